This design comes from an exercise in tuning for small area, a short achievable clock period and few clock cycles per item on the open sky130 flow, not from production work. At most, simulation tests tie the RTL to the original design; equivalence was not proved. Runs are listed by start time; runs that overlapped did not see each other's results, and the first one shown may already differ from the original design. The series may have gaps, and a smaller design here may also do less where the tests do not look. Function not checked in runs 2 to 7, 9, 11, 13 to 15, 17, 19, 21, 23, 25, 27, 29 to 31, 49 to 52, 65, 66 and 70 to 78: the RTL went through the layout flow alone. Power is estimated from default activity; no workload was simulated.

[flow/config.mk]
export PLATFORM = sky130hd
export DESIGN_NAME = huffmandecode
export DESIGN_NICKNAME = huffmandecode
export VERILOG_FILES = /design/flow/design.v
export SDC_FILE = /design/flow/constraint.sdc
export NUM_CORES = 8
export LEC_CHECK = 0
export CAP_MARGIN = 20
export CORE_MARGIN = 2
export CORE_UTILIZATION = 40
export SLEW_MARGIN = 20
[flow/constraint.sdc]
create_clock -name core_clock -period 11.0 [get_ports {clk}]
set_input_delay 2.2000 -clock core_clock [delete_from_list [all_inputs] [get_ports {clk}]]
set_output_delay 2.2000 -clock core_clock [all_outputs]
set_load 0.01 [all_outputs]
[flow/design.v]
`timescale 1ns / 1ps
module huffmandecode(
clk,
huffrst,
code,
hufftable,
symaddr,
symdata,
huffdata,
hufflength,
hufffinish
    );
input clk,huffrst;
input[15:0] code;
input[8*16-1:0] hufftable;
output reg[7:0] symaddr;    
input[7:0] symdata;         
output reg[7:0] huffdata;
output reg[7:0] hufflength;
output reg hufffinish;
reg[23:0] ub;
reg[7:0] n;
reg[15:0] comp;
reg[7:0] sc;
reg[7:0] index;
reg[7:0] count;
reg[7:0] dummy;
reg found;
reg rd;
always@(posedge clk or negedge huffrst)begin
    if(~huffrst)begin
		hufffinish<=0;
		 ub <= 0;   
		 n <=0;;  
		 comp<=0;
		 sc<=0;
		 index<=0;
		 dummy<=0;
		 huffdata<=0;
		 hufflength<=0;
		 symaddr<=0;
		 found<=0;
		 rd<=0;
    end
    else begin
    if(hufffinish ==0) begin
	if(found) begin   
		if(rd) begin
			huffdata<=symdata;   
			hufffinish<=1;
		end
		rd<=1;
	end
	else if(n < 16) begin   
		 comp = (code >> (15-n)); 
	     dummy = (hufftable >> (8*n)) & 'hff;
		 ub = (ub<<1) + dummy;  
		 count =(hufftable >> (8*n)) & 'hff;
		sc = sc + count;   
		if(comp < ub) begin  
		    index = sc-(ub-comp);   
			hufflength =n+1;   
			symaddr <= index;   
			found <= 1;
		end
		n = n + 1;  
	end	
	else begin 
	    hufflength <=0;
		hufffinish<=1;
		huffdata<='hff;
	end
	end
    end
end
endmodule
[flow/run.sh]
#!/bin/bash
# synth_recipe.tcl (not shown) runs the flow's synth.tcl, then flattens the netlist and writes it again
# the make line also repeats each setting of config.mk as NAME=value (left out here)
make -C /OpenROAD-flow-scripts/flow DESIGN_CONFIG=/design/flow/config.mk WORK_HOME=/design/flow/orfs CLKGATE_MAP_FILE= SYNTH_SCRIPT=/design/flow/synth_recipe.tcl finish
==> impl_results.md, run 1 <==
- Outcome: no timing/DRC/antenna violations
- # nets final: 989
- Starting density of the core: 40.7%
- CP endpoint kind: flip-flop
- First-pass GRT wire length: 30.0 mm
- Detailed Route Iter0 Violations: 235
- Non-Filler Instances: 982
- Initial antenna violation count: 1
- GPL Wtd Cong: 0.892
- Fin. max-slew vios: 0
- Pleak: 0.00347 µW
- Share of cells above drive strength 1: 10.5%
- Top FF cell, synth: dfrtp_1
- DR pass1 iterations: 5
- Register area share after synthesis: 26.9%
- Class of the worst hold path: reg2reg
- Required time worst endpoint: 11.21 ns
- Clock Skew: 0.00524 ns
- Worst-path clk slew: 0.05 ns
- Synth Register Bits: 66
- Post-CTS Hold Buffers: 0
- Num rows: 45
- Final setup fails: 0
- Drt drc: 0
- YS warnings: 1
- Largest net degree at the start of global routing: 67
- Max-Cap Viols: 0
- Total power: 745 µW
- Layout area overhead: 36.8%
- Final Hold Fails: 0
- CTS Buf Count: 9
- Post-detail-place hpwl: 15.5 mm
- Critical Path, Cell by Cell: clkdlybuf4s50_1 > mux4_2 > mux4_2 > and2_1 > ha_1 > and4_1 > a21oi_1 > o21ai_0 > a21oi_1 > nand2_1 > nand2_1 > xor2_1 > ha_1 > nand4_1 > nor4_1 > o21ai_0 > a41oi_1 > o21ai_0 > a221oi_2 > nand4_2 > o21ai_4 > mux2_1
- Critical Path Max Stage Delay: 0.50 ns
- Mapped Cells: 628
- Pwr per Cell Area: 88.7 nW/µm²
- Vias per cell: 5.62
- Antenna viol nets, final: 0
- Crit-path most repeated cell: o21ai_0
- Root buffer cell: clkbuf_16
- Number of setup buffers added after CTS: 0
- Mapped cell area: 6140 µm²
- Fmax: 125 MHz
- Final Cycle Share: 72.9%
- Clk buf depth: 2
- Die ar.: 16400 µm²
- Setup CP Type: in2reg
- Crit Path Max Fanout: 15
- CP top delay family: compound AO/OA/AOI/OAI gates
- IO Count: 179
- Die Wd: 128 µm
- Final Util: 55.7%
- Placed cell count: 966
- RSZ-0062 raised after global routing: false
- H-tree depth: 3
- Crit path buffers/inverters: 1
- Startpoint Class: input port
- Crit path DAT: 8.23 ns
- Avg WL per Cell: 19.4 µm
- Cts repair resizes: 0
- Worst-Margin Slew: 0.943 ns
- Worst-Skew Late Latency: 0.33 ns
- Die height: 128 µm
- Relative slew slack: 36.8%
- TritonCTS clock tree: built
- Count of different cell masters after synthesis: 65
- Total routed wirelength: 19.0 mm
- IO Port Bufs: 178
- Synth Area per Inst: 9.78 µm²
- Tot GR Track Use: 23.7%
- Number of synthesized flops with an enable pin: 0
- Peak VDD IR: 0.0000834 V
- Final setup TNS: 0 ns
- Global route total overflow: 0
- Total number of vias: 5521
- Tmin final: 8.02 ns
- Vias in the first global route: 5770
- Asr flop ratio synth: 100%
- Clk sink count: 66
- CP max-delay cell: mux4_2
- Core ar.: 15100 µm²
cell usage in the layout (no fill, tap or decap), types with 28 or more instances in the layout:
master	instances
a21oi_1	28
xnor2_1	35
nand2_1	73
mux4_2	37
nor2_1	31
dfrtp_1	64
clkdlybuf4s50_1	177
ha_1	38
mux2i_1	35
inv_1	33
o21ai_0	37
sequential cells by signal (all words and copies together) (netlist names):
name	cells
ub	23
huffdata	8
hufflength	8
n	8
sc	8
symaddr	8
found	1
hufffinish	1
rd	1
Yosys cell counts, types with 11 or more instances:
library cell  count  area share (%)
o21ai_0          37             3.0
nor2_1           31             1.9
o22a_1           11             1.6
mux4_2           37              14
nand3_1          16             1.3
xnor2_1          35             5.0
dfrtp_1          66              27
clkbuf_1         17             1.0
inv_1            33             2.0
a21oi_1          28             2.3
ha_1             38             7.7
nand2_1          73             4.5
xor2_1           15             2.1
mux2i_1          35             5.7
power breakdown:
group	leakage [µW]	switching [µW]	internal, µW
Clock	0.000162	103	216
Combinational	0.00258	76.8	105
Sequential	0.000728	0.761	244
Total	0.00347	180	565
cell type report:
class | count | area (µm²)
fill | 1338 | 6690
multi-input combinational | 495 | 4230
timing repair buffer | 184 | 1820
sequential | 66 | 1660
clock buffer | 13 | 270
tap | 188 | 235
inverter | 33 | 124
clock inverter | 2 | 60.1
antenna | 1 | 2.50
stage by stage:
| step | cell area [µm²] | worst slack, ns | hold slack (ns) |
|---|---|---|---|
| after floorplan | 6140 | 3.96 | 0.449 |
| after global placement | 8060 | 2.94 | 0.398 |
| after detailed placement | 8060 | 2.77 | 0.408 |
| after CTS | 8390 | 3.00 | 0.434 |
| after global routing | 8400 | 2.47 | 0.458 |
| final | 8400 | 2.98 | 0.449 |
logic make-up (layout without fill, tap and decap cells):
group / after synthesis / in the layout / share of synthesized area (%)
simple gates: 177 / 177 / 13.7
compound gates: 135 / 135 / 15.4
mux: 86 / 86 / 21.9
buf+inv: 67 / 232 / 4.52
flops: 66 / 66 / 26.9
xor+xnor: 50 / 50 / 7.13
fa+ha+maj: 47 / 47 / 10.5
other cells: 0 / 1 / 0
worst register-to-register path: stages, from the launching register on:
cell and delay [ns]:
dfrtp_4 0.52, buf_4 0.74, mux4_2 0.70, mux4_2 0.49
and2_1 0.21, ha_1 0.35, and4_1 0.24, a21oi_1 0.14
o21ai_0 0.10, a21oi_1 0.46, nand2_1 0.31, nand2_1 0.15
xor2_1 0.09, ha_1 0.34, nand4_1 0.15, nor4_1 0.34
o21ai_0 0.15, a41oi_1 0.21, o21ai_0 0.12, a221oi_2 0.24
nand4_2 0.23, o21ai_4 0.43, mux2_1 0.38
layer usage:
| metal | track usage (%) | part of all wire, % | vias up |
|---|---|---|---|
| met5 | 0 | 0 | - |
| met4 | 7.30 | 1.7 | 0 |
| met3 | 5.22 | 6.7 | 26 |
| met2 | 41.7 | 50 | 216 |
| met1 | 29.0 | 42 | 2647 |
| li1 | - | - | 2632 |
path summary, 6_finish.rpt:
check	startpoint	endpoint	slack, ns	cells after the start
max	hufftable[103]	symaddr[0]	2.98	22
min	n[7]	n[7]	0.45	0
max reg2reg	n[0]	symaddr[0]	3.80	22
min reg2reg	n[7]	n[7]	0.45	0
max in group asynchronous	huffrst	n[0]	8.31	2
min in group asynchronous	huffrst	huffdata[7]	2.07	2
Testbench counts, summed over its fixed seeds: cycles 14,533, items 2,048.
==> run 2, diff against run 1 <==
==> flow/design.v (replaced) <==
`timescale 1ns / 1ps
module huffmandecode(
clk,
huffrst,
code,
hufftable,
symaddr,
symdata,
huffdata,
hufflength,
hufffinish
    );
input clk,huffrst;
input[15:0] code;
input[8*16-1:0] hufftable;
output reg[7:0] symaddr;    
input[7:0] symdata;         
output reg[7:0] huffdata;
output [7:0] hufflength;
output reg hufffinish;
reg [7:0] ca;       
reg [7:0] cb;       
reg [2:0] w;        
reg [8:0] g;        
reg [7:0] sc;       
reg [4:0] n;        
reg       sp1, sp2;  
assign hufflength = {3'b000, n};
wire [9:0] x     = {g, w[2]};                     
wire       hit   = (g[8:7] == 2'b00) && ({g[6:0], w[2]} < cb);
wire [9:0] gn    = x - {2'b00, cb};
wire       dead  = g[8] | gn[8];
wire [7:0] anext = sc - cb - {cb[6:0], 1'b0} - ca + {g[4:0], w};
wire       busy  = ~hufffinish & ~sp1 & ~sp2;
reg [7:0] fetch_c;
always @* begin
    case (n)
        5'd1:  fetch_c = hufftable[8*2 +: 8];
        5'd2:  fetch_c = hufftable[8*3 +: 8];
        5'd3:  fetch_c = hufftable[8*4 +: 8];
        5'd4:  fetch_c = hufftable[8*5 +: 8];
        5'd5:  fetch_c = hufftable[8*6 +: 8];
        5'd6:  fetch_c = hufftable[8*7 +: 8];
        5'd7:  fetch_c = hufftable[8*8 +: 8];
        5'd8:  fetch_c = hufftable[8*9 +: 8];
        5'd9:  fetch_c = hufftable[8*10 +: 8];
        5'd10: fetch_c = hufftable[8*11 +: 8];
        5'd11: fetch_c = hufftable[8*12 +: 8];
        5'd12: fetch_c = hufftable[8*13 +: 8];
        5'd13: fetch_c = hufftable[8*14 +: 8];
        5'd14: fetch_c = hufftable[8*15 +: 8];
        default: fetch_c = 8'hxx;
    endcase
end
reg fetch_b;
always @* begin
    case (n)
        5'd1:  fetch_b = code[12];
        5'd2:  fetch_b = code[11];
        5'd3:  fetch_b = code[10];
        5'd4:  fetch_b = code[9];
        5'd5:  fetch_b = code[8];
        5'd6:  fetch_b = code[7];
        5'd7:  fetch_b = code[6];
        5'd8:  fetch_b = code[5];
        5'd9:  fetch_b = code[4];
        5'd10: fetch_b = code[3];
        5'd11: fetch_b = code[2];
        5'd12: fetch_b = code[1];
        5'd13: fetch_b = code[0];
        default: fetch_b = 1'bx;
    endcase
end
always @(posedge clk) begin
    if (~huffrst) begin
        symaddr <= {6'd0, code[15:14]} - hufftable[7:0];    
        cb <= hufftable[7:0];
        ca <= hufftable[15:8];
        w  <= code[15:13];
    end else if (busy) begin
        symaddr <= (n == 5'd1 && hit) ? {7'd0, w[2]} : anext;
        cb <= ca;
        ca <= fetch_c;
        w  <= {w[1:0], fetch_b};
    end
    if (huffrst && busy && n != 5'd1 && hit)
        huffdata <= symdata;
    else if (huffrst && sp2)
        huffdata <= symdata;
    else if (huffrst && busy && (dead || n == 5'd16))
        huffdata <= 8'hff;
end
always @(posedge clk or negedge huffrst) begin
    if (~huffrst) begin
        hufffinish <= 1'b0;
        g   <= 9'd0;
        sc  <= 8'd0;
        n   <= 5'd1;
        sp1 <= 1'b0;
        sp2 <= 1'b0;
    end else begin
        sp2 <= sp1;
        sp1 <= 1'b0;
        if (sp2)
            hufffinish <= 1'b1;
        if (busy) begin
            if (hit) begin
                if (n == 5'd1) sp1 <= 1'b1;
                else hufffinish <= 1'b1;
            end else if (dead || n == 5'd16) begin
                hufffinish <= 1'b1;
                n <= 5'd0;
            end else begin
                n  <= n + 5'd1;
                g  <= gn[8:0];
                sc <= sc + cb;
            end
        end
    end
end
endmodule
==> impl_results.md, run 2 <==
- Combinational Power Share: 35.9% (was 24.4%)
- Synth Register Bits: 60 (was 66)
- Detailed Route Iter0 Violations: 268 (was 235)
- Root buffer cell: clkbuf_16 (unchanged)
- Initial antenna violation count: 1 (unchanged)
- Required time worst endpoint: 11.03 ns (was 11.21 ns)
- Seq area share: 23.1% (was 19.7%)
- Clock network fraction of total power: 30.3% (was 42.7%)
- Tot GR Track Use: 25.1% (was 23.7%)
- Total power: 803 µW (was 745 µW)
- Starting density of the core: 40.7% (about the same)
- Crit path buffers/inverters: 2 (was 1)
- Tmin final: 4.14 ns (was 8.02 ns)
- Area of the multi-input gates: 3090 µm² (was 4230 µm²)
- Final Hold Fails: 0 (unchanged)
- Post-detail-place hpwl: 13.8 mm (was 15.5 mm)
- Critical path depth: 8 (was 22)
- Die height: 117 µm (was 128 µm)
- CP top delay family: adder cells (was compound AO/OA/AOI/OAI gates)
- DR pass1 iterations: 4 (was 5)
- YS warnings: 1 (unchanged)
- Core ar.: 12600 µm² (was 15100 µm²)
- Psw: 238 µW (was 180 µW)
- Total number of vias: 4699 (was 5521)
- Outcome: no timing/DRC/antenna violations (unchanged)
- DP Area: 6990 µm² (was 8060 µm²)
- P_clk: 244 µW (was 319 µW)
- Mapped Cells: 554 (was 628)
- Final Util: 57.7% (was 55.7%)
- Asr flop ratio synth: 41.7% (was 100%)
- Number of synthesized flops with an enable pin: 35 (was 0)
- Number of setup buffers added after CTS: 0 (unchanged)
- Total routed wirelength: 16.8 mm (was 19.0 mm)
- Relative slew slack: 34.3% (was 36.8%)
- Power Sequential: 271 µW (was 245 µW)
- # nets final: 927 (was 989)
- Top FF cell, synth: edfxtp_1 (was dfrtp_1)
- Global route total overflow: 0 (unchanged)
- Drt drc: 0 (unchanged)
- Top-count cell post-synth: inv_1 (was nand2_1)
- Share of cells above drive strength 1: 6.34% (was 10.5%)
- Fin. max-slew vios: 0 (unchanged)
- P_comb: 288 µW (was 182 µW)
- Register area share after synthesis: 32.8% (was 26.9%)
- H-tree depth: 3 (unchanged)
- IO Port Bufs: 175 (was 178)
- Worst-case reg-to-reg path depth: 13 (was 22)
- Fmax: 242 MHz (was 125 MHz)
- Layout area overhead: 41.8% (was 36.8%)
[run 2: cell count changes after synthesis, moves of 19 or more]
cell / change
nand2_1: -22
dfrtp_1: -42
xnor2_1: -19
inv_1: +31
mux2i_1: -20
edfxtp_1: +35
mux4_2: -36
[run 2: kinds of logic after synthesis]
family                   after synthesis  synth area share, %
AO/OA/AOI/OAI                        123                 16.3
XOR/XNOR                              30                 5.14
adder cells (fa/ha/maj)               52                 15.8
buffers and inverters                 88                 6.92
flip-flops                            60                 32.8
multiplexers                          30                 6.46
other                                  1               0.0733
AND/OR/NAND/NOR                      170                 16.5
[run 2: metal layers]
layer | vias up | global-route usage (%) | part of all wire, %
li1 | 2307 | - | -
met1 | 2206 | 26.9 | 38
met2 | 159 | 48.3 | 53
met3 | 27 | 5.46 | 6.0
met4 | 0 | 8.94 | 2.6
met5 | - | 0 | 0
==> run 3, diff against run 2 <==
==> flow/design.v (replaced) <==
`timescale 1ns / 1ps
module huffmandecode(
clk,
huffrst,
code,
hufftable,
symaddr,
symdata,
huffdata,
hufflength,
hufffinish
    );
input clk,huffrst;
input[15:0] code;
input[8*16-1:0] hufftable;
output reg[7:0] symaddr;    
input[7:0] symdata;         
output reg[7:0] huffdata;
output [7:0] hufflength;
output reg hufffinish;
reg [7:0] ca;        
reg [7:0] cb;        
reg [2:0] w;         
reg [7:0] s;         
reg [7:0] g;         
reg [4:0] n;         
reg       first;     
reg       sp1, sp2;  
reg [4:0] hl;        
assign hufflength = {3'b000, hl};
wire [9:0] gn   = {1'b0, g, w[2]} - {2'b00, cb};    
wire       hit  = gn[9];                            
wire       dead = ~gn[9] & gn[8];                   
wire       busy = ~sp1 & ~sp2;
wire       nf   = busy & ~hit & (dead | n[4]);      
wire       done = busy & hit & ~first;              
reg [7:0] fetch_c;
always @* begin
    case (n[3:0])
        4'd1:  fetch_c = hufftable[8*2 +: 8];
        4'd2:  fetch_c = hufftable[8*3 +: 8];
        4'd3:  fetch_c = hufftable[8*4 +: 8];
        4'd4:  fetch_c = hufftable[8*5 +: 8];
        4'd5:  fetch_c = hufftable[8*6 +: 8];
        4'd6:  fetch_c = hufftable[8*7 +: 8];
        4'd7:  fetch_c = hufftable[8*8 +: 8];
        4'd8:  fetch_c = hufftable[8*9 +: 8];
        4'd9:  fetch_c = hufftable[8*10 +: 8];
        4'd10: fetch_c = hufftable[8*11 +: 8];
        4'd11: fetch_c = hufftable[8*12 +: 8];
        4'd12: fetch_c = hufftable[8*13 +: 8];
        4'd13: fetch_c = hufftable[8*14 +: 8];
        4'd14: fetch_c = hufftable[8*15 +: 8];
        default: fetch_c = 8'hxx;
    endcase
end
reg fetch_b;
always @* begin
    case (n[3:0])
        4'd1:  fetch_b = code[12];
        4'd2:  fetch_b = code[11];
        4'd3:  fetch_b = code[10];
        4'd4:  fetch_b = code[9];
        4'd5:  fetch_b = code[8];
        4'd6:  fetch_b = code[7];
        4'd7:  fetch_b = code[6];
        4'd8:  fetch_b = code[5];
        4'd9:  fetch_b = code[4];
        4'd10: fetch_b = code[3];
        4'd11: fetch_b = code[2];
        4'd12: fetch_b = code[1];
        4'd13: fetch_b = code[0];
        default: fetch_b = 1'bx;
    endcase
end
always @(posedge clk) begin
    if (~huffrst) begin
        symaddr <= {6'd0, hufftable[0] ? {code[14], ~code[14]} : code[15:14]};
        s  <= hufftable[0] ? 8'hfd : 8'h00;
        cb <= hufftable[7:0];
        ca <= hufftable[15:8];
        w  <= code[15:13];
    end else begin
        symaddr <= first & hit ? {7'd0, w[2]} : s - ca + {g[4:0], w};
        s  <= s + {cb[5:0], 2'b00} - ca - {ca[6:0], 1'b0};
        cb <= ca;
        ca <= fetch_c;
        w  <= {w[1:0], fetch_b};
    end
    if (~hufffinish) begin
        huffdata <= symdata | {8{nf}};
        hl <= sp2 ? 5'd1 : nf ? 5'd0 : n;
    end
end
always @(posedge clk or negedge huffrst) begin
    if (~huffrst) begin
        hufffinish <= 1'b0;
        g     <= 8'd0;
        n     <= 5'd1;
        first <= 1'b1;
        sp1   <= 1'b0;
        sp2   <= 1'b0;
    end else begin
        first <= 1'b0;
        sp1   <= first & hit;
        sp2   <= sp1;
        if (done | nf | sp2)
            hufffinish <= 1'b1;
        g <= gn[7:0];
        n <= n + 5'd1;
    end
end
endmodule
==> impl_results.md, run 3 <==
- Critical path launch point: hufffinish (was code[14])
- CP endpoint kind: output port (was flip-flop)
- Hold Crit Start: sp1 (was g[8])
- Avg WL per Cell: 16.6 µm (was 18.7 µm)
- Layout filler cell count: 1018 (was 1147)
- Outcome: no timing/DRC/antenna violations (unchanged)
- Largest net degree at the start of global routing: 61 (was 74)
- RSZ-0062 raised after global routing: false (unchanged)
- Total number of vias: 4070 (was 4699)
- TritonCTS clock tree: built (unchanged)
- Total power: 1250 µW (was 803 µW)
- Worst-Margin Slew: 0.983 ns (was 0.979 ns)
- Synth top area share: 15.3% (was 20.6%)
- Synth top cells by count: 53 x inv_1, 35 x dfxtp_1, 31 x nand2_1 (was 64 x inv_1, 51 x nand2_1, 37 x nor2_1)
- YS warnings: 1 (unchanged)
- DP Area: 6370 µm² (was 6990 µm²)
- Initial antenna violation count: 0 (was 1)
- Post-synthesis mux area share: 6.21% (was 6.46%)
- Dpl ws: 7.31 ns (was 6.53 ns)
- Hold path cells: 0 (unchanged)
- Synth Area in Simple Gates: 12.6% (was 16.5%)
- H-tree depth: 3 (unchanged)
- DR pass1 iterations: 4 (unchanged)
- Startpoint Class: flip-flop (was input port)
- Post-CTS Hold Buffers: 0 (unchanged)
- Most common cell after layout, fill and taps aside: clkdlybuf4s50_1 (unchanged)
- Detailed Route Iter0 Violations: 201 (was 268)
- Required time worst endpoint: 8.80 ns (was 11.03 ns)
- Finished Cell Area: 6660 µm² (was 7250 µm²)
- Clk sink count: 65 (was 60)
- Tot GR Track Use: 22.0% (was 25.1%)
- Final setup TNS: 0 ns (unchanged)
- WHS Endpoint: sp2 (was g[8])
- Antenna viol nets, final: 0 (unchanged)
-- run 3: cell types whose count changed in the layout (fill, tap and decap cells not counted), sizes merged, moves of 7 or more --
cell | previous run | this run
nand2 | 51 | 31
xor2 | 14 | 5
dfrtp | 24 | 15
nor2 | 37 | 23
o21ai | 35 | 22
a222oi | 3 | 11
nor3 | 17 | 3
dfxtp | 0 | 35
a21oi | 15 | 25
mux2i | 15 | 7
or2 | 8 | 1
edfxtp | 35 | 13
inv | 64 | 54
-- run 3: cell type report --
cell class | instances | area [µm²] | area share, %
well taps | 143 | 179 | 2.69
clock buffers | 10 | 250 | 3.76
flip-flops and latches | 65 | 1520 | 22.8
repair buffers | 179 | 1780 | 26.7
multi-input cells | 333 | 2690 | 40.5
clock inverters | 6 | 40.0 | 0.601
inverters | 53 | 199 | 2.99
-- run 3: power breakdown --
group          switching, µW  internal [µW]  leakage, µW  total, µW
clock network            108            166     0.000145        274
logic                    329            322      0.00199        652
registers               23.7            300     0.000611        324
==> run 4, diff against run 3 <==
--- a/flow/config.mk
+++ b/flow/config.mk
@@ -7,2 +7,3 @@
 export LEC_CHECK = 0
+export ABC_AREA = 1
 export CAP_MARGIN = 20
==> impl_results.md, run 4 <==
- Outcome: no timing/DRC/antenna violations (unchanged)
- Crit Path Max Fanout: 38 (was 3)
- Area of the multi-input gates: 2700 µm² (was 2690 µm²)
- Total power: 1220 µW (was 1250 µW)
- Count of different cell masters after synthesis: 35 (was 58)
- Cts repair resizes: 0 (unchanged)
- Final Cycle Share: 35.8% (was 31.6%)
- CP top delay family: buffers and inverters (unchanged)
- Fin. max-slew vios: 0 (unchanged)
- Num rows: 39 (unchanged)
- Starting density of the core: 40.9% (was 40.6%)
- Critical path depth: 5 (was 1)
- Total routed wirelength: 14.8 mm (was 13.1 mm)
- Critical Path End: s[5] (was hufffinish)
- Multi-input gate share of total cell area: 39.8% (was 40.5%)
- Critical Path Max Stage Delay: 0.52 ns (was 0.57 ns)
- Number of setup buffers added after CTS: 0 (unchanged)
- Met1 usage: 27.8% (was 25.2%)
- Class of the worst hold path: reg2reg (unchanged)
- Tot GR Track Use: 24.2% (was 22.0%)
- Reg2Reg Setup Slack: 8.13 ns (was 8.05 ns)
- Reg power frac: 26.2% (was 25.9%)
- Layout area overhead: 45.4% (was 45.6%)
- Clk sink count: 65 (unchanged)
- Relative slew slack: 41.6% (was 34.5%)
- Synth Register Bits: 65 (unchanged)
- Most common cell after layout, fill and taps aside: nand2_1 (was clkdlybuf4s50_1)
- CTS Buf Count: 9 (unchanged)
- Detailed Route Iter0 Violations: 225 (was 201)
- Synth Area per Inst: 7.15 µm² (was 9.63 µm²)
- YS warnings: 1 (unchanged)
- Psw: 482 µW (was 461 µW)
- Max-Cap Viols: 0 (unchanged)
- Largest net degree at the start of global routing: 39 (was 61)
==> run 4: changes by cell type after synthesis, sizes merged, moves of 11 or more <==
| cell | delta |
|---|---|
| nand2 | +222 |
| inv | +48 |
| nor2 | +40 |
| nand4 | +20 |
| nand3 | +14 |
| mux2 | -13 |
| nand2b | -13 |
| a21oi | -12 |
| a222oi | -11 |
| o21ai | -11 |
==> run 4: kinds of logic (layout without fill, tap and decap cells) <==
logic type	after synthesis	in the layout
buf+inv	113	293
fa+ha+maj	46	46
flops	65	65
other cells	1	4
simple gates	373	373
xor+xnor	18	18
compound gates	37	37
==> run 4: worst min-delay path by stage <==
stage	from	to	slack [ns]	cells past startpoint
2_1_floorplan	sp1	sp2	0.35	0
3_3_place_gp	sp1	sp2	0.36	0
3_5_place_dp	sp1	sp2	0.36	0
4_1_cts	sp1	sp2	0.38	0
5_1_grt	sp1	sp2	0.38	0
6_report	sp1	sp2	0.37	0
==> run 4: layer usage <==
layer	vias up	wire (µm)
met5	-	0
met4	0	346
met3	25	1150
met2	153	7360
met1	2143	5960
li1	2370	-
==> run 5, diff against run 4 <==
==> flow/design.v (replaced) <==
`timescale 1ns / 1ps
module huffmandecode(
clk,
huffrst,
code,
hufftable,
symaddr,
symdata,
huffdata,
hufflength,
hufffinish
    );
input clk,huffrst;
input[15:0] code;
input[8*16-1:0] hufftable;
output reg[7:0] symaddr;    
input[7:0] symdata;         
output reg[7:0] huffdata;
output [7:0] hufflength;
output reg hufffinish;
reg [7:0] g;         
reg [7:0] sc;        
reg [7:0] ca;        
reg [1:0] w;         
reg [3:0] n;         
reg       h;         
reg       one;       
reg [4:0] hl;        
assign hufflength = {3'b000, hl};
wire [7:0] c1   = hufftable[7:0];
wire       b1   = code[15];
wire       hit1 = (c1[7:1] != 7'd0) | (c1[0] & ~b1);
wire [9:0] gn   = {1'b0, g, w[1]} - {2'b00, ca};    
wire       hit  = gn[9];                            
wire       dead = ~gn[9] & gn[8];                   
wire       nf   = ~one & ~h & ~hit & (dead | n == 4'd14);   
wire [3:0] n1   = n + 4'd1;
reg [7:0] fetch_c;   
always @* begin
    case (n)
        4'd0:  fetch_c = hufftable[8*2 +: 8];
        4'd1:  fetch_c = hufftable[8*3 +: 8];
        4'd2:  fetch_c = hufftable[8*4 +: 8];
        4'd3:  fetch_c = hufftable[8*5 +: 8];
        4'd4:  fetch_c = hufftable[8*6 +: 8];
        4'd5:  fetch_c = hufftable[8*7 +: 8];
        4'd6:  fetch_c = hufftable[8*8 +: 8];
        4'd7:  fetch_c = hufftable[8*9 +: 8];
        4'd8:  fetch_c = hufftable[8*10 +: 8];
        4'd9:  fetch_c = hufftable[8*11 +: 8];
        4'd10: fetch_c = hufftable[8*12 +: 8];
        4'd11: fetch_c = hufftable[8*13 +: 8];
        4'd12: fetch_c = hufftable[8*14 +: 8];
        4'd13: fetch_c = hufftable[8*15 +: 8];
        default: fetch_c = 8'hxx;
    endcase
end
reg fetch_b;         
always @* begin
    case (n)
        4'd0:  fetch_b = code[12];
        4'd1:  fetch_b = code[11];
        4'd2:  fetch_b = code[10];
        4'd3:  fetch_b = code[9];
        4'd4:  fetch_b = code[8];
        4'd5:  fetch_b = code[7];
        4'd6:  fetch_b = code[6];
        4'd7:  fetch_b = code[5];
        4'd8:  fetch_b = code[4];
        4'd9:  fetch_b = code[3];
        4'd10: fetch_b = code[2];
        4'd11: fetch_b = code[1];
        4'd12: fetch_b = code[0];
        default: fetch_b = 1'bx;
    endcase
end
always @(posedge clk) begin
    one <= hit1;
    if (~huffrst) begin
        g  <= {7'd0, b1 & ~c1[0]};
        sc <= {7'd0, c1[0]};
        symaddr <= hit1 ? {7'd0, b1} : {6'd0, c1[0] ? {code[14], ~code[14]} : code[15:14]};
        ca <= hufftable[15:8];
        w  <= code[14:13];
    end else begin
        g  <= gn[7:0];
        sc <= sc + ca;
        symaddr <= sc - ca + {g[5:0], w};
        ca <= fetch_c;
        w  <= {w[0], fetch_b};
    end
    if (~hufffinish & (h | nf)) begin
        huffdata <= h ? symdata : 8'hff;
        hl <= ~h ? 5'd0 : one ? 5'd1 : {1'b0, n} + 5'd1;
    end
end
always @(posedge clk or negedge huffrst) begin
    if (~huffrst) begin
        hufffinish <= 1'b0;
        h <= 1'b0;
        n <= 4'd0;
    end else begin
        if (h | nf)
            hufffinish <= 1'b1;
        h <= one | hit;
        n <= n1;
    end
end
endmodule
--- a/flow/config.mk
+++ b/flow/config.mk
@@ -7,3 +7,2 @@
 export LEC_CHECK = 0
-export ABC_AREA = 1
 export CAP_MARGIN = 20
==> impl_results.md, run 5 <==
- Outcome: no timing/DRC/antenna violations (unchanged)
- Worst-Margin Slew: 0.968 ns (was 0.874 ns)
- Hold slack: 0.541 ns (was 0.373 ns)
- Non-Filler Instances: 766 (was 979)
- H-tree depth: 2 (was 3)
- Adder-cell share of the synthesized area: 13.1% (was 15.5%)
- Mapped cell area: 4060 µm² (was 4670 µm²)
- YS warnings: 1 (unchanged)
- Hold Crit Start: w[0] (was sp1)
- Post-synthesis mux area share: 5.55% (was 0%)
- Synth top cells by count: 49 x inv_1, 37 x nand2_1, 35 x dfxtp_1 (was 249 x nand2_1, 97 x inv_1, 50 x nor2_1)
- Met1 usage: 25.6% (was 27.8%)
- Die ar.: 11000 µm² (was 12600 µm²)
- Core ar.: 9820 µm² (was 11400 µm²)
- Starting density of the core: 41.4% (was 40.9%)
- Crit path DAT: 4.02 ns (was 4.11 ns)
- Top-count cell post-synth: inv_1 (was nand2_1)
- # nets final: 821 (was 1031)
- Fmax: 259 MHz (was 254 MHz)
- Critical Path Max Stage Delay: 0.68 ns (was 0.52 ns)
- Synth Area in Simple Gates: 17.1% (was 33.8%)
- Num rows: 36 (was 39)
- Final Cycle Share: 35.0% (was 35.8%)
- Global routing usage on met3: 4.99% (was 7.56%)
- Final Hold Fails: 0 (unchanged)
- Pwr per Cell Area: 119 nW/µm² (was 180 nW/µm²)
- CTS Buf Count: 5 (was 9)
- Total routed wirelength: 12.6 mm (was 14.8 mm)
- Post-synthesis xor/xnor area fraction: 1.73% (was 3.38%)
- Cts repair resizes: 0 (unchanged)
- Busiest grt layer: met2 (unchanged)
- Post-detail-place hpwl: 10.1 mm (was 12.5 mm)
- Startpoint Class: input port (unchanged)
- Avg WL per Cell: 16.5 µm (was 15.1 µm)
## run 5: cell count changes in the layout (fill, tap and decap cells not counted), moves of 11 or more
| cell | previous run | this run |
|---|---|---|
| nor3_1 | 0 | 12 |
| nor2_1 | 50 | 28 |
| nor2_2 | 12 | 0 |
| a21oi_1 | 13 | 24 |
| inv_1 | 97 | 49 |
| o21ai_0 | 10 | 22 |
| nand3_1 | 32 | 10 |
| nand4_1 | 20 | 1 |
| nand2b_1 | 0 | 13 |
| fa_1 | 20 | 9 |
| nor2b_1 | 0 | 12 |
| nand2_1 | 249 | 37 |
## run 5: cell type report
class                           instances  area (µm²)
Fill cell                             953        3860
Multi-Input combinational cell        338        2480
Timing Repair Buffer                  181        1800
Sequential cell                        54        1240
Inverter                               50         188
Tap cell                              133         166
Clock buffer                            6        72.6
Clock inverter                          2        8.76
Antenna cell                            2        5.00
## run 5: metrics by stage
stage	area, µm²	total power (µW)	util [%]
2_1_floorplan	4070	478	-
3_3_place_gp	5880	598	59.8
3_5_place_dp	5880	609	59.8
4_1_cts	5960	717	60.7
5_1_grt	5960	767	60.7
6_report	5960	710	60.7
==> run 6, diff against run 5 <==
==> flow/flow/run.sh (new file) <==
#!/bin/bash
# Standard layout, with plain buffers on the ports and repair_timing aiming
# below the clock period (setup margin).
set -euo pipefail
export BUFFER_PORTS_ARGS="-buffer_cell sky130_fd_sc_hd__buf_1"
export SETUP_SLACK_MARGIN=0
bash standard.sh > standard.log 2>&1
==> flow/standard.sh (new file) <==
#!/bin/bash
# synth_recipe.tcl (not shown) runs the flow's synth.tcl, then flattens the netlist and writes it again
# the make line also repeats each setting of config.mk as NAME=value (left out here)
make -C /OpenROAD-flow-scripts/flow DESIGN_CONFIG=/design/flow/config.mk WORK_HOME=/design/flow/orfs CLKGATE_MAP_FILE= SYNTH_SCRIPT=/design/flow/synth_recipe.tcl "${@:-finish}"
removed: flow/run.sh
==> impl_results.md, run 6 <==
- Final worst setup slack: 7.21 ns (was 7.15 ns)
- Crit Path Max Fanout: 38 (unchanged)
- Register area share after synthesis: 30.6% (unchanged)
- IO Port Bufs: 175 (unchanged)
- Multi-input gate share of total cell area: 50.9% (was 41.7%)
- Die Wd: 105 µm (unchanged)
- Pwr per Cell Area: 140 nW/µm² (was 119 nW/µm²)
- Vias per cell: 5.26 (was 5.29)
- Reg power frac: 36.6% (was 35.5%)
- Final-layout clock buffer total: 6 (unchanged)
- Mapped Cells: 468 (unchanged)
- Starting density of the core: 41.4% (unchanged)
- Synth Register Bits: 54 (unchanged)
- Tmin final: 3.79 ns (was 3.85 ns)
- Outcome: no timing/DRC/antenna violations (unchanged)
- Final setup fails: 0 (unchanged)
- Seq_cells: 54 (unchanged)
- Power Sequential: 251 µW (was 252 µW)
- Avg WL per Cell: 15.7 µm (was 16.5 µm)
- Synth Area per Inst: 8.68 µm² (unchanged)
- Top-count cell post-synth: inv_1 (unchanged)
- Biggest Area Class: multi-input gates (unchanged)
- Int Pwr: 431 µW (was 464 µW)
- P_clk: 133 µW (was 107 µW)
- Crit-path most repeated cell: or3_1
- Most common cell after layout, fill and taps aside: buf_1 (was clkdlybuf4s50_1)
- CP top delay family: buffers and inverters (was compound AO/OA/AOI/OAI gates)
- Multi-In Gates: 338 (unchanged)
- Switching portion of total power: 37.1% (was 34.7%)
- Seq. cell area: 1240 µm² (unchanged)
- Clk buf depth: 2 (unchanged)
- Mapped cell area: 4060 µm² (unchanged)
- Final setup TNS: 0 ns (unchanged)
- Finished Cell Area: 4880 µm² (was 5960 µm²)
==> run 6: cell counts after synthesis <==
Identical to the previous run, type by type.
==> run 6: routing by layer <==
layer / part of all wire, % / global-route usage (%) / vias to the layer above
met2: 51 / 37.8 / 122
met1: 42 / 25.6 / 1858
met5: 0 / 0 / -
li1: - / - / 2021
met4: 1.9 / 6.95 / 0
met3: 4.5 / 2.12 / 13
==> run 6: kinds of logic after synthesis <==
family,Yosys count,synth area share [%]
other,1,0.0923
XOR/XNOR,8,1.73
AO/OA/AOI/OAI,134,23.3
adder cells (fa/ha/maj),37,13.1
buffers and inverters,78,8.60
multiplexers,19,5.55
AND/OR/NAND/NOR,137,17.1
flip-flops,54,30.6
==> run 6: worst max path at each step <==
| stage | startpoint | to | cells past startpoint |
|---|---|---|---|
| 2_1_floorplan | hufftable[3] | symaddr[0] | 5 |
| 3_3_place_gp | huffrst | sc[6] | 5 |
| 3_5_place_dp | huffrst | sc[6] | 5 |
| 4_1_cts | huffrst | sc[6] | 5 |
| 5_1_grt | huffrst | sc[6] | 5 |
| 6_report | huffrst | sc[6] | 5 |
==> run 7, diff against run 6 <==
--- a/flow/flow/run.sh
+++ b/flow/flow/run.sh
@@ -5,3 +5,3 @@
 export BUFFER_PORTS_ARGS="-buffer_cell sky130_fd_sc_hd__buf_1"
-export SETUP_SLACK_MARGIN=0
+export SETUP_SLACK_MARGIN=8
 bash standard.sh > standard.log 2>&1
==> impl_results.md, run 7 <==
- Top FF cell, synth: dfxtp_1 (unchanged)
- Die height: 105 µm (unchanged)
- Final setup fails: 0 (unchanged)
- H-tree depth: 2 (unchanged)
- Pwr per Cell Area: 139 nW/µm² (was 140 nW/µm²)
- RSZ-0062 raised after global routing: true (was false)
- Switching portion of total power: 36.3% (was 37.1%)
- Tot GR Track Use: 21.8% (was 20.8%)
- Fmax: 317 MHz (was 264 MHz)
- Layout filler cell count: 1002 (was 1041)
- CP endpoint kind: flip-flop (unchanged)
- Clk buf depth: 2 (unchanged)
- Share of cells above drive strength 1: 9.49% (was 4.77%)
- Synth area leader: dfxtp_1 (unchanged)
- Placed cell count: 755 (was 754)
- Non-Filler Instances: 765 (was 763)
- Total number of vias: 4128 (was 4014)
- CTS Buf Count: 5 (unchanged)
- Reg power frac: 36.1% (was 36.6%)
- Required time worst endpoint: 11.19 ns (was 11.25 ns)
- Number of setup buffers added after CTS: 1 (was 0)
- Adder-cell share of the synthesized area: 13.1% (unchanged)
- Crit path buffers/inverters: 1 (was 2)
- Startpoint Class: input port (unchanged)
- CP top delay family: compound AO/OA/AOI/OAI gates (was buffers and inverters)
- Outcome: no timing/DRC/antenna violations (unchanged)
- Root buffer cell: clkbuf_8 (unchanged)
- Relative slew slack: 39.8% (was 30.0%)
- DR pass1 iterations: 6 (was 5)
- Clock Skew: 0.00556 ns (was 0.00827 ns)
- Diodes inserted: 0 (was 1)
- Clk sink count: 54 (unchanged)
- Crit path DAT: 3.34 ns (was 4.04 ns)
- Vias per cell: 5.40 (was 5.26)
## run 7: cell count changes in the layout (fill, tap and decap cells not counted), sizes merged
cell	before	now
clkbuf	7	25
bufinv	0	1
diode	1	0
inv	52	51
buf	178	163
## run 7: path summary, 6_finish.rpt
check / slack [ns] / from / depth (start not counted) / to
max: 7.85 / hufftable[64] / 6 / ca[0]
min: 0.53 / w[0] / 1 / w[1]
max reg2reg: 8.38 / ca[2] / 7 / huffdata[0]
min reg2reg: 0.53 / w[0] / 1 / w[1]
max in group asynchronous: 9.09 / huffrst / 1 / n[1]
min in group asynchronous: 1.74 / huffrst / 1 / hufffinish
## run 7: cell type report
class                      instances  area (µm²)  share of cell area (%)
multi-input combinational        338        2560                    50.9
sequential                        54        1240                    24.7
timing repair buffer             182         761                    15.1
inverter                          50         190                    3.78
tap                              133         166                    3.31
clock buffer                       6        72.6                    1.44
clock inverter                     2        36.3                   0.722
## run 7: metal layers
layer  track usage, %  vias to the layer above  routed length [µm]
met4             7.24                        0                 190
met2             40.9                      142                6460
met1             25.7                     1951                5000
met3             2.25                       13                 584
met5                0                        -                   0
li1                 -                     2022                   -
==> run 8, diff against run 7 <==
--- a/flow/design.v
+++ b/flow/design.v
@@ -37,22 +37,5 @@
 wire [3:0] n1   = n + 4'd1;
-reg [7:0] fetch_c;   
-always @* begin
-    case (n)
-        4'd0:  fetch_c = hufftable[8*2 +: 8];
-        4'd1:  fetch_c = hufftable[8*3 +: 8];
-        4'd2:  fetch_c = hufftable[8*4 +: 8];
-        4'd3:  fetch_c = hufftable[8*5 +: 8];
-        4'd4:  fetch_c = hufftable[8*6 +: 8];
-        4'd5:  fetch_c = hufftable[8*7 +: 8];
-        4'd6:  fetch_c = hufftable[8*8 +: 8];
-        4'd7:  fetch_c = hufftable[8*9 +: 8];
-        4'd8:  fetch_c = hufftable[8*10 +: 8];
-        4'd9:  fetch_c = hufftable[8*11 +: 8];
-        4'd10: fetch_c = hufftable[8*12 +: 8];
-        4'd11: fetch_c = hufftable[8*13 +: 8];
-        4'd12: fetch_c = hufftable[8*14 +: 8];
-        4'd13: fetch_c = hufftable[8*15 +: 8];
-        default: fetch_c = 8'hxx;
-    endcase
-end
+wire [7:0] scn  = sc + ca;                          
+wire [127:0] tbl2 = {16'd0, hufftable[127:16]};
+wire [7:0] fetch_c = tbl2[8*n +: 8];    
 reg fetch_b;         
@@ -86,4 +69,4 @@
         g  <= gn[7:0];
-        sc <= sc + ca;
-        symaddr <= sc - ca + {g[5:0], w};
+        sc <= scn;
+        symaddr <= scn + {gn[6:0], w[0]};
         ca <= fetch_c;
==> impl_results.md, run 8 <==
- CP max-delay cell: or4_4 (was a311oi_2)
- Synth top area share: 18.3% (was 17.3%)
- Largest net degree at the start of global routing: 41 (unchanged)
- Outcome: no timing/DRC/antenna violations (unchanged)
- Critical path launch point: hufftable[3] (was hufftable[64])
- Starting density of the core: 41.4% (about the same)
- Hold slack: 0.465 ns (was 0.532 ns)
- Critical Path Max Stage Delay: 0.54 ns (was 0.35 ns)
- YS warnings: 1 (unchanged)
- # nets final: 735 (was 822)
- Peak VDD IR: 0.0000816 V (was 0.0000767 V)
- Critical path depth: 6 (unchanged)
- TritonCTS clock tree: built (unchanged)
- Avg WL per Cell: 14.8 µm (was 16.0 µm)
- Clock Skew: 0.00614 ns (was 0.00556 ns)
- Required time worst endpoint: 11.21 ns (was 11.19 ns)
- Combinational Power Share: 52.5% (was 44.4%)
- CP top delay family: simple AND/OR/NAND/NOR gates (was compound AO/OA/AOI/OAI gates)
- H-tree depth: 2 (unchanged)
- Startpoint Class: input port (unchanged)
- Class of the worst hold path: reg2reg (unchanged)
- Final Hold Fails: 0 (unchanged)
- Worst-path clk slew: 0.10 ns (about the same)
- Top FF cell, synth: dfxtp_1 (unchanged)
- Cts repair resizes: 20 (was 15)
- Number of synthesized flops with an enable pin: 13 (unchanged)
- Finished Cell Area: 4830 µm² (was 5030 µm²)
- Mapped cell area: 3820 µm² (was 4060 µm²)
- Total power: 821 µW (was 697 µW)
- Final worst setup slack: 7.87 ns (was 7.85 ns)
- Die ar.: 10400 µm² (was 11000 µm²)
- Clk sink count: 54 (unchanged)
- First-pass GRT wire length: 16.5 mm (was 19.5 mm)
- Placed cell count: 669 (was 755)
[run 8: cell types whose count changed in the layout (fill, tap and decap cells not counted), moves of 7 or more]
cell / delta
nor2_1: +7
a222oi_1: -7
nand2_1: -18
o21ai_0: -11
and2_1: +8
nor2b_1: -10
inv_1: -29
mux4_2: +22
a22oi_1: -12
a31oi_1: -9
[run 8: per-layer routing]
layer	share of wire, %	global-route usage, %	up-vias
li1	-	-	1738
met1	41	24.5	1584
met2	52	36.9	137
met3	5.9	3.17	12
met4	1.6	6.86	0
met5	0	0	-
[run 8: area by class of cell]
type / count / area (µm²) / share of cell area, %
well taps: 129 / 161 / 3.34
flip-flops and latches: 54 / 1240 / 25.8
repair buffers: 183 / 764 / 15.8
clock inverters: 3 / 47.5 / 0.983
inverters: 22 / 86.3 / 1.79
clock buffers: 5 / 68.8 / 1.42
multi-input cells: 286 / 2460 / 50.9
[run 8: cell families after synthesis]
group	after synthesis	synth area share (%)
mux	37	17.9
xor+xnor	18	4.52
compound gates	84	14.4
simple gates	115	15.0
other cells	1	0.0981
fa+ha+maj	29	10.1
flops	54	32.5
buf+inv	44	5.60
Testbench counts for the RTL of run 8, summed over its fixed seeds: cycles 10,437, items 2,048.
==> run 9, diff against run 8 <==
==> flow/design.v (replaced) <==
`timescale 1ns / 1ps
module huffmandecode(
clk,
huffrst,
code,
hufftable,
symaddr,
symdata,
huffdata,
hufflength,
hufffinish
    );
input clk,huffrst;
input[15:0] code;
input[8*16-1:0] hufftable;
output reg[7:0] symaddr;    
input[7:0] symdata;         
output reg[7:0] huffdata;
output [7:0] hufflength;
output reg hufffinish;
reg [7:0] g;         
reg [7:0] sc;        
reg [7:0] ca;        
reg [1:0] w;         
reg [3:0] n;         
reg       h;         
reg       one;       
reg       short;     
reg [4:0] hl;        
assign hufflength = {3'b000, hl};
wire [7:0] c1   = hufftable[7:0];
wire [7:0] c2   = hufftable[15:8];
wire       b1   = code[15];
wire       b2   = code[14];
wire       b3   = code[13];
wire       hit1 = (c1[7:1] != 7'd0) | (c1[0] & ~b1);
wire       g1   = b1 & ~c1[0];                            
wire       hit2 = (c2[7:2] != 6'd0) | (c2[1:0] > {g1, b2});
wire [1:0] g2   = {g1, b2} - c2[1:0];                     
wire [2:0] sc2  = {2'b00, c1[0]} + {1'b0, c2[1:0]};       
wire [3:0] a1   = {3'd0, b1};
wire [3:0] a2   = {3'd0, c1[0]} + {2'd0, g1, b2};
wire [3:0] a3   = {1'b0, sc2} + {1'b0, g2, b3};
wire [3:0] a0   = hit1 ? a1 : hit2 ? a2 : a3;
wire [9:0] gn   = {1'b0, g, w[1]} - {2'b00, ca};    
wire       hit  = gn[9];                            
wire       dead = ~gn[9] & gn[8];                   
wire       nf   = ~short & ~h & ~hit & (dead | n == 4'd13);   
wire [7:0] scn  = sc + ca;                          
wire [127:0] tbl3 = {24'd0, hufftable[127:24]};
wire [7:0] fetch_c = tbl3[8*n +: 8];                
wire [15:0] code4 = {code[11:0], 4'd0};
wire       fetch_b = code4[15 - n];                 
always @(posedge clk) begin
    one   <= hit1;
    short <= hit1 | hit2;
    if (~huffrst) begin
        g  <= {6'd0, g2};
        sc <= {5'd0, sc2};
        symaddr <= {4'd0, a0};
        ca <= hufftable[23:16];
        w  <= code[13:12];
    end else begin
        g  <= gn[7:0];
        sc <= scn;
        symaddr <= scn + {gn[6:0], w[0]};
        ca <= fetch_c;
        w  <= {w[0], fetch_b};
    end
    if (~hufffinish & (h | nf)) begin
        huffdata <= h ? symdata : 8'hff;
        hl <= ~h ? 5'd0 : one ? 5'd1 : short ? 5'd2 : {1'b0, n} + 5'd2;
    end
end
always @(posedge clk or negedge huffrst) begin
    if (~huffrst) begin
        hufffinish <= 1'b0;
        h <= 1'b0;
        n <= 4'd0;
    end else begin
        if (h | nf)
            hufffinish <= 1'b1;
        h <= short | hit;
        n <= n + 4'd1;
    end
end
endmodule
==> impl_results.md, run 9 <==
- Tmin final: 3.50 ns (was 3.13 ns)
- YS warnings: 1 (unchanged)
- DP Area: 4790 µm² (was 4550 µm²)
- Synth top area share: 18.3% (about the same)
- Drt drc: 0 (unchanged)
- Tap cells: 133 (was 129)
- Final-layout clock buffer total: 5 (unchanged)
- Met2 wire length: 5.77 mm (was 5.25 mm)
- WHS Endpoint: w[1] (was n[0])
- Avg WL per Cell: 15.7 µm (was 14.8 µm)
- Crit Path Max Fanout: 2 (was 3)
- IO Count: 179 (unchanged)
- Core ar.: 9680 µm² (was 9240 µm²)
- Total routed wirelength: 10.9 mm (was 10.1 mm)
- # nets final: 751 (was 735)
- Vias in the first global route: 3567 (was 3580)
- Seq area share: 24.2% (was 25.8%)
- Worst-path clk slew: 0.10 ns (about the same)
- R2r endpoint: symaddr[7] (unchanged)
- Main combinational cell family by area after synthesis: multiplexers (unchanged)
- Final clock-cell share: 1.81% (was 2.41%)
- Final worst setup slack: 7.50 ns (was 7.87 ns)
- Crit path buffers/inverters: 3 (was 1)
- Antenna viol nets, final: 0 (unchanged)
- Synth area leader: dfxtp_1 (unchanged)
- Post-synthesis mux area share: 19.1% (was 17.9%)
- Area share of buffers outside the clock network: 16.6% (was 15.8%)
- Mapped Cells: 379 (was 382)
- Outcome: no timing/DRC/antenna violations (unchanged)
- Setup CP Type: in2reg (unchanged)
- Worst-Skew Late Latency: 0.31 ns (about the same)
- Met1 usage: 24.0% (was 24.5%)
- Total number of vias: 3593 (was 3471)
- Synth top area cells: dfxtp_1 18%, mux4_2 15%, ha_1 10% (was dfxtp_1 18%, mux4_2 12%, edfxtp_1 10%)
==> run 9: worst max-delay path by stage <==
stage	start	endpoint	slack, ns	depth (start not counted)
after floorplan	code[14]	symaddr[3]	7.35	8
after global placement	code[14]	symaddr[3]	6.95	9
after detailed placement	code[14]	symaddr[3]	6.89	9
after CTS	code[14]	symaddr[3]	7.49	9
after global routing	code[14]	symaddr[2]	7.40	10
final	code[14]	symaddr[2]	7.50	10
==> run 9: kinds of logic (layout without fill, tap and decap cells) <==
family                   after synthesis  after routing
AND/OR/NAND/NOR                      102            102
flip-flops                            55             55
other                                  1              3
AO/OA/AOI/OAI                         79             79
multiplexers                          41             41
XOR/XNOR                              16             16
adder cells (fa/ha/maj)               38             38
buffers and inverters                 47            226
==> run 9: power groups by stage <==
| stage | Clock (µW) | Combinational (µW) | Sequential (µW) |
|---|---|---|---|
| 2_1_floorplan | 0 | 321 | 263 |
| 3_3_place_gp | 0 | 410 | 260 |
| 3_5_place_dp | 0 | 420 | 260 |
| 4_1_cts | 123 | 443 | 257 |
| 5_1_grt | 134 | 535 | 263 |
| 6_report | 121 | 478 | 259 |
==> run 10, diff against run 9 <==
==> flow/design.v (replaced) <==
`timescale 1ns / 1ps
module huffmandecode(
clk,
huffrst,
code,
hufftable,
symaddr,
symdata,
huffdata,
hufflength,
hufffinish
    );
input clk,huffrst;
input[15:0] code;
input[8*16-1:0] hufftable;
output reg[7:0] symaddr;    
input[7:0] symdata;         
output reg[7:0] huffdata;
output [7:0] hufflength;
output reg hufffinish;
reg [7:0] g;         
reg [7:0] sc;        
reg [7:0] ca;        
reg [1:0] w;         
reg [3:0] n;         
reg       h;         
reg       one;       
reg [4:0] hl;        
assign hufflength = {3'b000, hl};
wire [7:0] c1   = hufftable[7:0];
wire       b1   = code[15];
wire       hit1 = (c1[7:1] != 7'd0) | (c1[0] & ~b1);
wire [9:0] gn   = {1'b0, g, w[1]} - {2'b00, ca};    
wire       hit  = gn[9];                            
wire       dead = ~gn[9] & gn[8];                   
wire       nf   = ~one & ~h & ~hit & (dead | n == 4'd14);   
wire [3:0] n1   = n + 4'd1;
wire [7:0] scn  = sc + ca;                          
wire [127:0] tbl2 = {16'd0, hufftable[127:16]};
wire [7:0] fetch_c = tbl2[8*n +: 8];    
reg fetch_b;         
always @* begin
    case (n)
        4'd0:  fetch_b = code[12];
        4'd1:  fetch_b = code[11];
        4'd2:  fetch_b = code[10];
        4'd3:  fetch_b = code[9];
        4'd4:  fetch_b = code[8];
        4'd5:  fetch_b = code[7];
        4'd6:  fetch_b = code[6];
        4'd7:  fetch_b = code[5];
        4'd8:  fetch_b = code[4];
        4'd9:  fetch_b = code[3];
        4'd10: fetch_b = code[2];
        4'd11: fetch_b = code[1];
        4'd12: fetch_b = code[0];
        default: fetch_b = 1'bx;
    endcase
end
always @(posedge clk) begin
    one <= hit1;
    if (~huffrst) begin
        g  <= {7'd0, b1 & ~c1[0]};
        sc <= {7'd0, c1[0]};
        symaddr <= hit1 ? {7'd0, b1} : {6'd0, c1[0] ? {code[14], ~code[14]} : code[15:14]};
        ca <= hufftable[15:8];
        w  <= code[14:13];
    end else begin
        g  <= gn[7:0];
        sc <= scn;
        symaddr <= scn + {gn[6:0], w[0]};
        ca <= fetch_c;
        w  <= {w[0], fetch_b};
    end
    if (~hufffinish & (h | nf)) begin
        huffdata <= h ? symdata : 8'hff;
        hl <= ~h ? 5'd0 : one ? 5'd1 : {1'b0, n} + 5'd1;
    end
end
always @(posedge clk or negedge huffrst) begin
    if (~huffrst) begin
        hufffinish <= 1'b0;
        h <= 1'b0;
        n <= 4'd0;
    end else begin
        if (h | nf)
            hufffinish <= 1'b1;
        h <= one | hit;
        n <= n1;
    end
end
endmodule
==> flow/flow/run.sh (replaced) <==
#!/bin/bash
# Standard layout, with plain buffers on the ports, repair_timing aiming
# below the clock period (setup margin), and no full/half adder cells.
set -euo pipefail
export BUFFER_PORTS_ARGS="-buffer_cell sky130_fd_sc_hd__buf_1"
export SETUP_SLACK_MARGIN=8
export DONT_USE_CELLS="sky130_fd_sc_hd__fa_1 sky130_fd_sc_hd__fa_2 sky130_fd_sc_hd__fa_4 sky130_fd_sc_hd__ha_1 sky130_fd_sc_hd__ha_2 sky130_fd_sc_hd__ha_4 sky130_fd_sc_hd__fah_1 sky130_fd_sc_hd__fahcin_1 sky130_fd_sc_hd__fahcon_1"
bash standard.sh > standard.log 2>&1
==> impl_results.md, run 10 <==
- Clock Skew: 0.00614 ns (was 0.00789 ns)
- P_clk: 138 µW (was 121 µW)
- Clk buf depth: 2 (unchanged)
- Crit path buffers/inverters: 1 (was 3)
- Core ar.: 9240 µm² (was 9680 µm²)
- Starting density of the core: 41.4% (was 40.7%)
- Finished Cell Area: 4830 µm² (was 5270 µm²)
- Crit path DAT: 3.34 ns (was 3.73 ns)
- Synth area leader: dfxtp_1 (unchanged)
- # nets final: 735 (was 751)
- Num rows: 35 (was 36)
- Vias in the first global route: 3580 (was 3567)
- Asr flop ratio synth: 11.1% (was 10.9%)
- Critical path launch point: hufftable[3] (was code[14])
- Met2 wire length: 5.25 mm (was 5.77 mm)
- Synth Register Bits: 54 (was 55)
- Initial antenna violation count: 0 (unchanged)
- Combinational Power Share: 52.5% (was 55.7%)
- Outcome: no timing/DRC/antenna violations (unchanged)
- Worst-path clk slew: 0.10 ns (about the same)
- Startpoint Class: input port (unchanged)
- H-tree depth: 2 (unchanged)
- Pleak: 0.00197 µW (was 0.00212 µW)
- Post-detail-place hpwl: 8.44 mm (was 8.73 mm)
- Dpl ws: 7.17 ns (was 6.89 ns)
- Fin. max-slew vios: 0 (unchanged)
- Share of cells above drive strength 1: 18.1% (was 23.6%)
- Final worst setup slack: 7.87 ns (was 7.50 ns)
- CP top delay family: simple AND/OR/NAND/NOR gates (was adder cells)
- Vias per cell: 5.09 (was 5.18)
- Root buffer cell: clkbuf_8 (unchanged)
- Tot GR Track Use: 20.4% (was 20.3%)
- Adder-cell share of the synthesized area: 10.1% (was 13.0%)
- Antenna viol nets, final: 0 (unchanged)
==> run 10: cell types whose count changed after synthesis, moves of 6 or more <==
cell	before	now
a221oi_1	10	0
a311oi_1	1	8
ha_1	33	26
inv_1	28	21
mux4_2	27	21
nand2_1	7	25
nor2_1	42	35
o21ai_0	6	16
==> run 10: cell type report <==
| class | count | area (µm²) |
|---|---|---|
| Fill cell | 883 | 4410 |
| Clock inverter | 3 | 47.5 |
| Clock buffer | 5 | 68.8 |
| Timing Repair Buffer | 183 | 764 |
| Inverter | 22 | 86.3 |
| Sequential cell | 54 | 1240 |
| Tap cell | 129 | 161 |
| Multi-Input combinational cell | 286 | 2460 |
==> run 10: per-stage QoR <==
stage | std cells | total power [µW]
CTS | 680 | 809
global route | 682 | 891
global placement | 669 | 658
floorplan | 384 | 572
finish | 682 | 821
detailed placement | 669 | 664
==> run 10: logic make-up after synthesis <==
logic type | Yosys count
AOI/OAI and AO/OA | 84
other | 1
xor gates and xnor gates | 18
buffers and inverters | 44
DFF | 54
muxes | 37
and+or+nand+nor | 115
adders and majority gates | 29
Testbench counts for the RTL of run 10, summed over its fixed seeds: cycles 10,437, items 2,048.
==> run 11, diff against run 10 <==
==> flow/design.v: back to that of run 9 <==
==> impl_results.md, run 11 <==
- Num rows: 36 (was 35)
- Mapped cell area: 3940 µm² (was 3820 µm²)
- Largest net degree at the start of global routing: 46 (was 41)
- Number of setup buffers added after CTS: 5 (was 3)
- Area of the multi-input gates: 2730 µm² (was 2460 µm²)
- Diodes inserted: 0 (unchanged)
- Pleak: 0.00212 µW (was 0.00197 µW)
- CP endpoint kind: flip-flop (unchanged)
- Root buffer cell: clkbuf_8 (unchanged)
- Top FF cell, synth: dfxtp_1 (unchanged)
- Non-Clock Buffer Count: 189 (was 183)
- Top-count cell post-synth: nor2_1
- Starting density of the core: 40.7% (was 41.4%)
- Met2 global-route usage: 37.2% (was 36.9%)
- CTS Buf Count: 5 (unchanged)
- Complex-gate fraction of the synthesized area: 14.3% (was 14.4%)
- Total routed wirelength: 10.9 mm (was 10.1 mm)
- First-pass GRT wire length: 16.7 mm (was 16.5 mm)
- Area share of buffers outside the clock network: 16.6% (was 15.8%)
- Clk sink count: 55 (was 54)
- GPL Wtd Cong: 0.794 (was 0.857)
- Worst-Margin Slew: 0.977 ns (was 0.976 ns)
- Register area share after synthesis: 32.0% (was 32.5%)
- Required time worst endpoint: 11.23 ns (was 11.21 ns)
- Final Cycle Share: 31.8% (was 28.5%)
- Tmin final: 3.50 ns (was 3.13 ns)
- Synth Area in Simple Gates: 13.1% (was 15.0%)
- DR pass1 iterations: 4 (unchanged)
- Critical Path Max Stage Delay: 0.56 ns (was 0.54 ns)
- Fmax: 286 MHz (was 319 MHz)
- Outcome: no timing/DRC/antenna violations (unchanged)
- Dpl ws: 6.89 ns (was 7.17 ns)
- Final-layout clock buffer total: 5 (unchanged)
- Hold path cells: 1 (unchanged)
[run 11: cell count changes in the layout (fill, tap and decap cells not counted), sizes merged, moves of 4 or more]
| cell | delta |
|---|---|
| nand2 | -18 |
| buf | +11 |
| o21ai | -11 |
| a221oi | +10 |
| inv | +9 |
| a311oi | -7 |
| ha | +7 |
| nor2 | +7 |
| clkbuf | -5 |
| xnor2 | -4 |
[run 11: power breakdown]
part | leakage [µW] | switching (µW) | internal (µW)
Clock | 0.0000491 | 73.4 | 47.1
Combinational | 0.00158 | 237 | 241
Sequential | 0.000491 | 15.6 | 244
[run 11: worst max-delay path by stage]
stage | slack [ns] | cells past startpoint | end | from
5_1_grt | 7.40 | 10 | symaddr[2] | code[14]
3_5_place_dp | 6.89 | 9 | symaddr[3] | code[14]
4_1_cts | 7.49 | 9 | symaddr[3] | code[14]
2_1_floorplan | 7.35 | 8 | symaddr[3] | code[14]
3_3_place_gp | 6.95 | 9 | symaddr[3] | code[14]
6_report | 7.50 | 10 | symaddr[2] | code[14]
==> run 12, diff against run 11 <==
==> flow/design.v (replaced) <==
`timescale 1ns / 1ps
module huffmandecode(
clk,
huffrst,
code,
hufftable,
symaddr,
symdata,
huffdata,
hufflength,
hufffinish
    );
input clk,huffrst;
input[15:0] code;
input[8*16-1:0] hufftable;
output reg[7:0] symaddr;    
input[7:0] symdata;         
output reg[7:0] huffdata;
output [7:0] hufflength;
output reg hufffinish;
reg [7:0] g;         
reg [7:0] sc;        
reg [7:0] ca;        
reg [1:0] w;         
reg [3:0] n;         
reg       h;         
reg       one;       
reg [4:0] hl;        
assign hufflength = {3'b000, hl};
wire [7:0] c1   = hufftable[7:0];
wire       b1   = code[15];
wire       hit1 = (c1[7:1] != 7'd0) | (c1[0] & ~b1);
wire [9:0] gn   = {1'b0, g, w[1]} - {2'b00, ca};    
wire       hit  = gn[9];                            
wire       dead = ~gn[9] & gn[8];                   
wire       nf   = ~one & ~h & ~hit & (dead | n == 4'd14);   
wire [3:0] n1   = n + 4'd1;
wire [7:0] scn  = sc + ca;                          
wire [127:0] tbl2 = {16'd0, hufftable[127:16]};
wire [7:0] fetch_c = tbl2[8*n +: 8];    
reg fetch_b;         
always @* begin
    case (n)
        4'd0:  fetch_b = code[12];
        4'd1:  fetch_b = code[11];
        4'd2:  fetch_b = code[10];
        4'd3:  fetch_b = code[9];
        4'd4:  fetch_b = code[8];
        4'd5:  fetch_b = code[7];
        4'd6:  fetch_b = code[6];
        4'd7:  fetch_b = code[5];
        4'd8:  fetch_b = code[4];
        4'd9:  fetch_b = code[3];
        4'd10: fetch_b = code[2];
        4'd11: fetch_b = code[1];
        4'd12: fetch_b = code[0];
        default: fetch_b = 1'bx;
    endcase
end
always @(posedge clk) begin
    one <= hit1;
    if (~huffrst) begin
        g  <= {7'd0, b1 & ~c1[0]};
        sc <= {7'd0, c1[0]};
        symaddr <= hit1 ? {7'd0, b1} : {6'd0, c1[0] ? {code[14], ~code[14]} : code[15:14]};
        ca <= hufftable[15:8];
        w  <= code[14:13];
    end else begin
        g  <= gn[7:0];
        sc <= scn;
        symaddr <= scn + {gn[6:0], w[0]};
        ca <= fetch_c;
        w  <= {w[0], fetch_b};
    end
    if (~hufffinish & (h | nf)) begin
        huffdata <= h ? symdata : 8'hff;
        hl <= ~h ? 5'd0 : one ? 5'd1 : {1'b0, n} + 5'd1;
    end
end
always @(posedge clk or negedge huffrst) begin
    if (~huffrst) begin
        hufffinish <= 1'b0;
        h <= 1'b0;
        n <= 4'd0;
    end else begin
        if (h | nf)
            hufffinish <= 1'b1;
        h <= one | hit;
        n <= n1;
    end
end
endmodule
==> flow/flow/run.sh (replaced) <==
#!/bin/bash
# Standard layout, with plain buffers on the ports, repair_timing aiming
# below the clock period (setup margin), and no full/half adder cells.
set -euo pipefail
export BUFFER_PORTS_ARGS="-buffer_cell sky130_fd_sc_hd__buf_1"
export SETUP_SLACK_MARGIN=8
DU="sky130_fd_sc_hd__probe_p_8 sky130_fd_sc_hd__probec_p_8 sky130_fd_sc_hd__lpflow_bleeder_1 sky130_fd_sc_hd__lpflow_clkbufkapwr_1 sky130_fd_sc_hd__lpflow_clkbufkapwr_16 sky130_fd_sc_hd__lpflow_clkbufkapwr_2 sky130_fd_sc_hd__lpflow_clkbufkapwr_4 sky130_fd_sc_hd__lpflow_clkbufkapwr_8 sky130_fd_sc_hd__lpflow_clkinvkapwr_1 sky130_fd_sc_hd__lpflow_clkinvkapwr_16 sky130_fd_sc_hd__lpflow_clkinvkapwr_2 sky130_fd_sc_hd__lpflow_clkinvkapwr_4 sky130_fd_sc_hd__lpflow_clkinvkapwr_8 sky130_fd_sc_hd__lpflow_decapkapwr_12 sky130_fd_sc_hd__lpflow_decapkapwr_3 sky130_fd_sc_hd__lpflow_decapkapwr_4 sky130_fd_sc_hd__lpflow_decapkapwr_6 sky130_fd_sc_hd__lpflow_decapkapwr_8 sky130_fd_sc_hd__lpflow_inputiso0n_1 sky130_fd_sc_hd__lpflow_inputiso0p_1 sky130_fd_sc_hd__lpflow_inputiso1n_1 sky130_fd_sc_hd__lpflow_inputiso1p_1 sky130_fd_sc_hd__lpflow_inputisolatch_1 sky130_fd_sc_hd__lpflow_isobufsrc_1 sky130_fd_sc_hd__lpflow_isobufsrc_16 sky130_fd_sc_hd__lpflow_isobufsrc_2 sky130_fd_sc_hd__lpflow_isobufsrc_4 sky130_fd_sc_hd__lpflow_isobufsrc_8 sky130_fd_sc_hd__lpflow_isobufsrckapwr_16 sky130_fd_sc_hd__lpflow_lsbuf_lh_hl_isowell_tap_1 sky130_fd_sc_hd__lpflow_lsbuf_lh_hl_isowell_tap_2 sky130_fd_sc_hd__lpflow_lsbuf_lh_hl_isowell_tap_4 sky130_fd_sc_hd__lpflow_lsbuf_lh_isowell_4 sky130_fd_sc_hd__lpflow_lsbuf_lh_isowell_tap_1 sky130_fd_sc_hd__lpflow_lsbuf_lh_isowell_tap_2 sky130_fd_sc_hd__lpflow_lsbuf_lh_isowell_tap_4 sky130_fd_sc_hd__fill_1 sky130_fd_sc_hd__fill_2 sky130_fd_sc_hd__fill_4 sky130_fd_sc_hd__fill_8  sky130_fd_sc_hd__fa_1 sky130_fd_sc_hd__fa_2 sky130_fd_sc_hd__fa_4 sky130_fd_sc_hd__ha_1 sky130_fd_sc_hd__ha_2 sky130_fd_sc_hd__ha_4 sky130_fd_sc_hd__fah_1 sky130_fd_sc_hd__fahcin_1 sky130_fd_sc_hd__fahcon_1"
bash standard.sh "DONT_USE_CELLS=$DU" finish > standard.log 2>&1
==> impl_results.md, run 12 <==
- Outcome: no timing/DRC/antenna violations (unchanged)
- Synth area leader: dfxtp_1 (unchanged)
- Placed cell count: 652 (was 673)
- # nets final: 712 (was 751)
- Clk sink count: 54 (was 55)
- IO Count: 179 (unchanged)
- Relative slew slack: 51.7% (was 34.7%)
- Clk buf depth: 2 (unchanged)
- Max-Cap Viols: 0 (unchanged)
- Final Hold Fails: 0 (unchanged)
- Complex-gate fraction of the synthesized area: 11.8% (was 14.3%)
- Crit path buffers/inverters: 1 (was 3)
- Multi-input gate share of total cell area: 50.2% (was 51.9%)
- Psw: 238 µW (was 326 µW)
- Tap cells: 111 (was 133)
- Hold Crit Start: g[7] (was w[0])
- Tmin final: 3.24 ns (was 3.50 ns)
- Main combinational cell family by area after synthesis: multiplexers (unchanged)
- Post-synthesis mux area share: 21.5% (was 19.1%)
- Asr flop ratio synth: 11.1% (was 10.9%)
- Synth top area cells: dfxtp_1 19%, mux4_2 15%, edfxtp_1 11% (was dfxtp_1 18%, mux4_2 15%, ha_1 10%)
- Multi-In Gates: 297 (was 279)
- CP top delay family: simple AND/OR/NAND/NOR gates (was adder cells)
- Seq. cell area: 1240 µm² (was 1270 µm²)
- Post-synthesis xor/xnor area fraction: 9.44% (was 3.56%)
- Final-layout clock buffer total: 6 (was 5)
- Worst-Skew Late Latency: 0.32 ns (was 0.31 ns)
- Final worst setup slack: 7.76 ns (was 7.50 ns)
- Hold path cells: 1 (unchanged)
- Clock network fraction of total power: 19.0% (was 14.1%)
- Peak VDD IR: 0.0000679 V (was 0.0000863 V)
- Synth top cells by count: 56 x nor2_1, 35 x dfxtp_1, 27 x xnor2_1 (was 42 x nor2_1, 36 x dfxtp_1, 33 x ha_1)
- Pwr per Cell Area: 142 nW/µm² (was 163 nW/µm²)
- Finished Cell Area: 4780 µm² (was 5270 µm²)
## run 12: changes by cell type in the layout (fill, tap and decap cells not counted), sizes merged, moves of 8 or more
cell / before / now
clkbuf: 17 / 25
buf: 177 / 169
inv: 31 / 11
mux2i: 11 / 20
xnor2: 8 / 27
ha: 33 / 0
nor2: 42 / 56
nor2b: 5 / 13
nand2: 7 / 22
## run 12: worst reg2reg max path, cell delays in order, from the launching register on
cell,delay [ns]
dfxtp_1,0.53
nor2b_4,0.08
maj3_2,0.35
o221a_4,0.29
o31ai_1,0.29
a32o_1,0.25
and2_1,0.16
a221oi_1,0.12
nor2_4,0.34
## run 12: per-layer routing
layer	track usage [%]	up-vias	share of wire, %
met2	38.7	125	53
met1	24.5	1661	39
met3	4.11	16	5.6
met5	0	-	0
met4	6.53	0	2.3
li1	-	1729	-
## run 12: timing repair
| action | 4_1_cts | 5_1_grt |
|---|---|---|
| endpoints found under the hold margin | 0 | 0 |
| gates resized for setup | 11 | 39 |
| buffers inserted | 8 | 1 |
| cloned | 0 | 1 |
| setup endpoints to repair | 45 | 53 |
| pin swaps | 3 | 4 |
Testbench counts for the RTL of run 12, summed over its fixed seeds: cycles 10,437, items 2,048.
==> run 13, diff against run 12 <==
==> flow/design.v: back to that of run 9 <==
==> impl_results.md, run 13 <==
- Required time worst endpoint: 11.22 ns (about the same)
- Total routed wirelength: 10.3 mm (was 10.7 mm)
- Post-CTS Hold Buffers: 0 (unchanged)
- Synth top area share: 18.4% (was 18.9%)
- First-pass GRT wire length: 16.7 mm (was 16.5 mm)
- Seq area share: 25.2% (was 26.0%)
- Outcome: no timing/DRC/antenna violations (unchanged)
- Top power group: combinational cells (unchanged)
- YS warnings: 1 (unchanged)
- WL met1: 4.29 mm (was 4.22 mm)
- Global routing usage on met3: 4.68% (was 4.11%)
- IO Port Bufs: 175 (unchanged)
- Final Cycle Share: 31.5% (was 29.4%)
- Clk buf depth: 2 (unchanged)
- Class of the worst hold path: reg2reg (unchanged)
- Diodes inserted: 0 (unchanged)
- Pleak: 0.00184 µW (was 0.00179 µW)
- CTS Buf Count: 5 (unchanged)
- Mapped Cells: 401 (was 387)
- Switching portion of total power: 34.3% (was 35.1%)
- P_clk: 138 µW (was 129 µW)
- Non-Clock Buffer Count: 189 (was 188)
- Die height: 103 µm (was 100 µm)
- Asr flop ratio synth: 10.9% (was 11.1%)
- Vias in the first global route: 3527 (was 3492)
- Max-Cap Viols: 0 (unchanged)
- Pwr per Cell Area: 148 nW/µm² (was 142 nW/µm²)
- Power Sequential: 274 µW (was 260 µW)
- Busiest grt layer: met2 (unchanged)
- Drt drc: 0 (unchanged)
- Area of the multi-input gates: 2550 µm² (was 2400 µm²)
- Synth top cells by count: 40 x nor2_1, 36 x dfxtp_1, 36 x xnor2_1 (was 56 x nor2_1, 35 x dfxtp_1, 27 x xnor2_1)
- Detailed Route Iter0 Violations: 71 (was 174)
- Hold Crit Start: g[7] (unchanged)
-- run 13: logic make-up (layout without fill, tap and decap cells) --
kind of cell | Yosys count | count (layout) | synth area share [%]
adders and majority gates | 6 | 6 | 1.66
xor gates and xnor gates | 51 | 51 | 12.0
and+or+nand+nor | 127 | 127 | 17.1
buffers and inverters | 46 | 212 | 4.99
DFF | 55 | 55 | 32.3
other | 1 | 3 | 0.0959
muxes | 41 | 41 | 18.5
AOI/OAI and AO/OA | 74 | 74 | 13.4
-- run 13: path summary, 6_finish.rpt --
check,endpoint,cells after the start
hold / removal,h,1
min in group asynchronous,hufffinish,1
setup / recovery,symaddr[1],9
hold reg to reg,h,1
max in group asynchronous,n[0],1
setup reg to reg,huffdata[7],9
-- run 13: worst max-delay path, cell delays in order --
cell,delay [ns]
buf_8,0.08
nand2b_4,0.12
inv_2,0.04
maj3_2,0.32
nor4_4,0.25
buf_4,0.18
mux2i_1,0.20
o21ai_1,0.08
o41ai_1,0.21
-- run 13: repair_timing --
action	in CTS	in global routing
pin swaps	7	11
endpoints found under the setup margin	44	48
setup buffers	5	7
gates resized for setup	21	48
==> run 14, diff against run 13 <==
--- a/flow/design.v
+++ b/flow/design.v
@@ -28,2 +28,3 @@
 reg       short;     
+reg       fix;       
 reg [4:0] hl;        
@@ -40,6 +41,8 @@
 wire [2:0] sc2  = {2'b00, c1[0]} + {1'b0, c2[1:0]};       
-wire [3:0] a1   = {3'd0, b1};
-wire [3:0] a2   = {3'd0, c1[0]} + {2'd0, g1, b2};
-wire [3:0] a3   = {1'b0, sc2} + {1'b0, g2, b3};
-wire [3:0] a0   = hit1 ? a1 : hit2 ? a2 : a3;
+wire       big  = (c1[7:1] != 7'd0) | (c2[7:2] != 6'd0);
+wire       hs1  = c1[0] & ~b1;                            
+wire       hs2  = c2[1:0] > {g1, b2};                     
+wire [1:0] a2   = c1[0] ? {b2, ~b2} : {b1, b2};           
+wire [3:0] a3   = {1'b0, sc2} + {1'b0, g2, b3};           
+wire [3:0] a0   = hs1 ? {3'd0, b1} : hs2 ? {2'd0, a2} : a3;
 wire [9:0] gn   = {1'b0, g, w[1]} - {2'b00, ca};    
@@ -56,2 +59,3 @@
     short <= hit1 | hit2;
+    fix   <= big;
     if (~huffrst) begin
@@ -65,3 +69,3 @@
         sc <= scn;
-        symaddr <= scn + {gn[6:0], w[0]};
+        symaddr <= fix & (n == 4'd0) ? {6'd0, one ? {1'b0, b1} : a2} : scn + {gn[6:0], w[0]};
         ca <= fetch_c;
@@ -82,3 +86,3 @@
             hufffinish <= 1'b1;
-        h <= short | hit;
+        h <= short ? ~fix | (n == 4'd1) : hit;
         n <= n + 4'd1;
==> flow/flow/run.sh (replaced) <==
#!/bin/bash
# Standard layout, with plain buffers on the ports and repair_timing aiming
# below the clock period (setup margin).
set -euo pipefail
export BUFFER_PORTS_ARGS="-buffer_cell sky130_fd_sc_hd__buf_1"
export SETUP_SLACK_MARGIN=8
bash standard.sh > standard.log 2>&1
==> impl_results.md, run 14 <==
- Synth top cells by count: 38 x nor2_1, 37 x dfxtp_1, 32 x ha_1 (was 40 x nor2_1, 36 x dfxtp_1, 36 x xnor2_1)
- Crit Path Max Fanout: 2 (was 6)
- Starting density of the core: 40.6% (about the same)
- Count of different cell masters after synthesis: 65 (was 61)
- Total routed wirelength: 11.3 mm (was 10.3 mm)
- Die ar.: 11100 µm² (was 10600 µm²)
- Tmin final: 3.29 ns (was 3.47 ns)
- Crit path buffers/inverters: 3 (unchanged)
- Worst-path clk slew: 0.10 ns (was 0.11 ns)
- Total number of vias: 3685 (was 3510)
- Cts repair resizes: 33 (was 21)
- Share of cells above drive strength 1: 22.8% (was 20.6%)
- Placed cell count: 689 (was 681)
- First-pass GRT wire length: 18.2 mm (was 16.7 mm)
- CP top delay family: adder cells (was simple AND/OR/NAND/NOR gates)
- Post-synthesis mux area share: 18.3% (was 18.5%)
- Top-count cell post-synth: nor2_1 (unchanged)
- Num rows: 37 (was 36)
- Drt drc: 0 (unchanged)
- Synth top area share: 18.0% (was 18.4%)
- DR pass1 iterations: 5 (was 4)
- Post-synthesis xor/xnor area fraction: 4.22% (was 12.0%)
- Post-detail-place hpwl: 9.23 mm (was 8.17 mm)
- Met2 global-route usage: 36.8% (was 34.9%)
- Outcome: no timing/DRC/antenna violations (unchanged)
- Number of synthesized flops with an enable pin: 13 (unchanged)
- Non-Filler Instances: 703 (was 702)
- Complex-gate fraction of the synthesized area: 16.4% (was 13.4%)
- Avg WL per Cell: 16.1 µm (was 14.6 µm)
- Met2 wire length: 5.81 mm (was 5.08 mm)
- GPL Wtd Cong: 0.874 (was 0.938)
- Fmax: 304 MHz (was 288 MHz)
- Detailed Route Iter0 Violations: 125 (was 71)
- Final Util: 52.8% (was 52.2%)
run 14: area by class of cell:
type | count | area [µm²]
clock inverters | 3 | 46.3
clock buffers | 5 | 68.8
well taps | 136 | 170
multi-input cells | 295 | 2870
inverters | 26 | 110
fillers | 944 | 4790
repair buffers | 182 | 801
flip-flops and latches | 56 | 1290
run 14: final timing paths:
check | slack [ns] | cells past startpoint | to | start
min in group asynchronous | 1.78 | 1 | n[3] | huffrst
setup / recovery | 7.71 | 8 | symaddr[3] | code[14]
setup reg to reg | 8.17 | 12 | symaddr[7] | ca[0]
hold / removal | 0.51 | 1 | w[1] | w[0]
max in group asynchronous | 8.97 | 1 | n[0] | huffrst
hold reg to reg | 0.51 | 1 | w[1] | w[0]
run 14: power breakdown:
part | internal, µW | switching (µW)
combinational | 239 | 275
sequential | 237 | 11.8
clock | 68.9 | 69.9
total | 545 | 357
run 14: per-stage QoR:
step                      cell area [µm²]  hold slack [ns]
after floorplan                      4220            0.463
after global placement               4950            0.492
after detailed placement             4950            0.498
after CTS                            5220            0.518
after global routing                 5350            0.538
final                                5350            0.511
==> run 15, diff against run 14 <==
--- a/flow/design.v
+++ b/flow/design.v
@@ -35,3 +35,2 @@
 wire       b2   = code[14];
-wire       b3   = code[13];
 wire       hit1 = (c1[7:1] != 7'd0) | (c1[0] & ~b1);
@@ -39,10 +38,33 @@
 wire       hit2 = (c2[7:2] != 6'd0) | (c2[1:0] > {g1, b2});
-wire [1:0] g2   = {g1, b2} - c2[1:0];                     
-wire [2:0] sc2  = {2'b00, c1[0]} + {1'b0, c2[1:0]};       
 wire       big  = (c1[7:1] != 7'd0) | (c2[7:2] != 6'd0);
-wire       hs1  = c1[0] & ~b1;                            
-wire       hs2  = c2[1:0] > {g1, b2};                     
 wire [1:0] a2   = c1[0] ? {b2, ~b2} : {b1, b2};           
-wire [3:0] a3   = {1'b0, sc2} + {1'b0, g2, b3};           
-wire [3:0] a0   = hs1 ? {3'd0, b1} : hs2 ? {2'd0, a2} : a3;
+function [8:0] first_entry(input [5:0] x);
+    reg [2:0] c, b, g, s, a;
+    reg       h1, h2;
+    begin
+        c = {1'b0, x[4:3]};           
+        b = x[2:0];                   
+        h1 = x[5] & ~b[2];            
+        g = {2'b00, b[2] & ~x[5]};    
+        g = {g[1:0], b[1]};           
+        h2 = c > g;
+        g = g - c;                    
+        s = {2'b00, x[5]} + c;        
+        a = s + {g[1:0], b[0]};       
+        if (h1)      first_entry = {3'd0, b[2], 5'd0};
+        else if (h2) first_entry = {2'd0, x[5] ? {b[1], ~b[1]} : b[2:1], 5'd0};
+        else         first_entry = {1'b0, a, g[1:0], s};
+    end
+endfunction
+function [64*9-1:0] first_table(input dummy);
+    integer i;
+    begin
+        for (i = 0; i < 64; i = i + 1) first_table[9*i +: 9] = first_entry(i[5:0]);
+    end
+endfunction
+localparam [64*9-1:0] FIRST = first_table(1'b0);
+wire [8:0] first = FIRST[9*{c1[0], c2[1:0], code[15:13]} +: 9];
+wire [3:0] a0   = first[8:5];
+wire [1:0] g2   = first[4:3];
+wire [2:0] sc2  = first[2:0];
 wire [9:0] gn   = {1'b0, g, w[1]} - {2'b00, ca};    
==> impl_results.md, run 15 <==
- Outcome: no timing/DRC/antenna violations (unchanged)
- Register area share after synthesis: 30.7% (was 31.1%)
- Top FF cell, synth: dfxtp_1 (unchanged)
- Hold Crit Start: w[0] (unchanged)
- Worst reg2reg startpoint: ca[0] (unchanged)
- CP endpoint kind: flip-flop (unchanged)
- Reg power frac: 29.6% (was 27.6%)
- Synth area leader: dfxtp_1 (unchanged)
- TritonCTS clock tree: built (unchanged)
- Num rows: 37 (unchanged)
- P_clk: 129 µW (was 139 µW)
- Required time worst endpoint: 11.22 ns (was 11.20 ns)
- Tap cells: 136 (unchanged)
- Final Hold Fails: 0 (unchanged)
- Power Sequential: 248 µW (was 249 µW)
- Most common cell after layout, fill and taps aside: buf_1 (unchanged)
- Worst-Margin Slew: 1.01 ns (was 0.990 ns)
- Largest net degree at the start of global routing: 34 (was 43)
- Clk buf depth: 2 (unchanged)
- Non-Clock Buffer Count: 187 (was 182)
- Pleak: 0.00216 µW (was 0.00206 µW)
- Seq_cells: 56 (unchanged)
- YS warnings: 1 (unchanged)
- Worst-path clk slew: 0.12 ns (was 0.10 ns)
- Synth top area share: 17.8% (was 18.0%)
- Post-CTS Hold Buffers: 0 (unchanged)
- Asr flop ratio synth: 10.7% (unchanged)
- Vias in the first global route: 4022 (was 3919)
- First-pass GRT wire length: 19.2 mm (was 18.2 mm)
- Count of different cell masters after synthesis: 59 (was 65)
- Busiest grt layer: met2 (unchanged)
- Tot GR Track Use: 21.3% (was 20.4%)
- CP max-delay cell: or4_4 (was fa_2)
- Diodes inserted: 0 (unchanged)
## run 15: cell families (layout without fill, tap and decap cells)
group | Yosys count | after routing | synth area share (%)
compound gates | 112 | 112 | 18.8
xor+xnor | 19 | 19 | 4.17
fa+ha+maj | 34 | 34 | 10.7
buf+inv | 53 | 225 | 5.16
flops | 56 | 56 | 30.7
mux | 38 | 38 | 17.3
other cells | 1 | 3 | 0.0899
simple gates | 112 | 112 | 13.1
## run 15: metrics by stage
stage | cells | setup slack, ns | total power [µW] | util [%] | area (µm²)
after floorplan | 427 | 7.65 | 579 | - | 4320
after global placement | 717 | 7.16 | 664 | 49.0 | 5010
after detailed placement | 717 | 7.13 | 669 | 49.0 | 5010
after CTS | 731 | 7.84 | 811 | 52.1 | 5340
after global routing | 735 | 7.78 | 904 | 53.8 | 5510
final | 735 | 7.82 | 838 | 53.8 | 5510
## run 15: layer usage
layer  wire, µm  vias up
met5          0        -
met3        725       11
met4        180        0
met2       6550      141
met1       4980     1928
li1           -     1932
==> run 16, diff against run 15 <==
==> flow/design.v (replaced) <==
`timescale 1ns / 1ps
module huffmandecode(
clk,
huffrst,
code,
hufftable,
symaddr,
symdata,
huffdata,
hufflength,
hufffinish
    );
input clk,huffrst;
input[15:0] code;
input[8*16-1:0] hufftable;
output reg[7:0] symaddr;    
input[7:0] symdata;         
output reg[7:0] huffdata;
output [7:0] hufflength;
output reg hufffinish;
reg [7:0] g;         
reg [7:0] sc;        
reg [7:0] ca;        
reg [1:0] w;         
reg [3:0] n;         
reg       h;         
reg       one;       
reg [4:0] hl;        
assign hufflength = {3'b000, hl};
wire [7:0] c1   = hufftable[7:0];
wire       b1   = code[15];
wire       hit1 = (c1[7:1] != 7'd0) | (c1[0] & ~b1);
wire [9:0] gn   = {1'b0, g, w[1]} - {2'b00, ca};    
wire       hit  = gn[9];                            
wire       dead = ~gn[9] & gn[8];                   
wire       nf   = ~one & ~h & ~hit & (dead | n == 4'd14);   
wire [3:0] n1   = n + 4'd1;
wire [7:0] scn  = sc + ca;                          
wire [127:0] tbl2 = {16'd0, hufftable[127:16]};
wire [7:0] fetch_c = tbl2[8*n +: 8];    
reg fetch_b;         
always @* begin
    case (n)
        4'd0:  fetch_b = code[12];
        4'd1:  fetch_b = code[11];
        4'd2:  fetch_b = code[10];
        4'd3:  fetch_b = code[9];
        4'd4:  fetch_b = code[8];
        4'd5:  fetch_b = code[7];
        4'd6:  fetch_b = code[6];
        4'd7:  fetch_b = code[5];
        4'd8:  fetch_b = code[4];
        4'd9:  fetch_b = code[3];
        4'd10: fetch_b = code[2];
        4'd11: fetch_b = code[1];
        4'd12: fetch_b = code[0];
        default: fetch_b = 1'bx;
    endcase
end
always @(posedge clk) begin
    one <= hit1;
    if (~huffrst) begin
        g  <= {7'd0, b1 & ~c1[0]};
        sc <= {7'd0, c1[0]};
        symaddr <= hit1 ? {7'd0, b1} : {6'd0, c1[0] ? {code[14], ~code[14]} : code[15:14]};
        ca <= hufftable[15:8];
        w  <= code[14:13];
    end else begin
        g  <= gn[7:0];
        sc <= scn;
        symaddr <= scn + {gn[6:0], w[0]};
        ca <= fetch_c;
        w  <= {w[0], fetch_b};
    end
    if (~hufffinish & (h | nf)) begin
        huffdata <= h ? symdata : 8'hff;
        hl <= ~h ? 5'd0 : one ? 5'd1 : {1'b0, n} + 5'd1;
    end
end
always @(posedge clk or negedge huffrst) begin
    if (~huffrst) begin
        hufffinish <= 1'b0;
        h <= 1'b0;
        n <= 4'd0;
    end else begin
        if (h | nf)
            hufffinish <= 1'b1;
        h <= one | hit;
        n <= n1;
    end
end
endmodule
--- a/flow/flow/run.sh
+++ b/flow/flow/run.sh
@@ -5,3 +5,3 @@
 export BUFFER_PORTS_ARGS="-buffer_cell sky130_fd_sc_hd__buf_1"
-export SETUP_SLACK_MARGIN=8
+export SETUP_SLACK_MARGIN=6.5
 bash standard.sh > standard.log 2>&1
==> impl_results.md, run 16 <==
- Register area share after synthesis: 32.5% (was 30.7%)
- Synth top cells by count: 35 x dfxtp_1, 35 x nor2_1, 27 x a21oi_1 (was 40 x nor2_1, 37 x dfxtp_1, 32 x a21oi_1)
- YS warnings: 1 (unchanged)
- Vias in the first global route: 3543 (was 4022)
- Met2 wire length: 5.18 mm (was 6.55 mm)
- Mapped cell area: 3820 µm² (was 4170 µm²)
- Number of setup buffers added after CTS: 0 (was 5)
- Dpl ws: 7.18 ns (was 7.13 ns)
- Total number of vias: 3489 (was 4012)
- Crit Path Max Fanout: 40 (was 2)
- Synth top area share: 18.3% (was 17.8%)
- Biggest Area Class: multi-input gates (unchanged)
- Outcome: no timing/DRC/antenna violations (unchanged)
- Final setup fails: 0 (unchanged)
- Final clock-cell share: 1.92% (was 1.86%)
- Final worst setup slack: 7.50 ns (was 7.82 ns)
- Busiest grt layer: met2 (unchanged)
- Final Cycle Share: 31.8% (was 28.9%)
- DR pass1 iterations: 4 (was 5)
- Non-Clock Buffer Count: 177 (was 187)
- Share of cells above drive strength 1: 8.23% (was 21.4%)
- Non-clk invs: 22 (was 30)
- Tot GR Track Use: 20.1% (was 21.3%)
- Worst-Skew Late Latency: 0.31 ns (was 0.32 ns)
- Area of the multi-input gates: 2380 µm² (was 2890 µm²)
- Combinational Power Share: 53.0% (was 54.9%)
- Drt drc: 0 (unchanged)
- Synth area leader: dfxtp_1 (unchanged)
- Top power group: combinational cells (unchanged)
- Synth Area per Inst: 10.0 µm² (was 9.81 µm²)
- Class of the worst hold path: reg2reg (unchanged)
- Seq area share: 26.9% (was 23.4%)
- Post-CTS Hold Buffers: 0 (unchanged)
- Root buffer cell: clkbuf_8 (unchanged)
[run 16: path summary, 6_finish.rpt]
| path | depth (start not counted) | to | slack (ns) | startpoint |
|---|---|---|---|---|
| setup / recovery | 6 | symaddr[7] | 7.50 | huffrst |
| hold / removal | 1 | n[0] | 0.47 | n[0] |
| setup reg to reg | 14 | symaddr[7] | 7.78 | ca[1] |
| hold reg to reg | 1 | n[0] | 0.47 | n[0] |
| max in group asynchronous | 2 | n[0] | 8.77 | huffrst |
| min in group asynchronous | 2 | n[2] | 1.92 | huffrst |
[run 16: kinds of logic (layout without fill, tap and decap cells)]
family | count (synthesis) | in the layout | share of synthesized area (%)
xor gates and xnor gates | 18 | 18 | 4.52
DFF | 54 | 54 | 32.5
AOI/OAI and AO/OA | 84 | 84 | 14.4
muxes | 37 | 37 | 17.9
adders and majority gates | 29 | 29 | 10.1
buffers and inverters | 44 | 207 | 5.60
other | 1 | 3 | 0.0981
and+or+nand+nor | 115 | 115 | 15.0
Testbench counts for the RTL of run 16, summed over its fixed seeds: cycles 10,437, items 2,048.
==> run 17, diff against run 16 <==
==> flow/design.v: back to that of run 15 <==
==> impl_results.md, run 17 <==
- Critical path depth: 8 (was 6)
- Final setup TNS: 0 ns (unchanged)
- Global route total overflow: 0 (unchanged)
- Seq. cell area: 1280 µm² (was 1240 µm²)
- P_clk: 121 µW (was 110 µW)
- Int Pwr: 476 µW (was 474 µW)
- Required time worst endpoint: 11.25 ns (about the same)
- Most common cell after layout, fill and taps aside: buf_1 (unchanged)
- Class of the worst hold path: reg2reg (unchanged)
- Diodes inserted: 0 (unchanged)
- Synth top cells by count: 40 x nor2_1, 37 x dfxtp_1, 32 x a21oi_1 (was 35 x dfxtp_1, 35 x nor2_1, 27 x a21oi_1)
- Met2 wire length: 5.84 mm (was 5.18 mm)
- Busiest grt layer: met2 (unchanged)
- Num rows: 37 (was 35)
- H-tree depth: 2 (unchanged)
- Final Hold Fails: 0 (unchanged)
- Non-Filler Instances: 725 (was 676)
- Top FF cell, synth: dfxtp_1 (unchanged)
- Mapped Cells: 425 (was 382)
- Clock Skew: 0.0119 ns (was 0.00843 ns)
- WL met1: 4.88 mm (was 4.02 mm)
- GPL Wtd Cong: 0.807 (was 0.914)
- DP Area: 4920 µm² (was 4540 µm²)
- First-pass GRT wire length: 18.5 mm (was 16.3 mm)
- Synth Area per Inst: 9.81 µm² (was 10.0 µm²)
- Layout filler cell count: 1004 (was 922)
- Root buffer cell: clkbuf_8 (unchanged)
- Uppermost layer routed: met4 (unchanged)
- Die ar.: 11300 µm² (was 10400 µm²)
- Number of synthesized flops with an enable pin: 13 (unchanged)
- Outcome: no timing/DRC/antenna violations (unchanged)
- Final Cycle Share: 33.6% (was 31.8%)
- CP endpoint kind: flip-flop (unchanged)
- Final Util: 49.1% (was 50.1%)
==> run 17: changes by cell type after synthesis, sizes merged, moves of 5 or more <==
cell | before | now
a221oi | 0 | 9
inv | 22 | 29
nand2 | 25 | 16
nor2 | 35 | 40
a21oi | 27 | 32
a311oi | 8 | 1
o2111a | 0 | 5
ha | 26 | 31
nand3 | 6 | 11
==> run 17: cells by family after synthesis <==
| group | count (synthesis) | share of synthesized area, % |
|---|---|---|
| multiplexers | 38 | 17.3 |
| adder cells (fa/ha/maj) | 34 | 10.7 |
| AND/OR/NAND/NOR | 112 | 13.1 |
| buffers and inverters | 53 | 5.16 |
| XOR/XNOR | 19 | 4.17 |
| other | 1 | 0.0899 |
| AO/OA/AOI/OAI | 112 | 18.8 |
| flip-flops | 56 | 30.7 |
==> run 17: area by class of cell <==
cell class / instances / area share (%)
multi-input cells: 318 / 53.5
flip-flops and latches: 56 / 25.6
well taps: 136 / 3.39
repair buffers: 177 / 13.4
inverters: 30 / 2.24
clock buffers: 5 / 1.37
clock inverters: 3 / 0.524
==> run 18, diff against run 17 <==
==> flow/design.v (replaced) <==
`timescale 1ns / 1ps
module huffmandecode(
clk,
huffrst,
code,
hufftable,
symaddr,
symdata,
huffdata,
hufflength,
hufffinish
    );
input clk,huffrst;
input[15:0] code;
input[8*16-1:0] hufftable;
output reg[7:0] symaddr;    
input[7:0] symdata;         
output reg[7:0] huffdata;
output [7:0] hufflength;
output reg hufffinish;
reg [7:0] g;         
reg [7:0] sc;        
reg [7:0] ca;        
reg [1:0] w;         
reg [3:0] n;         
reg       h;         
reg       one;       
reg [4:0] hl;        
assign hufflength = {3'b000, hl};
wire [7:0] c1   = hufftable[7:0];
wire       b1   = code[15];
wire       hit1 = (c1[7:1] != 7'd0) | (c1[0] & ~b1);
wire [9:0] gn   = {1'b0, g, w[1]} - {2'b00, ca};    
wire       hit  = gn[9];                            
wire       dead = ~gn[9] & gn[8];                   
wire       nf   = ~one & ~h & ~hit & (dead | n == 4'd14);   
wire [3:0] n1   = n + 4'd1;
wire [7:0] scn  = sc + ca;                          
wire [127:0] tbl2 = {16'd0, hufftable[127:16]};
wire [7:0] fetch_c = tbl2[8*n +: 8];    
reg fetch_b;         
always @* begin
    case (n)
        4'd0:  fetch_b = code[12];
        4'd1:  fetch_b = code[11];
        4'd2:  fetch_b = code[10];
        4'd3:  fetch_b = code[9];
        4'd4:  fetch_b = code[8];
        4'd5:  fetch_b = code[7];
        4'd6:  fetch_b = code[6];
        4'd7:  fetch_b = code[5];
        4'd8:  fetch_b = code[4];
        4'd9:  fetch_b = code[3];
        4'd10: fetch_b = code[2];
        4'd11: fetch_b = code[1];
        4'd12: fetch_b = code[0];
        default: fetch_b = 1'bx;
    endcase
end
always @(posedge clk) begin
    one <= hit1;
    if (~huffrst) begin
        g  <= {7'd0, b1 & ~c1[0]};
        sc <= {7'd0, c1[0]};
        symaddr <= hit1 ? {7'd0, b1} : {6'd0, c1[0] ? {code[14], ~code[14]} : code[15:14]};
        ca <= hufftable[15:8];
        w  <= code[14:13];
    end else begin
        g  <= gn[7:0];
        sc <= scn;
        symaddr <= scn + {gn[6:0], w[0]};
        ca <= fetch_c;
        w  <= {w[0], fetch_b};
    end
    if (~hufffinish & (h | nf)) begin
        huffdata <= h ? symdata : 8'hff;
        hl <= ~h ? 5'd0 : one ? 5'd1 : {1'b0, n} + 5'd1;
    end
end
always @(posedge clk or negedge huffrst) begin
    if (~huffrst) begin
        hufffinish <= 1'b0;
        h <= 1'b0;
        n <= 4'd0;
    end else begin
        if (h | nf)
            hufffinish <= 1'b1;
        h <= one | hit;
        n <= n1;
    end
end
endmodule
--- a/flow/flow/run.sh
+++ b/flow/flow/run.sh
@@ -5,3 +5,3 @@
 export BUFFER_PORTS_ARGS="-buffer_cell sky130_fd_sc_hd__buf_1"
-export SETUP_SLACK_MARGIN=6.5
+export SETUP_SLACK_MARGIN=7.5
 bash standard.sh > standard.log 2>&1
==> impl_results.md, run 18 <==
- Vias in the first global route: 3543 (was 3920)
- Global route total overflow: 0 (unchanged)
- Psw: 297 µW (was 307 µW)
- Complex-gate fraction of the synthesized area: 14.4% (was 18.8%)
- Total routed wirelength: 10.0 mm (was 11.5 mm)
- Synth top area share: 18.3% (was 17.8%)
- Fin. max-slew vios: 0 (unchanged)
- Outcome: no timing/DRC/antenna violations (unchanged)
- Max-Cap Viols: 0 (unchanged)
- Crit path DAT: 3.58 ns (was 3.95 ns)
- IO Count: 179 (unchanged)
- Met2 global-route usage: 37.1% (about the same)
- Seq area share: 26.7% (was 25.6%)
- Register area share after synthesis: 32.5% (was 30.7%)
- Largest net degree at the start of global routing: 41 (was 43)
- Uppermost layer routed: met4 (unchanged)
- Reg2Reg Setup Slack: 7.86 ns (was 7.74 ns)
- Final Util: 50.5% (was 49.1%)
- Number of synthesized flops with an enable pin: 13 (unchanged)
- Root buffer cell: clkbuf_8 (unchanged)
- Critical path depth: 6 (was 8)
- Detailed Route Iter0 Violations: 215 (was 145)
- Num rows: 35 (was 37)
- Met1 usage: 23.8% (was 25.2%)
- Post-CTS Hold Buffers: 0 (unchanged)
- Die Wd: 102 µm (was 106 µm)
- Final setup TNS: 0 ns (unchanged)
- Die ar.: 10400 µm² (was 11300 µm²)
- Worst-path clk slew: 0.09 ns (was 0.11 ns)
- TritonCTS clock tree: built (unchanged)
- Die height: 102 µm (was 106 µm)
- Antenna viol nets, final: 0 (unchanged)
- Worst-case reg-to-reg path depth: 13 (was 14)
- Clock network fraction of total power: 14.3% (was 15.5%)
[run 18: cell types whose count changed in the layout (fill, tap and decap cells not counted), moves of 7 or more]
cell | before | now
inv_1 | 29 | 20
a221oi_1 | 9 | 0
a311oi_1 | 1 | 8
nand2_1 | 16 | 25
[run 18: timing repair]
action,CTS,global route
setup endpoints to repair,0,2
resized for setup,0,4
buffers inserted,0,3
[run 18: how the worst max path moves through the flow]
stage,start,endpoint
2_1_floorplan,hufftable[3],symaddr[0]
3_5_place_dp,huffrst,symaddr[7]
5_1_grt,ca[0],symaddr[7]
6_report,huffrst,symaddr[7]
3_3_place_gp,huffrst,symaddr[7]
4_1_cts,huffrst,symaddr[7]
[run 18: metrics by stage]
step,total power (µW),area [µm²],hold WS (ns)
global route,848,4660,0.490
detailed placement,664,4540,0.459
global placement,656,4540,0.445
finish,772,4660,0.468
CTS,779,4630,0.473
floorplan,572,3830,0.460
[run 18: power groups by stage]
stage	combinational, µW	clock [µW]	sequential, µW
after global placement	399	0	256
after floorplan	313	0	259
after global routing	471	122	255
after detailed placement	407	0	257
after CTS	411	117	252
final	410	110	251
Testbench counts for the RTL of run 18, summed over its fixed seeds: cycles 10,437, items 2,048.
==> run 19, diff against run 18 <==
==> flow/design.v: back to that of run 15 <==
==> impl_results.md, run 19 <==
- Outcome: no timing/DRC/antenna violations (unchanged)
- Total power: 779 µW (was 772 µW)
- Class of the worst hold path: reg2reg (unchanged)
- RSZ-0062 raised after global routing: true (was false)
- Biggest Area Class: multi-input gates (unchanged)
- Crit path DAT: 3.66 ns (was 3.58 ns)
- Combinational Power Share: 53.0% (was 53.1%)
- Dpl ws: 6.98 ns (was 7.18 ns)
- Vias per cell: 5.35 (was 5.15)
- Relative slew slack: 32.6% (was 37.5%)
- Worst reg2reg startpoint: ca[1] (was sc[0])
- Clock Skew: 0.0102 ns (was 0.00747 ns)
- Fin. max-slew vios: 0 (unchanged)
- Post-detail-place hpwl: 9.42 mm (was 8.28 mm)
- Setup CP Type: in2reg (unchanged)
- R2r endpoint: symaddr[7] (unchanged)
- Final Cycle Share: 31.1% (was 30.2%)
- Worst-Skew Late Latency: 0.31 ns (about the same)
- DR pass1 iterations: 4 (unchanged)
- DP Area: 4920 µm² (was 4540 µm²)
- Synth Register Bits: 56 (was 54)
- CTS Buf Count: 5 (unchanged)
- Crit path buffers/inverters: 2 (was 3)
- WHS Endpoint: w[1] (was n[0])
- Critical Path Max Stage Delay: 0.43 ns (was 0.39 ns)
- CP endpoint kind: flip-flop (unchanged)
- Reg2Reg Setup Slack: 7.88 ns (was 7.86 ns)
- H-tree depth: 2 (unchanged)
- # nets final: 776 (was 732)
- Top power group: combinational cells (unchanged)
- Commonest cells after routing, fill and taps aside: 171 x buf_1, 40 x nor2_1, 37 x dfxtp_1 (was 175 x buf_1, 35 x nor2_1, 35 x dfxtp_1)
- Met1 usage: 26.3% (was 23.8%)
- P_comb: 412 µW (was 410 µW)
- Initial antenna violation count: 0 (unchanged)
## run 19: cell count changes after synthesis, moves of 4 or more
cell / change
a311oi_1: -7
a221oi_1: +9
o32ai_1: +4
o2111a_1: +5
nand2_1: -9
ha_1: +5
o21ai_0: +5
nand3_1: +6
a21oi_1: +5
mux4_2: +6
nor2_1: +5
inv_1: +8
## run 19: kinds of logic (layout without fill, tap and decap cells)
group	Yosys count	count (layout)	synth area share, %
AOI/OAI and AO/OA	112	112	18.8
and+or+nand+nor	112	112	13.1
DFF	56	56	30.7
buffers and inverters	53	215	5.16
muxes	38	38	17.3
adders and majority gates	34	34	10.7
xor gates and xnor gates	19	19	4.17
other	1	4	0.0899
## run 19: worst max path at each step
stage	cells after the start	startpoint	end
4_1_cts	9	code[13]	symaddr[0]
3_5_place_dp	8	code[14]	symaddr[1]
2_1_floorplan	8	code[14]	symaddr[1]
3_3_place_gp	8	code[14]	symaddr[1]
6_report	8	code[14]	symaddr[1]
5_1_grt	8	code[14]	symaddr[1]
==> run 20, diff against run 19 <==
==> flow/design.v (replaced) <==
`timescale 1ns / 1ps
module huffmandecode(
clk,
huffrst,
code,
hufftable,
symaddr,
symdata,
huffdata,
hufflength,
hufffinish
    );
input clk,huffrst;
input[15:0] code;
input[8*16-1:0] hufftable;
output reg[7:0] symaddr;    
input[7:0] symdata;         
output reg[7:0] huffdata;
output [7:0] hufflength;
output reg hufffinish;
reg [7:0] g;         
reg [7:0] sc;        
reg [7:0] ca;        
reg [1:0] w;         
reg [3:0] n;         
reg       h;         
reg       one;       
reg [4:0] hl;        
assign hufflength = {3'b000, hl};
wire [7:0] c1   = hufftable[7:0];
wire       b1   = code[15];
wire       hit1 = (c1[7:1] != 7'd0) | (c1[0] & ~b1);
wire [9:0] gn   = {1'b0, g, w[1]} - {2'b00, ca};    
wire       hit  = gn[9];                            
wire       dead = ~gn[9] & gn[8];                   
wire       nf   = ~one & ~h & ~hit & (dead | n == 4'd14);   
wire [3:0] n1   = n + 4'd1;
wire [7:0] scn  = sc + ca;                          
wire [127:0] tbl2 = {16'd0, hufftable[127:16]};
wire [7:0] fetch_c = tbl2[8*n +: 8];    
reg fetch_b;         
always @* begin
    case (n)
        4'd0:  fetch_b = code[12];
        4'd1:  fetch_b = code[11];
        4'd2:  fetch_b = code[10];
        4'd3:  fetch_b = code[9];
        4'd4:  fetch_b = code[8];
        4'd5:  fetch_b = code[7];
        4'd6:  fetch_b = code[6];
        4'd7:  fetch_b = code[5];
        4'd8:  fetch_b = code[4];
        4'd9:  fetch_b = code[3];
        4'd10: fetch_b = code[2];
        4'd11: fetch_b = code[1];
        4'd12: fetch_b = code[0];
        default: fetch_b = 1'bx;
    endcase
end
always @(posedge clk) begin
    one <= hit1;
    if (~huffrst) begin
        g  <= {7'd0, b1 & ~c1[0]};
        sc <= {7'd0, c1[0]};
        symaddr <= hit1 ? {7'd0, b1} : {6'd0, c1[0] ? {code[14], ~code[14]} : code[15:14]};
        ca <= hufftable[15:8];
        w  <= code[14:13];
    end else begin
        g  <= gn[7:0];
        sc <= scn;
        symaddr <= scn + {gn[6:0], w[0]};
        ca <= fetch_c;
        w  <= {w[0], fetch_b};
    end
    if (~hufffinish & (h | nf)) begin
        huffdata <= h ? symdata : 8'hff;
        hl <= ~h ? 5'd0 : one ? 5'd1 : {1'b0, n} + 5'd1;
    end
end
always @(posedge clk or negedge huffrst) begin
    if (~huffrst) begin
        hufffinish <= 1'b0;
        h <= 1'b0;
        n <= 4'd0;
    end else begin
        if (h | nf)
            hufffinish <= 1'b1;
        h <= one | hit;
        n <= n1;
    end
end
endmodule
--- a/flow/flow/run.sh
+++ b/flow/flow/run.sh
@@ -5,3 +5,3 @@
 export BUFFER_PORTS_ARGS="-buffer_cell sky130_fd_sc_hd__buf_1"
-export SETUP_SLACK_MARGIN=7.5
+export SETUP_SLACK_MARGIN=8.3
 bash standard.sh > standard.log 2>&1
==> impl_results.md, run 20 <==
- Reg2Reg Setup Slack: 8.03 ns (was 7.88 ns)
- DR pass1 iterations: 4 (unchanged)
- Final-layout clock buffer total: 6 (was 5)
- Area of the multi-input gates: 2490 µm² (was 2690 µm²)
- Register area share after synthesis: 32.5% (was 30.7%)
- Die height: 102 µm (was 106 µm)
- Share of cells above drive strength 1: 17.5% (was 9.00%)
- Pleak: 0.00200 µW (was 0.00193 µW)
- Initial antenna violation count: 0 (unchanged)
- Combinational Power Share: 56.0% (was 53.0%)
- Commonest cells after routing, fill and taps aside: 156 x buf_1, 34 x nor2_1, 33 x dfxtp_1 (was 171 x buf_1, 40 x nor2_1, 37 x dfxtp_1)
- Synth top cells by count: 35 x dfxtp_1, 35 x nor2_1, 27 x a21oi_1 (was 40 x nor2_1, 37 x dfxtp_1, 32 x a21oi_1)
- Final setup fails: 0 (unchanged)
- Root buffer cell: clkbuf_8 (unchanged)
- Met2 wire length: 5.43 mm (was 5.82 mm)
- GPL Wtd Cong: 0.855 (was 0.816)
- Placed cell count: 669 (was 717)
- YS warnings: 1 (unchanged)
- Largest net degree at the start of global routing: 28 (was 43)
- Outcome: no timing/DRC/antenna violations (unchanged)
- Tmin final: 3.14 ns (was 3.42 ns)
- Worst-path clk slew: 0.10 ns (about the same)
- Biggest Area Class: multi-input gates (unchanged)
- Worst-Skew Late Latency: 0.30 ns (was 0.31 ns)
- Final worst setup slack: 7.86 ns (was 7.58 ns)
- Global routing usage on met3: 4.00% (was 3.31%)
- Clock Skew: 0.00941 ns (was 0.0102 ns)
- Critical Path, Cell by Cell: buf_1 > mux4_2 > mux2i_2 > nor2_1 > a311oi_1 > a21oi_1 (was buf_2 > inv_1 > ha_1 > nor2_1 > a21oi_1 > a2111oi_0 > a211oi_1 > a21oi_1)
- Busiest grt layer: met2 (unchanged)
- Tap cells: 129 (was 136)
- Synth area leader: dfxtp_1 (unchanged)
- CP max-delay cell: mux4_2 (was a2111oi_0)
- Top FF cell, synth: dfxtp_1 (unchanged)
- Mapped cell area: 3820 µm² (was 4170 µm²)
==> run 20: changes by cell type in the layout (fill, tap and decap cells not counted), moves of 5 or more <==
cell	before	now
a311oi_1	0	6
nand2_1	16	21
buf_1	171	156
nor2_1	40	34
inv_1	29	20
o21ai_1	0	6
a221oi_1	9	0
o21ai_0	21	10
nand3_1	11	5
clkbuf_2	3	9
o2111a_1	5	0
buf_2	1	6
ha_1	31	26
a21oi_1	32	23
==> run 20: what timing repair did <==
item,in CTS,in global routing
setup endpoints to repair,59,51
pin swaps,8,10
buffers inserted,4,1
gates cloned,2,0
gates resized for setup,24,33
==> run 20: path summary, 6_finish.rpt <==
path,startpoint,endpoint,cells past startpoint
worst max-delay path,hufftable[87],ca[7],6
worst min-delay path,hufffinish,hufffinish,1
worst max register to register,ca[0],symaddr[7],13
worst min register to register,hufffinish,hufffinish,1
max in group asynchronous,huffrst,n[0],2
min in group asynchronous,huffrst,n[2],2
Testbench counts for the RTL of run 20, summed over its fixed seeds: cycles 10,437, items 2,048.
==> run 21, diff against run 20 <==
==> flow/design.v: back to that of run 15 <==
==> impl_results.md, run 21 <==
- Outcome: no timing/DRC/antenna violations (unchanged)
- Crit Path Max Fanout: 2 (was 1)
- Number of synthesized flops with an enable pin: 13 (unchanged)
- Crit path DAT: 3.39 ns (was 3.34 ns)
- IO Count: 179 (unchanged)
- Pleak: 0.00231 µW (was 0.00200 µW)
- Worst-path clk slew: 0.10 ns (about the same)
- Hold slack: 0.536 ns (was 0.598 ns)
- Root buffer cell: clkbuf_8 (unchanged)
- Startpoint Class: input port (unchanged)
- Top-count cell post-synth: nor2_1
- CTS Buf Count: 5 (unchanged)
- Clk buf depth: 2 (unchanged)
- Final setup fails: 0 (unchanged)
- # nets final: 806 (was 737)
- Vias in the first global route: 4253 (was 3567)
- Register area share after synthesis: 30.7% (was 32.5%)
- Avg WL per Cell: 16.5 µm (was 15.4 µm)
- Placed cell count: 717 (was 669)
- DP Area: 5090 µm² (was 4560 µm²)
- Top FF cell, synth: dfxtp_1 (unchanged)
- Synth top area cells: dfxtp_1 18%, mux4_2 15%, edfxtp_1 9.4% (was dfxtp_1 18%, mux4_2 12%, edfxtp_1 10%)
- H-tree depth: 2 (unchanged)
- Commonest cells after routing, fill and taps aside: 148 x buf_1, 37 x nor2_1, 32 x dfxtp_1 (was 156 x buf_1, 34 x nor2_1, 33 x dfxtp_1)
- Total number of vias: 4087 (was 3502)
- Initial antenna violation count: 0 (unchanged)
- Met2 wire length: 6.37 mm (was 5.43 mm)
- Diodes inserted: 0 (unchanged)
- Post-synthesis mux area share: 17.3% (was 17.9%)
- IO Port Bufs: 175 (unchanged)
- WL met1: 4.94 mm (was 4.24 mm)
- Synth Register Bits: 56 (was 54)
- Largest net degree at the start of global routing: 34 (was 28)
- Total routed wirelength: 12.5 mm (was 10.5 mm)
run 21: power by group:
group          leakage [µW]  internal, µW  switching (µW)
clock             0.0000422          45.0            67.7
combinational       0.00177           255             268
sequential         0.000499           236            12.5
run 21: worst max-delay path, cell delays in order:
cell	delay [ns]
buf_1	0.08
or4_4	0.54
nor4_4	0.18
nand3_2	0.12
a211o_1	0.27
run 21: layout make-up:
class / count / area share, %
well taps: 136 / 2.89
inverters: 30 / 2.74
repair buffers: 207 / 18.9
clock inverters: 1 / 0.0850
multi-input cells: 318 / 52.2
clock buffers: 7 / 1.30
flip-flops and latches: 56 / 21.9
run 21: worst paths after layout:
kind | from | end | cells past startpoint
max | hufftable[3] | short | 5
min | w[0] | w[1] | 2
max reg2reg | ca[0] | symaddr[7] | 12
min reg2reg | w[0] | w[1] | 2
max in group asynchronous | huffrst | n[0] | 3
min in group asynchronous | huffrst | h | 3
run 21: repair_timing:
action                     in CTS  in global routing
hold endpoints to repair        0                  0
hold buffers                    0                  0
cloned                          2                  0
setup endpoints to repair      60                 56
resized for setup              69                 49
pin swaps                      20                 24
setup buffers                  20                  8
==> run 22, diff against run 21 <==
==> flow/design.v (replaced) <==
`timescale 1ns / 1ps
module huffmandecode(
clk,
huffrst,
code,
hufftable,
symaddr,
symdata,
huffdata,
hufflength,
hufffinish
    );
input clk,huffrst;
input[15:0] code;
input[8*16-1:0] hufftable;
output reg[7:0] symaddr;    
input[7:0] symdata;         
output reg[7:0] huffdata;
output [7:0] hufflength;
output reg hufffinish;
reg [7:0] g;         
reg [7:0] sc;        
reg [7:0] ca;        
reg [1:0] w;         
reg [3:0] n;         
reg       h;         
reg       one;       
reg [4:0] hl;        
assign hufflength = {3'b000, hl};
wire [7:0] c1   = hufftable[7:0];
wire       b1   = code[15];
wire       hit1 = (c1[7:1] != 7'd0) | (c1[0] & ~b1);
wire [9:0] gn   = {1'b0, g, w[1]} - {2'b00, ca};    
wire       hit  = gn[9];                            
wire       dead = ~gn[9] & gn[8];                   
wire       nf   = ~one & ~h & ~hit & (dead | n == 4'd14);   
wire [3:0] n1   = n + 4'd1;
wire [7:0] scn  = sc + ca;                          
wire [127:0] tbl2 = {16'd0, hufftable[127:16]};
wire [7:0] fetch_c = tbl2[8*n +: 8];    
reg fetch_b;         
always @* begin
    case (n)
        4'd0:  fetch_b = code[12];
        4'd1:  fetch_b = code[11];
        4'd2:  fetch_b = code[10];
        4'd3:  fetch_b = code[9];
        4'd4:  fetch_b = code[8];
        4'd5:  fetch_b = code[7];
        4'd6:  fetch_b = code[6];
        4'd7:  fetch_b = code[5];
        4'd8:  fetch_b = code[4];
        4'd9:  fetch_b = code[3];
        4'd10: fetch_b = code[2];
        4'd11: fetch_b = code[1];
        4'd12: fetch_b = code[0];
        default: fetch_b = 1'bx;
    endcase
end
always @(posedge clk) begin
    one <= hit1;
    if (~huffrst) begin
        g  <= {7'd0, b1 & ~c1[0]};
        sc <= {7'd0, c1[0]};
        symaddr <= hit1 ? {7'd0, b1} : {6'd0, c1[0] ? {code[14], ~code[14]} : code[15:14]};
        ca <= hufftable[15:8];
        w  <= code[14:13];
    end else begin
        g  <= gn[7:0];
        sc <= scn;
        symaddr <= scn + {gn[6:0], w[0]};
        ca <= fetch_c;
        w  <= {w[0], fetch_b};
    end
    if (~hufffinish & (h | nf)) begin
        huffdata <= h ? symdata : 8'hff;
        hl <= ~h ? 5'd0 : one ? 5'd1 : {1'b0, n} + 5'd1;
    end
end
always @(posedge clk or negedge huffrst) begin
    if (~huffrst) begin
        hufffinish <= 1'b0;
        h <= 1'b0;
        n <= 4'd0;
    end else begin
        if (h | nf)
            hufffinish <= 1'b1;
        h <= one | hit;
        n <= n1;
    end
end
endmodule
--- a/flow/flow/run.sh
+++ b/flow/flow/run.sh
@@ -5,3 +5,3 @@
 export BUFFER_PORTS_ARGS="-buffer_cell sky130_fd_sc_hd__buf_1"
-export SETUP_SLACK_MARGIN=8.3
+export SETUP_SLACK_MARGIN=7.8
 bash standard.sh > standard.log 2>&1
--- a/flow/config.mk
+++ b/flow/config.mk
@@ -11 +11,2 @@
 export SLEW_MARGIN = 20
+export TNS_END_PERCENT = 5
==> impl_results.md, run 22 <==
- Detailed Route Iter0 Violations: 126 (was 152)
- Hold path cells: 1 (was 2)
- Synth top area share: 18.3% (was 17.8%)
- Starting density of the core: 41.4% (was 40.8%)
- Synth Area per Inst: 10.0 µm² (was 9.81 µm²)
- Total routed wirelength: 9.98 mm (was 12.5 mm)
- Diodes inserted: 0 (unchanged)
- Final Cycle Share: 28.8% (about the same)
- Top FF cell, synth: dfxtp_1 (unchanged)
- Final setup TNS: 0 ns (unchanged)
- Global routing usage on met3: 3.04% (was 4.11%)
- Die ar.: 10400 µm² (was 11300 µm²)
- Top power group: combinational cells (unchanged)
- Clk buf depth: 2 (unchanged)
- # nets final: 732 (was 806)
- Mapped Cells: 382 (was 425)
- Drt drc: 0 (unchanged)
- Vias per cell: 5.13 (was 5.41)
- Crit-path most repeated cell: a21oi_1
- DR pass1 iterations: 4 (unchanged)
- Required time worst endpoint: 11.20 ns (was 11.22 ns)
- Tot GR Track Use: 19.8% (was 22.2%)
- Tmin final: 3.17 ns (about the same)
- Hold Crit Start: n[0] (was w[0])
- Mapped cell area: 3820 µm² (was 4170 µm²)
- Max-Cap Viols: 0 (unchanged)
- Setup CP Type: in2reg (unchanged)
- Count of different cell masters after synthesis: 60 (was 59)
- Outcome: no timing/DRC/antenna violations (unchanged)
- WL met1: 3.99 mm (was 4.94 mm)
- Post-CTS Hold Buffers: 0 (unchanged)
- WHS Endpoint: n[0] (was w[1])
- Fmax: 315 MHz (was 316 MHz)
- H-tree depth: 2 (unchanged)
run 22: metrics by stage:
step | area [µm²] | hold slack, ns
after floorplan | 3840 | 0.460
after global placement | 4550 | 0.448
after detailed placement | 4550 | 0.457
after CTS | 4680 | 0.472
after global routing | 4720 | 0.490
final | 4720 | 0.466
run 22: cell families after synthesis:
| kind of cell | Yosys count | share of synthesized area (%) |
|---|---|---|
| buffers and inverters | 44 | 5.60 |
| other | 1 | 0.0981 |
| AND/OR/NAND/NOR | 115 | 15.0 |
| flip-flops | 54 | 32.5 |
| AO/OA/AOI/OAI | 84 | 14.4 |
| multiplexers | 37 | 17.9 |
| XOR/XNOR | 18 | 4.52 |
| adder cells (fa/ha/maj) | 29 | 10.1 |
run 22: area by class of cell:
cell class,instances,area (µm²),area share (%)
Tap cell,129,161,3.42
Inverter,22,86.3,1.83
Timing Repair Buffer,180,702,14.9
Sequential cell,54,1240,26.3
Multi-Input combinational cell,286,2410,51.1
Clock buffer,5,68.8,1.46
Clock inverter,3,48.8,1.03
Testbench counts for the RTL of run 22, summed over its fixed seeds: cycles 10,437, items 2,048.
==> run 23, diff against run 22 <==
==> flow/design.v: back to that of run 15 <==
==> impl_results.md, run 23 <==
- Clk buf depth: 2 (unchanged)
- Critical Path End: short (was ca[3])
- Die Wd: 106 µm (was 102 µm)
- Critical path depth: 5 (was 6)
- Outcome: no timing/DRC/antenna violations (unchanged)
- Critical Path Max Stage Delay: 0.54 ns (was 0.49 ns)
- Global routing usage on met3: 3.31% (was 3.04%)
- Register area share after synthesis: 30.7% (was 32.5%)
- Root buffer cell: clkbuf_8 (unchanged)
- Final setup fails: 0 (unchanged)
- Worst-path clk slew: 0.10 ns (about the same)
- Synth Area per Inst: 9.81 µm² (was 10.0 µm²)
- Crit path buffers/inverters: 1 (unchanged)
- Worst-case reg-to-reg path depth: 13 (unchanged)
- Tmin final: 3.22 ns (was 3.17 ns)
- Total number of vias: 3930 (was 3485)
- H-tree depth: 2 (unchanged)
- Asr flop ratio synth: 10.7% (was 11.1%)
- Top FF cell, synth: dfxtp_1 (unchanged)
- Final Cycle Share: 29.2% (was 28.8%)
- IO Port Bufs: 175 (unchanged)
- Area share of buffers outside the clock network: 13.6% (was 14.9%)
- R2r endpoint: symaddr[7] (unchanged)
- Busiest grt layer: met2 (unchanged)
- Core ar.: 10200 µm² (was 9240 µm²)
- Reg power frac: 30.2% (was 31.0%)
- Mapped Cells: 425 (was 382)
- TritonCTS clock tree: built (unchanged)
- Multi-input gate share of total cell area: 53.6% (was 51.1%)
- Vias in the first global route: 3975 (was 3564)
- Peak VDD IR: 0.0000914 V (was 0.0000858 V)
- Area of the multi-input gates: 2780 µm² (was 2410 µm²)
- Worst reg2reg startpoint: ca[0] (unchanged)
- Total power: 822 µW (was 814 µW)
-- run 23: logic make-up (layout without fill, tap and decap cells) --
logic type                 after synthesis  in the layout  synth area share [%]
AOI/OAI and AO/OA                      112            112                  18.8
and+or+nand+nor                        112            112                  13.1
DFF                                     56             56                  30.7
buffers and inverters                   53            217                  5.16
muxes                                   38             38                  17.3
adders and majority gates               34             34                  10.7
xor gates and xnor gates                19             19                  4.17
other                                    1              3                0.0899
-- run 23: timing repair --
action / 4_1_cts / 5_1_grt
endpoints found under the setup margin: 8 / 23
pin swaps: 2 / 8
hold buffers: 0 / 0
setup buffers: 1 / 1
gates resized for setup: 10 / 22
-- run 23: worst min-delay path by stage --
stage | cells after the start | startpoint | end
after global routing | 2 | w[0] | w[1]
after global placement | 2 | hufffinish | hufffinish
after floorplan | 2 | w[0] | w[1]
final | 2 | w[0] | w[1]
after CTS | 2 | w[0] | w[1]
after detailed placement | 2 | hufffinish | hufffinish
-- run 23: metrics by stage --
step                std cells  hold slack, ns
global route              727           0.573
finish                    727           0.521
detailed placement        717           0.512
floorplan                 427           0.435
global placement          717           0.506
CTS                       726           0.527
==> run 24, diff against run 23 <==
==> flow/design.v (replaced) <==
`timescale 1ns / 1ps
module huffmandecode(
clk,
huffrst,
code,
hufftable,
symaddr,
symdata,
huffdata,
hufflength,
hufffinish
    );
input clk,huffrst;
input[15:0] code;
input[8*16-1:0] hufftable;
output reg[7:0] symaddr;    
input[7:0] symdata;         
output reg[7:0] huffdata;
output [7:0] hufflength;
output reg hufffinish;
reg [7:0] g;         
reg [7:0] sc;        
reg [7:0] ca;        
reg [1:0] w;         
reg [3:0] n;         
reg       h;         
reg       one;       
reg [4:0] hl;        
assign hufflength = {3'b000, hl};
wire [7:0] c1   = hufftable[7:0];
wire       b1   = code[15];
wire       hit1 = (c1[7:1] != 7'd0) | (c1[0] & ~b1);
wire [9:0] gn   = {1'b0, g, w[1]} - {2'b00, ca};    
wire       hit  = gn[9];                            
wire       dead = ~gn[9] & gn[8];                   
wire       nf   = ~one & ~h & ~hit & (dead | n == 4'd14);   
wire [3:0] n1   = n + 4'd1;
wire [7:0] scn  = sc + ca;                          
wire [127:0] tbl2 = {16'd0, hufftable[127:16]};
wire [7:0] fetch_c = tbl2[8*n +: 8];    
reg fetch_b;         
always @* begin
    case (n)
        4'd0:  fetch_b = code[12];
        4'd1:  fetch_b = code[11];
        4'd2:  fetch_b = code[10];
        4'd3:  fetch_b = code[9];
        4'd4:  fetch_b = code[8];
        4'd5:  fetch_b = code[7];
        4'd6:  fetch_b = code[6];
        4'd7:  fetch_b = code[5];
        4'd8:  fetch_b = code[4];
        4'd9:  fetch_b = code[3];
        4'd10: fetch_b = code[2];
        4'd11: fetch_b = code[1];
        4'd12: fetch_b = code[0];
        default: fetch_b = 1'bx;
    endcase
end
always @(posedge clk) begin
    one <= hit1;
    if (~huffrst) begin
        g  <= {7'd0, b1 & ~c1[0]};
        sc <= {7'd0, c1[0]};
        symaddr <= hit1 ? {7'd0, b1} : {6'd0, c1[0] ? {code[14], ~code[14]} : code[15:14]};
        ca <= hufftable[15:8];
        w  <= code[14:13];
    end else begin
        g  <= gn[7:0];
        sc <= scn;
        symaddr <= scn + {gn[6:0], w[0]};
        ca <= fetch_c;
        w  <= {w[0], fetch_b};
    end
    if (~hufffinish & (h | nf)) begin
        huffdata <= h ? symdata : 8'hff;
        hl <= ~h ? 5'd0 : one ? 5'd1 : {1'b0, n} + 5'd1;
    end
end
always @(posedge clk or negedge huffrst) begin
    if (~huffrst) begin
        hufffinish <= 1'b0;
        h <= 1'b0;
        n <= 4'd0;
    end else begin
        if (h | nf)
            hufffinish <= 1'b1;
        h <= one | hit;
        n <= n1;
    end
end
endmodule
--- a/flow/config.mk
+++ b/flow/config.mk
@@ -11,2 +11,2 @@
 export SLEW_MARGIN = 20
-export TNS_END_PERCENT = 5
+export TNS_END_PERCENT = 20
==> impl_results.md, run 24 <==
- Final worst setup slack: 7.79 ns (was 7.78 ns)
- Drt drc: 0 (unchanged)
- Met3 wire length: 552 µm (was 607 µm)
- Synth Register Bits: 54 (was 56)
- Diodes inserted: 0 (unchanged)
- Placed cell count: 669 (was 717)
- Count of different cell masters after synthesis: 60 (was 59)
- Startpoint Class: input port (unchanged)
- DP Area: 4550 µm² (was 4950 µm²)
- Outcome: no timing/DRC/antenna violations (unchanged)
- Starting density of the core: 41.4% (was 40.8%)
- Synth top area cells: dfxtp_1 18%, mux4_2 12%, edfxtp_1 10% (was dfxtp_1 18%, mux4_2 15%, edfxtp_1 9.4%)
- Crit Path Max Fanout: 1 (was 2)
- Final Hold Fails: 0 (unchanged)
- Worst-Skew Late Latency: 0.31 ns (was 0.32 ns)
- Crit-path most repeated cell: a21oi_1
- Die height: 102 µm (was 106 µm)
- CP max-delay cell: mux4_1 (was or4_4)
- Final Cycle Share: 29.2% (about the same)
- Mapped cell area: 3820 µm² (was 4170 µm²)
- Busiest grt layer: met2 (unchanged)
- Global routing usage on met3: 3.11% (was 3.31%)
- Fmax: 312 MHz (was 311 MHz)
- IO Count: 179 (unchanged)
- Adder-cell share of the synthesized area: 10.1% (was 10.7%)
- Synth Area in Simple Gates: 15.0% (was 13.1%)
- Main combinational cell family by area after synthesis: multiplexers (was compound AO/OA/AOI/OAI gates)
- CP endpoint kind: flip-flop (unchanged)
- Root buffer cell: clkbuf_8 (unchanged)
- Register area share after synthesis: 32.5% (was 30.7%)
- YS warnings: 1 (unchanged)
- Met2 wire length: 5.08 mm (was 6.22 mm)
- First-pass GRT wire length: 16.2 mm (was 18.7 mm)
- GPL Wtd Cong: 0.891 (was 0.803)
-- run 24: report_power, final --
group	internal (µW)	switching, µW	total [µW]
Clock	69.4	69.1	139
Sequential	239	12.8	252
Combinational	208	228	435
Total	516	309	826
-- run 24: final timing paths --
| path | to | depth (start not counted) | slack, ns | startpoint |
|---|---|---|---|---|
| setup / recovery | ca[3] | 6 | 7.79 | hufftable[27] |
| hold / removal | n[0] | 1 | 0.47 | n[0] |
| setup reg to reg | symaddr[7] | 13 | 7.99 | ca[0] |
| hold reg to reg | n[0] | 1 | 0.47 | n[0] |
| max in group asynchronous | n[0] | 2 | 8.86 | huffrst |
| min in group asynchronous | n[2] | 2 | 1.89 | huffrst |
-- run 24: layout make-up --
| type | count | area (µm²) |
|---|---|---|
| clock buffers | 5 | 68.8 |
| flip-flops and latches | 54 | 1240 |
| well taps | 129 | 161 |
| clock inverters | 3 | 48.8 |
| multi-input cells | 286 | 2420 |
| repair buffers | 181 | 706 |
| fillers | 883 | 4500 |
| inverters | 22 | 86.3 |
Testbench counts for the RTL of run 24, summed over its fixed seeds: cycles 10,437, items 2,048.
==> run 25, diff against run 24 <==
==> flow/design.v: back to that of run 15 <==
==> impl_results.md, run 25 <==
- YS warnings: 1 (unchanged)
- Synth top area cells: dfxtp_1 18%, mux4_2 15%, edfxtp_1 9.4% (was dfxtp_1 18%, mux4_2 12%, edfxtp_1 10%)
- Core ar.: 10200 µm² (was 9240 µm²)
- Critical Path Max Stage Delay: 0.52 ns (was 0.49 ns)
- DP Area: 4950 µm² (was 4550 µm²)
- CP endpoint kind: flip-flop (unchanged)
- Relative slew slack: 31.1% (was 42.9%)
- Switching portion of total power: 38.4% (was 37.5%)
- Post-detail-place hpwl: 9.66 mm (was 8.34 mm)
- Finished Cell Area: 5220 µm² (was 4740 µm²)
- Critical Path, Cell by Cell: buf_1 > or4_4 > nor4_2 > nand3_1 > a211o_1 (was buf_1 > mux4_1 > nand2_1 > a21oi_1 > a311oi_1 > a21oi_1)
- Class of the worst hold path: reg2reg (unchanged)
- Total number of vias: 3946 (was 3492)
- Total power: 820 µW (was 826 µW)
- Clock Skew: 0.00712 ns (was 0.00997 ns)
- Synth Register Bits: 56 (was 54)
- Reg2Reg Setup Slack: 7.92 ns (was 7.99 ns)
- Pleak: 0.00198 µW (was 0.00188 µW)
- Pwr per Cell Area: 157 nW/µm² (was 174 nW/µm²)
- Global route total overflow: 0 (unchanged)
- Worst reg2reg startpoint: w[1] (was ca[0])
- Top power group: combinational cells (unchanged)
- Outcome: no timing/DRC/antenna violations (unchanged)
- Final Util: 51.0% (was 51.3%)
- Setup CP Type: in2reg (unchanged)
- Reg power frac: 30.3% (was 30.5%)
- P_comb: 429 µW (was 435 µW)
- Clock network fraction of total power: 17.4% (was 16.8%)
- Count of different cell masters after synthesis: 59 (was 60)
- Final Hold Fails: 0 (unchanged)
- Busiest grt layer: met2 (unchanged)
- Avg WL per Cell: 16.5 µm (was 14.8 µm)
- Worst-case reg-to-reg path depth: 9 (was 13)
- Worst-Margin Slew: 1.03 ns (was 0.856 ns)
[run 25: cells by family after synthesis]
group | synth area share, %
AOI/OAI and AO/OA | 18.8
xor gates and xnor gates | 4.17
adders and majority gates | 10.7
buffers and inverters | 5.16
DFF | 30.7
muxes | 17.3
other | 0.0899
and+or+nand+nor | 13.1
[run 25: critical path: cells and delay by family]
kind,cells,cell delay (ns)
AND/OR/NAND/NOR,3,0.86
buffers and inverters,1,0.07
AO/OA/AOI/OAI,1,0.29
[run 25: area by class of cell]
cell class	instances	share of cell area (%)
Antenna cell	3	0.144
Clock buffer	5	1.32
Clock inverter	3	0.911
Multi-Input combinational cell	318	53.2
Tap cell	136	3.26
Timing Repair Buffer	181	14.1
Sequential cell	56	24.6
Inverter	30	2.44
[run 25: repair_timing]
| item | CTS | global route |
|---|---|---|
| buffers inserted | 0 | 4 |
| pin swaps | 1 | 7 |
| endpoints found under the setup margin | 9 | 24 |
| hold buffers | 0 | 0 |
| gates resized for setup | 5 | 39 |
==> run 26, diff against run 25 <==
==> flow/design.v (replaced) <==
`timescale 1ns / 1ps
module huffmandecode(
clk,
huffrst,
code,
hufftable,
symaddr,
symdata,
huffdata,
hufflength,
hufffinish
    );
input clk,huffrst;
input[15:0] code;
input[8*16-1:0] hufftable;
output reg[7:0] symaddr;    
input[7:0] symdata;         
output reg[7:0] huffdata;
output [7:0] hufflength;
output reg hufffinish;
reg [7:0] g;         
reg [7:0] sc;        
reg [7:0] ca;        
reg [1:0] w;         
reg [3:0] n;         
reg       h;         
reg       one;       
reg [4:0] hl;        
assign hufflength = {3'b000, hl};
wire [7:0] c1   = hufftable[7:0];
wire       b1   = code[15];
wire       hit1 = (c1[7:1] != 7'd0) | (c1[0] & ~b1);
wire [9:0] gn   = {1'b0, g, w[1]} - {2'b00, ca};    
wire       hit  = gn[9];                            
wire       dead = ~gn[9] & gn[8];                   
wire       nf   = ~one & ~h & ~hit & (dead | n == 4'd14);   
wire [3:0] n1   = n + 4'd1;
wire [7:0] scn  = sc + ca;                          
wire [127:0] tbl2 = {16'd0, hufftable[127:16]};
wire [7:0] fetch_c = tbl2[8*n +: 8];    
reg fetch_b;         
always @* begin
    case (n)
        4'd0:  fetch_b = code[12];
        4'd1:  fetch_b = code[11];
        4'd2:  fetch_b = code[10];
        4'd3:  fetch_b = code[9];
        4'd4:  fetch_b = code[8];
        4'd5:  fetch_b = code[7];
        4'd6:  fetch_b = code[6];
        4'd7:  fetch_b = code[5];
        4'd8:  fetch_b = code[4];
        4'd9:  fetch_b = code[3];
        4'd10: fetch_b = code[2];
        4'd11: fetch_b = code[1];
        4'd12: fetch_b = code[0];
        default: fetch_b = 1'bx;
    endcase
end
always @(posedge clk) begin
    one <= hit1;
    if (~huffrst) begin
        g  <= {7'd0, b1 & ~c1[0]};
        sc <= {7'd0, c1[0]};
        symaddr <= hit1 ? {7'd0, b1} : {6'd0, c1[0] ? {code[14], ~code[14]} : code[15:14]};
        ca <= hufftable[15:8];
        w  <= code[14:13];
    end else begin
        g  <= gn[7:0];
        sc <= scn;
        symaddr <= scn + {gn[6:0], w[0]};
        ca <= fetch_c;
        w  <= {w[0], fetch_b};
    end
    if (~hufffinish & (h | nf)) begin
        huffdata <= h ? symdata : 8'hff;
        hl <= ~h ? 5'd0 : one ? 5'd1 : {1'b0, n} + 5'd1;
    end
end
always @(posedge clk or negedge huffrst) begin
    if (~huffrst) begin
        hufffinish <= 1'b0;
        h <= 1'b0;
        n <= 4'd0;
    end else begin
        if (h | nf)
            hufffinish <= 1'b1;
        h <= one | hit;
        n <= n1;
    end
end
endmodule
--- a/flow/flow/run.sh
+++ b/flow/flow/run.sh
@@ -5,3 +5,3 @@
 export BUFFER_PORTS_ARGS="-buffer_cell sky130_fd_sc_hd__buf_1"
-export SETUP_SLACK_MARGIN=7.8
+export SETUP_SLACK_MARGIN=8.0
 bash standard.sh > standard.log 2>&1
--- a/flow/config.mk
+++ b/flow/config.mk
@@ -11,2 +11,2 @@
 export SLEW_MARGIN = 20
-export TNS_END_PERCENT = 20
+export TNS_END_PERCENT = 5
==> impl_results.md, run 26 <==
- Int Pwr: 509 µW (was 505 µW)
- Clk sink count: 54 (was 56)
- Worst reg2reg startpoint: ca[0] (was w[1])
- Synth top area cells: dfxtp_1 18%, mux4_2 12%, edfxtp_1 10% (was dfxtp_1 18%, mux4_2 15%, edfxtp_1 9.4%)
- Share of cells above drive strength 1: 9.82% (was 13.2%)
- Clock Skew: 0.00953 ns (was 0.00712 ns)
- IO Port Bufs: 175 (unchanged)
- Final Util: 51.2% (was 51.0%)
- Avg WL per Cell: 14.7 µm (was 16.5 µm)
- Fmax: 316 MHz (was 312 MHz)
- Diodes inserted: 0 (was 3)
- WL met1: 3.98 mm (was 5.05 mm)
- Asr flop ratio synth: 11.1% (was 10.7%)
- Seq. cell area: 1240 µm² (was 1280 µm²)
- # nets final: 732 (was 780)
- Worst-case reg-to-reg path depth: 13 (was 9)
- Outcome: no timing/DRC/antenna violations (unchanged)
- Layout area overhead: 23.9% (was 25.2%)
- Critical Path, Cell by Cell: buf_1 > or4_1 > nor4_4 > o21ai_1 > a21oi_1 > o21ai_0 (was buf_1 > or4_4 > nor4_2 > nand3_1 > a211o_1)
- Register area share after synthesis: 32.5% (was 30.7%)
- Met3 wire length: 568 µm (was 526 µm)
- Worst-Skew Late Latency: 0.31 ns (was 0.32 ns)
- YS warnings: 1 (unchanged)
- RSZ-0062 raised after global routing: true (unchanged)
- Drt drc: 0 (unchanged)
- Finished Cell Area: 4730 µm² (was 5220 µm²)
- Clk buf depth: 2 (unchanged)
- Starting density of the core: 41.4% (was 40.8%)
- Met1 usage: 21.9% (was 25.7%)
- Critical path launch point: hufftable[3] (unchanged)
- Power Sequential: 252 µW (was 248 µW)
- Top power group: combinational cells (unchanged)
- Post-CTS Hold Buffers: 0 (unchanged)
- Setup CP Type: in2reg (unchanged)
run 26: cells by family after synthesis:
group / Yosys count / synth area share, %
and+or+nand+nor: 115 / 15.0
AOI/OAI and AO/OA: 84 / 14.4
DFF: 54 / 32.5
buffers and inverters: 44 / 5.60
muxes: 37 / 17.9
adders and majority gates: 29 / 10.1
xor gates and xnor gates: 18 / 4.52
other: 1 / 0.0981
run 26: final cells by class:
class / instances / share of cell area (%)
Inverter: 22 / 1.82
Multi-Input combinational cell: 286 / 51.1
Timing Repair Buffer: 180 / 14.9
Clock buffer: 5 / 1.45
Tap cell: 129 / 3.41
Clock inverter: 3 / 1.03
Sequential cell: 54 / 26.2
run 26: stage by stage:
stage	cells	setup WS [ns]	total power [µW]
final	679	7.83	816
after global routing	679	7.78	889
after CTS	678	7.83	805
after detailed placement	669	7.17	663
after global placement	669	7.27	657
after floorplan	384	7.66	572
run 26: timing repair:
item / in CTS / in global routing
buffers inserted: 1 / 1
endpoints found under the hold margin: 0 / 0
gates resized for setup: 6 / 7
cloned: 0 / 0
pin swaps: 1 / 2
setup endpoints to repair: 45 / 48
Testbench counts for the RTL of run 26, summed over its fixed seeds: cycles 10,437, items 2,048.
==> run 27, diff against run 26 <==
==> flow/design.v: back to that of run 15 <==
==> impl_results.md, run 27 <==
- Number of setup buffers added after CTS: 5 (was 1)
- Clk buf depth: 2 (unchanged)
- Die height: 106 µm (was 102 µm)
- Drt drc: 0 (unchanged)
- Die Wd: 106 µm (was 102 µm)
- Placed cell count: 717 (was 669)
- P_comb: 430 µW (was 427 µW)
- Uppermost layer routed: met4 (unchanged)
- Final Hold Fails: 0 (unchanged)
- Most common cell after layout, fill and taps aside: buf_1 (unchanged)
- Peak VDD IR: 0.0000912 V (was 0.0000858 V)
- Complex-gate fraction of the synthesized area: 18.8% (was 14.4%)
- CTS Buf Count: 5 (unchanged)
- H-tree depth: 2 (unchanged)
- CP endpoint kind: flip-flop (unchanged)
- Diodes inserted: 0 (unchanged)
- Psw: 318 µW (was 308 µW)
- Worst-Skew Late Latency: 0.32 ns (was 0.31 ns)
- TritonCTS clock tree: built (unchanged)
- Met3 wire length: 615 µm (was 568 µm)
- Outcome: no timing/DRC/antenna violations (unchanged)
- Combinational Power Share: 52.2% (was 52.4%)
- Worst-path clk slew: 0.10 ns (about the same)
- Critical Path, Cell by Cell: buf_1 > or4_4 > nor4_4 > nand3_2 > a211o_1 (was buf_1 > or4_1 > nor4_4 > o21ai_1 > a21oi_1 > o21ai_0)
- IO Port Bufs: 175 (unchanged)
- Hold path cells: 2 (was 1)
- Relative slew slack: 34.4% (was 39.8%)
- Avg WL per Cell: 16.2 µm (was 14.7 µm)
- Core ar.: 10200 µm² (was 9240 µm²)
- Critical Path Max Stage Delay: 0.54 ns (was 0.56 ns)
- Class of the worst hold path: reg2reg (unchanged)
- Total number of vias: 3922 (was 3456)
- Pleak: 0.00200 µW (was 0.00188 µW)
- GPL Wtd Cong: 0.803 (was 0.890)
run 27: changes by cell type in the layout (fill, tap and decap cells not counted), sizes merged, moves of 5 or more:
cell    before  now
nand3        6   11
nor2        35   40
ha          26   31
o2111a       0    5
inv         22   30
a221oi       0    9
a21oi       27   32
nand2       25   16
a311oi       8    1
run 27: final cells by class:
cell class	count	area [µm²]
fill	994	4990
multi-input combinational	318	2770
sequential	56	1280
timing repair buffer	183	758
tap	136	170
inverter	30	134
clock buffer	5	68.8
clock inverter	3	50.0
run 27: stage by stage:
step | cell area [µm²] | utilization [%] | power (µW) | worst slack [ns]
after floorplan | 4210 | - | 575 | 7.63
after global placement | 4950 | 48.4 | 661 | 7.17
after detailed placement | 4950 | 48.4 | 670 | 7.10
after CTS | 5180 | 50.7 | 824 | 7.77
after global routing | 5240 | 51.2 | 887 | 7.66
final | 5240 | 51.2 | 824 | 7.78
run 27: worst min-delay path, delay by kind of cell, from the launching register on:
kind / cells / cell delay [ns]
simple gates: 1 / 0.07
flops: 1 / 0.35
compound gates: 1 / 0.07
==> run 28, diff against run 27 <==
==> flow/design.v (replaced) <==
`timescale 1ns / 1ps
module huffmandecode(
clk,
huffrst,
code,
hufftable,
symaddr,
symdata,
huffdata,
hufflength,
hufffinish
    );
input clk,huffrst;
input[15:0] code;
input[8*16-1:0] hufftable;
output reg[7:0] symaddr;    
input[7:0] symdata;         
output reg[7:0] huffdata;
output [7:0] hufflength;
output reg hufffinish;
reg [7:0] g;         
reg [7:0] sc;        
reg [7:0] ca;        
reg [1:0] w;         
reg [3:0] n;         
reg       h;         
reg       one;       
reg [4:0] hl;        
assign hufflength = {3'b000, hl};
wire [7:0] c1   = hufftable[7:0];
wire       b1   = code[15];
wire       hit1 = (c1[7:1] != 7'd0) | (c1[0] & ~b1);
wire [9:0] gn   = {1'b0, g, w[1]} - {2'b00, ca};    
wire       hit  = gn[9];                            
wire       dead = ~gn[9] & gn[8];                   
wire       nf   = ~one & ~h & ~hit & (dead | n == 4'd14);   
wire [3:0] n1   = n + 4'd1;
wire [7:0] scn  = sc + ca;                          
wire [127:0] tbl2 = {16'd0, hufftable[127:16]};
wire [7:0] fetch_c = tbl2[8*n +: 8];    
reg fetch_b;         
always @* begin
    case (n)
        4'd0:  fetch_b = code[12];
        4'd1:  fetch_b = code[11];
        4'd2:  fetch_b = code[10];
        4'd3:  fetch_b = code[9];
        4'd4:  fetch_b = code[8];
        4'd5:  fetch_b = code[7];
        4'd6:  fetch_b = code[6];
        4'd7:  fetch_b = code[5];
        4'd8:  fetch_b = code[4];
        4'd9:  fetch_b = code[3];
        4'd10: fetch_b = code[2];
        4'd11: fetch_b = code[1];
        4'd12: fetch_b = code[0];
        default: fetch_b = 1'bx;
    endcase
end
always @(posedge clk) begin
    one <= hit1;
    if (~huffrst) begin
        g  <= {7'd0, b1 & ~c1[0]};
        sc <= {7'd0, c1[0]};
        symaddr <= hit1 ? {7'd0, b1} : {6'd0, c1[0] ? {code[14], ~code[14]} : code[15:14]};
        ca <= hufftable[15:8];
        w  <= code[14:13];
    end else begin
        g  <= gn[7:0];
        sc <= scn;
        symaddr <= scn + {gn[6:0], w[0]};
        ca <= fetch_c;
        w  <= {w[0], fetch_b};
    end
    if (~hufffinish & (h | nf)) begin
        huffdata <= h ? symdata : 8'hff;
        hl <= ~h ? 5'd0 : one ? 5'd1 : {1'b0, n} + 5'd1;
    end
end
always @(posedge clk or negedge huffrst) begin
    if (~huffrst) begin
        hufffinish <= 1'b0;
        h <= 1'b0;
        n <= 4'd0;
    end else begin
        if (h | nf)
            hufffinish <= 1'b1;
        h <= one | hit;
        n <= n1;
    end
end
endmodule
--- a/flow/config.mk
+++ b/flow/config.mk
@@ -11,2 +11,2 @@
 export SLEW_MARGIN = 20
-export TNS_END_PERCENT = 5
+export TNS_END_PERCENT = 20
==> impl_results.md, run 28 <==
- Pwr per Cell Area: 169 nW/µm² (was 157 nW/µm²)
- Final Util: 51.8% (was 51.2%)
- Clock Skew: 0.00925 ns (was 0.0109 ns)
- Crit path DAT: 3.35 ns (was 3.43 ns)
- Global route total overflow: 0 (unchanged)
- Peak VDD IR: 0.0000789 V (was 0.0000912 V)
- Outcome: no timing/DRC/antenna violations (unchanged)
- Tot GR Track Use: 20.7% (was 20.9%)
- Dpl ws: 7.16 ns (was 7.10 ns)
- Commonest cells after routing, fill and taps aside: 174 x buf_1, 35 x dfxtp_1, 34 x nor2_1 (was 169 x buf_1, 38 x nor2_1, 36 x dfxtp_1)
- Register area share after synthesis: 32.5% (was 30.7%)
- First-pass GRT wire length: 16.7 mm (was 18.9 mm)
- Tmin final: 3.15 ns (was 3.22 ns)
- Synth Register Bits: 54 (was 56)
- Clk buf depth: 2 (unchanged)
- TritonCTS clock tree: built (unchanged)
- Complex-gate fraction of the synthesized area: 14.4% (was 18.8%)
- Seq_cells: 54 (was 56)
- Reg2Reg Setup Slack: 7.99 ns (was 7.96 ns)
- Final setup TNS: 0 ns (unchanged)
- Mapped cell area: 3820 µm² (was 4170 µm²)
- WL met1: 3.98 mm (was 4.88 mm)
- Worst-Skew Late Latency: 0.31 ns (was 0.32 ns)
- Class of the worst hold path: reg2reg (unchanged)
- Final Hold Fails: 0 (unchanged)
- Hold Crit Start: w[0] (unchanged)
- Worst-path clk slew: 0.10 ns (about the same)
- Met1 usage: 23.2% (was 25.7%)
- Detailed Route Iter0 Violations: 100 (was 109)
- Crit Path Max Fanout: 3 (was 2)
- Main combinational cell family by area after synthesis: multiplexers (was compound AO/OA/AOI/OAI gates)
- Seq area share: 26.0% (was 24.5%)
- Top FF cell, synth: dfxtp_1 (unchanged)
- Multi-input gate share of total cell area: 51.6% (was 52.9%)
## run 28: kinds of logic (layout without fill, tap and decap cells)
family | Yosys count | after routing
flip-flops | 54 | 54
buffers and inverters | 44 | 211
other | 1 | 3
XOR/XNOR | 18 | 18
adder cells (fa/ha/maj) | 29 | 29
AO/OA/AOI/OAI | 84 | 84
multiplexers | 37 | 37
AND/OR/NAND/NOR | 115 | 115
## run 28: final timing paths
check                              to  cells after the start
setup / recovery           symaddr[0]                      6
min in group asynchronous        n[2]                      2
max in group asynchronous        n[0]                      2
setup reg to reg           symaddr[7]                     13
hold reg to reg                  w[1]                      1
hold / removal                   w[1]                      1
## run 28: power by group
group	internal (µW)	switching, µW
sequential	239	12.5
clock	45.0	66.8
combinational	205	239
total	489	318
## run 28: what timing repair did
action | CTS | global route
hold endpoints to repair | 0 | 0
endpoints found under the setup margin | 45 | 48
gates resized for setup | 23 | 7
pin swaps | 15 | 3
setup buffers | 3 | 2
## run 28: critical path, delay by kind of cell
kind	cells	cell delay, ns
AND/OR/NAND/NOR	2	0.71
buffers and inverters	1	0.07
AO/OA/AOI/OAI	3	0.37
Testbench counts for the RTL of run 28, summed over its fixed seeds: cycles 10,437, items 2,048.
==> run 29, diff against run 28 <==
==> flow/design.v: back to that of run 15 <==
==> impl_results.md, run 29 <==
- Final setup fails: 0 (unchanged)
- Pleak: 0.00202 µW (was 0.00188 µW)
- Pwr per Cell Area: 152 nW/µm² (was 169 nW/µm²)
- Clock Skew: 0.0178 ns (was 0.00925 ns)
- Non-clk invs: 30 (was 22)
- Worst-path clk slew: 0.12 ns (was 0.10 ns)
- Class of the worst hold path: reg2reg (unchanged)
- Synth Area in Simple Gates: 13.1% (was 15.0%)
- Count of different cell masters after synthesis: 59 (was 60)
- Commonest cells after routing, fill and taps aside: 167 x buf_1, 38 x nor2_1, 36 x dfxtp_1 (was 174 x buf_1, 35 x dfxtp_1, 34 x nor2_1)
- Seq. cell area: 1280 µm² (was 1250 µm²)
- Seq_cells: 56 (was 54)
- Dpl ws: 6.93 ns (was 7.16 ns)
- Synth top cells by count: 40 x nor2_1, 37 x dfxtp_1, 32 x a21oi_1 (was 35 x dfxtp_1, 35 x nor2_1, 27 x a21oi_1)
- Mapped Cells: 425 (was 382)
- Final clock-cell share: 1.72% (was 1.86%)
- Max-Cap Viols: 0 (unchanged)
- DR pass1 iterations: 4 (unchanged)
- Die height: 106 µm (was 102 µm)
- IO Count: 179 (unchanged)
- Layout filler cell count: 989 (was 898)
- Area of the multi-input gates: 2810 µm² (was 2470 µm²)
- Met1 usage: 26.5% (was 23.2%)
- Post-detail-place hpwl: 9.57 mm (was 8.39 mm)
- WHS Endpoint: w[1] (unchanged)
- H-tree depth: 2 (unchanged)
- Die Wd: 106 µm (was 102 µm)
- Psw: 322 µW (was 318 µW)
- GPL Wtd Cong: 0.837 (was 0.916)
- Cts repair resizes: 33 (was 23)
- Mapped cell area: 4170 µm² (was 3820 µm²)
- Outcome: no timing/DRC/antenna violations (unchanged)
- P_comb: 438 µW (was 444 µW)
- Clk sink count: 56 (was 54)
## run 29: changes by cell type after synthesis, sizes merged, moves of 4 or more
cell,change
o21ai,+4
a311oi,-7
a221oi,+9
a2111oi,+4
o2111a,+5
inv,+7
nand3,+5
a21oi,+5
nand2,-9
ha,+5
o32ai,+4
nor2,+5
## run 29: tightest hold or removal path: stages (launching register included)
cell	delay (ns)
dfxtp_1	0.35
nand2_1	0.06
o21ai_0	0.07
## run 29: stage by stage
| step | hold slack (ns) | total power (µW) | util, % | instance area (µm²) | cells |
|---|---|---|---|---|---|
| 4_1_cts | 0.513 | 800 | 51.1 | 5230 | 729 |
| 5_1_grt | 0.560 | 870 | 51.8 | 5300 | 732 |
| 3_3_place_gp | 0.510 | 665 | 48.8 | 4990 | 716 |
| 2_1_floorplan | 0.435 | 577 | - | 4280 | 427 |
| 3_5_place_dp | 0.508 | 672 | 48.8 | 4990 | 716 |
| 6_report | 0.520 | 805 | 51.8 | 5300 | 732 |
==> run 30, diff against run 29 <==
--- a/flow/design.v
+++ b/flow/design.v
@@ -28,3 +28,2 @@
 reg       short;     
-reg       fix;       
 reg [4:0] hl;        
@@ -38,5 +37,3 @@
 wire       hit2 = (c2[7:2] != 6'd0) | (c2[1:0] > {g1, b2});
-wire       big  = (c1[7:1] != 7'd0) | (c2[7:2] != 6'd0);
-wire [1:0] a2   = c1[0] ? {b2, ~b2} : {b1, b2};           
-function [8:0] first_entry(input [5:0] x);
+function [8:0] first_entry(input [7:0] x);
     reg [2:0] c, b, g, s, a;
@@ -46,6 +43,6 @@
         b = x[2:0];                   
-        h1 = x[5] & ~b[2];            
+        h1 = x[7] | (x[5] & ~b[2]);   
         g = {2'b00, b[2] & ~x[5]};    
         g = {g[1:0], b[1]};           
-        h2 = c > g;
+        h2 = x[6] | (c > g);
         g = g - c;                    
@@ -58,10 +55,10 @@
 endfunction
-function [64*9-1:0] first_table(input dummy);
+function [256*9-1:0] first_table(input dummy);
     integer i;
     begin
-        for (i = 0; i < 64; i = i + 1) first_table[9*i +: 9] = first_entry(i[5:0]);
+        for (i = 0; i < 256; i = i + 1) first_table[9*i +: 9] = first_entry(i[7:0]);
     end
 endfunction
-localparam [64*9-1:0] FIRST = first_table(1'b0);
-wire [8:0] first = FIRST[9*{c1[0], c2[1:0], code[15:13]} +: 9];
+localparam [256*9-1:0] FIRST = first_table(1'b0);
+wire [8:0] first = FIRST[9*{c1[7:1] != 7'd0, c2[7:2] != 6'd0, c1[0], c2[1:0], code[15:13]} +: 9];
 wire [3:0] a0   = first[8:5];
@@ -81,3 +78,2 @@
     short <= hit1 | hit2;
-    fix   <= big;
     if (~huffrst) begin
@@ -91,3 +87,3 @@
         sc <= scn;
-        symaddr <= fix & (n == 4'd0) ? {6'd0, one ? {1'b0, b1} : a2} : scn + {gn[6:0], w[0]};
+        symaddr <= scn + {gn[6:0], w[0]};
         ca <= fetch_c;
@@ -108,3 +104,3 @@
             hufffinish <= 1'b1;
-        h <= short ? ~fix | (n == 4'd1) : hit;
+        h <= short | hit;
         n <= n + 4'd1;
--- a/flow/flow/run.sh
+++ b/flow/flow/run.sh
@@ -5,3 +5,3 @@
 export BUFFER_PORTS_ARGS="-buffer_cell sky130_fd_sc_hd__buf_1"
-export SETUP_SLACK_MARGIN=8.0
+export SETUP_SLACK_MARGIN=7.8
 bash standard.sh > standard.log 2>&1
--- a/flow/config.mk
+++ b/flow/config.mk
@@ -11,2 +11,2 @@
 export SLEW_MARGIN = 20
-export TNS_END_PERCENT = 20
+export TNS_END_PERCENT = 5
==> impl_results.md, run 30 <==
- Outcome: no timing/DRC/antenna violations (unchanged)
- Crit path DAT: 3.60 ns (was 3.38 ns)
- Max-Cap Viols: 0 (unchanged)
- Fmax: 293 MHz (was 316 MHz)
- Synth top area share: 17.7% (was 17.8%)
- Diodes inserted: 0 (unchanged)
- Final worst setup slack: 7.59 ns (was 7.83 ns)
- Pwr per Cell Area: 151 nW/µm² (was 152 nW/µm²)
- R2r endpoint: symaddr[7] (unchanged)
- Placed cell count: 699 (was 716)
- Synth top area cells: dfxtp_1 18%, mux4_2 15%, edfxtp_1 9.6% (was dfxtp_1 18%, mux4_2 15%, edfxtp_1 9.4%)
- Met3 wire length: 647 µm (was 688 µm)
- Synth top cells by count: 42 x nor2_1, 36 x dfxtp_1, 31 x ha_1 (was 40 x nor2_1, 37 x dfxtp_1, 32 x a21oi_1)
- Top FF cell, synth: dfxtp_1 (unchanged)
- Final setup TNS: 0 ns (unchanged)
- Worst-path clk slew: 0.10 ns (was 0.12 ns)
- Antenna viol nets, final: 0 (unchanged)
- Post-detail-place hpwl: 8.81 mm (was 9.57 mm)
- Required time worst endpoint: 11.20 ns (was 11.21 ns)
- Layout filler cell count: 991 (was 989)
- Most common cell after layout, fill and taps aside: buf_1 (unchanged)
- Met2 global-route usage: 32.6% (was 37.0%)
- Vias in the first global route: 3690 (was 3917)
- Finished Cell Area: 5100 µm² (was 5300 µm²)
- Starting density of the core: 41.5% (was 40.8%)
- Synth Area in Simple Gates: 13.8% (was 13.1%)
- Vias per cell: 5.25 (was 5.39)
- Count of different cell masters after synthesis: 59 (unchanged)
- Startpoint Class: input port (unchanged)
- Critical Path, Cell by Cell: buf_12 > inv_8 > ha_4 > a21oi_2 > mux4_2 > mux2_4 > a22oi_2 > o31ai_1 (was buf_6 > mux4_2 > mux2i_1 > nor2_1 > a221oi_2 > a21oi_1)
- CP endpoint kind: flip-flop (unchanged)
- Dpl ws: 6.65 ns (was 6.93 ns)
- TritonCTS clock tree: built (unchanged)
- Synth Area per Inst: 9.92 µm² (was 9.81 µm²)
run 30: cell types whose count changed in the layout (fill, tap and decap cells not counted), sizes merged, moves of 3 or more:
cell and delta:
a2111oi -4, nor3 +5, a21oi -5, o21ai -6, o2111a -4, o21a +3, nand3 -8, a31oi +4
run 30: cell type report:
type / count / share of cell area [%]
clock buffer: 5 / 1.35
clock inverter: 3 / 0.515
inverter: 30 / 2.58
multi-input combinational: 304 / 52.1
sequential: 55 / 24.8
tap: 133 / 3.26
timing repair buffer: 185 / 15.4
run 30: where the power goes:
group / internal, µW / switching [µW] / leakage, µW
Sequential: 241 / 11.6 / 0.000478
Combinational: 186 / 215 / 0.00140
Clock: 47.0 / 72.1 / 0.0000491
Total: 474 / 298 / 0.00192
run 30: worst max-delay path: cells and delay by family:
kind / cells / cell delay, ns
AO/OA/AOI/OAI: 3 / 0.28
buffers and inverters: 2 / 0.14
multiplexers: 2 / 0.73
adder cells (fa/ha/maj): 1 / 0.25
==> run 31, diff against run 30 <==
--- a/flow/flow/run.sh
+++ b/flow/flow/run.sh
@@ -5,3 +5,3 @@
 export BUFFER_PORTS_ARGS="-buffer_cell sky130_fd_sc_hd__buf_1"
-export SETUP_SLACK_MARGIN=7.8
+export SETUP_SLACK_MARGIN=8.0
 bash standard.sh > standard.log 2>&1
==> impl_results.md, run 31 <==
- Startpoint Class: input port (unchanged)
- Hold path cells: 2 (unchanged)
- Root buffer cell: clkbuf_8 (unchanged)
- Synth Register Bits: 55 (unchanged)
- Post-synthesis xor/xnor area fraction: 4.27% (unchanged)
- Die Wd: 105 µm (unchanged)
- Final worst setup slack: 7.59 ns (about the same)
- Outcome: no timing/DRC/antenna violations (unchanged)
- Critical Path End: symaddr[1] (unchanged)
- Post-detail-place hpwl: 8.81 mm (unchanged)
- Complex-gate fraction of the synthesized area: 15.9% (unchanged)
- P_clk: 119 µW (about the same)
- Worst reg2reg startpoint: ca[0] (unchanged)
- Area of the multi-input gates: 2660 µm² (about the same)
- Pleak: 0.00193 µW (was 0.00192 µW)
- Relative slew slack: 36.6% (about the same)
- Count of different cell masters after synthesis: 59 (unchanged)
- YS warnings: 1 (unchanged)
- Top FF cell, synth: dfxtp_1 (unchanged)
- Fmax: 294 MHz (was 293 MHz)
- Tot GR Track Use: 19.8% (unchanged)
- Final setup fails: 0 (unchanged)
- Clk buf depth: 2 (unchanged)
- DP Area: 4850 µm² (unchanged)
- Vias per cell: 5.23 (was 5.25)
- Synth area leader: dfxtp_1 (unchanged)
- Top power group: combinational cells (unchanged)
- Hold slack: 0.525 ns (was 0.524 ns)
- Synth top area share: 17.7% (unchanged)
- Seq. cell area: 1260 µm² (unchanged)
- # nets final: 771 (was 769)
- R2r endpoint: symaddr[7] (unchanged)
- Antenna viol nets, final: 0 (unchanged)
- TritonCTS clock tree: built (unchanged)
==> run 31: repair_timing <==
action	CTS	global route
setup buffers	8	2
gates resized for setup	23	4
pin swaps	4	8
endpoints found under the setup margin	37	48
==> run 31: kinds of logic (layout without fill, tap and decap cells) <==
| kind of cell | Yosys count | count (layout) |
|---|---|---|
| other cells | 1 | 3 |
| simple gates | 112 | 112 |
| flops | 55 | 55 |
| buf+inv | 54 | 225 |
| compound gates | 96 | 96 |
| fa+ha+maj | 34 | 34 |
| xor+xnor | 19 | 19 |
| mux | 40 | 40 |
==> run 31: layout make-up <==
| class | instances | share of cell area (%) |
|---|---|---|
| Clock buffer | 5 | 1.34 |
| Clock inverter | 3 | 0.513 |
| Tap cell | 133 | 3.25 |
| Timing Repair Buffer | 187 | 15.6 |
| Inverter | 30 | 2.57 |
| Multi-Input combinational cell | 304 | 52.0 |
| Sequential cell | 55 | 24.7 |
==> run 31: critical path, cell delays in order <==
cell and delay (ns):
buf_12 0.10, inv_8 0.03, ha_4 0.26, a21oi_2 0.04
mux4_2 0.45, mux2_4 0.28, a22oi_2 0.15, o31ai_1 0.09
==> run 32, diff against run 31 <==
--- a/flow/design.v
+++ b/flow/design.v
@@ -21,3 +21,2 @@
 reg [7:0] g;         
-reg [7:0] sc;        
 reg [7:0] ca;        
@@ -28,2 +27,3 @@
 reg       short;     
+reg       fix;       
 reg [4:0] hl;        
@@ -37,3 +37,5 @@
 wire       hit2 = (c2[7:2] != 6'd0) | (c2[1:0] > {g1, b2});
-function [8:0] first_entry(input [7:0] x);
+wire       big  = (c1[7:1] != 7'd0) | (c2[7:2] != 6'd0);
+wire [1:0] a2   = c1[0] ? {b2, ~b2} : {b1, b2};           
+function [5:0] first_entry(input [5:0] x);
     reg [2:0] c, b, g, s, a;
@@ -43,6 +45,6 @@
         b = x[2:0];                   
-        h1 = x[7] | (x[5] & ~b[2]);   
+        h1 = x[5] & ~b[2];            
         g = {2'b00, b[2] & ~x[5]};    
         g = {g[1:0], b[1]};           
-        h2 = x[6] | (c > g);
+        h2 = c > g;
         g = g - c;                    
@@ -50,18 +52,17 @@
         a = s + {g[1:0], b[0]};       
-        if (h1)      first_entry = {3'd0, b[2], 5'd0};
-        else if (h2) first_entry = {2'd0, x[5] ? {b[1], ~b[1]} : b[2:1], 5'd0};
-        else         first_entry = {1'b0, a, g[1:0], s};
+        if (h1)      first_entry = {3'd0, b[2], 2'd0};
+        else if (h2) first_entry = {2'd0, x[5] ? {b[1], ~b[1]} : b[2:1], 2'd0};
+        else         first_entry = {1'b0, a, g[1:0]};
     end
 endfunction
-function [256*9-1:0] first_table(input dummy);
+function [64*6-1:0] first_table(input dummy);
     integer i;
     begin
-        for (i = 0; i < 256; i = i + 1) first_table[9*i +: 9] = first_entry(i[7:0]);
+        for (i = 0; i < 64; i = i + 1) first_table[6*i +: 6] = first_entry(i[5:0]);
     end
 endfunction
-localparam [256*9-1:0] FIRST = first_table(1'b0);
-wire [8:0] first = FIRST[9*{c1[7:1] != 7'd0, c2[7:2] != 6'd0, c1[0], c2[1:0], code[15:13]} +: 9];
-wire [3:0] a0   = first[8:5];
-wire [1:0] g2   = first[4:3];
-wire [2:0] sc2  = first[2:0];
+localparam [64*6-1:0] FIRST = first_table(1'b0);
+wire [5:0] first = FIRST[6*{c1[0], c2[1:0], code[15:13]} +: 6];
+wire [3:0] a0   = first[5:2];
+wire [1:0] g2   = first[1:0];
 wire [9:0] gn   = {1'b0, g, w[1]} - {2'b00, ca};    
@@ -70,3 +71,2 @@
 wire       nf   = ~short & ~h & ~hit & (dead | n == 4'd13);   
-wire [7:0] scn  = sc + ca;                          
 wire [127:0] tbl3 = {24'd0, hufftable[127:24]};
@@ -78,5 +78,5 @@
     short <= hit1 | hit2;
+    fix   <= big;
     if (~huffrst) begin
         g  <= {6'd0, g2};
-        sc <= {5'd0, sc2};
         symaddr <= {4'd0, a0};
@@ -86,4 +86,3 @@
         g  <= gn[7:0];
-        sc <= scn;
-        symaddr <= scn + {gn[6:0], w[0]};
+        symaddr <= fix & (n == 4'd0) ? {6'd0, one ? {1'b0, b1} : a2} : symaddr + gn[7:0] + {7'd0, w[0]};
         ca <= fetch_c;
@@ -104,3 +103,3 @@
             hufffinish <= 1'b1;
-        h <= short | hit;
+        h <= short ? ~fix | (n == 4'd1) : hit;
         n <= n + 4'd1;
--- a/flow/flow/run.sh
+++ b/flow/flow/run.sh
@@ -5,3 +5,3 @@
 export BUFFER_PORTS_ARGS="-buffer_cell sky130_fd_sc_hd__buf_1"
-export SETUP_SLACK_MARGIN=8.0
+export SETUP_SLACK_MARGIN=7.6
 bash standard.sh > standard.log 2>&1
==> impl_results.md, run 32 <==
- Starting density of the core: 41.1% (was 41.5%)
- Pwr per Cell Area: 119 nW/µm² (was 151 nW/µm²)
- Asr flop ratio synth: 12.5% (was 10.9%)
- Top FF cell, synth: dfxtp_1 (unchanged)
- Root buffer cell: clkbuf_8 (unchanged)
- YS warnings: 1 (unchanged)
- Final Hold Fails: 0 (unchanged)
- Synth top cells by count: 32 x a21oi_1, 31 x nor2_1, 29 x dfxtp_1 (was 42 x nor2_1, 36 x dfxtp_1, 31 x ha_1)
- Top-count cell post-synth: a21oi_1 (was nor2_1)
- Setup CP Type: in2reg (unchanged)
- Final-layout clock buffer total: 5 (unchanged)
- Layout area overhead: 23.3% (was 25.5%)
- Worst-Margin Slew: 0.945 ns (was 0.951 ns)
- Drt drc: 0 (unchanged)
- Multi-In Gates: 261 (was 304)
- Layout filler cell count: 824 (was 986)
- H-tree depth: 2 (unchanged)
- Crit Path Max Fanout: 4 (unchanged)
- Startpoint Class: input port (unchanged)
- Count of different cell masters after synthesis: 58 (was 59)
- Mapped cell area: 3590 µm² (was 4080 µm²)
- Biggest Area Class: multi-input gates (unchanged)
- Hold path cells: 1 (was 2)
- Register area share after synthesis: 31.3% (was 30.9%)
- Outcome: no timing/DRC/antenna violations (unchanged)
- Total routed wirelength: 10.2 mm (was 11.0 mm)
- WHS Endpoint: h (was w[1])
- Seq_cells: 48 (was 55)
- Largest net degree at the start of global routing: 42 (was 43)
- Mapped Cells: 353 (was 411)
- Final clock-cell share: 2.63% (was 1.86%)
- Synth top area cells: dfxtp_1 16%, mux4_2 16%, edfxtp_1 11% (was dfxtp_1 18%, mux4_2 15%, edfxtp_1 9.6%)
- Total number of vias: 3325 (was 3750)
- Non-Clock Buffer Count: 178 (was 187)
[run 32: worst max-delay path, cell delays in order]
cell and delay [ns]:
buf_1 0.17, inv_2 0.08, ha_1 0.30, nor2_1 0.05, a32o_1 0.21, a21oi_1 0.15, o22ai_1 0.09, mux2_2 0.27
[run 32: report_power, final]
group / internal, µW / leakage [µW] / total (µW) / switching (µW)
clock network: 68.5 / 0.0000583 / 131 / 62.5
registers: 195 / 0.000436 / 201 / 6.36
logic: 96.8 / 0.00123 / 196 / 98.9
[run 32: metrics by stage]
stage               cells  hold slack (ns)  instance area [µm²]  worst slack (ns)  util (%)
global route          628            0.516                 4420              7.58      50.7
finish                628            0.472                 4420              7.67      50.7
floorplan             355            0.416                 3600              7.59         -
detailed placement    619            0.454                 4300              7.09      49.3
CTS                   627            0.467                 4410              7.64      50.6
global placement      619            0.466                 4300              7.11      49.3
[run 32: per-layer routing]
layer  GRT usage (%)  routed length, µm
met5               0                  0
met4            4.11                170
met3            5.67                734
met2            35.5               5130
met1            25.8               4130
Testbench counts for the RTL of run 32, summed over its fixed seeds: cycles 9,412, items 2,048.
==> run 33, diff against run 32 <==
--- a/flow/flow/run.sh
+++ b/flow/flow/run.sh
@@ -5,3 +5,3 @@
 export BUFFER_PORTS_ARGS="-buffer_cell sky130_fd_sc_hd__buf_1"
-export SETUP_SLACK_MARGIN=7.6
+export SETUP_SLACK_MARGIN=8.0
 bash standard.sh > standard.log 2>&1
==> impl_results.md, run 33 <==
- Outcome: no timing/DRC/antenna violations (unchanged)
- Biggest Area Class: multi-input gates (unchanged)
- Adder-cell share of the synthesized area: 9.98% (unchanged)
- Combinational Power Share: 39.1% (was 37.1%)
- Worst-Skew Late Latency: 0.31 ns (was 0.30 ns)
- Synth Area in Simple Gates: 13.9% (unchanged)
- Hold Crit Start: w[0] (was fix)
- Die ar.: 9740 µm² (unchanged)
- P_comb: 214 µW (was 196 µW)
- Total routed wirelength: 10.5 mm (was 10.2 mm)
- Count of different cell masters after synthesis: 58 (unchanged)
- Startpoint Class: input port (unchanged)
- Antenna viol nets, final: 0 (unchanged)
- Critical path launch point: hufftable[53] (was code[13])
- GPL Wtd Cong: 0.851 (was 0.887)
- Seq_cells: 48 (unchanged)
- Final clock-cell share: 2.57% (was 2.63%)
- Vias in the first global route: 3346 (was 3266)
- Final Util: 51.9% (was 50.7%)
- Root buffer cell: clkbuf_8 (unchanged)
- Most common cell after layout, fill and taps aside: buf_1 (unchanged)
- Switching portion of total power: 32.4% (was 31.8%)
- Top-count cell post-synth: a21oi_1 (unchanged)
- Final Cycle Share: 29.2% (was 30.3%)
- Class of the worst hold path: reg2reg (unchanged)
- Top power group: combinational cells (was registers)
- Total number of vias: 3372 (was 3325)
- Synth top area share: 16.2% (unchanged)
- Power Sequential: 201 µW (about the same)
- Crit path buffers/inverters: 1 (was 2)
- CP max-delay cell: mux4_2 (was ha_1)
- Max-Cap Viols: 0 (unchanged)
- Fin. max-slew vios: 0 (unchanged)
- Synth Area per Inst: 10.2 µm² (unchanged)
run 33: metrics by stage:
stage | setup slack, ns | area [µm²] | total power, µW | instances
2_1_floorplan | 7.62 | 3600 | 351 | 355
3_3_place_gp | 7.12 | 4300 | 398 | 619
3_5_place_dp | 7.08 | 4300 | 402 | 619
4_1_cts | 7.74 | 4460 | 537 | 630
5_1_grt | 7.73 | 4530 | 589 | 632
6_report | 7.79 | 4530 | 548 | 632
run 33: metal layers:
metal,global-route usage (%),wire length (µm)
met3,4.54,650
met4,6.74,256
met2,36.8,5260
met5,0,0
met1,26.2,4280
run 33: repair_timing:
action,in CTS,in global routing
pin swaps,4,6
gates resized for setup,10,10
buffers inserted,3,2
endpoints found under the setup margin,38,42
run 33: worst paths after layout:
check | end | slack, ns | depth (start not counted)
hold reg to reg | w[1] | 0.48 | 2
setup reg to reg | symaddr[7] | 7.93 | 13
min in group asynchronous | n[2] | 1.91 | 2
hold / removal | w[1] | 0.48 | 2
setup / recovery | ca[5] | 7.79 | 6
max in group asynchronous | n[0] | 8.76 | 2
==> run 34, diff against run 33 <==
--- a/flow/flow/run.sh
+++ b/flow/flow/run.sh
@@ -5,3 +5,3 @@
 export BUFFER_PORTS_ARGS="-buffer_cell sky130_fd_sc_hd__buf_1"
-export SETUP_SLACK_MARGIN=8.0
+export SETUP_SLACK_MARGIN=8.2
 bash standard.sh > standard.log 2>&1
==> impl_results.md, run 34 <==
- IO Count: 179 (unchanged)
- Seq area share: 24.8% (unchanged)
- Seq_cells: 48 (unchanged)
- Mapped cell area: 3590 µm² (unchanged)
- Crit path buffers/inverters: 1 (unchanged)
- Final setup fails: 0 (unchanged)
- Pleak: 0.00178 µW (unchanged)
- Synth Area per Inst: 10.2 µm² (unchanged)
- Tmin final: 3.21 ns (unchanged)
- Worst reg2reg startpoint: w[1] (unchanged)
- IO Port Bufs: 175 (unchanged)
- Vias per cell: 5.34 (unchanged)
- Busiest grt layer: met2 (unchanged)
- Met2 global-route usage: 36.8% (unchanged)
- Worst-Skew Late Latency: 0.31 ns (about the same)
- Total number of vias: 3372 (unchanged)
- Commonest cells after routing, fill and taps aside: 169 x buf_1, 31 x nor2_1, 31 x a21oi_1 (unchanged)
- Detailed Route Iter0 Violations: 116 (unchanged)
- Psw: 178 µW (unchanged)
- CP max-delay cell: mux4_2 (unchanged)
- Top power group: combinational cells (unchanged)
- Met1 usage: 26.2% (unchanged)
- CTS Buf Count: 5 (unchanged)
- Final Util: 51.9% (unchanged)
- Area of the multi-input gates: 2340 µm² (unchanged)
- Clk buf depth: 2 (unchanged)
- Required time worst endpoint: 11.17 ns (about the same)
- Outcome: no timing/DRC/antenna violations (unchanged)
- Final setup TNS: 0 ns (unchanged)
- Top-count cell post-synth: a21oi_1 (unchanged)
- Combinational Power Share: 39.1% (about the same)
- H-tree depth: 2 (unchanged)
- R2r endpoint: symaddr[7] (unchanged)
- Crit Path Max Fanout: 1 (unchanged)
- Int Pwr: 370 µW (unchanged)
- Synth top area share: 16.2% (unchanged)
- Max-Cap Viols: 0 (unchanged)
- Final clock-cell share: 2.57% (unchanged)
- Root buffer cell: clkbuf_8 (unchanged)
- Worst-Margin Slew: 0.950 ns (unchanged)
- Die height: 98.7 µm (unchanged)
- CP top delay family: multiplexers (unchanged)
- Pwr per Cell Area: 121 nW/µm² (unchanged)
- P_comb: 214 µW (about the same)
- Synth Register Bits: 48 (unchanged)
- Non-clk invs: 25 (unchanged)
- Synth top area cells: dfxtp_1 16%, mux4_2 16%, edfxtp_1 11% (unchanged)
- Placed cell count: 619 (unchanged)
- Worst-case reg-to-reg path depth: 13 (unchanged)
==> run 34: worst max path at each step <==
stage                  startpoint          to  cells past startpoint
floorplan            hufftable[3]       short                      4
global placement         code[14]  symaddr[1]                      8
detailed placement       code[14]  symaddr[1]                      8
CTS                  hufftable[7]       short                      5
global route                 w[1]  symaddr[7]                     13
finish              hufftable[53]       ca[5]                      6
==> run 34: logic make-up (layout without fill, tap and decap cells) <==
group           count (synthesis)  after routing  synth area share [%]
simple gates                   97             97                  13.9
compound gates                 83             83                  15.3
flops                          48             48                  31.3
buf+inv                        46            215                  5.82
mux                            41             41                  21.2
fa+ha+maj                      27             27                  9.98
xor+xnor                       10             10                  2.44
other cells                     1              3                 0.105
==> run 34: timing repair <==
| action | 4_1_cts | 5_1_grt |
|---|---|---|
| pin swaps | 4 | 6 |
| gates resized for setup | 10 | 10 |
| setup buffers | 3 | 2 |
| hold buffers | 0 | 0 |
| gates cloned | 0 | 0 |
| endpoints found under the setup margin | 44 | 58 |
==> run 35, diff against run 34 <==
--- a/flow/flow/run.sh
+++ b/flow/flow/run.sh
@@ -5,3 +5,3 @@
 export BUFFER_PORTS_ARGS="-buffer_cell sky130_fd_sc_hd__buf_1"
-export SETUP_SLACK_MARGIN=8.2
+export SETUP_SLACK_MARGIN=7.8
 bash standard.sh > standard.log 2>&1
==> impl_results.md, run 35 <==
- Non-Clock Buffer Count: 180 (was 182)
- Critical Path, Cell by Cell: buf_2 > inv_2 > ha_1 > nor2_1 > a32o_1 > a21oi_1 > o22ai_1 > mux2_2 (was buf_1 > mux4_2 > mux2i_1 > nor2_1 > a221oi_1 > a21oi_1)
- Post-detail-place hpwl: 8.48 mm (unchanged)
- Vias per cell: 5.32 (was 5.34)
- CP top delay family: compound AO/OA/AOI/OAI gates (was multiplexers)
- Avg WL per Cell: 16.4 µm (was 16.5 µm)
- Synth top area cells: dfxtp_1 16%, mux4_2 16%, edfxtp_1 11% (unchanged)
- Setup CP Type: in2reg (unchanged)
- Worst-Skew Late Latency: 0.31 ns (about the same)
- Outcome: no timing/DRC/antenna violations (unchanged)
- First-pass GRT wire length: 16.3 mm (unchanged)
- Mapped Cells: 353 (unchanged)
- CP endpoint kind: flip-flop (unchanged)
- Int Pwr: 362 µW (was 370 µW)
- Clock network fraction of total power: 24.9% (was 24.3%)
- Mapped cell area: 3590 µm² (unchanged)
- Max-Cap Viols: 0 (unchanged)
- Synth Register Bits: 48 (unchanged)
- Dpl ws: 7.08 ns (unchanged)
- DP Area: 4300 µm² (unchanged)
- Synth area leader: dfxtp_1 (unchanged)
- Power Sequential: 201 µW (about the same)
- IO Port Bufs: 175 (unchanged)
- Non-Filler Instances: 630 (was 632)
- Antenna viol nets, final: 0 (unchanged)
- Multi-In Gates: 261 (unchanged)
- Worst-Margin Slew: 0.943 ns (was 0.950 ns)
- Final Hold Fails: 0 (unchanged)
- GPL Wtd Cong: 0.851 (unchanged)
- Reg power frac: 37.5% (was 36.6%)
- Share of cells above drive strength 1: 11.1% (was 12.8%)
- Final setup fails: 0 (unchanged)
- Total power: 536 µW (was 548 µW)
- Switching portion of total power: 32.4% (about the same)
-- run 35: cell counts after synthesis --
No cell type changed its count.
-- run 35: worst paths after layout --
kind	start	end	slack, ns	cells past startpoint
setup / recovery	code[13]	symaddr[1]	7.76	8
hold / removal	fix	h	0.49	1
setup reg to reg	w[1]	symaddr[7]	7.92	13
hold reg to reg	fix	h	0.49	1
max in group asynchronous	huffrst	n[0]	8.76	2
min in group asynchronous	huffrst	n[3]	1.91	2
-- run 35: what timing repair did --
| item | CTS | global route |
|---|---|---|
| gates resized for setup | 10 | 3 |
| buffers inserted | 3 | 0 |
| endpoints found under the setup margin | 6 | 8 |
| pin swaps | 4 | 1 |
-- run 35: layer usage --
metal	global-route usage (%)	wire, µm
met2	36.8	5220
met1	26.2	4190
met4	6.74	251
met5	0	0
met3	4.54	667
-- run 35: cell families after synthesis --
family / synth area share [%]
AO/OA/AOI/OAI: 15.3
XOR/XNOR: 2.44
adder cells (fa/ha/maj): 9.98
buffers and inverters: 5.82
flip-flops: 31.3
multiplexers: 21.2
other: 0.105
AND/OR/NAND/NOR: 13.9
==> run 36, diff against run 35 <==
--- a/flow/config.mk
+++ b/flow/config.mk
@@ -9,3 +9,3 @@
 export CORE_MARGIN = 2
-export CORE_UTILIZATION = 40
+export CORE_UTILIZATION = 60
 export SLEW_MARGIN = 20
==> impl_results.md, run 36 <==
- Outcome: no timing/DRC/antenna violations (unchanged)
- DR pass1 iterations: 5 (was 4)
- Top FF cell, synth: dfxtp_1 (unchanged)
- Drt drc: 0 (unchanged)
- Global route total overflow: 0 (unchanged)
- Non-Filler Instances: 597 (was 630)
- First-pass GRT wire length: 15.2 mm (was 16.3 mm)
- Final Hold Fails: 0 (unchanged)
- Psw: 171 µW (was 173 µW)
- Relative slew slack: 37.8% (was 37.1%)
- Critical path launch point: hufftable[52] (was code[13])
- WL met1: 4.03 mm (was 4.19 mm)
- Clock network fraction of total power: 23.8% (was 24.9%)
- Total routed wirelength: 10.5 mm (was 10.3 mm)
- GPL Wtd Cong: 0.885 (was 0.851)
- Global routing usage on met3: 7.78% (was 4.54%)
- Final Cycle Share: 29.6% (was 29.5%)
- YS warnings: 1 (unchanged)
- Multi-In Gates: 261 (unchanged)
- Multi-input gate share of total cell area: 52.1% (was 51.5%)
- Number of setup buffers added after CTS: 3 (unchanged)
- Layout area overhead: 23.7% (was 24.9%)
- # nets final: 701 (unchanged)
- CP endpoint kind: flip-flop (unchanged)
- Final Util: 75.9% (was 51.4%)
- Combinational Power Share: 38.6% (was 37.7%)
- Final setup fails: 0 (unchanged)
- Dpl ws: 7.13 ns (was 7.08 ns)
- Worst-case reg-to-reg path depth: 13 (unchanged)
- Most common cell after layout, fill and taps aside: buf_1 (unchanged)
- Final worst setup slack: 7.74 ns (was 7.76 ns)
- Critical Path Max Stage Delay: 0.47 ns (was 0.28 ns)
- Crit Path Max Fanout: 1 (was 4)
- IO Count: 179 (unchanged)
==> run 36: changes by cell type in the layout (fill, tap and decap cells not counted), sizes merged <==
cell	change
clkbuf	+1
clkinv	-1
==> run 36: cells by family (layout without fill, tap and decap cells) <==
group | after synthesis | after routing | share of synthesized area, %
simple gates | 97 | 97 | 13.9
compound gates | 83 | 83 | 15.3
flops | 48 | 48 | 31.3
buf+inv | 46 | 213 | 5.82
mux | 41 | 41 | 21.2
fa+ha+maj | 27 | 27 | 9.98
xor+xnor | 10 | 10 | 2.44
other cells | 1 | 3 | 0.105
==> run 36: path summary, 6_finish.rpt <==
check,slack (ns),to
setup / recovery,7.74,ca[4]
hold / removal,0.50,w[1]
setup reg to reg,7.90,symaddr[7]
hold reg to reg,0.50,w[1]
max in group asynchronous,8.77,n[0]
min in group asynchronous,1.90,hufffinish
==> run 36: power groups by stage <==
stage	Combinational, µW	Clock, µW	Sequential, µW
floorplan	147	0	203
global placement	190	0	205
detailed placement	197	0	205
CTS	200	129	200
global route	228	135	202
finish	206	127	201
==> run 37, diff against run 36 <==
--- a/flow/config.mk
+++ b/flow/config.mk
@@ -9,3 +9,4 @@
 export CORE_MARGIN = 2
-export CORE_UTILIZATION = 60
+export CORE_UTILIZATION = 40
+export PLACE_DENSITY = 0.8
 export SLEW_MARGIN = 20
==> impl_results.md, run 37 <==
- Outcome: no timing/DRC/antenna violations (unchanged)
- Layout filler cell count: 780 (was 430)
- Finished Cell Area: 4450 µm² (was 4440 µm²)
- Drt drc: 0 (unchanged)
- IO Port Bufs: 175 (unchanged)
- Number of setup buffers added after CTS: 1 (was 3)
- Top FF cell, synth: dfxtp_1 (unchanged)
- Fin. max-slew vios: 0 (unchanged)
- H-tree depth: 2 (unchanged)
- Clk sink count: 48 (unchanged)
- Non-Filler Instances: 630 (was 597)
- Die height: 98.7 µm (was 81.3 µm)
- Number of synthesized flops with an enable pin: 13 (unchanged)
- Root buffer cell: clkbuf_8 (unchanged)
- Post-detail-place hpwl: 7.78 mm (was 8.47 mm)
- Avg WL per Cell: 15.5 µm (was 17.7 µm)
- Initial antenna violation count: 0 (unchanged)
- Synth Area in Simple Gates: 13.9% (unchanged)
- Clock Skew: 0.00626 ns (was 0.00910 ns)
- Cts repair resizes: 6 (was 10)
- Post-CTS Hold Buffers: 0 (unchanged)
- Reg power frac: 38.5% (was 37.7%)
- Crit path DAT: 3.44 ns (about the same)
- Detailed Route Iter0 Violations: 229 (was 273)
- Seq. cell area: 1120 µm² (unchanged)
- Synth Area per Inst: 10.2 µm² (unchanged)
- Synth top area share: 16.2% (unchanged)
- Layout area overhead: 24.2% (was 23.7%)
- Uppermost layer routed: met4 (unchanged)
- GPL Wtd Cong: 0.840 (was 0.885)
- Peak VDD IR: 0.0000586 V (was 0.000132 V)
- Crit path buffers/inverters: 1 (unchanged)
- Clock network fraction of total power: 21.1% (was 23.8%)
- # nets final: 701 (unchanged)
[run 37: cell counts after synthesis]
No cell type changed its count.
[run 37: worst reg2reg max path: stages, from the launching register on]
cell      delay, ns
dfxtp_1        0.31
inv_1          0.04
ha_1           0.15
inv_1          0.05
fa_1           0.42
a21o_1         0.22
a221oi_4       0.30
xnor2_1        0.19
ha_1           0.28
a21o_1         0.20
or4_1          0.41
o32a_1         0.19
a21o_1         0.16
mux2i_1        0.11
[run 37: worst paths after layout]
path | start | endpoint | slack (ns) | cells after the start
max in group asynchronous | huffrst | n[0] | 8.76 | 2
min in group asynchronous | huffrst | n[3] | 1.92 | 2
max reg2reg | w[1] | symaddr[7] | 7.92 | 13
min reg2reg | w[0] | w[1] | 0.49 | 2
min | w[0] | w[1] | 0.49 | 2
max | hufftable[3] | short | 7.77 | 5
[run 37: area by class of cell]
cell class,instances,share of cell area [%]
Multi-Input combinational cell,261,51.8
Sequential cell,48,25.2
Timing Repair Buffer,180,15.8
Tap cell,108,3.03
Inverter,25,2.11
Clock buffer,5,1.54
Clock inverter,3,0.506
==> run 38, diff against run 37 <==
--- a/flow/config.mk
+++ b/flow/config.mk
@@ -10,3 +10,4 @@
 export CORE_UTILIZATION = 40
-export PLACE_DENSITY = 0.8
+export CTS_CLUSTER_DIAMETER = 200
+export CTS_CLUSTER_SIZE = 40
 export SLEW_MARGIN = 20
==> impl_results.md, run 38 <==
- Power Sequential: 201 µW (about the same)
- Fmax: 309 MHz (about the same)
- First-pass GRT wire length: 16.3 mm (was 15.1 mm)
- Outcome: no timing/DRC/antenna violations (unchanged)
- Peak VDD IR: 0.0000581 V (was 0.0000586 V)
- CP endpoint kind: flip-flop (unchanged)
- WHS Endpoint: h (was w[1])
- Top FF cell, synth: dfxtp_1 (unchanged)
- Antenna viol nets, final: 0 (unchanged)
- Tmin final: 3.24 ns (was 3.23 ns)
- Non-Clock Buffer Count: 180 (unchanged)
- Final Hold Fails: 0 (unchanged)
- Top power group: combinational cells (unchanged)
- Clk sink count: 48 (unchanged)
- Max-Cap Viols: 0 (unchanged)
- Final Cycle Share: 29.5% (was 29.4%)
- Worst-Margin Slew: 0.943 ns (was 0.946 ns)
- Reg2Reg Setup Slack: 7.92 ns (about the same)
- Initial antenna violation count: 0 (unchanged)
- Global route total overflow: 0 (unchanged)
- Vias per cell: 5.32 (was 5.44)
- CP max-delay cell: ha_1 (was or4_1)
- Diodes inserted: 0 (unchanged)
- Pwr per Cell Area: 119 nW/µm² (was 117 nW/µm²)
- Root buffer cell: clkbuf_8 (unchanged)
- Multi-In Gates: 261 (unchanged)
- Seq area share: 25.0% (was 25.2%)
- Class of the worst hold path: reg2reg (unchanged)
- Count of different cell masters after synthesis: 58 (unchanged)
- Num rows: 34 (unchanged)
- Synth top area cells: dfxtp_1 16%, mux4_2 16%, edfxtp_1 11% (unchanged)
- R2r endpoint: symaddr[7] (unchanged)
- Final setup fails: 0 (unchanged)
- Pleak: 0.00175 µW (was 0.00174 µW)
[run 38: cell counts after synthesis]
No cell type changed its count.
[run 38: how the worst max path moves through the flow]
stage                             from  slack (ns)    endpoint
after floorplan           hufftable[3]        7.62       short
after global placement        code[14]        7.12  symaddr[1]
after detailed placement      code[14]        7.08  symaddr[1]
after CTS                 hufftable[7]        7.74       short
after global routing              w[1]        7.68  symaddr[7]
final                         code[13]        7.76  symaddr[1]
[run 38: routing by layer]
metal | global-route usage (%) | vias up | share of wire, %
met4 | 6.74 | 0 | 2.4
met2 | 36.8 | 123 | 51
met5 | 0 | - | 0
li1 | - | 1654 | -
met1 | 26.2 | 1560 | 41
met3 | 4.54 | 16 | 6.5
[run 38: kinds of logic after synthesis]
| family | after synthesis | synth area share (%) |
|---|---|---|
| AO/OA/AOI/OAI | 83 | 15.3 |
| XOR/XNOR | 10 | 2.44 |
| adder cells (fa/ha/maj) | 27 | 9.98 |
| buffers and inverters | 46 | 5.82 |
| flip-flops | 48 | 31.3 |
| multiplexers | 41 | 21.2 |
| other | 1 | 0.105 |
| AND/OR/NAND/NOR | 97 | 13.9 |
==> run 39, diff against run 38 <==
--- a/flow/config.mk
+++ b/flow/config.mk
@@ -9,5 +9,4 @@
 export CORE_MARGIN = 2
-export CORE_UTILIZATION = 40
-export CTS_CLUSTER_DIAMETER = 200
-export CTS_CLUSTER_SIZE = 40
+export CORE_UTILIZATION = 60
+export PLACE_DENSITY = 0.8
 export SLEW_MARGIN = 20
==> impl_results.md, run 39 <==
- Outcome: no timing/DRC/antenna violations (unchanged)
- Avg WL per Cell: 17.6 µm (was 16.4 µm)
- Class of the worst hold path: reg2reg (unchanged)
- Diodes inserted: 0 (unchanged)
- GPL Wtd Cong: 0.835 (was 0.851)
- Critical path launch point: hufftable[6] (was code[13])
- CTS Buf Count: 5 (unchanged)
- TritonCTS clock tree: built (unchanged)
- Final setup TNS: 0 ns (unchanged)
- Most common cell after layout, fill and taps aside: buf_1 (unchanged)
- Core ar.: 5850 µm² (was 8720 µm²)
- Worst-Skew Late Latency: 0.31 ns (about the same)
- Hold path cells: 1 (unchanged)
- Met1 usage: 38.2% (was 26.2%)
- YS warnings: 1 (unchanged)
- Worst-path clk slew: 0.09 ns (about the same)
- IO Port Bufs: 175 (unchanged)
- Required time worst endpoint: 11.21 ns (was 11.20 ns)
- Share of cells above drive strength 1: 10.6% (was 11.1%)
- Mapped Cells: 353 (unchanged)
- DR pass1 iterations: 7 (was 4)
- Relative slew slack: 37.5% (was 37.1%)
- DP Area: 4250 µm² (was 4300 µm²)
- # nets final: 697 (was 701)
- Switching portion of total power: 32.8% (was 32.4%)
- Uppermost layer routed: met4 (unchanged)
- Top FF cell, synth: dfxtp_1 (unchanged)
- CP endpoint kind: flip-flop (unchanged)
- Hold Crit Start: fix (unchanged)
- P_clk: 130 µW (was 133 µW)
- Clk sink count: 48 (unchanged)
- Starting density of the core: 61.3% (was 41.1%)
- Met2 global-route usage: 53.1% (was 36.8%)
- Root buffer cell: clkbuf_8 (unchanged)
## run 39: cell counts after synthesis
No cell type changed its count.
## run 39: final cells by class
cell class / instances / area, µm² / share of cell area (%)
Timing Repair Buffer: 176 / 676 / 15.3
Tap cell: 75 / 93.8 / 2.12
Multi-Input combinational cell: 261 / 2320 / 52.5
Inverter: 25 / 93.8 / 2.12
Sequential cell: 48 / 1120 / 25.4
Clock inverter: 3 / 42.5 / 0.963
Clock buffer: 5 / 68.8 / 1.56
## run 39: repair_timing
| action | 4_1_cts | 5_1_grt |
|---|---|---|
| pin swaps | 1 | 0 |
| resized for setup | 7 | 6 |
| endpoints found under the setup margin | 6 | 8 |
## run 39: worst reg2reg max path, stage by stage, from the launching register on
cell      delay, ns
dfxtp_1        0.30
inv_1          0.04
ha_1           0.15
inv_1          0.05
fa_1           0.41
a21o_1         0.23
a221oi_4       0.31
xnor2_1        0.20
ha_1           0.31
a21o_1         0.20
or4_1          0.41
o32a_1         0.19
a21o_1         0.16
mux2i_1        0.11
==> run 40, diff against run 39 <==
--- a/flow/config.mk
+++ b/flow/config.mk
@@ -7,6 +7,6 @@
 export LEC_CHECK = 0
+export ABC_AREA = 1
 export CAP_MARGIN = 20
 export CORE_MARGIN = 2
-export CORE_UTILIZATION = 60
-export PLACE_DENSITY = 0.8
+export CORE_UTILIZATION = 40
 export SLEW_MARGIN = 20
==> impl_results.md, run 40 <==
- IO Port Bufs: 175 (unchanged)
- Relative slew slack: 26.3% (was 37.5%)
- Worst-Margin Slew: 1.11 ns (was 0.938 ns)
- Worst-path clk slew: 0.08 ns (was 0.09 ns)
- Setup CP Type: in2reg (unchanged)
- Outcome: no timing/DRC/antenna violations (unchanged)
- Post-synthesis xor/xnor area fraction: 1.40% (was 2.44%)
- Register area share after synthesis: 29.8% (was 31.3%)
- Synth top area cells: dfxtp_1 15%, edfxtp_1 10%, o21ai_0 9.3% (was dfxtp_1 16%, mux4_2 16%, edfxtp_1 11%)
- Worst-case reg-to-reg path depth: 6 (was 13)
- Global route total overflow: 0 (unchanged)
- Crit path buffers/inverters: 3 (was 1)
- Diodes inserted: 0 (unchanged)
- Final worst setup slack: 7.91 ns (was 7.76 ns)
- Startpoint Class: input port (unchanged)
- RSZ-0062 raised after global routing: true (unchanged)
- Post-detail-place hpwl: 9.05 mm (was 8.31 mm)
- Global routing usage on met3: 3.40% (was 8.11%)
- Vias per cell: 5.12 (was 5.82)
- Final Hold Fails: 0 (unchanged)
- CP endpoint kind: flip-flop (unchanged)
- Hold Crit Start: fix (unchanged)
- Met2 wire length: 5.82 mm (was 5.36 mm)
- Finished Cell Area: 4510 µm² (was 4420 µm²)
- YS warnings: 1 (unchanged)
- Uppermost layer routed: met4 (unchanged)
- Fmax: 323 MHz (was 309 MHz)
- Complex-gate fraction of the synthesized area: 22.7% (was 15.3%)
- Met2 global-route usage: 41.5% (was 53.1%)
- Max-Cap Viols: 0 (unchanged)
- Die height: 101 µm (was 81.3 µm)
- Reg2Reg Setup Slack: 8.01 ns (was 7.86 ns)
- Final setup fails: 0 (unchanged)
- Commonest cells after routing, fill and taps aside: 171 x buf_1, 88 x nor2_1, 77 x nand2_1 (was 171 x buf_1, 31 x nor2_1, 31 x a21oi_1)
-- run 40: cell count changes in the layout (fill, tap and decap cells not counted), sizes merged, moves of 11 or more --
cell / change
nand2b: -12
nand2: +70
a31oi: +11
nor2: +60
nand3: +20
mux2i: -11
o22ai: +26
inv: +38
mux4: -27
o21ai: +64
-- run 40: final cells by class --
class | instances | area [µm²]
Clock inverter | 1 | 5.00
Fill cell | 1018 | 4680
Timing Repair inverter | 1 | 5.00
Clock buffer | 7 | 76.3
Inverter | 65 | 251
Sequential cell | 48 | 1120
Multi-Input combinational cell | 410 | 2230
Tap cell | 111 | 139
Timing Repair Buffer | 177 | 681
-- run 40: power by group through the flow --
stage | Sequential [µW] | Clock, µW | Combinational [µW]
detailed placement | 205 | 0 | 205
CTS | 201 | 105 | 206
floorplan | 203 | 0 | 146
global placement | 205 | 0 | 202
global route | 203 | 113 | 236
finish | 201 | 103 | 206
-- run 40: timing repair --
item                                    in CTS  in global routing
buffers inserted                             1                  0
cloned                                       0                  1
resized for setup                            2                  5
endpoints found under the setup margin      15                 21
==> run 41, diff against run 40 <==
--- a/flow/flow/run.sh
+++ b/flow/flow/run.sh
@@ -5,3 +5,3 @@
 export BUFFER_PORTS_ARGS="-buffer_cell sky130_fd_sc_hd__buf_1"
-export SETUP_SLACK_MARGIN=7.8
+export SETUP_SLACK_MARGIN=8.0
 bash standard.sh > standard.log 2>&1
--- a/flow/config.mk
+++ b/flow/config.mk
@@ -12,2 +12,2 @@
 export SLEW_MARGIN = 20
-export TNS_END_PERCENT = 5
+export TNS_END_PERCENT = 20
==> impl_results.md, run 41 <==
- CP endpoint kind: output port (was flip-flop)
- DR pass1 iterations: 4 (unchanged)
- DP Area: 4450 µm² (was 4400 µm²)
- Required time worst endpoint: 8.80 ns (was 11.15 ns)
- GPL Wtd Cong: 0.885 (was 0.850)
- Peak VDD IR: 0.0000673 V (was 0.0000524 V)
- Area of the multi-input gates: 2270 µm² (was 2230 µm²)
- Non-Filler Instances: 823 (was 820)
- Crit Path Max Fanout: 2 (was 7)
- Class of the worst hold path: reg2reg (unchanged)
- Total number of vias: 4210 (was 4196)
- P_clk: 172 µW (was 103 µW)
- Count of different cell masters after synthesis: 40 (unchanged)
- Hold path cells: 1 (unchanged)
- Mapped Cells: 548 (unchanged)
- CP max-delay cell: dfrtp_1 (was ha_1)
- Outcome: no timing/DRC/antenna violations (unchanged)
- Core ar.: 9200 µm² (unchanged)
- RSZ-0062 raised after global routing: true (unchanged)
- Global route total overflow: 0 (unchanged)
- Synth Register Bits: 48 (unchanged)
- Pleak: 0.00200 µW (was 0.00190 µW)
- Final-layout clock buffer total: 5 (was 7)
- Multi-In Gates: 410 (unchanged)
- Final setup fails: 0 (unchanged)
- Largest net degree at the start of global routing: 61 (unchanged)
- Switching portion of total power: 32.5% (was 37.2%)
- Final worst setup slack: 7.97 ns (was 7.91 ns)
- # nets final: 891 (was 888)
- Fin. max-slew vios: 0 (unchanged)
- Worst reg2reg startpoint: n[1] (unchanged)
- Non-clk invs: 66 (unchanged)
- Crit path buffers/inverters: 1 (was 3)
- Pwr per Cell Area: 123 nW/µm² (was 113 nW/µm²)
- CP top delay family: flip-flops (was buffers and inverters)
- Drt drc: 0 (unchanged)
- Startpoint Class: flip-flop (was input port)
- Synth area leader: dfxtp_1 (unchanged)
- Final Cycle Share: 27.6% (was 28.1%)
- Mapped cell area: 3760 µm² (unchanged)
- Final clock-cell share: 3.34% (was 1.80%)
- Top-count cell post-synth: nor2_1 (unchanged)
- Max-Cap Viols: 0 (unchanged)
- Critical Path Max Stage Delay: 0.40 ns (was 0.29 ns)
- Num rows: 35 (unchanged)
- Critical Path End: hufffinish (was short)
- Post-CTS Hold Buffers: 0 (unchanged)
- Diodes inserted: 0 (unchanged)
- Vias in the first global route: 3835 (was 4080)
## run 41: cell counts after synthesis
Identical to the previous run, type by type.
## run 41: repair_timing
item | in CTS | in global routing
setup endpoints to repair | 44 | 44
resized for setup | 8 | 27
setup buffers | 1 | 2
pin swaps | 0 | 4
gates cloned | 0 | 2
## run 41: layer usage
metal	up-vias	GRT usage (%)	wire length (µm)
met3	13	3.33	589
met5	-	0	0
met4	0	4.68	159
li1	2158	-	-
met2	133	39.2	5930
met1	1906	27.2	4880
## run 41: logic make-up after synthesis
kind of cell               count (synthesis)  share of synthesized area [%]
adders and majority gates                 26                           9.26
other                                      1                         0.0998
buffers and inverters                     92                           10.9
AOI/OAI and AO/OA                        153                           22.7
DFF                                       48                           29.8
and+or+nand+nor                          222                           25.8
xor gates and xnor gates                   6                           1.40
## run 41: worst min path at each step
stage                     endpoint  from  slack (ns)
after floorplan                  h   fix        0.41
after global placement           h   fix        0.44
after detailed placement         h   fix        0.45
after CTS                        h   fix        0.46
after global routing             h   fix        0.48
final                            h   fix        0.46
==> run 42, diff against run 41 <==
--- a/flow/flow/run.sh
+++ b/flow/flow/run.sh
@@ -5,3 +5,3 @@
 export BUFFER_PORTS_ARGS="-buffer_cell sky130_fd_sc_hd__buf_1"
-export SETUP_SLACK_MARGIN=8.0
+export SETUP_SLACK_MARGIN=7.5
 bash standard.sh > standard.log 2>&1
--- a/flow/config.mk
+++ b/flow/config.mk
@@ -12,2 +12,2 @@
 export SLEW_MARGIN = 20
-export TNS_END_PERCENT = 20
+export TNS_END_PERCENT = 5
==> impl_results.md, run 42 <==
- CTS Buf Count: 5 (unchanged)
- Final setup TNS: 0 ns (unchanged)
- Layout area overhead: 19.4% (was 26.4%)
- Most common cell after layout, fill and taps aside: buf_1 (unchanged)
- Pleak: 0.00189 µW (was 0.00200 µW)
- Finished Cell Area: 4490 µm² (was 4750 µm²)
- # nets final: 886 (was 891)
- Outcome: no timing/DRC/antenna violations (unchanged)
- Asr flop ratio synth: 12.5% (unchanged)
- Non-Filler Instances: 818 (was 823)
- Startpoint Class: input port (was flip-flop)
- Dpl ws: 7.41 ns (was 7.39 ns)
- Non-clk invs: 65 (was 66)
- Final worst setup slack: 7.72 ns (was 7.97 ns)
- Starting density of the core: 40.9% (unchanged)
- Pwr per Cell Area: 114 nW/µm² (was 123 nW/µm²)
- Tot GR Track Use: 22.5% (was 21.7%)
- Synth top area share: 15.5% (unchanged)
- Die ar.: 10200 µm² (unchanged)
- Synth top area cells: dfxtp_1 15%, edfxtp_1 10%, o21ai_0 9.3% (unchanged)
- Total routed wirelength: 11.5 mm (was 11.6 mm)
- Total power: 510 µW (was 582 µW)
- Drt drc: 0 (unchanged)
- Multi-In Gates: 410 (unchanged)
- Root buffer cell: clkbuf_8 (unchanged)
- Synth Register Bits: 48 (unchanged)
- Worst-Margin Slew: 1.08 ns (was 1.01 ns)
- Setup CP Type: in2reg (was reg2out)
- Area share of buffers outside the clock network: 14.8% (was 16.3%)
- DR pass1 iterations: 5 (was 4)
- Final Hold Fails: 0 (unchanged)
- Mapped cell area: 3760 µm² (unchanged)
- Tap cells: 111 (unchanged)
- Commonest cells after routing, fill and taps aside: 175 x buf_1, 88 x nor2_1, 77 x nand2_1 (was 163 x buf_1, 86 x nor2_1, 75 x nand2_1)
==> run 42: cell count changes in the layout (fill, tap and decap cells not counted), sizes merged <==
cell      delta
buf          +6
clkinvlp     -2
bufinv       -3
inv          +1
clkbuf       -8
clkinv       +1
==> run 42: cell families after synthesis <==
group / after synthesis / synth area share [%]
buf+inv: 92 / 10.9
other cells: 1 / 0.0998
xor+xnor: 6 / 1.40
fa+ha+maj: 26 / 9.26
flops: 48 / 29.8
simple gates: 222 / 25.8
compound gates: 153 / 22.7
==> run 42: routing by layer <==
metal	GRT usage, %	vias up	part of all wire [%]
met5	0	-	0
met4	3.53	0	0.74
met3	3.40	7	5.5
met1	28.1	1924	43
met2	41.5	130	50
li1	-	2150	-
==> run 42: final timing paths <==
check	start	end	cells past startpoint
max in group asynchronous	huffrst	n[0]	2
max reg2reg	n[1]	huffdata[0]	6
min	fix	h	1
min in group asynchronous	huffrst	n[1]	2
min reg2reg	fix	h	1
max	huffrst	symaddr[0]	7
==> run 42: report_power, final <==
part	total, µW	internal (µW)	switching, µW
sequential	201	195	6.61
combinational	205	80.6	125
clock	103	44.8	58.1
==> run 43, diff against run 42 <==
--- a/flow/flow/run.sh
+++ b/flow/flow/run.sh
@@ -5,3 +5,3 @@
 export BUFFER_PORTS_ARGS="-buffer_cell sky130_fd_sc_hd__buf_1"
-export SETUP_SLACK_MARGIN=7.5
+export SETUP_SLACK_MARGIN=7.7
 bash standard.sh > standard.log 2>&1
==> impl_results.md, run 43 <==
- Final setup TNS: 0 ns (unchanged)
- Top FF cell, synth: dfxtp_1 (unchanged)
- Complex-gate fraction of the synthesized area: 22.7% (unchanged)
- Busiest grt layer: met2 (unchanged)
- Core ar.: 9200 µm² (unchanged)
- Number of setup buffers added after CTS: 0 (unchanged)
- Pwr per Cell Area: 113 nW/µm² (was 114 nW/µm²)
- WL met1: 5.02 mm (was 4.96 mm)
- Finished Cell Area: 4520 µm² (was 4490 µm²)
- Met3 wire length: 598 µm (was 636 µm)
- Crit Path Max Fanout: 7 (was 30)
- First-pass GRT wire length: 18.6 mm (unchanged)
- Initial antenna violation count: 0 (unchanged)
- Clock Skew: 0.0212 ns (was 0.0202 ns)
- YS warnings: 1 (unchanged)
- Synth Register Bits: 48 (unchanged)
- Outcome: no timing/DRC/antenna violations (unchanged)
- Total power: 510 µW (about the same)
- Main combinational cell family by area after synthesis: simple AND/OR/NAND/NOR gates (unchanged)
- RSZ-0062 raised after global routing: true (was false)
- Pleak: 0.00190 µW (was 0.00189 µW)
- Worst-Skew Late Latency: 0.31 ns (about the same)
- Cts repair resizes: 1 (was 0)
- Asr flop ratio synth: 12.5% (unchanged)
- Post-detail-place hpwl: 9.05 mm (unchanged)
- Layout area overhead: 20.3% (was 19.4%)
- Mapped Cells: 548 (unchanged)
- Adder-cell share of the synthesized area: 9.26% (unchanged)
- Drt drc: 0 (unchanged)
- Clk buf depth: 2 (unchanged)
- Detailed Route Iter0 Violations: 105 (was 89)
- Root buffer cell: clkbuf_8 (unchanged)
- Num rows: 35 (unchanged)
- Final Cycle Share: 29.4% (was 29.8%)
[run 43: cell counts after synthesis]
Identical to the previous run, type by type.
[run 43: worst paths after layout]
| check | startpoint | end | slack [ns] | depth (start not counted) |
|---|---|---|---|---|
| max in group asynchronous | huffrst | n[0] | 8.84 | 2 |
| min reg2reg | fix | h | 0.45 | 1 |
| max reg2reg | n[1] | huffdata[0] | 7.97 | 6 |
| max | code[14] | symaddr[1] | 7.77 | 10 |
| min in group asynchronous | huffrst | n[1] | 1.89 | 2 |
| min | fix | h | 0.45 | 1 |
[run 43: cell type report]
type                            instances  area (µm²)
Tap cell                              111         139
Fill cell                            1020        4680
Timing Repair inverter                  1        5.00
Clock buffer                            7        76.3
Sequential cell                        48        1120
Inverter                               65         251
Timing Repair Buffer                  179         687
Multi-Input combinational cell        410        2230
Clock inverter                          1        5.00
[run 43: power by group]
group | switching, µW | internal [µW] | total, µW
logic | 124 | 81.3 | 205
clock network | 58.2 | 44.8 | 103
registers | 6.59 | 195 | 201
total | 189 | 321 | 510
==> run 44, diff against run 43 <==
--- a/flow/flow/run.sh
+++ b/flow/flow/run.sh
@@ -5,3 +5,3 @@
 export BUFFER_PORTS_ARGS="-buffer_cell sky130_fd_sc_hd__buf_1"
-export SETUP_SLACK_MARGIN=7.7
+export SETUP_SLACK_MARGIN=7.9
 bash standard.sh > standard.log 2>&1
==> impl_results.md, run 44 <==
- First-pass GRT wire length: 18.2 mm (was 18.6 mm)
- Commonest cells after routing, fill and taps aside: 171 x buf_1, 88 x nor2_1, 77 x nand2_1 (was 175 x buf_1, 88 x nor2_1, 77 x nand2_1)
- Avg WL per Cell: 13.9 µm (was 14.1 µm)
- Mapped cell area: 3760 µm² (unchanged)
- CP max-delay cell: dfrtp_1 (was ha_1)
- Critical Path, Cell by Cell: buf_1 (was buf_1 > inv_1 > ha_1 > nand2_1 > nand2_1 > a21oi_1 > o21ai_0 > nand3_1 > nand3_1 > o211ai_1)
- Die ar.: 10200 µm² (unchanged)
- Pwr per Cell Area: 126 nW/µm² (was 113 nW/µm²)
- Class of the worst hold path: reg2reg (unchanged)
- IO Count: 179 (unchanged)
- Detailed Route Iter0 Violations: 137 (was 105)
- Total power: 582 µW (was 510 µW)
- Required time worst endpoint: 8.80 ns (was 11.19 ns)
- Final setup TNS: 0 ns (unchanged)
- Relative slew slack: 32.5% (was 24.1%)
- Final Cycle Share: 27.9% (was 29.4%)
- Largest net degree at the start of global routing: 61 (unchanged)
- Layout area overhead: 22.5% (was 20.3%)
- Critical Path Max Stage Delay: 0.39 ns (was 0.29 ns)
- Final worst setup slack: 7.93 ns (was 7.77 ns)
- Met2 wire length: 5.65 mm (was 5.91 mm)
- Hold slack: 0.484 ns (was 0.452 ns)
- Die Wd: 101 µm (unchanged)
- Top FF cell, synth: dfxtp_1 (unchanged)
- Hold Crit Start: fix (unchanged)
- Final Util: 50.0% (was 49.1%)
- Share of cells above drive strength 1: 7.05% (was 6.05%)
- IO Port Bufs: 175 (unchanged)
- Worst-case reg-to-reg path depth: 6 (unchanged)
- Register area share after synthesis: 29.8% (unchanged)
- Critical path depth: 1 (was 10)
- Placed cell count: 810 (unchanged)
- Number of synthesized flops with an enable pin: 13 (unchanged)
- Outcome: no timing/DRC/antenna violations (unchanged)
-- run 44: cell counts after synthesis --
No cell type changed its count.
-- run 44: area by class of cell --
cell class	count	share of cell area (%)
antenna	1	0.0544
clock buffer	5	1.50
clock inverter	3	1.96
inverter	65	5.46
multi-input combinational	410	48.5
sequential	48	24.4
tap	111	3.02
timing repair buffer	177	14.9
timing repair inverter	1	0.109
-- run 44: cell families after synthesis --
group	after synthesis	share of synthesized area, %
xor+xnor	6	1.40
fa+ha+maj	26	9.26
simple gates	222	25.8
compound gates	153	22.7
buf+inv	92	10.9
flops	48	29.8
other cells	1	0.0998
-- run 44: power by group through the flow --
| stage | clock [µW] | combinational [µW] | sequential [µW] |
|---|---|---|---|
| after floorplan | 0 | 146 | 203 |
| after global placement | 0 | 204 | 205 |
| after detailed placement | 0 | 205 | 205 |
| after CTS | 178 | 206 | 201 |
| after global routing | 184 | 239 | 203 |
| final | 175 | 205 | 201 |
-- run 44: what timing repair did --
action / CTS / global route
endpoints found under the setup margin: 20 / 22
pin swaps: 0 / 1
buffers inserted: 1 / 0
gates resized for setup: 3 / 11
cloned: 0 / 1
==> run 45, diff against run 44 <==
--- a/flow/flow/run.sh
+++ b/flow/flow/run.sh
@@ -5,3 +5,3 @@
 export BUFFER_PORTS_ARGS="-buffer_cell sky130_fd_sc_hd__buf_1"
-export SETUP_SLACK_MARGIN=7.9
+export SETUP_SLACK_MARGIN=8.0
 bash standard.sh > standard.log 2>&1
==> impl_results.md, run 45 <==
- Antenna viol nets, final: 0 (unchanged)
- Relative slew slack: 33.0% (was 32.5%)
- Synth top area share: 15.5% (unchanged)
- Seq area share: 23.8% (was 24.4%)
- Count of different cell masters after synthesis: 40 (unchanged)
- R2r endpoint: huffdata[3] (unchanged)
- # nets final: 890 (was 888)
- Adder-cell share of the synthesized area: 9.26% (unchanged)
- Post-synthesis mux area share: 0% (unchanged)
- Layout area overhead: 25.5% (was 22.5%)
- Vias in the first global route: 3835 (was 4062)
- Critical path depth: 1 (unchanged)
- CP top delay family: flip-flops (unchanged)
- Initial antenna violation count: 0 (was 1)
- Startpoint Class: flip-flop (unchanged)
- Class of the worst hold path: reg2reg (unchanged)
- Crit path buffers/inverters: 1 (unchanged)
- Pleak: 0.00199 µW (was 0.00193 µW)
- Root buffer cell: clkbuf_8 (unchanged)
- CP endpoint kind: output port (unchanged)
- Seq_cells: 48 (unchanged)
- Synth top area cells: dfxtp_1 15%, edfxtp_1 10%, o21ai_0 9.3% (unchanged)
- Core ar.: 9200 µm² (unchanged)
- Vias per cell: 5.10 (was 5.13)
- Die ar.: 10200 µm² (unchanged)
- GPL Wtd Cong: 0.885 (was 0.871)
- Tot GR Track Use: 21.7% (was 22.2%)
- Placed cell count: 810 (unchanged)
- CTS Buf Count: 5 (unchanged)
- Critical path launch point: hufffinish (unchanged)
- Register area share after synthesis: 29.8% (unchanged)
- Outcome: no timing/DRC/antenna violations (unchanged)
- Crit Path Max Fanout: 2 (was 3)
- Finished Cell Area: 4720 µm² (was 4600 µm²)
run 45: where the power goes:
group | switching [µW] | internal [µW] | leakage (µW) | total (µW)
registers | 6.89 | 195 | 0.000436 | 202
logic | 123 | 84.0 | 0.00147 | 207
clock network | 58.3 | 114 | 0.0000784 | 172
run 45: routing by layer:
layer	GRT usage [%]	part of all wire, %	wire length (µm)
met1	27.2	42	4800
met2	39.2	51	5830
met3	3.33	5.7	647
met4	4.68	1.1	123
met5	0	0	0
run 45: what timing repair did:
item / CTS / global route
buffers inserted: 1 / 2
resized for setup: 8 / 24
cloned: 0 / 1
hold buffers: 0 / 0
pin swaps: 0 / 4
endpoints found under the setup margin: 44 / 44
run 45: worst min-delay path by stage:
| stage | endpoint | slack [ns] | cells past startpoint | startpoint |
|---|---|---|---|---|
| after floorplan | h | 0.41 | 1 | fix |
| after global placement | h | 0.44 | 1 | fix |
| after detailed placement | h | 0.45 | 1 | fix |
| after CTS | h | 0.46 | 1 | fix |
| after global routing | h | 0.48 | 1 | fix |
| final | h | 0.46 | 1 | fix |
==> run 46, diff against run 45 <==
--- a/flow/design.v
+++ b/flow/design.v
@@ -26,3 +26,3 @@
 reg       one;       
-reg       short;     
+reg       hs;        
 reg       fix;       
@@ -36,3 +36,2 @@
 wire       g1   = b1 & ~c1[0];                            
-wire       hit2 = (c2[7:2] != 6'd0) | (c2[1:0] > {g1, b2});
 wire       big  = (c1[7:1] != 7'd0) | (c2[7:2] != 6'd0);
@@ -67,2 +66,3 @@
 wire [1:0] g2   = first[1:0];
+wire       short = fix | hs;                        
 wire [9:0] gn   = {1'b0, g, w[1]} - {2'b00, ca};    
@@ -77,3 +77,3 @@
     one   <= hit1;
-    short <= hit1 | hit2;
+    hs    <= (c1[0] & ~b1) | (c2[1:0] > {g1, b2});
     fix   <= big;
@@ -90,3 +90,3 @@
     end
-    if (~hufffinish & (h | nf)) begin
+    if (~hufffinish) begin
         huffdata <= h ? symdata : 8'hff;
--- a/flow/flow/run.sh
+++ b/flow/flow/run.sh
@@ -5,3 +5,3 @@
 export BUFFER_PORTS_ARGS="-buffer_cell sky130_fd_sc_hd__buf_1"
-export SETUP_SLACK_MARGIN=8.0
+export SETUP_SLACK_MARGIN=7.7
 bash standard.sh > standard.log 2>&1
==> impl_results.md, run 46 <==
- Count of different cell masters after synthesis: 41 (was 40)
- Synth top area share: 15.6% (was 15.5%)
- Worst-case reg-to-reg path depth: 8 (was 6)
- Drt drc: 0 (unchanged)
- WHS Endpoint: hufffinish (was h)
- Largest net degree at the start of global routing: 60 (was 61)
- Synth top cells by count: 86 x nor2_1, 71 x nand2_1, 55 x o21ai_0 (was 88 x nor2_1, 77 x nand2_1, 70 x o21ai_0)
- Peak VDD IR: 0.0000641 V (was 0.0000668 V)
- Final clock-cell share: 2.58% (was 3.37%)
- Synth Area per Inst: 7.03 µm² (was 6.86 µm²)
- Outcome: no timing/DRC/antenna violations (unchanged)
- Non-clk invs: 59 (was 66)
- IO Port Bufs: 175 (unchanged)
- Power Sequential: 200 µW (was 202 µW)
- R2r endpoint: symaddr[0] (was huffdata[3])
- Starting density of the core: 40.8% (was 40.9%)
- Multi-In Gates: 399 (was 410)
- Final setup fails: 0 (unchanged)
- Antenna viol nets, final: 0 (unchanged)
- Detailed Route Iter0 Violations: 184 (was 230)
- H-tree depth: 2 (unchanged)
- Num rows: 35 (unchanged)
- Most common cell after layout, fill and taps aside: buf_1 (unchanged)
- Die height: 101 µm (about the same)
- IO Count: 179 (unchanged)
- CP endpoint kind: flip-flop (was output port)
- Area share of buffers outside the clock network: 15.2% (was 15.9%)
- Final Cycle Share: 28.7% (was 27.6%)
- Hold slack: 0.491 ns (was 0.457 ns)
- Register area share after synthesis: 30.0% (was 29.8%)
- Pwr per Cell Area: 118 nW/µm² (was 123 nW/µm²)
- DP Area: 4360 µm² (was 4450 µm²)
- Final Hold Fails: 0 (unchanged)
- Clk sink count: 48 (unchanged)
[run 46: what timing repair did]
item,in CTS,in global routing
endpoints found under the hold margin,0,0
gates resized for setup,0,2
setup endpoints to repair,0,1
setup buffers,0,3
[run 46: metal layers]
layer / track usage (%) / wire, µm / up-vias
li1: - / - / 2110
met1: 27.5 / 4670 / 1858
met2: 39.0 / 5570 / 127
met3: 3.47 / 663 / 6
met4: 4.11 / 92 / 0
met5: 0 / 0 / -
[run 46: cells by family (layout without fill, tap and decap cells)]
family,after synthesis,in the layout
DFF,48,48
and+or+nand+nor,212,212
AOI/OAI and AO/OA,152,152
other,1,3
buffers and inverters,86,246
adders and majority gates,26,26
xor gates and xnor gates,6,6
[run 46: stage by stage]
stage | power (µW) | utilization (%) | worst slack, ns | std cells
finish | 532 | 49.2 | 7.85 | 804
global route | 573 | 49.2 | 7.73 | 804
CTS | 534 | 48.9 | 7.78 | 801
detailed placement | 401 | 47.7 | 7.46 | 793
global placement | 398 | 47.7 | 7.50 | 793
floorplan | 344 | - | 7.81 | 533
Testbench counts for the RTL of run 46, summed over its fixed seeds: cycles 9,412, items 2,048.
==> run 47, diff against run 46 <==
--- a/flow/flow/run.sh
+++ b/flow/flow/run.sh
@@ -5,3 +5,3 @@
 export BUFFER_PORTS_ARGS="-buffer_cell sky130_fd_sc_hd__buf_1"
-export SETUP_SLACK_MARGIN=7.7
+export SETUP_SLACK_MARGIN=7.8
 bash standard.sh > standard.log 2>&1
==> impl_results.md, run 47 <==
- Outcome: no timing/DRC/antenna violations (unchanged)
- Reg2Reg Setup Slack: 8.36 ns (about the same)
- Initial antenna violation count: 0 (unchanged)
- Adder-cell share of the synthesized area: 9.32% (unchanged)
- Critical Path Max Stage Delay: 0.27 ns (was 0.29 ns)
- Fin. max-slew vios: 0 (unchanged)
- Relative slew slack: 37.9% (was 37.7%)
- Core ar.: 9150 µm² (unchanged)
- Final setup fails: 0 (unchanged)
- Die height: 101 µm (unchanged)
- Most common cell after layout, fill and taps aside: buf_1 (unchanged)
- Synth top area cells: dfxtp_1 16%, edfxtp_1 10%, nor2_1 8.7% (unchanged)
- IO Count: 179 (unchanged)
- Starting density of the core: 40.8% (unchanged)
- Area of the multi-input gates: 2220 µm² (unchanged)
- Die Wd: 101 µm (unchanged)
- Crit Path Max Fanout: 4 (was 7)
- CP top delay family: simple AND/OR/NAND/NOR gates (was compound AO/OA/AOI/OAI gates)
- WL met1: 4.69 mm (was 4.67 mm)
- Layout area overhead: 20.6% (was 20.8%)
- Synth area leader: dfxtp_1 (unchanged)
- Synth Register Bits: 48 (unchanged)
- Clock Skew: 0.00847 ns (was 0.00981 ns)
- Hold slack: 0.490 ns (was 0.491 ns)
- Share of cells above drive strength 1: 6.94% (was 6.78%)
- Worst-Skew Late Latency: 0.31 ns (about the same)
- H-tree depth: 2 (unchanged)
- GPL Wtd Cong: 0.860 (unchanged)
- RSZ-0062 raised after global routing: true (was false)
- Worst reg2reg startpoint: n[0] (unchanged)
- Register area share after synthesis: 30.0% (unchanged)
- Crit path buffers/inverters: 2 (unchanged)
- Final worst setup slack: 7.89 ns (was 7.85 ns)
- Setup CP Type: in2reg (unchanged)
[run 47: cell counts after synthesis]
No cell type changed its count.
[run 47: layout make-up]
class | instances | area share (%)
clock inverter | 3 | 1.06
tap | 111 | 3.09
timing repair buffer | 178 | 15.1
multi-input combinational | 399 | 49.2
clock buffer | 5 | 1.53
sequential | 48 | 24.9
inverter | 59 | 5.01
[run 47: logic make-up (layout without fill, tap and decap cells)]
logic type	count (synthesis)	count (layout)
AO/OA/AOI/OAI	152	152
XOR/XNOR	6	6
adder cells (fa/ha/maj)	26	26
buffers and inverters	86	245
flip-flops	48	48
other	1	3
AND/OR/NAND/NOR	212	212
[run 47: report_power, final]
| group | switching, µW | total (µW) | internal [µW] |
|---|---|---|---|
| combinational | 119 | 198 | 79.0 |
| clock | 64.9 | 134 | 68.6 |
| sequential | 4.99 | 200 | 195 |
| total | 189 | 531 | 343 |
[run 47: repair_timing]
item,CTS,global route
resized for setup,1,3
endpoints found under the hold margin,0,0
gates cloned,0,0
setup endpoints to repair,1,2
buffers inserted,2,0
hold buffers,0,0
==> run 48, diff against run 47 <==
--- a/flow/flow/run.sh
+++ b/flow/flow/run.sh
@@ -5,3 +5,3 @@
 export BUFFER_PORTS_ARGS="-buffer_cell sky130_fd_sc_hd__buf_1"
-export SETUP_SLACK_MARGIN=7.8
+export SETUP_SLACK_MARGIN=8.0
 bash standard.sh > standard.log 2>&1
==> impl_results.md, run 48 <==
- Total number of vias: 4140 (was 4099)
- Worst-case reg-to-reg path depth: 17 (was 8)
- Vias per cell: 5.14 (was 5.10)
- Synth top cells by count: 86 x nor2_1, 71 x nand2_1, 55 x o21ai_0 (unchanged)
- Post-synthesis mux area share: 0% (unchanged)
- Share of cells above drive strength 1: 8.06% (was 6.94%)
- Outcome: no timing/DRC/antenna violations (unchanged)
- Largest net degree at the start of global routing: 60 (unchanged)
- GPL Wtd Cong: 0.864 (was 0.860)
- IO Port Bufs: 175 (unchanged)
- Critical Path Max Stage Delay: 0.39 ns (was 0.27 ns)
- Synth Register Bits: 48 (unchanged)
- Worst-Skew Late Latency: 0.31 ns (about the same)
- Setup CP Type: reg2out (was in2reg)
- Final Cycle Share: 27.8% (was 28.3%)
- Synth area leader: dfxtp_1 (unchanged)
- Startpoint Class: flip-flop (was input port)
- Post-synthesis xor/xnor area fraction: 1.41% (unchanged)
- Global route total overflow: 0 (unchanged)
- Starting density of the core: 40.8% (unchanged)
- RSZ-0062 raised after global routing: true (unchanged)
- Tot GR Track Use: 21.3% (was 21.8%)
- CTS Buf Count: 5 (unchanged)
- Main combinational cell family by area after synthesis: simple AND/OR/NAND/NOR gates (unchanged)
- Antenna viol nets, final: 0 (unchanged)
- Total power: 532 µW (was 531 µW)
- Top FF cell, synth: dfxtp_1 (unchanged)
- Worst reg2reg startpoint: w[1] (was n[0])
- Synth top area share: 15.6% (unchanged)
- WHS Endpoint: hufffinish (unchanged)
- Die Wd: 101 µm (unchanged)
- Dpl ws: 7.39 ns (was 7.46 ns)
- Peak VDD IR: 0.0000533 V (was 0.0000623 V)
- Synth top area cells: dfxtp_1 16%, edfxtp_1 10%, nor2_1 8.7% (unchanged)
==> run 48: where the power goes <==
group | leakage, µW | switching (µW) | internal [µW]
Combinational | 0.00137 | 119 | 80.0
Clock | 0.0000583 | 64.7 | 68.6
Sequential | 0.000432 | 4.80 | 195
==> run 48: cell type report <==
class / instances / area, µm² / share of cell area [%]
clock buffers: 5 / 68.8 / 1.51
clock inverters: 3 / 47.5 / 1.04
flip-flops and latches: 48 / 1120 / 24.6
well taps: 111 / 139 / 3.05
multi-input cells: 399 / 2230 / 49.0
repair buffers: 181 / 713 / 15.7
inverters: 59 / 231 / 5.09
==> run 48: metal layers <==
layer / GRT usage, % / routed length (µm) / vias to the layer above
li1: - / - / 2116
met1: 26.2 / 4640 / 1889
met4: 3.79 / 71 / 0
met3: 3.12 / 526 / 8
met5: 0 / 0 / -
met2: 39.6 / 5650 / 127
==> run 48: timing repair <==
action | 4_1_cts | 5_1_grt
resized for setup | 4 | 4
setup endpoints to repair | 31 | 31
pin swaps | 0 | 1
buffers inserted | 4 | 0
==> run 49, diff against run 48 <==
--- a/flow/design.v
+++ b/flow/design.v
@@ -26,4 +26,3 @@
 reg       one;       
-reg       hs;        
-reg       fix;       
+reg       short;     
 reg [4:0] hl;        
@@ -36,5 +35,6 @@
 wire       g1   = b1 & ~c1[0];                            
-wire       big  = (c1[7:1] != 7'd0) | (c2[7:2] != 6'd0);
-wire [1:0] a2   = c1[0] ? {b2, ~b2} : {b1, b2};           
-function [5:0] first_entry(input [5:0] x);
+wire       big1 = c1[7:1] != 7'd0;
+wire       big2 = c2[7:2] != 6'd0;
+wire       hit2 = big2 | (c2[1:0] > {g1, b2});
+function [5:0] first_entry(input [7:0] x);
     reg [2:0] c, b, g, s, a;
@@ -44,6 +44,6 @@
         b = x[2:0];                   
-        h1 = x[5] & ~b[2];            
+        h1 = x[7] | (x[5] & ~b[2]);   
         g = {2'b00, b[2] & ~x[5]};    
         g = {g[1:0], b[1]};           
-        h2 = c > g;
+        h2 = x[6] | (c > g);
         g = g - c;                    
@@ -56,13 +56,12 @@
 endfunction
-function [64*6-1:0] first_table(input dummy);
+function [256*6-1:0] first_table(input dummy);
     integer i;
     begin
-        for (i = 0; i < 64; i = i + 1) first_table[6*i +: 6] = first_entry(i[5:0]);
+        for (i = 0; i < 256; i = i + 1) first_table[6*i +: 6] = first_entry(i[7:0]);
     end
 endfunction
-localparam [64*6-1:0] FIRST = first_table(1'b0);
-wire [5:0] first = FIRST[6*{c1[0], c2[1:0], code[15:13]} +: 6];
+localparam [256*6-1:0] FIRST = first_table(1'b0);
+wire [5:0] first = FIRST[6*{big1, big2, c1[0], c2[1:0], code[15:13]} +: 6];
 wire [3:0] a0   = first[5:2];
 wire [1:0] g2   = first[1:0];
-wire       short = fix | hs;                        
 wire [9:0] gn   = {1'b0, g, w[1]} - {2'b00, ca};    
@@ -77,4 +76,3 @@
     one   <= hit1;
-    hs    <= (c1[0] & ~b1) | (c2[1:0] > {g1, b2});
-    fix   <= big;
+    short <= hit1 | hit2;
     if (~huffrst) begin
@@ -86,3 +84,3 @@
         g  <= gn[7:0];
-        symaddr <= fix & (n == 4'd0) ? {6'd0, one ? {1'b0, b1} : a2} : symaddr + gn[7:0] + {7'd0, w[0]};
+        symaddr <= symaddr + gn[7:0] + {7'd0, w[0]};
         ca <= fetch_c;
@@ -103,3 +101,3 @@
             hufffinish <= 1'b1;
-        h <= short ? ~fix | (n == 4'd1) : hit;
+        h <= short | hit;
         n <= n + 4'd1;
--- a/flow/flow/run.sh
+++ b/flow/flow/run.sh
@@ -5,3 +5,3 @@
 export BUFFER_PORTS_ARGS="-buffer_cell sky130_fd_sc_hd__buf_1"
-export SETUP_SLACK_MARGIN=8.0
+export SETUP_SLACK_MARGIN=7.8
 bash standard.sh > standard.log 2>&1
==> impl_results.md, run 49 <==
- Met3 wire length: 714 µm (was 526 µm)
- Synth top cells by count: 109 x nor2_1, 71 x nand2_1, 67 x o21ai_0 (was 86 x nor2_1, 71 x nand2_1, 55 x o21ai_0)
- Synth Register Bits: 47 (was 48)
- Total power: 601 µW (was 532 µW)
- Global route total overflow: 0 (unchanged)
- P_clk: 130 µW (was 133 µW)
- Drt drc: 0 (unchanged)
- Layout area overhead: 21.1% (was 22.0%)
- Biggest Area Class: multi-input gates (unchanged)
- Layout filler cell count: 1010 (was 977)
- Avg WL per Cell: 13.4 µm (was 13.5 µm)
- Final setup fails: 0 (unchanged)
- Area of the multi-input gates: 2230 µm² (unchanged)
- Antenna viol nets, final: 0 (unchanged)
- Uppermost layer routed: met4 (unchanged)
- Area share of buffers outside the clock network: 15.2% (was 15.7%)
- Starting density of the core: 40.7% (was 40.8%)
- # nets final: 887 (was 874)
- Diodes inserted: 0 (unchanged)
- Non-clk invs: 57 (was 59)
- Worst-Margin Slew: 0.767 ns (was 0.936 ns)
- DP Area: 4360 µm² (was 4390 µm²)
- First-pass GRT wire length: 17.3 mm (was 17.6 mm)
- TritonCTS clock tree: built (unchanged)
- IO Count: 179 (unchanged)
- Post-CTS Hold Buffers: 0 (unchanged)
- Switching portion of total power: 37.8% (was 35.4%)
- Post-detail-place hpwl: 8.87 mm (was 8.83 mm)
- Num rows: 35 (unchanged)
- Fin. max-slew vios: 0 (unchanged)
- Outcome: no timing/DRC/antenna violations (unchanged)
- Clk buf depth: 2 (unchanged)
- Die ar.: 10100 µm² (about the same)
- Detailed Route Iter0 Violations: 192 (was 202)
run 49: cell types whose count changed after synthesis, sizes merged, moves of 5 or more:
cell	delta
nor2	+19
o22ai	-15
nand3	+14
o211ai	+14
nand2	-6
a31oi	+5
or2	-5
run 49: critical path, cell delays in order:
cell and delay [ns]:
buf_1 0.07, buf_4 0.31, clkinvlp_2 0.44, a31oi_1 0.27, nand2_1 0.07
run 49: worst paths after layout:
path	start	end	slack, ns
worst max-delay path	huffrst	symaddr[0]	7.83
min in group asynchronous	huffrst	hufffinish	1.87
worst max register to register	ca[0]	symaddr[7]	8.42
worst min-delay path	hufffinish	hufffinish	0.51
max in group asynchronous	huffrst	n[3]	8.88
worst min register to register	hufffinish	hufffinish	0.51
run 49: routing by layer:
| layer | vias to the layer above | track usage (%) |
|---|---|---|
| met5 | - | 0 |
| met1 | 1890 | 27.5 |
| met2 | 143 | 36.1 |
| met4 | 0 | 6.11 |
| li1 | 2163 | - |
| met3 | 12 | 3.90 |
run 49: repair_timing:
item / in CTS / in global routing
cloned: 0 / 1
endpoints found under the setup margin: 4 / 12
resized for setup: 2 / 2
==> run 50, diff against run 49 <==
--- a/flow/flow/run.sh
+++ b/flow/flow/run.sh
@@ -5,3 +5,3 @@
 export BUFFER_PORTS_ARGS="-buffer_cell sky130_fd_sc_hd__buf_1"
-export SETUP_SLACK_MARGIN=7.8
+export SETUP_SLACK_MARGIN=7.9
 bash standard.sh > standard.log 2>&1
==> impl_results.md, run 50 <==
- Synth top area cells: dfxtp_1 15%, nor2_1 11%, edfxtp_1 11% (unchanged)
- Final Cycle Share: 27.8% (was 28.8%)
- Crit-path most repeated cell: nand2_1
- Peak VDD IR: 0.0000505 V (was 0.0000641 V)
- Switching portion of total power: 36.5% (was 37.8%)
- Crit Path Max Fanout: 8 (was 26)
- Mapped cell area: 3710 µm² (unchanged)
- Commonest cells after routing, fill and taps aside: 171 x buf_1, 109 x nor2_1, 70 x nand2_1 (was 172 x buf_1, 109 x nor2_1, 71 x nand2_1)
- P_comb: 259 µW (was 255 µW)
- CP max-delay cell: ha_4 (was clkinvlp_2)
- Tot GR Track Use: 21.6% (was 21.2%)
- Top FF cell, synth: dfxtp_1 (unchanged)
- Count of different cell masters after synthesis: 34 (unchanged)
- Critical Path, Cell by Cell: clkbuf_4 > inv_2 > ha_4 > nand2_1 > o21ai_0 > nand2_1 > nand3_1 > nand3_1 > nand2_1 > a21oi_1 > nand2_1 > nand2_1 (was buf_1 > buf_4 > clkinvlp_2 > a31oi_1 > nand2_1)
- Pleak: 0.00185 µW (about the same)
- Number of synthesized flops with an enable pin: 13 (unchanged)
- Final setup fails: 0 (unchanged)
- Outcome: no timing/DRC/antenna violations (unchanged)
- Final worst setup slack: 7.95 ns (was 7.83 ns)
- Met1 usage: 26.5% (was 27.5%)
- Die ar.: 10100 µm² (unchanged)
- Antenna viol nets, final: 0 (unchanged)
- Avg WL per Cell: 13.8 µm (was 13.4 µm)
- Worst-Margin Slew: 0.975 ns (was 0.767 ns)
- Met3 wire length: 748 µm (was 714 µm)
- IO Count: 179 (unchanged)
- Dpl ws: 7.35 ns (about the same)
- Asr flop ratio synth: 12.8% (unchanged)
- Detailed Route Iter0 Violations: 177 (was 192)
- Power Sequential: 216 µW (was 215 µW)
- Layout area overhead: 22.6% (was 21.1%)
- Layout filler cell count: 961 (was 1010)
- Clock network fraction of total power: 24.1% (was 21.7%)
- Synth area leader: dfxtp_1 (unchanged)
## run 50: cell counts after synthesis
Identical to the previous run, type by type.
## run 50: cell type report
class	count	area (µm²)	area share [%]
repair inverters	2	15.0	0.330
inverters	56	216	4.76
clock buffers	5	68.8	1.51
multi-input cells	418	2260	49.7
well taps	111	139	3.05
flip-flops and latches	47	1100	24.2
repair buffers	177	679	14.9
clock inverters	3	67.6	1.49
## run 50: final timing paths
| path | endpoint | slack (ns) | cells past startpoint |
|---|---|---|---|
| setup / recovery | symaddr[1] | 7.95 | 12 |
| hold / removal | hufffinish | 0.52 | 2 |
| setup reg to reg | symaddr[7] | 8.40 | 17 |
| hold reg to reg | hufffinish | 0.52 | 2 |
| max in group asynchronous | n[0] | 8.80 | 2 |
| min in group asynchronous | hufffinish | 1.89 | 2 |
## run 50: kinds of logic (layout without fill, tap and decap cells)
family          Yosys count  count (layout)  share of synthesized area [%]
compound gates          151             151                           23.0
fa+ha+maj                26              26                           9.38
buf+inv                  88             243                           10.3
other cells               1               3                          0.101
simple gates            231             231                           25.8
xor+xnor                  7               7                           1.65
flops                    47              47                           29.7
==> run 51, diff against run 50 <==
--- a/flow/flow/run.sh
+++ b/flow/flow/run.sh
@@ -5,3 +5,3 @@
 export BUFFER_PORTS_ARGS="-buffer_cell sky130_fd_sc_hd__buf_1"
-export SETUP_SLACK_MARGIN=7.9
+export SETUP_SLACK_MARGIN=8.0
 bash standard.sh > standard.log 2>&1
==> impl_results.md, run 51 <==
- Final setup TNS: 0 ns (unchanged)
- Clock Skew: 0.0112 ns (was 0.00428 ns)
- Tmin final: 3.05 ns (about the same)
- Synth Register Bits: 47 (unchanged)
- Mapped cell area: 3710 µm² (unchanged)
- RSZ-0062 raised after global routing: true (unchanged)
- Antenna viol nets, final: 0 (unchanged)
- Final worst setup slack: 7.95 ns (about the same)
- Num rows: 35 (unchanged)
- Met1 usage: 26.7% (was 26.5%)
- Required time worst endpoint: 8.80 ns (was 11.26 ns)
- CP endpoint kind: output port (was flip-flop)
- Share of cells above drive strength 1: 6.18% (was 5.23%)
- Top-count cell post-synth: nor2_1 (unchanged)
- Worst-Skew Late Latency: 0.30 ns (was 0.31 ns)
- Worst-path clk slew: 0.09 ns (about the same)
- # nets final: 891 (was 887)
- DR pass1 iterations: 5 (was 4)
- Total routed wirelength: 10.8 mm (was 11.3 mm)
- Met3 wire length: 756 µm (was 748 µm)
- Critical Path, Cell by Cell: clkbuf_2 (was clkbuf_4 > inv_2 > ha_4 > nand2_1 > o21ai_0 > nand2_1 > nand3_1 > nand3_1 > nand2_1 > a21oi_1 > nand2_1 > nand2_1)
- First-pass GRT wire length: 16.9 mm (was 17.5 mm)
- Busiest grt layer: met2 (unchanged)
- Max-Cap Viols: 0 (unchanged)
- Final setup fails: 0 (unchanged)
- Global routing usage on met3: 3.83% (was 4.53%)
- Synth top area share: 15.1% (unchanged)
- Class of the worst hold path: reg2reg (unchanged)
- Global route total overflow: 0 (unchanged)
- Count of different cell masters after synthesis: 34 (unchanged)
- Outcome: no timing/DRC/antenna violations (unchanged)
- Number of setup buffers added after CTS: 0 (unchanged)
- Die ar.: 10100 µm² (unchanged)
- Non-Filler Instances: 823 (was 819)
## run 51: worst paths after layout
check	startpoint	slack [ns]	endpoint	cells after the start
min in group asynchronous	huffrst	1.89	hufffinish	2
worst min-delay path	h	0.53	hufffinish	2
worst min register to register	h	0.53	hufffinish	2
max in group asynchronous	huffrst	8.84	n[0]	2
worst max register to register	w[1]	8.45	symaddr[7]	17
worst max-delay path	hufffinish	7.95	hufffinish	1
## run 51: power by group
group          internal [µW]  leakage (µW)  total [µW]  switching, µW
Sequential               203      0.000414         215           12.1
Clock                   44.4     0.0000418         104           59.2
Combinational            106       0.00142         258            153
Total                    353       0.00187         577            224
## run 51: layout make-up
type | count | area (µm²)
clock buffers | 5 | 68.8
clock inverters | 3 | 20.0
fillers | 945 | 4530
inverters | 56 | 234
multi-input cells | 418 | 2270
flip-flops and latches | 47 | 1100
well taps | 111 | 139
repair buffers | 182 | 738
repair inverters | 1 | 7.51
## run 51: cells by family after synthesis
group	share of synthesized area [%]
simple gates	25.8
xor+xnor	1.65
other cells	0.101
fa+ha+maj	9.38
flops	29.7
compound gates	23.0
buf+inv	10.3
==> run 52, diff against run 51 <==
--- a/flow/design.v
+++ b/flow/design.v
@@ -23,6 +23,7 @@
 reg [1:0] w;         
-reg [3:0] n;         
+reg [4:0] k;         
 reg       h;         
 reg       one;       
-reg       short;     
+reg       hs;        
+reg       fix;       
 reg [4:0] hl;        
@@ -35,6 +36,5 @@
 wire       g1   = b1 & ~c1[0];                            
-wire       big1 = c1[7:1] != 7'd0;
-wire       big2 = c2[7:2] != 6'd0;
-wire       hit2 = big2 | (c2[1:0] > {g1, b2});
-function [5:0] first_entry(input [7:0] x);
+wire       big  = (c1[7:1] != 7'd0) | (c2[7:2] != 6'd0);
+wire [1:0] a2   = c1[0] ? {b2, ~b2} : {b1, b2};           
+function [5:0] first_entry(input [5:0] x);
     reg [2:0] c, b, g, s, a;
@@ -44,6 +44,6 @@
         b = x[2:0];                   
-        h1 = x[7] | (x[5] & ~b[2]);   
+        h1 = x[5] & ~b[2];            
         g = {2'b00, b[2] & ~x[5]};    
         g = {g[1:0], b[1]};           
-        h2 = x[6] | (c > g);
+        h2 = c > g;
         g = g - c;                    
@@ -56,12 +56,13 @@
 endfunction
-function [256*6-1:0] first_table(input dummy);
+function [64*6-1:0] first_table(input dummy);
     integer i;
     begin
-        for (i = 0; i < 256; i = i + 1) first_table[6*i +: 6] = first_entry(i[7:0]);
+        for (i = 0; i < 64; i = i + 1) first_table[6*i +: 6] = first_entry(i[5:0]);
     end
 endfunction
-localparam [256*6-1:0] FIRST = first_table(1'b0);
-wire [5:0] first = FIRST[6*{big1, big2, c1[0], c2[1:0], code[15:13]} +: 6];
+localparam [64*6-1:0] FIRST = first_table(1'b0);
+wire [5:0] first = FIRST[6*{c1[0], c2[1:0], code[15:13]} +: 6];
 wire [3:0] a0   = first[5:2];
 wire [1:0] g2   = first[1:0];
+wire       short = fix | hs;                        
 wire [9:0] gn   = {1'b0, g, w[1]} - {2'b00, ca};    
@@ -69,10 +70,11 @@
 wire       dead = ~gn[9] & gn[8];                   
-wire       nf   = ~short & ~h & ~hit & (dead | n == 4'd13);   
-wire [127:0] tbl3 = {24'd0, hufftable[127:24]};
-wire [7:0] fetch_c = tbl3[8*n +: 8];                
-wire [15:0] code4 = {code[11:0], 4'd0};
-wire       fetch_b = code4[15 - n];                 
+wire       nf   = ~short & ~h & ~hit & (dead | k == 5'd15);   
+wire [127:0] tblk = {8'd0, hufftable[127:24], 16'd0};
+wire [7:0] fetch_c = tblk[8*k[3:0] +: 8];           
+wire [15:0] codek = {2'd0, code[11:0], 2'd0};
+wire       fetch_b = codek[15 - k[3:0]];            
 always @(posedge clk) begin
     one   <= hit1;
-    short <= hit1 | hit2;
+    hs    <= (c1[0] & ~b1) | (c2[1:0] > {g1, b2});
+    fix   <= big;
     if (~huffrst) begin
@@ -84,3 +86,3 @@
         g  <= gn[7:0];
-        symaddr <= symaddr + gn[7:0] + {7'd0, w[0]};
+        symaddr <= fix & (k == 5'd2) ? {6'd0, one ? {1'b0, b1} : a2} : symaddr + gn[7:0] + {7'd0, w[0]};
         ca <= fetch_c;
@@ -90,3 +92,3 @@
         huffdata <= h ? symdata : 8'hff;
-        hl <= ~h ? 5'd0 : one ? 5'd1 : short ? 5'd2 : {1'b0, n} + 5'd2;
+        hl <= ~h ? 5'd0 : short ? {3'd0, ~one, one} : k;
     end
@@ -97,3 +99,3 @@
         h <= 1'b0;
-        n <= 4'd0;
+        k <= 5'd2;
     end else begin
@@ -101,4 +103,4 @@
             hufffinish <= 1'b1;
-        h <= short | hit;
-        n <= n + 4'd1;
+        h <= short ? ~fix | (k == 5'd3) : hit;
+        k <= k + 5'd1;
     end
--- a/flow/flow/run.sh
+++ b/flow/flow/run.sh
@@ -5,3 +5,3 @@
 export BUFFER_PORTS_ARGS="-buffer_cell sky130_fd_sc_hd__buf_1"
-export SETUP_SLACK_MARGIN=8.0
+export SETUP_SLACK_MARGIN=7.9
 bash standard.sh > standard.log 2>&1
==> impl_results.md, run 52 <==
- Outcome: no timing/DRC/antenna violations (unchanged)
- Top-count cell post-synth: nand2_1 (was nor2_1)
- Layout filler cell count: 994 (was 945)
- Final setup fails: 0 (unchanged)
- Cts repair resizes: 1 (was 4)
- Reg2Reg Setup Slack: 8.44 ns (was 8.45 ns)
- Initial antenna violation count: 0 (unchanged)
- Die height: 100 µm (about the same)
- Dpl ws: 7.45 ns (was 7.25 ns)
- Class of the worst hold path: reg2reg (unchanged)
- R2r endpoint: symaddr[7] (unchanged)
- Commonest cells after routing, fill and taps aside: 173 x buf_1, 92 x nand2_1, 76 x nor2_1 (was 169 x buf_1, 109 x nor2_1, 69 x nand2_1)
- Max-Cap Viols: 0 (unchanged)
- Crit-path most repeated cell: nand2_1
- Mapped cell area: 3690 µm² (was 3710 µm²)
- Layout area overhead: 20.9% (was 23.4%)
- Clk sink count: 49 (was 47)
- CP endpoint kind: flip-flop (was output port)
- RSZ-0062 raised after global routing: true (unchanged)
- Placed cell count: 799 (was 810)
- Final Cycle Share: 28.0% (was 27.7%)
- Critical Path Max Stage Delay: 0.30 ns (was 0.41 ns)
- Top FF cell, synth: dfxtp_1 (unchanged)
- Register area share after synthesis: 31.1% (was 29.7%)
- Synth area leader: dfxtp_1 (unchanged)
- Clk buf depth: 2 (unchanged)
- Relative slew slack: 45.8% (was 49.0%)
- Synth Area per Inst: 6.87 µm² (was 6.73 µm²)
- Core ar.: 9110 µm² (unchanged)
- Clock Skew: 0.00601 ns (was 0.0112 ns)
- Tmin final: 3.08 ns (was 3.05 ns)
- H-tree depth: 2 (unchanged)
- Die ar.: 10000 µm² (was 10100 µm²)
- Num rows: 35 (unchanged)
run 52: power breakdown:
group	leakage (µW)	internal (µW)	switching (µW)
combinational	0.00129	112	159
sequential	0.000435	209	11.9
clock	0.0000534	58.4	60.6
total	0.00178	380	231
run 52: final cells by class:
class	count	area (µm²)	area share, %
tap	111	139	3.11
clock buffer	7	97.6	2.19
clock inverter	1	5.00	0.112
inverter	50	194	4.35
sequential	49	1150	25.7
timing repair buffer	177	674	15.1
multi-input combinational	412	2200	49.4
run 52: worst max path at each step:
| stage | from | to | slack, ns | depth (start not counted) |
|---|---|---|---|---|
| floorplan | hufftable[0] | hs | 7.92 | 7 |
| global placement | code[15] | hs | 7.48 | 7 |
| detailed placement | code[14] | symaddr[1] | 7.45 | 9 |
| CTS | code[15] | hs | 7.78 | 7 |
| global route | hufftable[0] | hs | 7.77 | 8 |
| finish | code[13] | symaddr[1] | 7.92 | 9 |
run 52: critical path, delay by kind of cell:
kind	cells	cell delay, ns
buf+inv	2	0.27
compound gates	3	0.27
fa+ha+maj	1	0.30
simple gates	3	0.22
==> run 53, diff against run 52 <==
--- a/flow/design.v
+++ b/flow/design.v
@@ -23,3 +23,3 @@
 reg [1:0] w;         
-reg [4:0] k;         
+reg [3:0] n;         
 reg       h;         
@@ -70,7 +70,7 @@
 wire       dead = ~gn[9] & gn[8];                   
-wire       nf   = ~short & ~h & ~hit & (dead | k == 5'd15);   
-wire [127:0] tblk = {8'd0, hufftable[127:24], 16'd0};
-wire [7:0] fetch_c = tblk[8*k[3:0] +: 8];           
-wire [15:0] codek = {2'd0, code[11:0], 2'd0};
-wire       fetch_b = codek[15 - k[3:0]];            
+wire       nf   = ~short & ~h & ~hit & (dead | n == 4'd13);   
+wire [127:0] tbl3 = {24'd0, hufftable[127:24]};
+wire [7:0] fetch_c = tbl3[8*n +: 8];                
+wire [15:0] code4 = {code[11:0], 4'd0};
+wire       fetch_b = code4[15 - n];                 
 always @(posedge clk) begin
@@ -86,3 +86,3 @@
         g  <= gn[7:0];
-        symaddr <= fix & (k == 5'd2) ? {6'd0, one ? {1'b0, b1} : a2} : symaddr + gn[7:0] + {7'd0, w[0]};
+        symaddr <= fix & (n == 4'd0) ? {6'd0, one ? {1'b0, b1} : a2} : symaddr + gn[7:0] + {7'd0, w[0]};
         ca <= fetch_c;
@@ -92,3 +92,3 @@
         huffdata <= h ? symdata : 8'hff;
-        hl <= ~h ? 5'd0 : short ? {3'd0, ~one, one} : k;
+        hl <= ~h ? 5'd0 : one ? 5'd1 : short ? 5'd2 : {1'b0, n} + 5'd2;
     end
@@ -99,3 +99,3 @@
         h <= 1'b0;
-        k <= 5'd2;
+        n <= 4'd0;
     end else begin
@@ -103,4 +103,4 @@
             hufffinish <= 1'b1;
-        h <= short ? ~fix | (k == 5'd3) : hit;
-        k <= k + 5'd1;
+        h <= short ? ~fix | (n == 4'd1) : hit;
+        n <= n + 4'd1;
     end
==> impl_results.md, run 53 <==
- Initial antenna violation count: 0 (unchanged)
- DR pass1 iterations: 4 (was 5)
- Outcome: no timing/DRC/antenna violations (unchanged)
- Avg WL per Cell: 13.6 µm (was 13.8 µm)
- Main combinational cell family by area after synthesis: simple AND/OR/NAND/NOR gates (unchanged)
- Asr flop ratio synth: 12.5% (was 14.3%)
- Critical Path Max Stage Delay: 0.39 ns (was 0.30 ns)
- Combinational Power Share: 37.2% (was 44.4%)
- Largest net degree at the start of global routing: 60 (was 57)
- Post-CTS Hold Buffers: 0 (unchanged)
- Synth Area in Simple Gates: 25.3% (was 28.0%)
- Met2 global-route usage: 38.2% (was 40.1%)
- Post-synthesis xor/xnor area fraction: 1.41% (was 1.42%)
- Met2 wire length: 5.55 mm (was 5.42 mm)
- Worst reg2reg startpoint: n[0] (was w[1])
- Antenna viol nets, final: 0 (unchanged)
- Synth area leader: dfxtp_1 (unchanged)
- Final worst setup slack: 7.94 ns (was 7.92 ns)
- Uppermost layer routed: met4 (unchanged)
- Share of cells above drive strength 1: 7.51% (was 4.17%)
- Synth top cells by count: 86 x nor2_1, 71 x nand2_1, 55 x o21ai_0 (was 92 x nand2_1, 76 x nor2_1, 62 x o21ai_0)
- H-tree depth: 2 (unchanged)
- Number of setup buffers added after CTS: 2 (was 0)
- Worst-path clk slew: 0.10 ns (was 0.09 ns)
- Tmin final: 3.06 ns (was 3.08 ns)
- Crit path buffers/inverters: 1 (was 2)
- Die height: 101 µm (was 100 µm)
- Final Util: 49.3% (was 49.0%)
- Setup CP Type: reg2out (was in2reg)
- Power Sequential: 200 µW (was 221 µW)
- Core ar.: 9150 µm² (was 9110 µm²)
- Diodes inserted: 0 (unchanged)
- GPL Wtd Cong: 0.883 (was 0.927)
- Drt drc: 0 (unchanged)
run 53: changes by cell type after synthesis, sizes merged, moves of 6 or more:
cell and delta:
o211ai -10, nand3 -22, nand2 -15, a31oi +6
inv +10, o22ai +8, nor2 +11
run 53: cell families (layout without fill, tap and decap cells):
logic type,count (synthesis),after routing
fa+ha+maj,26,26
xor+xnor,6,6
other cells,1,3
compound gates,152,152
flops,48,48
buf+inv,86,245
simple gates,212,212
run 53: area by class of cell:
class,count,area (µm²)
clock inverter,3,47.5
timing repair buffer,178,683
sequential,48,1120
fill,989,4640
multi-input combinational,399,2230
tap,111,139
clock buffer,5,68.8
inverter,59,225
run 53: metrics by stage:
step | std cells | power (µW)
after global routing | 803 | 573
after detailed placement | 793 | 402
final | 803 | 533
after global placement | 793 | 399
after CTS | 803 | 537
after floorplan | 533 | 344
run 53: worst max-delay path by stage:
stage	slack, ns	end	cells after the start
floorplan	7.90	hs	7
global placement	7.49	symaddr[1]	6
detailed placement	7.45	symaddr[1]	6
CTS	7.88	symaddr[0]	8
global route	7.84	symaddr[0]	7
finish	7.94	symaddr[7]	1
Testbench counts for the RTL of run 53, summed over its fixed seeds: cycles 9,412, items 2,048.
==> run 54, diff against run 53 <==
--- a/flow/design.v
+++ b/flow/design.v
@@ -71,6 +71,16 @@
 wire       nf   = ~short & ~h & ~hit & (dead | n == 4'd13);   
-wire [127:0] tbl3 = {24'd0, hufftable[127:24]};
-wire [7:0] fetch_c = tbl3[8*n +: 8];                
-wire [15:0] code4 = {code[11:0], 4'd0};
-wire       fetch_b = code4[15 - n];                 
+wire [14:0] sel = 15'd1 << n;                      
+wire [7:0] grp [0:4];                               
+wire [4:0] grpb;
+genvar gi;
+generate for (gi = 0; gi < 5; gi = gi + 1) begin : fg
+    assign grp[gi] = (hufftable[8*(3*gi+3) +: 8] & {8{sel[3*gi]}})
+                   | (hufftable[8*(3*gi+4) +: 8] & {8{sel[3*gi+1]}})
+                   | (gi < 4 ? hufftable[8*(3*gi+5) +: 8] & {8{sel[3*gi+2]}} : 8'd0);
+    assign grpb[gi] = (code[11-3*gi] & sel[3*gi])
+                    | (gi < 4 ? code[10-3*gi] & sel[3*gi+1] : 1'b0)
+                    | (gi < 4 ? code[9-3*gi] & sel[3*gi+2] : 1'b0);
+end endgenerate
+wire [7:0] fetch_c = grp[0] | grp[1] | grp[2] | grp[3] | grp[4];    
+wire       fetch_b = |grpb;                                           
 always @(posedge clk) begin
==> flow/flow/run.sh (replaced) <==
#!/bin/bash
# The standard layout (standard.sh) with three changes: synthesis maps with
# ABC on flow/abc.script (flow/synth.tcl), the ports get plain buf_1 buffers,
# and repair_timing aims below the clock period (setup margin).
set -euo pipefail
W=$(pwd)
export BUFFER_PORTS_ARGS="-buffer_cell sky130_fd_sc_hd__buf_1"
export SETUP_SLACK_MARGIN=7.8
export FLOW_ABC_SCRIPT=$W/flow/abc.script
sed "s#SYNTH_SCRIPT=[^ ]*#SYNTH_SCRIPT=$W/flow/synth.tcl#" standard.sh > synth_step.sh
bash synth_step.sh synth > synth.log 2>&1
bash standard.sh > standard.log 2>&1
==> flow/flow/abc.script (new file) <==
strash
dch
amap
topo
stime -c
buffer -c
upsize -c
dnsize -c
==> flow/flow/synth.tcl (new file) <==
# The standard flow's synthesis script (synth_recipe.tcl), with ABC run on flow/abc.script
# (area-oriented mapping) instead of ORFS's speed or area script.
proc synth {args} { yosys synth -nofsm -noshare {*}$args }
proc abc {args} {
  set i [lsearch -exact $args -script]
  if {$i >= 0} { lset args [expr {$i + 1}] $::env(FLOW_ABC_SCRIPT) }
  yosys abc {*}$args
}
source $::env(SCRIPTS_DIR)/synth.tcl
# left out here: clear keep_hierarchy, flatten, clean up, hide names made inside functions, write 1_2_yosys.v
--- a/flow/config.mk
+++ b/flow/config.mk
@@ -7,3 +7,2 @@
 export LEC_CHECK = 0
-export ABC_AREA = 1
 export CAP_MARGIN = 20
==> impl_results.md, run 54 <==
- Outcome: no timing/DRC/antenna violations (unchanged)
- Int Pwr: 341 µW (was 343 µW)
- Post-synthesis xor/xnor area fraction: 0.265% (was 1.41%)
- Pwr per Cell Area: 121 nW/µm² (was 118 nW/µm²)
- Root buffer cell: clkbuf_8 (unchanged)
- Avg WL per Cell: 16.5 µm (was 13.6 µm)
- Synth area leader: dfxtp_1 (unchanged)
- Clk buf depth: 2 (unchanged)
- Seq. cell area: 1120 µm² (about the same)
- Synth Register Bits: 48 (unchanged)
- Post-detail-place hpwl: 8.55 mm (was 8.73 mm)
- Synth top area share: 17.6% (was 15.6%)
- Cts repair resizes: 4 (was 2)
- WL met1: 4.52 mm (was 4.59 mm)
- Total number of vias: 3684 (was 4099)
- Vias in the first global route: 3343 (was 3816)
- Die height: 94.8 µm (was 101 µm)
- Worst-path clk slew: 0.08 ns (was 0.10 ns)
- Number of setup buffers added after CTS: 0 (was 2)
- Crit path DAT: 3.34 ns (was 0.86 ns)
- Clk sink count: 48 (unchanged)
- Biggest Area Class: multi-input gates (unchanged)
- Final Hold Fails: 0 (unchanged)
- CP max-delay cell: a222oi_1 (was dfxtp_1)
- Core ar.: 8090 µm² (was 9150 µm²)
- Commonest cells after routing, fill and taps aside: 171 x buf_1, 41 x inv_1, 41 x nor2_1 (was 172 x buf_1, 86 x nor2_1, 71 x nand2_1)
- Global route total overflow: 0 (unchanged)
- Final clock-cell share: 3.08% (was 2.58%)
- Num rows: 33 (was 35)
- Critical Path, Cell by Cell: buf_1 > inv_2 > ha_2 > a21oi_1 > o21ai_1 > o21a_1 > a222oi_1 > o22ai_1 (was buf_1)
- Combinational Power Share: 32.0% (was 37.2%)
- Tap cells: 105 (was 111)
- H-tree depth: 2 (unchanged)
- Hold slack: 0.472 ns (was 0.498 ns)
run 54: cell types whose count changed after synthesis, sizes merged, moves of 18 or more:
cell / delta
a222oi: +28
nand2: -56
nand3: -18
nor2: -48
o21ai: -55
o22ai: -22
run 54: worst paths after layout:
| path | end | cells past startpoint | startpoint | slack, ns |
|---|---|---|---|---|
| min in group asynchronous | n[2] | 1 | huffrst | 1.78 |
| setup / recovery | symaddr[0] | 8 | code[13] | 7.84 |
| hold reg to reg | h | 1 | fix | 0.47 |
| max in group asynchronous | h | 1 | huffrst | 8.96 |
| setup reg to reg | symaddr[7] | 17 | w[1] | 8.10 |
| hold / removal | h | 1 | fix | 0.47 |
run 54: stage by stage:
| step | setup slack, ns | cells | instance area (µm²) | total power, µW |
|---|---|---|---|---|
| 2_1_floorplan | 7.75 | 388 | 3310 | 309 |
| 3_3_place_gp | 7.09 | 647 | 3990 | 356 |
| 3_5_place_dp | 6.99 | 647 | 3990 | 359 |
| 4_1_cts | 7.76 | 656 | 4130 | 502 |
| 5_1_grt | 7.74 | 658 | 4140 | 531 |
| 6_report | 7.84 | 658 | 4140 | 500 |
Testbench counts for the RTL of run 54, summed over its fixed seeds: cycles 9,412, items 2,048.
==> run 55, diff against run 54 <==
--- a/flow/flow/run.sh
+++ b/flow/flow/run.sh
@@ -7,3 +7,3 @@
 export BUFFER_PORTS_ARGS="-buffer_cell sky130_fd_sc_hd__buf_1"
-export SETUP_SLACK_MARGIN=7.8
+export SETUP_SLACK_MARGIN=7.9
 export FLOW_ABC_SCRIPT=$W/flow/abc.script
==> impl_results.md, run 55 <==
- Outcome: no timing/DRC/antenna violations (unchanged)
- Worst-path clk slew: 0.08 ns (about the same)
- Post-synthesis mux area share: 0% (unchanged)
- Global route total overflow: 0 (unchanged)
- Largest net degree at the start of global routing: 18 (unchanged)
- Crit path DAT: 3.35 ns (was 3.34 ns)
- Seq area share: 27.1% (about the same)
- Mapped Cells: 386 (unchanged)
- Crit path buffers/inverters: 2 (unchanged)
- Class of the worst hold path: reg2reg (unchanged)
- Vias in the first global route: 3350 (was 3343)
- Non-Filler Instances: 657 (was 658)
- Register area share after synthesis: 34.0% (unchanged)
- Busiest grt layer: met2 (unchanged)
- Fmax: 316 MHz (about the same)
- Multi-input gate share of total cell area: 45.9% (was 45.8%)
- Starting density of the core: 40.8% (unchanged)
- Commonest cells after routing, fill and taps aside: 171 x buf_1, 41 x inv_1, 41 x nor2_1 (unchanged)
- Area share of buffers outside the clock network: 16.2% (was 16.3%)
- Biggest Area Class: multi-input gates (unchanged)
- H-tree depth: 2 (unchanged)
- Count of different cell masters after synthesis: 58 (unchanged)
- Required time worst endpoint: 11.18 ns (about the same)
- Die height: 94.8 µm (unchanged)
- Complex-gate fraction of the synthesized area: 26.8% (unchanged)
- Layout filler cell count: 857 (was 859)
- Clk sink count: 48 (unchanged)
- Multi-In Gates: 272 (unchanged)
- Finished Cell Area: 4140 µm² (about the same)
- Root buffer cell: clkbuf_8 (unchanged)
- Final setup TNS: 0 ns (unchanged)
- Final-layout clock buffer total: 7 (unchanged)
- Post-detail-place hpwl: 8.55 mm (unchanged)
- Final Hold Fails: 0 (unchanged)
- DP Area: 3990 µm² (unchanged)
- Drt drc: 0 (unchanged)
- CP max-delay cell: a222oi_1 (unchanged)
- Combinational Power Share: 32.1% (was 32.0%)
- Main combinational cell family by area after synthesis: compound AO/OA/AOI/OAI gates (unchanged)
- Setup CP Type: in2reg (unchanged)
- Share of cells above drive strength 1: 6.34% (was 6.51%)
- Relative slew slack: 40.7% (was 42.0%)
- CP top delay family: compound AO/OA/AOI/OAI gates (unchanged)
- Final setup fails: 0 (unchanged)
- Max-Cap Viols: 0 (unchanged)
- Diodes inserted: 0 (unchanged)
- Met2 global-route usage: 38.8% (was 38.5%)
- Initial antenna violation count: 0 (unchanged)
- Tap cells: 105 (unchanged)
run 55: cell counts after synthesis:
Identical to the previous run, type by type.
run 55: path summary, 6_finish.rpt:
path | end | cells after the start | from | slack (ns)
worst max-delay path | symaddr[0] | 8 | code[13] | 7.83
worst min-delay path | h | 1 | fix | 0.47
worst max register to register | symaddr[7] | 17 | w[1] | 8.07
worst min register to register | h | 1 | fix | 0.47
max in group asynchronous | hufffinish | 1 | huffrst | 8.94
min in group asynchronous | n[2] | 1 | huffrst | 1.78
run 55: cell families (layout without fill, tap and decap cells):
group / count (synthesis) / count (layout)
AO/OA/AOI/OAI: 119 / 119
other: 1 / 3
XOR/XNOR: 1 / 1
buffers and inverters: 68 / 232
adder cells (fa/ha/maj): 29 / 29
flip-flops: 48 / 48
AND/OR/NAND/NOR: 120 / 120
run 55: per-layer routing:
layer  vias to the layer above  routed length [µm]
li1                       1777                   -
met1                      1689                4590
met2                       175                5200
met3                        19                 761
met4                         0                 276
met5                         -                   0
==> run 56, diff against run 55 <==
--- a/flow/flow/run.sh
+++ b/flow/flow/run.sh
@@ -7,3 +7,3 @@
 export BUFFER_PORTS_ARGS="-buffer_cell sky130_fd_sc_hd__buf_1"
-export SETUP_SLACK_MARGIN=7.9
+export SETUP_SLACK_MARGIN=8.0
 export FLOW_ABC_SCRIPT=$W/flow/abc.script
==> impl_results.md, run 56 <==
- Class of the worst hold path: reg2reg (unchanged)
- WHS Endpoint: h (unchanged)
- Hold Crit Start: fix (unchanged)
- Area share of buffers outside the clock network: 16.2% (about the same)
- Synth top area cells: dfxtp_1 18%, edfxtp_1 12%, ha_1 9.9% (unchanged)
- Seq_cells: 48 (unchanged)
- Post-synthesis xor/xnor area fraction: 0.265% (unchanged)
- Drt drc: 0 (unchanged)
- Register area share after synthesis: 34.0% (unchanged)
- WL met1: 4.58 mm (was 4.59 mm)
- Count of different cell masters after synthesis: 58 (unchanged)
- TritonCTS clock tree: built (unchanged)
- Post-CTS Hold Buffers: 0 (unchanged)
- Switching portion of total power: 31.9% (about the same)
- Reg2Reg Setup Slack: 8.07 ns (about the same)
- Worst-path clk slew: 0.08 ns (about the same)
- Top FF cell, synth: dfxtp_1 (unchanged)
- Die height: 94.8 µm (unchanged)
- Busiest grt layer: met2 (unchanged)
- Setup CP Type: in2reg (unchanged)
- Antenna viol nets, final: 0 (unchanged)
- Worst reg2reg startpoint: w[1] (unchanged)
- Outcome: no timing/DRC/antenna violations (unchanged)
- Hold path cells: 1 (unchanged)
- Initial antenna violation count: 0 (unchanged)
- # nets final: 734 (unchanged)
- Main combinational cell family by area after synthesis: compound AO/OA/AOI/OAI gates (unchanged)
- Starting density of the core: 40.8% (unchanged)
- Seq area share: 27.1% (about the same)
- Vias in the first global route: 3350 (unchanged)
- IO Port Bufs: 175 (unchanged)
- Avg WL per Cell: 16.5 µm (about the same)
- Combinational Power Share: 32.1% (about the same)
- Synth Register Bits: 48 (unchanged)
run 56: cell counts after synthesis:
Identical to the previous run, type by type.
run 56: through the flow:
stage               total power, µW  hold slack (ns)  utilization, %  instance area (µm²)
floorplan                       309            0.415               -                 3310
global placement                356            0.463            49.3                 3990
detailed placement              359            0.464            49.3                 3990
CTS                             503            0.484            51.1                 4140
global route                    531            0.497            51.2                 4140
finish                          501            0.474            51.2                 4140
run 56: worst register-to-register path, cell delays in order, from the launching register on:
cell and delay (ns):
dfxtp_1 0.31, inv_1 0.04, ha_1 0.17, inv_1 0.06, fa_1 0.40, a21oi_1 0.15, nor2_1 0.06, nor2_2 0.12
nor2_1 0.06, a21oi_1 0.24, ha_1 0.30, inv_1 0.10, nor2_1 0.05, a211oi_1 0.37, o31ai_1 0.16, nor2_1 0.14
a21oi_1 0.05, nor2_1 0.09
run 56: power groups by stage:
stage               clock [µW]  sequential (µW)  combinational (µW)
floorplan                    0              201                 108
global route               152              198                 181
CTS                        145              198                 160
global placement             0              202                 154
detailed placement           0              202                 157
finish                     142              198                 161
==> run 57, diff against run 56 <==
--- a/flow/flow/run.sh
+++ b/flow/flow/run.sh
@@ -7,3 +7,3 @@
 export BUFFER_PORTS_ARGS="-buffer_cell sky130_fd_sc_hd__buf_1"
-export SETUP_SLACK_MARGIN=8.0
+export SETUP_SLACK_MARGIN=7.9
 export FLOW_ABC_SCRIPT=$W/flow/abc.script
==> flow/flow/abc.script (replaced) <==
strash
dch -f
amap
strash
dch -f
amap
topo
stime -c
buffer -c
upsize -c
dnsize -c
==> impl_results.md, run 57 <==
- Non-Filler Instances: 655 (was 657)
- WL met1: 4.58 mm (about the same)
- Critical Path End: symaddr[0] (unchanged)
- Largest net degree at the start of global routing: 28 (was 18)
- Num rows: 32 (was 33)
- First-pass GRT wire length: 16.6 mm (was 16.1 mm)
- GPL Wtd Cong: 0.855 (was 0.911)
- Final Cycle Share: 28.8% (was 28.7%)
- Global routing usage on met3: 4.74% (was 3.83%)
- Outcome: no timing/DRC/antenna violations (unchanged)
- Required time worst endpoint: 11.17 ns (was 11.18 ns)
- Die Wd: 94.2 µm (was 94.8 µm)
- Dpl ws: 7.09 ns (was 6.99 ns)
- Synth top area cells: dfxtp_1 18%, edfxtp_1 12%, ha_1 10% (was dfxtp_1 18%, edfxtp_1 12%, ha_1 9.9%)
- Drt drc: 0 (unchanged)
- Clk buf depth: 2 (unchanged)
- H-tree depth: 2 (unchanged)
- Clock Skew: 0.00418 ns (was 0.0121 ns)
- Diodes inserted: 0 (unchanged)
- # nets final: 735 (was 734)
- Global route total overflow: 0 (unchanged)
- Psw: 144 µW (was 160 µW)
- Pwr per Cell Area: 116 nW/µm² (was 121 nW/µm²)
- Final Util: 52.1% (was 51.2%)
- Post-detail-place hpwl: 8.75 mm (was 8.55 mm)
- Pleak: 0.00166 µW (was 0.00167 µW)
- Total routed wirelength: 10.7 mm (was 10.8 mm)
- Reg2Reg Setup Slack: 8.26 ns (was 8.07 ns)
- Setup CP Type: in2reg (unchanged)
- Worst-path clk slew: 0.08 ns (about the same)
- Combinational Power Share: 30.7% (was 32.1%)
- Critical path launch point: code[13] (unchanged)
- Detailed Route Iter0 Violations: 359 (was 363)
- Busiest grt layer: met2 (unchanged)
[run 57: kinds of logic after synthesis]
logic type	Yosys count	synth area share, %
compound gates	116	26.1
flops	48	34.5
simple gates	127	18.8
other cells	1	0.115
fa+ha+maj	29	11.8
buf+inv	66	8.62
[run 57: critical path: stages]
cell,delay [ns]
buf_1,0.09
inv_1,0.11
ha_1,0.25
o22ai_1,0.11
nor2_1,0.05
o21ai_0,0.17
o311ai_0,0.16
nand2_1,0.09
o221ai_1,0.11
[run 57: cell type report]
cell class                 instances  area, µm²
clock inverter                     2       33.8
inverter                          47        180
timing repair buffer             175        662
clock buffer                       6       82.6
fill                             799       3740
sequential                        48       1120
multi-input combinational        275       1860
tap                              102        128
[run 57: how the worst min path moves through the flow]
| stage | startpoint | end | cells after the start |
|---|---|---|---|
| final | w[0] | w[1] | 2 |
| after global routing | w[0] | w[1] | 2 |
| after CTS | w[0] | w[1] | 2 |
| after detailed placement | w[0] | w[1] | 2 |
| after global placement | w[0] | w[1] | 2 |
| after floorplan | fix | h | 1 |
==> run 58, diff against run 57 <==
--- a/flow/config.mk
+++ b/flow/config.mk
@@ -11,2 +11 @@
 export SLEW_MARGIN = 20
-export TNS_END_PERCENT = 5
==> impl_results.md, run 58 <==
- Worst-Skew Late Latency: 0.30 ns (about the same)
- CTS Buf Count: 5 (unchanged)
- Clock Skew: 0.00657 ns (was 0.00418 ns)
- IO Count: 179 (unchanged)
- Synth Area per Inst: 8.41 µm² (unchanged)
- Outcome: no timing/DRC/antenna violations (unchanged)
- CP endpoint kind: flip-flop (unchanged)
- Combinational Power Share: 32.9% (was 30.7%)
- First-pass GRT wire length: 17.1 mm (was 16.6 mm)
- Crit path DAT: 3.39 ns (was 3.33 ns)
- Met1 usage: 33.4% (was 32.4%)
- Global route total overflow: 0 (unchanged)
- CP top delay family: compound AO/OA/AOI/OAI gates (unchanged)
- Clock network fraction of total power: 23.3% (was 27.5%)
- YS warnings: 3 (unchanged)
- R2r endpoint: symaddr[7] (unchanged)
- Switching portion of total power: 33.3% (was 30.5%)
- Crit Path Max Fanout: 1 (was 5)
- Final Hold Fails: 0 (unchanged)
- Met2 wire length: 5.16 mm (was 4.94 mm)
- Max-Cap Viols: 0 (unchanged)
- Antenna viol nets, final: 0 (unchanged)
- Starting density of the core: 41.7% (unchanged)
- Pleak: 0.00165 µW (was 0.00166 µW)
- Crit path buffers/inverters: 1 (was 2)
- Final Cycle Share: 29.0% (was 28.8%)
- Final Util: 52.5% (was 52.1%)
- H-tree depth: 2 (unchanged)
- Root buffer cell: clkbuf_8 (unchanged)
- Required time worst endpoint: 11.20 ns (was 11.17 ns)
- Pwr per Cell Area: 110 nW/µm² (was 116 nW/µm²)
- Vias per cell: 5.54 (was 5.49)
- Total power: 452 µW (was 473 µW)
- Total number of vias: 3628 (was 3595)
==> run 58: kinds of logic after synthesis <==
kind of cell | after synthesis | share of synthesized area (%)
AO/OA/AOI/OAI | 116 | 26.1
adder cells (fa/ha/maj) | 29 | 11.8
buffers and inverters | 66 | 8.62
flip-flops | 48 | 34.5
other | 1 | 0.115
AND/OR/NAND/NOR | 127 | 18.8
==> run 58: repair_timing <==
item | 4_1_cts | 5_1_grt
setup endpoints to repair | 26 | 7
resized for setup | 5 | 11
hold buffers | 0 | 0
pin swaps | 1 | 1
==> run 58: power groups by stage <==
stage          logic [µW]  clock network (µW)  registers, µW
2_1_floorplan         102                   0            201
3_3_place_gp          143                   0            201
3_5_place_dp          146                   0            202
4_1_cts               148                 108            198
5_1_grt               174                 114            199
6_report              149                 105            198
==> run 58: final cells by class <==
| class | instances | area, µm² |
|---|---|---|
| clock buffers | 5 | 68.8 |
| clock inverters | 3 | 18.8 |
| fillers | 801 | 3710 |
| inverters | 47 | 189 |
| multi-input cells | 275 | 1900 |
| flip-flops and latches | 48 | 1120 |
| well taps | 102 | 128 |
| repair buffers | 175 | 673 |
==> run 59, diff against run 58 <==
--- a/flow/flow/run.sh
+++ b/flow/flow/run.sh
@@ -7,3 +7,3 @@
 export BUFFER_PORTS_ARGS="-buffer_cell sky130_fd_sc_hd__buf_1"
-export SETUP_SLACK_MARGIN=7.9
+export SETUP_SLACK_MARGIN=8.0
 export FLOW_ABC_SCRIPT=$W/flow/abc.script
--- a/flow/config.mk
+++ b/flow/config.mk
@@ -11 +11,2 @@
 export SLEW_MARGIN = 20
+export TNS_END_PERCENT = 20
==> impl_results.md, run 59 <==
- Initial antenna violation count: 0 (unchanged)
- Total routed wirelength: 10.9 mm (was 11.0 mm)
- Combinational Power Share: 31.8% (was 32.9%)
- Worst-Skew Late Latency: 0.30 ns (about the same)
- Register area share after synthesis: 34.5% (unchanged)
- Final clock-cell share: 2.64% (was 2.14%)
- Hold path cells: 1 (was 2)
- Worst-case reg-to-reg path depth: 13 (was 15)
- Starting density of the core: 41.7% (unchanged)
- Tmin final: 3.17 ns (was 3.19 ns)
- Global route total overflow: 0 (unchanged)
- Biggest Area Class: multi-input gates (unchanged)
- Power Sequential: 198 µW (about the same)
- H-tree depth: 2 (unchanged)
- Reg power frac: 41.8% (was 43.8%)
- Outcome: no timing/DRC/antenna violations (unchanged)
- Core ar.: 7810 µm² (unchanged)
- # nets final: 735 (unchanged)
- Crit path DAT: 3.37 ns (was 3.39 ns)
- Required time worst endpoint: 11.19 ns (was 11.20 ns)
- RSZ-0062 raised after global routing: true (unchanged)
- Number of synthesized flops with an enable pin: 13 (unchanged)
- Diodes inserted: 0 (unchanged)
- Int Pwr: 327 µW (was 301 µW)
- Synth Area per Inst: 8.41 µm² (unchanged)
- Total number of vias: 3567 (was 3628)
- R2r endpoint: symaddr[7] (unchanged)
- Non-clk invs: 47 (unchanged)
- Antenna viol nets, final: 0 (unchanged)
- Avg WL per Cell: 16.7 µm (about the same)
- Switching portion of total power: 31.0% (was 33.3%)
- Largest net degree at the start of global routing: 28 (unchanged)
- Final setup TNS: 0 ns (unchanged)
- Seq. cell area: 1120 µm² (about the same)
[run 59: cell counts after synthesis]
Identical to the previous run, type by type.
[run 59: metrics by stage]
stage / util [%] / power, µW / cell area [µm²] / cells
finish: 53.9 / 474 / 4210 / 655
global route: 53.9 / 511 / 4210 / 655
CTS: 53.1 / 474 / 4140 / 655
detailed placement: 51.3 / 347 / 4000 / 647
global placement: 51.3 / 344 / 4000 / 647
floorplan: - / 303 / 3370 / 389
[run 59: critical path, stage by stage]
cell and delay [ns]:
buf_1 0.07, a222oi_1 0.34, o2111ai_1 0.16, a31oi_1 0.16
nand3_1 0.14, o32a_1 0.31
[run 59: what timing repair did]
| item | in CTS | in global routing |
|---|---|---|
| setup endpoints to repair | 51 | 32 |
| gates resized for setup | 12 | 19 |
| pin swaps | 0 | 8 |
[run 59: kinds of logic after synthesis]
logic type	share of synthesized area [%]
and+or+nand+nor	18.8
AOI/OAI and AO/OA	26.1
buffers and inverters	8.62
DFF	34.5
adders and majority gates	11.8
other	0.115
==> run 60, diff against run 59 <==
--- a/flow/flow/run.sh
+++ b/flow/flow/run.sh
@@ -7,3 +7,3 @@
 export BUFFER_PORTS_ARGS="-buffer_cell sky130_fd_sc_hd__buf_1"
-export SETUP_SLACK_MARGIN=8.0
+export SETUP_SLACK_MARGIN=8.1
 export FLOW_ABC_SCRIPT=$W/flow/abc.script
--- a/flow/config.mk
+++ b/flow/config.mk
@@ -11,2 +11 @@
 export SLEW_MARGIN = 20
-export TNS_END_PERCENT = 20
==> impl_results.md, run 60 <==
- Outcome: no timing/DRC/antenna violations (unchanged)
- YS warnings: 3 (unchanged)
- Top power group: registers (unchanged)
- Die Wd: 94.2 µm (unchanged)
- CP top delay family: compound AO/OA/AOI/OAI gates (unchanged)
- Synth top area cells: dfxtp_1 18%, edfxtp_1 12%, ha_1 10% (unchanged)
- Final Util: 56.8% (was 53.9%)
- Met2 wire length: 5.22 mm (about the same)
- Critical Path, Cell by Cell: buf_1 > a222oi_1 > o2111ai_1 > a31oi_1 > nand3_1 > o32a_1 (unchanged)
- Critical Path End: ca[2] (unchanged)
- Hold Crit Start: w[0] (was fix)
- Setup CP Type: in2reg (unchanged)
- Register area share after synthesis: 34.5% (unchanged)
- Avg WL per Cell: 16.7 µm (about the same)
- GPL Wtd Cong: 0.975 (was 0.924)
- Critical Path Max Stage Delay: 0.34 ns (about the same)
- RSZ-0062 raised after global routing: true (unchanged)
- Total number of vias: 3690 (was 3567)
- IO Count: 179 (unchanged)
- Met1 usage: 32.7% (was 32.5%)
- Layout filler cell count: 760 (was 797)
- Final Cycle Share: 28.9% (about the same)
- Clock Skew: 0.0101 ns (was 0.00505 ns)
- Startpoint Class: input port (unchanged)
- DP Area: 4100 µm² (was 4000 µm²)
- Num rows: 32 (unchanged)
- Initial antenna violation count: 0 (unchanged)
- Met3 wire length: 879 µm (was 828 µm)
- Synth top area share: 17.8% (unchanged)
- Worst-path clk slew: 0.09 ns (about the same)
- CP endpoint kind: flip-flop (unchanged)
- Synth area leader: dfxtp_1 (unchanged)
- Global route total overflow: 0 (unchanged)
- Diodes inserted: 0 (unchanged)
run 60: layout make-up:
| type | instances | area [µm²] | area share [%] |
|---|---|---|---|
| timing repair buffer | 179 | 815 | 18.4 |
| multi-input combinational | 275 | 2070 | 46.6 |
| clock inverter | 2 | 11.3 | 0.254 |
| clock buffer | 6 | 72.6 | 1.64 |
| sequential | 48 | 1130 | 25.5 |
| tap | 102 | 128 | 2.88 |
| inverter | 47 | 209 | 4.71 |
run 60: repair_timing:
action	in CTS	in global routing
setup endpoints to repair	51	39
buffers inserted	2	2
pin swaps	3	7
resized for setup	49	34
run 60: worst register-to-register path, cell delays in order (launching register included):
cell       delay [ns]
dfrtp_1          0.79
inv_4            0.11
nand3_1          0.12
clkinv_1         0.31
a222oi_1         0.42
o2111ai_1        0.15
a31oi_1          0.21
nand3_1          0.13
o32a_1           0.29
run 60: kinds of logic after synthesis:
family	count (synthesis)	synth area share, %
other	1	0.115
DFF	48	34.5
AOI/OAI and AO/OA	116	26.1
adders and majority gates	29	11.8
buffers and inverters	66	8.62
and+or+nand+nor	127	18.8
==> run 61, diff against run 60 <==
--- a/flow/flow/run.sh
+++ b/flow/flow/run.sh
@@ -7,3 +7,3 @@
 export BUFFER_PORTS_ARGS="-buffer_cell sky130_fd_sc_hd__buf_1"
-export SETUP_SLACK_MARGIN=8.1
+export SETUP_SLACK_MARGIN=7.0
 export FLOW_ABC_SCRIPT=$W/flow/abc.script
--- a/flow/config.mk
+++ b/flow/config.mk
@@ -11 +11,2 @@
 export SLEW_MARGIN = 20
+export TNS_END_PERCENT = 5
==> impl_results.md, run 61 <==
- Outcome: no timing/DRC/antenna violations (unchanged)
- # nets final: 736 (was 739)
- Final clock-cell share: 2.05% (was 1.89%)
- Fmax: 288 MHz (was 314 MHz)
- Multi-In Gates: 275 (unchanged)
- Complex-gate fraction of the synthesized area: 26.1% (unchanged)
- CP endpoint kind: flip-flop (unchanged)
- Post-CTS Hold Buffers: 0 (unchanged)
- Final Cycle Share: 31.6% (was 28.9%)
- Worst-Skew Late Latency: 0.30 ns (was 0.31 ns)
- Die ar.: 8870 µm² (unchanged)
- Int Pwr: 299 µW (was 307 µW)
- IO Port Bufs: 175 (unchanged)
- Asr flop ratio synth: 12.5% (unchanged)
- Non-clk invs: 47 (unchanged)
- Tap cells: 102 (unchanged)
- Final-layout clock buffer total: 5 (was 6)
- Tmin final: 3.47 ns (was 3.18 ns)
- Final Hold Fails: 0 (unchanged)
- Startpoint Class: input port (unchanged)
- Psw: 143 µW (was 149 µW)
- Synth top area share: 17.8% (unchanged)
- Crit path DAT: 3.66 ns (was 3.39 ns)
- Multi-input gate share of total cell area: 46.1% (was 46.6%)
- Layout area overhead: 24.0% (was 36.2%)
- CP max-delay cell: clkinv_1 (was a222oi_1)
- First-pass GRT wire length: 16.7 mm (was 17.6 mm)
- Area share of buffers outside the clock network: 16.5% (was 18.4%)
- Final Util: 51.7% (was 56.8%)
- Synth Area in Simple Gates: 18.8% (unchanged)
- Seq area share: 27.8% (was 25.5%)
- Post-synthesis mux area share: 0% (unchanged)
- Die height: 94.2 µm (unchanged)
- Root buffer cell: clkbuf_8 (unchanged)
==> run 61: stage by stage <==
step           cell area, µm²  setup WS [ns]  instances  power (µW)  hold slack, ns
2_1_floorplan            3260           7.58        389         300           0.427
3_3_place_gp             3950           7.28        648         342           0.495
4_1_cts                  4030           7.50        656         446           0.514
3_5_place_dp             3950           7.19        648         346           0.498
5_1_grt                  4030           7.35        656         477           0.546
6_report                 4030           7.53        656         442           0.514
==> run 61: path summary, 6_finish.rpt <==
kind                              end  slack [ns]  depth (start not counted)
setup / recovery                ca[2]        7.53                          4
hold / removal                   w[1]        0.51                          2
setup reg to reg           symaddr[7]        8.27                         14
hold reg to reg                  w[1]        0.51                          2
max in group asynchronous        n[0]        8.99                          2
min in group asynchronous  hufffinish        1.83                          2
==> run 61: routing by layer <==
layer | track usage [%] | share of wire (%) | wire length [µm] | up-vias
li1 | - | - | - | 1760
met1 | 32.6 | 45 | 4860 | 1627
met2 | 39.3 | 45 | 4800 | 161
met3 | 5.22 | 8.0 | 855 | 17
met4 | 6.40 | 1.6 | 172 | 0
met5 | 0 | 0 | 0 | -
==> run 62, diff against run 61 <==
--- a/flow/flow/run.sh
+++ b/flow/flow/run.sh
@@ -7,3 +7,3 @@
 export BUFFER_PORTS_ARGS="-buffer_cell sky130_fd_sc_hd__buf_1"
-export SETUP_SLACK_MARGIN=7.0
+export SETUP_SLACK_MARGIN=7.4
 export FLOW_ABC_SCRIPT=$W/flow/abc.script
==> impl_results.md, run 62 <==
- Outcome: no timing/DRC/antenna violations (unchanged)
- Vias per cell: 5.48 (was 5.43)
- Register area share after synthesis: 34.5% (unchanged)
- Post-CTS Hold Buffers: 0 (unchanged)
- GPL Wtd Cong: 0.949 (unchanged)
- Initial antenna violation count: 0 (unchanged)
- Die height: 94.2 µm (unchanged)
- Setup CP Type: in2reg (unchanged)
- Synth top cells by count: 41 x inv_1, 41 x nor2_1, 30 x nand2_1 (unchanged)
- Number of synthesized flops with an enable pin: 13 (unchanged)
- Diodes inserted: 0 (unchanged)
- Complex-gate fraction of the synthesized area: 26.1% (unchanged)
- Critical Path, Cell by Cell: buf_1 > inv_1 > ha_1 > nand2_1 > nor2_1 > a31oi_1 > a21oi_1 > a31o_2 (was buf_1 > buf_4 > clkinv_1 > o32a_1)
- Power Sequential: 198 µW (about the same)
- Clock network fraction of total power: 22.5% (about the same)
- Crit path buffers/inverters: 2 (was 3)
- Number of setup buffers added after CTS: 0 (unchanged)
- Class of the worst hold path: reg2reg (unchanged)
- Cts repair resizes: 0 (unchanged)
- Vias in the first global route: 3499 (unchanged)
- Hold Crit Start: w[0] (unchanged)
- Starting density of the core: 41.7% (unchanged)
- Combinational Power Share: 32.8% (about the same)
- Synth Register Bits: 48 (unchanged)
- Top power group: registers (unchanged)
- Psw: 143 µW (about the same)
- Synth Area in Simple Gates: 18.8% (unchanged)
- Core ar.: 7810 µm² (unchanged)
- Clock Skew: 0.00643 ns (was 0.00739 ns)
- Commonest cells after routing, fill and taps aside: 175 x buf_1, 41 x inv_1, 41 x nor2_1 (unchanged)
- H-tree depth: 2 (unchanged)
- Tot GR Track Use: 24.2% (unchanged)
- Crit path DAT: 3.58 ns (was 3.66 ns)
- Count of different cell masters after synthesis: 52 (unchanged)
run 62: cell counts after synthesis:
No cell type changed its count.
run 62: layer usage:
layer  vias up  routed length (µm)  global-route usage [%]
met4         0                 177                    6.40
met1      1646                4820                    32.6
li1       1760                   -                       -
met5         -                   0                       0
met2       170                4840                    39.3
met3        19                 906                    5.22
run 62: stage by stage:
step	area, µm²	setup slack (ns)	hold WS, ns	util (%)	cells
after global routing	4040	7.41	0.546	51.7	656
after global placement	3950	7.28	0.495	50.6	648
final	4040	7.61	0.514	51.7	656
after CTS	4030	7.50	0.514	51.7	656
after detailed placement	3950	7.19	0.498	50.6	648
after floorplan	3260	7.58	0.427	-	389
run 62: layout make-up:
| class | instances | area, µm² |
|---|---|---|
| Fill cell | 813 | 3770 |
| Timing Repair Buffer | 176 | 664 |
| Clock inverter | 3 | 13.8 |
| Tap cell | 102 | 128 |
| Multi-Input combinational cell | 275 | 1860 |
| Clock buffer | 5 | 68.8 |
| Sequential cell | 48 | 1120 |
| Inverter | 47 | 183 |
==> run 63, diff against run 62 <==
--- a/flow/flow/run.sh
+++ b/flow/flow/run.sh
@@ -7,3 +7,3 @@
 export BUFFER_PORTS_ARGS="-buffer_cell sky130_fd_sc_hd__buf_1"
-export SETUP_SLACK_MARGIN=7.4
+export SETUP_SLACK_MARGIN=7.6
 export FLOW_ABC_SCRIPT=$W/flow/abc.script
==> impl_results.md, run 63 <==
- Outcome: no timing/DRC/antenna violations (unchanged)
- Register area share after synthesis: 34.5% (unchanged)
- Commonest cells after routing, fill and taps aside: 172 x buf_1, 41 x inv_1, 41 x nor2_1 (was 175 x buf_1, 41 x inv_1, 41 x nor2_1)
- Worst-path clk slew: 0.09 ns (was 0.08 ns)
- RSZ-0062 raised after global routing: false (unchanged)
- Antenna viol nets, final: 0 (unchanged)
- Non-Filler Instances: 655 (was 656)
- Pwr per Cell Area: 110 nW/µm² (was 109 nW/µm²)
- Clk sink count: 48 (unchanged)
- Final Util: 51.7% (about the same)
- Seq. cell area: 1120 µm² (unchanged)
- Drt drc: 0 (unchanged)
- Vias per cell: 5.49 (was 5.48)
- Clk buf depth: 2 (unchanged)
- Total power: 446 µW (was 442 µW)
- Psw: 146 µW (was 143 µW)
- Synth Register Bits: 48 (unchanged)
- R2r endpoint: symaddr[7] (unchanged)
- H-tree depth: 2 (unchanged)
- Final setup fails: 0 (unchanged)
- Pleak: 0.00165 µW (was 0.00164 µW)
- GPL Wtd Cong: 0.951 (was 0.949)
- Post-detail-place hpwl: 8.60 mm (was 8.85 mm)
- Dpl ws: 6.75 ns (was 7.19 ns)
- Num rows: 32 (unchanged)
- Root buffer cell: clkbuf_8 (unchanged)
- Mapped cell area: 3250 µm² (unchanged)
- P_clk: 105 µW (was 99.4 µW)
- Synth top area share: 17.8% (unchanged)
- Startpoint Class: input port (unchanged)
- Worst reg2reg startpoint: ca[0] (was w[1])
- Mapped Cells: 387 (unchanged)
- Fin. max-slew vios: 0 (unchanged)
- WHS Endpoint: h (was w[1])
- Busiest grt layer: met2 (unchanged)
- Vias in the first global route: 3417 (was 3499)
- Total number of vias: 3596 (was 3595)
- Synth Area in Simple Gates: 18.8% (unchanged)
- Die ar.: 8870 µm² (unchanged)
- Initial antenna violation count: 0 (unchanged)
- CP endpoint kind: flip-flop (unchanged)
- DR pass1 iterations: 7 (was 8)
- Worst-case reg-to-reg path depth: 13 (was 14)
- Final setup TNS: 0 ns (unchanged)
- Die height: 94.2 µm (unchanged)
- DP Area: 3940 µm² (was 3950 µm²)
- Avg WL per Cell: 16.3 µm (was 16.4 µm)
- Relative slew slack: 61.7% (was 63.3%)
- Post-synthesis xor/xnor area fraction: 0% (unchanged)
-- run 63: worst max-delay path: stages --
cell and delay [ns]:
buf_1 0.27, inv_1 0.18, a22oi_1 0.21, nor2_1 0.05, o21ai_0 0.21, a21oi_1 0.07, a31o_2 0.21
-- run 63: routing by layer --
metal | share of wire (%) | vias up
met3 | 10 | 14
met2 | 44 | 190
met5 | 0 | -
met4 | 1.3 | 0
met1 | 44 | 1627
li1 | - | 1765
-- run 63: layout make-up --
class / count / area share [%]
clock buffer: 5 / 1.70
clock inverter: 3 / 0.465
inverter: 47 / 4.46
multi-input combinational: 275 / 46.1
sequential: 48 / 27.8
tap: 102 / 3.16
timing repair buffer: 175 / 16.4
-- run 63: cell families (layout without fill, tap and decap cells) --
logic type      after synthesis  in the layout
simple gates                127            127
compound gates              116            116
buf+inv                      66            230
flops                        48             48
fa+ha+maj                    29             29
other cells                   1              3
==> run 64, diff against run 63 <==
--- a/flow/flow/run.sh
+++ b/flow/flow/run.sh
@@ -7,3 +7,3 @@
 export BUFFER_PORTS_ARGS="-buffer_cell sky130_fd_sc_hd__buf_1"
-export SETUP_SLACK_MARGIN=7.6
+export SETUP_SLACK_MARGIN=0
 export FLOW_ABC_SCRIPT=$W/flow/abc.script
--- a/flow/config.mk
+++ b/flow/config.mk
@@ -11,2 +11 @@
 export SLEW_MARGIN = 20
-export TNS_END_PERCENT = 5
==> impl_results.md, run 64 <==
- Outcome: no timing/DRC/antenna violations (unchanged)
- Synth top area share: 17.8% (unchanged)
- Final worst setup slack: 7.53 ns (was 7.80 ns)
- Register area share after synthesis: 34.5% (unchanged)
- Share of cells above drive strength 1: 4.51% (was 5.24%)
- Critical Path, Cell by Cell: buf_1 > buf_4 > clkinv_1 > o32a_1 (was buf_1 > inv_1 > a22oi_1 > nor2_1 > o21ai_0 > a21oi_1 > a31o_2)
- Root buffer cell: clkbuf_8 (unchanged)
- Cts repair resizes: 0 (was 2)
- Fmax: 288 MHz (was 313 MHz)
- H-tree depth: 2 (unchanged)
- Tmin final: 3.47 ns (was 3.20 ns)
- Final Util: 51.7% (about the same)
- Hold path cells: 2 (was 1)
- Clk buf depth: 2 (unchanged)
- Max-Cap Viols: 0 (unchanged)
- DP Area: 3950 µm² (was 3940 µm²)
- Global route total overflow: 0 (unchanged)
- CP top delay family: buffers and inverters (was compound AO/OA/AOI/OAI gates)
- # nets final: 736 (was 735)
- CTS Buf Count: 5 (unchanged)
- Worst-case reg-to-reg path depth: 14 (was 13)
- IO Port Bufs: 175 (unchanged)
- Final setup fails: 0 (unchanged)
- Class of the worst hold path: reg2reg (unchanged)
- Synth top cells by count: 41 x inv_1, 41 x nor2_1, 30 x nand2_1 (unchanged)
- Post-CTS Hold Buffers: 0 (unchanged)
- Diodes inserted: 0 (unchanged)
- Hold slack: 0.514 ns (was 0.510 ns)
- Hold Crit Start: w[0] (was fix)
- CP max-delay cell: clkinv_1 (was buf_1)
- Core ar.: 7810 µm² (unchanged)
- Worst-Skew Late Latency: 0.30 ns (was 0.31 ns)
- Critical Path Max Stage Delay: 0.59 ns (was 0.27 ns)
- Synth Area per Inst: 8.41 µm² (unchanged)
run 64: changes by cell type in the layout (fill, tap and decap cells not counted), sizes merged:
cell,before,now
buf,173,176
clkbuf,7,5
run 64: routing by layer:
layer | GRT usage (%) | up-vias | share of wire (%)
li1 | - | 1760 | -
met2 | 39.3 | 161 | 45
met4 | 6.40 | 0 | 1.6
met5 | 0 | - | 0
met3 | 5.22 | 17 | 8.0
met1 | 32.6 | 1627 | 45
run 64: logic make-up after synthesis:
family,share of synthesized area (%)
buffers and inverters,8.62
adders and majority gates,11.8
and+or+nand+nor,18.8
DFF,34.5
other,0.115
AOI/OAI and AO/OA,26.1
run 64: cell type report:
type | count | area (µm²)
fill | 815 | 3770
multi-input combinational | 275 | 1860
sequential | 48 | 1120
timing repair buffer | 176 | 664
inverter | 47 | 179
tap | 102 | 128
clock buffer | 5 | 68.8
clock inverter | 3 | 13.8
run 64: report_power, final:
group          internal (µW)  switching (µW)  total [µW]
clock                   43.2            56.0        99.2
sequential               193            4.48         198
combinational           62.6            82.3         145
==> run 65, diff against run 64 <==
--- a/flow/design.v
+++ b/flow/design.v
@@ -71,16 +71,13 @@
 wire       nf   = ~short & ~h & ~hit & (dead | n == 4'd13);   
-wire [14:0] sel = 15'd1 << n;                      
-wire [7:0] grp [0:4];                               
-wire [4:0] grpb;
+wire [13:0] sel = 14'd1 << n;                      
+wire [7:0] grp [0:6];                               
+wire [6:0] grpb;
 genvar gi;
-generate for (gi = 0; gi < 5; gi = gi + 1) begin : fg
-    assign grp[gi] = (hufftable[8*(3*gi+3) +: 8] & {8{sel[3*gi]}})
-                   | (hufftable[8*(3*gi+4) +: 8] & {8{sel[3*gi+1]}})
-                   | (gi < 4 ? hufftable[8*(3*gi+5) +: 8] & {8{sel[3*gi+2]}} : 8'd0);
-    assign grpb[gi] = (code[11-3*gi] & sel[3*gi])
-                    | (gi < 4 ? code[10-3*gi] & sel[3*gi+1] : 1'b0)
-                    | (gi < 4 ? code[9-3*gi] & sel[3*gi+2] : 1'b0);
+generate for (gi = 0; gi < 7; gi = gi + 1) begin : fg
+    assign grp[gi] = (hufftable[8*(2*gi+3) +: 8] & {8{sel[2*gi]}})
+                   | (hufftable[8*(2*gi+4) +: 8] & {8{sel[2*gi+1]}});
+    assign grpb[gi] = gi < 6 ? (code[11-2*gi] & sel[2*gi]) | (code[10-2*gi] & sel[2*gi+1]) : 1'b0;
 end endgenerate
-wire [7:0] fetch_c = grp[0] | grp[1] | grp[2] | grp[3] | grp[4];    
-wire       fetch_b = |grpb;                                           
+wire [7:0] fetch_c = grp[0] | grp[1] | grp[2] | grp[3] | grp[4] | grp[5] | grp[6];    
+wire       fetch_b = |grpb;                                                           
 always @(posedge clk) begin
--- a/flow/flow/run.sh
+++ b/flow/flow/run.sh
@@ -7,3 +7,3 @@
 export BUFFER_PORTS_ARGS="-buffer_cell sky130_fd_sc_hd__buf_1"
-export SETUP_SLACK_MARGIN=0
+export SETUP_SLACK_MARGIN=7.7
 export FLOW_ABC_SCRIPT=$W/flow/abc.script
--- a/flow/config.mk
+++ b/flow/config.mk
@@ -11 +11,2 @@
 export SLEW_MARGIN = 20
+export TNS_END_PERCENT = 5
==> impl_results.md, run 65 <==
- DP Area: 4080 µm² (was 3950 µm²)
- Top power group: registers (unchanged)
- P_clk: 130 µW (was 99.2 µW)
- Synth area leader: dfxtp_1 (unchanged)
- Clk sink count: 48 (unchanged)
- Share of cells above drive strength 1: 7.13% (was 4.51%)
- Outcome: no timing/DRC/antenna violations (unchanged)
- Core ar.: 8180 µm² (was 7810 µm²)
- IO Count: 179 (unchanged)
- Die Wd: 95.8 µm (was 94.2 µm)
- GPL Wtd Cong: 1.04 (was 0.949)
- Layout filler cell count: 833 (was 815)
- Tap cells: 105 (was 102)
- Final Cycle Share: 29.3% (was 31.6%)
- TritonCTS clock tree: built (unchanged)
- Crit path DAT: 3.45 ns (was 3.66 ns)
- Critical Path Max Stage Delay: 0.32 ns (was 0.59 ns)
- Num rows: 33 (was 32)
- Seq_cells: 48 (unchanged)
- Critical path launch point: code[14] (was huffrst)
- Total power: 481 µW (was 442 µW)
- Mapped Cells: 391 (was 387)
- Register area share after synthesis: 33.3% (was 34.5%)
- Synth top cells by count: 47 x nor2_1, 42 x inv_1, 29 x dfxtp_1 (was 41 x inv_1, 41 x nor2_1, 30 x nand2_1)
- Fmax: 310 MHz (was 288 MHz)
- Synth Area per Inst: 8.61 µm² (was 8.41 µm²)
- Reg power frac: 41.1% (was 44.7%)
- Number of synthesized flops with an enable pin: 13 (unchanged)
- Worst-case reg-to-reg path depth: 14 (unchanged)
- Pleak: 0.00169 µW (was 0.00164 µW)
- Initial antenna violation count: 0 (unchanged)
- Global route total overflow: 0 (unchanged)
- Asr flop ratio synth: 12.5% (unchanged)
- Vias per cell: 5.53 (was 5.43)
-- run 65: cell types whose count changed in the layout (fill, tap and decap cells not counted), sizes merged, moves of 5 or more --
cell | previous run | this run
clkinv | 6 | 1
nor3 | 4 | 13
a21oi | 21 | 15
a222oi | 24 | 7
nand4 | 7 | 2
nor2b | 7 | 19
a22oi | 3 | 11
o21ai | 23 | 10
nor2 | 41 | 48
and3 | 12 | 3
-- run 65: repair_timing --
action                                  4_1_cts  5_1_grt
buffers inserted                              0        0
resized for setup                             1        4
endpoints found under the setup margin        2        3
-- run 65: cells by family (layout without fill, tap and decap cells) --
logic type,after synthesis,after routing,synth area share [%]
other,1,3,0.111
adders and majority gates,29,29,11.4
and+or+nand+nor,136,136,19.7
buffers and inverters,62,230,7.91
AOI/OAI and AO/OA,115,115,27.6
DFF,48,48,33.3
-- run 65: worst max path at each step --
stage / to / depth (start not counted)
final: symaddr[1] / 7
after floorplan: symaddr[1] / 6
after global routing: symaddr[0] / 8
after detailed placement: symaddr[1] / 7
after global placement: symaddr[1] / 7
after CTS: symaddr[0] / 7
==> run 66, diff against run 65 <==
--- a/flow/flow/run.sh
+++ b/flow/flow/run.sh
@@ -7,3 +7,3 @@
 export BUFFER_PORTS_ARGS="-buffer_cell sky130_fd_sc_hd__buf_1"
-export SETUP_SLACK_MARGIN=7.7
+export SETUP_SLACK_MARGIN=7.9
 export FLOW_ABC_SCRIPT=$W/flow/abc.script
==> impl_results.md, run 66 <==
- Layout filler cell count: 802 (was 833)
- CTS Buf Count: 5 (unchanged)
- H-tree depth: 2 (unchanged)
- GPL Wtd Cong: 0.946 (was 1.04)
- Int Pwr: 313 µW (was 327 µW)
- Reg power frac: 42.1% (was 41.1%)
- Worst-path clk slew: 0.09 ns (about the same)
- Hold Crit Start: w[0] (unchanged)
- Startpoint Class: input port (unchanged)
- Mapped cell area: 3370 µm² (unchanged)
- Relative slew slack: 39.1% (was 44.6%)
- Worst reg2reg startpoint: ca[2] (unchanged)
- Layout area overhead: 27.3% (was 24.9%)
- Busiest grt layer: met2 (unchanged)
- Global route total overflow: 0 (unchanged)
- Final Util: 52.5% (was 51.5%)
- R2r endpoint: symaddr[7] (unchanged)
- Global routing usage on met3: 4.39% (was 4.31%)
- IO Count: 179 (unchanged)
- Clock network fraction of total power: 24.3% (was 27.0%)
- Psw: 158 µW (was 153 µW)
- Seq. cell area: 1120 µm² (unchanged)
- Worst-case reg-to-reg path depth: 15 (was 14)
- # nets final: 747 (was 743)
- Post-detail-place hpwl: 9.27 mm (was 8.88 mm)
- CP endpoint kind: flip-flop (unchanged)
- Non-Filler Instances: 670 (was 666)
- Critical Path End: ca[6] (was symaddr[1])
- Antenna viol nets, final: 0 (unchanged)
- IO Port Bufs: 175 (unchanged)
- RSZ-0062 raised after global routing: true (unchanged)
- Commonest cells after routing, fill and taps aside: 172 x buf_1, 47 x nor2_1, 38 x inv_1 (was 172 x buf_1, 47 x nor2_1, 42 x inv_1)
- Asr flop ratio synth: 12.5% (unchanged)
- Outcome: no timing/DRC/antenna violations (unchanged)
==> run 66: cell families (layout without fill, tap and decap cells) <==
family / after synthesis / in the layout / synth area share, %
flops: 48 / 48 / 33.3
buf+inv: 62 / 234 / 7.91
fa+ha+maj: 29 / 29 / 11.4
simple gates: 136 / 136 / 19.7
other cells: 1 / 3 / 0.111
compound gates: 115 / 115 / 27.6
==> run 66: final cells by class <==
type                            count  share of cell area, %
Multi-Input combinational cell    283                   47.8
Sequential cell                    48                   26.1
Timing Repair Buffer              180                   16.4
Inverter                           46                   4.32
Tap cell                          105                   3.06
Clock buffer                        6                   1.93
Clock inverter                      2                  0.350
==> run 66: timing repair <==
item,CTS,global route
hold buffers,0,0
resized for setup,3,12
buffers inserted,0,4
pin swaps,0,4
endpoints found under the setup margin,9,14
==> run 66: critical path, stage by stage <==
cell and delay [ns]:
buf_1 0.07, a22o_1 0.20, a31oi_1 0.16, nand3_1 0.11, a2111oi_0 0.47, a21oi_1 0.13
==> run 67, diff against run 66 <==
--- a/flow/design.v
+++ b/flow/design.v
@@ -71,13 +71,16 @@
 wire       nf   = ~short & ~h & ~hit & (dead | n == 4'd13);   
-wire [13:0] sel = 14'd1 << n;                      
-wire [7:0] grp [0:6];                               
-wire [6:0] grpb;
+wire [14:0] sel = 15'd1 << n;                      
+wire [7:0] grp [0:4];                               
+wire [4:0] grpb;
 genvar gi;
-generate for (gi = 0; gi < 7; gi = gi + 1) begin : fg
-    assign grp[gi] = (hufftable[8*(2*gi+3) +: 8] & {8{sel[2*gi]}})
-                   | (hufftable[8*(2*gi+4) +: 8] & {8{sel[2*gi+1]}});
-    assign grpb[gi] = gi < 6 ? (code[11-2*gi] & sel[2*gi]) | (code[10-2*gi] & sel[2*gi+1]) : 1'b0;
+generate for (gi = 0; gi < 5; gi = gi + 1) begin : fg
+    assign grp[gi] = (hufftable[8*(3*gi+3) +: 8] & {8{sel[3*gi]}})
+                   | (hufftable[8*(3*gi+4) +: 8] & {8{sel[3*gi+1]}})
+                   | (gi < 4 ? hufftable[8*(3*gi+5) +: 8] & {8{sel[3*gi+2]}} : 8'd0);
+    assign grpb[gi] = (code[11-3*gi] & sel[3*gi])
+                    | (gi < 4 ? code[10-3*gi] & sel[3*gi+1] : 1'b0)
+                    | (gi < 4 ? code[9-3*gi] & sel[3*gi+2] : 1'b0);
 end endgenerate
-wire [7:0] fetch_c = grp[0] | grp[1] | grp[2] | grp[3] | grp[4] | grp[5] | grp[6];    
-wire       fetch_b = |grpb;                                                           
+wire [7:0] fetch_c = grp[0] | grp[1] | grp[2] | grp[3] | grp[4];    
+wire       fetch_b = |grpb;                                           
 always @(posedge clk) begin
--- a/flow/flow/run.sh
+++ b/flow/flow/run.sh
@@ -7,3 +7,3 @@
 export BUFFER_PORTS_ARGS="-buffer_cell sky130_fd_sc_hd__buf_1"
-export SETUP_SLACK_MARGIN=7.9
+export SETUP_SLACK_MARGIN=7.7
 export FLOW_ABC_SCRIPT=$W/flow/abc.script
==> impl_results.md, run 67 <==
- Pwr per Cell Area: 110 nW/µm² (about the same)
- Core ar.: 7810 µm² (was 8180 µm²)
- Non-clk invs: 47 (was 46)
- Dpl ws: 6.71 ns (was 7.26 ns)
- Met2 global-route usage: 39.8% (was 45.6%)
- Synth Area per Inst: 8.41 µm² (was 8.61 µm²)
- Clk buf depth: 2 (unchanged)
- Power Sequential: 198 µW (about the same)
- Largest net degree at the start of global routing: 28 (was 26)
- WHS Endpoint: w[1] (unchanged)
- P_comb: 143 µW (was 158 µW)
- Biggest Area Class: multi-input gates (unchanged)
- Antenna viol nets, final: 0 (unchanged)
- Number of synthesized flops with an enable pin: 13 (unchanged)
- Combinational Power Share: 32.1% (was 33.6%)
- Max-Cap Viols: 0 (unchanged)
- Fmax: 314 MHz (was 315 MHz)
- Die Wd: 94.2 µm (was 95.8 µm)
- Outcome: no timing/DRC/antenna violations (unchanged)
- Final-layout clock buffer total: 5 (was 6)
- Area of the multi-input gates: 1860 µm² (was 2050 µm²)
- Critical Path Max Stage Delay: 0.28 ns (was 0.47 ns)
- YS warnings: 3 (was 2)
- Worst-Skew Late Latency: 0.30 ns (was 0.31 ns)
- Register area share after synthesis: 34.5% (was 33.3%)
- Multi-input gate share of total cell area: 46.1% (was 47.8%)
- Tap cells: 102 (was 105)
- Met1 usage: 32.5% (was 30.3%)
- Drt drc: 0 (unchanged)
- RSZ-0062 raised after global routing: true (unchanged)
- Startpoint Class: input port (unchanged)
- Critical Path, Cell by Cell: clkbuf_2 > inv_1 > ha_1 > nand2_1 > nor2_1 > a31oi_1 > a21oi_1 > a31o_2 (was buf_1 > a22o_1 > a31oi_1 > nand3_1 > a2111oi_0 > a21oi_1)
- Worst-case reg-to-reg path depth: 15 (unchanged)
- Final Cycle Share: 28.9% (was 28.8%)
==> run 67: changes by cell type after synthesis, moves of 7 or more <==
| cell | before | now |
|---|---|---|
| a21oi_1 | 14 | 21 |
| a222oi_1 | 7 | 24 |
| a22oi_1 | 11 | 3 |
| and3_1 | 3 | 11 |
| nor2b_1 | 19 | 7 |
| o21ai_0 | 9 | 23 |
==> run 67: logic make-up (layout without fill, tap and decap cells) <==
| kind of cell | Yosys count | after routing | synth area share, % |
|---|---|---|---|
| compound gates | 116 | 116 | 26.1 |
| flops | 48 | 48 | 34.5 |
| simple gates | 127 | 127 | 18.8 |
| fa+ha+maj | 29 | 29 | 11.8 |
| other cells | 1 | 4 | 0.115 |
| buf+inv | 66 | 230 | 8.62 |
==> run 67: routing by layer <==
| layer | vias up | wire length, µm |
|---|---|---|
| li1 | 1762 | - |
| met1 | 1621 | 4780 |
| met2 | 179 | 4800 |
| met3 | 20 | 977 |
| met4 | 0 | 141 |
| met5 | - | 0 |
==> run 67: repair_timing <==
item / in CTS / in global routing
resized for setup: 2 / 4
pin swaps: 0 / 0
setup endpoints to repair: 20 / 3
Testbench counts for the RTL of run 67, summed over its fixed seeds: cycles 9,412, items 2,048.
==> run 68, diff against run 67 <==
==> flow/flow/abc.script (replaced) <==
strash
dch -f
amap
topo
stime -c
==> impl_results.md, run 68 <==
- Seq. cell area: 1120 µm² (unchanged)
- Starting density of the core: 41.2% (was 41.7%)
- Biggest Area Class: multi-input gates (unchanged)
- Vias per cell: 5.52 (was 5.46)
- CP top delay family: compound AO/OA/AOI/OAI gates (unchanged)
- First-pass GRT wire length: 17.1 mm (was 16.8 mm)
- Synth top cells by count: 49 x clkinv_1, 46 x nor2_1, 30 x a21oi_1 (was 41 x inv_1, 41 x nor2_1, 30 x nand2_1)
- Global route total overflow: 0 (unchanged)
- Worst-Margin Slew: 0.821 ns (was 0.568 ns)
- Crit Path Max Fanout: 6 (was 11)
- Met2 global-route usage: 41.7% (was 39.8%)
- Non-clk invs: 49 (was 47)
- H-tree depth: 2 (unchanged)
- Core ar.: 7730 µm² (was 7810 µm²)
- DR pass1 iterations: 5 (unchanged)
- DP Area: 3990 µm² (was 3940 µm²)
- Mapped cell area: 3180 µm² (was 3250 µm²)
- Tot GR Track Use: 24.9% (was 24.3%)
- Clk buf depth: 2 (unchanged)
- Die Wd: 93.2 µm (was 94.2 µm)
- Total power: 462 µW (was 446 µW)
- Reg2Reg Setup Slack: 7.96 ns (was 8.28 ns)
- Avg WL per Cell: 16.3 µm (about the same)
- IO Count: 179 (unchanged)
- Global routing usage on met3: 5.24% (was 5.62%)
- Diodes inserted: 1 (unchanged)
- Die ar.: 8690 µm² (was 8870 µm²)
- Drt drc: 0 (unchanged)
- Outcome: no timing/DRC/antenna violations (unchanged)
- Crit path DAT: 3.48 ns (was 3.38 ns)
- Final Cycle Share: 30.1% (was 28.9%)
- CP max-delay cell: a222oi_1 (was ha_1)
- Final worst setup slack: 7.69 ns (was 7.82 ns)
- Hold slack: 0.470 ns (was 0.511 ns)
==> run 68: worst max path at each step <==
stage,slack (ns),endpoint,from
after floorplan,7.70,symaddr[0],code[13]
after global placement,7.15,hs,code[15]
after detailed placement,7.11,hs,code[15]
after CTS,7.58,symaddr[1],code[14]
after global routing,7.49,symaddr[7],ca[0]
final,7.69,symaddr[0],code[13]
==> run 68: where the power goes <==
| group | leakage (µW) | switching (µW) | internal [µW] |
|---|---|---|---|
| clock | 0.0000424 | 56.6 | 45.5 |
| combinational | 0.00103 | 94.0 | 67.5 |
| sequential | 0.000432 | 5.20 | 193 |
==> run 68: cell families after synthesis <==
| family | count (synthesis) | share of synthesized area [%] |
|---|---|---|
| compound gates | 115 | 25.9 |
| other cells | 1 | 0.118 |
| buf+inv | 52 | 6.49 |
| flops | 48 | 35.2 |
| fa+ha+maj | 29 | 12.1 |
| xor+xnor | 1 | 0.275 |
| simple gates | 130 | 19.9 |
==> run 68: metal layers <==
metal / up-vias / wire, µm
met1: 1682 / 4750
met3: 9 / 946
met5: - / 0
met4: 0 / 106
met2: 175 / 5020
li1: 1806 / -
==> run 69, diff against run 68 <==
--- a/flow/flow/run.sh
+++ b/flow/flow/run.sh
@@ -7,3 +7,3 @@
 export BUFFER_PORTS_ARGS="-buffer_cell sky130_fd_sc_hd__buf_1"
-export SETUP_SLACK_MARGIN=7.7
+export SETUP_SLACK_MARGIN=7.9
 export FLOW_ABC_SCRIPT=$W/flow/abc.script
==> impl_results.md, run 69 <==
- IO Port Bufs: 175 (unchanged)
- Final Cycle Share: 29.1% (was 30.1%)
- Seq. cell area: 1120 µm² (unchanged)
- Initial antenna violation count: 0 (was 1)
- Total routed wirelength: 10.9 mm (was 10.8 mm)
- Synth top area share: 18.2% (unchanged)
- CP max-delay cell: a222oi_1 (unchanged)
- Critical Path End: symaddr[0] (unchanged)
- IO Count: 179 (unchanged)
- Vias in the first global route: 3624 (was 3694)
- Total number of vias: 3683 (was 3672)
- Non-clk invs: 49 (unchanged)
- Crit Path Max Fanout: 6 (unchanged)
- Synth Area per Inst: 8.47 µm² (unchanged)
- Post-detail-place hpwl: 8.56 mm (was 8.84 mm)
- Met1 usage: 33.9% (was 33.5%)
- Fin. max-slew vios: 0 (unchanged)
- Register area share after synthesis: 35.2% (unchanged)
- Peak VDD IR: 0.0000622 V (was 0.0000610 V)
- YS warnings: 3 (unchanged)
- Num rows: 32 (unchanged)
- Mapped cell area: 3180 µm² (unchanged)
- Met3 wire length: 984 µm (was 946 µm)
- Synth Register Bits: 48 (unchanged)
- Starting density of the core: 41.2% (unchanged)
- Met2 global-route usage: 42.6% (was 41.7%)
- Worst-case reg-to-reg path depth: 17 (unchanged)
- Outcome: no timing/DRC/antenna violations (unchanged)
- Final Hold Fails: 0 (unchanged)
- Worst-Margin Slew: 0.821 ns (about the same)
- Synth top cells by count: 49 x clkinv_1, 46 x nor2_1, 30 x a21oi_1 (unchanged)
- H-tree depth: 2 (unchanged)
- Reg2Reg Setup Slack: 8.05 ns (was 7.96 ns)
- Adder-cell share of the synthesized area: 12.1% (unchanged)
[run 69: changes by cell type in the layout (fill, tap and decap cells not counted), moves of 2 or more]
| cell | previous run | this run |
|---|---|---|
| ha_4 | 0 | 3 |
| a21oi_1 | 30 | 26 |
| nor2_1 | 46 | 44 |
| ha_1 | 25 | 23 |
| nor2_2 | 0 | 2 |
| a21oi_2 | 0 | 3 |
| buf_1 | 173 | 171 |
[run 69: where the power goes]
group	internal (µW)	switching [µW]	total [µW]
sequential	193	5.27	198
clock	44.2	57.7	102
combinational	74.0	100	174
total	311	163	475
[run 69: per-stage QoR]
step                std cells  cell area (µm²)  hold slack (ns)  total power (µW)
global route              663             4210            0.517               512
floorplan                 378             3260            0.415               313
global placement          655             4040            0.472               360
CTS                       663             4130            0.497               467
detailed placement        655             4040            0.493               362
finish                    663             4210            0.494               475
[run 69: what timing repair did]
| action | 4_1_cts | 5_1_grt |
|---|---|---|
| resized for setup | 3 | 22 |
| pin swaps | 0 | 5 |
| endpoints found under the setup margin | 22 | 10 |
==> run 70, diff against run 69 <==
--- a/flow/design.v
+++ b/flow/design.v
@@ -71,3 +71,3 @@
 wire       nf   = ~short & ~h & ~hit & (dead | n == 4'd13);   
-wire [14:0] sel = 15'd1 << n;                      
+wire [14:0] sel = {~huffrst, {14{huffrst}} & (14'd1 << n)};
 wire [7:0] grp [0:4];                               
@@ -78,6 +78,7 @@
                    | (hufftable[8*(3*gi+4) +: 8] & {8{sel[3*gi+1]}})
-                   | (gi < 4 ? hufftable[8*(3*gi+5) +: 8] & {8{sel[3*gi+2]}} : 8'd0);
+                   | (gi < 4 ? hufftable[8*(3*gi+5) +: 8] & {8{sel[3*gi+2]}}
+                             : hufftable[8*2 +: 8] & {8{sel[14]}});
     assign grpb[gi] = (code[11-3*gi] & sel[3*gi])
                     | (gi < 4 ? code[10-3*gi] & sel[3*gi+1] : 1'b0)
-                    | (gi < 4 ? code[9-3*gi] & sel[3*gi+2] : 1'b0);
+                    | (gi < 4 ? code[9-3*gi] & sel[3*gi+2] : code[12] & sel[14]);
 end endgenerate
@@ -89,2 +90,4 @@
     fix   <= big;
+    ca   <= fetch_c;
+    w[0] <= fetch_b;
     if (~huffrst) begin
@@ -92,4 +95,3 @@
         symaddr <= {4'd0, a0};
-        ca <= hufftable[23:16];
-        w  <= code[13:12];
+        w[1] <= code[13];
     end else begin
@@ -97,4 +99,3 @@
         symaddr <= fix & (n == 4'd0) ? {6'd0, one ? {1'b0, b1} : a2} : symaddr + gn[7:0] + {7'd0, w[0]};
-        ca <= fetch_c;
-        w  <= {w[0], fetch_b};
+        w[1] <= w[0];
     end
--- a/flow/flow/run.sh
+++ b/flow/flow/run.sh
@@ -7,3 +7,3 @@
 export BUFFER_PORTS_ARGS="-buffer_cell sky130_fd_sc_hd__buf_1"
-export SETUP_SLACK_MARGIN=7.9
+export SETUP_SLACK_MARGIN=7.7
 export FLOW_ABC_SCRIPT=$W/flow/abc.script
==> flow/flow/abc.script (replaced) <==
strash
dch -f
amap
strash
dch -f
amap
topo
stime -c
buffer -c
upsize -c
dnsize -c
==> impl_results.md, run 70 <==
- Met2 global-route usage: 44.0% (was 42.6%)
- Uppermost layer routed: met4 (unchanged)
- Crit path buffers/inverters: 4 (was 2)
- Die height: 94.1 µm (was 93.2 µm)
- Post-CTS Hold Buffers: 0 (unchanged)
- Worst-Margin Slew: 0.746 ns (was 0.821 ns)
- Detailed Route Iter0 Violations: 320 (was 419)
- Synth Area in Simple Gates: 18.8% (was 19.9%)
- Layout area overhead: 34.4% (was 32.3%)
- Outcome: no timing/DRC/antenna violations (unchanged)
- Num rows: 32 (unchanged)
- Global route total overflow: 0 (unchanged)
- Die Wd: 94.1 µm (was 93.2 µm)
- Vias per cell: 5.66 (was 5.56)
- Synth Register Bits: 48 (unchanged)
- Startpoint Class: input port (unchanged)
- Share of cells above drive strength 1: 10.7% (was 5.88%)
- YS warnings: 3 (unchanged)
- Non-Filler Instances: 653 (was 663)
- Final setup fails: 0 (unchanged)
- Reg2Reg Setup Slack: 8.16 ns (was 8.05 ns)
- Worst-path clk slew: 0.09 ns (about the same)
- Relative slew slack: 50.1% (was 45.2%)
- Final worst setup slack: 7.69 ns (was 7.80 ns)
- Post-detail-place hpwl: 8.88 mm (was 8.56 mm)
- Worst-Skew Late Latency: 0.30 ns (about the same)
- Pwr per Cell Area: 112 nW/µm² (was 113 nW/µm²)
- # nets final: 733 (was 743)
- Tmin final: 3.31 ns (was 3.20 ns)
- Number of synthesized flops with an enable pin: 13 (unchanged)
- Peak VDD IR: 0.0000604 V (was 0.0000622 V)
- Fmax: 302 MHz (was 312 MHz)
- Most common cell after layout, fill and taps aside: buf_1 (unchanged)
- Crit path DAT: 3.50 ns (was 3.38 ns)
[run 70: worst max path at each step]
stage,endpoint,slack [ns],startpoint
6_report,ca[4],7.69,huffrst
5_1_grt,ca[7],7.64,huffrst
4_1_cts,ca[4],7.58,huffrst
3_5_place_dp,ca[3],6.92,huffrst
3_3_place_gp,ca[3],6.99,huffrst
2_1_floorplan,ca[6],7.63,huffrst
[run 70: final cells by class]
type                            count  share of cell area [%]
Inverter                           45                    4.47
Clock buffer                        5                    1.58
Clock inverter                      3                   0.975
Sequential cell                    48                    25.7
Timing Repair inverter              1                   0.258
Timing Repair Buffer              185                    19.3
Multi-Input combinational cell    264                    44.8
Tap cell                          102                    2.93
[run 70: worst register-to-register path: cells and delay by family, from the launching register on]
family / cells / cell delay [ns]
AND/OR/NAND/NOR: 3 / 0.19
AO/OA/AOI/OAI: 7 / 1.05
flip-flops: 1 / 0.37
buffers and inverters: 4 / 0.26
adder cells (fa/ha/maj): 3 / 0.87
[run 70: report_power, final]
group | internal (µW) | switching [µW]
sequential | 193 | 5.00
combinational | 72.3 | 91.7
clock | 67.3 | 61.0
==> run 71, diff against run 70 <==
--- a/flow/flow/run.sh
+++ b/flow/flow/run.sh
@@ -7,3 +7,3 @@
 export BUFFER_PORTS_ARGS="-buffer_cell sky130_fd_sc_hd__buf_1"
-export SETUP_SLACK_MARGIN=7.7
+export SETUP_SLACK_MARGIN=7.9
 export FLOW_ABC_SCRIPT=$W/flow/abc.script
==> impl_results.md, run 71 <==
- Post-detail-place hpwl: 8.88 mm (unchanged)
- Post-synthesis mux area share: 0% (unchanged)
- Number of synthesized flops with an enable pin: 13 (unchanged)
- Die height: 94.1 µm (unchanged)
- Adder-cell share of the synthesized area: 11.9% (unchanged)
- Final setup TNS: 0 ns (unchanged)
- Hold slack: 0.521 ns (was 0.517 ns)
- Seq. cell area: 1120 µm² (unchanged)
- Number of setup buffers added after CTS: 10 (was 0)
- Top power group: registers (unchanged)
- CP top delay family: compound AO/OA/AOI/OAI gates (unchanged)
- Hold Crit Start: fix (unchanged)
- CP endpoint kind: flip-flop (unchanged)
- Layout area overhead: 34.0% (was 34.4%)
- Post-synthesis xor/xnor area fraction: 0.270% (unchanged)
- Crit Path Max Fanout: 7 (was 8)
- H-tree depth: 2 (unchanged)
- DP Area: 4000 µm² (unchanged)
- Outcome: no timing/DRC/antenna violations (unchanged)
- Vias in the first global route: 3795 (was 3654)
- Int Pwr: 333 µW (about the same)
- Starting density of the core: 41.6% (unchanged)
- Power Sequential: 198 µW (about the same)
- Tmin final: 3.21 ns (was 3.31 ns)
- Synth Area per Inst: 8.80 µm² (unchanged)
- Avg WL per Cell: 17.3 µm (was 17.4 µm)
- Total number of vias: 3674 (was 3698)
- Share of cells above drive strength 1: 12.1% (was 10.7%)
- Uppermost layer routed: met4 (unchanged)
- Root buffer cell: clkbuf_8 (unchanged)
- # nets final: 736 (was 733)
- Antenna viol nets, final: 0 (unchanged)
- Reg2Reg Setup Slack: 8.17 ns (was 8.16 ns)
- Met2 wire length: 5.77 mm (was 5.91 mm)
[run 71: cell counts after synthesis]
No cell type changed its count.
[run 71: tightest hold or removal path, cell delays in order, from the launching register on]
cell,delay (ns)
dfxtp_1,0.34
inv_1,0.05
o21a_1,0.11
[run 71: worst max path at each step]
stage                     slack, ns      from  depth (start not counted)    endpoint
after detailed placement       6.92   huffrst                          7       ca[3]
final                          7.79  code[14]                          7  symaddr[1]
after floorplan                7.63   huffrst                          6       ca[6]
after CTS                      7.80   huffrst                          8       ca[1]
after global placement         6.99   huffrst                          7       ca[3]
after global routing           7.72   huffrst                          8       ca[1]
[run 71: area by class of cell]
cell class,instances,area share [%]
inverter,45,4.31
multi-input combinational,264,45.6
clock buffer,5,1.58
timing repair inverter,2,0.403
tap,102,2.93
sequential,48,25.8
clock inverter,3,0.978
timing repair buffer,187,18.5
[run 71: cells by family after synthesis]
group,Yosys count
other cells,1
simple gates,119
xor+xnor,1
buf+inv,59
compound gates,112
flops,48
fa+ha+maj,29
==> run 72, diff against run 71 <==
--- a/flow/flow/run.sh
+++ b/flow/flow/run.sh
@@ -7,3 +7,3 @@
 export BUFFER_PORTS_ARGS="-buffer_cell sky130_fd_sc_hd__buf_1"
-export SETUP_SLACK_MARGIN=7.9
+export SETUP_SLACK_MARGIN=8.0
 export FLOW_ABC_SCRIPT=$W/flow/abc.script
==> impl_results.md, run 72 <==
- DR pass1 iterations: 6 (unchanged)
- Die height: 94.1 µm (unchanged)
- Synth area leader: dfxtp_1 (unchanged)
- H-tree depth: 2 (unchanged)
- CP top delay family: compound AO/OA/AOI/OAI gates (unchanged)
- Crit Path Max Fanout: 7 (unchanged)
- Met1 usage: 29.0% (unchanged)
- Number of synthesized flops with an enable pin: 13 (unchanged)
- Starting density of the core: 41.6% (unchanged)
- WL met1: 4.32 mm (unchanged)
- Initial antenna violation count: 0 (unchanged)
- Psw: 156 µW (unchanged)
- Asr flop ratio synth: 12.5% (unchanged)
- Class of the worst hold path: reg2reg (unchanged)
- Vias per cell: 5.60 (unchanged)
- Tot GR Track Use: 25.5% (unchanged)
- Total power: 489 µW (unchanged)
- Crit path DAT: 3.41 ns (about the same)
- Synth top area cells: dfxtp_1 18%, edfxtp_1 12%, ha_1 10% (unchanged)
- Diodes inserted: 0 (unchanged)
- Mapped cell area: 3250 µm² (unchanged)
- Pwr per Cell Area: 112 nW/µm² (unchanged)
- Max-Cap Viols: 0 (unchanged)
- DP Area: 4000 µm² (unchanged)
- Critical Path, Cell by Cell: buf_4 > inv_2 > ha_1 > a211oi_1 > nor4_1 > o32a_1 > o41ai_1 (unchanged)
- RSZ-0062 raised after global routing: true (unchanged)
- Number of setup buffers added after CTS: 10 (unchanged)
- YS warnings: 3 (unchanged)
- Die Wd: 94.1 µm (unchanged)
- Post-CTS Hold Buffers: 0 (unchanged)
- Global route total overflow: 0 (unchanged)
- Met2 global-route usage: 46.1% (unchanged)
- Outcome: no timing/DRC/antenna violations (unchanged)
- R2r endpoint: symaddr[7] (unchanged)
- Root buffer cell: clkbuf_8 (unchanged)
- Clock network fraction of total power: 26.0% (about the same)
- CTS Buf Count: 5 (unchanged)
- Worst-Skew Late Latency: 0.30 ns (about the same)
- Final Hold Fails: 0 (unchanged)
- First-pass GRT wire length: 17.5 mm (unchanged)
- Synth Register Bits: 48 (unchanged)
- IO Port Bufs: 175 (unchanged)
- Relative slew slack: 52.4% (unchanged)
- Clk sink count: 48 (unchanged)
- Num rows: 32 (unchanged)
- Crit path buffers/inverters: 2 (unchanged)
- Final Cycle Share: 29.2% (unchanged)
- Top FF cell, synth: dfxtp_1 (unchanged)
- Final setup fails: 0 (unchanged)
-- run 72: cell counts in the layout (fill, tap and decap cells not counted) --
No cell type changed its count.
-- run 72: cell families after synthesis --
group	after synthesis	synth area share, %
flip-flops	48	34.5
other	1	0.115
adder cells (fa/ha/maj)	29	11.9
buffers and inverters	59	7.32
AO/OA/AOI/OAI	112	27.1
XOR/XNOR	1	0.270
AND/OR/NAND/NOR	119	18.8
-- run 72: layout make-up --
| class | instances | share of cell area (%) |
|---|---|---|
| tap | 102 | 2.93 |
| inverter | 45 | 4.31 |
| timing repair buffer | 187 | 18.5 |
| sequential | 48 | 25.8 |
| multi-input combinational | 264 | 45.6 |
| timing repair inverter | 2 | 0.403 |
| clock inverter | 3 | 0.978 |
| clock buffer | 5 | 1.58 |
-- run 72: tightest hold or removal path, delay by kind of cell (launching register included) --
family	cells	cell delay, ns
AO/OA/AOI/OAI	1	0.11
buffers and inverters	1	0.05
flip-flops	1	0.34
==> run 73, diff against run 72 <==
--- a/flow/design.v
+++ b/flow/design.v
@@ -15,7 +15,10 @@
 input[8*16-1:0] hufftable;
-output reg[7:0] symaddr;    
+output [7:0] symaddr;       
 input[7:0] symdata;         
-output reg[7:0] huffdata;
+output [7:0] huffdata;
 output [7:0] hufflength;
 output reg hufffinish;
+reg [7:0] sa;
+assign symaddr  = sa;
+assign huffdata = sa;
 reg [7:0] g;         
@@ -71,3 +74,3 @@
 wire       nf   = ~short & ~h & ~hit & (dead | n == 4'd13);   
-wire [14:0] sel = {~huffrst, {14{huffrst}} & (14'd1 << n)};
+wire [14:0] sel = 15'd1 << n;                      
 wire [7:0] grp [0:4];                               
@@ -78,7 +81,6 @@
                    | (hufftable[8*(3*gi+4) +: 8] & {8{sel[3*gi+1]}})
-                   | (gi < 4 ? hufftable[8*(3*gi+5) +: 8] & {8{sel[3*gi+2]}}
-                             : hufftable[8*2 +: 8] & {8{sel[14]}});
+                   | (gi < 4 ? hufftable[8*(3*gi+5) +: 8] & {8{sel[3*gi+2]}} : 8'd0);
     assign grpb[gi] = (code[11-3*gi] & sel[3*gi])
                     | (gi < 4 ? code[10-3*gi] & sel[3*gi+1] : 1'b0)
-                    | (gi < 4 ? code[9-3*gi] & sel[3*gi+2] : code[12] & sel[14]);
+                    | (gi < 4 ? code[9-3*gi] & sel[3*gi+2] : 1'b0);
 end endgenerate
@@ -90,15 +92,16 @@
     fix   <= big;
-    ca   <= fetch_c;
-    w[0] <= fetch_b;
     if (~huffrst) begin
         g  <= {6'd0, g2};
-        symaddr <= {4'd0, a0};
-        w[1] <= code[13];
+        sa <= {4'd0, a0};
+        ca <= hufftable[23:16];
+        w  <= code[13:12];
     end else begin
         g  <= gn[7:0];
-        symaddr <= fix & (n == 4'd0) ? {6'd0, one ? {1'b0, b1} : a2} : symaddr + gn[7:0] + {7'd0, w[0]};
-        w[1] <= w[0];
+        if (~hufffinish)
+            sa <= h ? symdata : nf ? 8'hff : fix & (n == 4'd0) ? {6'd0, one ? {1'b0, b1} : a2}
+                                           : sa + gn[7:0] + {7'd0, w[0]};
+        ca <= fetch_c;
+        w  <= {w[0], fetch_b};
     end
     if (~hufffinish) begin
-        huffdata <= h ? symdata : 8'hff;
         hl <= ~h ? 5'd0 : one ? 5'd1 : short ? 5'd2 : {1'b0, n} + 5'd2;
--- a/flow/flow/run.sh
+++ b/flow/flow/run.sh
@@ -7,3 +7,3 @@
 export BUFFER_PORTS_ARGS="-buffer_cell sky130_fd_sc_hd__buf_1"
-export SETUP_SLACK_MARGIN=8.0
+export SETUP_SLACK_MARGIN=7.7
 export FLOW_ABC_SCRIPT=$W/flow/abc.script
==> impl_results.md, run 73 <==
- Avg WL per Cell: 16.5 µm (was 17.3 µm)
- Vias per cell: 5.52 (was 5.60)
- Complex-gate fraction of the synthesized area: 29.5% (was 27.1%)
- CTS Buf Count: 5 (unchanged)
- Outcome: no timing/DRC/antenna violations (unchanged)
- Dpl ws: 6.72 ns (was 6.92 ns)
- Busiest grt layer: met2 (unchanged)
- Met2 global-route usage: 37.1% (was 46.1%)
- Num rows: 32 (unchanged)
- Count of different cell masters after synthesis: 55 (was 52)
- Class of the worst hold path: reg2reg (unchanged)
- Non-Clock Buffer Count: 178 (was 187)
- Post-synthesis xor/xnor area fraction: 0% (was 0.270%)
- Int Pwr: 294 µW (was 333 µW)
- H-tree depth: 2 (unchanged)
- Most common cell after layout, fill and taps aside: buf_1 (unchanged)
- IO Port Bufs: 175 (unchanged)
- Final setup fails: 0 (unchanged)
- Post-detail-place hpwl: 8.78 mm (was 8.88 mm)
- Die height: 93.0 µm (was 94.1 µm)
- Worst-case reg-to-reg path depth: 16 (was 17)
- Multi-In Gates: 277 (was 264)
- Worst-Skew Late Latency: 0.30 ns (about the same)
- Worst-Margin Slew: 1.11 ns (was 0.712 ns)
- Combinational Power Share: 36.4% (was 33.5%)
- Fin. max-slew vios: 0 (unchanged)
- Non-Filler Instances: 660 (was 656)
- Total power: 445 µW (was 489 µW)
- Final Cycle Share: 29.7% (was 29.2%)
- Peak VDD IR: 0.0000542 V (was 0.0000485 V)
- Main combinational cell family by area after synthesis: compound AO/OA/AOI/OAI gates (unchanged)
- Commonest cells after routing, fill and taps aside: 172 x buf_1, 41 x inv_1, 36 x nor2_1 (was 170 x buf_1, 36 x nor2_1, 33 x inv_1)
- Core ar.: 7690 µm² (was 7810 µm²)
- Area of the multi-input gates: 1930 µm² (was 1980 µm²)
## run 73: cell count changes in the layout (fill, tap and decap cells not counted), moves of 5 or more
cell      previous run  this run
a221oi_1             1         9
buf_4               11         3
a31oi_1              0         8
inv_1               33        41
nor3_4               6         0
and3_1               1        11
a211oi_1             5         0
a32o_1               9         1
o21ai_1              3        13
## run 73: cells by family after synthesis
logic type	after synthesis
flops	40
buf+inv	79
compound gates	125
simple gates	120
other cells	1
fa+ha+maj	29
## run 73: critical path, stage by stage
cell             delay (ns)
clkdlybuf4s18_2        0.46
clkinvlp_4             0.23
nand2_1                0.15
o41ai_1                0.10
a31o_1                 0.19
## run 73: metal layers
layer  wire, µm  up-vias
met5          0        -
met4        143        0
met3        884       16
met2       5100      161
met1       4780     1680
li1           -     1787
## run 73: power by group through the flow
stage | sequential (µW) | combinational (µW) | clock (µW)
2_1_floorplan | 170 | 112 | 0
3_3_place_gp | 171 | 154 | 0
3_5_place_dp | 171 | 157 | 0
4_1_cts | 168 | 160 | 119
5_1_grt | 168 | 182 | 125
6_report | 167 | 162 | 116
==> run 74, diff against run 73 <==
--- a/flow/flow/run.sh
+++ b/flow/flow/run.sh
@@ -7,3 +7,3 @@
 export BUFFER_PORTS_ARGS="-buffer_cell sky130_fd_sc_hd__buf_1"
-export SETUP_SLACK_MARGIN=7.7
+export SETUP_SLACK_MARGIN=7.8
 export FLOW_ABC_SCRIPT=$W/flow/abc.script
==> impl_results.md, run 74 <==
- Outcome: no timing/DRC/antenna violations (unchanged)
- First-pass GRT wire length: 16.2 mm (was 15.9 mm)
- Diodes inserted: 0 (was 1)
- Reg power frac: 37.7% (was 37.6%)
- Critical path depth: 7 (was 5)
- Hold path cells: 2 (unchanged)
- Final worst setup slack: 7.80 ns (was 7.74 ns)
- Dpl ws: 6.71 ns (was 6.72 ns)
- Area of the multi-input gates: 1970 µm² (was 1930 µm²)
- Avg WL per Cell: 16.6 µm (was 16.5 µm)
- Vias in the first global route: 3311 (was 3245)
- Top flop regs: ca (8), g (8), sa (8) (unchanged)
- Layout filler cell count: 767 (was 786)
- Setup CP Type: in2reg (unchanged)
- Synth area leader: dfxtp_1 (unchanged)
- Tmin final: 3.20 ns (was 3.26 ns)
- Starting density of the core: 41.3% (unchanged)
- Worst-Margin Slew: 0.872 ns (was 1.11 ns)
- Pwr per Cell Area: 110 nW/µm² (was 111 nW/µm²)
- Synth top area cells: dfxtp_1 16%, ha_1 10%, edfxtp_1 8.5% (unchanged)
- Most common cell after layout, fill and taps aside: buf_1 (unchanged)
- Final Cycle Share: 29.1% (was 29.7%)
- Worst-path clk slew: 0.09 ns (about the same)
- Complex-gate fraction of the synthesized area: 29.5% (unchanged)
- Crit path DAT: 3.26 ns (was 3.33 ns)
- DP Area: 3890 µm² (was 3840 µm²)
- Multi-input gate share of total cell area: 48.7% (was 48.3%)
- Power Sequential: 167 µW (about the same)
- Post-detail-place hpwl: 8.75 mm (was 8.78 mm)
- CP endpoint kind: flip-flop (unchanged)
- Biggest Area Class: multi-input gates (unchanged)
- CTS Buf Count: 5 (unchanged)
- Startpoint Class: input port (unchanged)
- Non-Filler Instances: 661 (was 660)
- Mapped Cells: 394 (unchanged)
- Drt drc: 0 (unchanged)
- Class of the worst hold path: reg2reg (unchanged)
- Final setup TNS: 0 ns (unchanged)
- Worst-Skew Late Latency: 0.31 ns (was 0.30 ns)
- Die height: 93.0 µm (unchanged)
- Share of cells above drive strength 1: 8.59% (was 7.00%)
- CP top delay family: compound AO/OA/AOI/OAI gates (was buffers and inverters)
- # nets final: 741 (was 739)
- RSZ-0062 raised after global routing: true (unchanged)
- Multi-In Gates: 277 (unchanged)
- Relative slew slack: 41.4% (was 25.5%)
- Seq area share: 22.8% (was 23.1%)
- Post-synthesis mux area share: 0% (unchanged)
- Non-clk invs: 54 (unchanged)
[run 74: cell families (layout without fill, tap and decap cells)]
| family | count (synthesis) | in the layout |
|---|---|---|
| AOI/OAI and AO/OA | 125 | 125 |
| adders and majority gates | 29 | 29 |
| buffers and inverters | 79 | 242 |
| DFF | 40 | 40 |
| other | 1 | 3 |
| and+or+nand+nor | 120 | 120 |
[run 74: repair_timing]
action,4_1_cts,5_1_grt
setup endpoints to repair,30,16
buffers inserted,3,0
gates cloned,1,0
resized for setup,7,9
pin swaps,0,0
[run 74: metal layers]
| layer | track usage, % | up-vias | part of all wire [%] | wire length [µm] |
|---|---|---|---|---|
| li1 | - | 1794 | - | - |
| met1 | 34.5 | 1716 | 44 | 4770 |
| met2 | 36.8 | 198 | 46 | 5000 |
| met3 | 5.40 | 19 | 9.4 | 1030 |
| met4 | 5.51 | 0 | 1.3 | 141 |
| met5 | 0 | - | 0 | 0 |
==> run 75, diff against run 74 <==
--- a/flow/flow/run.sh
+++ b/flow/flow/run.sh
@@ -7,3 +7,3 @@
 export BUFFER_PORTS_ARGS="-buffer_cell sky130_fd_sc_hd__buf_1"
-export SETUP_SLACK_MARGIN=7.8
+export SETUP_SLACK_MARGIN=7.9
 export FLOW_ABC_SCRIPT=$W/flow/abc.script
==> impl_results.md, run 75 <==
- Peak VDD IR: 0.0000597 V (was 0.0000582 V)
- Post-synthesis xor/xnor area fraction: 0% (unchanged)
- First-pass GRT wire length: 16.5 mm (was 16.2 mm)
- Largest net degree at the start of global routing: 20 (unchanged)
- Diodes inserted: 0 (unchanged)
- Synth Register Bits: 40 (unchanged)
- Class of the worst hold path: reg2reg (unchanged)
- Pwr per Cell Area: 110 nW/µm² (about the same)
- # nets final: 741 (unchanged)
- Placed cell count: 649 (unchanged)
- Tmin final: 3.17 ns (was 3.20 ns)
- Worst-Skew Late Latency: 0.30 ns (was 0.31 ns)
- Outcome: no timing/DRC/antenna violations (unchanged)
- RSZ-0062 raised after global routing: true (unchanged)
- Final setup TNS: 0 ns (unchanged)
- Die Wd: 93.0 µm (unchanged)
- Mapped cell area: 3170 µm² (unchanged)
- Pleak: 0.00165 µW (was 0.00164 µW)
- Root buffer cell: clkbuf_8 (unchanged)
- Most common cell after layout, fill and taps aside: buf_1 (unchanged)
- Psw: 150 µW (about the same)
- H-tree depth: 2 (unchanged)
- IO Port Bufs: 175 (unchanged)
- Critical Path, Cell by Cell: buf_2 > inv_4 > ha_4 > a211oi_2 > a32oi_1 > o221ai_2 > a32o_1 (was buf_2 > inv_4 > o22ai_1 > nor2_1 > o21ai_1 > o221ai_1 > a32o_1)
- Core ar.: 7690 µm² (unchanged)
- Power Sequential: 167 µW (about the same)
- Synth Area per Inst: 8.05 µm² (unchanged)
- Total number of vias: 3697 (was 3727)
- Starting density of the core: 41.3% (unchanged)
- Die ar.: 8660 µm² (unchanged)
- Mapped Cells: 394 (unchanged)
- Final worst setup slack: 7.83 ns (was 7.80 ns)
- Synth top area share: 15.8% (unchanged)
- Drt drc: 0 (unchanged)
## run 75: cell counts after synthesis
Identical to the previous run, type by type.
## run 75: final cells by class
class	instances	area (µm²)
inverter	53	208
tap	102	128
clock buffer	6	93.8
timing repair buffer	180	708
fill	786	3620
clock inverter	2	15.0
timing repair inverter	1	7.51
multi-input combinational	277	1990
sequential	40	921
## run 75: metal layers
layer	vias up	GRT usage, %
met5	-	0
li1	1790	-
met2	184	36.5
met1	1708	36.3
met3	15	4.75
met4	0	3.55
## run 75: final timing paths
| kind | start | to | slack [ns] | cells past startpoint |
|---|---|---|---|---|
| setup / recovery | code[13] | sa[0] | 7.83 | 7 |
| hold / removal | w[0] | w[1] | 0.51 | 2 |
| setup reg to reg | ca[2] | sa[7] | 8.02 | 16 |
| hold reg to reg | w[0] | w[1] | 0.51 | 2 |
| max in group asynchronous | huffrst | hufffinish | 9.03 | 1 |
| min in group asynchronous | huffrst | n[1] | 1.76 | 1 |
## run 75: worst min-delay path, delay by kind of cell, from the launching register on
family             cells  cell delay [ns]
DFF                    1             0.34
AOI/OAI and AO/OA      1             0.07
and+or+nand+nor        1             0.06
==> run 76, diff against run 75 <==
--- a/flow/design.v
+++ b/flow/design.v
@@ -26,3 +26,3 @@
 reg [1:0] w;         
-reg [3:0] n;         
+reg [4:0] k;         
 reg       h;         
@@ -31,4 +31,3 @@
 reg       fix;       
-reg [4:0] hl;        
-assign hufflength = {3'b000, hl};
+assign hufflength = {3'b000, k};
 wire [7:0] c1   = hufftable[7:0];
@@ -73,4 +72,5 @@
 wire       dead = ~gn[9] & gn[8];                   
-wire       nf   = ~short & ~h & ~hit & (dead | n == 4'd13);   
-wire [14:0] sel = 15'd1 << n;                      
+wire       nf   = ~short & ~h & ~hit & (dead | k == 5'd15);   
+wire [16:0] selk = 17'd1 << k;
+wire [14:0] sel = selk[16:2];                       
 wire [7:0] grp [0:4];                               
@@ -100,3 +100,3 @@
         if (~hufffinish)
-            sa <= h ? symdata : nf ? 8'hff : fix & (n == 4'd0) ? {6'd0, one ? {1'b0, b1} : a2}
+            sa <= h ? symdata : nf ? 8'hff : fix & (k == 5'd2) ? {6'd0, one ? {1'b0, b1} : a2}
                                            : sa + gn[7:0] + {7'd0, w[0]};
@@ -104,5 +104,2 @@
         w  <= {w[0], fetch_b};
-    end
-    if (~hufffinish) begin
-        hl <= ~h ? 5'd0 : one ? 5'd1 : short ? 5'd2 : {1'b0, n} + 5'd2;
     end
@@ -113,3 +110,3 @@
         h <= 1'b0;
-        n <= 4'd0;
+        k <= 5'd2;
     end else begin
@@ -117,4 +114,5 @@
             hufffinish <= 1'b1;
-        h <= short ? ~fix | (n == 4'd1) : hit;
-        n <= n + 4'd1;
+        h <= short ? ~fix | (k == 5'd3) : hit;
+        if (~hufffinish)
+            k <= h ? (short ? {3'd0, ~one, one} : k) : nf ? 5'd0 : k + 5'd1;
     end
--- a/flow/flow/run.sh
+++ b/flow/flow/run.sh
@@ -7,3 +7,3 @@
 export BUFFER_PORTS_ARGS="-buffer_cell sky130_fd_sc_hd__buf_1"
-export SETUP_SLACK_MARGIN=7.9
+export SETUP_SLACK_MARGIN=7.7
 export FLOW_ABC_SCRIPT=$W/flow/abc.script
==> impl_results.md, run 76 <==
- Outcome: no timing/DRC/antenna violations (unchanged)
- GPL Wtd Cong: 0.979 (was 0.875)
- Final Cycle Share: 29.8% (was 28.9%)
- Final clock-cell share: 2.64% (was 2.68%)
- Global route total overflow: 0 (unchanged)
- Met2 wire length: 5.22 mm (was 5.01 mm)
- Final worst setup slack: 7.72 ns (was 7.83 ns)
- Crit Path Max Fanout: 9 (was 5)
- Top-count cell post-synth: inv_1 (unchanged)
- Worst-path clk slew: 0.08 ns (about the same)
- Pleak: 0.00156 µW (was 0.00165 µW)
- Tot GR Track Use: 26.4% (was 24.1%)
- Die ar.: 8360 µm² (was 8660 µm²)
- Tap cells: 99 (was 102)
- Class of the worst hold path: reg2reg (unchanged)
- Top FF cell, synth: dfxtp_1 (unchanged)
- WL met1: 5.16 mm (was 4.90 mm)
- Vias per cell: 5.65 (was 5.59)
- Top flop regs: ca (8), g (8), sa (8) (unchanged)
- Final Hold Fails: 0 (unchanged)
- Reg2Reg Setup Slack: 7.91 ns (was 8.02 ns)
- Area of the multi-input gates: 2010 µm² (was 1990 µm²)
- Met1 usage: 40.7% (was 36.3%)
- Synth top area share: 16.4% (was 15.8%)
- Busiest grt layer: met1 (was met2)
- Fin. max-slew vios: 0 (unchanged)
- Number of synthesized flops with an enable pin: 4 (was 9)
- Commonest cells after routing, fill and taps aside: 170 x buf_1, 43 x inv_1, 42 x nor2_1 (was 170 x buf_1, 39 x inv_1, 34 x nor2_1)
- Fmax: 305 MHz (was 315 MHz)
- Antenna viol nets, final: 0 (unchanged)
- Initial antenna violation count: 0 (unchanged)
- Layout filler cell count: 735 (was 786)
- Pwr per Cell Area: 119 nW/µm² (was 110 nW/µm²)
- Non-Clock Buffer Count: 181 (was 180)
run 76: changes by cell type after synthesis, sizes merged, moves of 4 or more:
| cell | change |
|---|---|
| nand2 | +6 |
| a22oi | +4 |
| a221oi | -5 |
| o22a | +5 |
| nor2 | +9 |
| o21ai | -10 |
| clkbuf | -6 |
| and3 | -9 |
| edfxtp | -5 |
| a222oi | +5 |
run 76: power by group:
group | total [µW] | leakage, µW | internal [µW] | switching, µW
registers | 158 | 0.000332 | 149 | 9.23
logic | 205 | 0.00117 | 86.8 | 118
clock network | 111 | 0.0000566 | 58.1 | 52.9
run 76: what timing repair did:
action,in CTS,in global routing
resized for setup,6,14
setup buffers,4,0
setup endpoints to repair,11,10
cloned,1,0
pin swaps,0,4
run 76: logic make-up after synthesis:
| logic type | after synthesis | share of synthesized area [%] |
|---|---|---|
| simple gates | 124 | 19.4 |
| flops | 36 | 26.1 |
| fa+ha+maj | 29 | 12.6 |
| buf+inv | 72 | 10.2 |
| other cells | 1 | 0.123 |
| compound gates | 122 | 31.6 |
==> run 77, diff against run 76 <==
--- a/flow/flow/run.sh
+++ b/flow/flow/run.sh
@@ -7,3 +7,3 @@
 export BUFFER_PORTS_ARGS="-buffer_cell sky130_fd_sc_hd__buf_1"
-export SETUP_SLACK_MARGIN=7.7
+export SETUP_SLACK_MARGIN=7.8
 export FLOW_ABC_SCRIPT=$W/flow/abc.script
==> impl_results.md, run 77 <==
- Startpoint Class: input port (unchanged)
- Clk buf depth: 2 (unchanged)
- Area share of buffers outside the clock network: 18.4% (was 18.1%)
- Clk sink count: 36 (unchanged)
- Worst-Margin Slew: 1.10 ns (was 1.11 ns)
- Fin. max-slew vios: 0 (unchanged)
- IO Port Bufs: 175 (unchanged)
- Top FF cell, synth: dfxtp_1 (unchanged)
- Mapped Cells: 384 (unchanged)
- Post-CTS Hold Buffers: 0 (unchanged)
- YS warnings: 3 (unchanged)
- Asr flop ratio synth: 19.4% (unchanged)
- Relative slew slack: 25.9% (was 25.5%)
- Met2 global-route usage: 39.2% (was 38.6%)
- Final setup TNS: 0 ns (unchanged)
- CP max-delay cell: a221oi_4 (was or3_1)
- Clock Skew: 0.00638 ns (was 0.00816 ns)
- Non-Clock Buffer Count: 181 (unchanged)
- First-pass GRT wire length: 17.4 mm (was 17.3 mm)
- Core ar.: 7330 µm² (unchanged)
- Global route total overflow: 0 (unchanged)
- Largest net degree at the start of global routing: 27 (unchanged)
- Final Hold Fails: 0 (unchanged)
- Worst-path clk slew: 0.08 ns (about the same)
- Final-layout clock buffer total: 6 (unchanged)
- Total power: 477 µW (was 474 µW)
- Switching portion of total power: 38.1% (was 38.0%)
- Outcome: no timing/DRC/antenna violations (unchanged)
- Setup CP Type: in2reg (unchanged)
- P_clk: 111 µW (about the same)
- Pleak: 0.00157 µW (was 0.00156 µW)
- Reg power frac: 33.2% (was 33.4%)
- Diodes inserted: 0 (unchanged)
- Dpl ws: 7.10 ns (unchanged)
-- run 77: cell counts after synthesis --
No cell type changed its count.
-- run 77: final timing paths --
| path | from | to | slack (ns) | depth (start not counted) |
|---|---|---|---|---|
| worst max-delay path | code[13] | sa[0] | 7.71 | 7 |
| worst min-delay path | sa[6] | sa[6] | 0.50 | 2 |
| worst max register to register | w[1] | sa[1] | 7.92 | 15 |
| worst min register to register | sa[6] | sa[6] | 0.50 | 2 |
| max in group asynchronous | huffrst | k[1] | 8.89 | 2 |
| min in group asynchronous | huffrst | k[4] | 1.87 | 2 |
-- run 77: layer usage --
metal	up-vias	share of wire [%]
met4	0	1.0
met3	13	8.0
met1	1702	46
li1	1797	-
met2	177	45
met5	-	0
-- run 77: kinds of logic after synthesis --
logic type / synth area share (%)
adders and majority gates: 12.6
buffers and inverters: 10.2
other: 0.123
AOI/OAI and AO/OA: 31.6
and+or+nand+nor: 19.4
DFF: 26.1
-- run 77: what timing repair did --
action | CTS | global route
cloned | 1 | 0
endpoints found under the setup margin | 13 | 13
resized for setup | 17 | 10
setup buffers | 4 | 0
pin swaps | 4 | 4
==> run 78, diff against run 77 <==
--- a/flow/flow/run.sh
+++ b/flow/flow/run.sh
@@ -7,3 +7,3 @@
 export BUFFER_PORTS_ARGS="-buffer_cell sky130_fd_sc_hd__buf_1"
-export SETUP_SLACK_MARGIN=7.8
+export SETUP_SLACK_MARGIN=7.9
 export FLOW_ABC_SCRIPT=$W/flow/abc.script
==> impl_results.md, run 78 <==
- Non-Filler Instances: 660 (was 657)
- Tot GR Track Use: 26.9% (was 26.6%)
- Number of setup buffers added after CTS: 7 (was 4)
- Global route total overflow: 0 (unchanged)
- First-pass GRT wire length: 17.6 mm (was 17.4 mm)
- Adder-cell share of the synthesized area: 12.6% (unchanged)
- Share of cells above drive strength 1: 9.09% (was 8.42%)
- Diodes inserted: 0 (unchanged)
- Crit path buffers/inverters: 2 (unchanged)
- Number of synthesized flops with an enable pin: 4 (unchanged)
- Worst-path clk slew: 0.08 ns (about the same)
- Required time worst endpoint: 11.03 ns (about the same)
- TritonCTS clock tree: built (unchanged)
- Finished Cell Area: 4020 µm² (was 4030 µm²)
- Critical Path Max Stage Delay: 0.29 ns (was 0.32 ns)
- Initial antenna violation count: 0 (unchanged)
- Pwr per Cell Area: 119 nW/µm² (about the same)
- Fin. max-slew vios: 0 (unchanged)
- Fmax: 312 MHz (was 304 MHz)
- Dpl ws: 7.10 ns (unchanged)
- Clk sink count: 36 (unchanged)
- YS warnings: 3 (unchanged)
- Die height: 91.4 µm (unchanged)
- Placed cell count: 644 (unchanged)
- Outcome: no timing/DRC/antenna violations (unchanged)
- # nets final: 743 (was 740)
- Hold slack: 0.504 ns (was 0.505 ns)
- Clk buf depth: 2 (unchanged)
- Synth Register Bits: 36 (unchanged)
- Pleak: 0.00158 µW (was 0.00157 µW)
- Synth Area in Simple Gates: 19.4% (unchanged)
- Class of the worst hold path: reg2reg (unchanged)
- Synth Area per Inst: 7.96 µm² (unchanged)
- Tmin final: 3.20 ns (was 3.29 ns)
==> run 78: layout make-up <==
class	instances	area [µm²]	area share [%]
clock inverter	2	11.3	0.280
multi-input combinational	278	2000	49.8
inverter	54	221	5.50
tap	99	124	3.08
sequential	36	798	19.8
timing repair inverter	1	5.00	0.124
clock buffer	6	93.8	2.33
timing repair buffer	184	766	19.0
==> run 78: path summary, 6_finish.rpt <==
kind | start | endpoint | cells after the start
max reg2reg | w[1] | sa[1] | 15
max | code[13] | sa[0] | 7
min reg2reg | sa[6] | sa[6] | 2
min in group asynchronous | huffrst | k[4] | 2
max in group asynchronous | huffrst | k[1] | 2
min | sa[6] | sa[6] | 2
==> run 78: per-layer routing <==
layer	vias up	share of wire, %	track usage [%]
met1	1705	45	41.3
met3	11	9.1	4.07
met2	200	45	39.3
met5	-	0	0
met4	0	1.0	5.81
li1	1807	-	-
==> run 78: report_power, final <==
part / switching, µW / leakage, µW / internal [µW]
combinational: 119 / 0.00120 / 88.8
sequential: 8.94 / 0.000330 / 149
clock: 53.4 / 0.0000566 / 58.2
total: 181 / 0.00158 / 296
==> run 79, diff against run 78 <==
--- a/flow/design.v
+++ b/flow/design.v
@@ -26,3 +26,3 @@
 reg [1:0] w;         
-reg [4:0] k;         
+reg [3:0] n;         
 reg       h;         
@@ -31,3 +31,4 @@
 reg       fix;       
-assign hufflength = {3'b000, k};
+reg [4:0] hl;        
+assign hufflength = {3'b000, hl};
 wire [7:0] c1   = hufftable[7:0];
@@ -41,3 +42,3 @@
 function [5:0] first_entry(input [5:0] x);
-    reg [2:0] c, b, g, s, a;
+    reg [2:0] c, b, gg, s, a;
     reg       h1, h2;
@@ -47,11 +48,11 @@
         h1 = x[5] & ~b[2];            
-        g = {2'b00, b[2] & ~x[5]};    
-        g = {g[1:0], b[1]};           
-        h2 = c > g;
-        g = g - c;                    
+        gg = {2'b00, b[2] & ~x[5]};    
+        gg = {gg[1:0], b[1]};           
+        h2 = c > gg;
+        gg = gg - c;                    
         s = {2'b00, x[5]} + c;        
-        a = s + {g[1:0], b[0]};       
+        a = s + {gg[1:0], b[0]};       
         if (h1)      first_entry = {3'd0, b[2], 2'd0};
         else if (h2) first_entry = {2'd0, x[5] ? {b[1], ~b[1]} : b[2:1], 2'd0};
-        else         first_entry = {1'b0, a, g[1:0]};
+        else         first_entry = {1'b0, a, gg[1:0]};
     end
@@ -72,16 +73,21 @@
 wire       dead = ~gn[9] & gn[8];                   
-wire       nf   = ~short & ~h & ~hit & (dead | k == 5'd15);   
-wire [16:0] selk = 17'd1 << k;
-wire [14:0] sel = selk[16:2];                       
-wire [7:0] grp [0:4];                               
-wire [4:0] grpb;
+wire       nf   = ~short & ~h & ~hit & (dead | n == 4'd13);   
+wire [12:0]  sel  = 13'd1 << n;
+wire [103:0] cpad = hufftable[127:24];
+wire [11:0]  bpad = {code[0], code[1], code[2], code[3], code[4], code[5],
+                     code[6], code[7], code[8], code[9], code[10], code[11]};
+wire [7:0]   grp [0:4];
+wire [4:0]   grpb;
 genvar gi;
-generate for (gi = 0; gi < 5; gi = gi + 1) begin : fg
-    assign grp[gi] = (hufftable[8*(3*gi+3) +: 8] & {8{sel[3*gi]}})
-                   | (hufftable[8*(3*gi+4) +: 8] & {8{sel[3*gi+1]}})
-                   | (gi < 4 ? hufftable[8*(3*gi+5) +: 8] & {8{sel[3*gi+2]}} : 8'd0);
-    assign grpb[gi] = (code[11-3*gi] & sel[3*gi])
-                    | (gi < 4 ? code[10-3*gi] & sel[3*gi+1] : 1'b0)
-                    | (gi < 4 ? code[9-3*gi] & sel[3*gi+2] : 1'b0);
-end endgenerate
+generate
+    for (gi = 0; gi < 4; gi = gi + 1) begin : fg
+        assign grp[gi] = (cpad[8*(3*gi)   +: 8] & {8{sel[3*gi]}})
+                       | (cpad[8*(3*gi+1) +: 8] & {8{sel[3*gi+1]}})
+                       | (cpad[8*(3*gi+2) +: 8] & {8{sel[3*gi+2]}});
+        assign grpb[gi] = (bpad[3*gi] & sel[3*gi]) | (bpad[3*gi+1] & sel[3*gi+1])
+                        | (bpad[3*gi+2] & sel[3*gi+2]);
+    end
+endgenerate
+assign grp[4]  = cpad[8*12 +: 8] & {8{sel[12]}};
+assign grpb[4] = 1'b0;
 wire [7:0] fetch_c = grp[0] | grp[1] | grp[2] | grp[3] | grp[4];    
@@ -100,3 +106,3 @@
         if (~hufffinish)
-            sa <= h ? symdata : nf ? 8'hff : fix & (k == 5'd2) ? {6'd0, one ? {1'b0, b1} : a2}
+            sa <= h ? symdata : nf ? 8'hff : fix & (n == 4'd0) ? {6'd0, one ? {1'b0, b1} : a2}
                                            : sa + gn[7:0] + {7'd0, w[0]};
@@ -104,2 +110,5 @@
         w  <= {w[0], fetch_b};
+    end
+    if (~hufffinish) begin
+        hl <= ~h ? 5'd0 : one ? 5'd1 : short ? 5'd2 : {1'b0, n} + 5'd2;
     end
@@ -110,3 +119,3 @@
         h <= 1'b0;
-        k <= 5'd2;
+        n <= 4'd0;
     end else begin
@@ -114,5 +123,4 @@
             hufffinish <= 1'b1;
-        h <= short ? ~fix | (k == 5'd3) : hit;
-        if (~hufffinish)
-            k <= h ? (short ? {3'd0, ~one, one} : k) : nf ? 5'd0 : k + 5'd1;
+        h <= short ? ~fix | (n == 4'd1) : hit;
+        n <= n + 4'd1;
     end
--- a/flow/flow/run.sh
+++ b/flow/flow/run.sh
@@ -7,6 +7,8 @@
 export BUFFER_PORTS_ARGS="-buffer_cell sky130_fd_sc_hd__buf_1"
-export SETUP_SLACK_MARGIN=7.9
+export SETUP_SLACK_MARGIN=7.8
 export FLOW_ABC_SCRIPT=$W/flow/abc.script
 sed "s#SYNTH_SCRIPT=[^ ]*#SYNTH_SCRIPT=$W/flow/synth.tcl#" standard.sh > synth_step.sh
-bash synth_step.sh synth > synth.log 2>&1
+# synthesis also leaves out the full and half adder cells (the platform list
+# plus fa/ha): ABC builds the adders from plain gates, which is smaller here.
+bash synth_step.sh "DONT_USE_CELLS=sky130_fd_sc_hd__probe_p_8 sky130_fd_sc_hd__probec_p_8 sky130_fd_sc_hd__lpflow_bleeder_1 sky130_fd_sc_hd__lpflow_clkbufkapwr_1 sky130_fd_sc_hd__lpflow_clkbufkapwr_16 sky130_fd_sc_hd__lpflow_clkbufkapwr_2 sky130_fd_sc_hd__lpflow_clkbufkapwr_4 sky130_fd_sc_hd__lpflow_clkbufkapwr_8 sky130_fd_sc_hd__lpflow_clkinvkapwr_1 sky130_fd_sc_hd__lpflow_clkinvkapwr_16 sky130_fd_sc_hd__lpflow_clkinvkapwr_2 sky130_fd_sc_hd__lpflow_clkinvkapwr_4 sky130_fd_sc_hd__lpflow_clkinvkapwr_8 sky130_fd_sc_hd__lpflow_decapkapwr_12 sky130_fd_sc_hd__lpflow_decapkapwr_3 sky130_fd_sc_hd__lpflow_decapkapwr_4 sky130_fd_sc_hd__lpflow_decapkapwr_6 sky130_fd_sc_hd__lpflow_decapkapwr_8 sky130_fd_sc_hd__lpflow_inputiso0n_1 sky130_fd_sc_hd__lpflow_inputiso0p_1 sky130_fd_sc_hd__lpflow_inputiso1n_1 sky130_fd_sc_hd__lpflow_inputiso1p_1 sky130_fd_sc_hd__lpflow_inputisolatch_1 sky130_fd_sc_hd__lpflow_isobufsrc_1 sky130_fd_sc_hd__lpflow_isobufsrc_16 sky130_fd_sc_hd__lpflow_isobufsrc_2 sky130_fd_sc_hd__lpflow_isobufsrc_4 sky130_fd_sc_hd__lpflow_isobufsrc_8 sky130_fd_sc_hd__lpflow_isobufsrckapwr_16 sky130_fd_sc_hd__lpflow_lsbuf_lh_hl_isowell_tap_1 sky130_fd_sc_hd__lpflow_lsbuf_lh_hl_isowell_tap_2 sky130_fd_sc_hd__lpflow_lsbuf_lh_hl_isowell_tap_4 sky130_fd_sc_hd__lpflow_lsbuf_lh_isowell_4 sky130_fd_sc_hd__lpflow_lsbuf_lh_isowell_tap_1 sky130_fd_sc_hd__lpflow_lsbuf_lh_isowell_tap_2 sky130_fd_sc_hd__lpflow_lsbuf_lh_isowell_tap_4 sky130_fd_sc_hd__fill_1 sky130_fd_sc_hd__fill_2 sky130_fd_sc_hd__fill_4 sky130_fd_sc_hd__fill_8 sky130_fd_sc_hd__fa_1 sky130_fd_sc_hd__fa_2 sky130_fd_sc_hd__fa_4 sky130_fd_sc_hd__ha_1 sky130_fd_sc_hd__ha_2 sky130_fd_sc_hd__ha_4" synth > synth.log 2>&1
 bash standard.sh > standard.log 2>&1
==> impl_results.md, run 79 <==
- Share of cells above drive strength 1: 8.83% (was 9.09%)
- Fin. max-slew vios: 0 (unchanged)
- Clk buf depth: 2 (unchanged)
- Top flop regs: ca (8), g (8), sa (8) (unchanged)
- YS warnings: 1 (was 3)
- CP top delay family: compound AO/OA/AOI/OAI gates (unchanged)
- Critical path depth: 10 (was 7)
- Area of the multi-input gates: 1720 µm² (was 2000 µm²)
- Clock network fraction of total power: 25.1% (was 23.4%)
- Seq_cells: 40 (was 36)
- Finished Cell Area: 3780 µm² (was 4020 µm²)
- Combinational Power Share: 31.0% (was 43.5%)
- Top-count cell post-synth: nor2_1 (was inv_1)
- Reg power frac: 43.9% (was 33.1%)
- Crit path DAT: 3.29 ns (was 3.24 ns)
- Critical path launch point: hufftable[8] (was code[13])
- Hold slack: 0.523 ns (was 0.504 ns)
- Tmin final: 3.24 ns (was 3.20 ns)
- Die Wd: 88.8 µm (was 91.4 µm)
- Layout area overhead: 31.5% (was 31.6%)
- Commonest cells after routing, fill and taps aside: 171 x buf_1, 51 x nor2_1, 43 x nand2_1 (was 169 x buf_1, 43 x inv_1, 43 x nor2_1)
- Clk sink count: 40 (was 36)
- Largest net degree at the start of global routing: 23 (was 27)
- Worst-Skew Late Latency: 0.29 ns (was 0.30 ns)
- Multi-input gate share of total cell area: 45.3% (was 49.8%)
- Final setup fails: 0 (unchanged)
- Seq area share: 24.3% (was 19.8%)
- Final clock-cell share: 2.21% (was 2.61%)
- Switching portion of total power: 32.2% (was 37.9%)
- Outcome: no timing/DRC/antenna violations (unchanged)
- R2r endpoint: sa[0] (was sa[1])
- Root buffer cell: clkbuf_8 (unchanged)
- Die height: 88.8 µm (was 91.4 µm)
- Worst reg2reg startpoint: ca[1] (was w[1])
[run 79: timing repair]
| item | CTS | global route |
|---|---|---|
| cloned | 1 | 0 |
| setup endpoints to repair | 8 | 10 |
| pin swaps | 0 | 5 |
| setup buffers | 3 | 1 |
| gates resized for setup | 1 | 15 |
[run 79: kinds of logic after synthesis]
family,synth area share [%]
compound gates,34.3
flops,32.0
buf+inv,10.2
other cells,0.130
simple gates,23.3
[run 79: metrics by stage]
| stage | utilization, % | worst slack (ns) | total power [µW] |
|---|---|---|---|
| after floorplan | - | 7.66 | 244 |
| after global placement | 52.6 | 7.32 | 277 |
| after detailed placement | 52.8 | 7.21 | 280 |
| after CTS | 54.5 | 7.69 | 375 |
| after global routing | 55.1 | 7.71 | 399 |
| final | 55.1 | 7.76 | 376 |
[run 79: layer usage]
metal  vias to the layer above  global-route usage (%)  part of all wire (%)
met3                        18                    5.13                   7.6
met4                         0                    7.85                   2.1
met2                       188                    48.8                    51
met1                      1683                    33.2                    40
li1                       1798                       -                     -
met5                         -                       0                     0
Testbench counts for the RTL of run 79, summed over its fixed seeds: cycles 9,412, items 2,048.
==> run 80, diff against run 79 <==
--- a/flow/flow/run.sh
+++ b/flow/flow/run.sh
@@ -7,3 +7,3 @@
 export BUFFER_PORTS_ARGS="-buffer_cell sky130_fd_sc_hd__buf_1"
-export SETUP_SLACK_MARGIN=7.8
+export SETUP_SLACK_MARGIN=7.9
 export FLOW_ABC_SCRIPT=$W/flow/abc.script
==> impl_results.md, run 80 <==
- WHS Endpoint: sa[4] (unchanged)
- Avg WL per Cell: 16.6 µm (about the same)
- Complex-gate fraction of the synthesized area: 34.3% (unchanged)
- Setup CP Type: in2reg (unchanged)
- First-pass GRT wire length: 16.4 mm (was 16.3 mm)
- Clk buf depth: 2 (unchanged)
- Critical Path, Cell by Cell: buf_12 > clkinv_8 > nor2_4 > inv_2 > nor2_4 > a211oi_2 > nor3_1 > nor2_1 > o221ai_1 > a32o_2 (was buf_6 > inv_4 > nor2_4 > inv_2 > nor2_4 > a211oi_2 > nor3_1 > nor2_1 > o221ai_1 > a32o_2)
- Synth top area cells: dfxtp_1 17%, edfxtp_1 9.4%, a222oi_1 7.0% (unchanged)
- CP endpoint kind: flip-flop (unchanged)
- Number of synthesized flops with an enable pin: 9 (unchanged)
- Global route total overflow: 0 (unchanged)
- Post-synthesis xor/xnor area fraction: 0% (unchanged)
- Asr flop ratio synth: 15.0% (unchanged)
- Num rows: 30 (unchanged)
- Finished Cell Area: 3830 µm² (was 3780 µm²)
- Post-synthesis mux area share: 0% (unchanged)
- Worst-Margin Slew: 0.831 ns (was 0.839 ns)
- Top power group: registers (unchanged)
- Clk sink count: 40 (unchanged)
- Reg power frac: 43.8% (was 43.9%)
- Critical Path Max Stage Delay: 0.23 ns (was 0.25 ns)
- P_comb: 118 µW (was 117 µW)
- Post-detail-place hpwl: 8.92 mm (unchanged)
- R2r endpoint: sa[0] (unchanged)
- Startpoint Class: input port (unchanged)
- Outcome: no timing/DRC/antenna violations (unchanged)
- IO Count: 179 (unchanged)
- Antenna viol nets, final: 0 (unchanged)
- Core ar.: 6870 µm² (unchanged)
- Crit Path Max Fanout: 5 (unchanged)
- Top flop regs: ca (8), g (8), sa (8) (unchanged)
- P_clk: 94.2 µW (was 94.5 µW)
- Power Sequential: 165 µW (about the same)
- Hold path cells: 2 (unchanged)
run 80: cell count changes in the layout (fill, tap and decap cells not counted), sizes merged:
cell,previous run,this run
buf,184,189
clkbuf,9,6
clkinv,4,5
inv,42,41
run 80: repair_timing:
action                                  CTS  global route
endpoints found under the setup margin   15            19
pin swaps                                 5             8
setup buffers                             5             1
resized for setup                        13            10
gates cloned                              1             0
run 80: metrics by stage:
step	instances	worst slack, ns	hold WS (ns)	util (%)	power (µW)
floorplan	390	7.66	0.486	-	244
global placement	647	7.32	0.508	52.6	277
detailed placement	649	7.21	0.514	52.8	280
CTS	663	7.85	0.526	55.2	377
global route	664	7.72	0.557	55.7	400
finish	664	7.82	0.523	55.7	377
run 80: final cells by class:
| type | instances | area share [%] |
|---|---|---|
| clock inverters | 2 | 0.294 |
| flip-flops and latches | 40 | 24.1 |
| clock buffers | 6 | 1.90 |
| well taps | 96 | 3.14 |
| repair inverters | 1 | 0.131 |
| repair buffers | 189 | 20.5 |
| multi-input cells | 284 | 44.9 |
| inverters | 46 | 5.13 |
==> run 81, diff against run 80 <==
--- a/flow/flow/run.sh
+++ b/flow/flow/run.sh
@@ -7,3 +7,3 @@
 export BUFFER_PORTS_ARGS="-buffer_cell sky130_fd_sc_hd__buf_1"
-export SETUP_SLACK_MARGIN=7.9
+export SETUP_SLACK_MARGIN=8.0
 export FLOW_ABC_SCRIPT=$W/flow/abc.script
==> impl_results.md, run 81 <==
- Critical path depth: 9 (was 10)
- Biggest Area Class: multi-input gates (unchanged)
- Reg2Reg Setup Slack: 8.25 ns (about the same)
- DR pass1 iterations: 6 (was 7)
- Crit path buffers/inverters: 2 (was 3)
- IO Count: 179 (unchanged)
- Relative slew slack: 44.9% (was 44.4%)
- Crit path DAT: 3.21 ns (was 3.23 ns)
- Die height: 88.8 µm (unchanged)
- Outcome: no timing/DRC/antenna violations (unchanged)
- Clk buf depth: 2 (unchanged)
- Clk sink count: 40 (unchanged)
- Tot GR Track Use: 27.6% (was 27.4%)
- Seq area share: 24.0% (was 24.1%)
- Final setup TNS: 0 ns (unchanged)
- Multi-In Gates: 284 (unchanged)
- RSZ-0062 raised after global routing: true (unchanged)
- Adder-cell share of the synthesized area: 0% (unchanged)
- Diodes inserted: 0 (unchanged)
- Num rows: 30 (unchanged)
- Clock network fraction of total power: 25.0% (about the same)
- Fin. max-slew vios: 0 (unchanged)
- Final Cycle Share: 28.7% (was 28.9%)
- Multi-input gate share of total cell area: 45.1% (was 44.9%)
- WL met1: 4.31 mm (was 4.39 mm)
- Count of different cell masters after synthesis: 50 (unchanged)
- Total number of vias: 3644 (was 3657)
- Seq. cell area: 921 µm² (unchanged)
- Area of the multi-input gates: 1730 µm² (was 1720 µm²)
- Top-count cell post-synth: nor2_1 (unchanged)
- Reg power frac: 43.7% (was 43.8%)
- Layout filler cell count: 708 (was 714)
- Int Pwr: 256 µW (about the same)
- Pleak: 0.00140 µW (about the same)
==> run 81: through the flow <==
step	hold WS (ns)	total power [µW]	util, %	setup WS (ns)
final	0.523	377	55.9	7.84
after CTS	0.526	377	55.5	7.87
after global routing	0.557	401	55.9	7.78
after floorplan	0.486	244	-	7.66
after detailed placement	0.514	280	52.8	7.21
after global placement	0.508	277	52.6	7.32
==> run 81: power groups by stage <==
stage,Combinational [µW],Clock [µW],Sequential [µW]
2_1_floorplan,77.1,0,167
3_3_place_gp,109,0,168
3_5_place_dp,112,0,168
4_1_cts,116,96.1,165
5_1_grt,132,103,166
6_report,118,94.5,165
==> run 81: worst paths after layout <==
| kind | startpoint | endpoint |
|---|---|---|
| min in group asynchronous | huffrst | n[3] |
| worst max register to register | ca[1] | sa[0] |
| worst min register to register | sa[4] | sa[4] |
| worst min-delay path | sa[4] | sa[4] |
| max in group asynchronous | huffrst | hufffinish |
| worst max-delay path | code[13] | sa[0] |
==> run 81: timing repair <==
item                                    CTS  global route
cloned                                    1             0
gates resized for setup                  17             5
buffers inserted                          7             0
pin swaps                                 7             3
endpoints found under the setup margin   37            44
==> run 82, diff against run 81 <==
--- a/flow/design.v
+++ b/flow/design.v
@@ -26,3 +26,3 @@
 reg [1:0] w;         
-reg [3:0] n;         
+reg [4:0] k;         
 reg       h;         
@@ -31,4 +31,3 @@
 reg       fix;       
-reg [4:0] hl;        
-assign hufflength = {3'b000, hl};
+assign hufflength = {3'b000, k};
 wire [7:0] c1   = hufftable[7:0];
@@ -73,4 +72,5 @@
 wire       dead = ~gn[9] & gn[8];                   
-wire       nf   = ~short & ~h & ~hit & (dead | n == 4'd13);   
-wire [12:0]  sel  = 13'd1 << n;
+wire       nf   = ~short & ~h & ~hit & (dead | k == 5'd15);   
+wire [14:0]  selk = 15'd1 << k[3:0];
+wire [12:0]  sel  = selk[14:2];
 wire [103:0] cpad = hufftable[127:24];
@@ -106,3 +106,3 @@
         if (~hufffinish)
-            sa <= h ? symdata : nf ? 8'hff : fix & (n == 4'd0) ? {6'd0, one ? {1'b0, b1} : a2}
+            sa <= h ? symdata : nf ? 8'hff : fix & (k == 5'd2) ? {6'd0, one ? {1'b0, b1} : a2}
                                            : sa + gn[7:0] + {7'd0, w[0]};
@@ -110,5 +110,2 @@
         w  <= {w[0], fetch_b};
-    end
-    if (~hufffinish) begin
-        hl <= ~h ? 5'd0 : one ? 5'd1 : short ? 5'd2 : {1'b0, n} + 5'd2;
     end
@@ -119,3 +116,3 @@
         h <= 1'b0;
-        n <= 4'd0;
+        k <= 5'd2;
     end else begin
@@ -123,4 +120,5 @@
             hufffinish <= 1'b1;
-        h <= short ? ~fix | (n == 4'd1) : hit;
-        n <= n + 4'd1;
+        h <= short ? ~fix | (k == 5'd3) : hit;
+        if (~hufffinish)
+            k <= h ? (short ? {3'd0, ~one, one} : k) : nf ? 5'd0 : k + 5'd1;
     end
--- a/flow/flow/run.sh
+++ b/flow/flow/run.sh
@@ -7,3 +7,3 @@
 export BUFFER_PORTS_ARGS="-buffer_cell sky130_fd_sc_hd__buf_1"
-export SETUP_SLACK_MARGIN=8.0
+export SETUP_SLACK_MARGIN=7.8
 export FLOW_ABC_SCRIPT=$W/flow/abc.script
==> impl_results.md, run 82 <==
- Final Hold Fails: 0 (unchanged)
- Psw: 138 µW (was 121 µW)
- Final worst setup slack: 7.74 ns (was 7.84 ns)
- Busiest grt layer: met2 (unchanged)
- Crit path DAT: 3.29 ns (was 3.21 ns)
- CP max-delay cell: a32o_1 (unchanged)
- Worst-Skew Late Latency: 0.29 ns (about the same)
- Drt drc: 0 (unchanged)
- Synth top cells by count: 44 x nor2_1, 35 x nand2_1, 32 x a222oi_1 (was 53 x nor2_1, 43 x nand2_1, 41 x inv_1)
- Fin. max-slew vios: 0 (unchanged)
- GPL Wtd Cong: 0.986 (was 0.913)
- Power Sequential: 153 µW (was 165 µW)
- H-tree depth: 2 (unchanged)
- Asr flop ratio synth: 19.4% (was 15.0%)
- Synth top area share: 18.1% (was 17.4%)
- Clk buf depth: 2 (unchanged)
- Final clock-cell share: 2.24% (was 2.18%)
- Clock network fraction of total power: 23.6% (was 25.0%)
- Outcome: no timing/DRC/antenna violations (unchanged)
- Top power group: registers (unchanged)
- Global route total overflow: 0 (unchanged)
- DP Area: 3470 µm² (was 3630 µm²)
- Vias in the first global route: 3290 (was 3409)
- Synth top area cells: dfxtp_1 18%, a222oi_1 12%, nor2_1 6.0% (was dfxtp_1 17%, edfxtp_1 9.4%, a222oi_1 7.0%)
- Die Wd: 87.1 µm (was 88.8 µm)
- Synth Register Bits: 36 (was 40)
- Synth area leader: dfxtp_1 (unchanged)
- Post-CTS Hold Buffers: 0 (unchanged)
- Initial antenna violation count: 0 (unchanged)
- RSZ-0062 raised after global routing: true (unchanged)
- Critical Path Max Stage Delay: 0.23 ns (about the same)
- Commonest cells after routing, fill and taps aside: 172 x buf_1, 41 x nor2_1, 34 x nand2_1 (was 170 x buf_1, 51 x nor2_1, 43 x nand2_1)
- Mapped Cells: 366 (was 388)
- CP top delay family: compound AO/OA/AOI/OAI gates (unchanged)
run 82: changes by cell type in the layout (fill, tap and decap cells not counted), moves of 6 or more:
| cell | previous run | this run |
|---|---|---|
| a21oi_2 | 1 | 9 |
| a222oi_1 | 20 | 32 |
| nor3_1 | 12 | 6 |
| nand2_1 | 43 | 34 |
| nor2_2 | 0 | 7 |
| o21ai_2 | 0 | 8 |
| inv_1 | 35 | 26 |
| nor2_1 | 51 | 41 |
run 82: final timing paths:
path | from | end | depth (start not counted)
setup / recovery | code[15] | sa[1] | 8
setup reg to reg | g[0] | sa[2] | 19
hold / removal | fix | h | 1
max in group asynchronous | huffrst | k[1] | 2
min in group asynchronous | huffrst | k[4] | 2
hold reg to reg | fix | h | 1
run 82: kinds of logic (layout without fill, tap and decap cells):
family | count (synthesis) | count (layout) | synth area share [%]
compound gates | 136 | 136 | 37.7
simple gates | 134 | 134 | 23.7
buf+inv | 59 | 234 | 9.56
flops | 36 | 36 | 28.9
other cells | 1 | 3 | 0.136
Testbench counts for the RTL of run 82, summed over its fixed seeds: cycles 9,412, items 2,048.
==> run 83, diff against run 82 <==
--- a/flow/flow/run.sh
+++ b/flow/flow/run.sh
@@ -7,3 +7,3 @@
 export BUFFER_PORTS_ARGS="-buffer_cell sky130_fd_sc_hd__buf_1"
-export SETUP_SLACK_MARGIN=7.8
+export SETUP_SLACK_MARGIN=8.0
 export FLOW_ABC_SCRIPT=$W/flow/abc.script
==> impl_results.md, run 83 <==
- Outcome: no timing/DRC/antenna violations (unchanged)
- Pleak: 0.00133 µW (was 0.00127 µW)
- Setup CP Type: in2reg (unchanged)
- Mapped cell area: 2760 µm² (unchanged)
- Top power group: registers (unchanged)
- Avg WL per Cell: 16.0 µm (was 15.9 µm)
- Final Cycle Share: 29.1% (was 29.6%)
- R2r endpoint: sa[2] (unchanged)
- Worst reg2reg startpoint: g[0] (unchanged)
- Number of synthesized flops with an enable pin: 4 (unchanged)
- Die height: 87.1 µm (unchanged)
- CP endpoint kind: flip-flop (unchanged)
- Int Pwr: 253 µW (was 250 µW)
- # nets final: 704 (was 696)
- Synth Register Bits: 36 (unchanged)
- Initial antenna violation count: 0 (unchanged)
- Detailed Route Iter0 Violations: 351 (was 307)
- Vias per cell: 5.82 (was 5.76)
- Num rows: 30 (unchanged)
- Seq area share: 21.3% (was 22.0%)
- TritonCTS clock tree: built (unchanged)
- Multi-In Gates: 273 (unchanged)
- Biggest Area Class: multi-input gates (unchanged)
- Final worst setup slack: 7.80 ns (was 7.74 ns)
- Combinational Power Share: 38.1% (was 37.1%)
- WHS Endpoint: h (unchanged)
- Hold path cells: 1 (unchanged)
- Asr flop ratio synth: 19.4% (unchanged)
- Hold slack: 0.466 ns (was 0.480 ns)
- Critical path launch point: code[15] (unchanged)
- Commonest cells after routing, fill and taps aside: 169 x buf_1, 38 x nor2_1, 34 x nand2_1 (was 172 x buf_1, 41 x nor2_1, 34 x nand2_1)
- Power Sequential: 152 µW (was 153 µW)
- Tap cells: 80 (unchanged)
- Number of setup buffers added after CTS: 7 (was 0)
## run 83: per-stage QoR
| stage | instances | utilization (%) | power (µW) |
|---|---|---|---|
| after global routing | 631 | 55.8 | 425 |
| after CTS | 626 | 54.3 | 391 |
| after global placement | 610 | 51.7 | 293 |
| final | 631 | 55.8 | 395 |
| after floorplan | 368 | - | 256 |
| after detailed placement | 610 | 51.7 | 296 |
## run 83: critical path, cell delays in order
cell and delay [ns]:
buf_2 0.14, inv_2 0.10, buf_4 0.12, nor2_1 0.04, o21ai_0 0.18, o221ai_1 0.15
a32o_2 0.29
## run 83: logic make-up (layout without fill, tap and decap cells)
group / count (synthesis) / after routing / share of synthesized area (%)
buf+inv: 59 / 242 / 9.56
other cells: 1 / 3 / 0.136
simple gates: 134 / 134 / 23.7
flops: 36 / 36 / 28.9
compound gates: 136 / 136 / 37.7
## run 83: metal layers
metal / GRT usage [%] / routed length, µm / vias to the layer above
met5: 0 / 0 / -
met3: 7.49 / 1020 / 21
met4: 4.97 / 166 / 0
met1: 33.5 / 4170 / 1679
met2: 42.8 / 4720 / 205
li1: - / - / 1770
==> run 84, diff against run 83 <==
--- a/flow/flow/run.sh
+++ b/flow/flow/run.sh
@@ -7,3 +7,3 @@
 export BUFFER_PORTS_ARGS="-buffer_cell sky130_fd_sc_hd__buf_1"
-export SETUP_SLACK_MARGIN=8.0
+export SETUP_SLACK_MARGIN=7.9
 export FLOW_ABC_SCRIPT=$W/flow/abc.script
==> impl_results.md, run 84 <==
- Outcome: no timing/DRC/antenna violations (unchanged)
- Pleak: 0.00129 µW (was 0.00133 µW)
- Top FF cell, synth: dfxtp_1 (unchanged)
- Core ar.: 6720 µm² (unchanged)
- Dpl ws: 7.28 ns (unchanged)
- Die ar.: 7580 µm² (unchanged)
- Post-detail-place hpwl: 7.89 mm (unchanged)
- RSZ-0062 raised after global routing: true (unchanged)
- Root buffer cell: clkbuf_8 (unchanged)
- GPL Wtd Cong: 0.986 (unchanged)
- Worst-Margin Slew: 1.16 ns (was 1.19 ns)
- H-tree depth: 2 (unchanged)
- P_comb: 146 µW (was 150 µW)
- CP endpoint kind: flip-flop (unchanged)
- Crit path buffers/inverters: 2 (was 3)
- Synth Area in Simple Gates: 23.7% (unchanged)
- Adder-cell share of the synthesized area: 0% (unchanged)
- IO Port Bufs: 175 (unchanged)
- Die height: 87.1 µm (unchanged)
- Main combinational cell family by area after synthesis: compound AO/OA/AOI/OAI gates (unchanged)
- Mapped Cells: 366 (unchanged)
- Reg2Reg Setup Slack: 8.12 ns (was 8.16 ns)
- DR pass1 iterations: 11 (unchanged)
- Worst-path clk slew: 0.08 ns (was 0.07 ns)
- Final setup TNS: 0 ns (unchanged)
- Post-synthesis xor/xnor area fraction: 0% (unchanged)
- Diodes inserted: 0 (unchanged)
- Clock Skew: 0.00937 ns (was 0.00819 ns)
- Clock network fraction of total power: 23.6% (was 23.3%)
- Post-CTS Hold Buffers: 0 (unchanged)
- Setup CP Type: in2reg (unchanged)
- Non-Filler Instances: 626 (was 631)
- Count of different cell masters after synthesis: 55 (unchanged)
- Largest net degree at the start of global routing: 20 (unchanged)
==> run 84: final cells by class <==
cell class | count | share of cell area [%]
clock buffer | 7 | 2.09
clock inverter | 1 | 0.137
inverter | 39 | 4.25
multi-input combinational | 273 | 47.7
sequential | 36 | 21.9
tap | 80 | 2.74
timing repair buffer | 189 | 21.1
timing repair inverter | 1 | 0.205
==> run 84: per-layer routing <==
layer / global-route usage, % / up-vias / share of wire, %
met2: 42.5 / 182 / 46
met5: 0 / - / 0
met4: 4.97 / 0 / 1.2
met3: 7.58 / 17 / 10
li1: - / 1758 / -
met1: 33.2 / 1652 / 42
==> run 84: timing repair <==
item,CTS,global route
resized for setup,7,8
setup buffers,4,3
cloned,1,0
endpoints found under the setup margin,24,31
==> run 84: worst paths after layout <==
path | from | endpoint | cells after the start
setup / recovery | hufftable[8] | sa[1] | 8
hold / removal | fix | h | 1
setup reg to reg | g[0] | sa[2] | 19
hold reg to reg | fix | h | 1
max in group asynchronous | huffrst | k[1] | 2
min in group asynchronous | huffrst | k[4] | 2
==> run 85, diff against run 84 <==
==> flow/flow/abc.script (replaced) <==
strash
dch -f
amap
strash
dch -f
amap
topo
stime -c
upsize -c
dnsize -c
==> impl_results.md, run 85 <==
- Top-count cell post-synth: nor2_1 (unchanged)
- R2r endpoint: sa[0] (was sa[2])
- Global routing usage on met3: 6.38% (was 7.58%)
- Busiest grt layer: met2 (unchanged)
- Top flop regs: ca (8), g (8), sa (8) (unchanged)
- Largest net degree at the start of global routing: 30 (was 20)
- Pwr per Cell Area: 106 nW/µm² (was 107 nW/µm²)
- Dpl ws: 7.18 ns (was 7.28 ns)
- Critical path launch point: k[1] (was hufftable[8])
- WHS Endpoint: h (unchanged)
- Hold path cells: 1 (unchanged)
- Outcome: no timing/DRC/antenna violations (unchanged)
- Synth Area per Inst: 7.61 µm² (was 7.54 µm²)
- Number of synthesized flops with an enable pin: 4 (unchanged)
- Mapped cell area: 2720 µm² (was 2760 µm²)
- Post-detail-place hpwl: 8.49 mm (was 7.89 mm)
- Fin. max-slew vios: 0 (unchanged)
- YS warnings: 1 (unchanged)
- Worst-Margin Slew: 1.00 ns (was 1.16 ns)
- Asr flop ratio synth: 19.4% (unchanged)
- Reg2Reg Setup Slack: 8.18 ns (was 8.12 ns)
- Detailed Route Iter0 Violations: 272 (was 336)
- Layout area overhead: 35.9% (was 32.4%)
- Antenna viol nets, final: 0 (unchanged)
- Die height: 86.4 µm (was 87.1 µm)
- Core ar.: 6680 µm² (was 6720 µm²)
- Share of cells above drive strength 1: 15.4% (was 15.2%)
- Synth top area cells: dfxtp_1 18%, a222oi_1 12%, nor2_1 6.1% (was dfxtp_1 18%, a222oi_1 12%, nor2_1 6.0%)
- Clk sink count: 36 (unchanged)
- Fmax: 311 MHz (was 309 MHz)
- Area of the multi-input gates: 1770 µm² (was 1740 µm²)
- DR pass1 iterations: 6 (was 11)
- Synth top cells by count: 44 x nor2_1, 35 x nand2_1, 32 x a222oi_1 (unchanged)
- Synth area leader: dfxtp_1 (unchanged)
[run 85: cell types whose count changed after synthesis, moves of 3 or more]
cell,before,now
clkbuf_1,8,0
clkinv_1,3,30
inv_1,28,2
o21ai_0,21,16
o21ai_1,5,11
or2_0,0,3
or2_2,4,1
[run 85: power breakdown]
group	internal (µW)	switching (µW)	total, µW
registers	145	7.97	153
logic	60.1	84.6	145
clock network	44.5	49.3	93.8
total	250	142	392
[run 85: cell families after synthesis]
group | share of synthesized area, %
compound gates | 37.9
flops | 29.3
other cells | 0.138
buf+inv | 8.47
simple gates | 24.2
[run 85: layout make-up]
cell class                 instances  area share (%)
clock buffer                       7            2.07
clock inverter                     1           0.136
inverter                          39            4.57
multi-input combinational        273            47.9
sequential                        36            21.7
tap                               80            2.71
timing repair buffer             188            20.9
[run 85: stage by stage]
step	hold slack (ns)	std cells	utilization, %	instance area, µm²	power [µW]
after detailed placement	0.459	612	52.1	3480	295
after global placement	0.453	612	52.1	3480	293
after floorplan	0.415	359	-	2730	253
after CTS	0.469	621	54.5	3640	391
final	0.461	624	55.3	3690	392
after global routing	0.481	624	55.3	3690	419
==> run 86, diff against run 85 <==
==> flow/flow/abc.script (replaced) <==
strash
dch -f
amap
strash
dch -f
amap
topo
stime -c
==> impl_results.md, run 86 <==
- Outcome: no timing/DRC/antenna violations (unchanged)
- Share of cells above drive strength 1: 11.7% (was 15.4%)
- Worst-path clk slew: 0.07 ns (about the same)
- Final Util: 57.6% (was 55.3%)
- Top flop regs: ca (8), g (8), sa (8) (unchanged)
- Max-Cap Viols: 0 (unchanged)
- Starting density of the core: 41.2% (was 40.7%)
- Post-CTS Hold Buffers: 0 (unchanged)
- Final setup fails: 0 (unchanged)
- Asr flop ratio synth: 19.4% (unchanged)
- Placed cell count: 606 (was 612)
- Drt drc: 0 (unchanged)
- Die height: 84.6 µm (was 86.4 µm)
- Uppermost layer routed: met4 (was met5)
- First-pass GRT wire length: 15.9 mm (was 16.8 mm)
- Synth top area cells: dfxtp_1 19%, a222oi_1 12%, nor2_1 7.1% (was dfxtp_1 18%, a222oi_1 12%, nor2_1 6.1%)
- Post-synthesis mux area share: 0% (unchanged)
- Final Cycle Share: 29.1% (was 29.2%)
- Layout filler cell count: 667 (was 693)
- Root buffer cell: clkbuf_8 (unchanged)
- Synth top area share: 19.2% (was 18.4%)
- Total routed wirelength: 10.3 mm (was 10.7 mm)
- Reg power frac: 39.6% (was 39.1%)
- CP max-delay cell: a31oi_1 (was dfstp_2)
- Complex-gate fraction of the synthesized area: 37.0% (was 37.9%)
- Pwr per Cell Area: 106 nW/µm² (about the same)
- Clock network fraction of total power: 25.5% (was 23.9%)
- Pleak: 0.00121 µW (was 0.00125 µW)
- WL met1: 4.52 mm (about the same)
- Critical Path, Cell by Cell: buf_2 > inv_4 > nor2_4 > buf_4 > o21ai_1 > o21a_1 > a21oi_1 > a31oi_1 > o32ai_1 (was buf_6)
- Global route total overflow: 0 (unchanged)
- Dpl ws: 7.27 ns (was 7.18 ns)
- Hold slack: 0.461 ns (about the same)
- CP endpoint kind: flip-flop (was output port)
[run 86: final cells by class]
class	count	area [µm²]	share of cell area, %
Multi-Input combinational cell	273	1720	47.3
Sequential cell	36	800	22.0
Timing Repair Buffer	189	771	21.2
Inverter	39	159	4.37
Tap cell	77	96.3	2.65
Clock buffer	8	90.1	2.48
[run 86: worst paths after layout]
| kind | startpoint | end | slack, ns | cells past startpoint |
|---|---|---|---|---|
| worst min-delay path | fix | h | 0.46 | 1 |
| max in group asynchronous | huffrst | k[1] | 8.88 | 2 |
| worst max register to register | g[0] | sa[1] | 8.04 | 18 |
| worst min register to register | fix | h | 0.46 | 1 |
| worst max-delay path | hufftable[8] | sa[0] | 7.80 | 9 |
| min in group asynchronous | huffrst | k[4] | 1.86 | 2 |
[run 86: power by group through the flow]
stage / clock network (µW) / registers (µW) / logic [µW]
after floorplan: 0 / 155 / 80.6
after global placement: 0 / 155 / 119
after detailed placement: 0 / 155 / 120
after CTS: 99.7 / 152 / 125
after global routing: 109 / 153 / 153
final: 98.4 / 152 / 134
==> run 87, diff against run 86 <==
--- a/flow/flow/run.sh
+++ b/flow/flow/run.sh
@@ -7,3 +7,3 @@
 export BUFFER_PORTS_ARGS="-buffer_cell sky130_fd_sc_hd__buf_1"
-export SETUP_SLACK_MARGIN=7.9
+export SETUP_SLACK_MARGIN=7.8
 export FLOW_ABC_SCRIPT=$W/flow/abc.script
==> impl_results.md, run 87 <==
- Int Pwr: 253 µW (about the same)
- Register area share after synthesis: 30.7% (unchanged)
- CP endpoint kind: flip-flop (unchanged)
- Psw: 131 µW (was 132 µW)
- Asr flop ratio synth: 19.4% (unchanged)
- Outcome: no timing/DRC/antenna violations (unchanged)
- Finished Cell Area: 3630 µm² (was 3640 µm²)
- Total routed wirelength: 10.3 mm (about the same)
- CP top delay family: simple AND/OR/NAND/NOR gates (was compound AO/OA/AOI/OAI gates)
- Total power: 384 µW (was 385 µW)
- Met3 wire length: 1.01 mm (was 980 µm)
- Clock network fraction of total power: 25.7% (was 25.5%)
- Final Cycle Share: 29.2% (was 29.1%)
- Die height: 84.6 µm (unchanged)
- Clk buf depth: 2 (unchanged)
- Layout area overhead: 39.8% (was 39.9%)
- Complex-gate fraction of the synthesized area: 37.0% (unchanged)
- Number of synthesized flops with an enable pin: 4 (unchanged)
- Pleak: 0.00122 µW (was 0.00121 µW)
- Crit Path Max Fanout: 6 (was 4)
- Avg WL per Cell: 16.4 µm (was 16.6 µm)
- H-tree depth: 2 (unchanged)
- Die ar.: 7160 µm² (unchanged)
- WL met1: 4.49 mm (was 4.52 mm)
- Worst-Margin Slew: 1.10 ns (was 1.16 ns)
- Synth Area in Simple Gates: 23.4% (unchanged)
- Busiest grt layer: met2 (unchanged)
- Synth top cells by count: 49 x nor2_1, 39 x clkinv_1, 39 x nand2_1 (unchanged)
- Root buffer cell: clkbuf_8 (unchanged)
- RSZ-0062 raised after global routing: true (unchanged)
- Share of cells above drive strength 1: 10.8% (was 11.7%)
- P_comb: 133 µW (was 134 µW)
- Drt drc: 0 (unchanged)
- Largest net degree at the start of global routing: 30 (unchanged)
-- run 87: cell counts after synthesis --
Identical to the previous run, type by type.
-- run 87: repair_timing --
action	CTS	global route
hold buffers	0	0
buffers inserted	0	10
setup endpoints to repair	16	21
gates resized for setup	4	39
pin swaps	0	5
-- run 87: final cells by class --
type / count / area, µm²
clock buffers: 8 / 90.1
fillers: 664 / 2680
inverters: 39 / 158
multi-input cells: 273 / 1710
flip-flops and latches: 36 / 800
well taps: 77 / 96.3
repair buffers: 191 / 786
-- run 87: per-stage QoR --
step / setup slack (ns) / std cells
after floorplan: 7.75 / 359
after global placement: 7.35 / 606
after detailed placement: 7.27 / 606
after CTS: 7.65 / 614
after global routing: 7.70 / 624
final: 7.79 / 624
-- run 87: final timing paths --
check	slack, ns	to	from	cells after the start
worst max-delay path	7.79	sa[1]	code[15]	6
worst min-delay path	0.46	h	fix	1
worst max register to register	8.04	sa[1]	g[0]	18
worst min register to register	0.46	h	fix	1
max in group asynchronous	8.87	k[1]	huffrst	2
min in group asynchronous	1.86	k[4]	huffrst	2
==> run 88, diff against run 87 <==
--- a/flow/flow/run.sh
+++ b/flow/flow/run.sh
@@ -7,3 +7,3 @@
 export BUFFER_PORTS_ARGS="-buffer_cell sky130_fd_sc_hd__buf_1"
-export SETUP_SLACK_MARGIN=7.8
+export SETUP_SLACK_MARGIN=8.0
 export FLOW_ABC_SCRIPT=$W/flow/abc.script
==> impl_results.md, run 88 <==
- Mapped cell area: 2600 µm² (unchanged)
- Pwr per Cell Area: 105 nW/µm² (was 106 nW/µm²)
- Worst-path clk slew: 0.07 ns (about the same)
- First-pass GRT wire length: 16.0 mm (was 15.7 mm)
- CP endpoint kind: flip-flop (unchanged)
- Non-Filler Instances: 628 (was 624)
- Hold slack: 0.462 ns (was 0.459 ns)
- Busiest grt layer: met2 (unchanged)
- Detailed Route Iter0 Violations: 321 (was 330)
- Outcome: no timing/DRC/antenna violations (unchanged)
- Die height: 84.6 µm (unchanged)
- Die Wd: 84.6 µm (unchanged)
- Non-Clock Buffer Count: 195 (was 191)
- Drt drc: 0 (unchanged)
- Starting density of the core: 41.2% (unchanged)
- Synth top area cells: dfxtp_1 19%, a222oi_1 12%, nor2_1 7.1% (unchanged)
- Layout area overhead: 43.7% (was 39.8%)
- Final Util: 59.2% (was 57.6%)
- Total routed wirelength: 10.6 mm (was 10.3 mm)
- DR pass1 iterations: 8 (unchanged)
- GPL Wtd Cong: 0.919 (unchanged)
- Post-detail-place hpwl: 7.98 mm (unchanged)
- Synth top area share: 19.2% (unchanged)
- Dpl ws: 7.27 ns (unchanged)
- Relative slew slack: 25.1% (was 26.0%)
- Most common cell after layout, fill and taps aside: buf_1 (unchanged)
- CTS Buf Count: 5 (unchanged)
- Post-CTS Hold Buffers: 0 (unchanged)
- YS warnings: 1 (unchanged)
- Clock Skew: 0.00156 ns (was 0.00323 ns)
- Share of cells above drive strength 1: 13.4% (was 10.8%)
- Count of different cell masters after synthesis: 37 (unchanged)
- IO Count: 179 (unchanged)
- Initial antenna violation count: 0 (unchanged)
run 88: cell counts after synthesis:
No cell type changed its count.
run 88: critical path, cell delays in order:
cell and delay (ns):
buf_2 0.17, nor2_4 0.15, inv_2 0.05, nor2_2 0.13, nor2_1 0.05, a31oi_1 0.13, nor2_1 0.08, a21oi_2 0.17
o32ai_2 0.09
run 88: final timing paths:
check	from	end	slack [ns]	depth (start not counted)
min in group asynchronous	huffrst	k[4]	1.87	2
min	fix	h	0.46	1
max in group asynchronous	huffrst	k[1]	8.85	2
max reg2reg	g[0]	sa[0]	8.05	18
max	code[14]	sa[2]	7.80	9
min reg2reg	fix	h	0.46	1
run 88: timing repair:
item                                    in CTS  in global routing
endpoints found under the hold margin        0                  0
pin swaps                                    4                 12
buffers inserted                             4                 10
resized for setup                           30                 37
cloned                                       0                  0
endpoints found under the setup margin      39                 42
run 88: report_power, final:
part | switching (µW) | leakage (µW) | internal (µW)
Clock | 47.7 | 0.0000455 | 51.1
Combinational | 80.3 | 0.000887 | 59.4
Sequential | 7.29 | 0.000328 | 145
==> run 89, diff against run 88 <==
--- a/flow/flow/run.sh
+++ b/flow/flow/run.sh
@@ -7,3 +7,3 @@
 export BUFFER_PORTS_ARGS="-buffer_cell sky130_fd_sc_hd__buf_1"
-export SETUP_SLACK_MARGIN=8.0
+export SETUP_SLACK_MARGIN=7.9
 export FLOW_ABC_SCRIPT=$W/flow/abc.script
--- a/flow/config.mk
+++ b/flow/config.mk
@@ -10,2 +10,3 @@
 export CORE_UTILIZATION = 40
+export CTS_BUF_LIST = sky130_fd_sc_hd__clkbuf_8 sky130_fd_sc_hd__clkbuf_4
 export SLEW_MARGIN = 20
==> impl_results.md, run 89 <==
- Outcome: no timing/DRC/antenna violations (unchanged)
- Share of cells above drive strength 1: 12.1% (was 13.4%)
- Register area share after synthesis: 30.7% (unchanged)
- Fmax: 314 MHz (was 313 MHz)
- Total routed wirelength: 10.3 mm (was 10.6 mm)
- Psw: 133 µW (was 135 µW)
- DR pass1 iterations: 9 (was 8)
- Seq. cell area: 800 µm² (was 801 µm²)
- Placed cell count: 606 (unchanged)
- Number of synthesized flops with an enable pin: 4 (unchanged)
- Worst-Margin Slew: 1.15 ns (was 1.12 ns)
- Num rows: 29 (unchanged)
- Required time worst endpoint: 11.02 ns (was 11.03 ns)
- Clock network fraction of total power: 26.5% (was 25.3%)
- Die Wd: 84.6 µm (unchanged)
- Peak VDD IR: 0.0000730 V (was 0.0000732 V)
- IO Count: 179 (unchanged)
- Asr flop ratio synth: 19.4% (unchanged)
- Synth Area per Inst: 7.28 µm² (unchanged)
- Non-Filler Instances: 622 (was 628)
- Crit path DAT: 3.21 ns (was 3.23 ns)
- Diodes inserted: 0 (unchanged)
- Power Sequential: 152 µW (was 153 µW)
- Total power: 390 µW (was 391 µW)
- Top FF cell, synth: dfxtp_1 (unchanged)
- H-tree depth: 2 (unchanged)
- IO Port Bufs: 175 (unchanged)
- Top flop regs: ca (8), g (8), sa (8) (unchanged)
- Layout filler cell count: 664 (was 651)
- Tmin final: 3.19 ns (was 3.20 ns)
- Clock Skew: 0.00443 ns (was 0.00156 ns)
- Relative slew slack: 23.0% (was 25.1%)
- Layout area overhead: 40.3% (was 43.7%)
- GPL Wtd Cong: 0.919 (unchanged)
run 89: logic make-up after synthesis:
group	count (synthesis)
buffers and inverters	50
other	1
and+or+nand+nor	134
DFF	36
AOI/OAI and AO/OA	136
run 89: repair_timing:
item                       in CTS  in global routing
hold endpoints to repair        0                  0
gates resized for setup        26                 28
setup buffers                   4                  4
hold buffers                    0                  0
setup endpoints to repair      19                 28
pin swaps                       4                  6
run 89: worst paths after layout:
check	start	to	slack [ns]	cells past startpoint
max in group asynchronous	huffrst	k[1]	8.85	2
max	hufftable[8]	sa[0]	7.81	9
min	fix	h	0.46	1
min in group asynchronous	huffrst	k[4]	1.86	2
min reg2reg	fix	h	0.46	1
max reg2reg	g[0]	sa[1]	8.04	18
run 89: area by class of cell:
type | instances | area share, %
multi-input combinational | 273 | 47.2
sequential | 36 | 21.9
inverter | 39 | 4.46
timing repair buffer | 189 | 21.1
clock buffer | 8 | 2.67
tap | 77 | 2.64
run 89: layer usage:
layer | share of wire [%] | global-route usage (%)
met3 | 9.8 | 6.69
met1 | 44 | 39.3
met4 | 1.5 | 5.92
met5 | 0 | 0
met2 | 45 | 43.7
==> run 90, diff against run 89 <==
--- a/flow/config.mk
+++ b/flow/config.mk
@@ -10,4 +10,3 @@
 export CORE_UTILIZATION = 40
-export CTS_BUF_LIST = sky130_fd_sc_hd__clkbuf_8 sky130_fd_sc_hd__clkbuf_4
 export SLEW_MARGIN = 20
-export TNS_END_PERCENT = 5
+export TNS_END_PERCENT = 20
==> impl_results.md, run 90 <==
- Synth top cells by count: 49 x nor2_1, 39 x clkinv_1, 39 x nand2_1 (unchanged)
- Drt drc: 0 (unchanged)
- Detailed Route Iter0 Violations: 327 (was 335)
- Largest net degree at the start of global routing: 30 (unchanged)
- Reg2Reg Setup Slack: 8.07 ns (was 8.04 ns)
- Synth Register Bits: 36 (unchanged)
- Outcome: no timing/DRC/antenna violations (unchanged)
- CP endpoint kind: flip-flop (unchanged)
- Most common cell after layout, fill and taps aside: buf_1 (unchanged)
- Required time worst endpoint: 11.17 ns (was 11.02 ns)
- CTS Buf Count: 5 (unchanged)
- Seq. cell area: 800 µm² (unchanged)
- IO Port Bufs: 175 (unchanged)
- Top flop regs: ca (8), g (8), sa (8) (unchanged)
- Total routed wirelength: 9.85 mm (was 10.3 mm)
- Dpl ws: 7.29 ns (was 7.27 ns)
- Top FF cell, synth: dfxtp_1 (unchanged)
- GPL Wtd Cong: 0.918 (was 0.919)
- Hold slack: 0.455 ns (was 0.458 ns)
- Worst-Skew Late Latency: 0.29 ns (about the same)
- Clk sink count: 36 (unchanged)
- Tap cells: 77 (unchanged)
- Worst-case reg-to-reg path depth: 17 (was 18)
- Finished Cell Area: 3670 µm² (was 3650 µm²)
- Critical Path End: ca[3] (was sa[0])
- Crit path DAT: 3.34 ns (was 3.21 ns)
- Non-clk invs: 39 (unchanged)
- Non-Filler Instances: 620 (was 622)
- Biggest Area Class: multi-input gates (unchanged)
- Global routing usage on met3: 5.70% (was 6.69%)
- Post-detail-place hpwl: 7.83 mm (was 7.98 mm)
- # nets final: 696 (was 698)
- Post-CTS Hold Buffers: 0 (unchanged)
- Num rows: 29 (unchanged)
==> run 90: cell counts after synthesis <==
No cell type changed its count.
==> run 90: report_power, final <==
group	leakage (µW)	switching (µW)	internal [µW]
sequential	0.000328	6.95	145
clock	0.0000515	46.9	57.2
combinational	0.000844	79.2	56.7
==> run 90: timing repair <==
| item | in CTS | in global routing |
|---|---|---|
| setup buffers | 3 | 1 |
| resized for setup | 26 | 39 |
| endpoints found under the setup margin | 18 | 30 |
| pin swaps | 4 | 11 |
==> run 90: stage by stage <==
stage          utilization [%]  total power [µW]
5_1_grt                   58.1               419
3_5_place_dp              53.4               277
6_report                  58.1               392
2_1_floorplan                -               236
3_3_place_gp              53.3               274
4_1_cts                   56.1               383
==> run 90: layer usage <==
metal	wire length, µm	part of all wire [%]	vias up
met4	123	1.2	0
met1	4180	42	1624
li1	-	-	1756
met5	0	0	-
met2	4610	47	178
met3	933	9.5	19
==> run 90: worst max-delay path: stages <==
cell and delay (ns):
buf_1 0.07, a222oi_1 0.36, nand3_1 0.14, a2111oi_2 0.26
nand2_1 0.11, a22o_1 0.20
==> run 91, diff against run 90 <==
--- a/flow/design.v
+++ b/flow/design.v
@@ -105,5 +105,5 @@
         g  <= gn[7:0];
-        if (~hufffinish)
-            sa <= h ? symdata : nf ? 8'hff : fix & (k == 5'd2) ? {6'd0, one ? {1'b0, b1} : a2}
-                                           : sa + gn[7:0] + {7'd0, w[0]};
+        sa <= ~hufffinish & h ? symdata : ~hufffinish & nf ? 8'hff
+            : ~hufffinish & fix & (k == 5'd2) ? {6'd0, one ? {1'b0, b1} : a2}
+            : sa + (gn[7:0] & {8{~hufffinish}}) + {7'd0, w[0] & ~hufffinish};
         ca <= fetch_c;
--- a/flow/flow/run.sh
+++ b/flow/flow/run.sh
@@ -7,3 +7,3 @@
 export BUFFER_PORTS_ARGS="-buffer_cell sky130_fd_sc_hd__buf_1"
-export SETUP_SLACK_MARGIN=7.9
+export SETUP_SLACK_MARGIN=7.8
 export FLOW_ABC_SCRIPT=$W/flow/abc.script
--- a/flow/config.mk
+++ b/flow/config.mk
@@ -11,2 +11,2 @@
 export SLEW_MARGIN = 20
-export TNS_END_PERCENT = 20
+export TNS_END_PERCENT = 5
==> impl_results.md, run 91 <==
- Dpl ws: 7.14 ns (was 7.29 ns)
- Fin. max-slew vios: 0 (unchanged)
- Detailed Route Iter0 Violations: 363 (was 327)
- Antenna viol nets, final: 0 (unchanged)
- Critical Path Max Stage Delay: 0.58 ns (was 0.36 ns)
- Top flop regs: ca (8), g (8), sa (8) (unchanged)
- Die height: 84.4 µm (was 84.6 µm)
- Hold path cells: 2 (was 1)
- Num rows: 29 (unchanged)
- First-pass GRT wire length: 15.6 mm (was 15.4 mm)
- Placed cell count: 610 (was 608)
- Setup CP Type: reg2out (was in2reg)
- Synth Register Bits: 36 (unchanged)
- Worst-path clk slew: 0.07 ns (about the same)
- Combinational Power Share: 24.4% (was 34.6%)
- Worst-Margin Slew: 0.880 ns (was 1.14 ns)
- Synth Area per Inst: 7.21 µm² (was 7.28 µm²)
- CTS Buf Count: 5 (unchanged)
- Int Pwr: 243 µW (was 259 µW)
- Clock Skew: 0.00845 ns (was 0.0116 ns)
- Reg2Reg Setup Slack: 7.81 ns (was 8.07 ns)
- Hold Crit Start: w[0] (was fix)
- Outcome: no timing/DRC/antenna violations (unchanged)
- Psw: 106 µW (was 133 µW)
- Total number of vias: 3650 (was 3577)
- Synth top area cells: dfxtp_1 22%, a222oi_1 12%, nor2_1 7.6% (was dfxtp_1 19%, a222oi_1 12%, nor2_1 7.1%)
- Layout area overhead: 38.5% (was 41.0%)
- CP top delay family: flip-flops (was compound AO/OA/AOI/OAI gates)
- Final worst setup slack: 7.76 ns (was 7.83 ns)
- Critical Path, Cell by Cell: buf_1 (was buf_1 > a222oi_1 > nand3_1 > a2111oi_2 > nand2_1 > a22o_1)
- Top-count cell post-synth: nor2_1 (unchanged)
- Clock network fraction of total power: 33.5% (was 26.6%)
- IO Port Bufs: 175 (unchanged)
- Cts repair resizes: 5 (was 26)
## run 91: final cells by class
type / instances / area (µm²) / area share [%]
clock buffers: 5 / 68.8 / 1.92
clock inverters: 3 / 42.5 / 1.19
inverters: 35 / 136 / 3.81
multi-input cells: 278 / 1710 / 47.7
flip-flops and latches: 36 / 762 / 21.3
well taps: 77 / 96.3 / 2.69
repair buffers: 189 / 763 / 21.3
## run 91: logic make-up after synthesis
group           count (synthesis)  synth area share (%)
other cells                     1                 0.145
compound gates                128                  36.5
flops                          36                  29.3
simple gates                  147                  25.8
buf+inv                        46                  8.29
## run 91: worst max path at each step
stage                             start          to  slack (ns)  cells after the start
final                        hufffinish  hufffinish        7.76                      1
after global routing               g[0]       sa[7]        7.55                     19
after CTS                          g[0]        k[3]        7.69                     19
after detailed placement        huffrst       ca[5]        7.14                      5
after global placement          huffrst       ca[5]        7.34                      5
after floorplan           hufftable[12]         fix        7.73                      2
## run 91: per-layer routing
layer	up-vias	track usage (%)	wire, µm
li1	1766	-	-
met1	1657	37.0	4270
met2	213	42.6	4600
met3	14	9.14	1150
met4	0	5.19	110
met5	-	0	0
Testbench counts for the RTL of run 91, summed over its fixed seeds: cycles 9,412, items 2,048.
==> run 92, diff against run 91 <==
--- a/flow/flow/run.sh
+++ b/flow/flow/run.sh
@@ -7,3 +7,3 @@
 export BUFFER_PORTS_ARGS="-buffer_cell sky130_fd_sc_hd__buf_1"
-export SETUP_SLACK_MARGIN=7.8
+export SETUP_SLACK_MARGIN=7.9
 export FLOW_ABC_SCRIPT=$W/flow/abc.script
==> impl_results.md, run 92 <==
- Number of synthesized flops with an enable pin: 0 (unchanged)
- Detailed Route Iter0 Violations: 375 (was 363)
- Non-Filler Instances: 628 (was 623)
- Post-CTS Hold Buffers: 0 (unchanged)
- Dpl ws: 7.14 ns (unchanged)
- Final Cycle Share: 28.8% (was 29.4%)
- Synth top area cells: dfxtp_1 22%, a222oi_1 12%, nor2_1 7.6% (unchanged)
- Relative slew slack: 40.0% (was 40.8%)
- Layout filler cell count: 657 (was 668)
- Final Hold Fails: 0 (unchanged)
- Outcome: no timing/DRC/antenna violations (unchanged)
- TritonCTS clock tree: built (unchanged)
- Post-synthesis xor/xnor area fraction: 0% (unchanged)
- Post-detail-place hpwl: 8.01 mm (unchanged)
- Total power: 352 µW (was 349 µW)
- Vias per cell: 5.85 (was 5.86)
- CP top delay family: flip-flops (unchanged)
- Seq. cell area: 764 µm² (was 762 µm²)
- Synth Register Bits: 36 (unchanged)
- Synth Area in Simple Gates: 25.8% (unchanged)
- Avg WL per Cell: 16.3 µm (about the same)
- Tot GR Track Use: 27.2% (about the same)
- Num rows: 29 (unchanged)
- Crit path DAT: 0.97 ns (was 1.04 ns)
- Synth top area share: 22.5% (unchanged)
- Finished Cell Area: 3650 µm² (was 3580 µm²)
- Core ar.: 6310 µm² (unchanged)
- Fin. max-slew vios: 0 (unchanged)
- Startpoint Class: flip-flop (unchanged)
- Pwr per Cell Area: 96.3 nW/µm² (was 97.7 nW/µm²)
- RSZ-0062 raised after global routing: true (unchanged)
- First-pass GRT wire length: 15.7 mm (was 15.6 mm)
- CTS Buf Count: 5 (unchanged)
- CP max-delay cell: dfrtp_4 (unchanged)
[run 92: cell counts after synthesis]
Identical to the previous run, type by type.
[run 92: path summary, 6_finish.rpt]
kind                            slack [ns]  depth (start not counted)    endpoint
max in group asynchronous             8.87                          2        k[1]
worst min-delay path                  0.47                          2        w[1]
worst max-delay path                  7.83                          1  hufffinish
min in group asynchronous             1.86                          2        k[4]
worst min register to register        0.47                          2        w[1]
worst max register to register        7.91                         19       sa[7]
[run 92: routing by layer]
layer  vias up  routed length, µm  global-route usage (%)
met5         -                  0                       0
met1      1684               4430                    37.3
li1       1781                  -                       -
met4         0                 95                    4.76
met3        10               1100                    9.14
met2       198               4620                    42.6
[run 92: where the power goes]
part	leakage [µW]	switching, µW	internal [µW]
Sequential	0.000321	6.50	141
Combinational	0.000859	51.6	36.2
Clock	0.0000541	50.0	67.0
[run 92: what timing repair did]
action                                  in CTS  in global routing
pin swaps                                    1                  7
resized for setup                            6                 53
endpoints found under the hold margin        0                  0
buffers inserted                             2                  8
endpoints found under the setup margin      22                 28
==> run 93, diff against run 92 <==
==> flow/flow/abc.script (replaced) <==
strash
dch -f
amap
strash
dch -f
amap
topo
stime -c
buffer -c
upsize -c
dnsize -c
==> impl_results.md, run 93 <==
- Outcome: no timing/DRC/antenna violations (unchanged)
- Multi-In Gates: 278 (unchanged)
- Pwr per Cell Area: 91.4 nW/µm² (was 96.3 nW/µm²)
- YS warnings: 1 (unchanged)
- Clock Skew: 0.00486 ns (was 0.00956 ns)
- Tot GR Track Use: 28.3% (was 27.2%)
- Synth top cells by count: 49 x nor2_1, 35 x nand2_1, 31 x a222oi_1 (was 52 x nor2_1, 39 x nand2_1, 35 x clkinv_1)
- TritonCTS clock tree: built (unchanged)
- Share of cells above drive strength 1: 14.0% (was 12.7%)
- H-tree depth: 2 (unchanged)
- Critical Path, Cell by Cell: clkbuf_2 (was buf_6)
- Die height: 86.7 µm (was 84.4 µm)
- Pleak: 0.00133 µW (was 0.00123 µW)
- Total number of vias: 3707 (was 3673)
- Vias in the first global route: 3446 (was 3307)
- Post-synthesis xor/xnor area fraction: 0% (unchanged)
- First-pass GRT wire length: 16.8 mm (was 15.7 mm)
- Non-Clock Buffer Count: 193 (was 194)
- Multi-input gate share of total cell area: 48.1% (was 47.4%)
- Startpoint Class: flip-flop (unchanged)
- Max-Cap Viols: 0 (unchanged)
- P_clk: 98.5 µW (was 117 µW)
- Synth area leader: dfxtp_1 (unchanged)
- Vias per cell: 5.87 (was 5.85)
- Most common cell after layout, fill and taps aside: buf_1 (unchanged)
- Final Cycle Share: 28.8% (about the same)
- Fmax: 315 MHz (about the same)
- Post-detail-place hpwl: 8.47 mm (was 8.01 mm)
- Switching portion of total power: 31.9% (was 30.7%)
- Final clock-cell share: 2.53% (was 3.05%)
- Final Hold Fails: 0 (unchanged)
- Avg WL per Cell: 17.1 µm (was 16.3 µm)
- IO Count: 179 (unchanged)
- Top-count cell post-synth: nor2_1 (unchanged)
==> run 93: cell types whose count changed after synthesis, sizes merged <==
cell	delta
and2b	+1
nor2b	-1
dlymetal6s2s	+1
inv	+29
clkinv	-29
clkbuf	+9
==> run 93: final timing paths <==
check / startpoint / end / slack (ns) / cells after the start
worst max-delay path: k[1] / hufflength[1] / 7.83 / 1
worst min-delay path: w[0] / w[1] / 0.49 / 2
worst max register to register: g[0] / sa[7] / 8.01 / 20
worst min register to register: w[0] / w[1] / 0.49 / 2
max in group asynchronous: huffrst / k[1] / 8.87 / 2
min in group asynchronous: huffrst / k[4] / 1.86 / 2
==> run 93: routing by layer <==
layer  GRT usage, %  wire length (µm)
met5              0                 0
met4           6.82               196
met3           7.52               999
met2           44.9              4820
met1           38.3              4770
==> run 93: what timing repair did <==
| action | in CTS | in global routing |
|---|---|---|
| gates cloned | 1 | 0 |
| buffers inserted | 5 | 4 |
| pin swaps | 0 | 6 |
| setup endpoints to repair | 32 | 41 |
| resized for setup | 2 | 28 |
==> run 94, diff against run 93 <==
==> flow/flow/abc.script (replaced) <==
strash
dch -f
amap
strash
dch -f
amap
topo
stime -c
upsize -c
dnsize -c
==> impl_results.md, run 94 <==
- Outcome: no timing/DRC/antenna violations (unchanged)
- Total power: 386 µW (was 335 µW)
- Clk sink count: 36 (unchanged)
- Post-CTS Hold Buffers: 0 (unchanged)
- Crit path DAT: 0.95 ns (was 0.97 ns)
- Met3 wire length: 1.24 mm (was 999 µm)
- Setup CP Type: reg2out (unchanged)
- Core ar.: 6350 µm² (was 6720 µm²)
- Non-Filler Instances: 635 (was 631)
- RSZ-0062 raised after global routing: true (unchanged)
- Peak VDD IR: 0.0000698 V (was 0.0000556 V)
- Total routed wirelength: 10.5 mm (was 10.8 mm)
- WL met1: 4.53 mm (was 4.77 mm)
- Dpl ws: 7.27 ns (was 7.16 ns)
- Largest net degree at the start of global routing: 30 (was 22)
- Startpoint Class: flip-flop (unchanged)
- Multi-input gate share of total cell area: 46.3% (was 48.1%)
- Final clock-cell share: 3.97% (was 2.53%)
- Synth Area in Simple Gates: 25.9% (was 26.2%)
- IO Port Bufs: 175 (unchanged)
- Antenna viol nets, final: 0 (unchanged)
- Finished Cell Area: 3750 µm² (was 3660 µm²)
- Diodes inserted: 1 (was 0)
- Fin. max-slew vios: 0 (unchanged)
- Max-Cap Viols: 0 (unchanged)
- Relative slew slack: 49.2% (was 35.2%)
- Met2 wire length: 4.60 mm (was 4.82 mm)
- Complex-gate fraction of the synthesized area: 36.8% (was 35.8%)
- DR pass1 iterations: 11 (unchanged)
- TritonCTS clock tree: built (unchanged)
- Commonest cells after routing, fill and taps aside: 172 x buf_1, 42 x nor2_1, 39 x nand2_1 (was 171 x buf_1, 43 x nor2_1, 35 x nand2_1)
- Pwr per Cell Area: 103 nW/µm² (was 91.4 nW/µm²)
- Final setup fails: 0 (unchanged)
- Avg WL per Cell: 16.6 µm (was 17.1 µm)
## run 94: final timing paths
check | cells past startpoint | end | slack, ns | from
max | 1 | hufflength[1] | 7.85 | k[1]
min | 2 | w[1] | 0.47 | w[0]
max reg2reg | 18 | sa[7] | 8.03 | hufffinish
max in group asynchronous | 2 | k[1] | 8.91 | huffrst
min reg2reg | 2 | w[1] | 0.47 | w[0]
min in group asynchronous | 2 | k[4] | 1.85 | huffrst
## run 94: tightest hold or removal path: cells and delay by family (launching register included)
family	cells	cell delay, ns
DFF	1	0.31
AOI/OAI and AO/OA	1	0.07
buffers and inverters	1	0.06
## run 94: where the power goes
| part | leakage [µW] | switching [µW] | internal, µW |
|---|---|---|---|
| clock network | 0.0000747 | 53.5 | 95.2 |
| registers | 0.000320 | 6.54 | 141 |
| logic | 0.000880 | 52.3 | 37.6 |
| total | 0.00128 | 112 | 274 |
## run 94: routing by layer
layer | GRT usage (%) | vias up
li1 | - | 1790
met1 | 39.8 | 1697
met2 | 42.0 | 223
met3 | 7.88 | 19
met4 | 6.49 | 0
met5 | 0 | -

## separate check: timing with driven ports
The results above use ideal ports. As a check the final layouts listed here were re-extracted and re-timed, cells and wires unchanged.
Step 1 assumes that a clkbuf_16 drives the clock port and a buf_2 every other input.
Step 2 adds t to the input delays and takes it off the output delays; t is the mean of the earliest and latest rising clock arrival at the registers after step 1. Input paths then give back, and output paths get back, about the clock's delay inside the block.
Slacks: no drivers / after step 1 / after step 2; pairs: no drivers / after step 1.
run	shift t [ns]	setup WS [ns]	cell pins on the clock port's net
run 1	0.365	2.982 / 2.991 / 2.625	1
run 2	0.357	6.860 / 6.869 / 6.511	1
run 3	0.371	7.521 / 7.484 / 7.301	1
run 4	0.363	7.062 / 7.073 / 6.710	1
run 5	0.331	7.146 / 7.145 / 6.814	1
run 6	0.339	7.207 / 7.219 / 6.881	1
run 7	0.332	7.847 / 7.846 / 7.514	1
run 8	0.336	7.868 / 7.873 / 7.537	1
run 9	0.343	7.501 / 7.482 / 7.139	1
run 10	0.336	7.868 / 7.873 / 7.537	1
run 11	0.343	7.501 / 7.482 / 7.139	1
run 12	0.336	7.764 / 7.766 / 7.430	1
run 13	0.338	7.533 / 7.512 / 7.174	1
run 14	0.335	7.706 / 7.687 / 7.352	1
run 15	0.349	7.822 / 7.834 / 7.484	1
run 16	0.335	7.503 / 7.506 / 7.172	1
run 17	0.340	7.304 / 7.311 / 6.971	1
run 18	0.334	7.675 / 7.678 / 7.344	1
run 19	0.339	7.581 / 7.591 / 7.252	1
run 20	0.330	7.856 / 7.865 / 7.535	1
run 21	0.345	7.834 / 7.846 / 7.501	1
run 22	0.338	7.829 / 7.840 / 7.503	1
run 23	0.346	7.785 / 7.794 / 7.449	1
run 24	0.337	7.790 / 7.803 / 7.466	1
run 25	0.344	7.800 / 7.804 / 7.461	1
run 26	0.338	7.834 / 7.845 / 7.507	1
run 27	0.345	7.783 / 7.793 / 7.449	1
run 28	0.340	7.852 / 7.861 / 7.521	1
run 29	0.343	7.832 / 7.819 / 7.476	1
run 30	0.343	7.592 / 7.556 / 7.213	1
run 31	0.343	7.593 / 7.556 / 7.213	1
run 32	0.328	7.672 / 7.677 / 7.349	1
run 33	0.336	7.793 / 7.798 / 7.462	1
run 34	0.336	7.793 / 7.798 / 7.462	1
run 35	0.335	7.760 / 7.761 / 7.427	1
run 36	0.330	7.743 / 7.752 / 7.422	1
run 37	0.333	7.767 / 7.764 / 7.431	1
run 38	0.335	7.760 / 7.761 / 7.427	1
run 39	0.330	7.761 / 7.763 / 7.433	1
run 40	0.328	7.908 / 7.887 / 7.585	1
run 41	0.327	7.969 / 7.937 / 7.690	1
run 42	0.327	7.720 / 7.726 / 7.399	1
run 43	0.328	7.771 / 7.769 / 7.441	1
run 44	0.332	7.934 / 7.903 / 7.675	1
run 45	0.326	7.968 / 7.937 / 7.706	1
run 46	0.336	7.848 / 7.851 / 7.515	1
run 47	0.335	7.888 / 7.896 / 7.562	1
run 48	0.329	7.938 / 7.910 / 7.638	1
run 49	0.331	7.830 / 7.836 / 7.505	1
run 50	0.332	7.946 / 7.919 / 7.621	1
run 51	0.327	7.951 / 7.922 / 7.625	1
run 52	0.328	7.915 / 7.921 / 7.593	1
run 53	0.335	7.938 / 7.908 / 7.620	1
run 54	0.337	7.837 / 7.848 / 7.511	1
run 55	0.337	7.832 / 7.843 / 7.506	1
run 56	0.337	7.838 / 7.849 / 7.512	1
run 57	0.321	7.835 / 7.837 / 7.516	1
run 58	0.327	7.811 / 7.808 / 7.481	1
run 59	0.330	7.826 / 7.821 / 7.491	1
run 60	0.328	7.816 / 7.806 / 7.478	1
run 61	0.320	7.526 / 7.524 / 7.204	1
run 62	0.320	7.608 / 7.612 / 7.292	1
run 63	0.332	7.802 / 7.804 / 7.473	1
run 64	0.320	7.526 / 7.524 / 7.204	1
run 65	0.336	7.774 / 7.782 / 7.446	1
run 66	0.335	7.828 / 7.840 / 7.505	1
run 67	0.328	7.818 / 7.823 / 7.495	1
run 68	0.317	7.692 / 7.694 / 7.377	1
run 69	0.324	7.796 / 7.784 / 7.460	1
run 70	0.330	7.694 / 7.681 / 7.351	1
run 71	0.328	7.792 / 7.787 / 7.459	1
run 72	0.328	7.792 / 7.787 / 7.459	1
run 73	0.324	7.738 / 7.737 / 7.414	1
run 74	0.330	7.800 / 7.810 / 7.480	1
run 75	0.319	7.826 / 7.830 / 7.511	1
run 76	0.325	7.719 / 7.727 / 7.402	1
run 77	0.326	7.710 / 7.679 / 7.353	1
run 78	0.327	7.799 / 7.779 / 7.453	1
run 79	0.315	7.759 / 7.758 / 7.443	1
run 80	0.317	7.823 / 7.806 / 7.490	1
run 81	0.317	7.843 / 7.836 / 7.519	1
run 82	0.309	7.741 / 7.720 / 7.434	1
run 83	0.309	7.802 / 7.789 / 7.484	1
run 84	0.309	7.766 / 7.763 / 7.457	1
run 85	0.317	7.788 / 7.757 / 7.515	1
run 86	0.310	7.796 / 7.799 / 7.489	1
run 87	0.315	7.793 / 7.771 / 7.487	1
run 88	0.312	7.803 / 7.807 / 7.495	1
run 89	0.317	7.815 / 7.798 / 7.504	1
run 90	0.309	7.829 / 7.810 / 7.527	1
run 91	0.321	7.764 / 7.738 / 7.480	1
run 92	0.321	7.830 / 7.804 / 7.598	1
run 93	0.312	7.828 / 7.800 / 7.521	1
run 94	0.327	7.849 / 7.821 / 7.602	1
After both steps every run listed still meets setup and hold. The setup slack of run 31, which loses most, moves by -0.037 ns with the drivers and by -0.380 ns with both steps.
